Background: an optimization exercise with open tools, aiming at small area, a short achievable clock period and few clock cycles per item. Do not read the settings as production practice.
Only simulation tests tie the RTL to the original design; equivalence was not proved.
The runs stand in the order in which they began. Some may have run side by side, so a run need not build on the results above it, and the first need not be the original design.
Some runs may be left out. An edit can pass the tests and still lose a function that they never use.
Power figures rest on the tool's default switching activity, not on a simulated workload.

==> flow/design.v <==
module controlFSM(clk, reset, input_valid, output_ready, addr_x, wr_en_x,addr_w,
                 clear_acc, en_acc, input_ready, output_valid, countToP);
    parameter M = 12;
    parameter N = 12;
    parameter P = 1;
    localparam LOGSIZE_M = $clog2(M*N);  
    localparam LOGSIZE_N = $clog2(N);
    localparam LOGSIZE_P = $clog2(P);
    localparam JUMP = N*(P-1) + 1; 
    input clk;
    input reset;
    input input_valid;
    input output_ready;
    output logic unsigned [LOGSIZE_N-1 : 0] addr_x;  
    output logic unsigned [LOGSIZE_M-1 : 0] addr_w;  
    output logic wr_en_x;  
    output logic clear_acc;
    output logic en_acc;
    output logic input_ready;
    output logic output_valid;
    logic unsigned [LOGSIZE_N : 0] countLoad;  
    logic unsigned [LOGSIZE_M : 0] countComp;  
    logic unsigned [LOGSIZE_N - 1: 0] countVec;
    logic unsigned iterationDone;
    logic unsigned loadingDone;
    logic unsigned [LOGSIZE_M : 0] out_index_count; 
    logic unsigned temp;
    logic unsigned [LOGSIZE_N-1 : 0] countToN;
    output logic unsigned [LOGSIZE_P-1 : 0] countToP;
    typedef enum logic [1:0] {Loading, Compute} State;
    State currentState, nextState;
    always_ff @(posedge clk) begin
        if(reset) begin
            currentState <= Loading;
        end
        else currentState <= nextState;
    end
    always_comb begin
        case (currentState)
            Loading: begin
                if(countLoad == N) begin
                    loadingDone = 1;
                    nextState = Compute;  
                end 
                else begin
                    nextState = Loading;
                    loadingDone = 0;
                end
            end
            Compute: begin
                loadingDone = 0;
                if(out_index_count == M) nextState = Loading;
                else nextState = Compute;
            end
            default: begin
                nextState = Loading;
                loadingDone = 0;
            end
        endcase
    end
    always_comb begin
        if (currentState == Loading) begin
            addr_w = 0;
            if(countLoad < N) begin
                input_ready = 1;
                wr_en_x = 1;
            end
            else begin
                input_ready = 0;
                wr_en_x = 0;
            end
            if(input_valid && input_ready) begin
                if(countLoad < N) begin
                    wr_en_x = 1; 
                    addr_x = countLoad;
                end
                else begin
                    wr_en_x = 0;
                    addr_x = 0;
                end
            end
            else begin
                wr_en_x = 0;
                addr_x = 0;
            end
        end
        else if (currentState == Compute) begin
            wr_en_x = 0;
            input_ready = 0;
            addr_w = countComp;
            addr_x = countVec;
        end
        else begin
            input_ready = 0;
            wr_en_x = 0;
            addr_x = 0;
            addr_w = 0;
        end
    end
    always_ff @(posedge clk) begin
        if(currentState == Loading) begin
            if(reset) countLoad <= 0;
            countComp <= 0;
            countVec <= 0;
            countToN <= 0;
            countToP <= 0;
            en_acc <= 0;
            clear_acc <= 1; 
            output_valid <= 0;
            iterationDone <= 0;
            temp <= 0;
            out_index_count <= 0;
            if(loadingDone == 1)begin
                countLoad <= 0;
            end
            if(input_valid && input_ready)
                countLoad <= countLoad + 1;  
        end
        if(currentState == Compute)begin
            if(iterationDone) begin
                countVec <= 0;
                countToN <= 0;
                en_acc <= 0;
                output_valid <= 1;
                if(output_ready && output_valid)begin
                    countToP <= countToP + 1;                    
                    if(countToP == P-1) begin
                        clear_acc <= 1;
                        countToP <= 0;
                        output_valid <= 0;
                        iterationDone <= 0;
                    end
                    temp <= 1;
                    out_index_count <= out_index_count + 1;
                end 
            end
            else begin
                clear_acc <= 0;
                if(countComp == 0 || temp || countVec != 0 ) begin  
                    if(countToN == N-1) begin
                        countComp <= countComp + JUMP;
                    end
                    else begin
                        countToN <= countToN + 1;
                        countComp <= countComp + 1;
                    end
                    if(countVec == N-1) countVec <= 0;
                    else countVec <= countVec + 1;
                    en_acc <= 1;
                    output_valid <= 0;
                    temp <= 0; 
                end        
                else begin
                    iterationDone <= 1;
                end
            end 
        end
    end
endmodule
module datapath(clk, reset, clear_acc, en_acc,
                output_data, output_ready, output_valid, m_out, v_out);
    parameter WIDTH = 12;
    parameter R = 0;
    input clk, reset;
    input unsigned clear_acc, en_acc;
    output logic signed [WIDTH-1 : 0] output_data;
    input logic output_ready;
    input logic output_valid;
    input logic signed [WIDTH - 1 : 0] v_out;
    input logic signed [WIDTH - 1 : 0] m_out;
    logic signed [WIDTH : 0] result;
    logic signed [WIDTH : 0] intermediate;
    always_comb begin
        if((v_out * m_out) > 2**(WIDTH-1) -1) intermediate = 2**(WIDTH-1) -1;
        else if((v_out * m_out) < -(2**(WIDTH-1))) intermediate = -(2**(WIDTH-1));
        else intermediate = (v_out * m_out); 
    end
    always_ff @(posedge clk) begin
        if(clear_acc) begin
        end
        else if (en_acc) begin
            if(result > 2**(WIDTH-1) -1) begin 
                output_data <= 2**(WIDTH-1) -1;
            end
            else if(result < -(2**(WIDTH-1))) begin
                if(R == 1) output_data <= 0;
                else begin                    
                    output_data <= -(2**(WIDTH-1));
                end
            end
            else begin
                if(R == 1 && result < 0)
                    output_data <= 0;
                else output_data <= result;                
            end
        end
    end
    always_ff @(posedge clk) begin
        if(clear_acc) begin
            result <= 0;
        end
        else if(en_acc) begin
            if((result + intermediate)  > 2**(WIDTH-1) -1) begin
                result <=  2**(WIDTH-1) -1;
            end
            else if ((result + intermediate) < -(2**(WIDTH-1))) begin
                result <= -(2**(WIDTH-1));
            end    
            else result <= intermediate + result;
        end
    end
endmodule
module memory(clk, data_in, data_out, addr, wr_en);
    parameter                   WIDTH = 16;  
    parameter                   SIZE = 64;   
    localparam                  LOGSIZE = $clog2(SIZE);  
    input [WIDTH-1 : 0]         data_in;
    output logic [WIDTH-1 : 0]  data_out;
    input [LOGSIZE-1 : 0]       addr;
    input                       clk;
    input                       wr_en;
    logic [SIZE-1 : 0][WIDTH-1 : 0] mem;
    always_ff @(posedge clk) begin
        data_out <= mem[addr];
        if(wr_en) 
            mem[addr] <= data_in;
    end
endmodule
module net_4_8_12_16_16_1_10(clk, reset, input_valid, input_ready, input_data, output_valid, output_ready, output_data);
	input clk, reset, input_valid, output_ready;
	input signed [15 : 0] input_data;
	output signed [15 : 0] output_data;
	output output_valid, input_ready;
	logic signed [15 : 0] layer1_output_data;
	logic unsigned layer1_output_valid;
	logic unsigned layer2_input_ready;
	logic signed [15 : 0] layer2_output_data;
	logic unsigned layer2_output_valid;
	logic unsigned layer3_input_ready;
l1_fc_8_4_16_1_2	layer1(.clk(clk), .reset(reset), .input_valid(input_valid), 
					.input_data(input_data), .input_ready(input_ready), .output_data(layer1_output_data), 
					.output_valid(layer1_output_valid), .output_ready(layer2_input_ready));
l2_fc_12_8_16_1_3	layer2(.clk(clk), .reset(reset), .input_data(layer1_output_data), .input_valid(layer1_output_valid), 
					 .input_ready(layer2_input_ready), .output_data(layer2_output_data), .output_valid(layer2_output_valid), .output_ready(layer3_input_ready));
l3_fc3_16_12_16_1_4	layer3(.clk(clk), .reset(reset), .input_data(layer2_output_data), .input_valid(layer2_output_valid), 
					 .input_ready(layer3_input_ready), .output_data(output_data), .output_valid(output_valid), .output_ready(output_ready));
endmodule
module l1_fc_8_4_16_1_2(clk, reset, input_valid, input_ready, input_data, output_valid, output_ready, output_data);
	parameter M = 8;
	parameter N = 4;
	parameter T = 16;
	parameter R = 1;
	localparam LOGSIZE_M = $clog2(M*N);
	localparam LOGSIZE_N = $clog2(N);
	input clk, reset, input_valid, output_ready;
	input signed [T-1 : 0] input_data;
	output signed [T-1 : 0] output_data;
	output output_valid, input_ready;
	logic unsigned [0 : 0] sel;
	logic signed [T-1 : 0] parallel_out0;
	logic signed [T-1 : 0] parallel_out1;
	logic unsigned[1 : 0] addr_x;
	logic signed [15 : 0] v_out;
	logic unsigned wr_en_x;
	logic unsigned[4 : 0] addr;
	logic unsigned[4 : 0] addr_w0;
	logic signed [15 : 0] m_out0;
	logic unsigned[4 : 0] addr_w1;
	logic signed [15 : 0] m_out1;
	logic unsigned clear_acc;
	logic unsigned en_acc;
	always_comb begin
		addr_w0 = addr + 0;
		addr_w1 = addr + 4;
	end
	controlFSM #(8,4,2) controlMod(.clk(clk), .reset(reset), .input_valid(input_valid), .output_ready(output_ready),
									.addr_x(addr_x) , .wr_en_x(wr_en_x),.addr_w(addr), .en_acc(en_acc), .clear_acc(clear_acc),
									.input_ready(input_ready), .output_valid(output_valid), .countToP(sel));
	memory #(16, 4 )  vector(.clk(clk), .data_in(input_data), .data_out(v_out), .addr(addr_x), .wr_en(wr_en_x));
	l1_fc_8_4_16_1_2_mux #(16, 2) muxMod(.parallel_out0(parallel_out0), .parallel_out1(parallel_out1), .sel(sel), .f(output_data));
	datapath #(16, 1) datapathMod0(.clk(clk), .reset(reset), .m_out(m_out0), .v_out(v_out),.en_acc(en_acc),
									.output_data(parallel_out0), .clear_acc(clear_acc), .output_valid(output_valid),
									.output_ready(output_ready));
	datapath #(16, 1) datapathMod1(.clk(clk), .reset(reset), .m_out(m_out1), .v_out(v_out),.en_acc(en_acc),
									.output_data(parallel_out1), .clear_acc(clear_acc), .output_valid(output_valid),
									.output_ready(output_ready));
	l1_fc_8_4_16_1_2_W_rom  matrixRom(.clk(clk),.addr0(addr_w0), .addr1(addr_w1), .z0(m_out0), .z1(m_out1));
endmodule
module l1_fc_8_4_16_1_2_mux(parallel_out0, parallel_out1, sel, f);
	parameter T = 16;
	parameter P = 2;
	output signed [T-1 : 0] f;
	input logic unsigned [0 : 0] sel;
	input signed [T-1 : 0] parallel_out0;
	input signed [T-1 : 0] parallel_out1;
	logic unsigned [P*T-1 : 0] array;
	assign  array = {parallel_out0[15 : 0], parallel_out1[15: 0]};
	assign f = (sel == 0) ? parallel_out0 : 
			(sel == 1) ? parallel_out1 : 16'b0;
endmodule
module l1_fc_8_4_16_1_2_W_rom(clk, addr0, addr1, z0, z1);
	input clk;
	input [4:0] addr0;
	input [4:0] addr1;
	output logic signed [15:0] z0;
	output logic signed [15:0] z1;
	always_ff @(posedge clk) begin
		case(addr0)
		0: z0 <= -16'd6;
		1: z0 <= -16'd3;
		2: z0 <= 16'd6;
		3: z0 <= 16'd2;
		8: z0 <= -16'd1;
		9: z0 <= 16'd0;
		10: z0 <= 16'd1;
		11: z0 <= -16'd7;
		16: z0 <= 16'd3;
		17: z0 <= 16'd6;
		18: z0 <= -16'd1;
		19: z0 <= -16'd8;
		24: z0 <= 16'd5;
		25: z0 <= -16'd1;
		26: z0 <= 16'd7;
		27: z0 <= -16'd7;
		endcase
		case(addr1)
		4: z1 <= -16'd1;
		5: z1 <= 16'd3;
		6: z1 <= 16'd4;
		7: z1 <= -16'd3;
		12: z1 <= -16'd1;
		13: z1 <= 16'd3;
		14: z1 <= 16'd3;
		15: z1 <= -16'd7;
		20: z1 <= -16'd5;
		21: z1 <= -16'd4;
		22: z1 <= 16'd3;
		23: z1 <= 16'd5;
		28: z1 <= -16'd5;
		29: z1 <= -16'd4;
		30: z1 <= 16'd6;
		31: z1 <= -16'd2;
		endcase
	end
endmodule
module l2_fc_12_8_16_1_3(clk, reset, input_valid, input_ready, input_data, output_valid, output_ready, output_data);
	parameter M = 12;
	parameter N = 8;
	parameter T = 16;
	parameter R = 1;
	localparam LOGSIZE_M = $clog2(M*N);
	localparam LOGSIZE_N = $clog2(N);
	input clk, reset, input_valid, output_ready;
	input signed [T-1 : 0] input_data;
	output signed [T-1 : 0] output_data;
	output output_valid, input_ready;
	logic unsigned [1 : 0] sel;
	logic signed [T-1 : 0] parallel_out0;
	logic signed [T-1 : 0] parallel_out1;
	logic signed [T-1 : 0] parallel_out2;
	logic unsigned[2 : 0] addr_x;
	logic signed [15 : 0] v_out;
	logic unsigned wr_en_x;
	logic unsigned[6 : 0] addr;
	logic unsigned[6 : 0] addr_w0;
	logic signed [15 : 0] m_out0;
	logic unsigned[6 : 0] addr_w1;
	logic signed [15 : 0] m_out1;
	logic unsigned[6 : 0] addr_w2;
	logic signed [15 : 0] m_out2;
	logic unsigned clear_acc;
	logic unsigned en_acc;
	always_comb begin
		addr_w0 = addr + 0;
		addr_w1 = addr + 8;
		addr_w2 = addr + 16;
	end
	controlFSM #(12,8,3) controlMod(.clk(clk), .reset(reset), .input_valid(input_valid), .output_ready(output_ready),
									.addr_x(addr_x) , .wr_en_x(wr_en_x),.addr_w(addr), .en_acc(en_acc), .clear_acc(clear_acc),
									.input_ready(input_ready), .output_valid(output_valid), .countToP(sel));
	memory #(16, 8 )  vector(.clk(clk), .data_in(input_data), .data_out(v_out), .addr(addr_x), .wr_en(wr_en_x));
	l2_fc_12_8_16_1_3_mux #(16, 3) muxMod(.parallel_out0(parallel_out0), .parallel_out1(parallel_out1), .parallel_out2(parallel_out2), .sel(sel), .f(output_data));
	datapath #(16, 1) datapathMod0(.clk(clk), .reset(reset), .m_out(m_out0), .v_out(v_out),.en_acc(en_acc),
									.output_data(parallel_out0), .clear_acc(clear_acc), .output_valid(output_valid),
									.output_ready(output_ready));
	datapath #(16, 1) datapathMod1(.clk(clk), .reset(reset), .m_out(m_out1), .v_out(v_out),.en_acc(en_acc),
									.output_data(parallel_out1), .clear_acc(clear_acc), .output_valid(output_valid),
									.output_ready(output_ready));
	datapath #(16, 1) datapathMod2(.clk(clk), .reset(reset), .m_out(m_out2), .v_out(v_out),.en_acc(en_acc),
									.output_data(parallel_out2), .clear_acc(clear_acc), .output_valid(output_valid),
									.output_ready(output_ready));
	l2_fc_12_8_16_1_3_W_rom  matrixRom(.clk(clk),.addr0(addr_w0), .addr1(addr_w1), .addr2(addr_w2), .z0(m_out0), .z1(m_out1), .z2(m_out2));
endmodule
module l2_fc_12_8_16_1_3_mux(parallel_out0, parallel_out1, parallel_out2, sel, f);
	parameter T = 16;
	parameter P = 3;
	output signed [T-1 : 0] f;
	input logic unsigned [1 : 0] sel;
	input signed [T-1 : 0] parallel_out0;
	input signed [T-1 : 0] parallel_out1;
	input signed [T-1 : 0] parallel_out2;
	logic unsigned [P*T-1 : 0] array;
	assign  array = {parallel_out0[15 : 0], parallel_out1[15 : 0], parallel_out2[15: 0]};
	assign f = (sel == 0) ? parallel_out0 : 
			(sel == 1) ? parallel_out1 : 
			(sel == 2) ? parallel_out2 : 16'b0;
endmodule
module l2_fc_12_8_16_1_3_W_rom(clk, addr0, addr1, addr2, z0, z1, z2);
	input clk;
	input [6:0] addr0;
	input [6:0] addr1;
	input [6:0] addr2;
	output logic signed [15:0] z0;
	output logic signed [15:0] z1;
	output logic signed [15:0] z2;
	always_ff @(posedge clk) begin
		case(addr0)
		0: z0 <= 16'd1;
		1: z0 <= 16'd4;
		2: z0 <= -16'd8;
		3: z0 <= -16'd8;
		4: z0 <= 16'd0;
		5: z0 <= 16'd4;
		6: z0 <= -16'd3;
		7: z0 <= 16'd7;
		24: z0 <= 16'd1;
		25: z0 <= 16'd1;
		26: z0 <= -16'd1;
		27: z0 <= 16'd4;
		28: z0 <= 16'd5;
		29: z0 <= -16'd3;
		30: z0 <= -16'd6;
		31: z0 <= -16'd2;
		48: z0 <= -16'd6;
		49: z0 <= -16'd6;
		50: z0 <= 16'd3;
		51: z0 <= 16'd3;
		52: z0 <= -16'd4;
		53: z0 <= -16'd3;
		54: z0 <= -16'd7;
		55: z0 <= 16'd5;
		72: z0 <= 16'd2;
		73: z0 <= -16'd5;
		74: z0 <= 16'd0;
		75: z0 <= 16'd7;
		76: z0 <= -16'd7;
		77: z0 <= -16'd4;
		78: z0 <= 16'd6;
		79: z0 <= -16'd4;
		endcase
		case(addr1)
		8: z1 <= -16'd3;
		9: z1 <= 16'd7;
		10: z1 <= -16'd8;
		11: z1 <= 16'd4;
		12: z1 <= 16'd2;
		13: z1 <= 16'd3;
		14: z1 <= 16'd5;
		15: z1 <= -16'd2;
		32: z1 <= -16'd7;
		33: z1 <= -16'd5;
		34: z1 <= -16'd1;
		35: z1 <= 16'd1;
		36: z1 <= 16'd7;
		37: z1 <= 16'd4;
		38: z1 <= 16'd1;
		39: z1 <= -16'd4;
		56: z1 <= 16'd7;
		57: z1 <= 16'd0;
		58: z1 <= 16'd1;
		59: z1 <= 16'd4;
		60: z1 <= 16'd5;
		61: z1 <= 16'd4;
		62: z1 <= -16'd5;
		63: z1 <= 16'd6;
		80: z1 <= -16'd2;
		81: z1 <= 16'd1;
		82: z1 <= 16'd7;
		83: z1 <= 16'd2;
		84: z1 <= 16'd7;
		85: z1 <= -16'd8;
		86: z1 <= -16'd1;
		87: z1 <= 16'd6;
		endcase
		case(addr2)
		16: z2 <= 16'd1;
		17: z2 <= -16'd4;
		18: z2 <= -16'd2;
		19: z2 <= 16'd5;
		20: z2 <= 16'd0;
		21: z2 <= -16'd7;
		22: z2 <= 16'd2;
		23: z2 <= -16'd2;
		40: z2 <= 16'd3;
		41: z2 <= 16'd1;
		42: z2 <= -16'd8;
		43: z2 <= -16'd2;
		44: z2 <= -16'd3;
		45: z2 <= 16'd6;
		46: z2 <= 16'd4;
		47: z2 <= 16'd6;
		64: z2 <= 16'd7;
		65: z2 <= 16'd2;
		66: z2 <= 16'd0;
		67: z2 <= 16'd6;
		68: z2 <= -16'd2;
		69: z2 <= -16'd7;
		70: z2 <= -16'd5;
		71: z2 <= -16'd6;
		88: z2 <= 16'd0;
		89: z2 <= -16'd7;
		90: z2 <= 16'd2;
		91: z2 <= -16'd3;
		92: z2 <= 16'd5;
		93: z2 <= 16'd5;
		94: z2 <= -16'd5;
		95: z2 <= 16'd4;
		endcase
	end
endmodule
module l3_fc3_16_12_16_1_4(clk, reset, input_valid, input_ready, input_data, output_valid, output_ready, output_data);
	parameter M = 16;
	parameter N = 12;
	parameter T = 16;
	parameter R = 1;
	localparam LOGSIZE_M = $clog2(M*N);
	localparam LOGSIZE_N = $clog2(N);
	input clk, reset, input_valid, output_ready;
	input signed [T-1 : 0] input_data;
	output signed [T-1 : 0] output_data;
	output output_valid, input_ready;
	logic unsigned [1 : 0] sel;
	logic signed [T-1 : 0] parallel_out0;
	logic signed [T-1 : 0] parallel_out1;
	logic signed [T-1 : 0] parallel_out2;
	logic signed [T-1 : 0] parallel_out3;
	logic unsigned[3 : 0] addr_x;
	logic signed [15 : 0] v_out;
	logic unsigned wr_en_x;
	logic unsigned[7 : 0] addr;
	logic unsigned[7 : 0] addr_w0;
	logic signed [15 : 0] m_out0;
	logic unsigned[7 : 0] addr_w1;
	logic signed [15 : 0] m_out1;
	logic unsigned[7 : 0] addr_w2;
	logic signed [15 : 0] m_out2;
	logic unsigned[7 : 0] addr_w3;
	logic signed [15 : 0] m_out3;
	logic unsigned clear_acc;
	logic unsigned en_acc;
	always_comb begin
		addr_w0 = addr + 0;
		addr_w1 = addr + 12;
		addr_w2 = addr + 24;
		addr_w3 = addr + 36;
	end
	controlFSM #(16,12,4) controlMod(.clk(clk), .reset(reset), .input_valid(input_valid), .output_ready(output_ready),
									.addr_x(addr_x) , .wr_en_x(wr_en_x),.addr_w(addr), .en_acc(en_acc), .clear_acc(clear_acc),
									.input_ready(input_ready), .output_valid(output_valid), .countToP(sel));
	memory #(16, 12 )  vector(.clk(clk), .data_in(input_data), .data_out(v_out), .addr(addr_x), .wr_en(wr_en_x));
	l3_fc3_16_12_16_1_4_mux #(16, 4) muxMod(.parallel_out0(parallel_out0), .parallel_out1(parallel_out1), .parallel_out2(parallel_out2), .parallel_out3(parallel_out3), .sel(sel), .f(output_data));
	datapath #(16, 1) datapathMod0(.clk(clk), .reset(reset), .m_out(m_out0), .v_out(v_out),.en_acc(en_acc),
									.output_data(parallel_out0), .clear_acc(clear_acc), .output_valid(output_valid),
									.output_ready(output_ready));
	datapath #(16, 1) datapathMod1(.clk(clk), .reset(reset), .m_out(m_out1), .v_out(v_out),.en_acc(en_acc),
									.output_data(parallel_out1), .clear_acc(clear_acc), .output_valid(output_valid),
									.output_ready(output_ready));
	datapath #(16, 1) datapathMod2(.clk(clk), .reset(reset), .m_out(m_out2), .v_out(v_out),.en_acc(en_acc),
									.output_data(parallel_out2), .clear_acc(clear_acc), .output_valid(output_valid),
									.output_ready(output_ready));
	datapath #(16, 1) datapathMod3(.clk(clk), .reset(reset), .m_out(m_out3), .v_out(v_out),.en_acc(en_acc),
									.output_data(parallel_out3), .clear_acc(clear_acc), .output_valid(output_valid),
									.output_ready(output_ready));
	l3_fc3_16_12_16_1_4_W_rom  matrixRom(.clk(clk),.addr0(addr_w0), .addr1(addr_w1), .addr2(addr_w2), .addr3(addr_w3), .z0(m_out0), .z1(m_out1), .z2(m_out2), .z3(m_out3));
endmodule
module l3_fc3_16_12_16_1_4_mux(parallel_out0, parallel_out1, parallel_out2, parallel_out3, sel, f);
	parameter T = 16;
	parameter P = 4;
	output signed [T-1 : 0] f;
	input logic unsigned [1 : 0] sel;
	input signed [T-1 : 0] parallel_out0;
	input signed [T-1 : 0] parallel_out1;
	input signed [T-1 : 0] parallel_out2;
	input signed [T-1 : 0] parallel_out3;
	logic unsigned [P*T-1 : 0] array;
	assign  array = {parallel_out0[15 : 0], parallel_out1[15 : 0], parallel_out2[15 : 0], parallel_out3[15: 0]};
	assign f = (sel == 0) ? parallel_out0 : 
			(sel == 1) ? parallel_out1 : 
			(sel == 2) ? parallel_out2 : 
			(sel == 3) ? parallel_out3 : 16'b0;
endmodule
module l3_fc3_16_12_16_1_4_W_rom(clk, addr0, addr1, addr2, addr3, z0, z1, z2, z3);
	input clk;
	input [7:0] addr0;
	input [7:0] addr1;
	input [7:0] addr2;
	input [7:0] addr3;
	output logic signed [15:0] z0;
	output logic signed [15:0] z1;
	output logic signed [15:0] z2;
	output logic signed [15:0] z3;
	always_ff @(posedge clk) begin
		case(addr0)
		0: z0 <= -16'd1;
		1: z0 <= 16'd3;
		2: z0 <= 16'd2;
		3: z0 <= 16'd6;
		4: z0 <= 16'd4;
		5: z0 <= 16'd5;
		6: z0 <= -16'd8;
		7: z0 <= -16'd1;
		8: z0 <= -16'd7;
		9: z0 <= 16'd0;
		10: z0 <= -16'd2;
		11: z0 <= -16'd6;
		48: z0 <= -16'd2;
		49: z0 <= 16'd4;
		50: z0 <= 16'd3;
		51: z0 <= 16'd3;
		52: z0 <= -16'd8;
		53: z0 <= -16'd2;
		54: z0 <= 16'd1;
		55: z0 <= -16'd2;
		56: z0 <= 16'd3;
		57: z0 <= 16'd3;
		58: z0 <= 16'd0;
		59: z0 <= 16'd6;
		96: z0 <= -16'd3;
		97: z0 <= -16'd4;
		98: z0 <= 16'd6;
		99: z0 <= 16'd7;
		100: z0 <= 16'd2;
		101: z0 <= 16'd4;
		102: z0 <= 16'd1;
		103: z0 <= 16'd3;
		104: z0 <= -16'd4;
		105: z0 <= -16'd8;
		106: z0 <= 16'd5;
		107: z0 <= 16'd5;
		144: z0 <= -16'd6;
		145: z0 <= 16'd1;
		146: z0 <= 16'd3;
		147: z0 <= 16'd2;
		148: z0 <= 16'd5;
		149: z0 <= 16'd7;
		150: z0 <= -16'd7;
		151: z0 <= -16'd7;
		152: z0 <= 16'd5;
		153: z0 <= 16'd0;
		154: z0 <= 16'd6;
		155: z0 <= 16'd6;
		endcase
		case(addr1)
		12: z1 <= 16'd4;
		13: z1 <= -16'd4;
		14: z1 <= -16'd2;
		15: z1 <= -16'd6;
		16: z1 <= 16'd6;
		17: z1 <= -16'd3;
		18: z1 <= 16'd5;
		19: z1 <= 16'd5;
		20: z1 <= -16'd3;
		21: z1 <= -16'd4;
		22: z1 <= 16'd3;
		23: z1 <= 16'd5;
		60: z1 <= -16'd7;
		61: z1 <= -16'd1;
		62: z1 <= 16'd1;
		63: z1 <= -16'd5;
		64: z1 <= -16'd8;
		65: z1 <= -16'd7;
		66: z1 <= -16'd7;
		67: z1 <= -16'd2;
		68: z1 <= 16'd2;
		69: z1 <= -16'd2;
		70: z1 <= 16'd6;
		71: z1 <= 16'd2;
		108: z1 <= -16'd2;
		109: z1 <= 16'd4;
		110: z1 <= 16'd3;
		111: z1 <= 16'd0;
		112: z1 <= -16'd1;
		113: z1 <= -16'd3;
		114: z1 <= 16'd3;
		115: z1 <= -16'd1;
		116: z1 <= 16'd0;
		117: z1 <= -16'd5;
		118: z1 <= -16'd5;
		119: z1 <= -16'd1;
		156: z1 <= -16'd6;
		157: z1 <= -16'd6;
		158: z1 <= -16'd3;
		159: z1 <= -16'd8;
		160: z1 <= -16'd3;
		161: z1 <= 16'd2;
		162: z1 <= 16'd0;
		163: z1 <= -16'd3;
		164: z1 <= 16'd1;
		165: z1 <= 16'd4;
		166: z1 <= 16'd1;
		167: z1 <= 16'd1;
		endcase
		case(addr2)
		24: z2 <= -16'd3;
		25: z2 <= -16'd3;
		26: z2 <= -16'd6;
		27: z2 <= -16'd6;
		28: z2 <= -16'd5;
		29: z2 <= -16'd2;
		30: z2 <= 16'd6;
		31: z2 <= 16'd2;
		32: z2 <= -16'd7;
		33: z2 <= 16'd1;
		34: z2 <= 16'd0;
		35: z2 <= 16'd6;
		72: z2 <= -16'd7;
		73: z2 <= 16'd0;
		74: z2 <= -16'd1;
		75: z2 <= -16'd7;
		76: z2 <= 16'd0;
		77: z2 <= -16'd2;
		78: z2 <= 16'd7;
		79: z2 <= 16'd6;
		80: z2 <= -16'd6;
		81: z2 <= 16'd2;
		82: z2 <= 16'd2;
		83: z2 <= -16'd6;
		120: z2 <= -16'd4;
		121: z2 <= 16'd6;
		122: z2 <= -16'd1;
		123: z2 <= 16'd4;
		124: z2 <= -16'd7;
		125: z2 <= 16'd2;
		126: z2 <= -16'd4;
		127: z2 <= -16'd2;
		128: z2 <= 16'd6;
		129: z2 <= -16'd5;
		130: z2 <= -16'd3;
		131: z2 <= 16'd0;
		168: z2 <= 16'd4;
		169: z2 <= 16'd2;
		170: z2 <= 16'd7;
		171: z2 <= 16'd1;
		172: z2 <= -16'd2;
		173: z2 <= 16'd5;
		174: z2 <= 16'd5;
		175: z2 <= 16'd0;
		176: z2 <= -16'd1;
		177: z2 <= 16'd1;
		178: z2 <= -16'd5;
		179: z2 <= -16'd4;
		endcase
		case(addr3)
		36: z3 <= -16'd2;
		37: z3 <= 16'd0;
		38: z3 <= -16'd3;
		39: z3 <= -16'd1;
		40: z3 <= -16'd8;
		41: z3 <= 16'd3;
		42: z3 <= 16'd2;
		43: z3 <= 16'd4;
		44: z3 <= -16'd8;
		45: z3 <= -16'd8;
		46: z3 <= 16'd7;
		47: z3 <= 16'd6;
		84: z3 <= -16'd8;
		85: z3 <= -16'd5;
		86: z3 <= 16'd0;
		87: z3 <= 16'd4;
		88: z3 <= 16'd6;
		89: z3 <= -16'd7;
		90: z3 <= 16'd2;
		91: z3 <= -16'd8;
		92: z3 <= 16'd0;
		93: z3 <= -16'd5;
		94: z3 <= -16'd5;
		95: z3 <= 16'd0;
		132: z3 <= 16'd7;
		133: z3 <= 16'd7;
		134: z3 <= -16'd5;
		135: z3 <= -16'd4;
		136: z3 <= 16'd7;
		137: z3 <= -16'd8;
		138: z3 <= -16'd7;
		139: z3 <= -16'd2;
		140: z3 <= 16'd5;
		141: z3 <= 16'd4;
		142: z3 <= 16'd6;
		143: z3 <= -16'd4;
		180: z3 <= 16'd0;
		181: z3 <= -16'd4;
		182: z3 <= -16'd3;
		183: z3 <= -16'd3;
		184: z3 <= 16'd5;
		185: z3 <= -16'd5;
		186: z3 <= -16'd5;
		187: z3 <= 16'd7;
		188: z3 <= -16'd2;
		189: z3 <= 16'd0;
		190: z3 <= -16'd8;
		191: z3 <= 16'd3;
		endcase
	end
endmodule
==> flow/run.sh <==
#!/bin/bash
# synth_recipe.tcl (not shown) runs the flow's synth.tcl, then flattens the netlist and writes it again
# the make line also repeats each setting of config.mk as NAME=value (left out here)
make -C /OpenROAD-flow-scripts/flow DESIGN_CONFIG=/design/flow/config.mk WORK_HOME=/design/flow/orfs CLKGATE_MAP_FILE= SYNTH_SCRIPT=/design/flow/synth_recipe.tcl finish
==> flow/config.mk <==
export PLATFORM = sky130hd
export DESIGN_NAME = net_4_8_12_16_16_1_10
export DESIGN_NICKNAME = net_4_8_12_16_16_1_10
export VERILOG_FILES = /design/flow/design.v
export SDC_FILE = /design/flow/constraint.sdc
export NUM_CORES = 4
export LEC_CHECK = 0
export CAP_MARGIN = 20
export CORE_MARGIN = 2
export CORE_UTILIZATION = 40
export SLEW_MARGIN = 20
==> flow/constraint.sdc <==
create_clock -name core_clock -period 12.0 [get_ports {clk}]
set_input_delay 2.4000 -clock core_clock [delete_from_list [all_inputs] [get_ports {clk}]]
set_output_delay 2.4000 -clock core_clock [all_outputs]
set_load 0.01 [all_outputs]
==> results of run 1 <==
## timing repair
item / in CTS / in global routing
setup endpoints to repair: 0 / 73
endpoints found under the hold margin: 0 / 0
resized for setup: 0 / 13
buffers inserted: 0 / 2
## cells in the mapped netlist, drive strengths merged (211+ instances only)
cell type	count
a22o	230
a21oi	507
o21ai	528
ha	972
edfxtp	576
inv	2819
a21o	211
nor2	924
xnor2	307
nand3	230
dfxtp	288
nand2	1278
clkbuf	492
fa	1765
and2	350
## logic make-up after synthesis
| family | synth area share [%] |
|---|---|
| AO/OA/AOI/OAI | 12.9 |
| XOR/XNOR | 3.58 |
| adder cells (fa/ha/maj) | 39.5 |
| buffers and inverters | 10.4 |
| flip-flops | 19.1 |
| multiplexers | 0.899 |
| other | 0.00311 |
| AND/OR/NAND/NOR | 13.6 |
## worst reg2reg max path: cells and delay by family (launching register included)
kind                       cells  cell delay, ns
AOI/OAI and AO/OA             13            3.66
adders and majority gates      8            3.91
DFF                            1            0.49
buffers and inverters          9            1.14
xor gates and xnor gates       1            0.18
and+or+nand+nor                6            1.95
## routing by layer
metal,routed length [um],up-vias
li1,-,42900
met1,144000,44400
met2,149000,2323
met3,16700,387
met4,9790,0
met5,0,-
## layout make-up
class	count	area, um^2
clock inverter	49	552
timing repair buffer	245	1950
multi-input combinational	9174	85100
fill	29600	171000
sequential	864	23100
inverter	2828	10600
clock buffer	147	2910
tap	3958	4950
antenna	32	80.1
## path summary, 6_finish.rpt
kind / startpoint / end / slack [ns] / cells past startpoint
worst max-delay path: layer3.vector.data_out[7] / layer3.datapathMod3.result[11] / 0.59 / 37
worst max register to register: layer3.vector.data_out[7] / layer3.datapathMod3.result[11] / 0.59 / 37
worst min-delay path: layer2.controlMod.out_index_count[1] / layer2.controlMod.out_index_count[1] / 0.48 / 2
worst min register to register: layer2.controlMod.out_index_count[1] / layer2.controlMod.out_index_count[1] / 0.48 / 2
## cells in the final DEF (no fill, tap or decap), types with 65 or more instances in the layout
cell / count
a221o_1: 74
a22o_1: 230
buf_4: 202
a21o_1: 210
a31oi_1: 89
nand2_1: 1278
nor2_1: 912
a211oi_1: 92
o21a_1: 85
nor3_1: 146
nand2b_1: 152
dfxtp_1: 286
clkbuf_16: 106
xor2_1: 186
a21oi_1: 504
o21ai_1: 134
inv_1: 2809
and2_1: 350
o21ai_0: 392
and3_1: 89
mux2i_1: 70
xnor2_1: 307
ha_1: 972
edfxtp_1: 576
nand3_1: 230
fa_1: 1763
nor2b_1: 65
## stage by stage
stage	instances	hold slack [ns]	utilization, %
6_report	17300	0.480	43.1
5_1_grt	17300	0.495	43.1
4_1_cts	17300	0.478	43.1
3_5_place_dp	17100	0.472	41.9
3_3_place_gp	17100	0.465	41.9
2_1_floorplan	13400	0.453	-
==> results.py, run 1 <==
metrics = {
    "status": {
        "status": "timing/DRC/antenna clean",
    },
    "clock_network": {
        "ctsHoldBuffers": 0,
        "cts_sinks": 864,
        "cts_buffers": 103,
        "cts_root_buf": "clkbuf_16",
        "clk_path_buf_depth": 3,
        "insertion_delay_ns": 0.77,
        "path_clk_slew_ns": 0.06,
        "cts_tree": "yes",
        "cts_max_level": 3,
    },
    "setup_path": {
        "end_kind": "register",
        "cp_data_arrival_time_ns": 12.07,
        "critical_path_required_ns": 12.66,
        "cpLargestDelayFamily": "adder cells",
        "crit_path_max_fanout": 17,
        "slowest_stage": "fa_1",
        "start_kind": "register",
        "slowest_delay_ns": 0.64,
        "critPathKind": "register to register",
        "crit_buf_inv": 9,
        "crit_path_frequent_cell": "inv_1",
    },
    "global_route": {
        "grt.total_usage_pct": 20.9,
        "antenna_found_initial": 7,
        "use_met2_pct": 34.3,
        "grt_pass1_wl_um": 514000,
        "top_usage_layer": "met2",
        "grt_pass1_vias": 91000,
        "grt_max_degree": 81,
        "grtUsageMet3_pct": 2.46,
        "globalRouteMet1Util_pct": 29.1,
        "grt_overflow": 0,
    },
    "logic_synthesis": {
        "synth-edff-count": 576,
        "async_flop_share_pct": 0,
        "yosys.area.top_type": "fa_1",
        "ys_warn_count": 13,
        "synth_seq_area_share_pct": 19.1,
        "ys_types": 97,
        "synth_top_area_share_pct": 29.3,
        "synthCells": 13400,
        "ys_seq_elements": 864,
        "synth_ff_type": "edfxtp_1",
        "synth_area_per_cell_um2": 9.01,
        "synthTopCellsByArea": "fa_1 (29%), edfxtp_1 (14%), ha_1 (10%)",
        "syn_area_um2": 120000,
    },
    "sta": {
        "fmax_ghz": 0.0876,
        "fin_crit_sh_pct": 95.1,
        "hold_viol_final": 0,
        "tns_ns": 0,
        "setup_slack_ns": 0.590,
        "setup_viol": 0,
        "finalClockSkew_ns": 0.0480,
        "drv_slew": 0,
        "worst_pin_slew_ns": 1.22,
        "period_minus_slack_ns": 11.41,
        "relSlewSlack_pct": 17.5,
    },
    "die": {
        "dieArea_um2": 306000,
        "die_x_um": 553,
        "start_util_pct": 40.2,
        "io_pins": 38,
        "row_count": 201,
        "dieHeight_um": 553,
        "core_area_um2": 300000,
    },
    "detailed_routing": {
        "vias": 90000,
        "drtIter0Drc": 6633,
        "postRouteWirelength_um": 320000,
        "first_pass_iters": 8,
        "post_drt_wl_per_cell_um": 18.5,
        "viasPerCell": 5.20,
        "ant_nets": 0,
        "drcViolationCount": 0,
    },
    "final_layout": {
        "largest_register_ffs": 192,
        "regMostFlops": "layer3.vector.mem",
        "area_growth_pct": 7.28,
        "nets": 16000,
        "reg_top3": "layer3.vector.mem (192), layer2.vector.mem (128), layer1.vector.mem (64)",
        "final_area_um2": 129000,
        "drive_above_1_share_pct": 3.79,
    },
    "run": {
        "maxCapViolations": 0,
    },
    "min_path": {
        "min_path_type": "register to register",
    },
    "placement": {
        "gp_congestion": 0.946,
        "detailed_place_hpwl_um": 258000,
        "post-place-ws_ns": 0.270,
        "portBuffers": 37,
        "postPlaceCellArea_um2": 126000,
    },
}
Testbench counts, summed over its fixed seeds: cycles 15,224, items 128.
Power of run 1 is not shown: default switching activity piles up to over one toggle a cycle in this logic, so the estimate is an artifact.
==> run 2: changes to the inputs <==
==> flow/design.v (replaced) <==
module net_4_8_12_16_16_1_10(clk, reset, input_valid, input_ready, input_data, output_valid, output_ready, output_data);
	input clk, reset, input_valid, output_ready;
	input signed [15 : 0] input_data;
	output signed [15 : 0] output_data;
	output output_valid, input_ready;
	logic [3:0] pos;           
	logic [2:0] vf;            
	logic [2:0] cnt;           
	logic in_rdy;
	logic sv;                  
	logic fv;                  
	logic go;
	assign go = ~sv;
	logic in_xfer, launch, wrap, idle, new_valid;
	logic [2:0] cnt_n;
	logic [3:0] pos_n;
	logic [2:0] vf_n;
	assign in_xfer = input_valid & in_rdy;
	assign cnt_n = cnt + {2'b0, in_xfer};
	assign idle = ~vf[0] & ~vf[1] & ~(vf[2] & (pos <= 4'd8));
	assign wrap = go & (pos == 4'd15);
	assign launch = go & (cnt_n == 3'd4) & (wrap | idle);
	assign new_valid = (pos >= 4'd9) ? vf[1] : vf[2];
	always_comb begin
		pos_n = pos;
		vf_n = vf;
		if (launch) begin
			pos_n = 4'd0;
			vf_n = {vf[1:0], 1'b1};
		end else if (wrap) begin
			pos_n = 4'd0;
			vf_n = {vf[1:0], 1'b0};
		end else if (go) begin
			pos_n = pos + 4'd1;
		end
	end
	always_ff @(posedge clk) begin
		if (reset) begin
			pos <= 4'd0;
			vf <= 3'd0;
			cnt <= 3'd0;
			in_rdy <= 1'b1;
		end else begin
			pos <= pos_n;
			vf <= vf_n;
			cnt <= launch ? 3'd0 : cnt_n;
			in_rdy <= ~launch & (cnt_n != 3'd4) & (~vf_n[0] | (pos_n >= 4'd11));
		end
	end
	function automatic logic signed [15:0] mulsat(input logic signed [3:0] wt, input logic signed [15:0] x);
		logic signed [19:0] m;
		m = wt * x;
		if (m[19:15] == 5'b00000 || m[19:15] == 5'b11111) mulsat = m[15:0];
		else mulsat = m[19] ? 16'sh8000 : 16'sh7fff;
	endfunction
	function automatic logic signed [15:0] addsat(input logic signed [15:0] a, input logic signed [15:0] b);
		logic signed [16:0] s;
		s = a + b;
		if (s[16] == s[15]) addsat = s[15:0];
		else addsat = s[16] ? 16'sh8000 : 16'sh7fff;
	endfunction
	function automatic logic [14:0] addrelu(input logic signed [15:0] a, input logic signed [15:0] b);
		logic signed [16:0] s;
		s = a + b;
		if (s[16]) addrelu = 15'd0;
		else if (s[15]) addrelu = 15'h7fff;
		else addrelu = s[14:0];
	endfunction
	logic signed [15:0] x1_0;
	logic signed [3:0] w1_0;
	logic signed [15:0] p1_0;
	logic signed [15:0] x1_1;
	logic signed [3:0] w1_1;
	logic signed [15:0] p1_1;
	logic signed [15:0] x1_2;
	logic signed [3:0] w1_2;
	logic signed [15:0] p1_2;
	logic signed [15:0] x1_3;
	logic signed [3:0] w1_3;
	logic signed [15:0] p1_3;
	logic signed [15:0] a1_1;
	logic signed [15:0] a1_2;
	logic [14:0] y1;
	logic [14:0] x2_0;
	logic signed [3:0] w2_0;
	logic signed [15:0] p2_0;
	logic [14:0] x2_1;
	logic signed [3:0] w2_1;
	logic signed [15:0] p2_1;
	logic [14:0] x2_2;
	logic signed [3:0] w2_2;
	logic signed [15:0] p2_2;
	logic [14:0] x2_3;
	logic signed [3:0] w2_3;
	logic signed [15:0] p2_3;
	logic [14:0] x2_4;
	logic signed [3:0] w2_4;
	logic signed [15:0] p2_4;
	logic [14:0] x2_5;
	logic signed [3:0] w2_5;
	logic signed [15:0] p2_5;
	logic [14:0] x2_6;
	logic signed [3:0] w2_6;
	logic signed [15:0] p2_6;
	logic [14:0] x2_7;
	logic signed [3:0] w2_7;
	logic signed [15:0] p2_7;
	logic signed [15:0] a2_1;
	logic signed [15:0] a2_2;
	logic signed [15:0] a2_3;
	logic signed [15:0] a2_4;
	logic signed [15:0] a2_5;
	logic signed [15:0] a2_6;
	logic [14:0] y2;
	logic [14:0] x3_0;
	logic signed [3:0] w3_0;
	logic signed [15:0] p3_0;
	logic [14:0] x3_1;
	logic signed [3:0] w3_1;
	logic signed [15:0] p3_1;
	logic [14:0] x3_2;
	logic signed [3:0] w3_2;
	logic signed [15:0] p3_2;
	logic [14:0] x3_3;
	logic signed [3:0] w3_3;
	logic signed [15:0] p3_3;
	logic [14:0] x3_4;
	logic signed [3:0] w3_4;
	logic signed [15:0] p3_4;
	logic [14:0] x3_5;
	logic signed [3:0] w3_5;
	logic signed [15:0] p3_5;
	logic [14:0] x3_6;
	logic signed [3:0] w3_6;
	logic signed [15:0] p3_6;
	logic [14:0] x3_7;
	logic signed [3:0] w3_7;
	logic signed [15:0] p3_7;
	logic [14:0] x3_8;
	logic signed [3:0] w3_8;
	logic signed [15:0] p3_8;
	logic [14:0] x3_9;
	logic signed [3:0] w3_9;
	logic signed [15:0] p3_9;
	logic [14:0] x3_10;
	logic signed [3:0] w3_10;
	logic signed [15:0] p3_10;
	logic [14:0] x3_11;
	logic signed [3:0] w3_11;
	logic signed [15:0] p3_11;
	logic signed [15:0] a3_0;
	logic signed [15:0] a3_1;
	logic signed [15:0] a3_2;
	logic signed [15:0] a3_3;
	logic signed [15:0] a3_4;
	logic signed [15:0] a3_5;
	logic signed [15:0] a3_6;
	logic signed [15:0] a3_7;
	logic signed [15:0] a3_8;
	logic signed [15:0] a3_9;
	logic signed [15:0] a3_10;
	logic [14:0] y3;
	always_ff @(posedge clk) begin
		if (in_xfer && cnt == 3'd0) x1_0 <= input_data;
		if (in_xfer && cnt == 3'd1) x1_1 <= input_data;
		if (in_xfer && cnt == 3'd2) x1_2 <= input_data;
		if (in_xfer && cnt == 3'd3) x1_3 <= input_data;
	end
	always_ff @(posedge clk) begin
		if (go && pos == 4'd4) x2_0 <= y1;
		if (go && pos == 4'd5) x2_1 <= y1;
		if (go && pos == 4'd6) x2_2 <= y1;
		if (go && pos == 4'd7) x2_3 <= y1;
		if (go && pos == 4'd8) x2_4 <= y1;
		if (go && pos == 4'd9) x2_5 <= y1;
		if (go && pos == 4'd10) x2_6 <= y1;
		if (go && pos == 4'd11) x2_7 <= y1;
	end
	always_ff @(posedge clk) begin
		if (go && pos == 4'd13) x3_0 <= y2;
		if (go && pos == 4'd14) x3_1 <= y2;
		if (go && pos == 4'd15) x3_2 <= y2;
		if (go && pos == 4'd0) x3_3 <= y2;
		if (go && pos == 4'd1) x3_4 <= y2;
		if (go && pos == 4'd2) x3_5 <= y2;
		if (go && pos == 4'd3) x3_6 <= y2;
		if (go && pos == 4'd4) x3_7 <= y2;
		if (go && pos == 4'd5) x3_8 <= y2;
		if (go && pos == 4'd6) x3_9 <= y2;
		if (go && pos == 4'd7) x3_10 <= y2;
		if (go && pos == 4'd8) x3_11 <= y2;
	end
	always_comb begin
		case (pos)
			4'd0: w1_0 = 4'sd0;
			4'd1: w1_0 = -4'sd6;
			4'd2: w1_0 = -4'sd1;
			4'd3: w1_0 = -4'sd1;
			4'd4: w1_0 = -4'sd1;
			4'd5: w1_0 = 4'sd3;
			4'd6: w1_0 = -4'sd5;
			4'd7: w1_0 = 4'sd5;
			4'd8: w1_0 = -4'sd5;
			4'd9: w1_0 = 4'sd0;
			4'd10: w1_0 = 4'sd0;
			4'd11: w1_0 = 4'sd0;
			4'd12: w1_0 = 4'sd0;
			4'd13: w1_0 = 4'sd0;
			4'd14: w1_0 = 4'sd0;
			4'd15: w1_0 = 4'sd0;
			default: w1_0 = 4'sd0;
		endcase
	end
	assign p1_0 = mulsat(w1_0, x1_0);
	always_comb begin
		case (pos)
			4'd0: w1_1 = 4'sd0;
			4'd1: w1_1 = -4'sd3;
			4'd2: w1_1 = 4'sd3;
			4'd3: w1_1 = 4'sd0;
			4'd4: w1_1 = 4'sd3;
			4'd5: w1_1 = 4'sd6;
			4'd6: w1_1 = -4'sd4;
			4'd7: w1_1 = -4'sd1;
			4'd8: w1_1 = -4'sd4;
			4'd9: w1_1 = 4'sd0;
			4'd10: w1_1 = 4'sd0;
			4'd11: w1_1 = 4'sd0;
			4'd12: w1_1 = 4'sd0;
			4'd13: w1_1 = 4'sd0;
			4'd14: w1_1 = 4'sd0;
			4'd15: w1_1 = 4'sd0;
			default: w1_1 = 4'sd0;
		endcase
	end
	assign p1_1 = mulsat(w1_1, x1_1);
	always_comb begin
		case (pos)
			4'd0: w1_2 = 4'sd0;
			4'd1: w1_2 = 4'sd0;
			4'd2: w1_2 = 4'sd6;
			4'd3: w1_2 = 4'sd4;
			4'd4: w1_2 = 4'sd1;
			4'd5: w1_2 = 4'sd3;
			4'd6: w1_2 = -4'sd1;
			4'd7: w1_2 = 4'sd3;
			4'd8: w1_2 = 4'sd7;
			4'd9: w1_2 = 4'sd6;
			4'd10: w1_2 = 4'sd0;
			4'd11: w1_2 = 4'sd0;
			4'd12: w1_2 = 4'sd0;
			4'd13: w1_2 = 4'sd0;
			4'd14: w1_2 = 4'sd0;
			4'd15: w1_2 = 4'sd0;
			default: w1_2 = 4'sd0;
		endcase
	end
	assign p1_2 = mulsat(w1_2, x1_2);
	always_comb begin
		case (pos)
			4'd0: w1_3 = 4'sd0;
			4'd1: w1_3 = 4'sd0;
			4'd2: w1_3 = 4'sd0;
			4'd3: w1_3 = 4'sd2;
			4'd4: w1_3 = -4'sd3;
			4'd5: w1_3 = -4'sd7;
			4'd6: w1_3 = -4'sd7;
			4'd7: w1_3 = -4'sd8;
			4'd8: w1_3 = 4'sd5;
			4'd9: w1_3 = -4'sd7;
			4'd10: w1_3 = -4'sd2;
			4'd11: w1_3 = 4'sd0;
			4'd12: w1_3 = 4'sd0;
			4'd13: w1_3 = 4'sd0;
			4'd14: w1_3 = 4'sd0;
			4'd15: w1_3 = 4'sd0;
			default: w1_3 = 4'sd0;
		endcase
	end
	assign p1_3 = mulsat(w1_3, x1_3);
	always_comb begin
		case (pos)
			4'd0: w2_0 = -4'sd2;
			4'd1: w2_0 = 4'sd0;
			4'd2: w2_0 = 4'sd0;
			4'd3: w2_0 = 4'sd0;
			4'd4: w2_0 = 4'sd0;
			4'd5: w2_0 = 4'sd0;
			4'd6: w2_0 = 4'sd1;
			4'd7: w2_0 = -4'sd3;
			4'd8: w2_0 = 4'sd1;
			4'd9: w2_0 = 4'sd1;
			4'd10: w2_0 = -4'sd7;
			4'd11: w2_0 = 4'sd3;
			4'd12: w2_0 = -4'sd6;
			4'd13: w2_0 = 4'sd7;
			4'd14: w2_0 = 4'sd7;
			4'd15: w2_0 = 4'sd2;
			default: w2_0 = 4'sd0;
		endcase
	end
	assign p2_0 = mulsat(w2_0, {1'b0, x2_0});
	always_comb begin
		case (pos)
			4'd0: w2_1 = 4'sd1;
			4'd1: w2_1 = -4'sd7;
			4'd2: w2_1 = 4'sd0;
			4'd3: w2_1 = 4'sd0;
			4'd4: w2_1 = 4'sd0;
			4'd5: w2_1 = 4'sd0;
			4'd6: w2_1 = 4'sd4;
			4'd7: w2_1 = 4'sd7;
			4'd8: w2_1 = -4'sd4;
			4'd9: w2_1 = 4'sd1;
			4'd10: w2_1 = -4'sd5;
			4'd11: w2_1 = 4'sd1;
			4'd12: w2_1 = -4'sd6;
			4'd13: w2_1 = 4'sd0;
			4'd14: w2_1 = 4'sd2;
			4'd15: w2_1 = -4'sd5;
			default: w2_1 = 4'sd0;
		endcase
	end
	assign p2_1 = mulsat(w2_1, {1'b0, x2_1});
	always_comb begin
		case (pos)
			4'd0: w2_2 = 4'sd0;
			4'd1: w2_2 = 4'sd7;
			4'd2: w2_2 = 4'sd2;
			4'd3: w2_2 = 4'sd0;
			4'd4: w2_2 = 4'sd0;
			4'd5: w2_2 = 4'sd0;
			4'd6: w2_2 = 4'sd0;
			4'd7: w2_2 = -4'sd8;
			4'd8: w2_2 = -4'sd8;
			4'd9: w2_2 = -4'sd2;
			4'd10: w2_2 = -4'sd1;
			4'd11: w2_2 = -4'sd1;
			4'd12: w2_2 = -4'sd8;
			4'd13: w2_2 = 4'sd3;
			4'd14: w2_2 = 4'sd1;
			4'd15: w2_2 = 4'sd0;
			default: w2_2 = 4'sd0;
		endcase
	end
	assign p2_2 = mulsat(w2_2, {1'b0, x2_2});
	always_comb begin
		case (pos)
			4'd0: w2_3 = 4'sd6;
			4'd1: w2_3 = 4'sd7;
			4'd2: w2_3 = 4'sd2;
			4'd3: w2_3 = -4'sd3;
			4'd4: w2_3 = 4'sd0;
			4'd5: w2_3 = 4'sd0;
			4'd6: w2_3 = 4'sd0;
			4'd7: w2_3 = 4'sd0;
			4'd8: w2_3 = -4'sd8;
			4'd9: w2_3 = 4'sd4;
			4'd10: w2_3 = 4'sd5;
			4'd11: w2_3 = 4'sd4;
			4'd12: w2_3 = 4'sd1;
			4'd13: w2_3 = -4'sd2;
			4'd14: w2_3 = 4'sd3;
			4'd15: w2_3 = 4'sd4;
			default: w2_3 = 4'sd0;
		endcase
	end
	assign p2_3 = mulsat(w2_3, {1'b0, x2_3});
	always_comb begin
		case (pos)
			4'd0: w2_4 = 4'sd5;
			4'd1: w2_4 = -4'sd2;
			4'd2: w2_4 = -4'sd7;
			4'd3: w2_4 = 4'sd7;
			4'd4: w2_4 = 4'sd5;
			4'd5: w2_4 = 4'sd0;
			4'd6: w2_4 = 4'sd0;
			4'd7: w2_4 = 4'sd0;
			4'd8: w2_4 = 4'sd0;
			4'd9: w2_4 = 4'sd0;
			4'd10: w2_4 = 4'sd2;
			4'd11: w2_4 = 4'sd0;
			4'd12: w2_4 = 4'sd5;
			4'd13: w2_4 = 4'sd7;
			4'd14: w2_4 = -4'sd3;
			4'd15: w2_4 = -4'sd4;
			default: w2_4 = 4'sd0;
		endcase
	end
	assign p2_4 = mulsat(w2_4, {1'b0, x2_4});
	always_comb begin
		case (pos)
			4'd0: w2_5 = -4'sd3;
			4'd1: w2_5 = 4'sd4;
			4'd2: w2_5 = -4'sd7;
			4'd3: w2_5 = -4'sd4;
			4'd4: w2_5 = -4'sd8;
			4'd5: w2_5 = 4'sd5;
			4'd6: w2_5 = 4'sd0;
			4'd7: w2_5 = 4'sd0;
			4'd8: w2_5 = 4'sd0;
			4'd9: w2_5 = 4'sd0;
			4'd10: w2_5 = 4'sd4;
			4'd11: w2_5 = 4'sd3;
			4'd12: w2_5 = -4'sd7;
			4'd13: w2_5 = -4'sd3;
			4'd14: w2_5 = 4'sd4;
			4'd15: w2_5 = 4'sd6;
			default: w2_5 = 4'sd0;
		endcase
	end
	assign p2_5 = mulsat(w2_5, {1'b0, x2_5});
	always_comb begin
		case (pos)
			4'd0: w2_6 = 4'sd4;
			4'd1: w2_6 = -4'sd7;
			4'd2: w2_6 = -4'sd5;
			4'd3: w2_6 = -4'sd5;
			4'd4: w2_6 = 4'sd6;
			4'd5: w2_6 = -4'sd1;
			4'd6: w2_6 = -4'sd5;
			4'd7: w2_6 = 4'sd0;
			4'd8: w2_6 = 4'sd0;
			4'd9: w2_6 = 4'sd0;
			4'd10: w2_6 = 4'sd0;
			4'd11: w2_6 = -4'sd3;
			4'd12: w2_6 = 4'sd5;
			4'd13: w2_6 = 4'sd2;
			4'd14: w2_6 = -4'sd6;
			4'd15: w2_6 = 4'sd1;
			default: w2_6 = 4'sd0;
		endcase
	end
	assign p2_6 = mulsat(w2_6, {1'b0, x2_6});
	always_comb begin
		case (pos)
			4'd0: w2_7 = -4'sd4;
			4'd1: w2_7 = 4'sd6;
			4'd2: w2_7 = 4'sd5;
			4'd3: w2_7 = 4'sd6;
			4'd4: w2_7 = -4'sd6;
			4'd5: w2_7 = -4'sd4;
			4'd6: w2_7 = 4'sd6;
			4'd7: w2_7 = 4'sd4;
			4'd8: w2_7 = 4'sd0;
			4'd9: w2_7 = 4'sd0;
			4'd10: w2_7 = 4'sd0;
			4'd11: w2_7 = 4'sd0;
			4'd12: w2_7 = 4'sd7;
			4'd13: w2_7 = -4'sd2;
			4'd14: w2_7 = -4'sd2;
			4'd15: w2_7 = -4'sd2;
			default: w2_7 = 4'sd0;
		endcase
	end
	assign p2_7 = mulsat(w2_7, {1'b0, x2_7});
	always_comb begin
		case (pos)
			4'd0: w3_0 = -4'sd3;
			4'd1: w3_0 = -4'sd2;
			4'd2: w3_0 = -4'sd2;
			4'd3: w3_0 = -4'sd7;
			4'd4: w3_0 = -4'sd7;
			4'd5: w3_0 = -4'sd8;
			4'd6: w3_0 = -4'sd3;
			4'd7: w3_0 = -4'sd2;
			4'd8: w3_0 = -4'sd4;
			4'd9: w3_0 = 4'sd7;
			4'd10: w3_0 = -4'sd6;
			4'd11: w3_0 = -4'sd6;
			4'd12: w3_0 = 4'sd4;
			4'd13: w3_0 = 4'sd0;
			4'd14: w3_0 = -4'sd1;
			4'd15: w3_0 = 4'sd4;
			default: w3_0 = 4'sd0;
		endcase
	end
	assign p3_0 = mulsat(w3_0, {1'b0, x3_0});
	always_comb begin
		case (pos)
			4'd0: w3_1 = -4'sd4;
			4'd1: w3_1 = -4'sd3;
			4'd2: w3_1 = 4'sd0;
			4'd3: w3_1 = 4'sd4;
			4'd4: w3_1 = -4'sd1;
			4'd5: w3_1 = 4'sd0;
			4'd6: w3_1 = -4'sd5;
			4'd7: w3_1 = -4'sd4;
			4'd8: w3_1 = 4'sd4;
			4'd9: w3_1 = 4'sd6;
			4'd10: w3_1 = 4'sd7;
			4'd11: w3_1 = 4'sd1;
			4'd12: w3_1 = -4'sd6;
			4'd13: w3_1 = 4'sd2;
			4'd14: w3_1 = -4'sd4;
			4'd15: w3_1 = 4'sd3;
			default: w3_1 = 4'sd0;
		endcase
	end
	assign p3_1 = mulsat(w3_1, {1'b0, x3_1});
	always_comb begin
		case (pos)
			4'd0: w3_2 = 4'sd2;
			4'd1: w3_2 = -4'sd2;
			4'd2: w3_2 = -4'sd6;
			4'd3: w3_2 = -4'sd3;
			4'd4: w3_2 = 4'sd3;
			4'd5: w3_2 = 4'sd1;
			4'd6: w3_2 = -4'sd1;
			4'd7: w3_2 = 4'sd0;
			4'd8: w3_2 = 4'sd6;
			4'd9: w3_2 = 4'sd3;
			4'd10: w3_2 = -4'sd1;
			4'd11: w3_2 = -4'sd5;
			4'd12: w3_2 = 4'sd3;
			4'd13: w3_2 = -4'sd3;
			4'd14: w3_2 = 4'sd7;
			4'd15: w3_2 = -4'sd3;
			default: w3_2 = 4'sd0;
		endcase
	end
	assign p3_2 = mulsat(w3_2, {1'b0, x3_2});
	always_comb begin
		case (pos)
			4'd0: w3_3 = -4'sd3;
			4'd1: w3_3 = 4'sd6;
			4'd2: w3_3 = -4'sd6;
			4'd3: w3_3 = -4'sd6;
			4'd4: w3_3 = -4'sd1;
			4'd5: w3_3 = 4'sd3;
			4'd6: w3_3 = -4'sd5;
			4'd7: w3_3 = -4'sd7;
			4'd8: w3_3 = 4'sd4;
			4'd9: w3_3 = 4'sd7;
			4'd10: w3_3 = 4'sd0;
			4'd11: w3_3 = 4'sd4;
			4'd12: w3_3 = -4'sd4;
			4'd13: w3_3 = 4'sd2;
			4'd14: w3_3 = -4'sd8;
			4'd15: w3_3 = 4'sd1;
			default: w3_3 = 4'sd0;
		endcase
	end
	assign p3_3 = mulsat(w3_3, {1'b0, x3_3});
	always_comb begin
		case (pos)
			4'd0: w3_4 = -4'sd2;
			4'd1: w3_4 = 4'sd5;
			4'd2: w3_4 = 4'sd4;
			4'd3: w3_4 = 4'sd6;
			4'd4: w3_4 = -4'sd5;
			4'd5: w3_4 = -4'sd8;
			4'd6: w3_4 = -4'sd8;
			4'd7: w3_4 = -4'sd8;
			4'd8: w3_4 = 4'sd0;
			4'd9: w3_4 = 4'sd6;
			4'd10: w3_4 = 4'sd2;
			4'd11: w3_4 = -4'sd1;
			4'd12: w3_4 = -4'sd7;
			4'd13: w3_4 = 4'sd7;
			4'd14: w3_4 = 4'sd5;
			4'd15: w3_4 = -4'sd3;
			default: w3_4 = 4'sd0;
		endcase
	end
	assign p3_4 = mulsat(w3_4, {1'b0, x3_4});
	always_comb begin
		case (pos)
			4'd0: w3_5 = 4'sd2;
			4'd1: w3_5 = 4'sd5;
			4'd2: w3_5 = -4'sd5;
			4'd3: w3_5 = 4'sd5;
			4'd4: w3_5 = -4'sd3;
			4'd5: w3_5 = -4'sd2;
			4'd6: w3_5 = 4'sd3;
			4'd7: w3_5 = -4'sd2;
			4'd8: w3_5 = -4'sd7;
			4'd9: w3_5 = -4'sd2;
			4'd10: w3_5 = -4'sd7;
			4'd11: w3_5 = 4'sd4;
			4'd12: w3_5 = -4'sd3;
			4'd13: w3_5 = 4'sd2;
			4'd14: w3_5 = -4'sd8;
			4'd15: w3_5 = 4'sd7;
			default: w3_5 = 4'sd0;
		endcase
	end
	assign p3_5 = mulsat(w3_5, {1'b0, x3_5});
	always_comb begin
		case (pos)
			4'd0: w3_6 = -4'sd7;
			4'd1: w3_6 = 4'sd0;
			4'd2: w3_6 = 4'sd5;
			4'd3: w3_6 = -4'sd5;
			4'd4: w3_6 = -4'sd8;
			4'd5: w3_6 = 4'sd5;
			4'd6: w3_6 = 4'sd6;
			4'd7: w3_6 = 4'sd2;
			4'd8: w3_6 = 4'sd1;
			4'd9: w3_6 = -4'sd7;
			4'd10: w3_6 = 4'sd7;
			4'd11: w3_6 = 4'sd2;
			4'd12: w3_6 = 4'sd1;
			4'd13: w3_6 = 4'sd3;
			4'd14: w3_6 = -4'sd4;
			4'd15: w3_6 = -4'sd7;
			default: w3_6 = 4'sd0;
		endcase
	end
	assign p3_6 = mulsat(w3_6, {1'b0, x3_6});
	always_comb begin
		case (pos)
			4'd0: w3_7 = -4'sd2;
			4'd1: w3_7 = -4'sd7;
			4'd2: w3_7 = -4'sd3;
			4'd3: w3_7 = 4'sd0;
			4'd4: w3_7 = 4'sd7;
			4'd5: w3_7 = -4'sd1;
			4'd6: w3_7 = 4'sd5;
			4'd7: w3_7 = 4'sd2;
			4'd8: w3_7 = 4'sd4;
			4'd9: w3_7 = -4'sd2;
			4'd10: w3_7 = -4'sd2;
			4'd11: w3_7 = 4'sd6;
			4'd12: w3_7 = -4'sd8;
			4'd13: w3_7 = 4'sd3;
			4'd14: w3_7 = -4'sd1;
			4'd15: w3_7 = -4'sd2;
			default: w3_7 = 4'sd0;
		endcase
	end
	assign p3_7 = mulsat(w3_7, {1'b0, x3_7});
	always_comb begin
		case (pos)
			4'd0: w3_8 = 4'sd6;
			4'd1: w3_8 = 4'sd5;
			4'd2: w3_8 = 4'sd5;
			4'd3: w3_8 = 4'sd1;
			4'd4: w3_8 = -4'sd1;
			4'd5: w3_8 = -4'sd2;
			4'd6: w3_8 = -4'sd7;
			4'd7: w3_8 = -4'sd3;
			4'd8: w3_8 = -4'sd7;
			4'd9: w3_8 = -4'sd8;
			4'd10: w3_8 = 4'sd3;
			4'd11: w3_8 = 4'sd2;
			4'd12: w3_8 = -4'sd6;
			4'd13: w3_8 = 4'sd0;
			4'd14: w3_8 = -4'sd4;
			4'd15: w3_8 = 4'sd0;
			default: w3_8 = 4'sd0;
		endcase
	end
	assign p3_8 = mulsat(w3_8, {1'b0, x3_8});
	always_comb begin
		case (pos)
			4'd0: w3_9 = -4'sd5;
			4'd1: w3_9 = -4'sd5;
			4'd2: w3_9 = 4'sd4;
			4'd3: w3_9 = 4'sd0;
			4'd4: w3_9 = 4'sd4;
			4'd5: w3_9 = 4'sd1;
			4'd6: w3_9 = 4'sd0;
			4'd7: w3_9 = 4'sd0;
			4'd8: w3_9 = -4'sd4;
			4'd9: w3_9 = 4'sd1;
			4'd10: w3_9 = -4'sd8;
			4'd11: w3_9 = 4'sd3;
			4'd12: w3_9 = -4'sd2;
			4'd13: w3_9 = 4'sd2;
			4'd14: w3_9 = -4'sd5;
			4'd15: w3_9 = -4'sd8;
			default: w3_9 = 4'sd0;
		endcase
	end
	assign p3_9 = mulsat(w3_9, {1'b0, x3_9});
	always_comb begin
		case (pos)
			4'd0: w3_10 = 4'sd5;
			4'd1: w3_10 = -4'sd5;
			4'd2: w3_10 = -4'sd3;
			4'd3: w3_10 = 4'sd6;
			4'd4: w3_10 = 4'sd6;
			4'd5: w3_10 = 4'sd1;
			4'd6: w3_10 = -4'sd5;
			4'd7: w3_10 = -4'sd8;
			4'd8: w3_10 = -4'sd2;
			4'd9: w3_10 = 4'sd3;
			4'd10: w3_10 = 4'sd0;
			4'd11: w3_10 = 4'sd7;
			4'd12: w3_10 = 4'sd0;
			4'd13: w3_10 = 4'sd6;
			4'd14: w3_10 = 4'sd2;
			4'd15: w3_10 = -4'sd5;
			default: w3_10 = 4'sd0;
		endcase
	end
	assign p3_10 = mulsat(w3_10, {1'b0, x3_10});
	always_comb begin
		case (pos)
			4'd0: w3_11 = 4'sd0;
			4'd1: w3_11 = 4'sd5;
			4'd2: w3_11 = -4'sd1;
			4'd3: w3_11 = 4'sd0;
			4'd4: w3_11 = -4'sd4;
			4'd5: w3_11 = 4'sd6;
			4'd6: w3_11 = 4'sd1;
			4'd7: w3_11 = -4'sd4;
			4'd8: w3_11 = 4'sd3;
			4'd9: w3_11 = -4'sd6;
			4'd10: w3_11 = 4'sd5;
			4'd11: w3_11 = 4'sd6;
			4'd12: w3_11 = 4'sd6;
			4'd13: w3_11 = 4'sd6;
			4'd14: w3_11 = 4'sd2;
			4'd15: w3_11 = -4'sd6;
			default: w3_11 = 4'sd0;
		endcase
	end
	assign p3_11 = mulsat(w3_11, {1'b0, x3_11});
	always_ff @(posedge clk) begin
		if (go) begin
			a1_1 <= addsat(p1_0, p1_1);
			a1_2 <= addsat(a1_1, p1_2);
			y1 <= addrelu(a1_2, p1_3);
		end
	end
	always_ff @(posedge clk) begin
		if (go) begin
			a2_1 <= addsat(p2_0, p2_1);
			a2_2 <= addsat(a2_1, p2_2);
			a2_3 <= addsat(a2_2, p2_3);
			a2_4 <= addsat(a2_3, p2_4);
			a2_5 <= addsat(a2_4, p2_5);
			a2_6 <= addsat(a2_5, p2_6);
			y2 <= addrelu(a2_6, p2_7);
		end
	end
	always_ff @(posedge clk) begin
		if (go) begin
			a3_0 <= p3_0;
			a3_1 <= addsat(a3_0, p3_1);
			a3_2 <= addsat(a3_1, p3_2);
			a3_3 <= addsat(a3_2, p3_3);
			a3_4 <= addsat(a3_3, p3_4);
			a3_5 <= addsat(a3_4, p3_5);
			a3_6 <= addsat(a3_5, p3_6);
			a3_7 <= addsat(a3_6, p3_7);
			a3_8 <= addsat(a3_7, p3_8);
			a3_9 <= addsat(a3_8, p3_9);
			a3_10 <= addsat(a3_9, p3_10);
		end
	end
	logic [14:0] s;
	logic [14:0] y3_new;
	logic y3_free;
	assign y3_new = addrelu(a3_10, p3_11);
	assign y3_free = ~fv | output_ready;
	always_ff @(posedge clk) begin
		if (y3_free) y3 <= sv ? s : y3_new;
		if (!y3_free && go) s <= y3_new;
	end
	always_ff @(posedge clk) begin
		if (reset) begin
			fv <= 1'b0;
			sv <= 1'b0;
		end else if (!y3_free) begin
			if (go) sv <= new_valid;
		end else if (sv) begin
			fv <= 1'b1;
			sv <= 1'b0;
		end else begin
			fv <= new_valid;
		end
	end
	assign output_valid = fv;
	assign output_data = {1'b0, y3};
	assign input_ready = in_rdy;
endmodule
==> results.py, run 2 <==
metrics = {
    "status": {
        "status": "timing/DRC/antenna clean",
    },
    "clock_network": {
        "cts_max_level": 3,
        "path_clk_slew_ns": 0.07,
        "insertion_delay_ns": 0.77,
        "cts_sinks": 837,
        "cts-resized-gates": 0,
        "ctsHoldBuffers": 0,
        "cts_root_buf": "clkbuf_16",
        "clk_path_buf_depth": 3,
        "cts_tree": "yes",
        "post_cts_buffers": 0,
        "cts_buffers": 106,
    },
    "setup_path": {
        "crit_path_max_fanout": 15,
        "slowest_delay_ns": 0.64,
        "cp_data_arrival_time_ns": 9.20,
        "crit_path_frequent_cell": "fa_1",
        "slowest_stage": "nor2_1",
        "critical_path_required_ns": 12.49,
        "start_kind": "register",
        "critPathKind": "register to register",
        "end_kind": "register",
    },
    "final_layout": {
        "nets": 11400,
        "layout_common_cells": "ha_1 (1279), and2_1 (998), a21oi_1 (837)",
        "layout.cells.non_filler": 12600,
        "drive_above_1_share_pct": 3.36,
        "final_common_cell": "ha_1",
        "n_fill_cell": 22000,
        "area_growth_pct": 7.94,
    },
    "sta": {
        "fin_crit_sh_pct": 72.5,
        "setup_slack_ns": 3.29,
        "period_minus_slack_ns": 8.71,
        "tns_ns": 0,
        "relSlewSlack_pct": 11.9,
        "finalClockSkew_ns": 0.0724,
        "rsz0062_at_grt": "false",
        "hold_viol_final": 0,
        "setup_viol": 0,
        "worst_pin_slew_ns": 1.31,
        "fmax_ghz": 0.115,
        "drv_slew": 0,
    },
    "logic_synthesis": {
        "synthCells": 9497,
        "synth_area_per_cell_um2": 9.77,
        "ys_types": 96,
        "syn_area_um2": 92700,
        "synth_common_cells": "ha_1 (1279), and2_1 (998), a21oi_1 (839)",
        "ys_seq_elements": 837,
        "synth_ff_type": "edfxtp_1",
        "ys_warn_count": 1,
        "synth_top_area_share_pct": 23.6,
        "async_flop_share_pct": 0,
        "synth-edff-count": 728,
        "synthTopCellsByArea": "edfxtp_1 (24%), ha_1 (17%), fa_1 (15%)",
        "yosysMostFrequentCell": "ha_1",
        "synth_seq_area_share_pct": 25.9,
        "yosys.area.top_type": "edfxtp_1",
    },
    "global_route": {
        "grt_pass1_vias": 70000,
        "antenna_found_initial": 19,
        "grt_max_degree": 79,
        "grt_pass1_wl_um": 383000,
        "grt_overflow": 0,
        "grt.total_usage_pct": 20.1,
    },
    "placement": {
        "portBuffers": 36,
        "detailed_place_hpwl_um": 190000,
        "gp_congestion": 0.915,
        "post-place-ws_ns": 3.45,
        "dp_cells": 12400,
    },
    "detailed_routing": {
        "ant_nets": 0,
        "post_drt_wl_per_cell_um": 19.0,
        "vias": 68900,
        "viasPerCell": 5.48,
        "drtIter0Drc": 4135,
        "postRouteWirelength_um": 238000,
        "first_pass_iters": 9,
        "drcViolationCount": 0,
    },
    "die": {
        "row_count": 176,
        "die_x_um": 486,
        "dieArea_um2": 236000,
        "start_util_pct": 40.3,
        "dieHeight_um": 486,
        "io_pins": 38,
        "core_area_um2": 230000,
    },
    "run": {
        "maxCapViolations": 0,
    },
    "min_path": {
        "min_path_type": "register to register",
    },
}
[run 2: cell count changes after synthesis, moves of 154 or more]
cell,previous run,this run
a21oi_1,505,839
a22o_1,230,5
ha_1,972,1279
inv_1,2812,528
fa_1,1765,693
and2_1,350,998
nor2_1,924,770
clkbuf_1,492,167
dfxtp_1,288,109
nand2_1,1278,440
[run 2: path summary, 6_finish.rpt]
kind | slack (ns) | from | cells after the start | end
min reg2reg | 0.48 | y2[8] | 0 | x3_9[8]
min | 0.48 | y2[8] | 0 | x3_9[8]
max reg2reg | 3.29 | w3_5[1] | 28 | a3_5[5]
max | 3.29 | w3_5[1] | 28 | a3_5[5]
[run 2: cell type report]
type	count	area, um^2	area share, %
multi-input cells	7887	65800	65.7
flip-flops and latches	837	24000	24.0
well taps	3026	3790	3.78
clock buffers	121	2810	2.81
inverters	529	1990	1.99
clock inverters	77	936	0.935
repair buffers	86	746	0.745
diodes	7	17.5	0.0175
[run 2: cell families after synthesis]
kind of cell	after synthesis	synth area share, %
adders and majority gates	2035	32.9
and+or+nand+nor	2844	15.8
xor gates and xnor gates	602	5.69
muxes	22	0.244
buffers and inverters	773	3.23
other	1	0.00404
DFF	837	25.9
AOI/OAI and AO/OA	2383	16.2
[run 2: per-stage QoR]
step | hold WS, ns | utilization, % | instance area, um^2
after detailed placement | 0.454 | 41.8 | 96300
after global placement | 0.450 | 41.8 | 96300
after floorplan | 0.471 | - | 92700
final | 0.476 | 43.5 | 100000
after CTS | 0.471 | 43.4 | 100000
after global routing | 0.483 | 43.5 | 100000
[run 2: worst max-delay path, delay by kind of cell, from the launching register on]
family,cells,cell delay [ns]
adders and majority gates,7,2.81
and+or+nand+nor,4,1.56
DFF,1,0.62
xor gates and xnor gates,1,0.57
AOI/OAI and AO/OA,14,2.72
buffers and inverters,2,0.13
[run 2: per-layer routing]
layer / GRT usage (%) / part of all wire (%) / wire length, um / vias to the layer above
li1: - / - / - / 33600
met1: 26.6 / 45 / 107000 / 33500
met2: 34.3 / 47 / 113000 / 1375
met3: 2.48 / 4.3 / 10200 / 380
met4: 6.38 / 3.3 / 7890 / 18
met5: 0 / 0.052 / 123 / -
Testbench counts for the RTL of run 2, summed over its fixed seeds: cycles 2,288, items 128.
Power of run 2 is not shown: the default activity estimate is doubtful for this run.
==> run 3: changes to the inputs <==
==> flow/design.v (replaced) <==
module net_4_8_12_16_16_1_10(clk, reset, input_valid, input_ready, input_data, output_valid, output_ready, output_data);
	input clk, reset, input_valid, output_ready;
	input signed [15 : 0] input_data;
	output signed [15 : 0] output_data;
	output output_valid, input_ready;
	logic [3:0] pos;           
	logic [2:0] vf;            
	logic [2:0] cnt;           
	logic in_rdy;
	logic sv;                  
	logic fv;                  
	logic go;
	assign go = ~sv;
	logic in_xfer, launch, wrap, idle, new_valid;
	logic [2:0] cnt_n;
	logic [3:0] pos_n;
	logic [2:0] vf_n;
	assign in_xfer = input_valid & in_rdy;
	assign idle = ~vf[0] & ~vf[1] & ~(vf[2] & (pos <= 4'd8));
	assign wrap = go & (pos == 4'd15);
	assign launch = go & (cnt == 3'd4) & (wrap | idle);
	assign cnt_n = launch ? 3'd0 : cnt + {2'b0, in_xfer};
	assign new_valid = (pos >= 4'd9) ? vf[1] : vf[2];
	always_comb begin
		pos_n = pos;
		vf_n = vf;
		if (launch) begin
			pos_n = 4'd0;
			vf_n = {vf[1:0], 1'b1};
		end else if (wrap) begin
			pos_n = 4'd0;
			vf_n = {vf[1:0], 1'b0};
		end else if (go) begin
			pos_n = pos + 4'd1;
		end
	end
	always_ff @(posedge clk) begin
		if (reset) begin
			pos <= 4'd0;
			vf <= 3'd0;
			cnt <= 3'd0;
			in_rdy <= 1'b1;
		end else begin
			pos <= pos_n;
			vf <= vf_n;
			cnt <= cnt_n;
			in_rdy <= (cnt_n != 3'd4) & (~vf_n[0] | (pos_n >= 4'd11));
		end
	end
	function automatic logic [16:0] prodq(input logic [5:0] k, input logic [14:0] x);
		logic s, a4, a8, b1, b2, bn;
		logic [17:0] pa, pb, m;
		logic [15:0] q;
		{s, a4, a8, b1, b2, bn} = k;
		pa = ({18{a4}} & {1'b0, x, 2'b0}) | ({18{a8}} & {x, 3'b0});
		pb = ({18{b1}} & {3'b0, x}) | ({18{b2}} & {2'b0, x, 1'b0}) | ({18{bn}} & ~{3'b0, x});
		m = pa + pb + {17'b0, bn};
		if (m[17:15] != 3'b000) q = {1'b0, 15'h7fff};
		else q = {1'b0, m[14:0]} ^ {16{s}};
		prodq = {s, q};
	endfunction
	function automatic logic [17:0] prodq1(input logic [5:0] k, input logic signed [15:0] x);
		logic s, a4, a8, b1, b2, bn, hi, lo;
		logic signed [19:0] pa, pb, m, xe;
		logic [16:0] q;
		{s, a4, a8, b1, b2, bn} = k;
		xe = x;
		pa = ({20{a4}} & (xe <<< 2)) | ({20{a8}} & (xe <<< 3));
		pb = ({20{b1}} & xe) | ({20{b2}} & (xe <<< 1)) | ({20{bn}} & ~xe);
		m = pa + pb + {19'b0, bn};
		if (s) begin
			hi = m < -20'sd32767;
			lo = m > 20'sd32768;
		end else begin
			hi = m > 20'sd32767;
			lo = m < -20'sd32768;
		end
		if (hi) q = s ? 17'h07ffe : 17'h07fff;
		else if (lo) q = s ? 17'h17fff : 17'h18000;
		else q = m[16:0] ^ {17{s}};
		prodq1 = {s, q};
	endfunction
	function automatic logic [16:0] ext(input logic [16:0] p);
		ext = {p[16], p[15:0]};
	endfunction
	function automatic logic signed [15:0] sat17(input logic [16:0] s);
		if (s[16] == s[15]) sat17 = s[15:0];
		else sat17 = s[16] ? 16'sh8000 : 16'sh7fff;
	endfunction
	function automatic logic [14:0] relu17(input logic [16:0] s);
		if (s[16]) relu17 = 15'd0;
		else if (s[15]) relu17 = 15'h7fff;
		else relu17 = s[14:0];
	endfunction
	logic signed [15:0] x1_0;
	logic [17:0] p1_0;
	logic [5:0] k1_0;
	logic signed [15:0] x1_1;
	logic [17:0] p1_1;
	logic [5:0] k1_1;
	logic signed [15:0] x1_2;
	logic [17:0] p1_2;
	logic [5:0] k1_2;
	logic signed [15:0] x1_3;
	logic [17:0] p1_3;
	logic [5:0] k1_3;
	logic signed [15:0] a1_1;
	logic signed [15:0] a1_2;
	logic [14:0] y1;
	logic [14:0] x2_0, x2_0_n;
	logic [16:0] p2_0;
	logic [5:0] k2_0;
	logic [14:0] x2_1, x2_1_n;
	logic [16:0] p2_1;
	logic [5:0] k2_1;
	logic [14:0] x2_2, x2_2_n;
	logic [16:0] p2_2;
	logic [5:0] k2_2;
	logic [14:0] x2_3, x2_3_n;
	logic [16:0] p2_3;
	logic [5:0] k2_3;
	logic [14:0] x2_4, x2_4_n;
	logic [16:0] p2_4;
	logic [5:0] k2_4;
	logic [14:0] x2_5, x2_5_n;
	logic [16:0] p2_5;
	logic [5:0] k2_5;
	logic [14:0] x2_6, x2_6_n;
	logic [16:0] p2_6;
	logic [5:0] k2_6;
	logic [14:0] x2_7, x2_7_n;
	logic [16:0] p2_7;
	logic [5:0] k2_7;
	logic signed [15:0] a2_1;
	logic signed [15:0] a2_2;
	logic signed [15:0] a2_3;
	logic signed [15:0] a2_4;
	logic signed [15:0] a2_5;
	logic signed [15:0] a2_6;
	logic [14:0] y2;
	logic [14:0] x3_0, x3_0_n;
	logic [16:0] p3_0;
	logic [5:0] k3_0;
	logic [14:0] x3_1, x3_1_n;
	logic [16:0] p3_1;
	logic [5:0] k3_1;
	logic [14:0] x3_2, x3_2_n;
	logic [16:0] p3_2;
	logic [5:0] k3_2;
	logic [14:0] x3_3, x3_3_n;
	logic [16:0] p3_3;
	logic [5:0] k3_3;
	logic [14:0] x3_4, x3_4_n;
	logic [16:0] p3_4;
	logic [5:0] k3_4;
	logic [14:0] x3_5, x3_5_n;
	logic [16:0] p3_5;
	logic [5:0] k3_5;
	logic [14:0] x3_6, x3_6_n;
	logic [16:0] p3_6;
	logic [5:0] k3_6;
	logic [14:0] x3_7, x3_7_n;
	logic [16:0] p3_7;
	logic [5:0] k3_7;
	logic [14:0] x3_8, x3_8_n;
	logic [16:0] p3_8;
	logic [5:0] k3_8;
	logic [14:0] x3_9, x3_9_n;
	logic [16:0] p3_9;
	logic [5:0] k3_9;
	logic [14:0] x3_10, x3_10_n;
	logic [16:0] p3_10;
	logic [5:0] k3_10;
	logic [14:0] x3_11, x3_11_n;
	logic [16:0] p3_11;
	logic [5:0] k3_11;
	logic signed [16:0] a3_0;
	logic signed [15:0] a3_1;
	logic signed [15:0] a3_2;
	logic signed [15:0] a3_3;
	logic signed [15:0] a3_4;
	logic signed [15:0] a3_5;
	logic signed [15:0] a3_6;
	logic signed [15:0] a3_7;
	logic signed [15:0] a3_8;
	logic signed [15:0] a3_9;
	logic signed [15:0] a3_10;
	logic [14:0] y3;
	always_ff @(posedge clk) begin
		if (in_xfer && cnt == 3'd0) x1_0 <= input_data;
		if (in_xfer && cnt == 3'd1) x1_1 <= input_data;
		if (in_xfer && cnt == 3'd2) x1_2 <= input_data;
		if (in_xfer && cnt == 3'd3) x1_3 <= input_data;
	end
	assign x2_0_n = (go && pos == 4'd4) ? y1 : x2_0;
	assign x2_1_n = (go && pos == 4'd5) ? y1 : x2_1;
	assign x2_2_n = (go && pos == 4'd6) ? y1 : x2_2;
	assign x2_3_n = (go && pos == 4'd7) ? y1 : x2_3;
	assign x2_4_n = (go && pos == 4'd8) ? y1 : x2_4;
	assign x2_5_n = (go && pos == 4'd9) ? y1 : x2_5;
	assign x2_6_n = (go && pos == 4'd10) ? y1 : x2_6;
	assign x2_7_n = (go && pos == 4'd11) ? y1 : x2_7;
	always_ff @(posedge clk) begin
		x2_0 <= x2_0_n;
		x2_1 <= x2_1_n;
		x2_2 <= x2_2_n;
		x2_3 <= x2_3_n;
		x2_4 <= x2_4_n;
		x2_5 <= x2_5_n;
		x2_6 <= x2_6_n;
		x2_7 <= x2_7_n;
	end
	assign x3_0_n = (go && pos == 4'd13) ? y2 : x3_0;
	assign x3_1_n = (go && pos == 4'd14) ? y2 : x3_1;
	assign x3_2_n = (go && pos == 4'd15) ? y2 : x3_2;
	assign x3_3_n = (go && pos == 4'd0) ? y2 : x3_3;
	assign x3_4_n = (go && pos == 4'd1) ? y2 : x3_4;
	assign x3_5_n = (go && pos == 4'd2) ? y2 : x3_5;
	assign x3_6_n = (go && pos == 4'd3) ? y2 : x3_6;
	assign x3_7_n = (go && pos == 4'd4) ? y2 : x3_7;
	assign x3_8_n = (go && pos == 4'd5) ? y2 : x3_8;
	assign x3_9_n = (go && pos == 4'd6) ? y2 : x3_9;
	assign x3_10_n = (go && pos == 4'd7) ? y2 : x3_10;
	assign x3_11_n = (go && pos == 4'd8) ? y2 : x3_11;
	always_ff @(posedge clk) begin
		x3_0 <= x3_0_n;
		x3_1 <= x3_1_n;
		x3_2 <= x3_2_n;
		x3_3 <= x3_3_n;
		x3_4 <= x3_4_n;
		x3_5 <= x3_5_n;
		x3_6 <= x3_6_n;
		x3_7 <= x3_7_n;
		x3_8 <= x3_8_n;
		x3_9 <= x3_9_n;
		x3_10 <= x3_10_n;
		x3_11 <= x3_11_n;
	end
	always_comb begin
		case (pos_n)
			4'd0: k1_0 = 6'b000000;   
			4'd1: k1_0 = 6'b110010;   
			4'd2: k1_0 = 6'b100100;   
			4'd3: k1_0 = 6'b100100;   
			4'd4: k1_0 = 6'b100100;   
			4'd5: k1_0 = 6'b010001;   
			4'd6: k1_0 = 6'b110100;   
			4'd7: k1_0 = 6'b010100;   
			4'd8: k1_0 = 6'b110100;   
			4'd9: k1_0 = 6'b000000;   
			4'd10: k1_0 = 6'b000000;   
			4'd11: k1_0 = 6'b000000;   
			4'd12: k1_0 = 6'b000000;   
			4'd13: k1_0 = 6'b000000;   
			4'd14: k1_0 = 6'b000000;   
			4'd15: k1_0 = 6'b000000;   
			default: k1_0 = 6'b000000;
		endcase
	end
	always_comb begin
		case (pos_n)
			4'd0: k1_1 = 6'b000000;   
			4'd1: k1_1 = 6'b110001;   
			4'd2: k1_1 = 6'b010001;   
			4'd3: k1_1 = 6'b000000;   
			4'd4: k1_1 = 6'b010001;   
			4'd5: k1_1 = 6'b010010;   
			4'd6: k1_1 = 6'b110000;   
			4'd7: k1_1 = 6'b100100;   
			4'd8: k1_1 = 6'b110000;   
			4'd9: k1_1 = 6'b000000;   
			4'd10: k1_1 = 6'b000000;   
			4'd11: k1_1 = 6'b000000;   
			4'd12: k1_1 = 6'b000000;   
			4'd13: k1_1 = 6'b000000;   
			4'd14: k1_1 = 6'b000000;   
			4'd15: k1_1 = 6'b000000;   
			default: k1_1 = 6'b000000;
		endcase
	end
	always_comb begin
		case (pos_n)
			4'd0: k1_2 = 6'b000000;   
			4'd1: k1_2 = 6'b000000;   
			4'd2: k1_2 = 6'b010010;   
			4'd3: k1_2 = 6'b010000;   
			4'd4: k1_2 = 6'b000100;   
			4'd5: k1_2 = 6'b010001;   
			4'd6: k1_2 = 6'b100100;   
			4'd7: k1_2 = 6'b010001;   
			4'd8: k1_2 = 6'b001001;   
			4'd9: k1_2 = 6'b010010;   
			4'd10: k1_2 = 6'b000000;   
			4'd11: k1_2 = 6'b000000;   
			4'd12: k1_2 = 6'b000000;   
			4'd13: k1_2 = 6'b000000;   
			4'd14: k1_2 = 6'b000000;   
			4'd15: k1_2 = 6'b000000;   
			default: k1_2 = 6'b000000;
		endcase
	end
	always_comb begin
		case (pos_n)
			4'd0: k1_3 = 6'b000000;   
			4'd1: k1_3 = 6'b000000;   
			4'd2: k1_3 = 6'b000000;   
			4'd3: k1_3 = 6'b000010;   
			4'd4: k1_3 = 6'b110001;   
			4'd5: k1_3 = 6'b101001;   
			4'd6: k1_3 = 6'b101001;   
			4'd7: k1_3 = 6'b101000;   
			4'd8: k1_3 = 6'b010100;   
			4'd9: k1_3 = 6'b101001;   
			4'd10: k1_3 = 6'b100010;   
			4'd11: k1_3 = 6'b000000;   
			4'd12: k1_3 = 6'b000000;   
			4'd13: k1_3 = 6'b000000;   
			4'd14: k1_3 = 6'b000000;   
			4'd15: k1_3 = 6'b000000;   
			default: k1_3 = 6'b000000;
		endcase
	end
	always_ff @(posedge clk) begin
		p1_0 <= prodq1(k1_0, x1_0);
		p1_1 <= prodq1(k1_1, x1_1);
		p1_2 <= prodq1(k1_2, x1_2);
		p1_3 <= prodq1(k1_3, x1_3);
	end
	always_comb begin
		case (pos_n)
			4'd0: k2_0 = 6'b100010;   
			4'd1: k2_0 = 6'b000000;   
			4'd2: k2_0 = 6'b000000;   
			4'd3: k2_0 = 6'b000000;   
			4'd4: k2_0 = 6'b000000;   
			4'd5: k2_0 = 6'b000000;   
			4'd6: k2_0 = 6'b000100;   
			4'd7: k2_0 = 6'b110001;   
			4'd8: k2_0 = 6'b000100;   
			4'd9: k2_0 = 6'b000100;   
			4'd10: k2_0 = 6'b101001;   
			4'd11: k2_0 = 6'b010001;   
			4'd12: k2_0 = 6'b110010;   
			4'd13: k2_0 = 6'b001001;   
			4'd14: k2_0 = 6'b001001;   
			4'd15: k2_0 = 6'b000010;   
			default: k2_0 = 6'b000000;
		endcase
	end
	always_comb begin
		case (pos_n)
			4'd0: k2_1 = 6'b000100;   
			4'd1: k2_1 = 6'b101001;   
			4'd2: k2_1 = 6'b000000;   
			4'd3: k2_1 = 6'b000000;   
			4'd4: k2_1 = 6'b000000;   
			4'd5: k2_1 = 6'b000000;   
			4'd6: k2_1 = 6'b010000;   
			4'd7: k2_1 = 6'b001001;   
			4'd8: k2_1 = 6'b110000;   
			4'd9: k2_1 = 6'b000100;   
			4'd10: k2_1 = 6'b110100;   
			4'd11: k2_1 = 6'b000100;   
			4'd12: k2_1 = 6'b110010;   
			4'd13: k2_1 = 6'b000000;   
			4'd14: k2_1 = 6'b000010;   
			4'd15: k2_1 = 6'b110100;   
			default: k2_1 = 6'b000000;
		endcase
	end
	always_comb begin
		case (pos_n)
			4'd0: k2_2 = 6'b000000;   
			4'd1: k2_2 = 6'b001001;   
			4'd2: k2_2 = 6'b000010;   
			4'd3: k2_2 = 6'b000000;   
			4'd4: k2_2 = 6'b000000;   
			4'd5: k2_2 = 6'b000000;   
			4'd6: k2_2 = 6'b000000;   
			4'd7: k2_2 = 6'b101000;   
			4'd8: k2_2 = 6'b101000;   
			4'd9: k2_2 = 6'b100010;   
			4'd10: k2_2 = 6'b100100;   
			4'd11: k2_2 = 6'b100100;   
			4'd12: k2_2 = 6'b101000;   
			4'd13: k2_2 = 6'b010001;   
			4'd14: k2_2 = 6'b000100;   
			4'd15: k2_2 = 6'b000000;   
			default: k2_2 = 6'b000000;
		endcase
	end
	always_comb begin
		case (pos_n)
			4'd0: k2_3 = 6'b010010;   
			4'd1: k2_3 = 6'b001001;   
			4'd2: k2_3 = 6'b000010;   
			4'd3: k2_3 = 6'b110001;   
			4'd4: k2_3 = 6'b000000;   
			4'd5: k2_3 = 6'b000000;   
			4'd6: k2_3 = 6'b000000;   
			4'd7: k2_3 = 6'b000000;   
			4'd8: k2_3 = 6'b101000;   
			4'd9: k2_3 = 6'b010000;   
			4'd10: k2_3 = 6'b010100;   
			4'd11: k2_3 = 6'b010000;   
			4'd12: k2_3 = 6'b000100;   
			4'd13: k2_3 = 6'b100010;   
			4'd14: k2_3 = 6'b010001;   
			4'd15: k2_3 = 6'b010000;   
			default: k2_3 = 6'b000000;
		endcase
	end
	always_comb begin
		case (pos_n)
			4'd0: k2_4 = 6'b010100;   
			4'd1: k2_4 = 6'b100010;   
			4'd2: k2_4 = 6'b101001;   
			4'd3: k2_4 = 6'b001001;   
			4'd4: k2_4 = 6'b010100;   
			4'd5: k2_4 = 6'b000000;   
			4'd6: k2_4 = 6'b000000;   
			4'd7: k2_4 = 6'b000000;   
			4'd8: k2_4 = 6'b000000;   
			4'd9: k2_4 = 6'b000000;   
			4'd10: k2_4 = 6'b000010;   
			4'd11: k2_4 = 6'b000000;   
			4'd12: k2_4 = 6'b010100;   
			4'd13: k2_4 = 6'b001001;   
			4'd14: k2_4 = 6'b110001;   
			4'd15: k2_4 = 6'b110000;   
			default: k2_4 = 6'b000000;
		endcase
	end
	always_comb begin
		case (pos_n)
			4'd0: k2_5 = 6'b110001;   
			4'd1: k2_5 = 6'b010000;   
			4'd2: k2_5 = 6'b101001;   
			4'd3: k2_5 = 6'b110000;   
			4'd4: k2_5 = 6'b101000;   
			4'd5: k2_5 = 6'b010100;   
			4'd6: k2_5 = 6'b000000;   
			4'd7: k2_5 = 6'b000000;   
			4'd8: k2_5 = 6'b000000;   
			4'd9: k2_5 = 6'b000000;   
			4'd10: k2_5 = 6'b010000;   
			4'd11: k2_5 = 6'b010001;   
			4'd12: k2_5 = 6'b101001;   
			4'd13: k2_5 = 6'b110001;   
			4'd14: k2_5 = 6'b010000;   
			4'd15: k2_5 = 6'b010010;   
			default: k2_5 = 6'b000000;
		endcase
	end
	always_comb begin
		case (pos_n)
			4'd0: k2_6 = 6'b010000;   
			4'd1: k2_6 = 6'b101001;   
			4'd2: k2_6 = 6'b110100;   
			4'd3: k2_6 = 6'b110100;   
			4'd4: k2_6 = 6'b010010;   
			4'd5: k2_6 = 6'b100100;   
			4'd6: k2_6 = 6'b110100;   
			4'd7: k2_6 = 6'b000000;   
			4'd8: k2_6 = 6'b000000;   
			4'd9: k2_6 = 6'b000000;   
			4'd10: k2_6 = 6'b000000;   
			4'd11: k2_6 = 6'b110001;   
			4'd12: k2_6 = 6'b010100;   
			4'd13: k2_6 = 6'b000010;   
			4'd14: k2_6 = 6'b110010;   
			4'd15: k2_6 = 6'b000100;   
			default: k2_6 = 6'b000000;
		endcase
	end
	always_comb begin
		case (pos_n)
			4'd0: k2_7 = 6'b110000;   
			4'd1: k2_7 = 6'b010010;   
			4'd2: k2_7 = 6'b010100;   
			4'd3: k2_7 = 6'b010010;   
			4'd4: k2_7 = 6'b110010;   
			4'd5: k2_7 = 6'b110000;   
			4'd6: k2_7 = 6'b010010;   
			4'd7: k2_7 = 6'b010000;   
			4'd8: k2_7 = 6'b000000;   
			4'd9: k2_7 = 6'b000000;   
			4'd10: k2_7 = 6'b000000;   
			4'd11: k2_7 = 6'b000000;   
			4'd12: k2_7 = 6'b001001;   
			4'd13: k2_7 = 6'b100010;   
			4'd14: k2_7 = 6'b100010;   
			4'd15: k2_7 = 6'b100010;   
			default: k2_7 = 6'b000000;
		endcase
	end
	always_ff @(posedge clk) begin
		p2_0 <= prodq(k2_0, x2_0_n);
		p2_1 <= prodq(k2_1, x2_1_n);
		p2_2 <= prodq(k2_2, x2_2_n);
		p2_3 <= prodq(k2_3, x2_3_n);
		p2_4 <= prodq(k2_4, x2_4_n);
		p2_5 <= prodq(k2_5, x2_5_n);
		p2_6 <= prodq(k2_6, x2_6_n);
		p2_7 <= prodq(k2_7, x2_7_n);
	end
	always_comb begin
		case (pos_n)
			4'd0: k3_0 = 6'b110001;   
			4'd1: k3_0 = 6'b100010;   
			4'd2: k3_0 = 6'b100010;   
			4'd3: k3_0 = 6'b101001;   
			4'd4: k3_0 = 6'b101001;   
			4'd5: k3_0 = 6'b101000;   
			4'd6: k3_0 = 6'b110001;   
			4'd7: k3_0 = 6'b100010;   
			4'd8: k3_0 = 6'b110000;   
			4'd9: k3_0 = 6'b001001;   
			4'd10: k3_0 = 6'b110010;   
			4'd11: k3_0 = 6'b110010;   
			4'd12: k3_0 = 6'b010000;   
			4'd13: k3_0 = 6'b000000;   
			4'd14: k3_0 = 6'b100100;   
			4'd15: k3_0 = 6'b010000;   
			default: k3_0 = 6'b000000;
		endcase
	end
	always_comb begin
		case (pos_n)
			4'd0: k3_1 = 6'b110000;   
			4'd1: k3_1 = 6'b110001;   
			4'd2: k3_1 = 6'b000000;   
			4'd3: k3_1 = 6'b010000;   
			4'd4: k3_1 = 6'b100100;   
			4'd5: k3_1 = 6'b000000;   
			4'd6: k3_1 = 6'b110100;   
			4'd7: k3_1 = 6'b110000;   
			4'd8: k3_1 = 6'b010000;   
			4'd9: k3_1 = 6'b010010;   
			4'd10: k3_1 = 6'b001001;   
			4'd11: k3_1 = 6'b000100;   
			4'd12: k3_1 = 6'b110010;   
			4'd13: k3_1 = 6'b000010;   
			4'd14: k3_1 = 6'b110000;   
			4'd15: k3_1 = 6'b010001;   
			default: k3_1 = 6'b000000;
		endcase
	end
	always_comb begin
		case (pos_n)
			4'd0: k3_2 = 6'b000010;   
			4'd1: k3_2 = 6'b100010;   
			4'd2: k3_2 = 6'b110010;   
			4'd3: k3_2 = 6'b110001;   
			4'd4: k3_2 = 6'b010001;   
			4'd5: k3_2 = 6'b000100;   
			4'd6: k3_2 = 6'b100100;   
			4'd7: k3_2 = 6'b000000;   
			4'd8: k3_2 = 6'b010010;   
			4'd9: k3_2 = 6'b010001;   
			4'd10: k3_2 = 6'b100100;   
			4'd11: k3_2 = 6'b110100;   
			4'd12: k3_2 = 6'b010001;   
			4'd13: k3_2 = 6'b110001;   
			4'd14: k3_2 = 6'b001001;   
			4'd15: k3_2 = 6'b110001;   
			default: k3_2 = 6'b000000;
		endcase
	end
	always_comb begin
		case (pos_n)
			4'd0: k3_3 = 6'b110001;   
			4'd1: k3_3 = 6'b010010;   
			4'd2: k3_3 = 6'b110010;   
			4'd3: k3_3 = 6'b110010;   
			4'd4: k3_3 = 6'b100100;   
			4'd5: k3_3 = 6'b010001;   
			4'd6: k3_3 = 6'b110100;   
			4'd7: k3_3 = 6'b101001;   
			4'd8: k3_3 = 6'b010000;   
			4'd9: k3_3 = 6'b001001;   
			4'd10: k3_3 = 6'b000000;   
			4'd11: k3_3 = 6'b010000;   
			4'd12: k3_3 = 6'b110000;   
			4'd13: k3_3 = 6'b000010;   
			4'd14: k3_3 = 6'b101000;   
			4'd15: k3_3 = 6'b000100;   
			default: k3_3 = 6'b000000;
		endcase
	end
	always_comb begin
		case (pos_n)
			4'd0: k3_4 = 6'b100010;   
			4'd1: k3_4 = 6'b010100;   
			4'd2: k3_4 = 6'b010000;   
			4'd3: k3_4 = 6'b010010;   
			4'd4: k3_4 = 6'b110100;   
			4'd5: k3_4 = 6'b101000;   
			4'd6: k3_4 = 6'b101000;   
			4'd7: k3_4 = 6'b101000;   
			4'd8: k3_4 = 6'b000000;   
			4'd9: k3_4 = 6'b010010;   
			4'd10: k3_4 = 6'b000010;   
			4'd11: k3_4 = 6'b100100;   
			4'd12: k3_4 = 6'b101001;   
			4'd13: k3_4 = 6'b001001;   
			4'd14: k3_4 = 6'b010100;   
			4'd15: k3_4 = 6'b110001;   
			default: k3_4 = 6'b000000;
		endcase
	end
	always_comb begin
		case (pos_n)
			4'd0: k3_5 = 6'b000010;   
			4'd1: k3_5 = 6'b010100;   
			4'd2: k3_5 = 6'b110100;   
			4'd3: k3_5 = 6'b010100;   
			4'd4: k3_5 = 6'b110001;   
			4'd5: k3_5 = 6'b100010;   
			4'd6: k3_5 = 6'b010001;   
			4'd7: k3_5 = 6'b100010;   
			4'd8: k3_5 = 6'b101001;   
			4'd9: k3_5 = 6'b100010;   
			4'd10: k3_5 = 6'b101001;   
			4'd11: k3_5 = 6'b010000;   
			4'd12: k3_5 = 6'b110001;   
			4'd13: k3_5 = 6'b000010;   
			4'd14: k3_5 = 6'b101000;   
			4'd15: k3_5 = 6'b001001;   
			default: k3_5 = 6'b000000;
		endcase
	end
	always_comb begin
		case (pos_n)
			4'd0: k3_6 = 6'b101001;   
			4'd1: k3_6 = 6'b000000;   
			4'd2: k3_6 = 6'b010100;   
			4'd3: k3_6 = 6'b110100;   
			4'd4: k3_6 = 6'b101000;   
			4'd5: k3_6 = 6'b010100;   
			4'd6: k3_6 = 6'b010010;   
			4'd7: k3_6 = 6'b000010;   
			4'd8: k3_6 = 6'b000100;   
			4'd9: k3_6 = 6'b101001;   
			4'd10: k3_6 = 6'b001001;   
			4'd11: k3_6 = 6'b000010;   
			4'd12: k3_6 = 6'b000100;   
			4'd13: k3_6 = 6'b010001;   
			4'd14: k3_6 = 6'b110000;   
			4'd15: k3_6 = 6'b101001;   
			default: k3_6 = 6'b000000;
		endcase
	end
	always_comb begin
		case (pos_n)
			4'd0: k3_7 = 6'b100010;   
			4'd1: k3_7 = 6'b101001;   
			4'd2: k3_7 = 6'b110001;   
			4'd3: k3_7 = 6'b000000;   
			4'd4: k3_7 = 6'b001001;   
			4'd5: k3_7 = 6'b100100;   
			4'd6: k3_7 = 6'b010100;   
			4'd7: k3_7 = 6'b000010;   
			4'd8: k3_7 = 6'b010000;   
			4'd9: k3_7 = 6'b100010;   
			4'd10: k3_7 = 6'b100010;   
			4'd11: k3_7 = 6'b010010;   
			4'd12: k3_7 = 6'b101000;   
			4'd13: k3_7 = 6'b010001;   
			4'd14: k3_7 = 6'b100100;   
			4'd15: k3_7 = 6'b100010;   
			default: k3_7 = 6'b000000;
		endcase
	end
	always_comb begin
		case (pos_n)
			4'd0: k3_8 = 6'b010010;   
			4'd1: k3_8 = 6'b010100;   
			4'd2: k3_8 = 6'b010100;   
			4'd3: k3_8 = 6'b000100;   
			4'd4: k3_8 = 6'b100100;   
			4'd5: k3_8 = 6'b100010;   
			4'd6: k3_8 = 6'b101001;   
			4'd7: k3_8 = 6'b110001;   
			4'd8: k3_8 = 6'b101001;   
			4'd9: k3_8 = 6'b101000;   
			4'd10: k3_8 = 6'b010001;   
			4'd11: k3_8 = 6'b000010;   
			4'd12: k3_8 = 6'b110010;   
			4'd13: k3_8 = 6'b000000;   
			4'd14: k3_8 = 6'b110000;   
			4'd15: k3_8 = 6'b000000;   
			default: k3_8 = 6'b000000;
		endcase
	end
	always_comb begin
		case (pos_n)
			4'd0: k3_9 = 6'b110100;   
			4'd1: k3_9 = 6'b110100;   
			4'd2: k3_9 = 6'b010000;   
			4'd3: k3_9 = 6'b000000;   
			4'd4: k3_9 = 6'b010000;   
			4'd5: k3_9 = 6'b000100;   
			4'd6: k3_9 = 6'b000000;   
			4'd7: k3_9 = 6'b000000;   
			4'd8: k3_9 = 6'b110000;   
			4'd9: k3_9 = 6'b000100;   
			4'd10: k3_9 = 6'b101000;   
			4'd11: k3_9 = 6'b010001;   
			4'd12: k3_9 = 6'b100010;   
			4'd13: k3_9 = 6'b000010;   
			4'd14: k3_9 = 6'b110100;   
			4'd15: k3_9 = 6'b101000;   
			default: k3_9 = 6'b000000;
		endcase
	end
	always_comb begin
		case (pos_n)
			4'd0: k3_10 = 6'b010100;   
			4'd1: k3_10 = 6'b110100;   
			4'd2: k3_10 = 6'b110001;   
			4'd3: k3_10 = 6'b010010;   
			4'd4: k3_10 = 6'b010010;   
			4'd5: k3_10 = 6'b000100;   
			4'd6: k3_10 = 6'b110100;   
			4'd7: k3_10 = 6'b101000;   
			4'd8: k3_10 = 6'b100010;   
			4'd9: k3_10 = 6'b010001;   
			4'd10: k3_10 = 6'b000000;   
			4'd11: k3_10 = 6'b001001;   
			4'd12: k3_10 = 6'b000000;   
			4'd13: k3_10 = 6'b010010;   
			4'd14: k3_10 = 6'b000010;   
			4'd15: k3_10 = 6'b110100;   
			default: k3_10 = 6'b000000;
		endcase
	end
	always_comb begin
		case (pos_n)
			4'd0: k3_11 = 6'b000000;   
			4'd1: k3_11 = 6'b010100;   
			4'd2: k3_11 = 6'b100100;   
			4'd3: k3_11 = 6'b000000;   
			4'd4: k3_11 = 6'b110000;   
			4'd5: k3_11 = 6'b010010;   
			4'd6: k3_11 = 6'b000100;   
			4'd7: k3_11 = 6'b110000;   
			4'd8: k3_11 = 6'b010001;   
			4'd9: k3_11 = 6'b110010;   
			4'd10: k3_11 = 6'b010100;   
			4'd11: k3_11 = 6'b010010;   
			4'd12: k3_11 = 6'b010010;   
			4'd13: k3_11 = 6'b010010;   
			4'd14: k3_11 = 6'b000010;   
			4'd15: k3_11 = 6'b110010;   
			default: k3_11 = 6'b000000;
		endcase
	end
	always_ff @(posedge clk) begin
		p3_0 <= prodq(k3_0, x3_0_n);
		p3_1 <= prodq(k3_1, x3_1_n);
		p3_2 <= prodq(k3_2, x3_2_n);
		p3_3 <= prodq(k3_3, x3_3_n);
		p3_4 <= prodq(k3_4, x3_4_n);
		p3_5 <= prodq(k3_5, x3_5_n);
		p3_6 <= prodq(k3_6, x3_6_n);
		p3_7 <= prodq(k3_7, x3_7_n);
		p3_8 <= prodq(k3_8, x3_8_n);
		p3_9 <= prodq(k3_9, x3_9_n);
		p3_10 <= prodq(k3_10, x3_10_n);
		p3_11 <= prodq(k3_11, x3_11_n);
	end
	always_ff @(posedge clk) begin
		if (go) begin
			a1_1 <= sat17(p1_0[16:0] + p1_1[16:0] + {16'b0, p1_0[17]} + {16'b0, p1_1[17]});
			a1_2 <= sat17({a1_1[15], a1_1} + p1_2[16:0] + {16'b0, p1_2[17]});
			y1 <= relu17({a1_2[15], a1_2} + p1_3[16:0] + {16'b0, p1_3[17]});
		end
	end
	always_ff @(posedge clk) begin
		if (go) begin
			a2_1 <= sat17(ext(p2_0) + ext(p2_1) + {16'b0, p2_0[16]} + {16'b0, p2_1[16]});
			a2_2 <= sat17({a2_1[15], a2_1} + ext(p2_2) + {16'b0, p2_2[16]});
			a2_3 <= sat17({a2_2[15], a2_2} + ext(p2_3) + {16'b0, p2_3[16]});
			a2_4 <= sat17({a2_3[15], a2_3} + ext(p2_4) + {16'b0, p2_4[16]});
			a2_5 <= sat17({a2_4[15], a2_4} + ext(p2_5) + {16'b0, p2_5[16]});
			a2_6 <= sat17({a2_5[15], a2_5} + ext(p2_6) + {16'b0, p2_6[16]});
			y2 <= relu17({a2_6[15], a2_6} + ext(p2_7) + {16'b0, p2_7[16]});
		end
	end
	always_ff @(posedge clk) begin
		if (go) begin
			a3_0 <= p3_0;   
			a3_1 <= sat17(ext(a3_0) + {16'b0, a3_0[16]} + ext(p3_1) + {16'b0, p3_1[16]});
			a3_2 <= sat17({a3_1[15], a3_1} + ext(p3_2) + {16'b0, p3_2[16]});
			a3_3 <= sat17({a3_2[15], a3_2} + ext(p3_3) + {16'b0, p3_3[16]});
			a3_4 <= sat17({a3_3[15], a3_3} + ext(p3_4) + {16'b0, p3_4[16]});
			a3_5 <= sat17({a3_4[15], a3_4} + ext(p3_5) + {16'b0, p3_5[16]});
			a3_6 <= sat17({a3_5[15], a3_5} + ext(p3_6) + {16'b0, p3_6[16]});
			a3_7 <= sat17({a3_6[15], a3_6} + ext(p3_7) + {16'b0, p3_7[16]});
			a3_8 <= sat17({a3_7[15], a3_7} + ext(p3_8) + {16'b0, p3_8[16]});
			a3_9 <= sat17({a3_8[15], a3_8} + ext(p3_9) + {16'b0, p3_9[16]});
			a3_10 <= sat17({a3_9[15], a3_9} + ext(p3_10) + {16'b0, p3_10[16]});
		end
	end
	logic [14:0] y3_new;
	assign y3_new = relu17({a3_10[15], a3_10} + ext(p3_11) + {16'b0, p3_11[16]});
	logic [14:0] s;
	logic y3_free;
	assign y3_free = ~fv | output_ready;
	always_ff @(posedge clk) begin
		if (y3_free) y3 <= sv ? s : y3_new;
		if (!y3_free && go) s <= y3_new;
	end
	always_ff @(posedge clk) begin
		if (reset) begin
			fv <= 1'b0;
			sv <= 1'b0;
		end else if (!y3_free) begin
			if (go) sv <= new_valid;
		end else if (sv) begin
			fv <= 1'b1;
			sv <= 1'b0;
		end else begin
			fv <= new_valid;
		end
	end
	assign output_valid = fv;
	assign output_data = {1'b0, y3};
	assign input_ready = in_rdy;
endmodule
==> results.py, run 3 <==
metrics = {
    "logic_synthesis": {
        "synth_seq_area_share_pct": 32.2,
        "synth_area_per_cell_um2": 8.76,
        "syn_area_um2": 85000,
        "synth_ff_type": "dfxtp_1",
        "async_flop_share_pct": 0,
        "synth_common_cells": "nand2_1 (915), ha_1 (795), a21oi_1 (743)",
        "ys_warn_count": 1,
        "ys_seq_elements": 1154,
        "synth-edff-count": 429,
        "synthTopCellsByArea": "dfxtp_1 (17%), edfxtp_1 (15%), ha_1 (12%)",
        "ys_types": 119,
        "yosysMostFrequentCell": "nand2_1",
        "yosys.area.top_type": "dfxtp_1",
        "synthCells": 9700,
        "synth_top_area_share_pct": 17.1,
    },
    "sta": {
        "drv_slew": 0,
        "hold_viol_final": 0,
        "worst_pin_slew_ns": 1.15,
        "period_minus_slack_ns": 9.28,
        "rsz0062_at_grt": "false",
        "setup_viol": 0,
        "relSlewSlack_pct": 23.2,
        "fin_crit_sh_pct": 77.4,
        "tns_ns": 0,
        "fmax_ghz": 0.108,
        "finalClockSkew_ns": 0.0303,
    },
    "setup_path": {
        "cp-startpoint": "pos[0]",
        "reg2reg_to": "p1_0[4]",
        "cp-endpoint": "p1_0[4]",
        "critPathKind": "register to register",
        "cp_data_arrival_time_ns": 9.90,
        "crit_path_max_fanout": 37,
        "end_kind": "register",
        "critical_path_required_ns": 12.61,
        "r2r_start": "pos[0]",
        "reg2reg_setup_slack_ns": 2.72,
        "start_kind": "register",
        "ff2ff_path_depth": 26,
    },
    "status": {
        "status": "timing/DRC/antenna clean",
    },
    "clock_network": {
        "post_cts_buffers": 0,
        "cts-resized-gates": 0,
        "path_clk_slew_ns": 0.06,
        "cts_sinks": 1154,
        "ctsHoldBuffers": 0,
        "cts_tree": "yes",
        "clk_path_buf_depth": 3,
        "cts_buffers": 133,
        "cts_root_buf": "clkbuf_16",
        "cts_max_level": 4,
        "insertion_delay_ns": 0.79,
    },
    "min_path": {
        "min_path_cells": 0,
        "min_path_type": "register to register",
    },
    "global_route": {
        "grt_overflow": 0,
        "grt_max_degree": 145,
        "grt_pass1_wl_um": 381000,
        "grt.total_usage_pct": 22.0,
        "grt_pass1_vias": 67200,
        "antenna_found_initial": 5,
    },
    "detailed_routing": {
        "ant_nets": 0,
        "post_drt_wl_per_cell_um": 19.6,
        "drtIter0Drc": 5236,
        "drcViolationCount": 0,
        "first_pass_iters": 6,
        "vias": 70700,
        "postRouteWirelength_um": 246000,
        "viasPerCell": 5.65,
    },
    "final_layout": {
        "layout_common_cells": "nand2_1 (915), ha_1 (795), a21oi_1 (739)",
        "nets": 10500,
        "drive_above_1_share_pct": 6.00,
        "final_common_cell": "nand2_1",
        "area_growth_pct": 9.49,
    },
    "die": {
        "dieHeight_um": 465,
        "start_util_pct": 40.1,
        "core_area_um2": 212000,
        "row_count": 169,
        "dieArea_um2": 216000,
        "io_pins": 38,
        "die_x_um": 465,
    },
    "placement": {
        "detailed_place_hpwl_um": 189000,
        "portBuffers": 36,
        "gp_congestion": 0.956,
    },
    "run": {
        "maxCapViolations": 0,
    },
}
run 3: cell count changes after synthesis, moves of 133 or more:
cell | before | now
fa_1 | 693 | 42
xnor2_1 | 353 | 655
o22ai_1 | 31 | 286
and2_1 | 998 | 122
ha_1 | 1279 | 795
nand3_1 | 81 | 214
clkbuf_1 | 167 | 304
nand2_1 | 440 | 915
o221ai_1 | 7 | 245
dfxtp_1 | 109 | 725
nor2_1 | 770 | 538
edfxtp_1 | 728 | 429
mux2i_1 | 17 | 302
run 3: worst max-delay path: stages (launching register included):
cell       delay, ns
dfxtp_1         0.59
inv_1           0.17
ha_1            0.27
nand3b_1        0.17
nand4_4         0.60
nand2_1         0.66
clkinv_1        0.47
ha_1            0.35
buf_4           0.22
clkinv_1        0.31
nor2_1          0.14
nand2_1         0.41
buf_4           0.37
nor2_1          0.07
a221o_1         0.27
ha_1            0.39
a211oi_1        0.37
o21ai_1         0.14
a21o_1          0.23
and3_1          0.18
o21ai_0         0.40
a2bb2oi_1       0.18
or4_1           0.54
or4_4           0.54
o21a_1          0.21
o31ai_4         0.60
o21ai_0         0.20
run 3: worst min path at each step:
stage | from | endpoint
floorplan | p3_0[0] | a3_0[0]
global placement | p3_0[15] | a3_0[15]
detailed placement | p3_0[6] | a3_0[6]
CTS | p3_0[9] | a3_0[9]
global route | p3_0[9] | a3_0[9]
finish | p3_0[15] | a3_0[15]
run 3: logic make-up (layout without fill, tap and decap cells):
group / Yosys count / count (layout) / share of synthesized area (%)
AO/OA/AOI/OAI: 2879 / 2879 / 22.7
AND/OR/NAND/NOR: 2516 / 2516 / 14.0
XOR/XNOR: 936 / 936 / 9.69
other: 1 / 4 / 0.00441
flip-flops: 1154 / 1154 / 32.2
adder cells (fa/ha/maj): 837 / 837 / 12.7
multiplexers: 316 / 316 / 3.74
buffers and inverters: 1061 / 1063 / 4.89
run 3: metrics by stage:
stage | utilization (%) | hold slack (ns) | instance area, um^2 | setup WS [ns] | cells
6_report | 43.9 | 0.397 | 93000 | 2.72 | 12500
5_1_grt | 43.9 | 0.405 | 93000 | 2.05 | 12500
4_1_cts | 43.9 | 0.397 | 92900 | 2.57 | 12500
3_5_place_dp | 41.8 | 0.391 | 88400 | 2.58 | 12300
3_3_place_gp | 41.8 | 0.391 | 88400 | 2.80 | 12300
2_1_floorplan | - | 0.386 | 85000 | 0.0111 | 9700
run 3: area by class of cell:
| cell class | instances | area (um^2) |
|---|---|---|
| Fill cell | 20500 | 119000 |
| Clock buffer | 187 | 3820 |
| Inverter | 642 | 2410 |
| Multi-Input combinational cell | 7485 | 53700 |
| Antenna cell | 3 | 7.51 |
| Tap cell | 2821 | 3530 |
| Timing Repair Buffer | 177 | 1440 |
| Sequential cell | 1154 | 27400 |
| Clock inverter | 57 | 668 |
run 3: routing by layer:
| layer | up-vias | global-route usage, % | wire length, um |
|---|---|---|---|
| met3 | 409 | 3.16 | 12600 |
| met1 | 33300 | 28.7 | 110000 |
| met5 | - | 0 | 0 |
| li1 | 35200 | - | - |
| met4 | 0 | 7.52 | 8190 |
| met2 | 1803 | 37.1 | 115000 |
Testbench counts for the RTL of run 3, summed over its fixed seeds: cycles 2,296, items 128.
Power of run 3 is not shown: the default activity estimate is doubtful for this run.
==> run 4: changes to the inputs <==
==> flow/design.v (replaced) <==
module net_4_8_12_16_16_1_10(clk, reset, input_valid, input_ready, input_data, output_valid, output_ready, output_data);
	input clk, reset, input_valid, output_ready;
	input signed [15 : 0] input_data;
	output signed [15 : 0] output_data;
	output output_valid, input_ready;
	logic [3:0] pos;           
	logic [2:0] vf;            
	logic [2:0] cnt;           
	logic in_rdy;
	logic sv;                  
	logic fv;                  
	logic go;
	assign go = ~sv;
	logic in_xfer, launch, wrap, idle, new_valid;
	logic [2:0] cnt_n;
	logic [3:0] pos_n;
	logic [2:0] vf_n;
	assign in_xfer = input_valid & in_rdy;
	assign idle = ~vf[0] & ~vf[1] & ~(vf[2] & (pos <= 4'd8));
	assign wrap = go & (pos == 4'd15);
	assign launch = go & (cnt == 3'd4) & (wrap | idle);
	assign cnt_n = launch ? 3'd0 : cnt + {2'b0, in_xfer};
	assign new_valid = (pos >= 4'd9) ? vf[1] : vf[2];
	always_comb begin
		pos_n = pos;
		vf_n = vf;
		if (launch) begin
			pos_n = 4'd0;
			vf_n = {vf[1:0], 1'b1};
		end else if (wrap) begin
			pos_n = 4'd0;
			vf_n = {vf[1:0], 1'b0};
		end else if (go) begin
			pos_n = pos + 4'd1;
		end
	end
	always_ff @(posedge clk) begin
		if (reset) begin
			pos <= 4'd0;
			vf <= 3'd0;
			cnt <= 3'd0;
			in_rdy <= 1'b1;
		end else begin
			pos <= pos_n;
			vf <= vf_n;
			cnt <= cnt_n;
			in_rdy <= (cnt_n != 3'd4) & (~vf_n[0] | (pos_n >= 4'd11));
		end
	end
	function automatic logic [16:0] prodq(input logic [5:0] k, input logic [14:0] x);
		logic s, a4, a8, b1, b2, bn;
		logic [17:0] pa, pb, m;
		logic [15:0] q;
		{s, a4, a8, b1, b2, bn} = k;
		pa = ({18{a4}} & {1'b0, x, 2'b0}) | ({18{a8}} & {x, 3'b0});
		pb = ({18{b1}} & {3'b0, x}) | ({18{b2}} & {2'b0, x, 1'b0}) | ({18{bn}} & ~{3'b0, x});
		m = pa + pb + {17'b0, bn};
		if (m[17:15] != 3'b000) q = {1'b0, 15'h7fff};
		else q = {1'b0, m[14:0]} ^ {16{s}};
		prodq = {s, q};
	endfunction
	function automatic logic [16:0] prodq1(input logic [5:0] k, input logic [15:0] xs);
		logic s, sx, a4, a8, b1, b2, bn;
		logic [14:0] x;
		logic [3:0] wa;
		logic [18:0] pa, pb, m;
		logic [15:0] q;
		{s, a4, a8, b1, b2, bn} = k;
		{sx, x} = xs;
		wa = {a8, a4, 2'b00} + {2'b00, b2, b1} - {3'b000, bn};
		pa = ({19{a4}} & {2'b0, x, 2'b0}) | ({19{a8}} & {1'b0, x, 3'b0});
		pb = ({19{b1}} & {4'b0, x}) | ({19{b2}} & {3'b0, x, 1'b0}) | ({19{bn}} & ~{4'b0, x});
		m = pa + pb + {18'b0, bn} + {15'b0, wa & {4{sx}}};
		if (m[18:15] != 4'b0000) q = {1'b0, 15'h7fff};
		else q = {1'b0, m[14:0]} ^ {16{s ^ sx}};
		prodq1 = {s ^ sx, q};
	endfunction
	function automatic logic [16:0] ext(input logic [16:0] p);
		ext = {p[16], p[15:0]};
	endfunction
	function automatic logic signed [15:0] sat17(input logic [16:0] s);
		if (s[16] == s[15]) sat17 = s[15:0];
		else sat17 = s[16] ? 16'sh8000 : 16'sh7fff;
	endfunction
	function automatic logic [14:0] relu17(input logic [16:0] s);
		if (s[16]) relu17 = 15'd0;
		else if (s[15]) relu17 = 15'h7fff;
		else relu17 = s[14:0];
	endfunction
	logic [15:0] x1_0;    
	logic [16:0] p1_0;
	logic [5:0] k1_0;
	logic [15:0] x1_1;    
	logic [16:0] p1_1;
	logic [5:0] k1_1;
	logic [15:0] x1_2;    
	logic [16:0] p1_2;
	logic [5:0] k1_2;
	logic [15:0] x1_3;    
	logic [16:0] p1_3;
	logic [5:0] k1_3;
	logic signed [15:0] a1_1;
	logic signed [15:0] a1_2;
	logic [14:0] y1;
	logic [14:0] x2_0, x2_0_n;
	logic [16:0] p2_0;
	logic [5:0] k2_0;
	logic [14:0] x2_1, x2_1_n;
	logic [16:0] p2_1;
	logic [5:0] k2_1;
	logic [14:0] x2_2, x2_2_n;
	logic [16:0] p2_2;
	logic [5:0] k2_2;
	logic [14:0] x2_3, x2_3_n;
	logic [16:0] p2_3;
	logic [5:0] k2_3;
	logic [14:0] x2_4, x2_4_n;
	logic [16:0] p2_4;
	logic [5:0] k2_4;
	logic [14:0] x2_5, x2_5_n;
	logic [16:0] p2_5;
	logic [5:0] k2_5;
	logic [14:0] x2_6, x2_6_n;
	logic [16:0] p2_6;
	logic [5:0] k2_6;
	logic [14:0] x2_7, x2_7_n;
	logic [16:0] p2_7;
	logic [5:0] k2_7;
	logic signed [15:0] a2_1;
	logic signed [15:0] a2_2;
	logic signed [15:0] a2_3;
	logic signed [15:0] a2_4;
	logic signed [15:0] a2_5;
	logic signed [15:0] a2_6;
	logic [14:0] y2;
	logic [14:0] x3_0, x3_0_n;
	logic [16:0] p3_0;
	logic [5:0] k3_0;
	logic [14:0] x3_1, x3_1_n;
	logic [16:0] p3_1;
	logic [5:0] k3_1;
	logic [14:0] x3_2, x3_2_n;
	logic [16:0] p3_2;
	logic [5:0] k3_2;
	logic [14:0] x3_3, x3_3_n;
	logic [16:0] p3_3;
	logic [5:0] k3_3;
	logic [14:0] x3_4, x3_4_n;
	logic [16:0] p3_4;
	logic [5:0] k3_4;
	logic [14:0] x3_5, x3_5_n;
	logic [16:0] p3_5;
	logic [5:0] k3_5;
	logic [14:0] x3_6, x3_6_n;
	logic [16:0] p3_6;
	logic [5:0] k3_6;
	logic [14:0] x3_7, x3_7_n;
	logic [16:0] p3_7;
	logic [5:0] k3_7;
	logic [14:0] x3_8, x3_8_n;
	logic [16:0] p3_8;
	logic [5:0] k3_8;
	logic [14:0] x3_9, x3_9_n;
	logic [16:0] p3_9;
	logic [5:0] k3_9;
	logic [14:0] x3_10, x3_10_n;
	logic [16:0] p3_10;
	logic [5:0] k3_10;
	logic [14:0] x3_11, x3_11_n;
	logic [16:0] p3_11;
	logic [5:0] k3_11;
	logic signed [16:0] a3_0;
	logic signed [15:0] a3_1;
	logic signed [15:0] a3_2;
	logic signed [15:0] a3_3;
	logic signed [15:0] a3_4;
	logic signed [15:0] a3_5;
	logic signed [15:0] a3_6;
	logic signed [15:0] a3_7;
	logic signed [15:0] a3_8;
	logic signed [15:0] a3_9;
	logic signed [15:0] a3_10;
	logic [14:0] y3;
	always_ff @(posedge clk) begin
		if (in_xfer && cnt == 3'd0) x1_0 <= {input_data[15], input_data[14:0] ^ {15{input_data[15]}}};
		if (in_xfer && cnt == 3'd1) x1_1 <= {input_data[15], input_data[14:0] ^ {15{input_data[15]}}};
		if (in_xfer && cnt == 3'd2) x1_2 <= {input_data[15], input_data[14:0] ^ {15{input_data[15]}}};
		if (in_xfer && cnt == 3'd3) x1_3 <= {input_data[15], input_data[14:0] ^ {15{input_data[15]}}};
	end
	assign x2_0_n = (go && pos == 4'd4) ? y1 : x2_0;
	assign x2_1_n = (go && pos == 4'd5) ? y1 : x2_1;
	assign x2_2_n = (go && pos == 4'd6) ? y1 : x2_2;
	assign x2_3_n = (go && pos == 4'd7) ? y1 : x2_3;
	assign x2_4_n = (go && pos == 4'd8) ? y1 : x2_4;
	assign x2_5_n = (go && pos == 4'd9) ? y1 : x2_5;
	assign x2_6_n = (go && pos == 4'd10) ? y1 : x2_6;
	assign x2_7_n = (go && pos == 4'd11) ? y1 : x2_7;
	always_ff @(posedge clk) begin
		x2_0 <= x2_0_n;
		x2_1 <= x2_1_n;
		x2_2 <= x2_2_n;
		x2_3 <= x2_3_n;
		x2_4 <= x2_4_n;
		x2_5 <= x2_5_n;
		x2_6 <= x2_6_n;
		x2_7 <= x2_7_n;
	end
	assign x3_0_n = (go && pos == 4'd13) ? y2 : x3_0;
	assign x3_1_n = (go && pos == 4'd14) ? y2 : x3_1;
	assign x3_2_n = (go && pos == 4'd15) ? y2 : x3_2;
	assign x3_3_n = (go && pos == 4'd0) ? y2 : x3_3;
	assign x3_4_n = (go && pos == 4'd1) ? y2 : x3_4;
	assign x3_5_n = (go && pos == 4'd2) ? y2 : x3_5;
	assign x3_6_n = (go && pos == 4'd3) ? y2 : x3_6;
	assign x3_7_n = (go && pos == 4'd4) ? y2 : x3_7;
	assign x3_8_n = (go && pos == 4'd5) ? y2 : x3_8;
	assign x3_9_n = (go && pos == 4'd6) ? y2 : x3_9;
	assign x3_10_n = (go && pos == 4'd7) ? y2 : x3_10;
	assign x3_11_n = (go && pos == 4'd8) ? y2 : x3_11;
	always_ff @(posedge clk) begin
		x3_0 <= x3_0_n;
		x3_1 <= x3_1_n;
		x3_2 <= x3_2_n;
		x3_3 <= x3_3_n;
		x3_4 <= x3_4_n;
		x3_5 <= x3_5_n;
		x3_6 <= x3_6_n;
		x3_7 <= x3_7_n;
		x3_8 <= x3_8_n;
		x3_9 <= x3_9_n;
		x3_10 <= x3_10_n;
		x3_11 <= x3_11_n;
	end
	logic [5:0] k1_0_h, k1_0_a;
	always_comb begin
		case (pos)
			4'd0: k1_0_h = 6'b000000;   
			4'd1: k1_0_h = 6'b110010;   
			4'd2: k1_0_h = 6'b100100;   
			4'd3: k1_0_h = 6'b100100;   
			4'd4: k1_0_h = 6'b100100;   
			4'd5: k1_0_h = 6'b010001;   
			4'd6: k1_0_h = 6'b110100;   
			4'd7: k1_0_h = 6'b010100;   
			4'd8: k1_0_h = 6'b110100;   
			4'd9: k1_0_h = 6'b000000;   
			4'd10: k1_0_h = 6'b000000;   
			4'd11: k1_0_h = 6'b000000;   
			4'd12: k1_0_h = 6'b000000;   
			4'd13: k1_0_h = 6'b000000;   
			4'd14: k1_0_h = 6'b000000;   
			4'd15: k1_0_h = 6'b000000;   
			default: k1_0_h = 6'b000000;
		endcase
	end
	always_comb begin
		case (pos)
			4'd0: k1_0_a = 6'b110010;   
			4'd1: k1_0_a = 6'b100100;   
			4'd2: k1_0_a = 6'b100100;   
			4'd3: k1_0_a = 6'b100100;   
			4'd4: k1_0_a = 6'b010001;   
			4'd5: k1_0_a = 6'b110100;   
			4'd6: k1_0_a = 6'b010100;   
			4'd7: k1_0_a = 6'b110100;   
			4'd8: k1_0_a = 6'b000000;   
			4'd9: k1_0_a = 6'b000000;   
			4'd10: k1_0_a = 6'b000000;   
			4'd11: k1_0_a = 6'b000000;   
			4'd12: k1_0_a = 6'b000000;   
			4'd13: k1_0_a = 6'b000000;   
			4'd14: k1_0_a = 6'b000000;   
			4'd15: k1_0_a = 6'b000000;   
			default: k1_0_a = 6'b000000;
		endcase
	end
	assign k1_0 = go ? k1_0_a : k1_0_h;
	logic [5:0] k1_1_h, k1_1_a;
	always_comb begin
		case (pos)
			4'd0: k1_1_h = 6'b000000;   
			4'd1: k1_1_h = 6'b110001;   
			4'd2: k1_1_h = 6'b010001;   
			4'd3: k1_1_h = 6'b000000;   
			4'd4: k1_1_h = 6'b010001;   
			4'd5: k1_1_h = 6'b010010;   
			4'd6: k1_1_h = 6'b110000;   
			4'd7: k1_1_h = 6'b100100;   
			4'd8: k1_1_h = 6'b110000;   
			4'd9: k1_1_h = 6'b000000;   
			4'd10: k1_1_h = 6'b000000;   
			4'd11: k1_1_h = 6'b000000;   
			4'd12: k1_1_h = 6'b000000;   
			4'd13: k1_1_h = 6'b000000;   
			4'd14: k1_1_h = 6'b000000;   
			4'd15: k1_1_h = 6'b000000;   
			default: k1_1_h = 6'b000000;
		endcase
	end
	always_comb begin
		case (pos)
			4'd0: k1_1_a = 6'b110001;   
			4'd1: k1_1_a = 6'b010001;   
			4'd2: k1_1_a = 6'b000000;   
			4'd3: k1_1_a = 6'b010001;   
			4'd4: k1_1_a = 6'b010010;   
			4'd5: k1_1_a = 6'b110000;   
			4'd6: k1_1_a = 6'b100100;   
			4'd7: k1_1_a = 6'b110000;   
			4'd8: k1_1_a = 6'b000000;   
			4'd9: k1_1_a = 6'b000000;   
			4'd10: k1_1_a = 6'b000000;   
			4'd11: k1_1_a = 6'b000000;   
			4'd12: k1_1_a = 6'b000000;   
			4'd13: k1_1_a = 6'b000000;   
			4'd14: k1_1_a = 6'b000000;   
			4'd15: k1_1_a = 6'b000000;   
			default: k1_1_a = 6'b000000;
		endcase
	end
	assign k1_1 = go ? k1_1_a : k1_1_h;
	logic [5:0] k1_2_h, k1_2_a;
	always_comb begin
		case (pos)
			4'd0: k1_2_h = 6'b000000;   
			4'd1: k1_2_h = 6'b000000;   
			4'd2: k1_2_h = 6'b010010;   
			4'd3: k1_2_h = 6'b010000;   
			4'd4: k1_2_h = 6'b000100;   
			4'd5: k1_2_h = 6'b010001;   
			4'd6: k1_2_h = 6'b100100;   
			4'd7: k1_2_h = 6'b010001;   
			4'd8: k1_2_h = 6'b001001;   
			4'd9: k1_2_h = 6'b010010;   
			4'd10: k1_2_h = 6'b000000;   
			4'd11: k1_2_h = 6'b000000;   
			4'd12: k1_2_h = 6'b000000;   
			4'd13: k1_2_h = 6'b000000;   
			4'd14: k1_2_h = 6'b000000;   
			4'd15: k1_2_h = 6'b000000;   
			default: k1_2_h = 6'b000000;
		endcase
	end
	always_comb begin
		case (pos)
			4'd0: k1_2_a = 6'b000000;   
			4'd1: k1_2_a = 6'b010010;   
			4'd2: k1_2_a = 6'b010000;   
			4'd3: k1_2_a = 6'b000100;   
			4'd4: k1_2_a = 6'b010001;   
			4'd5: k1_2_a = 6'b100100;   
			4'd6: k1_2_a = 6'b010001;   
			4'd7: k1_2_a = 6'b001001;   
			4'd8: k1_2_a = 6'b010010;   
			4'd9: k1_2_a = 6'b000000;   
			4'd10: k1_2_a = 6'b000000;   
			4'd11: k1_2_a = 6'b000000;   
			4'd12: k1_2_a = 6'b000000;   
			4'd13: k1_2_a = 6'b000000;   
			4'd14: k1_2_a = 6'b000000;   
			4'd15: k1_2_a = 6'b000000;   
			default: k1_2_a = 6'b000000;
		endcase
	end
	assign k1_2 = go ? k1_2_a : k1_2_h;
	logic [5:0] k1_3_h, k1_3_a;
	always_comb begin
		case (pos)
			4'd0: k1_3_h = 6'b000000;   
			4'd1: k1_3_h = 6'b000000;   
			4'd2: k1_3_h = 6'b000000;   
			4'd3: k1_3_h = 6'b000010;   
			4'd4: k1_3_h = 6'b110001;   
			4'd5: k1_3_h = 6'b101001;   
			4'd6: k1_3_h = 6'b101001;   
			4'd7: k1_3_h = 6'b101000;   
			4'd8: k1_3_h = 6'b010100;   
			4'd9: k1_3_h = 6'b101001;   
			4'd10: k1_3_h = 6'b100010;   
			4'd11: k1_3_h = 6'b000000;   
			4'd12: k1_3_h = 6'b000000;   
			4'd13: k1_3_h = 6'b000000;   
			4'd14: k1_3_h = 6'b000000;   
			4'd15: k1_3_h = 6'b000000;   
			default: k1_3_h = 6'b000000;
		endcase
	end
	always_comb begin
		case (pos)
			4'd0: k1_3_a = 6'b000000;   
			4'd1: k1_3_a = 6'b000000;   
			4'd2: k1_3_a = 6'b000010;   
			4'd3: k1_3_a = 6'b110001;   
			4'd4: k1_3_a = 6'b101001;   
			4'd5: k1_3_a = 6'b101001;   
			4'd6: k1_3_a = 6'b101000;   
			4'd7: k1_3_a = 6'b010100;   
			4'd8: k1_3_a = 6'b101001;   
			4'd9: k1_3_a = 6'b100010;   
			4'd10: k1_3_a = 6'b000000;   
			4'd11: k1_3_a = 6'b000000;   
			4'd12: k1_3_a = 6'b000000;   
			4'd13: k1_3_a = 6'b000000;   
			4'd14: k1_3_a = 6'b000000;   
			4'd15: k1_3_a = 6'b000000;   
			default: k1_3_a = 6'b000000;
		endcase
	end
	assign k1_3 = go ? k1_3_a : k1_3_h;
	always_ff @(posedge clk) begin
		p1_0 <= prodq1(k1_0, x1_0);
		p1_1 <= prodq1(k1_1, x1_1);
		p1_2 <= prodq1(k1_2, x1_2);
		p1_3 <= prodq1(k1_3, x1_3);
	end
	logic [5:0] k2_0_h, k2_0_a;
	always_comb begin
		case (pos)
			4'd0: k2_0_h = 6'b100010;   
			4'd1: k2_0_h = 6'b000000;   
			4'd2: k2_0_h = 6'b000000;   
			4'd3: k2_0_h = 6'b000000;   
			4'd4: k2_0_h = 6'b000000;   
			4'd5: k2_0_h = 6'b000000;   
			4'd6: k2_0_h = 6'b000100;   
			4'd7: k2_0_h = 6'b110001;   
			4'd8: k2_0_h = 6'b000100;   
			4'd9: k2_0_h = 6'b000100;   
			4'd10: k2_0_h = 6'b101001;   
			4'd11: k2_0_h = 6'b010001;   
			4'd12: k2_0_h = 6'b110010;   
			4'd13: k2_0_h = 6'b001001;   
			4'd14: k2_0_h = 6'b001001;   
			4'd15: k2_0_h = 6'b000010;   
			default: k2_0_h = 6'b000000;
		endcase
	end
	always_comb begin
		case (pos)
			4'd0: k2_0_a = 6'b000000;   
			4'd1: k2_0_a = 6'b000000;   
			4'd2: k2_0_a = 6'b000000;   
			4'd3: k2_0_a = 6'b000000;   
			4'd4: k2_0_a = 6'b000000;   
			4'd5: k2_0_a = 6'b000100;   
			4'd6: k2_0_a = 6'b110001;   
			4'd7: k2_0_a = 6'b000100;   
			4'd8: k2_0_a = 6'b000100;   
			4'd9: k2_0_a = 6'b101001;   
			4'd10: k2_0_a = 6'b010001;   
			4'd11: k2_0_a = 6'b110010;   
			4'd12: k2_0_a = 6'b001001;   
			4'd13: k2_0_a = 6'b001001;   
			4'd14: k2_0_a = 6'b000010;   
			4'd15: k2_0_a = 6'b100010;   
			default: k2_0_a = 6'b000000;
		endcase
	end
	assign k2_0 = go ? k2_0_a : k2_0_h;
	logic [5:0] k2_1_h, k2_1_a;
	always_comb begin
		case (pos)
			4'd0: k2_1_h = 6'b000100;   
			4'd1: k2_1_h = 6'b101001;   
			4'd2: k2_1_h = 6'b000000;   
			4'd3: k2_1_h = 6'b000000;   
			4'd4: k2_1_h = 6'b000000;   
			4'd5: k2_1_h = 6'b000000;   
			4'd6: k2_1_h = 6'b010000;   
			4'd7: k2_1_h = 6'b001001;   
			4'd8: k2_1_h = 6'b110000;   
			4'd9: k2_1_h = 6'b000100;   
			4'd10: k2_1_h = 6'b110100;   
			4'd11: k2_1_h = 6'b000100;   
			4'd12: k2_1_h = 6'b110010;   
			4'd13: k2_1_h = 6'b000000;   
			4'd14: k2_1_h = 6'b000010;   
			4'd15: k2_1_h = 6'b110100;   
			default: k2_1_h = 6'b000000;
		endcase
	end
	always_comb begin
		case (pos)
			4'd0: k2_1_a = 6'b101001;   
			4'd1: k2_1_a = 6'b000000;   
			4'd2: k2_1_a = 6'b000000;   
			4'd3: k2_1_a = 6'b000000;   
			4'd4: k2_1_a = 6'b000000;   
			4'd5: k2_1_a = 6'b010000;   
			4'd6: k2_1_a = 6'b001001;   
			4'd7: k2_1_a = 6'b110000;   
			4'd8: k2_1_a = 6'b000100;   
			4'd9: k2_1_a = 6'b110100;   
			4'd10: k2_1_a = 6'b000100;   
			4'd11: k2_1_a = 6'b110010;   
			4'd12: k2_1_a = 6'b000000;   
			4'd13: k2_1_a = 6'b000010;   
			4'd14: k2_1_a = 6'b110100;   
			4'd15: k2_1_a = 6'b000100;   
			default: k2_1_a = 6'b000000;
		endcase
	end
	assign k2_1 = go ? k2_1_a : k2_1_h;
	logic [5:0] k2_2_h, k2_2_a;
	always_comb begin
		case (pos)
			4'd0: k2_2_h = 6'b000000;   
			4'd1: k2_2_h = 6'b001001;   
			4'd2: k2_2_h = 6'b000010;   
			4'd3: k2_2_h = 6'b000000;   
			4'd4: k2_2_h = 6'b000000;   
			4'd5: k2_2_h = 6'b000000;   
			4'd6: k2_2_h = 6'b000000;   
			4'd7: k2_2_h = 6'b101000;   
			4'd8: k2_2_h = 6'b101000;   
			4'd9: k2_2_h = 6'b100010;   
			4'd10: k2_2_h = 6'b100100;   
			4'd11: k2_2_h = 6'b100100;   
			4'd12: k2_2_h = 6'b101000;   
			4'd13: k2_2_h = 6'b010001;   
			4'd14: k2_2_h = 6'b000100;   
			4'd15: k2_2_h = 6'b000000;   
			default: k2_2_h = 6'b000000;
		endcase
	end
	always_comb begin
		case (pos)
			4'd0: k2_2_a = 6'b001001;   
			4'd1: k2_2_a = 6'b000010;   
			4'd2: k2_2_a = 6'b000000;   
			4'd3: k2_2_a = 6'b000000;   
			4'd4: k2_2_a = 6'b000000;   
			4'd5: k2_2_a = 6'b000000;   
			4'd6: k2_2_a = 6'b101000;   
			4'd7: k2_2_a = 6'b101000;   
			4'd8: k2_2_a = 6'b100010;   
			4'd9: k2_2_a = 6'b100100;   
			4'd10: k2_2_a = 6'b100100;   
			4'd11: k2_2_a = 6'b101000;   
			4'd12: k2_2_a = 6'b010001;   
			4'd13: k2_2_a = 6'b000100;   
			4'd14: k2_2_a = 6'b000000;   
			4'd15: k2_2_a = 6'b000000;   
			default: k2_2_a = 6'b000000;
		endcase
	end
	assign k2_2 = go ? k2_2_a : k2_2_h;
	logic [5:0] k2_3_h, k2_3_a;
	always_comb begin
		case (pos)
			4'd0: k2_3_h = 6'b010010;   
			4'd1: k2_3_h = 6'b001001;   
			4'd2: k2_3_h = 6'b000010;   
			4'd3: k2_3_h = 6'b110001;   
			4'd4: k2_3_h = 6'b000000;   
			4'd5: k2_3_h = 6'b000000;   
			4'd6: k2_3_h = 6'b000000;   
			4'd7: k2_3_h = 6'b000000;   
			4'd8: k2_3_h = 6'b101000;   
			4'd9: k2_3_h = 6'b010000;   
			4'd10: k2_3_h = 6'b010100;   
			4'd11: k2_3_h = 6'b010000;   
			4'd12: k2_3_h = 6'b000100;   
			4'd13: k2_3_h = 6'b100010;   
			4'd14: k2_3_h = 6'b010001;   
			4'd15: k2_3_h = 6'b010000;   
			default: k2_3_h = 6'b000000;
		endcase
	end
	always_comb begin
		case (pos)
			4'd0: k2_3_a = 6'b001001;   
			4'd1: k2_3_a = 6'b000010;   
			4'd2: k2_3_a = 6'b110001;   
			4'd3: k2_3_a = 6'b000000;   
			4'd4: k2_3_a = 6'b000000;   
			4'd5: k2_3_a = 6'b000000;   
			4'd6: k2_3_a = 6'b000000;   
			4'd7: k2_3_a = 6'b101000;   
			4'd8: k2_3_a = 6'b010000;   
			4'd9: k2_3_a = 6'b010100;   
			4'd10: k2_3_a = 6'b010000;   
			4'd11: k2_3_a = 6'b000100;   
			4'd12: k2_3_a = 6'b100010;   
			4'd13: k2_3_a = 6'b010001;   
			4'd14: k2_3_a = 6'b010000;   
			4'd15: k2_3_a = 6'b010010;   
			default: k2_3_a = 6'b000000;
		endcase
	end
	assign k2_3 = go ? k2_3_a : k2_3_h;
	logic [5:0] k2_4_h, k2_4_a;
	always_comb begin
		case (pos)
			4'd0: k2_4_h = 6'b010100;   
			4'd1: k2_4_h = 6'b100010;   
			4'd2: k2_4_h = 6'b101001;   
			4'd3: k2_4_h = 6'b001001;   
			4'd4: k2_4_h = 6'b010100;   
			4'd5: k2_4_h = 6'b000000;   
			4'd6: k2_4_h = 6'b000000;   
			4'd7: k2_4_h = 6'b000000;   
			4'd8: k2_4_h = 6'b000000;   
			4'd9: k2_4_h = 6'b000000;   
			4'd10: k2_4_h = 6'b000010;   
			4'd11: k2_4_h = 6'b000000;   
			4'd12: k2_4_h = 6'b010100;   
			4'd13: k2_4_h = 6'b001001;   
			4'd14: k2_4_h = 6'b110001;   
			4'd15: k2_4_h = 6'b110000;   
			default: k2_4_h = 6'b000000;
		endcase
	end
	always_comb begin
		case (pos)
			4'd0: k2_4_a = 6'b100010;   
			4'd1: k2_4_a = 6'b101001;   
			4'd2: k2_4_a = 6'b001001;   
			4'd3: k2_4_a = 6'b010100;   
			4'd4: k2_4_a = 6'b000000;   
			4'd5: k2_4_a = 6'b000000;   
			4'd6: k2_4_a = 6'b000000;   
			4'd7: k2_4_a = 6'b000000;   
			4'd8: k2_4_a = 6'b000000;   
			4'd9: k2_4_a = 6'b000010;   
			4'd10: k2_4_a = 6'b000000;   
			4'd11: k2_4_a = 6'b010100;   
			4'd12: k2_4_a = 6'b001001;   
			4'd13: k2_4_a = 6'b110001;   
			4'd14: k2_4_a = 6'b110000;   
			4'd15: k2_4_a = 6'b010100;   
			default: k2_4_a = 6'b000000;
		endcase
	end
	assign k2_4 = go ? k2_4_a : k2_4_h;
	logic [5:0] k2_5_h, k2_5_a;
	always_comb begin
		case (pos)
			4'd0: k2_5_h = 6'b110001;   
			4'd1: k2_5_h = 6'b010000;   
			4'd2: k2_5_h = 6'b101001;   
			4'd3: k2_5_h = 6'b110000;   
			4'd4: k2_5_h = 6'b101000;   
			4'd5: k2_5_h = 6'b010100;   
			4'd6: k2_5_h = 6'b000000;   
			4'd7: k2_5_h = 6'b000000;   
			4'd8: k2_5_h = 6'b000000;   
			4'd9: k2_5_h = 6'b000000;   
			4'd10: k2_5_h = 6'b010000;   
			4'd11: k2_5_h = 6'b010001;   
			4'd12: k2_5_h = 6'b101001;   
			4'd13: k2_5_h = 6'b110001;   
			4'd14: k2_5_h = 6'b010000;   
			4'd15: k2_5_h = 6'b010010;   
			default: k2_5_h = 6'b000000;
		endcase
	end
	always_comb begin
		case (pos)
			4'd0: k2_5_a = 6'b010000;   
			4'd1: k2_5_a = 6'b101001;   
			4'd2: k2_5_a = 6'b110000;   
			4'd3: k2_5_a = 6'b101000;   
			4'd4: k2_5_a = 6'b010100;   
			4'd5: k2_5_a = 6'b000000;   
			4'd6: k2_5_a = 6'b000000;   
			4'd7: k2_5_a = 6'b000000;   
			4'd8: k2_5_a = 6'b000000;   
			4'd9: k2_5_a = 6'b010000;   
			4'd10: k2_5_a = 6'b010001;   
			4'd11: k2_5_a = 6'b101001;   
			4'd12: k2_5_a = 6'b110001;   
			4'd13: k2_5_a = 6'b010000;   
			4'd14: k2_5_a = 6'b010010;   
			4'd15: k2_5_a = 6'b110001;   
			default: k2_5_a = 6'b000000;
		endcase
	end
	assign k2_5 = go ? k2_5_a : k2_5_h;
	logic [5:0] k2_6_h, k2_6_a;
	always_comb begin
		case (pos)
			4'd0: k2_6_h = 6'b010000;   
			4'd1: k2_6_h = 6'b101001;   
			4'd2: k2_6_h = 6'b110100;   
			4'd3: k2_6_h = 6'b110100;   
			4'd4: k2_6_h = 6'b010010;   
			4'd5: k2_6_h = 6'b100100;   
			4'd6: k2_6_h = 6'b110100;   
			4'd7: k2_6_h = 6'b000000;   
			4'd8: k2_6_h = 6'b000000;   
			4'd9: k2_6_h = 6'b000000;   
			4'd10: k2_6_h = 6'b000000;   
			4'd11: k2_6_h = 6'b110001;   
			4'd12: k2_6_h = 6'b010100;   
			4'd13: k2_6_h = 6'b000010;   
			4'd14: k2_6_h = 6'b110010;   
			4'd15: k2_6_h = 6'b000100;   
			default: k2_6_h = 6'b000000;
		endcase
	end
	always_comb begin
		case (pos)
			4'd0: k2_6_a = 6'b101001;   
			4'd1: k2_6_a = 6'b110100;   
			4'd2: k2_6_a = 6'b110100;   
			4'd3: k2_6_a = 6'b010010;   
			4'd4: k2_6_a = 6'b100100;   
			4'd5: k2_6_a = 6'b110100;   
			4'd6: k2_6_a = 6'b000000;   
			4'd7: k2_6_a = 6'b000000;   
			4'd8: k2_6_a = 6'b000000;   
			4'd9: k2_6_a = 6'b000000;   
			4'd10: k2_6_a = 6'b110001;   
			4'd11: k2_6_a = 6'b010100;   
			4'd12: k2_6_a = 6'b000010;   
			4'd13: k2_6_a = 6'b110010;   
			4'd14: k2_6_a = 6'b000100;   
			4'd15: k2_6_a = 6'b010000;   
			default: k2_6_a = 6'b000000;
		endcase
	end
	assign k2_6 = go ? k2_6_a : k2_6_h;
	logic [5:0] k2_7_h, k2_7_a;
	always_comb begin
		case (pos)
			4'd0: k2_7_h = 6'b110000;   
			4'd1: k2_7_h = 6'b010010;   
			4'd2: k2_7_h = 6'b010100;   
			4'd3: k2_7_h = 6'b010010;   
			4'd4: k2_7_h = 6'b110010;   
			4'd5: k2_7_h = 6'b110000;   
			4'd6: k2_7_h = 6'b010010;   
			4'd7: k2_7_h = 6'b010000;   
			4'd8: k2_7_h = 6'b000000;   
			4'd9: k2_7_h = 6'b000000;   
			4'd10: k2_7_h = 6'b000000;   
			4'd11: k2_7_h = 6'b000000;   
			4'd12: k2_7_h = 6'b001001;   
			4'd13: k2_7_h = 6'b100010;   
			4'd14: k2_7_h = 6'b100010;   
			4'd15: k2_7_h = 6'b100010;   
			default: k2_7_h = 6'b000000;
		endcase
	end
	always_comb begin
		case (pos)
			4'd0: k2_7_a = 6'b010010;   
			4'd1: k2_7_a = 6'b010100;   
			4'd2: k2_7_a = 6'b010010;   
			4'd3: k2_7_a = 6'b110010;   
			4'd4: k2_7_a = 6'b110000;   
			4'd5: k2_7_a = 6'b010010;   
			4'd6: k2_7_a = 6'b010000;   
			4'd7: k2_7_a = 6'b000000;   
			4'd8: k2_7_a = 6'b000000;   
			4'd9: k2_7_a = 6'b000000;   
			4'd10: k2_7_a = 6'b000000;   
			4'd11: k2_7_a = 6'b001001;   
			4'd12: k2_7_a = 6'b100010;   
			4'd13: k2_7_a = 6'b100010;   
			4'd14: k2_7_a = 6'b100010;   
			4'd15: k2_7_a = 6'b110000;   
			default: k2_7_a = 6'b000000;
		endcase
	end
	assign k2_7 = go ? k2_7_a : k2_7_h;
	always_ff @(posedge clk) begin
		p2_0 <= prodq(k2_0, x2_0_n);
		p2_1 <= prodq(k2_1, x2_1_n);
		p2_2 <= prodq(k2_2, x2_2_n);
		p2_3 <= prodq(k2_3, x2_3_n);
		p2_4 <= prodq(k2_4, x2_4_n);
		p2_5 <= prodq(k2_5, x2_5_n);
		p2_6 <= prodq(k2_6, x2_6_n);
		p2_7 <= prodq(k2_7, x2_7_n);
	end
	logic [5:0] k3_0_h, k3_0_a;
	always_comb begin
		case (pos)
			4'd0: k3_0_h = 6'b110001;   
			4'd1: k3_0_h = 6'b100010;   
			4'd2: k3_0_h = 6'b100010;   
			4'd3: k3_0_h = 6'b101001;   
			4'd4: k3_0_h = 6'b101001;   
			4'd5: k3_0_h = 6'b101000;   
			4'd6: k3_0_h = 6'b110001;   
			4'd7: k3_0_h = 6'b100010;   
			4'd8: k3_0_h = 6'b110000;   
			4'd9: k3_0_h = 6'b001001;   
			4'd10: k3_0_h = 6'b110010;   
			4'd11: k3_0_h = 6'b110010;   
			4'd12: k3_0_h = 6'b010000;   
			4'd13: k3_0_h = 6'b000000;   
			4'd14: k3_0_h = 6'b100100;   
			4'd15: k3_0_h = 6'b010000;   
			default: k3_0_h = 6'b000000;
		endcase
	end
	always_comb begin
		case (pos)
			4'd0: k3_0_a = 6'b100010;   
			4'd1: k3_0_a = 6'b100010;   
			4'd2: k3_0_a = 6'b101001;   
			4'd3: k3_0_a = 6'b101001;   
			4'd4: k3_0_a = 6'b101000;   
			4'd5: k3_0_a = 6'b110001;   
			4'd6: k3_0_a = 6'b100010;   
			4'd7: k3_0_a = 6'b110000;   
			4'd8: k3_0_a = 6'b001001;   
			4'd9: k3_0_a = 6'b110010;   
			4'd10: k3_0_a = 6'b110010;   
			4'd11: k3_0_a = 6'b010000;   
			4'd12: k3_0_a = 6'b000000;   
			4'd13: k3_0_a = 6'b100100;   
			4'd14: k3_0_a = 6'b010000;   
			4'd15: k3_0_a = 6'b110001;   
			default: k3_0_a = 6'b000000;
		endcase
	end
	assign k3_0 = go ? k3_0_a : k3_0_h;
	logic [5:0] k3_1_h, k3_1_a;
	always_comb begin
		case (pos)
			4'd0: k3_1_h = 6'b110000;   
			4'd1: k3_1_h = 6'b110001;   
			4'd2: k3_1_h = 6'b000000;   
			4'd3: k3_1_h = 6'b010000;   
			4'd4: k3_1_h = 6'b100100;   
			4'd5: k3_1_h = 6'b000000;   
			4'd6: k3_1_h = 6'b110100;   
			4'd7: k3_1_h = 6'b110000;   
			4'd8: k3_1_h = 6'b010000;   
			4'd9: k3_1_h = 6'b010010;   
			4'd10: k3_1_h = 6'b001001;   
			4'd11: k3_1_h = 6'b000100;   
			4'd12: k3_1_h = 6'b110010;   
			4'd13: k3_1_h = 6'b000010;   
			4'd14: k3_1_h = 6'b110000;   
			4'd15: k3_1_h = 6'b010001;   
			default: k3_1_h = 6'b000000;
		endcase
	end
	always_comb begin
		case (pos)
			4'd0: k3_1_a = 6'b110001;   
			4'd1: k3_1_a = 6'b000000;   
			4'd2: k3_1_a = 6'b010000;   
			4'd3: k3_1_a = 6'b100100;   
			4'd4: k3_1_a = 6'b000000;   
			4'd5: k3_1_a = 6'b110100;   
			4'd6: k3_1_a = 6'b110000;   
			4'd7: k3_1_a = 6'b010000;   
			4'd8: k3_1_a = 6'b010010;   
			4'd9: k3_1_a = 6'b001001;   
			4'd10: k3_1_a = 6'b000100;   
			4'd11: k3_1_a = 6'b110010;   
			4'd12: k3_1_a = 6'b000010;   
			4'd13: k3_1_a = 6'b110000;   
			4'd14: k3_1_a = 6'b010001;   
			4'd15: k3_1_a = 6'b110000;   
			default: k3_1_a = 6'b000000;
		endcase
	end
	assign k3_1 = go ? k3_1_a : k3_1_h;
	logic [5:0] k3_2_h, k3_2_a;
	always_comb begin
		case (pos)
			4'd0: k3_2_h = 6'b000010;   
			4'd1: k3_2_h = 6'b100010;   
			4'd2: k3_2_h = 6'b110010;   
			4'd3: k3_2_h = 6'b110001;   
			4'd4: k3_2_h = 6'b010001;   
			4'd5: k3_2_h = 6'b000100;   
			4'd6: k3_2_h = 6'b100100;   
			4'd7: k3_2_h = 6'b000000;   
			4'd8: k3_2_h = 6'b010010;   
			4'd9: k3_2_h = 6'b010001;   
			4'd10: k3_2_h = 6'b100100;   
			4'd11: k3_2_h = 6'b110100;   
			4'd12: k3_2_h = 6'b010001;   
			4'd13: k3_2_h = 6'b110001;   
			4'd14: k3_2_h = 6'b001001;   
			4'd15: k3_2_h = 6'b110001;   
			default: k3_2_h = 6'b000000;
		endcase
	end
	always_comb begin
		case (pos)
			4'd0: k3_2_a = 6'b100010;   
			4'd1: k3_2_a = 6'b110010;   
			4'd2: k3_2_a = 6'b110001;   
			4'd3: k3_2_a = 6'b010001;   
			4'd4: k3_2_a = 6'b000100;   
			4'd5: k3_2_a = 6'b100100;   
			4'd6: k3_2_a = 6'b000000;   
			4'd7: k3_2_a = 6'b010010;   
			4'd8: k3_2_a = 6'b010001;   
			4'd9: k3_2_a = 6'b100100;   
			4'd10: k3_2_a = 6'b110100;   
			4'd11: k3_2_a = 6'b010001;   
			4'd12: k3_2_a = 6'b110001;   
			4'd13: k3_2_a = 6'b001001;   
			4'd14: k3_2_a = 6'b110001;   
			4'd15: k3_2_a = 6'b000010;   
			default: k3_2_a = 6'b000000;
		endcase
	end
	assign k3_2 = go ? k3_2_a : k3_2_h;
	logic [5:0] k3_3_h, k3_3_a;
	always_comb begin
		case (pos)
			4'd0: k3_3_h = 6'b110001;   
			4'd1: k3_3_h = 6'b010010;   
			4'd2: k3_3_h = 6'b110010;   
			4'd3: k3_3_h = 6'b110010;   
			4'd4: k3_3_h = 6'b100100;   
			4'd5: k3_3_h = 6'b010001;   
			4'd6: k3_3_h = 6'b110100;   
			4'd7: k3_3_h = 6'b101001;   
			4'd8: k3_3_h = 6'b010000;   
			4'd9: k3_3_h = 6'b001001;   
			4'd10: k3_3_h = 6'b000000;   
			4'd11: k3_3_h = 6'b010000;   
			4'd12: k3_3_h = 6'b110000;   
			4'd13: k3_3_h = 6'b000010;   
			4'd14: k3_3_h = 6'b101000;   
			4'd15: k3_3_h = 6'b000100;   
			default: k3_3_h = 6'b000000;
		endcase
	end
	always_comb begin
		case (pos)
			4'd0: k3_3_a = 6'b010010;   
			4'd1: k3_3_a = 6'b110010;   
			4'd2: k3_3_a = 6'b110010;   
			4'd3: k3_3_a = 6'b100100;   
			4'd4: k3_3_a = 6'b010001;   
			4'd5: k3_3_a = 6'b110100;   
			4'd6: k3_3_a = 6'b101001;   
			4'd7: k3_3_a = 6'b010000;   
			4'd8: k3_3_a = 6'b001001;   
			4'd9: k3_3_a = 6'b000000;   
			4'd10: k3_3_a = 6'b010000;   
			4'd11: k3_3_a = 6'b110000;   
			4'd12: k3_3_a = 6'b000010;   
			4'd13: k3_3_a = 6'b101000;   
			4'd14: k3_3_a = 6'b000100;   
			4'd15: k3_3_a = 6'b110001;   
			default: k3_3_a = 6'b000000;
		endcase
	end
	assign k3_3 = go ? k3_3_a : k3_3_h;
	logic [5:0] k3_4_h, k3_4_a;
	always_comb begin
		case (pos)
			4'd0: k3_4_h = 6'b100010;   
			4'd1: k3_4_h = 6'b010100;   
			4'd2: k3_4_h = 6'b010000;   
			4'd3: k3_4_h = 6'b010010;   
			4'd4: k3_4_h = 6'b110100;   
			4'd5: k3_4_h = 6'b101000;   
			4'd6: k3_4_h = 6'b101000;   
			4'd7: k3_4_h = 6'b101000;   
			4'd8: k3_4_h = 6'b000000;   
			4'd9: k3_4_h = 6'b010010;   
			4'd10: k3_4_h = 6'b000010;   
			4'd11: k3_4_h = 6'b100100;   
			4'd12: k3_4_h = 6'b101001;   
			4'd13: k3_4_h = 6'b001001;   
			4'd14: k3_4_h = 6'b010100;   
			4'd15: k3_4_h = 6'b110001;   
			default: k3_4_h = 6'b000000;
		endcase
	end
	always_comb begin
		case (pos)
			4'd0: k3_4_a = 6'b010100;   
			4'd1: k3_4_a = 6'b010000;   
			4'd2: k3_4_a = 6'b010010;   
			4'd3: k3_4_a = 6'b110100;   
			4'd4: k3_4_a = 6'b101000;   
			4'd5: k3_4_a = 6'b101000;   
			4'd6: k3_4_a = 6'b101000;   
			4'd7: k3_4_a = 6'b000000;   
			4'd8: k3_4_a = 6'b010010;   
			4'd9: k3_4_a = 6'b000010;   
			4'd10: k3_4_a = 6'b100100;   
			4'd11: k3_4_a = 6'b101001;   
			4'd12: k3_4_a = 6'b001001;   
			4'd13: k3_4_a = 6'b010100;   
			4'd14: k3_4_a = 6'b110001;   
			4'd15: k3_4_a = 6'b100010;   
			default: k3_4_a = 6'b000000;
		endcase
	end
	assign k3_4 = go ? k3_4_a : k3_4_h;
	logic [5:0] k3_5_h, k3_5_a;
	always_comb begin
		case (pos)
			4'd0: k3_5_h = 6'b000010;   
			4'd1: k3_5_h = 6'b010100;   
			4'd2: k3_5_h = 6'b110100;   
			4'd3: k3_5_h = 6'b010100;   
			4'd4: k3_5_h = 6'b110001;   
			4'd5: k3_5_h = 6'b100010;   
			4'd6: k3_5_h = 6'b010001;   
			4'd7: k3_5_h = 6'b100010;   
			4'd8: k3_5_h = 6'b101001;   
			4'd9: k3_5_h = 6'b100010;   
			4'd10: k3_5_h = 6'b101001;   
			4'd11: k3_5_h = 6'b010000;   
			4'd12: k3_5_h = 6'b110001;   
			4'd13: k3_5_h = 6'b000010;   
			4'd14: k3_5_h = 6'b101000;   
			4'd15: k3_5_h = 6'b001001;   
			default: k3_5_h = 6'b000000;
		endcase
	end
	always_comb begin
		case (pos)
			4'd0: k3_5_a = 6'b010100;   
			4'd1: k3_5_a = 6'b110100;   
			4'd2: k3_5_a = 6'b010100;   
			4'd3: k3_5_a = 6'b110001;   
			4'd4: k3_5_a = 6'b100010;   
			4'd5: k3_5_a = 6'b010001;   
			4'd6: k3_5_a = 6'b100010;   
			4'd7: k3_5_a = 6'b101001;   
			4'd8: k3_5_a = 6'b100010;   
			4'd9: k3_5_a = 6'b101001;   
			4'd10: k3_5_a = 6'b010000;   
			4'd11: k3_5_a = 6'b110001;   
			4'd12: k3_5_a = 6'b000010;   
			4'd13: k3_5_a = 6'b101000;   
			4'd14: k3_5_a = 6'b001001;   
			4'd15: k3_5_a = 6'b000010;   
			default: k3_5_a = 6'b000000;
		endcase
	end
	assign k3_5 = go ? k3_5_a : k3_5_h;
	logic [5:0] k3_6_h, k3_6_a;
	always_comb begin
		case (pos)
			4'd0: k3_6_h = 6'b101001;   
			4'd1: k3_6_h = 6'b000000;   
			4'd2: k3_6_h = 6'b010100;   
			4'd3: k3_6_h = 6'b110100;   
			4'd4: k3_6_h = 6'b101000;   
			4'd5: k3_6_h = 6'b010100;   
			4'd6: k3_6_h = 6'b010010;   
			4'd7: k3_6_h = 6'b000010;   
			4'd8: k3_6_h = 6'b000100;   
			4'd9: k3_6_h = 6'b101001;   
			4'd10: k3_6_h = 6'b001001;   
			4'd11: k3_6_h = 6'b000010;   
			4'd12: k3_6_h = 6'b000100;   
			4'd13: k3_6_h = 6'b010001;   
			4'd14: k3_6_h = 6'b110000;   
			4'd15: k3_6_h = 6'b101001;   
			default: k3_6_h = 6'b000000;
		endcase
	end
	always_comb begin
		case (pos)
			4'd0: k3_6_a = 6'b000000;   
			4'd1: k3_6_a = 6'b010100;   
			4'd2: k3_6_a = 6'b110100;   
			4'd3: k3_6_a = 6'b101000;   
			4'd4: k3_6_a = 6'b010100;   
			4'd5: k3_6_a = 6'b010010;   
			4'd6: k3_6_a = 6'b000010;   
			4'd7: k3_6_a = 6'b000100;   
			4'd8: k3_6_a = 6'b101001;   
			4'd9: k3_6_a = 6'b001001;   
			4'd10: k3_6_a = 6'b000010;   
			4'd11: k3_6_a = 6'b000100;   
			4'd12: k3_6_a = 6'b010001;   
			4'd13: k3_6_a = 6'b110000;   
			4'd14: k3_6_a = 6'b101001;   
			4'd15: k3_6_a = 6'b101001;   
			default: k3_6_a = 6'b000000;
		endcase
	end
	assign k3_6 = go ? k3_6_a : k3_6_h;
	logic [5:0] k3_7_h, k3_7_a;
	always_comb begin
		case (pos)
			4'd0: k3_7_h = 6'b100010;   
			4'd1: k3_7_h = 6'b101001;   
			4'd2: k3_7_h = 6'b110001;   
			4'd3: k3_7_h = 6'b000000;   
			4'd4: k3_7_h = 6'b001001;   
			4'd5: k3_7_h = 6'b100100;   
			4'd6: k3_7_h = 6'b010100;   
			4'd7: k3_7_h = 6'b000010;   
			4'd8: k3_7_h = 6'b010000;   
			4'd9: k3_7_h = 6'b100010;   
			4'd10: k3_7_h = 6'b100010;   
			4'd11: k3_7_h = 6'b010010;   
			4'd12: k3_7_h = 6'b101000;   
			4'd13: k3_7_h = 6'b010001;   
			4'd14: k3_7_h = 6'b100100;   
			4'd15: k3_7_h = 6'b100010;   
			default: k3_7_h = 6'b000000;
		endcase
	end
	always_comb begin
		case (pos)
			4'd0: k3_7_a = 6'b101001;   
			4'd1: k3_7_a = 6'b110001;   
			4'd2: k3_7_a = 6'b000000;   
			4'd3: k3_7_a = 6'b001001;   
			4'd4: k3_7_a = 6'b100100;   
			4'd5: k3_7_a = 6'b010100;   
			4'd6: k3_7_a = 6'b000010;   
			4'd7: k3_7_a = 6'b010000;   
			4'd8: k3_7_a = 6'b100010;   
			4'd9: k3_7_a = 6'b100010;   
			4'd10: k3_7_a = 6'b010010;   
			4'd11: k3_7_a = 6'b101000;   
			4'd12: k3_7_a = 6'b010001;   
			4'd13: k3_7_a = 6'b100100;   
			4'd14: k3_7_a = 6'b100010;   
			4'd15: k3_7_a = 6'b100010;   
			default: k3_7_a = 6'b000000;
		endcase
	end
	assign k3_7 = go ? k3_7_a : k3_7_h;
	logic [5:0] k3_8_h, k3_8_a;
	always_comb begin
		case (pos)
			4'd0: k3_8_h = 6'b010010;   
			4'd1: k3_8_h = 6'b010100;   
			4'd2: k3_8_h = 6'b010100;   
			4'd3: k3_8_h = 6'b000100;   
			4'd4: k3_8_h = 6'b100100;   
			4'd5: k3_8_h = 6'b100010;   
			4'd6: k3_8_h = 6'b101001;   
			4'd7: k3_8_h = 6'b110001;   
			4'd8: k3_8_h = 6'b101001;   
			4'd9: k3_8_h = 6'b101000;   
			4'd10: k3_8_h = 6'b010001;   
			4'd11: k3_8_h = 6'b000010;   
			4'd12: k3_8_h = 6'b110010;   
			4'd13: k3_8_h = 6'b000000;   
			4'd14: k3_8_h = 6'b110000;   
			4'd15: k3_8_h = 6'b000000;   
			default: k3_8_h = 6'b000000;
		endcase
	end
	always_comb begin
		case (pos)
			4'd0: k3_8_a = 6'b010100;   
			4'd1: k3_8_a = 6'b010100;   
			4'd2: k3_8_a = 6'b000100;   
			4'd3: k3_8_a = 6'b100100;   
			4'd4: k3_8_a = 6'b100010;   
			4'd5: k3_8_a = 6'b101001;   
			4'd6: k3_8_a = 6'b110001;   
			4'd7: k3_8_a = 6'b101001;   
			4'd8: k3_8_a = 6'b101000;   
			4'd9: k3_8_a = 6'b010001;   
			4'd10: k3_8_a = 6'b000010;   
			4'd11: k3_8_a = 6'b110010;   
			4'd12: k3_8_a = 6'b000000;   
			4'd13: k3_8_a = 6'b110000;   
			4'd14: k3_8_a = 6'b000000;   
			4'd15: k3_8_a = 6'b010010;   
			default: k3_8_a = 6'b000000;
		endcase
	end
	assign k3_8 = go ? k3_8_a : k3_8_h;
	logic [5:0] k3_9_h, k3_9_a;
	always_comb begin
		case (pos)
			4'd0: k3_9_h = 6'b110100;   
			4'd1: k3_9_h = 6'b110100;   
			4'd2: k3_9_h = 6'b010000;   
			4'd3: k3_9_h = 6'b000000;   
			4'd4: k3_9_h = 6'b010000;   
			4'd5: k3_9_h = 6'b000100;   
			4'd6: k3_9_h = 6'b000000;   
			4'd7: k3_9_h = 6'b000000;   
			4'd8: k3_9_h = 6'b110000;   
			4'd9: k3_9_h = 6'b000100;   
			4'd10: k3_9_h = 6'b101000;   
			4'd11: k3_9_h = 6'b010001;   
			4'd12: k3_9_h = 6'b100010;   
			4'd13: k3_9_h = 6'b000010;   
			4'd14: k3_9_h = 6'b110100;   
			4'd15: k3_9_h = 6'b101000;   
			default: k3_9_h = 6'b000000;
		endcase
	end
	always_comb begin
		case (pos)
			4'd0: k3_9_a = 6'b110100;   
			4'd1: k3_9_a = 6'b010000;   
			4'd2: k3_9_a = 6'b000000;   
			4'd3: k3_9_a = 6'b010000;   
			4'd4: k3_9_a = 6'b000100;   
			4'd5: k3_9_a = 6'b000000;   
			4'd6: k3_9_a = 6'b000000;   
			4'd7: k3_9_a = 6'b110000;   
			4'd8: k3_9_a = 6'b000100;   
			4'd9: k3_9_a = 6'b101000;   
			4'd10: k3_9_a = 6'b010001;   
			4'd11: k3_9_a = 6'b100010;   
			4'd12: k3_9_a = 6'b000010;   
			4'd13: k3_9_a = 6'b110100;   
			4'd14: k3_9_a = 6'b101000;   
			4'd15: k3_9_a = 6'b110100;   
			default: k3_9_a = 6'b000000;
		endcase
	end
	assign k3_9 = go ? k3_9_a : k3_9_h;
	logic [5:0] k3_10_h, k3_10_a;
	always_comb begin
		case (pos)
			4'd0: k3_10_h = 6'b010100;   
			4'd1: k3_10_h = 6'b110100;   
			4'd2: k3_10_h = 6'b110001;   
			4'd3: k3_10_h = 6'b010010;   
			4'd4: k3_10_h = 6'b010010;   
			4'd5: k3_10_h = 6'b000100;   
			4'd6: k3_10_h = 6'b110100;   
			4'd7: k3_10_h = 6'b101000;   
			4'd8: k3_10_h = 6'b100010;   
			4'd9: k3_10_h = 6'b010001;   
			4'd10: k3_10_h = 6'b000000;   
			4'd11: k3_10_h = 6'b001001;   
			4'd12: k3_10_h = 6'b000000;   
			4'd13: k3_10_h = 6'b010010;   
			4'd14: k3_10_h = 6'b000010;   
			4'd15: k3_10_h = 6'b110100;   
			default: k3_10_h = 6'b000000;
		endcase
	end
	always_comb begin
		case (pos)
			4'd0: k3_10_a = 6'b110100;   
			4'd1: k3_10_a = 6'b110001;   
			4'd2: k3_10_a = 6'b010010;   
			4'd3: k3_10_a = 6'b010010;   
			4'd4: k3_10_a = 6'b000100;   
			4'd5: k3_10_a = 6'b110100;   
			4'd6: k3_10_a = 6'b101000;   
			4'd7: k3_10_a = 6'b100010;   
			4'd8: k3_10_a = 6'b010001;   
			4'd9: k3_10_a = 6'b000000;   
			4'd10: k3_10_a = 6'b001001;   
			4'd11: k3_10_a = 6'b000000;   
			4'd12: k3_10_a = 6'b010010;   
			4'd13: k3_10_a = 6'b000010;   
			4'd14: k3_10_a = 6'b110100;   
			4'd15: k3_10_a = 6'b010100;   
			default: k3_10_a = 6'b000000;
		endcase
	end
	assign k3_10 = go ? k3_10_a : k3_10_h;
	logic [5:0] k3_11_h, k3_11_a;
	always_comb begin
		case (pos)
			4'd0: k3_11_h = 6'b000000;   
			4'd1: k3_11_h = 6'b010100;   
			4'd2: k3_11_h = 6'b100100;   
			4'd3: k3_11_h = 6'b000000;   
			4'd4: k3_11_h = 6'b110000;   
			4'd5: k3_11_h = 6'b010010;   
			4'd6: k3_11_h = 6'b000100;   
			4'd7: k3_11_h = 6'b110000;   
			4'd8: k3_11_h = 6'b010001;   
			4'd9: k3_11_h = 6'b110010;   
			4'd10: k3_11_h = 6'b010100;   
			4'd11: k3_11_h = 6'b010010;   
			4'd12: k3_11_h = 6'b010010;   
			4'd13: k3_11_h = 6'b010010;   
			4'd14: k3_11_h = 6'b000010;   
			4'd15: k3_11_h = 6'b110010;   
			default: k3_11_h = 6'b000000;
		endcase
	end
	always_comb begin
		case (pos)
			4'd0: k3_11_a = 6'b010100;   
			4'd1: k3_11_a = 6'b100100;   
			4'd2: k3_11_a = 6'b000000;   
			4'd3: k3_11_a = 6'b110000;   
			4'd4: k3_11_a = 6'b010010;   
			4'd5: k3_11_a = 6'b000100;   
			4'd6: k3_11_a = 6'b110000;   
			4'd7: k3_11_a = 6'b010001;   
			4'd8: k3_11_a = 6'b110010;   
			4'd9: k3_11_a = 6'b010100;   
			4'd10: k3_11_a = 6'b010010;   
			4'd11: k3_11_a = 6'b010010;   
			4'd12: k3_11_a = 6'b010010;   
			4'd13: k3_11_a = 6'b000010;   
			4'd14: k3_11_a = 6'b110010;   
			4'd15: k3_11_a = 6'b000000;   
			default: k3_11_a = 6'b000000;
		endcase
	end
	assign k3_11 = go ? k3_11_a : k3_11_h;
	always_ff @(posedge clk) begin
		p3_0 <= prodq(k3_0, x3_0_n);
		p3_1 <= prodq(k3_1, x3_1_n);
		p3_2 <= prodq(k3_2, x3_2_n);
		p3_3 <= prodq(k3_3, x3_3_n);
		p3_4 <= prodq(k3_4, x3_4_n);
		p3_5 <= prodq(k3_5, x3_5_n);
		p3_6 <= prodq(k3_6, x3_6_n);
		p3_7 <= prodq(k3_7, x3_7_n);
		p3_8 <= prodq(k3_8, x3_8_n);
		p3_9 <= prodq(k3_9, x3_9_n);
		p3_10 <= prodq(k3_10, x3_10_n);
		p3_11 <= prodq(k3_11, x3_11_n);
	end
	always_ff @(posedge clk) begin
		if (go) begin
			a1_1 <= sat17(ext(p1_0) + ext(p1_1) + {16'b0, p1_0[16]} + {16'b0, p1_1[16]});
			a1_2 <= sat17({a1_1[15], a1_1} + ext(p1_2) + {16'b0, p1_2[16]});
			y1 <= relu17({a1_2[15], a1_2} + ext(p1_3) + {16'b0, p1_3[16]});
		end
	end
	always_ff @(posedge clk) begin
		if (go) begin
			a2_1 <= sat17(ext(p2_0) + ext(p2_1) + {16'b0, p2_0[16]} + {16'b0, p2_1[16]});
			a2_2 <= sat17({a2_1[15], a2_1} + ext(p2_2) + {16'b0, p2_2[16]});
			a2_3 <= sat17({a2_2[15], a2_2} + ext(p2_3) + {16'b0, p2_3[16]});
			a2_4 <= sat17({a2_3[15], a2_3} + ext(p2_4) + {16'b0, p2_4[16]});
			a2_5 <= sat17({a2_4[15], a2_4} + ext(p2_5) + {16'b0, p2_5[16]});
			a2_6 <= sat17({a2_5[15], a2_5} + ext(p2_6) + {16'b0, p2_6[16]});
			y2 <= relu17({a2_6[15], a2_6} + ext(p2_7) + {16'b0, p2_7[16]});
		end
	end
	always_ff @(posedge clk) begin
		if (go) begin
			a3_0 <= p3_0;   
			a3_1 <= sat17(ext(a3_0) + {16'b0, a3_0[16]} + ext(p3_1) + {16'b0, p3_1[16]});
			a3_2 <= sat17({a3_1[15], a3_1} + ext(p3_2) + {16'b0, p3_2[16]});
			a3_3 <= sat17({a3_2[15], a3_2} + ext(p3_3) + {16'b0, p3_3[16]});
			a3_4 <= sat17({a3_3[15], a3_3} + ext(p3_4) + {16'b0, p3_4[16]});
			a3_5 <= sat17({a3_4[15], a3_4} + ext(p3_5) + {16'b0, p3_5[16]});
			a3_6 <= sat17({a3_5[15], a3_5} + ext(p3_6) + {16'b0, p3_6[16]});
			a3_7 <= sat17({a3_6[15], a3_6} + ext(p3_7) + {16'b0, p3_7[16]});
			a3_8 <= sat17({a3_7[15], a3_7} + ext(p3_8) + {16'b0, p3_8[16]});
			a3_9 <= sat17({a3_8[15], a3_8} + ext(p3_9) + {16'b0, p3_9[16]});
			a3_10 <= sat17({a3_9[15], a3_9} + ext(p3_10) + {16'b0, p3_10[16]});
		end
	end
	logic [14:0] y3_new;
	assign y3_new = relu17({a3_10[15], a3_10} + ext(p3_11) + {16'b0, p3_11[16]});
	logic [14:0] s;
	logic y3_free;
	assign y3_free = ~fv | output_ready;
	always_ff @(posedge clk) begin
		if (y3_free) y3 <= sv ? s : y3_new;
		if (!y3_free && go) s <= y3_new;
	end
	always_ff @(posedge clk) begin
		if (reset) begin
			fv <= 1'b0;
			sv <= 1'b0;
		end else if (!y3_free) begin
			if (go) sv <= new_valid;
		end else if (sv) begin
			fv <= 1'b1;
			sv <= 1'b0;
		end else begin
			fv <= new_valid;
		end
	end
	assign output_valid = fv;
	assign output_data = {1'b0, y3};
	assign input_ready = in_rdy;
endmodule
==> results.py, run 4 <==
metrics = {
    "status": {
        "status": "timing/DRC/antenna clean",
    },
    "sta": {
        "hold_viol_final": 0,
        "rsz0062_at_grt": "false",
        "period_minus_slack_ns": 6.32,
        "worst_pin_slew_ns": 1.11,
        "fin_crit_sh_pct": 52.7,
        "tns_ns": 0,
        "finalClockSkew_ns": 0.0326,
        "relSlewSlack_pct": 24.2,
        "fmax_ghz": 0.158,
        "setup_viol": 0,
        "drv_slew": 0,
    },
    "logic_synthesis": {
        "yosysMostFrequentCell": "nand2_1",
        "synthTopCellsByArea": "dfxtp_1 (21%), edfxtp_1 (14%), ha_1 (12%)",
        "syn_area_um2": 93100,
        "synth-edff-count": 429,
        "yosys.area_share.xor_xnor_pct": 9.75,
        "synthCells": 10100,
        "synth_fa_ha_area_share_pct": 13.8,
        "async_flop_share_pct": 0,
        "ys_warn_count": 1,
        "synth_seq_area_share_pct": 34.9,
        "synth_top_area_share_pct": 21.0,
        "synth.mux.area_fraction_pct": 5.34,
        "yosys.area_share.simple_pct": 11.9,
        "synth_compound_area_share_pct": 19.7,
        "ys_types": 120,
        "synth_top_family_by_area": "compound AO/OA/AOI/OAI gates",
        "synth_common_cells": "nand2_1 (1043), dfxtp_1 (978), ha_1 (863)",
        "synth_area_per_cell_um2": 9.23,
        "synth_ff_type": "dfxtp_1",
        "yosys.area.top_type": "dfxtp_1",
        "ys_seq_elements": 1407,
    },
    "die": {
        "start_util_pct": 40.1,
        "io_pins": 38,
        "row_count": 177,
        "die_x_um": 486,
        "dieArea_um2": 237000,
        "dieHeight_um": 486,
        "core_area_um2": 232000,
    },
    "run": {
        "maxCapViolations": 0,
    },
    "detailed_routing": {
        "viasPerCell": 5.60,
        "first_pass_iters": 6,
        "post_drt_wl_per_cell_um": 19.5,
        "drcViolationCount": 0,
        "vias": 74100,
        "drtIter0Drc": 5559,
        "postRouteWirelength_um": 258000,
        "ant_nets": 0,
    },
    "clock_network": {
        "cts_buffers": 153,
        "post_cts_buffers": 0,
        "cts_max_level": 4,
        "cts_tree": "yes",
        "cts-resized-gates": 0,
        "insertion_delay_ns": 0.82,
        "path_clk_slew_ns": 0.06,
        "clk_path_buf_depth": 3,
        "ctsHoldBuffers": 0,
        "cts_root_buf": "clkbuf_16",
        "cts_sinks": 1407,
    },
    "min_path": {
        "min_path_cells": 0,
        "min_path_type": "register to register",
    },
    "global_route": {
        "grt_pass1_wl_um": 403000,
        "antenna_found_initial": 6,
        "grt.total_usage_pct": 21.2,
        "grt_max_degree": 155,
        "grt_overflow": 0,
        "grt_pass1_vias": 71600,
    },
    "setup_path": {
        "crit_cells": 11,
        "crit_path_frequent_cell": "buf_4",
        "crit_buf_inv": 5,
        "slowest_delay_ns": 0.75,
        "crit_path_max_fanout": 117,
        "critPathKind": "register to register",
        "ff2ff_path_depth": 11,
        "cpLargestDelayFamily": "simple AND/OR/NAND/NOR gates",
        "start_kind": "register",
        "slowest_stage": "nor2_4",
        "path_cells": "buf_12 -> inv_8 -> and4_1 -> or3_1 -> nor2_4 -> buf_4 -> inv_1 -> buf_4 -> and2_0 -> nand2_1 -> nand3_1",
        "critical_path_required_ns": 12.62,
        "end_kind": "register",
        "cp_data_arrival_time_ns": 6.94,
    },
    "final_layout": {
        "multi_input_comb_area_um2": 56700,
        "drive_above_1_share_pct": 5.92,
        "nets": 11000,
        "final_common_cell": "nand2_1",
        "area_growth_pct": 9.95,
        "n_fill_cell": 22300,
        "register_area_um2": 32500,
        "layout_common_cells": "nand2_1 (1043), dfxtp_1 (977), ha_1 (863)",
    },
    "placement": {
        "gp_congestion": 0.957,
        "detailed_place_hpwl_um": 194000,
        "portBuffers": 36,
    },
}
## run 4: changes by cell type in the layout (fill, tap and decap cells not counted), moves of 47 or more
| cell | change |
|---|---|
| a21oi_1 | -56 |
| nand2_1 | +128 |
| nor2_1 | -63 |
| dfxtp_1 | +253 |
| xnor2_1 | +53 |
| mux2i_2 | +47 |
| mux2i_1 | +91 |
| ha_1 | +68 |
| a21o_1 | +157 |
| or2_2 | -47 |
| nor3_1 | -57 |
| maj3_1 | +92 |
| and2_1 | -67 |
## run 4: logic make-up (layout without fill, tap and decap cells)
family	Yosys count	after routing
compound gates	2726	2726
xor+xnor	1033	1033
fa+ha+maj	1013	1013
buf+inv	1044	1140
flops	1407	1407
mux	480	480
other cells	1	2
simple gates	2384	2384
## run 4: per-stage QoR
step | instance area, um^2 | utilization, % | instances | hold slack, ns | setup WS (ns)
2_1_floorplan | 93100 | - | 10100 | 0.386 | 0.576
3_3_place_gp | 96800 | 41.7 | 12900 | 0.387 | 5.84
3_5_place_dp | 96800 | 41.7 | 12900 | 0.389 | 5.86
4_1_cts | 102000 | 44.0 | 13200 | 0.403 | 5.88
5_1_grt | 102000 | 44.1 | 13200 | 0.409 | 5.47
6_report | 102000 | 44.1 | 13200 | 0.402 | 5.68
## run 4: area by class of cell
| type | count | area share (%) |
|---|---|---|
| Multi-Input combinational cell | 7637 | 55.4 |
| Sequential cell | 1407 | 31.7 |
| Clock buffer | 204 | 4.20 |
| Tap cell | 3043 | 3.72 |
| Inverter | 674 | 2.48 |
| Timing Repair Buffer | 181 | 1.46 |
| Clock inverter | 81 | 1.04 |
| Antenna cell | 1 | 0.00244 |
## run 4: path summary, 6_finish.rpt
path | startpoint | to | slack, ns
worst max-delay path | sv | k3_9_h[4] | 5.68
worst min register to register | p3_0[8] | a3_0[8] | 0.40
worst max register to register | sv | k3_9_h[4] | 5.68
worst min-delay path | p3_0[8] | a3_0[8] | 0.40
## run 4: layer usage
layer,vias to the layer above,part of all wire (%),global-route usage (%)
met5,-,0.082,0
met4,2,2.5,5.61
met3,335,4.4,2.35
met2,1834,47,36.5
met1,35400,46,28.1
li1,36500,-,-
## run 4: worst reg2reg max path, stage by stage (launching register included)
cell     delay [ns]
dfxtp_4        0.67
buf_12         0.59
inv_8          0.76
and4_1         0.54
or3_1          0.72
nor2_4         0.75
buf_4          0.40
inv_1          0.10
buf_4          0.35
and2_0         0.42
nand2_1        0.65
nand3_1        0.19
Testbench counts for the RTL of run 4, summed over its fixed seeds: cycles 2,296, items 128.
Power of run 4 is not shown: the default activity estimate is doubtful for this run.
==> run 5: changes to the inputs <==
==> flow/design.v (replaced) <==
module net_4_8_12_16_16_1_10(clk, reset, input_valid, input_ready, input_data, output_valid, output_ready, output_data);
	input clk, reset, input_valid, output_ready;
	input signed [15 : 0] input_data;
	output signed [15 : 0] output_data;
	output output_valid, input_ready;
	logic [3:0] pos;           
	logic [15:0] pos1h;        
	logic [2:0] vf;            
	logic [2:0] cnt;           
	logic in_rdy;
	logic sv;                  
	logic fv;                  
	logic go;
	assign go = ~sv;
	logic in_xfer, launch, wrap, idle, new_valid;
	logic [2:0] cnt_n;
	logic [3:0] pos_n;
	logic [2:0] vf_n;
	assign in_xfer = input_valid & in_rdy;
	assign idle = ~vf[0] & ~vf[1] & ~(vf[2] & (pos <= 4'd8));
	assign wrap = go & (pos == 4'd15);
	assign launch = go & (cnt == 3'd4) & (wrap | idle);
	assign cnt_n = launch ? 3'd0 : cnt + {2'b0, in_xfer};
	assign new_valid = (pos >= 4'd9) ? vf[1] : vf[2];
	always_comb begin
		pos_n = pos;
		vf_n = vf;
		if (launch) begin
			pos_n = 4'd0;
			vf_n = {vf[1:0], 1'b1};
		end else if (wrap) begin
			pos_n = 4'd0;
			vf_n = {vf[1:0], 1'b0};
		end else if (go) begin
			pos_n = pos + 4'd1;
		end
	end
	always_ff @(posedge clk) begin
		if (reset) begin
			pos <= 4'd0;
			pos1h <= 16'd1;
			vf <= 3'd0;
			cnt <= 3'd0;
			in_rdy <= 1'b1;
		end else begin
			pos <= pos_n;
			pos1h <= 16'd1 << pos_n;
			vf <= vf_n;
			cnt <= cnt_n;
			in_rdy <= (cnt_n != 3'd4) & (~vf_n[0] | (pos_n >= 4'd11));
		end
	end
	function automatic logic [16:0] prodq(input logic [5:0] k, input logic [14:0] x);
		logic s, a4, a8, b1, b2, bn;
		logic [17:0] pa, pb, m;
		logic [15:0] q;
		{s, a4, a8, b1, b2, bn} = k;
		pa = ({18{a4}} & {1'b0, x, 2'b0}) | ({18{a8}} & {x, 3'b0});
		pb = ({18{b1}} & {3'b0, x}) | ({18{b2}} & {2'b0, x, 1'b0}) | ({18{bn}} & ~{3'b0, x});
		m = pa + pb + {17'b0, bn};
		prodq = {s, m[17:15] != 3'b000, m[14:0]};
	endfunction
	function automatic logic [16:0] prodq1(input logic [9:0] k, input logic [15:0] xs);
		logic s, sx, a4, a8, b1, b2, bn;
		logic [14:0] x;
		logic [3:0] wa;
		logic [18:0] pa, pb, m;
		logic [15:0] q;
		{s, a4, a8, b1, b2, bn, wa} = k;
		{sx, x} = xs;
		pa = ({19{a4}} & {2'b0, x, 2'b0}) | ({19{a8}} & {1'b0, x, 3'b0});
		pb = ({19{b1}} & {4'b0, x}) | ({19{b2}} & {3'b0, x, 1'b0}) | ({19{bn}} & ~{4'b0, x});
		m = pa + pb + {18'b0, bn} + {15'b0, wa & {4{sx}}};
		prodq1 = {s ^ sx, m[18:15] != 4'b0000, m[14:0]};
	endfunction
	function automatic logic [16:0] ext(input logic [16:0] p);
		ext = {p[16], p[15] ? 16'h7fff : ({1'b0, p[14:0]} ^ {16{p[16]}})};
	endfunction
	function automatic logic signed [15:0] sat17(input logic [16:0] s);
		if (s[16] == s[15]) sat17 = s[15:0];
		else sat17 = s[16] ? 16'sh8000 : 16'sh7fff;
	endfunction
	function automatic logic [14:0] relu17(input logic [16:0] s);
		if (s[16]) relu17 = 15'd0;
		else if (s[15]) relu17 = 15'h7fff;
		else relu17 = s[14:0];
	endfunction
	logic [15:0] x1_0;    
	logic [16:0] p1_0;
	logic [9:0] k1_0, k1_0_r;
	logic [15:0] x1_1;    
	logic [16:0] p1_1;
	logic [9:0] k1_1, k1_1_r;
	logic [15:0] x1_2;    
	logic [16:0] p1_2;
	logic [9:0] k1_2, k1_2_r;
	logic [15:0] x1_3;    
	logic [16:0] p1_3;
	logic [9:0] k1_3, k1_3_r;
	logic signed [15:0] a1_1;
	logic signed [15:0] a1_2;
	logic [14:0] y1;
	logic [14:0] x2_0, x2_0_n;
	logic [16:0] p2_0;
	logic [5:0] k2_0, k2_0_r;
	logic [14:0] x2_1, x2_1_n;
	logic [16:0] p2_1;
	logic [5:0] k2_1, k2_1_r;
	logic [14:0] x2_2, x2_2_n;
	logic [16:0] p2_2;
	logic [5:0] k2_2, k2_2_r;
	logic [14:0] x2_3, x2_3_n;
	logic [16:0] p2_3;
	logic [5:0] k2_3, k2_3_r;
	logic [14:0] x2_4, x2_4_n;
	logic [16:0] p2_4;
	logic [5:0] k2_4, k2_4_r;
	logic [14:0] x2_5, x2_5_n;
	logic [16:0] p2_5;
	logic [5:0] k2_5, k2_5_r;
	logic [14:0] x2_6, x2_6_n;
	logic [16:0] p2_6;
	logic [5:0] k2_6, k2_6_r;
	logic [14:0] x2_7, x2_7_n;
	logic [16:0] p2_7;
	logic [5:0] k2_7, k2_7_r;
	logic signed [15:0] a2_1;
	logic signed [15:0] a2_2;
	logic signed [15:0] a2_3;
	logic signed [15:0] a2_4;
	logic signed [15:0] a2_5;
	logic signed [15:0] a2_6;
	logic [14:0] y2;
	logic [14:0] x3_0, x3_0_n;
	logic [16:0] p3_0;
	logic [5:0] k3_0, k3_0_r;
	logic [14:0] x3_1, x3_1_n;
	logic [16:0] p3_1;
	logic [5:0] k3_1, k3_1_r;
	logic [14:0] x3_2, x3_2_n;
	logic [16:0] p3_2;
	logic [5:0] k3_2, k3_2_r;
	logic [14:0] x3_3, x3_3_n;
	logic [16:0] p3_3;
	logic [5:0] k3_3, k3_3_r;
	logic [14:0] x3_4, x3_4_n;
	logic [16:0] p3_4;
	logic [5:0] k3_4, k3_4_r;
	logic [14:0] x3_5, x3_5_n;
	logic [16:0] p3_5;
	logic [5:0] k3_5, k3_5_r;
	logic [14:0] x3_6, x3_6_n;
	logic [16:0] p3_6;
	logic [5:0] k3_6, k3_6_r;
	logic [14:0] x3_7, x3_7_n;
	logic [16:0] p3_7;
	logic [5:0] k3_7, k3_7_r;
	logic [14:0] x3_8, x3_8_n;
	logic [16:0] p3_8;
	logic [5:0] k3_8, k3_8_r;
	logic [14:0] x3_9, x3_9_n;
	logic [16:0] p3_9;
	logic [5:0] k3_9, k3_9_r;
	logic [14:0] x3_10, x3_10_n;
	logic [16:0] p3_10;
	logic [5:0] k3_10, k3_10_r;
	logic [14:0] x3_11, x3_11_n;
	logic [16:0] p3_11;
	logic [5:0] k3_11, k3_11_r;
	logic signed [16:0] a3_0;
	logic signed [15:0] a3_1;
	logic signed [15:0] a3_2;
	logic signed [15:0] a3_3;
	logic signed [15:0] a3_4;
	logic signed [15:0] a3_5;
	logic signed [15:0] a3_6;
	logic signed [15:0] a3_7;
	logic signed [15:0] a3_8;
	logic signed [15:0] a3_9;
	logic signed [15:0] a3_10;
	logic [14:0] y3;
	always_ff @(posedge clk) begin
		if (in_xfer && cnt == 3'd0) x1_0 <= {input_data[15], input_data[14:0] ^ {15{input_data[15]}}};
		if (in_xfer && cnt == 3'd1) x1_1 <= {input_data[15], input_data[14:0] ^ {15{input_data[15]}}};
		if (in_xfer && cnt == 3'd2) x1_2 <= {input_data[15], input_data[14:0] ^ {15{input_data[15]}}};
		if (in_xfer && cnt == 3'd3) x1_3 <= {input_data[15], input_data[14:0] ^ {15{input_data[15]}}};
	end
	assign x2_0_n = pos1h[4] ? y1 : x2_0;
	assign x2_1_n = pos1h[5] ? y1 : x2_1;
	assign x2_2_n = pos1h[6] ? y1 : x2_2;
	assign x2_3_n = pos1h[7] ? y1 : x2_3;
	assign x2_4_n = pos1h[8] ? y1 : x2_4;
	assign x2_5_n = pos1h[9] ? y1 : x2_5;
	assign x2_6_n = pos1h[10] ? y1 : x2_6;
	assign x2_7_n = pos1h[11] ? y1 : x2_7;
	always_ff @(posedge clk) begin
		x2_0 <= x2_0_n;
		x2_1 <= x2_1_n;
		x2_2 <= x2_2_n;
		x2_3 <= x2_3_n;
		x2_4 <= x2_4_n;
		x2_5 <= x2_5_n;
		x2_6 <= x2_6_n;
		x2_7 <= x2_7_n;
	end
	assign x3_0_n = pos1h[13] ? y2 : x3_0;
	assign x3_1_n = pos1h[14] ? y2 : x3_1;
	assign x3_2_n = pos1h[15] ? y2 : x3_2;
	assign x3_3_n = pos1h[0] ? y2 : x3_3;
	assign x3_4_n = pos1h[1] ? y2 : x3_4;
	assign x3_5_n = pos1h[2] ? y2 : x3_5;
	assign x3_6_n = pos1h[3] ? y2 : x3_6;
	assign x3_7_n = pos1h[4] ? y2 : x3_7;
	assign x3_8_n = pos1h[5] ? y2 : x3_8;
	assign x3_9_n = pos1h[6] ? y2 : x3_9;
	assign x3_10_n = pos1h[7] ? y2 : x3_10;
	assign x3_11_n = pos1h[8] ? y2 : x3_11;
	always_ff @(posedge clk) begin
		x3_0 <= x3_0_n;
		x3_1 <= x3_1_n;
		x3_2 <= x3_2_n;
		x3_3 <= x3_3_n;
		x3_4 <= x3_4_n;
		x3_5 <= x3_5_n;
		x3_6 <= x3_6_n;
		x3_7 <= x3_7_n;
		x3_8 <= x3_8_n;
		x3_9 <= x3_9_n;
		x3_10 <= x3_10_n;
		x3_11 <= x3_11_n;
	end
	localparam logic [15:0] R_k1_0_r_0 = 16'b1000000001010111;
	localparam logic [15:0] R_k1_0_r_1 = 16'b1000000001111000;
	localparam logic [15:0] R_k1_0_r_2 = 16'b0000000000000000;
	localparam logic [15:0] R_k1_0_r_3 = 16'b0000000001110111;
	localparam logic [15:0] R_k1_0_r_4 = 16'b1000000000000000;
	localparam logic [15:0] R_k1_0_r_5 = 16'b0000000000001000;
	localparam logic [15:0] R_k1_0_r_6 = 16'b0000000000000000;
	localparam logic [15:0] R_k1_0_r_7 = 16'b1000000001110000;
	localparam logic [15:0] R_k1_0_r_8 = 16'b1000000000001000;
	localparam logic [15:0] R_k1_0_r_9 = 16'b0000000001111111;
	assign k1_0_r = {R_k1_0_r_0[pos], R_k1_0_r_1[pos], R_k1_0_r_2[pos], R_k1_0_r_3[pos], R_k1_0_r_4[pos], R_k1_0_r_5[pos], R_k1_0_r_6[pos], R_k1_0_r_7[pos], R_k1_0_r_8[pos], R_k1_0_r_9[pos]};
	always_ff @(posedge clk) if (go) k1_0 <= launch ? 10'b1100100110 : k1_0_r;
	localparam logic [15:0] R_k1_1_r_0 = 16'b1000000001110000;
	localparam logic [15:0] R_k1_1_r_1 = 16'b1000000001011101;
	localparam logic [15:0] R_k1_1_r_2 = 16'b0000000000000000;
	localparam logic [15:0] R_k1_1_r_3 = 16'b0000000000100000;
	localparam logic [15:0] R_k1_1_r_4 = 16'b0000000000001000;
	localparam logic [15:0] R_k1_1_r_5 = 16'b1000000000000101;
	localparam logic [15:0] R_k1_1_r_6 = 16'b0000000000000000;
	localparam logic [15:0] R_k1_1_r_7 = 16'b0000000001011000;
	localparam logic [15:0] R_k1_1_r_8 = 16'b1000000000001101;
	localparam logic [15:0] R_k1_1_r_9 = 16'b1000000000100101;
	assign k1_1_r = {R_k1_1_r_0[pos], R_k1_1_r_1[pos], R_k1_1_r_2[pos], R_k1_1_r_3[pos], R_k1_1_r_4[pos], R_k1_1_r_5[pos], R_k1_1_r_6[pos], R_k1_1_r_7[pos], R_k1_1_r_8[pos], R_k1_1_r_9[pos]};
	always_ff @(posedge clk) if (go) k1_1 <= launch ? 10'b1100010011 : k1_1_r;
	localparam logic [15:0] R_k1_2_r_0 = 16'b0000000000010000;
	localparam logic [15:0] R_k1_2_r_1 = 16'b0000000010101011;
	localparam logic [15:0] R_k1_2_r_2 = 16'b0000000001000000;
	localparam logic [15:0] R_k1_2_r_3 = 16'b0000000000010100;
	localparam logic [15:0] R_k1_2_r_4 = 16'b0000000010000001;
	localparam logic [15:0] R_k1_2_r_5 = 16'b0000000001101000;
	localparam logic [15:0] R_k1_2_r_6 = 16'b0000000000000000;
	localparam logic [15:0] R_k1_2_r_7 = 16'b0000000011000011;
	localparam logic [15:0] R_k1_2_r_8 = 16'b0000000011101001;
	localparam logic [15:0] R_k1_2_r_9 = 16'b0000000001111100;
	assign k1_2_r = {R_k1_2_r_0[pos], R_k1_2_r_1[pos], R_k1_2_r_2[pos], R_k1_2_r_3[pos], R_k1_2_r_4[pos], R_k1_2_r_5[pos], R_k1_2_r_6[pos], R_k1_2_r_7[pos], R_k1_2_r_8[pos], R_k1_2_r_9[pos]};
	always_ff @(posedge clk) if (go) k1_2 <= launch ? 10'b0000000000 : k1_2_r;
	localparam logic [15:0] R_k1_3_r_0 = 16'b0000000110111100;
	localparam logic [15:0] R_k1_3_r_1 = 16'b0000000001000100;
	localparam logic [15:0] R_k1_3_r_2 = 16'b0000000010111000;
	localparam logic [15:0] R_k1_3_r_3 = 16'b0000000001000000;
	localparam logic [15:0] R_k1_3_r_4 = 16'b0000000100000010;
	localparam logic [15:0] R_k1_3_r_5 = 16'b0000000010011100;
	localparam logic [15:0] R_k1_3_r_6 = 16'b0000000000100000;
	localparam logic [15:0] R_k1_3_r_7 = 16'b0000000011011000;
	localparam logic [15:0] R_k1_3_r_8 = 16'b0000000110011110;
	localparam logic [15:0] R_k1_3_r_9 = 16'b0000000011011100;
	assign k1_3_r = {R_k1_3_r_0[pos], R_k1_3_r_1[pos], R_k1_3_r_2[pos], R_k1_3_r_3[pos], R_k1_3_r_4[pos], R_k1_3_r_5[pos], R_k1_3_r_6[pos], R_k1_3_r_7[pos], R_k1_3_r_8[pos], R_k1_3_r_9[pos]};
	always_ff @(posedge clk) if (go) k1_3 <= launch ? 10'b0000000000 : k1_3_r;
	always_ff @(posedge clk) if (go) begin
		p1_0 <= prodq1(k1_0, x1_0);
		p1_1 <= prodq1(k1_1, x1_1);
		p1_2 <= prodq1(k1_2, x1_2);
		p1_3 <= prodq1(k1_3, x1_3);
	end
	localparam logic [15:0] R_k2_0_r_0 = 16'b0100010100100000;
	localparam logic [15:0] R_k2_0_r_1 = 16'b0000011000100000;
	localparam logic [15:0] R_k2_0_r_2 = 16'b0001100100000000;
	localparam logic [15:0] R_k2_0_r_3 = 16'b0000000011010000;
	localparam logic [15:0] R_k2_0_r_4 = 16'b0110010000000000;
	localparam logic [15:0] R_k2_0_r_5 = 16'b0001101100100000;
	assign k2_0_r = {R_k2_0_r_0[pos], R_k2_0_r_1[pos], R_k2_0_r_2[pos], R_k2_0_r_3[pos], R_k2_0_r_4[pos], R_k2_0_r_5[pos]};
	always_ff @(posedge clk) if (go) k2_0 <= launch ? 6'b000000 : k2_0_r;
	localparam logic [15:0] R_k2_1_r_0 = 16'b1010010101000000;
	localparam logic [15:0] R_k2_1_r_1 = 16'b0010010101010000;
	localparam logic [15:0] R_k2_1_r_2 = 16'b1000000000100000;
	localparam logic [15:0] R_k2_1_r_3 = 16'b0110001110000000;
	localparam logic [15:0] R_k2_1_r_4 = 16'b0001010000000000;
	localparam logic [15:0] R_k2_1_r_5 = 16'b1000000000100000;
	assign k2_1_r = {R_k2_1_r_0[pos], R_k2_1_r_1[pos], R_k2_1_r_2[pos], R_k2_1_r_3[pos], R_k2_1_r_4[pos], R_k2_1_r_5[pos]};
	always_ff @(posedge clk) if (go) k2_1 <= launch ? 6'b101001 : k2_1_r;
	localparam logic [15:0] R_k2_2_r_0 = 16'b0000011111100000;
	localparam logic [15:0] R_k2_2_r_1 = 16'b0000100000000000;
	localparam logic [15:0] R_k2_2_r_2 = 16'b1000010001100000;
	localparam logic [15:0] R_k2_2_r_3 = 16'b0001001100000000;
	localparam logic [15:0] R_k2_2_r_4 = 16'b0000000010000001;
	localparam logic [15:0] R_k2_2_r_5 = 16'b1000100000000000;
	assign k2_2_r = {R_k2_2_r_0[pos], R_k2_2_r_1[pos], R_k2_2_r_2[pos], R_k2_2_r_3[pos], R_k2_2_r_4[pos], R_k2_2_r_5[pos]};
	always_ff @(posedge clk) if (go) k2_2 <= launch ? 6'b001001 : k2_2_r;
	localparam logic [15:0] R_k2_3_r_0 = 16'b0000100001000010;
	localparam logic [15:0] R_k2_3_r_1 = 16'b0111001110000010;
	localparam logic [15:0] R_k2_3_r_2 = 16'b1000000001000000;
	localparam logic [15:0] R_k2_3_r_3 = 16'b0000010100000000;
	localparam logic [15:0] R_k2_3_r_4 = 16'b0100100000000001;
	localparam logic [15:0] R_k2_3_r_5 = 16'b1001000000000010;
	assign k2_3_r = {R_k2_3_r_0[pos], R_k2_3_r_1[pos], R_k2_3_r_2[pos], R_k2_3_r_3[pos], R_k2_3_r_4[pos], R_k2_3_r_5[pos]};
	always_ff @(posedge clk) if (go) k2_3 <= launch ? 6'b001001 : k2_3_r;
	localparam logic [15:0] R_k2_4_r_0 = 16'b1011000000000001;
	localparam logic [15:0] R_k2_4_r_1 = 16'b0111010000000100;
	localparam logic [15:0] R_k2_4_r_2 = 16'b0000100000000011;
	localparam logic [15:0] R_k2_4_r_3 = 16'b0100010000000100;
	localparam logic [15:0] R_k2_4_r_4 = 16'b1000000100000000;
	localparam logic [15:0] R_k2_4_r_5 = 16'b0001100000000011;
	assign k2_4_r = {R_k2_4_r_0[pos], R_k2_4_r_1[pos], R_k2_4_r_2[pos], R_k2_4_r_3[pos], R_k2_4_r_4[pos], R_k2_4_r_5[pos]};
	always_ff @(posedge clk) if (go) k2_4 <= launch ? 6'b100010 : k2_4_r;
	localparam logic [15:0] R_k2_5_r_0 = 16'b0100110000000111;
	localparam logic [15:0] R_k2_5_r_1 = 16'b1111101100001010;
	localparam logic [15:0] R_k2_5_r_2 = 16'b0000010000000101;
	localparam logic [15:0] R_k2_5_r_3 = 16'b0000000000001000;
	localparam logic [15:0] R_k2_5_r_4 = 16'b0010000000000000;
	localparam logic [15:0] R_k2_5_r_5 = 16'b0100111000000001;
	assign k2_5_r = {R_k2_5_r_0[pos], R_k2_5_r_1[pos], R_k2_5_r_2[pos], R_k2_5_r_3[pos], R_k2_5_r_4[pos], R_k2_5_r_5[pos]};
	always_ff @(posedge clk) if (go) k2_5 <= launch ? 6'b010000 : k2_5_r;
	localparam logic [15:0] R_k2_6_r_0 = 16'b1001001000011011;
	localparam logic [15:0] R_k2_6_r_1 = 16'b0101011000010111;
	localparam logic [15:0] R_k2_6_r_2 = 16'b1000000000000000;
	localparam logic [15:0] R_k2_6_r_3 = 16'b0010010000011011;
	localparam logic [15:0] R_k2_6_r_4 = 16'b0001100000000100;
	localparam logic [15:0] R_k2_6_r_5 = 16'b1000001000000000;
	assign k2_6_r = {R_k2_6_r_0[pos], R_k2_6_r_1[pos], R_k2_6_r_2[pos], R_k2_6_r_3[pos], R_k2_6_r_4[pos], R_k2_6_r_5[pos]};
	always_ff @(posedge clk) if (go) k2_6 <= launch ? 6'b101001 : k2_6_r;
	localparam logic [15:0] R_k2_7_r_0 = 16'b0111100000001100;
	localparam logic [15:0] R_k2_7_r_1 = 16'b1100000000111111;
	localparam logic [15:0] R_k2_7_r_2 = 16'b0000010000000000;
	localparam logic [15:0] R_k2_7_r_3 = 16'b0000000000000001;
	localparam logic [15:0] R_k2_7_r_4 = 16'b1011100000010110;
	localparam logic [15:0] R_k2_7_r_5 = 16'b0000010000000000;
	assign k2_7_r = {R_k2_7_r_0[pos], R_k2_7_r_1[pos], R_k2_7_r_2[pos], R_k2_7_r_3[pos], R_k2_7_r_4[pos], R_k2_7_r_5[pos]};
	always_ff @(posedge clk) if (go) k2_7 <= launch ? 6'b010010 : k2_7_r;
	always_ff @(posedge clk) if (go) begin
		p2_0 <= prodq(k2_0, x2_0_n);
		p2_1 <= prodq(k2_1, x2_1_n);
		p2_2 <= prodq(k2_2, x2_2_n);
		p2_3 <= prodq(k2_3, x2_3_n);
		p2_4 <= prodq(k2_4, x2_4_n);
		p2_5 <= prodq(k2_5, x2_5_n);
		p2_6 <= prodq(k2_6, x2_6_n);
		p2_7 <= prodq(k2_7, x2_7_n);
	end
	localparam logic [15:0] R_k3_0_r_0 = 16'b1101001101111111;
	localparam logic [15:0] R_k3_0_r_1 = 16'b0110011101010000;
	localparam logic [15:0] R_k3_0_r_2 = 16'b0000000010001110;
	localparam logic [15:0] R_k3_0_r_3 = 16'b0001000000000000;
	localparam logic [15:0] R_k3_0_r_4 = 16'b1000001100100001;
	localparam logic [15:0] R_k3_0_r_5 = 16'b0100000010010110;
	assign k3_0_r = {R_k3_0_r_0[pos], R_k3_0_r_1[pos], R_k3_0_r_2[pos], R_k3_0_r_3[pos], R_k3_0_r_4[pos], R_k3_0_r_5[pos]};
	always_ff @(posedge clk) if (go) k3_0 <= launch ? 6'b100010 : k3_0_r;
	localparam logic [15:0] R_k3_1_r_0 = 16'b1101010000110100;
	localparam logic [15:0] R_k3_1_r_1 = 16'b1111010011110010;
	localparam logic [15:0] R_k3_1_r_2 = 16'b0000000100000000;
	localparam logic [15:0] R_k3_1_r_3 = 16'b0000001000010100;
	localparam logic [15:0] R_k3_1_r_4 = 16'b0000110010000000;
	localparam logic [15:0] R_k3_1_r_5 = 16'b1010000100000000;
	assign k3_1_r = {R_k3_1_r_0[pos], R_k3_1_r_1[pos], R_k3_1_r_2[pos], R_k3_1_r_3[pos], R_k3_1_r_4[pos], R_k3_1_r_5[pos]};
	always_ff @(posedge clk) if (go) k3_1 <= launch ? 6'b110001 : k3_1_r;
	localparam logic [15:0] R_k3_2_r_0 = 16'b1010101100010011;
	localparam logic [15:0] R_k3_2_r_1 = 16'b0010111011000111;
	localparam logic [15:0] R_k3_2_r_2 = 16'b0001000000000000;
	localparam logic [15:0] R_k3_2_r_3 = 16'b0000001100011000;
	localparam logic [15:0] R_k3_2_r_4 = 16'b1100000001000001;
	localparam logic [15:0] R_k3_2_r_5 = 16'b0011110010000110;
	assign k3_2_r = {R_k3_2_r_0[pos], R_k3_2_r_1[pos], R_k3_2_r_2[pos], R_k3_2_r_3[pos], R_k3_2_r_4[pos], R_k3_2_r_5[pos]};
	always_ff @(posedge clk) if (go) k3_2 <= launch ? 6'b100010 : k3_2_r;
	localparam logic [15:0] R_k3_3_r_0 = 16'b0101010000110111;
	localparam logic [15:0] R_k3_3_r_1 = 16'b1100011001011011;
	localparam logic [15:0] R_k3_3_r_2 = 16'b0001000010100000;
	localparam logic [15:0] R_k3_3_r_3 = 16'b0010000000010100;
	localparam logic [15:0] R_k3_3_r_4 = 16'b1000100000000011;
	localparam logic [15:0] R_k3_3_r_5 = 16'b0100000010101000;
	assign k3_3_r = {R_k3_3_r_0[pos], R_k3_3_r_1[pos], R_k3_3_r_2[pos], R_k3_3_r_3[pos], R_k3_3_r_4[pos], R_k3_3_r_5[pos]};
	always_ff @(posedge clk) if (go) k3_3 <= launch ? 6'b010010 : k3_3_r;
	localparam logic [15:0] R_k3_4_r_0 = 16'b0110011000111100;
	localparam logic [15:0] R_k3_4_r_1 = 16'b1011000010000111;
	localparam logic [15:0] R_k3_4_r_2 = 16'b0000110000111000;
	localparam logic [15:0] R_k3_4_r_3 = 16'b1001001000000100;
	localparam logic [15:0] R_k3_4_r_4 = 16'b0100000110000010;
	localparam logic [15:0] R_k3_4_r_5 = 16'b0010110000000000;
	assign k3_4_r = {R_k3_4_r_0[pos], R_k3_4_r_1[pos], R_k3_4_r_2[pos], R_k3_4_r_3[pos], R_k3_4_r_4[pos], R_k3_4_r_5[pos]};
	always_ff @(posedge clk) if (go) k3_4 <= launch ? 6'b010100 : k3_4_r;
	localparam logic [15:0] R_k3_5_r_0 = 16'b0001010111101101;
	localparam logic [15:0] R_k3_5_r_1 = 16'b1000011000010111;
	localparam logic [15:0] R_k3_5_r_2 = 16'b0011000101000000;
	localparam logic [15:0] R_k3_5_r_3 = 16'b1000000000000011;
	localparam logic [15:0] R_k3_5_r_4 = 16'b0100100010101000;
	localparam logic [15:0] R_k3_5_r_5 = 16'b0010010101010100;
	assign k3_5_r = {R_k3_5_r_0[pos], R_k3_5_r_1[pos], R_k3_5_r_2[pos], R_k3_5_r_3[pos], R_k3_5_r_4[pos], R_k3_5_r_5[pos]};
	always_ff @(posedge clk) if (go) k3_5 <= launch ? 6'b010100 : k3_5_r;
	localparam logic [15:0] R_k3_6_r_0 = 16'b0111000010000110;
	localparam logic [15:0] R_k3_6_r_1 = 16'b0001100000011011;
	localparam logic [15:0] R_k3_6_r_2 = 16'b0110000110000100;
	localparam logic [15:0] R_k3_6_r_3 = 16'b0000010001001011;
	localparam logic [15:0] R_k3_6_r_4 = 16'b0000001000110000;
	localparam logic [15:0] R_k3_6_r_5 = 16'b0110100110000000;
	assign k3_6_r = {R_k3_6_r_0[pos], R_k3_6_r_1[pos], R_k3_6_r_2[pos], R_k3_6_r_3[pos], R_k3_6_r_4[pos], R_k3_6_r_5[pos]};
	always_ff @(posedge clk) if (go) k3_6 <= launch ? 6'b000000 : k3_6_r;
	localparam logic [15:0] R_k3_7_r_0 = 16'b1111010110001001;
	localparam logic [15:0] R_k3_7_r_1 = 16'b0000101001010001;
	localparam logic [15:0] R_k3_7_r_2 = 16'b1000010000000100;
	localparam logic [15:0] R_k3_7_r_3 = 16'b0001000000011000;
	localparam logic [15:0] R_k3_7_r_4 = 16'b0110001110100000;
	localparam logic [15:0] R_k3_7_r_5 = 16'b1000100000000101;
	assign k3_7_r = {R_k3_7_r_0[pos], R_k3_7_r_1[pos], R_k3_7_r_2[pos], R_k3_7_r_3[pos], R_k3_7_r_4[pos], R_k3_7_r_5[pos]};
	always_ff @(posedge clk) if (go) k3_7 <= launch ? 6'b101001 : k3_7_r;
	localparam logic [15:0] R_k3_8_r_0 = 16'b0001010011111100;
	localparam logic [15:0] R_k3_8_r_1 = 16'b1101010100100001;
	localparam logic [15:0] R_k3_8_r_2 = 16'b0000000011010000;
	localparam logic [15:0] R_k3_8_r_3 = 16'b1000000000000111;
	localparam logic [15:0] R_k3_8_r_4 = 16'b0100011000001000;
	localparam logic [15:0] R_k3_8_r_5 = 16'b0000000101110000;
	assign k3_8_r = {R_k3_8_r_0[pos], R_k3_8_r_1[pos], R_k3_8_r_2[pos], R_k3_8_r_3[pos], R_k3_8_r_4[pos], R_k3_8_r_5[pos]};
	always_ff @(posedge clk) if (go) k3_8 <= launch ? 6'b010100 : k3_8_r;
	localparam logic [15:0] R_k3_9_r_0 = 16'b1111010101000000;
	localparam logic [15:0] R_k3_9_r_1 = 16'b1101001001000101;
	localparam logic [15:0] R_k3_9_r_2 = 16'b0010000100000000;
	localparam logic [15:0] R_k3_9_r_3 = 16'b1101000010001000;
	localparam logic [15:0] R_k3_9_r_4 = 16'b0000110000000000;
	localparam logic [15:0] R_k3_9_r_5 = 16'b0000001000000000;
	assign k3_9_r = {R_k3_9_r_0[pos], R_k3_9_r_1[pos], R_k3_9_r_2[pos], R_k3_9_r_3[pos], R_k3_9_r_4[pos], R_k3_9_r_5[pos]};
	always_ff @(posedge clk) if (go) k3_9 <= launch ? 6'b110100 : k3_9_r;
	localparam logic [15:0] R_k3_10_r_0 = 16'b1010000001110001;
	localparam logic [15:0] R_k3_10_r_1 = 16'b1110100010010111;
	localparam logic [15:0] R_k3_10_r_2 = 16'b0000001000100000;
	localparam logic [15:0] R_k3_10_r_3 = 16'b1110000000011000;
	localparam logic [15:0] R_k3_10_r_4 = 16'b0001100001000110;
	localparam logic [15:0] R_k3_10_r_5 = 16'b0000001010000001;
	assign k3_10_r = {R_k3_10_r_0[pos], R_k3_10_r_1[pos], R_k3_10_r_2[pos], R_k3_10_r_3[pos], R_k3_10_r_4[pos], R_k3_10_r_5[pos]};
	always_ff @(posedge clk) if (go) k3_10 <= launch ? 6'b110100 : k3_10_r;
	localparam logic [15:0] R_k3_11_r_0 = 16'b0010000010100101;
	localparam logic [15:0] R_k3_11_r_1 = 16'b1010111111101100;
	localparam logic [15:0] R_k3_11_r_2 = 16'b0000000000000000;
	localparam logic [15:0] R_k3_11_r_3 = 16'b1000000100010001;
	localparam logic [15:0] R_k3_11_r_4 = 16'b0011111010001000;
	localparam logic [15:0] R_k3_11_r_5 = 16'b0000000001000000;
	assign k3_11_r = {R_k3_11_r_0[pos], R_k3_11_r_1[pos], R_k3_11_r_2[pos], R_k3_11_r_3[pos], R_k3_11_r_4[pos], R_k3_11_r_5[pos]};
	always_ff @(posedge clk) if (go) k3_11 <= launch ? 6'b010100 : k3_11_r;
	always_ff @(posedge clk) if (go) begin
		p3_0 <= prodq(k3_0, x3_0_n);
		p3_1 <= prodq(k3_1, x3_1_n);
		p3_2 <= prodq(k3_2, x3_2_n);
		p3_3 <= prodq(k3_3, x3_3_n);
		p3_4 <= prodq(k3_4, x3_4_n);
		p3_5 <= prodq(k3_5, x3_5_n);
		p3_6 <= prodq(k3_6, x3_6_n);
		p3_7 <= prodq(k3_7, x3_7_n);
		p3_8 <= prodq(k3_8, x3_8_n);
		p3_9 <= prodq(k3_9, x3_9_n);
		p3_10 <= prodq(k3_10, x3_10_n);
		p3_11 <= prodq(k3_11, x3_11_n);
	end
	always_ff @(posedge clk) begin
		if (go) begin
			a1_1 <= sat17(ext(p1_0) + ext(p1_1) + {16'b0, p1_0[16]} + {16'b0, p1_1[16]});
			a1_2 <= sat17({a1_1[15], a1_1} + ext(p1_2) + {16'b0, p1_2[16]});
			y1 <= relu17({a1_2[15], a1_2} + ext(p1_3) + {16'b0, p1_3[16]});
		end
	end
	always_ff @(posedge clk) begin
		if (go) begin
			a2_1 <= sat17(ext(p2_0) + ext(p2_1) + {16'b0, p2_0[16]} + {16'b0, p2_1[16]});
			a2_2 <= sat17({a2_1[15], a2_1} + ext(p2_2) + {16'b0, p2_2[16]});
			a2_3 <= sat17({a2_2[15], a2_2} + ext(p2_3) + {16'b0, p2_3[16]});
			a2_4 <= sat17({a2_3[15], a2_3} + ext(p2_4) + {16'b0, p2_4[16]});
			a2_5 <= sat17({a2_4[15], a2_4} + ext(p2_5) + {16'b0, p2_5[16]});
			a2_6 <= sat17({a2_5[15], a2_5} + ext(p2_6) + {16'b0, p2_6[16]});
			y2 <= relu17({a2_6[15], a2_6} + ext(p2_7) + {16'b0, p2_7[16]});
		end
	end
	always_ff @(posedge clk) begin
		if (go) begin
			a3_0 <= p3_0;   
			a3_1 <= sat17(ext(a3_0) + {16'b0, a3_0[16]} + ext(p3_1) + {16'b0, p3_1[16]});
			a3_2 <= sat17({a3_1[15], a3_1} + ext(p3_2) + {16'b0, p3_2[16]});
			a3_3 <= sat17({a3_2[15], a3_2} + ext(p3_3) + {16'b0, p3_3[16]});
			a3_4 <= sat17({a3_3[15], a3_3} + ext(p3_4) + {16'b0, p3_4[16]});
			a3_5 <= sat17({a3_4[15], a3_4} + ext(p3_5) + {16'b0, p3_5[16]});
			a3_6 <= sat17({a3_5[15], a3_5} + ext(p3_6) + {16'b0, p3_6[16]});
			a3_7 <= sat17({a3_6[15], a3_6} + ext(p3_7) + {16'b0, p3_7[16]});
			a3_8 <= sat17({a3_7[15], a3_7} + ext(p3_8) + {16'b0, p3_8[16]});
			a3_9 <= sat17({a3_8[15], a3_8} + ext(p3_9) + {16'b0, p3_9[16]});
			a3_10 <= sat17({a3_9[15], a3_9} + ext(p3_10) + {16'b0, p3_10[16]});
		end
	end
	logic [14:0] y3_new;
	assign y3_new = relu17({a3_10[15], a3_10} + ext(p3_11) + {16'b0, p3_11[16]});
	logic [14:0] s;
	logic y3_free;
	assign y3_free = ~fv | output_ready;
	always_ff @(posedge clk) begin
		if (y3_free) y3 <= sv ? s : y3_new;
		if (!y3_free && go) s <= y3_new;
	end
	always_ff @(posedge clk) begin
		if (reset) begin
			fv <= 1'b0;
			sv <= 1'b0;
		end else if (!y3_free) begin
			if (go) sv <= new_valid;
		end else if (sv) begin
			fv <= 1'b1;
			sv <= 1'b0;
		end else begin
			fv <= new_valid;
		end
	end
	assign output_valid = fv;
	assign output_data = {1'b0, y3};
	assign input_ready = in_rdy;
endmodule
==> results.py, run 5 <==
metrics = {
    "logic_synthesis": {
        "synth_ff_type": "edfxtp_1",
        "synthTopCellsByArea": "edfxtp_1 (31%), ha_1 (11%), xnor2_1 (7.2%)",
        "synth.mux.area_fraction_pct": 5.04,
        "synth_top_area_share_pct": 31.4,
        "synth_seq_area_share_pct": 38.4,
        "async_flop_share_pct": 0,
        "syn_area_um2": 93600,
        "synth_compound_area_share_pct": 18.5,
        "yosys.area_share.xor_xnor_pct": 9.42,
        "synth_area_per_cell_um2": 9.98,
        "synthCells": 9374,
        "synth_fa_ha_area_share_pct": 13.3,
        "ys_seq_elements": 1307,
        "synth_common_cells": "edfxtp_1 (979), ha_1 (859), xnor2_1 (766)",
        "synth_top_family_by_area": "compound AO/OA/AOI/OAI gates",
        "ys_warn_count": 1,
        "yosys.area.top_type": "edfxtp_1",
        "yosys.area_share.simple_pct": 12.6,
        "synth-edff-count": 979,
        "yosysMostFrequentCell": "edfxtp_1",
        "ys_types": 90,
    },
    "sta": {
        "finalClockSkew_ns": 0.0367,
        "hold_viol_final": 0,
        "fin_crit_sh_pct": 42.6,
        "tns_ns": 0,
        "fmax_ghz": 0.196,
        "period_minus_slack_ns": 5.11,
        "setup_viol": 0,
        "relSlewSlack_pct": 22.8,
        "drv_slew": 0,
        "rsz0062_at_grt": "false",
        "worst_pin_slew_ns": 1.16,
    },
    "global_route": {
        "antenna_found_initial": 20,
        "grt.total_usage_pct": 19.8,
        "grt_pass1_wl_um": 376000,
        "grt_pass1_vias": 66200,
        "grt_overflow": 0,
        "grt_max_degree": 170,
    },
    "final_layout": {
        "area_growth_pct": 9.09,
        "final_area_um2": 102000,
        "layout.cells.non_filler": 12400,
        "layout_common_cells": "edfxtp_1 (979), ha_1 (859), xnor2_1 (764)",
        "fin_util_pct": 43.9,
        "drive_above_1_share_pct": 7.35,
        "nets": 10200,
        "n_fill_cell": 21900,
        "final_common_cell": "edfxtp_1",
    },
    "setup_path": {
        "end_kind": "register",
        "critical_path_required_ns": 12.54,
        "cp_data_arrival_time_ns": 5.65,
        "start_kind": "register",
        "crit_path_max_fanout": 18,
        "critPathKind": "register to register",
    },
    "clock_network": {
        "cts_max_level": 4,
        "cts_tree": "yes",
        "clk_path_buf_depth": 3,
        "ctsHoldBuffers": 0,
        "cts-resized-gates": 0,
        "insertion_delay_ns": 0.83,
        "path_clk_slew_ns": 0.06,
        "cts_root_buf": "clkbuf_16",
        "post_cts_buffers": 0,
        "cts_buffers": 154,
        "cts_sinks": 1307,
    },
    "detailed_routing": {
        "first_pass_iters": 6,
        "postRouteWirelength_um": 240000,
        "vias": 69800,
        "drcViolationCount": 0,
        "ant_nets": 0,
        "post_drt_wl_per_cell_um": 19.3,
        "viasPerCell": 5.61,
        "drtIter0Drc": 5530,
    },
    "die": {
        "row_count": 177,
        "die_x_um": 488,
        "io_pins": 38,
        "dieHeight_um": 488,
        "start_util_pct": 40.2,
        "core_area_um2": 233000,
        "dieArea_um2": 238000,
    },
    "status": {
        "status": "timing/DRC/antenna clean",
    },
    "min_path": {
        "min_path_type": "register to register",
    },
    "placement": {
        "dp_cells": 12100,
        "detailed_place_hpwl_um": 180000,
        "portBuffers": 36,
        "postPlaceCellArea_um2": 96800,
        "gp_congestion": 0.913,
    },
    "run": {
        "maxCapViolations": 0,
    },
    "power_and_ir_drop": {
        "power.leakage_uw": 0.0419,
        "power_density_nw_per_um2": 287,
        "peakVddDrop_mv": 0.170,
    },
}
[run 5: changes by cell type after synthesis, moves of 280 or more]
cell	delta
inv_1	-374
mux2i_1	-298
edfxtp_1	+550
mux2_2	+280
nand2b_1	+357
nand2_1	-354
dfxtp_1	-650
[run 5: area by class of cell]
class | count | area, um^2 | share of cell area (%)
inverters | 297 | 1120 | 1.10
multi-input cells | 7408 | 55200 | 54.0
well taps | 3043 | 3810 | 3.73
clock inverters | 88 | 968 | 0.949
diodes | 11 | 27.5 | 0.0270
repair buffers | 90 | 806 | 0.789
flip-flops and latches | 1307 | 36000 | 35.2
clock buffers | 197 | 4220 | 4.14
[run 5: critical path: stages, from the launching register on]
cell	delay [ns]
edfxtp_1	0.90
xnor2_1	0.20
nand2b_1	0.10
fa_1	0.44
ha_1	0.24
fa_1	0.49
a211o_1	0.28
a21oi_1	0.17
o21ai_0	0.17
a211oi_1	0.36
o21bai_1	0.12
mux2i_1	0.13
a2111o_1	0.46
nor2_1	0.53
o21ai_0	0.22
[run 5: final timing paths]
kind / startpoint / to / slack (ns) / cells after the start
worst max-delay path: p2_1[16] / a2_1[7] / 6.89 / 14
worst min-delay path: p3_0[16] / a3_0[16] / 0.42 / 0
worst max register to register: p2_1[16] / a2_1[7] / 6.89 / 14
worst min register to register: p3_0[16] / a3_0[16] / 0.42 / 0
[run 5: kinds of logic after synthesis]
| group | count (synthesis) |
|---|---|
| multiplexers | 432 |
| buffers and inverters | 659 |
| XOR/XNOR | 1007 |
| AO/OA/AOI/OAI | 2580 |
| other | 1 |
| adder cells (fa/ha/maj) | 973 |
| AND/OR/NAND/NOR | 2415 |
| flip-flops | 1307 |
[run 5: stage by stage]
stage / setup slack [ns] / total power (uW) / hold slack (ns)
after CTS: 6.83 / 29400 / 0.418
after floorplan: -2.27 / 20400 / 0.400
after global placement: 6.92 / 24200 / 0.406
after global routing: 6.44 / 31700 / 0.431
after detailed placement: 6.90 / 24500 / 0.405
final: 6.89 / 29300 / 0.418
[run 5: routing by layer]
layer / wire length (um) / GRT usage (%) / share of wire [%] / vias up
met5: 55 / 0 / 0.023 / -
met4: 6980 / 6.04 / 2.9 / 8
li1: - / - / - / 34400
met2: 113000 / 33.2 / 47 / 1602
met1: 109000 / 26.3 / 45 / 33400
met3: 11200 / 2.77 / 4.7 / 346
[run 5: power breakdown]
group | internal [uW] | total [uW] | switching, uW
logic | 6760 | 15700 | 8950
clock network | 2750 | 4770 | 2020
registers | 7490 | 8830 | 1340
total | 17000 | 29300 | 12300
Testbench counts for the RTL of run 5, summed over its fixed seeds: cycles 2,296, items 128.
==> run 6: changes to the inputs <==
--- a/flow/config.mk
+++ b/flow/config.mk
@@ -5,7 +5,7 @@
 export SDC_FILE = /design/flow/constraint.sdc
 export NUM_CORES = 4
 export LEC_CHECK = 0
-export CAP_MARGIN = 20
+export CAP_MARGIN = 50
 export CORE_MARGIN = 2
-export CORE_UTILIZATION = 40
-export SLEW_MARGIN = 20
+export CORE_UTILIZATION = 60
+export SLEW_MARGIN = 70
==> results.py, run 6 <==
metrics = {
    "status": {
        "status": "timing/DRC/antenna clean",
    },
    "setup_path": {
        "critical_path_required_ns": 12.50,
        "critPathKind": "register to register",
        "slowest_stage": "edfxtp_1",
        "crit_path_frequent_cell": "buf_2",
        "crit_path_max_fanout": 7,
        "start_kind": "register",
        "slowest_delay_ns": 0.46,
        "path_cells": "buf_4 -> buf_2 -> buf_2 -> xnor2_1 -> nand2b_1 -> fa_1 -> inv_1 -> fa_1 -> nor2b_1 -> o31ai_1 -> a21oi_1 -> nor2_1 -> o21ai_0 -> o41ai_1 -> o21ai_0 -> xnor2_2 -> clkdlybuf4s18_2 -> buf_2 -> a21oi_1",
        "ff2ff_path_depth": 19,
        "end_kind": "register",
        "cp_data_arrival_time_ns": 5.14,
    },
    "run": {
        "maxCapViolations": 0,
    },
    "global_route": {
        "grt.total_usage_pct": 29.0,
        "antenna_found_initial": 18,
        "grt_pass1_wl_um": 368000,
        "grt_pass1_vias": 67300,
        "grt_max_degree": 69,
        "grt_overflow": 0,
    },
    "logic_synthesis": {
        "synth_seq_area_share_pct": 38.4,
        "synth_top_area_share_pct": 31.4,
        "synth-edff-count": 979,
        "synthCells": 9374,
        "ys_types": 90,
        "async_flop_share_pct": 0,
        "ys_warn_count": 1,
        "synthTopCellsByArea": "edfxtp_1 (31%), ha_1 (11%), xnor2_1 (7.2%)",
        "yosys.area.top_type": "edfxtp_1",
        "synth_common_cells": "edfxtp_1 (979), ha_1 (859), xnor2_1 (766)",
        "synth_ff_type": "edfxtp_1",
        "synth_area_per_cell_um2": 9.98,
        "yosysMostFrequentCell": "edfxtp_1",
        "syn_area_um2": 93600,
        "ys_seq_elements": 1307,
    },
    "sta": {
        "drv_slew": 0,
        "period_minus_slack_ns": 4.64,
        "worst_pin_slew_ns": 0.491,
        "setup_viol": 0,
        "fin_crit_sh_pct": 38.7,
        "hold_viol_final": 0,
        "rsz0062_at_grt": "false",
        "finalClockSkew_ns": 0.0289,
        "relSlewSlack_pct": 66.9,
        "worst_hold_slack_ns": 0.407,
        "fmax_ghz": 0.215,
    },
    "die": {
        "core_area_um2": 154000,
        "dieHeight_um": 399,
        "start_util_pct": 60.6,
        "die_x_um": 399,
        "row_count": 144,
        "io_pins": 38,
        "dieArea_um2": 159000,
    },
    "clock_network": {
        "insertion_delay_ns": 0.78,
        "cts_max_level": 4,
        "cts_root_buf": "clkbuf_16",
        "cts_sinks": 1307,
        "cts-resized-gates": 0,
        "clk_path_buf_depth": 3,
        "ctsHoldBuffers": 0,
        "cts_buffers": 150,
        "post_cts_buffers": 0,
        "cts_tree": "yes",
        "path_clk_slew_ns": 0.06,
    },
    "final_layout": {
        "layout_common_cells": "edfxtp_1 (979), ha_1 (855), xnor2_1 (747)",
        "area_growth_pct": 10.8,
        "final_area_um2": 104000,
        "final_common_cell": "edfxtp_1",
        "drive_above_1_share_pct": 11.6,
        "layout.cells.non_filler": 11700,
        "nets": 10500,
        "fin_util_pct": 67.1,
        "n_fill_cell": 12200,
    },
    "detailed_routing": {
        "post_drt_wl_per_cell_um": 20.0,
        "vias": 71200,
        "first_pass_iters": 9,
        "postRouteWirelength_um": 235000,
        "drcViolationCount": 0,
        "viasPerCell": 6.08,
        "drtIter0Drc": 5648,
        "ant_nets": 0,
    },
    "min_path": {
        "min_path_cells": 0,
        "min_path_type": "register to register",
    },
    "power_and_ir_drop": {
        "power_density_nw_per_um2": 286,
        "power.leakage_uw": 0.0437,
        "finalPower_uw": 29700,
        "peakVddDrop_mv": 0.252,
    },
    "placement": {
        "postPlaceCellArea_um2": 98000,
        "detailed_place_hpwl_um": 178000,
        "portBuffers": 36,
        "dp_cells": 11400,
        "gp_congestion": 0.931,
    },
}
==> run 6: cell counts after synthesis <==
No cell type changed its count.
==> run 6: worst max-delay path: cells and delay by family (launching register included) <==
kind | cells | cell delay [ns]
buffers and inverters | 6 | 1.23
xor gates and xnor gates | 2 | 0.44
and+or+nand+nor | 3 | 0.38
AOI/OAI and AO/OA | 6 | 1.25
DFF | 1 | 0.46
adders and majority gates | 2 | 0.60
==> run 6: cell families (layout without fill, tap and decap cells) <==
group                      after synthesis  after routing  share of synthesized area (%)
AOI/OAI and AO/OA                     2580           2580                           18.5
and+or+nand+nor                       2415           2415                           12.6
DFF                                   1307           1307                           38.4
xor gates and xnor gates              1007           1007                           9.42
adders and majority gates              973            973                           13.3
buffers and inverters                  659            948                           2.68
muxes                                  432            432                           5.04
other                                    1              6                        0.00401
==> run 6: layer usage <==
layer  up-vias  global-route usage [%]  wire length [um]
met4         8                    8.86              7470
met3       412                    3.48             11400
met2      1801                    49.1            112000
met1     34000                    38.8            104000
li1      34900                       -                 -
met5         -                       0                65
==> run 6: final timing paths <==
path         startpoint  endpoint  slack [ns]
max reg2reg    p2_7[16]     y2[1]        7.36
min            p3_0[15]  a3_0[15]        0.41
max            p2_7[16]     y2[1]        7.36
min reg2reg    p3_0[15]  a3_0[15]        0.41
==> run 6: final cells by class <==
class | instances | area [um^2] | share of cell area (%)
Clock buffer | 210 | 4410 | 4.26
Sequential cell | 1307 | 36000 | 34.7
Tap cell | 2044 | 2560 | 2.47
Antenna cell | 5 | 12.5 | 0.0121
Multi-Input combinational cell | 7408 | 56000 | 54.1
Clock inverter | 71 | 637 | 0.614
Inverter | 297 | 1120 | 1.08
Timing Repair Buffer | 370 | 2890 | 2.78
==> run 6: power breakdown <==
part / internal (uW) / switching (uW)
clock network: 2720 / 1920
registers: 7480 / 879
logic: 7130 / 9570
==> run 6: stage by stage <==
stage	setup TNS [ns]	setup slack, ns
2_1_floorplan	-2177.73	-2.27
3_3_place_gp	0	6.99
3_5_place_dp	0	7.37
4_1_cts	0	7.33
5_1_grt	0	6.96
6_report	0	7.36
==> run 7: changes to the inputs <==
--- a/flow/design.v
+++ b/flow/design.v
@@ -21,6 +21,8 @@
 	assign wrap = go & (pos == 4'd15);
 	assign launch = go & (cnt == 3'd4) & (wrap | idle);
 	assign cnt_n = launch ? 3'd0 : cnt + {2'b0, in_xfer};
+	logic rdy_room;
+	assign rdy_room = ~vf_n[0] | (pos_n >= 4'd11);
 	assign new_valid = (pos >= 4'd9) ? vf[1] : vf[2];
 	always_comb begin
 		pos_n = pos;
@@ -47,7 +49,7 @@
 			pos1h <= 16'd1 << pos_n;
 			vf <= vf_n;
 			cnt <= cnt_n;
-			in_rdy <= (cnt_n != 3'd4) & (~vf_n[0] | (pos_n >= 4'd11));
+			in_rdy <= in_xfer ? (cnt != 3'd3) & rdy_room : (launch | (cnt != 3'd4)) & rdy_room;
 		end
 	end
 	function automatic logic [16:0] prodq(input logic [5:0] k, input logic [14:0] x);
@@ -513,13 +515,9 @@
 		if (reset) begin
 			fv <= 1'b0;
 			sv <= 1'b0;
-		end else if (!y3_free) begin
-			if (go) sv <= new_valid;
-		end else if (sv) begin
-			fv <= 1'b1;
-			sv <= 1'b0;
 		end else begin
-			fv <= new_valid;
+			fv <= (output_ready | ~fv) ? (sv | new_valid) : 1'b1;
+			sv <= (output_ready | ~fv) ? 1'b0 : (go ? new_valid : sv);
 		end
 	end
 	assign output_valid = fv;
--- a/flow/config.mk
+++ b/flow/config.mk
@@ -5,6 +5,7 @@
 export SDC_FILE = /design/flow/constraint.sdc
 export NUM_CORES = 4
 export LEC_CHECK = 0
+export ABC_AREA = 1
 export CAP_MARGIN = 50
 export CORE_MARGIN = 2
 export CORE_UTILIZATION = 60
==> results.py, run 7 <==
metrics = {
    "logic_synthesis": {
        "synth_top_family_by_area": "simple AND/OR/NAND/NOR gates",
        "yosysMostFrequentCell": "nand2_1",
        "synth_top_area_share_pct": 30.1,
        "synth-edff-count": 979,
        "async_flop_share_pct": 0,
        "synth_seq_area_share_pct": 36.8,
        "synthCells": 12600,
        "ys_seq_elements": 1307,
        "synth_area_per_cell_um2": 7.75,
        "yosys.area_share.xor_xnor_pct": 5.34,
        "synth.mux.area_fraction_pct": 0,
        "yosys.area_share.simple_pct": 20.6,
        "synth_ff_type": "edfxtp_1",
        "ys_types": 59,
        "ys_warn_count": 1,
        "synth_compound_area_share_pct": 18.0,
        "synth_common_cells": "nand2_1 (3320), inv_1 (1391), a21oi_1 (988)",
        "synth_fa_ha_area_share_pct": 12.1,
        "synthTopCellsByArea": "edfxtp_1 (30%), nand2_1 (13%), ha_1 (11%)",
        "syn_area_um2": 97700,
        "yosys.area.top_type": "edfxtp_1",
    },
    "sta": {
        "period_minus_slack_ns": 4.34,
        "finalClockSkew_ns": 0.0318,
        "setup_viol": 0,
        "tns_ns": 0,
        "hold_viol_final": 0,
        "rsz0062_at_grt": "false",
        "fmax_ghz": 0.230,
        "drv_slew": 0,
        "fin_crit_sh_pct": 36.2,
    },
    "final_layout": {
        "n_fill_cell": 14000,
        "fin_util_pct": 65.4,
        "layout_common_cells": "nand2_1 (3309), inv_1 (1283), a21oi_1 (982)",
        "area_growth_pct": 8.68,
        "nets": 13500,
        "drive_above_1_share_pct": 5.46,
        "final_common_cell": "nand2_1",
    },
    "die": {
        "io_pins": 38,
        "dieArea_um2": 166000,
        "row_count": 148,
        "dieHeight_um": 407,
        "die_x_um": 407,
        "start_util_pct": 60.2,
        "core_area_um2": 162000,
    },
    "clock_network": {
        "ctsHoldBuffers": 0,
        "insertion_delay_ns": 0.82,
        "cts_sinks": 1307,
        "cts-resized-gates": 0,
        "path_clk_slew_ns": 0.07,
        "clk_path_buf_depth": 3,
        "cts_root_buf": "clkbuf_16",
        "cts_max_level": 4,
        "cts_buffers": 148,
        "cts_tree": "yes",
        "post_cts_buffers": 0,
    },
    "setup_path": {
        "cpLargestDelayFamily": "buffers and inverters",
        "cp-startpoint": "in_rdy",
        "cp_data_arrival_time_ns": 1.94,
        "crit_path_max_fanout": 2,
        "crit_cells": 1,
        "critPathKind": "register to output port",
        "critical_path_required_ns": 9.60,
        "slowest_delay_ns": 0.60,
        "start_kind": "register",
        "r2r_start": "p1_1[16]",
        "end_kind": "output port",
        "slowest_stage": "clkdlybuf4s50_1",
        "ff2ff_path_depth": 15,
        "path_cells": "clkdlybuf4s50_1",
        "crit_buf_inv": 1,
    },
    "detailed_routing": {
        "post_drt_wl_per_cell_um": 18.9,
        "drcViolationCount": 0,
        "postRouteWirelength_um": 280000,
        "vias": 87200,
        "drtIter0Drc": 8015,
        "ant_nets": 0,
        "viasPerCell": 5.86,
        "first_pass_iters": 6,
    },
    "min_path": {
        "min_from": "p3_0[5]",
        "min_path_type": "register to register",
        "min_path_cells": 0,
    },
    "run": {
        "maxCapViolations": 0,
    },
    "placement": {
        "portBuffers": 36,
        "detailed_place_hpwl_um": 218000,
        "gp_congestion": 1.00,
    },
    "global_route": {
        "grt_pass1_vias": 80700,
        "grt_max_degree": 92,
        "grt_pass1_wl_um": 439000,
        "grt_overflow": 0,
        "antenna_found_initial": 5,
        "grt.total_usage_pct": 32.9,
    },
    "status": {
        "status": "timing/DRC/antenna clean",
    },
    "power_and_ir_drop": {
        "power_density_nw_per_um2": 284,
        "power.leakage_uw": 0.0504,
        "peakVddDrop_mv": 0.291,
    },
}
-- run 7: layer usage --
metal,GRT usage [%],vias to the layer above,share of wire [%]
met4,12.8,2,4.1
li1,-,43300,-
met3,4.42,555,6.5
met5,0,-,0.0046
met1,43.6,40400,43
met2,54.6,2970,46
-- run 7: metrics by stage --
stage	cell area, um^2	worst slack [ns]	power, uW	hold slack [ns]	cells
2_1_floorplan	97700	3.86	20600	0.400	12600
3_3_place_gp	99400	7.54	24700	0.401	14400
3_5_place_dp	101000	7.81	25200	0.405	14600
4_1_cts	106000	7.63	29900	0.419	14900
5_1_grt	106000	7.66	32700	0.425	14900
6_report	106000	7.66	30200	0.419	14900
-- run 7: area by class of cell --
class | count | area, um^2 | area share, %
Antenna cell | 4 | 10.0 | 0.00943
Sequential cell | 1307 | 36000 | 33.9
Multi-Input combinational cell | 9484 | 55300 | 52.1
Tap cell | 2175 | 2720 | 2.56
Clock buffer | 195 | 4100 | 3.86
Clock inverter | 81 | 779 | 0.734
Timing Repair Buffer | 210 | 1880 | 1.78
Inverter | 1406 | 5380 | 5.07
-- run 7: kinds of logic after synthesis --
| family | Yosys count |
|---|---|
| xor gates and xnor gates | 594 |
| and+or+nand+nor | 4968 |
| other | 1 |
| DFF | 1307 |
| AOI/OAI and AO/OA | 3007 |
| buffers and inverters | 1806 |
| adders and majority gates | 914 |
-- run 7: path summary, 6_finish.rpt --
path | to | slack [ns]
worst max register to register | a1_1[7] | 8.26
worst min-delay path | a3_0[5] | 0.42
worst min register to register | a3_0[5] | 0.42
worst max-delay path | input_ready | 7.66
-- run 7: power by group --
part / internal [uW] / switching [uW] / leakage (uW)
registers: 7410 / 946 / 0.0132
clock network: 2630 / 1960 / 0.00237
logic: 5980 / 11300 / 0.0348
Testbench counts for the RTL of run 7, summed over its fixed seeds: cycles 2,296, items 128.
==> run 8: changes to the inputs <==
==> flow/flow/run.sh (new file) <==
#!/bin/bash
set -euo pipefail
export BUFFER_PORTS_ARGS="-buffer_cell sky130_fd_sc_hd__buf_4"
export SETUP_SLACK_MARGIN=8.6
bash standard.sh > standard.log 2>&1
==> flow/standard.sh (new file) <==
#!/bin/bash
# synth_recipe.tcl (not shown) runs the flow's synth.tcl, then flattens the netlist and writes it again
# the make line also repeats each setting of config.mk as NAME=value (left out here)
make -C /OpenROAD-flow-scripts/flow DESIGN_CONFIG=/design/flow/config.mk WORK_HOME=/design/flow/orfs CLKGATE_MAP_FILE= SYNTH_SCRIPT=/design/flow/synth_recipe.tcl "${@:-finish}"
removed: flow/run.sh
==> results.py, run 8 <==
metrics = {
    "status": {
        "status": "timing/DRC/antenna clean",
    },
    "detailed_routing": {
        "vias": 88400,
        "drtIter0Drc": 8501,
        "viasPerCell": 5.91,
        "postRouteWirelength_um": 286000,
        "ant_nets": 0,
        "first_pass_iters": 8,
        "post_drt_wl_per_cell_um": 19.1,
        "drcViolationCount": 0,
    },
    "global_route": {
        "globalRouteMet1Util_pct": 45.0,
        "grt_pass1_wl_um": 446000,
        "grt_pass1_vias": 81900,
        "antenna_found_initial": 3,
        "grt_max_degree": 84,
        "grtUsageMet3_pct": 4.51,
        "grt.total_usage_pct": 33.5,
        "use_met2_pct": 55.1,
        "grt_overflow": 0,
        "top_usage_layer": "met2",
    },
    "setup_path": {
        "crit_buf_inv": 1,
        "ff2ff_path_depth": 15,
        "slowest_delay_ns": 0.41,
        "critPathKind": "register to output port",
        "critical_path_required_ns": 9.60,
        "slowest_stage": "edfxtp_1",
        "crit_cells": 1,
        "crit_path_max_fanout": 1,
        "end_kind": "output port",
        "cpLargestDelayFamily": "flip-flops",
        "cp_data_arrival_time_ns": 1.38,
        "path_cells": "buf_6",
        "start_kind": "register",
    },
    "logic_synthesis": {
        "synth-edff-count": 979,
        "yosysMostFrequentCell": "nand2_1",
        "ys_seq_elements": 1307,
        "ys_types": 59,
        "async_flop_share_pct": 0,
        "synthCells": 12600,
        "ys_warn_count": 1,
        "synth_ff_type": "edfxtp_1",
        "synthTopCellsByArea": "edfxtp_1 (30%), nand2_1 (13%), ha_1 (11%)",
        "synth_seq_area_share_pct": 36.8,
        "synth_area_per_cell_um2": 7.75,
        "syn_area_um2": 97700,
        "yosys.area.top_type": "edfxtp_1",
        "synth_top_area_share_pct": 30.1,
        "synth_common_cells": "nand2_1 (3320), inv_1 (1391), a21oi_1 (988)",
    },
    "min_path": {
        "min_path_type": "register to register",
        "min_path_cells": 0,
    },
    "clock_network": {
        "cts_sinks": 1307,
        "clk_path_buf_depth": 3,
        "cts_max_level": 4,
        "insertion_delay_ns": 0.81,
        "path_clk_slew_ns": 0.06,
        "cts_tree": "yes",
        "ctsHoldBuffers": 0,
        "cts_buffers": 147,
        "cts_root_buf": "clkbuf_16",
    },
    "power_and_ir_drop": {
        "power.leakage_uw": 0.0512,
        "peakVddDrop_mv": 0.287,
        "finalPower_uw": 30700,
        "power_density_nw_per_um2": 285,
    },
    "sta": {
        "setup_viol": 0,
        "fin_crit_sh_pct": 31.5,
        "relSlewSlack_pct": 64.2,
        "finalClockSkew_ns": 0.0290,
        "fmax_ghz": 0.264,
        "hold_viol_final": 0,
        "tns_ns": 0,
        "period_minus_slack_ns": 3.78,
        "rsz0062_at_grt": "true",
        "drv_slew": 0,
        "worst_pin_slew_ns": 0.532,
    },
    "die": {
        "dieHeight_um": 407,
        "start_util_pct": 60.2,
        "row_count": 148,
        "dieArea_um2": 166000,
        "core_area_um2": 162000,
        "die_x_um": 407,
        "io_pins": 38,
    },
    "run": {
        "maxCapViolations": 0,
    },
    "final_layout": {
        "layout_common_cells": "nand2_1 (3293), inv_1 (1284), edfxtp_1 (979)",
        "multi_input_comb_area_um2": 55900,
        "area_growth_pct": 10.6,
        "nets": 13600,
        "drive_above_1_share_pct": 7.34,
        "register_area_um2": 36000,
        "final_common_cell": "nand2_1",
        "n_fill_cell": 13800,
    },
    "placement": {
        "portBuffers": 36,
        "gp_congestion": 0.974,
        "detailed_place_hpwl_um": 220000,
    },
}
[run 8: final timing paths]
check / from / endpoint / slack [ns]
setup reg to reg: pos[0] / k3_1[1] / 8.67
hold reg to reg: k2_2[5] / p2_2[16] / 0.41
setup / recovery: y3[3] / output_data[3] / 8.22
hold / removal: k2_2[5] / p2_2[16] / 0.41
[run 8: power breakdown]
part | internal, uW | switching [uW] | leakage, uW
clock | 2840 | 1950 | 0.00246
sequential | 7410 | 962 | 0.0132
combinational | 6150 | 11400 | 0.0356
[run 8: cells by family (layout without fill, tap and decap cells)]
| kind of cell | after synthesis | in the layout | share of synthesized area (%) |
|---|---|---|---|
| other cells | 1 | 5 | 0.00384 |
| compound gates | 3007 | 3007 | 18.0 |
| buf+inv | 1806 | 1992 | 7.10 |
| xor+xnor | 594 | 594 | 5.34 |
| simple gates | 4968 | 4969 | 20.6 |
| fa+ha+maj | 914 | 914 | 12.1 |
| flops | 1307 | 1307 | 36.8 |
[run 8: layout make-up]
cell class	instances	area share, %
diodes	4	0.00927
clock buffers	188	3.75
clock inverters	83	0.947
inverters	1406	5.09
multi-input cells	9485	51.8
flip-flops and latches	1307	33.4
well taps	2175	2.52
repair buffers	297	2.47
repair inverters	18	0.0857
[run 8: repair_timing]
item	4_1_cts	5_1_grt
gates cloned	2	17
buffers inserted	9	69
pin swaps	0	10
gates resized for setup	63	177
endpoints found under the setup margin	242	376
[run 8: worst register-to-register path, stage by stage (launching register included)]
cell        delay, ns
dfxtp_1          0.31
buf_4            0.28
clkinvlp_4       0.31
ha_1             0.29
inv_1            0.09
nor2_2           0.08
o21ai_1          0.16
nand3_1          0.08
nand2_1          0.08
nand2_2          0.06
buf_6            0.21
nand2_1          0.12
buf_6            0.31
clkinv_2         0.30
nand2_1          0.19
o21ai_0          0.17
[run 8: layer usage]
metal  part of all wire [%]  vias up  wire (um)
met5                 0.0045        -         13
met4                    3.9        2      11200
met3                    7.1      532      20300
met2                     46     3118     133000
met1                     43    41300     122000
li1                       -    43500          -
[run 8: through the flow]
step	setup WS, ns	hold slack [ns]	instance area (um^2)	util, %	std cells
after floorplan	8.38	0.400	97800	-	12600
after global placement	7.67	0.403	99400	61.2	14400
after detailed placement	8.13	0.405	101000	62.4	14600
after CTS	8.16	0.417	107000	65.7	14900
after global routing	8.18	0.429	108000	66.6	15000
final	8.22	0.411	108000	66.6	15000
==> run 9: changes to the inputs <==
--- a/flow/design.v
+++ b/flow/design.v
@@ -7,23 +7,20 @@
 	logic [15:0] pos1h;        
 	logic [2:0] vf;            
 	logic [2:0] cnt;           
+	logic lch;                 
 	logic in_rdy;
 	logic sv;                  
 	logic fv;                  
-	logic go;
-	assign go = ~sv;
+	logic go;                  
+	logic starve;              
 	logic in_xfer, launch, wrap, idle, new_valid;
-	logic [2:0] cnt_n;
 	logic [3:0] pos_n;
 	logic [2:0] vf_n;
 	assign in_xfer = input_valid & in_rdy;
 	assign idle = ~vf[0] & ~vf[1] & ~(vf[2] & (pos <= 4'd8));
 	assign wrap = go & (pos == 4'd15);
-	assign launch = go & (cnt == 3'd4) & (wrap | idle);
-	assign cnt_n = launch ? 3'd0 : cnt + {2'b0, in_xfer};
-	logic rdy_room;
-	assign rdy_room = ~vf_n[0] | (pos_n >= 4'd11);
-	assign new_valid = (pos >= 4'd9) ? vf[1] : vf[2];
+	assign launch = go & ~lch & (cnt != 3'd0) & (wrap | idle);
+	assign new_valid = go & ((pos >= 4'd9) ? vf[1] : vf[2]);
 	always_comb begin
 		pos_n = pos;
 		vf_n = vf;
@@ -37,21 +34,42 @@
 			pos_n = pos + 4'd1;
 		end
 	end
+	function automatic logic [5:0] nxt(input logic xf, input logic [2:0] cnt, input logic lch,
+		input logic launch, input logic busy, input logic [3:0] pos_n);
+		logic [2:0] c;
+		logic l, r, st;
+		c = cnt + {2'b0, xf};
+		l = lch | launch;
+		if (l && c == 3'd4) begin
+			c = 3'd0;
+			l = 1'b0;
+		end
+		r = (c != 3'd4) & (l | ~busy | (pos_n >= 4'd11));
+		st = l & ((pos_n == 4'd0 && c < 3'd2) || (pos_n == 4'd1 && c < 3'd3) ||
+		          (pos_n == 4'd2 && c < 3'd4));
+		nxt = {c, l, r, st};
+	endfunction
+	logic [5:0] nx0, nx1, nx;
+	assign nx0 = nxt(1'b0, cnt, lch, launch, vf_n[0], pos_n);
+	assign nx1 = nxt(1'b1, cnt, lch, launch, vf_n[0], pos_n);
+	assign nx = in_xfer ? nx1 : nx0;
 	always_ff @(posedge clk) begin
 		if (reset) begin
 			pos <= 4'd0;
 			pos1h <= 16'd1;
 			vf <= 3'd0;
 			cnt <= 3'd0;
+			lch <= 1'b0;
 			in_rdy <= 1'b1;
+			starve <= 1'b0;
 		end else begin
 			pos <= pos_n;
 			pos1h <= 16'd1 << pos_n;
 			vf <= vf_n;
-			cnt <= cnt_n;
-			in_rdy <= in_xfer ? (cnt != 3'd3) & rdy_room : (launch | (cnt != 3'd4)) & rdy_room;
+			{cnt, lch, in_rdy, starve} <= nx;
 		end
 	end
+	assign go = ~sv & ~starve;
 	function automatic logic [16:0] prodq(input logic [5:0] k, input logic [14:0] x);
 		logic s, a4, a8, b1, b2, bn;
 		logic [17:0] pa, pb, m;
==> results.py, run 9 <==
metrics = {
    "sta": {
        "fin_crit_sh_pct": 32.6,
        "worst_pin_slew_ns": 0.520,
        "relSlewSlack_pct": 64.9,
        "drv_slew": 0,
        "fmax_ghz": 0.256,
        "hold_viol_final": 0,
        "period_minus_slack_ns": 3.91,
        "rsz0062_at_grt": "true",
        "worst_hold_slack_ns": 0.418,
        "finalClockSkew_ns": 0.0272,
        "setup_slack_ns": 8.09,
        "setup_viol": 0,
        "tns_ns": 0,
    },
    "logic_synthesis": {
        "async_flop_share_pct": 0,
        "synth_common_cells": "nand2_1 (2959), inv_1 (1331), a21oi_1 (1044)",
        "syn_area_um2": 96900,
        "synthCells": 12200,
        "synth_top_area_share_pct": 30.3,
        "ys_types": 62,
        "synth-edff-count": 979,
        "synth_seq_area_share_pct": 37.2,
        "yosysMostFrequentCell": "nand2_1",
        "ys_warn_count": 1,
        "ys_seq_elements": 1309,
        "synth_ff_type": "edfxtp_1",
        "yosys.area.top_type": "edfxtp_1",
        "synth_area_per_cell_um2": 7.94,
        "synthTopCellsByArea": "edfxtp_1 (30%), nand2_1 (11%), ha_1 (11%)",
    },
    "global_route": {
        "grt_overflow": 0,
        "grt_max_degree": 65,
        "antenna_found_initial": 8,
        "globalRouteMet1Util_pct": 46.6,
        "grt_pass1_wl_um": 429000,
        "grt_pass1_vias": 78300,
        "top_usage_layer": "met2",
        "grtUsageMet3_pct": 5.64,
        "use_met2_pct": 51.0,
        "grt.total_usage_pct": 32.7,
    },
    "setup_path": {
        "slowest_stage": "edfxtp_1",
        "crit_path_max_fanout": 1,
        "end_kind": "output port",
        "critPathKind": "register to output port",
        "crit_buf_inv": 1,
        "start_kind": "register",
        "slowest_delay_ns": 0.53,
        "cpLargestDelayFamily": "flip-flops",
        "critical_path_required_ns": 9.60,
        "path_cells": "buf_6",
        "cp_data_arrival_time_ns": 1.51,
    },
    "detailed_routing": {
        "drtIter0Drc": 9079,
        "drcViolationCount": 0,
        "post_drt_wl_per_cell_um": 19.0,
        "first_pass_iters": 8,
        "postRouteWirelength_um": 278000,
        "ant_nets": 0,
        "viasPerCell": 5.92,
        "vias": 86400,
    },
    "placement": {
        "detailed_place_hpwl_um": 208000,
        "post-place-ws_ns": 8.08,
        "gp_congestion": 1.02,
        "portBuffers": 36,
    },
    "die": {
        "core_area_um2": 160000,
        "io_pins": 38,
        "row_count": 147,
        "start_util_pct": 60.4,
        "dieArea_um2": 165000,
        "dieHeight_um": 406,
        "die_x_um": 406,
    },
    "clock_network": {
        "cts_max_level": 4,
        "clk_path_buf_depth": 3,
        "cts_sinks": 1309,
        "cts_root_buf": "clkbuf_16",
        "ctsHoldBuffers": 0,
        "cts_buffers": 149,
        "insertion_delay_ns": 0.79,
        "cts_tree": "yes",
        "path_clk_slew_ns": 0.07,
    },
    "status": {
        "status": "timing/DRC/antenna clean",
    },
    "final_layout": {
        "layout_common_cells": "nand2_1 (2939), inv_1 (1233), a21oi_1 (999)",
        "drive_above_1_share_pct": 8.97,
        "n_fill_cell": 13600,
        "nets": 13300,
        "register_area_um2": 36100,
        "final_common_cell": "nand2_1",
        "area_growth_pct": 11.2,
        "fin_util_pct": 67.2,
        "multi_input_comb_area_um2": 55400,
    },
    "run": {
        "maxCapViolations": 0,
    },
    "min_path": {
        "min_path_type": "register to register",
    },
}
-- run 9: cell types whose count changed in the layout (fill, tap and decap cells not counted), sizes merged, moves of 42 or more --
cell / delta
inv: -59
buf: +50
o21ai: +169
nor2: -97
nand2: -334
a21o: -59
o21bai: -42
a21oi: +75
nand3: -105
-- run 9: final timing paths --
kind | from | endpoint | slack (ns) | cells after the start
worst max-delay path | y3[0] | output_data[0] | 8.09 | 1
worst min-delay path | k2_2[5] | p2_2[16] | 0.42 | 0
worst max register to register | k1_0[4] | p1_1[11] | 8.69 | 13
worst min register to register | k2_2[5] | p2_2[16] | 0.42 | 0
-- run 9: layer usage --
layer	wire, um	up-vias
met3	23700	510
li1	-	42600
met4	9090	4
met5	23	-
met1	123000	40100
met2	122000	3235
-- run 9: cell families after synthesis --
logic type      count (synthesis)  share of synthesized area, %
other cells                     1                       0.00387
compound gates               3149                          19.0
buf+inv                      1756                          7.06
simple gates                 4446                          18.8
flops                        1309                          37.2
fa+ha+maj                     922                          12.3
xor+xnor                      621                          5.62
-- run 9: final cells by class --
class | count | share of cell area (%)
Multi-Input combinational cell | 9141 | 51.4
Sequential cell | 1309 | 33.5
Inverter | 1350 | 4.91
Clock buffer | 189 | 3.87
Timing Repair Buffer | 340 | 2.93
Tap cell | 2160 | 2.51
Clock inverter | 86 | 0.784
Timing Repair inverter | 17 | 0.0813
Antenna cell | 2 | 0.00465
-- run 9: repair_timing --
item | 4_1_cts | 5_1_grt
gates resized for setup | 97 | 240
endpoints found under the setup margin | 216 | 417
pin swaps | 8 | 33
gates cloned | 4 | 15
setup buffers | 30 | 106
-- run 9: metrics by stage --
| stage | std cells | area, um^2 |
|---|---|---|
| final | 14600 | 108000 |
| after global routing | 14600 | 108000 |
| after CTS | 14500 | 106000 |
| after detailed placement | 14200 | 100000 |
| after global placement | 14000 | 98400 |
| after floorplan | 12200 | 97000 |
Testbench counts for the RTL of run 9, summed over its fixed seeds: cycles 2,272, items 128.
Power of run 9 is not shown: default switching activity piles up to over one toggle a cycle in this logic, so the estimate is an artifact.
==> run 10: changes to the inputs <==
==> flow/design.v (replaced) <==
module net_4_8_12_16_16_1_10(clk, reset, input_valid, input_ready, input_data, output_valid, output_ready, output_data);
	input clk, reset, input_valid, output_ready;
	input signed [15 : 0] input_data;
	output signed [15 : 0] output_data;
	output output_valid, input_ready;
	logic [3:0] pos;           
	logic [15:0] pos1h;        
	logic [2:0] vf;            
	logic [2:0] cnt;           
	logic lch;                 
	logic in_rdy;
	logic sv;                  
	logic fv;                  
	logic go;                  
	logic starve;              
	logic in_xfer, launch, wrap, idle, new_valid;
	logic [3:0] pos_n;
	logic [2:0] vf_n;
	assign in_xfer = input_valid & in_rdy;
	assign idle = ~vf[0] & ~vf[1] & ~(vf[2] & (pos <= 4'd8));
	assign wrap = go & (pos == 4'd15);
	assign launch = go & ~lch & (cnt != 3'd0) & (wrap | idle);
	assign new_valid = go & ((pos >= 4'd9) ? vf[1] : vf[2]);
	always_comb begin
		pos_n = pos;
		vf_n = vf;
		if (launch) begin
			pos_n = 4'd0;
			vf_n = {vf[1:0], 1'b1};
		end else if (wrap) begin
			pos_n = 4'd0;
			vf_n = {vf[1:0], 1'b0};
		end else if (go) begin
			pos_n = pos + 4'd1;
		end
	end
	function automatic logic [5:0] nxt(input logic xf, input logic [2:0] cnt, input logic lch,
		input logic launch, input logic busy, input logic [3:0] pos_n);
		logic [2:0] c;
		logic l, r, st;
		c = cnt + {2'b0, xf};
		l = lch | launch;
		if (l && c == 3'd4) begin
			c = 3'd0;
			l = 1'b0;
		end
		r = (c != 3'd4) & (l | ~busy | (pos_n >= 4'd11));
		st = l & ((pos_n == 4'd0 && c < 3'd2) || (pos_n == 4'd1 && c < 3'd3) ||
		          (pos_n == 4'd2 && c < 3'd4));
		nxt = {c, l, r, st};
	endfunction
	logic [5:0] nx0, nx1, nx;
	assign nx0 = nxt(1'b0, cnt, lch, launch, vf_n[0], pos_n);
	assign nx1 = nxt(1'b1, cnt, lch, launch, vf_n[0], pos_n);
	assign nx = in_xfer ? nx1 : nx0;
	always_ff @(posedge clk) begin
		if (reset) begin
			pos <= 4'd0;
			pos1h <= 16'd1;
			vf <= 3'd0;
			cnt <= 3'd0;
			lch <= 1'b0;
			in_rdy <= 1'b1;
			starve <= 1'b0;
		end else begin
			pos <= pos_n;
			pos1h <= 16'd1 << pos_n;
			vf <= vf_n;
			{cnt, lch, in_rdy, starve} <= nx;
		end
	end
	assign go = ~sv & ~starve;
	function automatic logic [16:0] prodq(input logic [5:0] k, input logic [14:0] x);
		logic s, a4, a8, b1, b2, bn;
		logic [17:0] pa, pb, m;
		logic [15:0] q;
		{s, a4, a8, b1, b2, bn} = k;
		pa = ({18{a4}} & {1'b0, x, 2'b0}) | ({18{a8}} & {x, 3'b0});
		pb = ({18{b1}} & {3'b0, x}) | ({18{b2}} & {2'b0, x, 1'b0}) | ({18{bn}} & ~{3'b0, x});
		m = pa + pb + {17'b0, bn};
		prodq = {s, m[17:15] != 3'b000, m[14:0]};
	endfunction
	function automatic logic [16:0] prodq1(input logic [9:0] k, input logic [15:0] xs);
		logic s, sx, a4, a8, b1, b2, bn;
		logic [14:0] x;
		logic [3:0] wa;
		logic [18:0] pa, pb, m;
		logic [15:0] q;
		{s, a4, a8, b1, b2, bn, wa} = k;
		{sx, x} = xs;
		pa = ({19{a4}} & {2'b0, x, 2'b0}) | ({19{a8}} & {1'b0, x, 3'b0});
		pb = ({19{b1}} & {4'b0, x}) | ({19{b2}} & {3'b0, x, 1'b0}) | ({19{bn}} & ~{4'b0, x});
		m = pa + pb + {18'b0, bn} + {15'b0, wa & {4{sx}}};
		prodq1 = {s ^ sx, m[18:15] != 4'b0000, m[14:0]};
	endfunction
	function automatic logic [16:0] ext(input logic [16:0] p);
		ext = {p[16], p[15] ? 16'h7fff : ({1'b0, p[14:0]} ^ {16{p[16]}})};
	endfunction
	function automatic logic signed [15:0] sat17(input logic [16:0] s);
		if (s[16] == s[15]) sat17 = s[15:0];
		else sat17 = s[16] ? 16'sh8000 : 16'sh7fff;
	endfunction
	function automatic logic [14:0] relu17(input logic [16:0] s);
		if (s[16]) relu17 = 15'd0;
		else if (s[15]) relu17 = 15'h7fff;
		else relu17 = s[14:0];
	endfunction
	logic [15:0] x1_0;    
	logic [16:0] p1_0;
	logic [9:0] k1_0, k1_0_r;
	logic [15:0] x1_1;    
	logic [16:0] p1_1;
	logic [9:0] k1_1, k1_1_r;
	logic [15:0] x1_2;    
	logic [16:0] p1_2;
	logic [9:0] k1_2, k1_2_r;
	logic [15:0] x1_3;    
	logic [16:0] p1_3;
	logic [9:0] k1_3, k1_3_r;
	logic signed [15:0] a1_1;
	logic signed [15:0] a1_2;
	logic [14:0] y1;
	logic [14:0] x2_0, x2_0_n;
	logic [16:0] p2_0;
	logic [5:0] k2_0, k2_0_r;
	logic [14:0] x2_1, x2_1_n;
	logic [16:0] p2_1;
	logic [5:0] k2_1, k2_1_r;
	logic [14:0] x2_2, x2_2_n;
	logic [16:0] p2_2;
	logic [5:0] k2_2, k2_2_r;
	logic [14:0] x2_3, x2_3_n;
	logic [16:0] p2_3;
	logic [5:0] k2_3, k2_3_r;
	logic [14:0] x2_4, x2_4_n;
	logic [16:0] p2_4;
	logic [5:0] k2_4, k2_4_r;
	logic [14:0] x2_5, x2_5_n;
	logic [16:0] p2_5;
	logic [5:0] k2_5, k2_5_r;
	logic [14:0] x2_6, x2_6_n;
	logic [16:0] p2_6;
	logic [5:0] k2_6, k2_6_r;
	logic [14:0] x2_7, x2_7_n;
	logic [16:0] p2_7;
	logic [5:0] k2_7, k2_7_r;
	logic signed [15:0] a2_1;
	logic signed [15:0] a2_2;
	logic signed [15:0] a2_3;
	logic signed [15:0] a2_4;
	logic signed [15:0] a2_5;
	logic signed [15:0] a2_6;
	logic [14:0] y2;
	logic [14:0] x3_0, x3_0_n;
	logic [16:0] p3_0;
	logic [5:0] k3_0, k3_0_r;
	logic [14:0] x3_1, x3_1_n;
	logic [16:0] p3_1;
	logic [5:0] k3_1, k3_1_r;
	logic [14:0] x3_2, x3_2_n;
	logic [16:0] p3_2;
	logic [5:0] k3_2, k3_2_r;
	logic [14:0] x3_3, x3_3_n;
	logic [16:0] p3_3;
	logic [5:0] k3_3, k3_3_r;
	logic [14:0] x3_4, x3_4_n;
	logic [16:0] p3_4;
	logic [5:0] k3_4, k3_4_r;
	logic [14:0] x3_5, x3_5_n;
	logic [16:0] p3_5;
	logic [5:0] k3_5, k3_5_r;
	logic [14:0] x3_6, x3_6_n;
	logic [16:0] p3_6;
	logic [5:0] k3_6, k3_6_r;
	logic [14:0] x3_7, x3_7_n;
	logic [16:0] p3_7;
	logic [5:0] k3_7, k3_7_r;
	logic [14:0] x3_8, x3_8_n;
	logic [16:0] p3_8;
	logic [5:0] k3_8, k3_8_r;
	logic [14:0] x3_9, x3_9_n;
	logic [16:0] p3_9;
	logic [5:0] k3_9, k3_9_r;
	logic [14:0] x3_10, x3_10_n;
	logic [16:0] p3_10;
	logic [5:0] k3_10, k3_10_r;
	logic [14:0] x3_11, x3_11_n;
	logic [16:0] p3_11;
	logic [5:0] k3_11, k3_11_r;
	logic signed [16:0] a3_0;
	logic signed [15:0] a3_1;
	logic signed [15:0] a3_2;
	logic signed [15:0] a3_3;
	logic signed [15:0] a3_4;
	logic signed [15:0] a3_5;
	logic signed [15:0] a3_6;
	logic signed [15:0] a3_7;
	logic signed [15:0] a3_8;
	logic signed [15:0] a3_9;
	logic signed [15:0] a3_10;
	logic [14:0] y3;
	always_ff @(posedge clk) begin
		if (in_xfer && cnt == 3'd0) x1_0 <= {input_data[15], input_data[14:0] ^ {15{input_data[15]}}};
		if (in_xfer && cnt == 3'd1) x1_1 <= {input_data[15], input_data[14:0] ^ {15{input_data[15]}}};
		if (in_xfer && cnt == 3'd2) x1_2 <= {input_data[15], input_data[14:0] ^ {15{input_data[15]}}};
		if (in_xfer && cnt == 3'd3) x1_3 <= {input_data[15], input_data[14:0] ^ {15{input_data[15]}}};
	end
	assign x2_0_n = pos1h[4] ? y1 : x2_0;
	assign x2_1_n = pos1h[5] ? y1 : x2_1;
	assign x2_2_n = pos1h[6] ? y1 : x2_2;
	assign x2_3_n = pos1h[7] ? y1 : x2_3;
	assign x2_4_n = pos1h[8] ? y1 : x2_4;
	assign x2_5_n = pos1h[9] ? y1 : x2_5;
	assign x2_6_n = pos1h[10] ? y1 : x2_6;
	assign x2_7_n = pos1h[11] ? y1 : x2_7;
	always_ff @(posedge clk) begin
		x2_0 <= x2_0_n;
		x2_1 <= x2_1_n;
		x2_2 <= x2_2_n;
		x2_3 <= x2_3_n;
		x2_4 <= x2_4_n;
		x2_5 <= x2_5_n;
		x2_6 <= x2_6_n;
		x2_7 <= x2_7_n;
	end
	assign x3_0_n = pos1h[13] ? y2 : x3_0;
	assign x3_1_n = pos1h[14] ? y2 : x3_1;
	assign x3_2_n = pos1h[15] ? y2 : x3_2;
	assign x3_3_n = pos1h[0] ? y2 : x3_3;
	assign x3_4_n = pos1h[1] ? y2 : x3_4;
	assign x3_5_n = pos1h[2] ? y2 : x3_5;
	assign x3_6_n = pos1h[3] ? y2 : x3_6;
	assign x3_7_n = pos1h[4] ? y2 : x3_7;
	assign x3_8_n = pos1h[5] ? y2 : x3_8;
	assign x3_9_n = pos1h[6] ? y2 : x3_9;
	assign x3_10_n = pos1h[7] ? y2 : x3_10;
	assign x3_11_n = pos1h[8] ? y2 : x3_11;
	always_ff @(posedge clk) begin
		x3_0 <= x3_0_n;
		x3_1 <= x3_1_n;
		x3_2 <= x3_2_n;
		x3_3 <= x3_3_n;
		x3_4 <= x3_4_n;
		x3_5 <= x3_5_n;
		x3_6 <= x3_6_n;
		x3_7 <= x3_7_n;
		x3_8 <= x3_8_n;
		x3_9 <= x3_9_n;
		x3_10 <= x3_10_n;
		x3_11 <= x3_11_n;
	end
	localparam logic [15:0] R_k1_0_r_0 = 16'b0000000010101111;
	localparam logic [15:0] R_k1_0_r_1 = 16'b0000000011110001;
	localparam logic [15:0] R_k1_0_r_2 = 16'b0000000000000000;
	localparam logic [15:0] R_k1_0_r_3 = 16'b0000000011101110;
	localparam logic [15:0] R_k1_0_r_4 = 16'b0000000000000001;
	localparam logic [15:0] R_k1_0_r_5 = 16'b0000000000010000;
	localparam logic [15:0] R_k1_0_r_6 = 16'b0000000000000000;
	localparam logic [15:0] R_k1_0_r_7 = 16'b0000000011100001;
	localparam logic [15:0] R_k1_0_r_8 = 16'b0000000000010001;
	localparam logic [15:0] R_k1_0_r_9 = 16'b0000000011111110;
	assign k1_0_r = {R_k1_0_r_0[pos_n], R_k1_0_r_1[pos_n], R_k1_0_r_2[pos_n], R_k1_0_r_3[pos_n], R_k1_0_r_4[pos_n], R_k1_0_r_5[pos_n], R_k1_0_r_6[pos_n], R_k1_0_r_7[pos_n], R_k1_0_r_8[pos_n], R_k1_0_r_9[pos_n]};
	always_ff @(posedge clk) k1_0 <= k1_0_r;
	localparam logic [15:0] R_k1_1_r_0 = 16'b0000000011100001;
	localparam logic [15:0] R_k1_1_r_1 = 16'b0000000010111011;
	localparam logic [15:0] R_k1_1_r_2 = 16'b0000000000000000;
	localparam logic [15:0] R_k1_1_r_3 = 16'b0000000001000000;
	localparam logic [15:0] R_k1_1_r_4 = 16'b0000000000010000;
	localparam logic [15:0] R_k1_1_r_5 = 16'b0000000000001011;
	localparam logic [15:0] R_k1_1_r_6 = 16'b0000000000000000;
	localparam logic [15:0] R_k1_1_r_7 = 16'b0000000010110000;
	localparam logic [15:0] R_k1_1_r_8 = 16'b0000000000011011;
	localparam logic [15:0] R_k1_1_r_9 = 16'b0000000001001011;
	assign k1_1_r = {R_k1_1_r_0[pos_n], R_k1_1_r_1[pos_n], R_k1_1_r_2[pos_n], R_k1_1_r_3[pos_n], R_k1_1_r_4[pos_n], R_k1_1_r_5[pos_n], R_k1_1_r_6[pos_n], R_k1_1_r_7[pos_n], R_k1_1_r_8[pos_n], R_k1_1_r_9[pos_n]};
	always_ff @(posedge clk) k1_1 <= k1_1_r;
	localparam logic [15:0] R_k1_2_r_0 = 16'b0000000000100000;
	localparam logic [15:0] R_k1_2_r_1 = 16'b0000000101010110;
	localparam logic [15:0] R_k1_2_r_2 = 16'b0000000010000000;
	localparam logic [15:0] R_k1_2_r_3 = 16'b0000000000101000;
	localparam logic [15:0] R_k1_2_r_4 = 16'b0000000100000010;
	localparam logic [15:0] R_k1_2_r_5 = 16'b0000000011010000;
	localparam logic [15:0] R_k1_2_r_6 = 16'b0000000000000000;
	localparam logic [15:0] R_k1_2_r_7 = 16'b0000000110000110;
	localparam logic [15:0] R_k1_2_r_8 = 16'b0000000111010010;
	localparam logic [15:0] R_k1_2_r_9 = 16'b0000000011111000;
	assign k1_2_r = {R_k1_2_r_0[pos_n], R_k1_2_r_1[pos_n], R_k1_2_r_2[pos_n], R_k1_2_r_3[pos_n], R_k1_2_r_4[pos_n], R_k1_2_r_5[pos_n], R_k1_2_r_6[pos_n], R_k1_2_r_7[pos_n], R_k1_2_r_8[pos_n], R_k1_2_r_9[pos_n]};
	always_ff @(posedge clk) k1_2 <= k1_2_r;
	localparam logic [15:0] R_k1_3_r_0 = 16'b0000001101111000;
	localparam logic [15:0] R_k1_3_r_1 = 16'b0000000010001000;
	localparam logic [15:0] R_k1_3_r_2 = 16'b0000000101110000;
	localparam logic [15:0] R_k1_3_r_3 = 16'b0000000010000000;
	localparam logic [15:0] R_k1_3_r_4 = 16'b0000001000000100;
	localparam logic [15:0] R_k1_3_r_5 = 16'b0000000100111000;
	localparam logic [15:0] R_k1_3_r_6 = 16'b0000000001000000;
	localparam logic [15:0] R_k1_3_r_7 = 16'b0000000110110000;
	localparam logic [15:0] R_k1_3_r_8 = 16'b0000001100111100;
	localparam logic [15:0] R_k1_3_r_9 = 16'b0000000110111000;
	assign k1_3_r = {R_k1_3_r_0[pos_n], R_k1_3_r_1[pos_n], R_k1_3_r_2[pos_n], R_k1_3_r_3[pos_n], R_k1_3_r_4[pos_n], R_k1_3_r_5[pos_n], R_k1_3_r_6[pos_n], R_k1_3_r_7[pos_n], R_k1_3_r_8[pos_n], R_k1_3_r_9[pos_n]};
	always_ff @(posedge clk) k1_3 <= k1_3_r;
	always_ff @(posedge clk) if (go) begin
		p1_0 <= prodq1(k1_0, x1_0);
		p1_1 <= prodq1(k1_1, x1_1);
		p1_2 <= prodq1(k1_2, x1_2);
		p1_3 <= prodq1(k1_3, x1_3);
	end
	localparam logic [15:0] R_k2_0_r_0 = 16'b1000101001000000;
	localparam logic [15:0] R_k2_0_r_1 = 16'b0000110001000000;
	localparam logic [15:0] R_k2_0_r_2 = 16'b0011001000000000;
	localparam logic [15:0] R_k2_0_r_3 = 16'b0000000110100000;
	localparam logic [15:0] R_k2_0_r_4 = 16'b1100100000000000;
	localparam logic [15:0] R_k2_0_r_5 = 16'b0011011001000000;
	assign k2_0_r = {R_k2_0_r_0[pos_n], R_k2_0_r_1[pos_n], R_k2_0_r_2[pos_n], R_k2_0_r_3[pos_n], R_k2_0_r_4[pos_n], R_k2_0_r_5[pos_n]};
	always_ff @(posedge clk) k2_0 <= k2_0_r;
	localparam logic [15:0] R_k2_1_r_0 = 16'b0100101010000001;
	localparam logic [15:0] R_k2_1_r_1 = 16'b0100101010100000;
	localparam logic [15:0] R_k2_1_r_2 = 16'b0000000001000001;
	localparam logic [15:0] R_k2_1_r_3 = 16'b1100011100000000;
	localparam logic [15:0] R_k2_1_r_4 = 16'b0010100000000000;
	localparam logic [15:0] R_k2_1_r_5 = 16'b0000000001000001;
	assign k2_1_r = {R_k2_1_r_0[pos_n], R_k2_1_r_1[pos_n], R_k2_1_r_2[pos_n], R_k2_1_r_3[pos_n], R_k2_1_r_4[pos_n], R_k2_1_r_5[pos_n]};
	always_ff @(posedge clk) k2_1 <= k2_1_r;
	localparam logic [15:0] R_k2_2_r_0 = 16'b0000111111000000;
	localparam logic [15:0] R_k2_2_r_1 = 16'b0001000000000000;
	localparam logic [15:0] R_k2_2_r_2 = 16'b0000100011000001;
	localparam logic [15:0] R_k2_2_r_3 = 16'b0010011000000000;
	localparam logic [15:0] R_k2_2_r_4 = 16'b0000000100000010;
	localparam logic [15:0] R_k2_2_r_5 = 16'b0001000000000001;
	assign k2_2_r = {R_k2_2_r_0[pos_n], R_k2_2_r_1[pos_n], R_k2_2_r_2[pos_n], R_k2_2_r_3[pos_n], R_k2_2_r_4[pos_n], R_k2_2_r_5[pos_n]};
	always_ff @(posedge clk) k2_2 <= k2_2_r;
	localparam logic [15:0] R_k2_3_r_0 = 16'b0001000010000100;
	localparam logic [15:0] R_k2_3_r_1 = 16'b1110011100000100;
	localparam logic [15:0] R_k2_3_r_2 = 16'b0000000010000001;
	localparam logic [15:0] R_k2_3_r_3 = 16'b0000101000000000;
	localparam logic [15:0] R_k2_3_r_4 = 16'b1001000000000010;
	localparam logic [15:0] R_k2_3_r_5 = 16'b0010000000000101;
	assign k2_3_r = {R_k2_3_r_0[pos_n], R_k2_3_r_1[pos_n], R_k2_3_r_2[pos_n], R_k2_3_r_3[pos_n], R_k2_3_r_4[pos_n], R_k2_3_r_5[pos_n]};
	always_ff @(posedge clk) k2_3 <= k2_3_r;
	localparam logic [15:0] R_k2_4_r_0 = 16'b0110000000000011;
	localparam logic [15:0] R_k2_4_r_1 = 16'b1110100000001000;
	localparam logic [15:0] R_k2_4_r_2 = 16'b0001000000000110;
	localparam logic [15:0] R_k2_4_r_3 = 16'b1000100000001000;
	localparam logic [15:0] R_k2_4_r_4 = 16'b0000001000000001;
	localparam logic [15:0] R_k2_4_r_5 = 16'b0011000000000110;
	assign k2_4_r = {R_k2_4_r_0[pos_n], R_k2_4_r_1[pos_n], R_k2_4_r_2[pos_n], R_k2_4_r_3[pos_n], R_k2_4_r_4[pos_n], R_k2_4_r_5[pos_n]};
	always_ff @(posedge clk) k2_4 <= k2_4_r;
	localparam logic [15:0] R_k2_5_r_0 = 16'b1001100000001110;
	localparam logic [15:0] R_k2_5_r_1 = 16'b1111011000010101;
	localparam logic [15:0] R_k2_5_r_2 = 16'b0000100000001010;
	localparam logic [15:0] R_k2_5_r_3 = 16'b0000000000010000;
	localparam logic [15:0] R_k2_5_r_4 = 16'b0100000000000000;
	localparam logic [15:0] R_k2_5_r_5 = 16'b1001110000000010;
	assign k2_5_r = {R_k2_5_r_0[pos_n], R_k2_5_r_1[pos_n], R_k2_5_r_2[pos_n], R_k2_5_r_3[pos_n], R_k2_5_r_4[pos_n], R_k2_5_r_5[pos_n]};
	always_ff @(posedge clk) k2_5 <= k2_5_r;
	localparam logic [15:0] R_k2_6_r_0 = 16'b0010010000110111;
	localparam logic [15:0] R_k2_6_r_1 = 16'b1010110000101110;
	localparam logic [15:0] R_k2_6_r_2 = 16'b0000000000000001;
	localparam logic [15:0] R_k2_6_r_3 = 16'b0100100000110110;
	localparam logic [15:0] R_k2_6_r_4 = 16'b0011000000001000;
	localparam logic [15:0] R_k2_6_r_5 = 16'b0000010000000001;
	assign k2_6_r = {R_k2_6_r_0[pos_n], R_k2_6_r_1[pos_n], R_k2_6_r_2[pos_n], R_k2_6_r_3[pos_n], R_k2_6_r_4[pos_n], R_k2_6_r_5[pos_n]};
	always_ff @(posedge clk) k2_6 <= k2_6_r;
	localparam logic [15:0] R_k2_7_r_0 = 16'b1111000000011000;
	localparam logic [15:0] R_k2_7_r_1 = 16'b1000000001111111;
	localparam logic [15:0] R_k2_7_r_2 = 16'b0000100000000000;
	localparam logic [15:0] R_k2_7_r_3 = 16'b0000000000000010;
	localparam logic [15:0] R_k2_7_r_4 = 16'b0111000000101101;
	localparam logic [15:0] R_k2_7_r_5 = 16'b0000100000000000;
	assign k2_7_r = {R_k2_7_r_0[pos_n], R_k2_7_r_1[pos_n], R_k2_7_r_2[pos_n], R_k2_7_r_3[pos_n], R_k2_7_r_4[pos_n], R_k2_7_r_5[pos_n]};
	always_ff @(posedge clk) k2_7 <= k2_7_r;
	always_ff @(posedge clk) if (go) begin
		p2_0 <= prodq(k2_0, x2_0_n);
		p2_1 <= prodq(k2_1, x2_1_n);
		p2_2 <= prodq(k2_2, x2_2_n);
		p2_3 <= prodq(k2_3, x2_3_n);
		p2_4 <= prodq(k2_4, x2_4_n);
		p2_5 <= prodq(k2_5, x2_5_n);
		p2_6 <= prodq(k2_6, x2_6_n);
		p2_7 <= prodq(k2_7, x2_7_n);
	end
	localparam logic [15:0] R_k3_0_r_0 = 16'b1010011011111111;
	localparam logic [15:0] R_k3_0_r_1 = 16'b1100111010100000;
	localparam logic [15:0] R_k3_0_r_2 = 16'b0000000100011100;
	localparam logic [15:0] R_k3_0_r_3 = 16'b0010000000000000;
	localparam logic [15:0] R_k3_0_r_4 = 16'b0000011001000011;
	localparam logic [15:0] R_k3_0_r_5 = 16'b1000000100101100;
	assign k3_0_r = {R_k3_0_r_0[pos_n], R_k3_0_r_1[pos_n], R_k3_0_r_2[pos_n], R_k3_0_r_3[pos_n], R_k3_0_r_4[pos_n], R_k3_0_r_5[pos_n]};
	always_ff @(posedge clk) k3_0 <= k3_0_r;
	localparam logic [15:0] R_k3_1_r_0 = 16'b1010100001101001;
	localparam logic [15:0] R_k3_1_r_1 = 16'b1110100111100101;
	localparam logic [15:0] R_k3_1_r_2 = 16'b0000001000000000;
	localparam logic [15:0] R_k3_1_r_3 = 16'b0000010000101000;
	localparam logic [15:0] R_k3_1_r_4 = 16'b0001100100000000;
	localparam logic [15:0] R_k3_1_r_5 = 16'b0100001000000001;
	assign k3_1_r = {R_k3_1_r_0[pos_n], R_k3_1_r_1[pos_n], R_k3_1_r_2[pos_n], R_k3_1_r_3[pos_n], R_k3_1_r_4[pos_n], R_k3_1_r_5[pos_n]};
	always_ff @(posedge clk) k3_1 <= k3_1_r;
	localparam logic [15:0] R_k3_2_r_0 = 16'b0101011000100111;
	localparam logic [15:0] R_k3_2_r_1 = 16'b0101110110001110;
	localparam logic [15:0] R_k3_2_r_2 = 16'b0010000000000000;
	localparam logic [15:0] R_k3_2_r_3 = 16'b0000011000110000;
	localparam logic [15:0] R_k3_2_r_4 = 16'b1000000010000011;
	localparam logic [15:0] R_k3_2_r_5 = 16'b0111100100001100;
	assign k3_2_r = {R_k3_2_r_0[pos_n], R_k3_2_r_1[pos_n], R_k3_2_r_2[pos_n], R_k3_2_r_3[pos_n], R_k3_2_r_4[pos_n], R_k3_2_r_5[pos_n]};
	always_ff @(posedge clk) k3_2 <= k3_2_r;
	localparam logic [15:0] R_k3_3_r_0 = 16'b1010100001101110;
	localparam logic [15:0] R_k3_3_r_1 = 16'b1000110010110111;
	localparam logic [15:0] R_k3_3_r_2 = 16'b0010000101000000;
	localparam logic [15:0] R_k3_3_r_3 = 16'b0100000000101000;
	localparam logic [15:0] R_k3_3_r_4 = 16'b0001000000000111;
	localparam logic [15:0] R_k3_3_r_5 = 16'b1000000101010000;
	assign k3_3_r = {R_k3_3_r_0[pos_n], R_k3_3_r_1[pos_n], R_k3_3_r_2[pos_n], R_k3_3_r_3[pos_n], R_k3_3_r_4[pos_n], R_k3_3_r_5[pos_n]};
	always_ff @(posedge clk) k3_3 <= k3_3_r;
	localparam logic [15:0] R_k3_4_r_0 = 16'b1100110001111000;
	localparam logic [15:0] R_k3_4_r_1 = 16'b0110000100001111;
	localparam logic [15:0] R_k3_4_r_2 = 16'b0001100001110000;
	localparam logic [15:0] R_k3_4_r_3 = 16'b0010010000001001;
	localparam logic [15:0] R_k3_4_r_4 = 16'b1000001100000100;
	localparam logic [15:0] R_k3_4_r_5 = 16'b0101100000000000;
	assign k3_4_r = {R_k3_4_r_0[pos_n], R_k3_4_r_1[pos_n], R_k3_4_r_2[pos_n], R_k3_4_r_3[pos_n], R_k3_4_r_4[pos_n], R_k3_4_r_5[pos_n]};
	always_ff @(posedge clk) k3_4 <= k3_4_r;
	localparam logic [15:0] R_k3_5_r_0 = 16'b0010101111011010;
	localparam logic [15:0] R_k3_5_r_1 = 16'b0000110000101111;
	localparam logic [15:0] R_k3_5_r_2 = 16'b0110001010000000;
	localparam logic [15:0] R_k3_5_r_3 = 16'b0000000000000111;
	localparam logic [15:0] R_k3_5_r_4 = 16'b1001000101010000;
	localparam logic [15:0] R_k3_5_r_5 = 16'b0100101010101000;
	assign k3_5_r = {R_k3_5_r_0[pos_n], R_k3_5_r_1[pos_n], R_k3_5_r_2[pos_n], R_k3_5_r_3[pos_n], R_k3_5_r_4[pos_n], R_k3_5_r_5[pos_n]};
	always_ff @(posedge clk) k3_5 <= k3_5_r;
	localparam logic [15:0] R_k3_6_r_0 = 16'b1110000100001100;
	localparam logic [15:0] R_k3_6_r_1 = 16'b0011000000110110;
	localparam logic [15:0] R_k3_6_r_2 = 16'b1100001100001000;
	localparam logic [15:0] R_k3_6_r_3 = 16'b0000100010010110;
	localparam logic [15:0] R_k3_6_r_4 = 16'b0000010001100000;
	localparam logic [15:0] R_k3_6_r_5 = 16'b1101001100000000;
	assign k3_6_r = {R_k3_6_r_0[pos_n], R_k3_6_r_1[pos_n], R_k3_6_r_2[pos_n], R_k3_6_r_3[pos_n], R_k3_6_r_4[pos_n], R_k3_6_r_5[pos_n]};
	always_ff @(posedge clk) k3_6 <= k3_6_r;
	localparam logic [15:0] R_k3_7_r_0 = 16'b1110101100010011;
	localparam logic [15:0] R_k3_7_r_1 = 16'b0001010010100010;
	localparam logic [15:0] R_k3_7_r_2 = 16'b0000100000001001;
	localparam logic [15:0] R_k3_7_r_3 = 16'b0010000000110000;
	localparam logic [15:0] R_k3_7_r_4 = 16'b1100011101000000;
	localparam logic [15:0] R_k3_7_r_5 = 16'b0001000000001011;
	assign k3_7_r = {R_k3_7_r_0[pos_n], R_k3_7_r_1[pos_n], R_k3_7_r_2[pos_n], R_k3_7_r_3[pos_n], R_k3_7_r_4[pos_n], R_k3_7_r_5[pos_n]};
	always_ff @(posedge clk) k3_7 <= k3_7_r;
	localparam logic [15:0] R_k3_8_r_0 = 16'b0010100111111000;
	localparam logic [15:0] R_k3_8_r_1 = 16'b1010101001000011;
	localparam logic [15:0] R_k3_8_r_2 = 16'b0000000110100000;
	localparam logic [15:0] R_k3_8_r_3 = 16'b0000000000001111;
	localparam logic [15:0] R_k3_8_r_4 = 16'b1000110000010000;
	localparam logic [15:0] R_k3_8_r_5 = 16'b0000001011100000;
	assign k3_8_r = {R_k3_8_r_0[pos_n], R_k3_8_r_1[pos_n], R_k3_8_r_2[pos_n], R_k3_8_r_3[pos_n], R_k3_8_r_4[pos_n], R_k3_8_r_5[pos_n]};
	always_ff @(posedge clk) k3_8 <= k3_8_r;
	localparam logic [15:0] R_k3_9_r_0 = 16'b1110101010000001;
	localparam logic [15:0] R_k3_9_r_1 = 16'b1010010010001011;
	localparam logic [15:0] R_k3_9_r_2 = 16'b0100001000000000;
	localparam logic [15:0] R_k3_9_r_3 = 16'b1010000100010001;
	localparam logic [15:0] R_k3_9_r_4 = 16'b0001100000000000;
	localparam logic [15:0] R_k3_9_r_5 = 16'b0000010000000000;
	assign k3_9_r = {R_k3_9_r_0[pos_n], R_k3_9_r_1[pos_n], R_k3_9_r_2[pos_n], R_k3_9_r_3[pos_n], R_k3_9_r_4[pos_n], R_k3_9_r_5[pos_n]};
	always_ff @(posedge clk) k3_9 <= k3_9_r;
	localparam logic [15:0] R_k3_10_r_0 = 16'b0100000011100011;
	localparam logic [15:0] R_k3_10_r_1 = 16'b1101000100101111;
	localparam logic [15:0] R_k3_10_r_2 = 16'b0000010001000000;
	localparam logic [15:0] R_k3_10_r_3 = 16'b1100000000110001;
	localparam logic [15:0] R_k3_10_r_4 = 16'b0011000010001100;
	localparam logic [15:0] R_k3_10_r_5 = 16'b0000010100000010;
	assign k3_10_r = {R_k3_10_r_0[pos_n], R_k3_10_r_1[pos_n], R_k3_10_r_2[pos_n], R_k3_10_r_3[pos_n], R_k3_10_r_4[pos_n], R_k3_10_r_5[pos_n]};
	always_ff @(posedge clk) k3_10 <= k3_10_r;
	localparam logic [15:0] R_k3_11_r_0 = 16'b0100000101001010;
	localparam logic [15:0] R_k3_11_r_1 = 16'b0101111111011001;
	localparam logic [15:0] R_k3_11_r_2 = 16'b0000000000000000;
	localparam logic [15:0] R_k3_11_r_3 = 16'b0000001000100011;
	localparam logic [15:0] R_k3_11_r_4 = 16'b0111110100010000;
	localparam logic [15:0] R_k3_11_r_5 = 16'b0000000010000000;
	assign k3_11_r = {R_k3_11_r_0[pos_n], R_k3_11_r_1[pos_n], R_k3_11_r_2[pos_n], R_k3_11_r_3[pos_n], R_k3_11_r_4[pos_n], R_k3_11_r_5[pos_n]};
	always_ff @(posedge clk) k3_11 <= k3_11_r;
	always_ff @(posedge clk) if (go) begin
		p3_0 <= prodq(k3_0, x3_0_n);
		p3_1 <= prodq(k3_1, x3_1_n);
		p3_2 <= prodq(k3_2, x3_2_n);
		p3_3 <= prodq(k3_3, x3_3_n);
		p3_4 <= prodq(k3_4, x3_4_n);
		p3_5 <= prodq(k3_5, x3_5_n);
		p3_6 <= prodq(k3_6, x3_6_n);
		p3_7 <= prodq(k3_7, x3_7_n);
		p3_8 <= prodq(k3_8, x3_8_n);
		p3_9 <= prodq(k3_9, x3_9_n);
		p3_10 <= prodq(k3_10, x3_10_n);
		p3_11 <= prodq(k3_11, x3_11_n);
	end
	always_ff @(posedge clk) begin
		if (go) begin
			a1_1 <= sat17(ext(p1_0) + ext(p1_1) + {16'b0, p1_0[16]} + {16'b0, p1_1[16]});
			a1_2 <= sat17({a1_1[15], a1_1} + ext(p1_2) + {16'b0, p1_2[16]});
			y1 <= relu17({a1_2[15], a1_2} + ext(p1_3) + {16'b0, p1_3[16]});
		end
	end
	always_ff @(posedge clk) begin
		if (go) begin
			a2_1 <= sat17(ext(p2_0) + ext(p2_1) + {16'b0, p2_0[16]} + {16'b0, p2_1[16]});
			a2_2 <= sat17({a2_1[15], a2_1} + ext(p2_2) + {16'b0, p2_2[16]});
			a2_3 <= sat17({a2_2[15], a2_2} + ext(p2_3) + {16'b0, p2_3[16]});
			a2_4 <= sat17({a2_3[15], a2_3} + ext(p2_4) + {16'b0, p2_4[16]});
			a2_5 <= sat17({a2_4[15], a2_4} + ext(p2_5) + {16'b0, p2_5[16]});
			a2_6 <= sat17({a2_5[15], a2_5} + ext(p2_6) + {16'b0, p2_6[16]});
			y2 <= relu17({a2_6[15], a2_6} + ext(p2_7) + {16'b0, p2_7[16]});
		end
	end
	always_ff @(posedge clk) begin
		if (go) begin
			a3_0 <= p3_0;   
			a3_1 <= sat17(ext(a3_0) + {16'b0, a3_0[16]} + ext(p3_1) + {16'b0, p3_1[16]});
			a3_2 <= sat17({a3_1[15], a3_1} + ext(p3_2) + {16'b0, p3_2[16]});
			a3_3 <= sat17({a3_2[15], a3_2} + ext(p3_3) + {16'b0, p3_3[16]});
			a3_4 <= sat17({a3_3[15], a3_3} + ext(p3_4) + {16'b0, p3_4[16]});
			a3_5 <= sat17({a3_4[15], a3_4} + ext(p3_5) + {16'b0, p3_5[16]});
			a3_6 <= sat17({a3_5[15], a3_5} + ext(p3_6) + {16'b0, p3_6[16]});
			a3_7 <= sat17({a3_6[15], a3_6} + ext(p3_7) + {16'b0, p3_7[16]});
			a3_8 <= sat17({a3_7[15], a3_7} + ext(p3_8) + {16'b0, p3_8[16]});
			a3_9 <= sat17({a3_8[15], a3_8} + ext(p3_9) + {16'b0, p3_9[16]});
			a3_10 <= sat17({a3_9[15], a3_9} + ext(p3_10) + {16'b0, p3_10[16]});
		end
	end
	logic [14:0] y3_new;
	assign y3_new = relu17({a3_10[15], a3_10} + ext(p3_11) + {16'b0, p3_11[16]});
	logic [14:0] s;
	logic y3_free;
	assign y3_free = ~fv | output_ready;
	always_ff @(posedge clk) begin
		if (y3_free) y3 <= sv ? s : y3_new;
		if (!y3_free && go) s <= y3_new;
	end
	always_ff @(posedge clk) begin
		if (reset) begin
			fv <= 1'b0;
			sv <= 1'b0;
		end else begin
			fv <= (output_ready | ~fv) ? (sv | new_valid) : 1'b1;
			sv <= (output_ready | ~fv) ? 1'b0 : (go ? new_valid : sv);
		end
	end
	assign output_valid = fv;
	assign output_data = {1'b0, y3};
	assign input_ready = in_rdy;
endmodule
==> results.py, run 10 <==
metrics = {
    "status": {
        "status": "timing/DRC/antenna clean",
    },
    "logic_synthesis": {
        "synth_fa_ha_area_share_pct": 12.4,
        "ys_warn_count": 1,
        "async_flop_share_pct": 0,
        "yosys.area_share.xor_xnor_pct": 5.43,
        "synth_seq_area_share_pct": 36.3,
        "synth-edff-count": 837,
        "yosys.area_share.simple_pct": 20.4,
        "synth.mux.area_fraction_pct": 0,
        "syn_area_um2": 95400,
        "synth_compound_area_share_pct": 18.2,
        "synth_ff_type": "edfxtp_1",
        "synth_top_family_by_area": "simple AND/OR/NAND/NOR gates",
        "yosysMostFrequentCell": "nand2_1",
        "synthTopCellsByArea": "edfxtp_1 (26%), nand2_1 (13%), ha_1 (11%)",
        "ys_seq_elements": 1309,
        "synth_top_area_share_pct": 26.3,
        "ys_types": 57,
        "synthCells": 12400,
        "synth_area_per_cell_um2": 7.71,
        "yosys.area.top_type": "edfxtp_1",
        "synth_common_cells": "nand2_1 (3198), inv_1 (1390), o21ai_0 (992)",
    },
    "clock_network": {
        "cts_root_buf": "clkbuf_16",
        "insertion_delay_ns": 0.78,
        "cts_sinks": 1309,
        "path_clk_slew_ns": 0.06,
        "cts_max_level": 4,
        "cts_buffers": 149,
        "cts_tree": "yes",
        "clk_path_buf_depth": 3,
    },
    "placement": {
        "portBuffers": 36,
        "detailed_place_hpwl_um": 211000,
        "gp_congestion": 0.977,
    },
    "setup_path": {
        "end_kind": "output port",
        "crit_path_max_fanout": 1,
        "cp_data_arrival_time_ns": 1.52,
        "ff2ff_path_depth": 14,
        "path_cells": "buf_6",
        "crit_buf_inv": 1,
        "start_kind": "register",
        "reg2reg_to": "a1_1[10]",
        "slowest_stage": "edfxtp_1",
        "reg2reg_setup_slack_ns": 8.74,
        "cpLargestDelayFamily": "flip-flops",
        "r2r_start": "p1_1[16]",
        "critical_path_required_ns": 9.60,
        "critPathKind": "register to output port",
        "slowest_delay_ns": 0.53,
    },
    "detailed_routing": {
        "drtIter0Drc": 8584,
        "vias": 86200,
        "ant_nets": 0,
        "viasPerCell": 5.89,
        "post_drt_wl_per_cell_um": 19.1,
        "postRouteWirelength_um": 279000,
        "drcViolationCount": 0,
        "first_pass_iters": 8,
    },
    "final_layout": {
        "n_fill_cell": 13400,
        "multi_input_comb_area_um2": 55200,
        "drive_above_1_share_pct": 7.94,
        "layout_common_cells": "nand2_1 (3158), inv_1 (1281), a21oi_1 (917)",
        "final_common_cell": "nand2_1",
        "area_growth_pct": 11.0,
        "nets": 13400,
        "register_area_um2": 34700,
    },
    "min_path": {
        "min_from": "k3_7[5]",
        "holdPathEnd": "p3_7[16]",
        "min_path_cells": 0,
        "min_path_type": "register to register",
    },
    "die": {
        "die_x_um": 403,
        "io_pins": 38,
        "dieArea_um2": 162000,
        "dieHeight_um": 403,
        "core_area_um2": 158000,
        "start_util_pct": 60.3,
        "row_count": 146,
    },
    "sta": {
        "period_minus_slack_ns": 3.92,
        "drv_slew": 0,
        "fin_crit_sh_pct": 32.7,
        "rsz0062_at_grt": "true",
        "setup_viol": 0,
        "fmax_ghz": 0.255,
        "finalClockSkew_ns": 0.0262,
        "hold_viol_final": 0,
        "tns_ns": 0,
    },
    "global_route": {
        "grt_pass1_vias": 79000,
        "grt_pass1_wl_um": 431000,
        "grt_max_degree": 65,
        "grt.total_usage_pct": 33.3,
        "grt_overflow": 0,
        "antenna_found_initial": 6,
    },
    "run": {
        "maxCapViolations": 0,
    },
}
-- run 10: cell types whose count changed in the layout (fill, tap and decap cells not counted), moves of 35 or more --
cell | before | now
edfxtp_1 | 979 | 837
nor2_1 | 655 | 697
o221ai_1 | 236 | 193
nand2_1 | 2939 | 3158
dfxtp_1 | 310 | 412
o21ai_1 | 244 | 284
nand3_1 | 458 | 513
inv_1 | 1233 | 1281
o21ai_0 | 723 | 688
nand3b_1 | 57 | 112
o21ai_2 | 159 | 89
a21oi_1 | 999 | 917
buf_2 | 67 | 28
o211ai_1 | 87 | 136
-- run 10: stage by stage --
| step | utilization (%) | worst slack (ns) | std cells | hold WS [ns] | cell area, um^2 |
|---|---|---|---|---|---|
| final | 67.0 | 8.08 | 14600 | 0.408 | 106000 |
| after floorplan | - | 3.00 | 12400 | 0.386 | 95700 |
| after detailed placement | 62.2 | 8.14 | 14200 | 0.394 | 98500 |
| after global placement | 61.3 | 6.87 | 14100 | 0.394 | 97000 |
| after global routing | 66.9 | 8.07 | 14600 | 0.414 | 106000 |
| after CTS | 65.8 | 8.06 | 14500 | 0.411 | 104000 |
-- run 10: worst max path at each step --
stage | end | start | cells after the start | slack [ns]
2_1_floorplan | in_rdy | sv | 12 | 3.00
3_3_place_gp | a2_4[6] | sv | 6 | 6.87
3_5_place_dp | a3_1[12] | p3_1[16] | 16 | 8.14
4_1_cts | output_data[3] | y3[3] | 1 | 8.06
5_1_grt | output_data[5] | y3[5] | 1 | 8.07
6_report | output_data[3] | y3[3] | 1 | 8.08
-- run 10: area by class of cell --
class	instances	share of cell area, %
Antenna cell	4	0.00945
Inverter	1408	5.21
Timing Repair Buffer	283	2.57
Clock inverter	72	0.748
Clock buffer	201	4.06
Tap cell	2072	2.45
Multi-Input combinational cell	9259	52.1
Sequential cell	1309	32.8
Timing Repair inverter	18	0.0851
-- run 10: what timing repair did --
action	in CTS	in global routing
endpoints found under the setup margin	419	429
setup buffers	25	105
pin swaps	6	26
hold endpoints to repair	0	0
hold buffers	0	0
gates resized for setup	115	244
gates cloned	3	17
-- run 10: logic make-up (layout without fill, tap and decap cells) --
kind of cell / after synthesis / count (layout)
XOR/XNOR: 591 / 591
flip-flops: 1309 / 1309
AO/OA/AOI/OAI: 2982 / 2982
adder cells (fa/ha/maj): 911 / 911
AND/OR/NAND/NOR: 4772 / 4774
other: 1 / 5
buffers and inverters: 1810 / 1982
-- run 10: routing by layer --
metal | part of all wire [%] | wire [um] | global-route usage (%) | up-vias
met4 | 3.5 | 9710 | 11.1 | 4
li1 | - | - | - | 42600
met1 | 45 | 125000 | 47.6 | 40100
met2 | 44 | 122000 | 51.5 | 3021
met3 | 8.0 | 22200 | 5.08 | 524
met5 | 0.0097 | 27 | 0 | -
Testbench counts for the RTL of run 10, summed over its fixed seeds: cycles 2,272, items 128.
Power of run 10 is left out for the same reason.
==> run 11: changes to the inputs <==
--- a/flow/config.mk
+++ b/flow/config.mk
@@ -6,7 +6,7 @@
 export NUM_CORES = 4
 export LEC_CHECK = 0
 export ABC_AREA = 1
-export CAP_MARGIN = 50
+export CAP_MARGIN = 20
 export CORE_MARGIN = 2
 export CORE_UTILIZATION = 60
-export SLEW_MARGIN = 70
+export SLEW_MARGIN = 20
==> results.py, run 11 <==
metrics = {
    "logic_synthesis": {
        "ys_warn_count": 1,
        "synthCells": 12400,
        "yosysMostFrequentCell": "nand2_1",
        "synth_fa_ha_area_share_pct": 12.4,
        "synth_common_cells": "nand2_1 (3198), inv_1 (1390), o21ai_0 (992)",
        "ys_types": 57,
        "synth-edff-count": 837,
        "ys_seq_elements": 1309,
        "synthTopCellsByArea": "edfxtp_1 (26%), nand2_1 (13%), ha_1 (11%)",
        "yosys.area_share.simple_pct": 20.4,
        "synth.mux.area_fraction_pct": 0,
        "synth_compound_area_share_pct": 18.2,
        "synth_area_per_cell_um2": 7.71,
        "async_flop_share_pct": 0,
        "yosys.area_share.xor_xnor_pct": 5.43,
        "synth_ff_type": "edfxtp_1",
        "synth_seq_area_share_pct": 36.3,
        "synth_top_area_share_pct": 26.3,
        "yosys.area.top_type": "edfxtp_1",
        "syn_area_um2": 95400,
        "synth_top_family_by_area": "simple AND/OR/NAND/NOR gates",
    },
    "setup_path": {
        "crit_buf_inv": 1,
        "start_kind": "register",
        "cp_data_arrival_time_ns": 1.54,
        "critPathKind": "register to output port",
        "slowest_stage": "edfxtp_1",
        "critical_path_required_ns": 9.60,
        "ff2ff_path_depth": 15,
        "path_cells": "buf_6",
        "slowest_delay_ns": 0.55,
        "cpLargestDelayFamily": "flip-flops",
        "end_kind": "output port",
        "r2r_start": "p2_0[16]",
        "reg2reg_setup_slack_ns": 8.71,
        "crit_path_max_fanout": 1,
        "reg2reg_to": "a2_1[10]",
    },
    "clock_network": {
        "cts_max_level": 4,
        "path_clk_slew_ns": 0.06,
        "insertion_delay_ns": 0.79,
        "cts_buffers": 149,
        "cts_sinks": 1309,
        "cts_tree": "yes",
        "cts_root_buf": "clkbuf_16",
        "ctsHoldBuffers": 0,
        "clk_path_buf_depth": 3,
    },
    "final_layout": {
        "area_growth_pct": 11.3,
        "register_area_um2": 34700,
        "nets": 13400,
        "final_common_cell": "nand2_1",
        "drive_above_1_share_pct": 8.00,
        "multi_input_comb_area_um2": 54900,
        "layout_common_cells": "nand2_1 (3157), inv_1 (1327), a21oi_1 (911)",
        "n_fill_cell": 13400,
    },
    "placement": {
        "gp_congestion": 0.977,
        "detailed_place_hpwl_um": 208000,
        "portBuffers": 36,
    },
    "sta": {
        "fin_crit_sh_pct": 32.8,
        "finalClockSkew_ns": 0.0391,
        "setup_viol": 0,
        "rsz0062_at_grt": "true",
        "drv_slew": 0,
        "tns_ns": 0,
        "hold_viol_final": 0,
        "fmax_ghz": 0.254,
        "worst_pin_slew_ns": 1.25,
        "relSlewSlack_pct": 16.5,
        "period_minus_slack_ns": 3.94,
    },
    "die": {
        "io_pins": 38,
        "core_area_um2": 158000,
        "die_x_um": 403,
        "start_util_pct": 60.3,
        "dieArea_um2": 162000,
        "dieHeight_um": 403,
        "row_count": 146,
    },
    "min_path": {
        "holdPathEnd": "a3_0[9]",
        "min_path_type": "register to register",
        "min_path_cells": 0,
        "min_from": "p3_0[9]",
    },
    "detailed_routing": {
        "post_drt_wl_per_cell_um": 19.3,
        "drtIter0Drc": 8862,
        "vias": 86900,
        "postRouteWirelength_um": 284000,
        "drcViolationCount": 0,
        "ant_nets": 0,
        "viasPerCell": 5.91,
        "first_pass_iters": 9,
    },
    "global_route": {
        "grt_pass1_vias": 79500,
        "grt_max_degree": 165,
        "grt_overflow": 0,
        "grt_pass1_wl_um": 434000,
        "antenna_found_initial": 10,
        "grt.total_usage_pct": 33.6,
    },
    "run": {
        "maxCapViolations": 0,
    },
    "status": {
        "status": "timing/DRC/antenna clean",
    },
}
## run 11: cell count changes in the layout (fill, tap and decap cells not counted), moves of 27 or more
| cell | change |
|---|---|
| buf_4 | +115 |
| inv_2 | -43 |
| buf_2 | -27 |
| o21ai_1 | -144 |
| inv_1 | +46 |
| o21ai_2 | -38 |
| clkinvlp_4 | +66 |
| o21ai_0 | +182 |
## run 11: layout make-up
class,instances,area share [%]
diodes,1,0.00236
clock buffers,206,4.05
clock inverters,71,0.652
inverters,1408,5.19
multi-input cells,9261,51.7
flip-flops and latches,1309,32.7
well taps,2072,2.44
repair buffers,361,3.14
repair inverters,28,0.191
## run 11: how the worst max path moves through the flow
| stage | from | to | slack (ns) | depth (start not counted) |
|---|---|---|---|---|
| final | y3[4] | output_data[4] | 8.06 | 1 |
| after CTS | y3[5] | output_data[5] | 8.06 | 1 |
| after floorplan | sv | in_rdy | 3.00 | 12 |
| after global placement | sv | a2_4[6] | 6.87 | 6 |
| after detailed placement | sv | a2_4[5] | 6.72 | 6 |
| after global routing | y3[4] | output_data[4] | 8.03 | 1 |
## run 11: kinds of logic after synthesis
logic type      Yosys count
xor+xnor                591
flops                  1309
compound gates         2982
buf+inv                1810
simple gates           4772
other cells               1
fa+ha+maj               911
## run 11: metrics by stage
step	instances	cell area (um^2)	utilization [%]	hold WS, ns	setup WS [ns]
2_1_floorplan	12400	95700	-	0.386	3.00
3_3_place_gp	14100	97000	61.3	0.394	6.87
3_5_place_dp	14100	97000	61.3	0.389	6.72
4_1_cts	14500	104000	65.6	0.404	8.06
5_1_grt	14700	106000	67.1	0.419	8.03
6_report	14700	106000	67.1	0.405	8.06
## run 11: routing by layer
| layer | up-vias | GRT usage, % | wire length (um) |
|---|---|---|---|
| met5 | - | 0 | 61 |
| met4 | 8 | 11.3 | 10200 |
| met3 | 539 | 5.39 | 23600 |
| met2 | 3232 | 52.0 | 124000 |
| met1 | 40500 | 47.8 | 126000 |
| li1 | 42700 | - | - |
## run 11: what timing repair did
| item | in CTS | in global routing |
|---|---|---|
| pin swaps | 12 | 47 |
| endpoints found under the setup margin | 792 | 432 |
| gates resized for setup | 168 | 396 |
| gates cloned | 26 | 8 |
| buffers inserted | 125 | 166 |
Power of run 11 is left out for the same reason.
==> run 12: changes to the inputs <==
--- a/flow/config.mk
+++ b/flow/config.mk
@@ -6,7 +6,7 @@
 export NUM_CORES = 4
 export LEC_CHECK = 0
 export ABC_AREA = 1
-export CAP_MARGIN = 20
+export CAP_MARGIN = 50
 export CORE_MARGIN = 2
-export CORE_UTILIZATION = 60
-export SLEW_MARGIN = 20
+export CORE_UTILIZATION = 65
+export SLEW_MARGIN = 70
==> results.py, run 12 <==
metrics = {
    "status": {
        "status": "timing/DRC/antenna clean",
    },
    "logic_synthesis": {
        "yosys.area.top_type": "edfxtp_1",
        "synth_common_cells": "nand2_1 (3198), inv_1 (1390), o21ai_0 (992)",
        "yosysMostFrequentCell": "nand2_1",
        "ys_types": 57,
        "synth_area_per_cell_um2": 7.71,
        "synth_seq_area_share_pct": 36.3,
        "synthTopCellsByArea": "edfxtp_1 (26%), nand2_1 (13%), ha_1 (11%)",
        "ys_seq_elements": 1309,
        "synth_top_area_share_pct": 26.3,
        "synthCells": 12400,
        "ys_warn_count": 1,
        "synth_ff_type": "edfxtp_1",
        "synth-edff-count": 837,
        "syn_area_um2": 95400,
        "async_flop_share_pct": 0,
    },
    "clock_network": {
        "cts_root_buf": "clkbuf_16",
        "cts_tree": "yes",
        "cts_sinks": 1309,
        "cts_buffers": 146,
        "ctsHoldBuffers": 0,
        "cts_max_level": 4,
        "path_clk_slew_ns": 0.06,
        "insertion_delay_ns": 0.79,
        "clk_path_buf_depth": 3,
    },
    "sta": {
        "drv_slew": 0,
        "fmax_ghz": 0.259,
        "setup_viol": 0,
        "tns_ns": 0,
        "fin_crit_sh_pct": 32.2,
        "period_minus_slack_ns": 3.86,
        "setup_slack_ns": 8.14,
        "hold_viol_final": 0,
        "rsz0062_at_grt": "true",
        "finalClockSkew_ns": 0.0319,
    },
    "setup_path": {
        "end_kind": "output port",
        "critPathKind": "register to output port",
        "slowest_delay_ns": 0.51,
        "crit_path_max_fanout": 1,
        "cp_data_arrival_time_ns": 1.46,
        "crit_cells": 1,
        "start_kind": "register",
        "ff2ff_path_depth": 15,
        "critical_path_required_ns": 9.60,
        "crit_buf_inv": 1,
        "path_cells": "buf_6",
        "slowest_stage": "edfxtp_1",
        "cpLargestDelayFamily": "flip-flops",
    },
    "detailed_routing": {
        "postRouteWirelength_um": 275000,
        "drcViolationCount": 0,
        "viasPerCell": 6.02,
        "ant_nets": 0,
        "post_drt_wl_per_cell_um": 19.0,
        "vias": 87200,
        "drtIter0Drc": 8486,
        "first_pass_iters": 13,
    },
    "die": {
        "dieArea_um2": 150000,
        "dieHeight_um": 387,
        "die_x_um": 387,
        "start_util_pct": 65.5,
        "io_pins": 38,
        "core_area_um2": 146000,
        "row_count": 140,
    },
    "final_layout": {
        "layout.cells.non_filler": 14500,
        "layout_common_cells": "nand2_1 (3157), inv_1 (1279), a21oi_1 (925)",
        "n_fill_cell": 11500,
        "area_growth_pct": 10.7,
        "nets": 13400,
        "drive_above_1_share_pct": 7.95,
        "final_common_cell": "nand2_1",
    },
    "placement": {
        "gp_congestion": 0.997,
        "dp_cells": 14000,
        "detailed_place_hpwl_um": 207000,
        "post-place-ws_ns": 7.96,
        "portBuffers": 36,
    },
    "global_route": {
        "grt_max_degree": 63,
        "grt_overflow": 0,
        "antenna_found_initial": 3,
        "grt_pass1_vias": 80500,
        "grt.total_usage_pct": 35.2,
        "grt_pass1_wl_um": 425000,
    },
    "min_path": {
        "min_path_cells": 0,
        "min_path_type": "register to register",
    },
    "run": {
        "maxCapViolations": 0,
    },
}
-- run 12: cell counts after synthesis --
No cell type changed its count.
-- run 12: final timing paths --
path	endpoint	startpoint	slack [ns]
hold / removal	p3_4[16]	k3_4[5]	0.41
setup reg to reg	a1_1[4]	p1_0[15]	8.69
setup / recovery	output_data[2]	y3[2]	8.14
hold reg to reg	p3_4[16]	k3_4[5]	0.41
-- run 12: kinds of logic after synthesis --
kind of cell / after synthesis / synth area share [%]
simple gates: 4772 / 20.4
compound gates: 2982 / 18.2
buf+inv: 1810 / 7.35
flops: 1309 / 36.3
fa+ha+maj: 911 / 12.4
xor+xnor: 591 / 5.43
other cells: 1 / 0.00393
-- run 12: metrics by stage --
stage          instance area, um^2  utilization [%]  hold WS (ns)
2_1_floorplan                95700                -         0.386
3_3_place_gp                 96800             66.4         0.392
3_5_place_dp                 98200             67.4         0.390
4_1_cts                     104000             71.1         0.405
5_1_grt                     106000             72.5         0.417
6_report                    106000             72.5         0.407
-- run 12: repair_timing --
action,CTS,global route
setup buffers,25,120
gates resized for setup,120,236
cloned,3,16
setup endpoints to repair,345,405
endpoints found under the hold margin,0,0
pin swaps,7,27
-- run 12: routing by layer --
layer / vias to the layer above / GRT usage, % / share of wire, %
met5: - / 0 / 0
met4: 0 / 14.1 / 4.4
li1: 42500 / - / -
met3: 688 / 4.83 / 7.8
met2: 3481 / 57.9 / 46
met1: 40500 / 46.9 / 42
-- run 12: cell type report --
| cell class | count | area [um^2] | area share [%] |
|---|---|---|---|
| clock buffer | 189 | 4110 | 3.89 |
| antenna | 5 | 12.5 | 0.0118 |
| clock inverter | 79 | 888 | 0.841 |
| tap | 1917 | 2400 | 2.27 |
| sequential | 1309 | 34700 | 32.9 |
| timing repair buffer | 288 | 2710 | 2.57 |
| multi-input combinational | 9261 | 55100 | 52.2 |
| inverter | 1408 | 5530 | 5.24 |
| timing repair inverter | 15 | 76.3 | 0.0723 |
Power of run 12 is left out for the same reason.
==> run 13: changes to the inputs <==
--- a/flow/config.mk
+++ b/flow/config.mk
@@ -8,5 +8,5 @@
 export ABC_AREA = 1
 export CAP_MARGIN = 50
 export CORE_MARGIN = 2
-export CORE_UTILIZATION = 65
+export CORE_UTILIZATION = 70
 export SLEW_MARGIN = 70
==> results.py, run 13 <==
metrics = {
    "placement": {
        "detailed_place_hpwl_um": 210000,
        "gp_congestion": 1.02,
        "portBuffers": 36,
    },
    "logic_synthesis": {
        "yosys.area.top_type": "edfxtp_1",
        "synth_seq_area_share_pct": 36.3,
        "synth_ff_type": "edfxtp_1",
        "synth_top_area_share_pct": 26.3,
        "ys_types": 57,
        "ys_warn_count": 1,
        "synth_compound_area_share_pct": 18.2,
        "synth_common_cells": "nand2_1 (3198), inv_1 (1390), o21ai_0 (992)",
        "yosysMostFrequentCell": "nand2_1",
        "yosys.area_share.simple_pct": 20.4,
        "syn_area_um2": 95400,
        "ys_seq_elements": 1309,
        "synth-edff-count": 837,
        "async_flop_share_pct": 0,
        "yosys.area_share.xor_xnor_pct": 5.43,
        "synth.mux.area_fraction_pct": 0,
        "synth_top_family_by_area": "simple AND/OR/NAND/NOR gates",
        "synth_fa_ha_area_share_pct": 12.4,
        "synth_area_per_cell_um2": 7.71,
        "synthTopCellsByArea": "edfxtp_1 (26%), nand2_1 (13%), ha_1 (11%)",
        "synthCells": 12400,
    },
    "die": {
        "dieArea_um2": 139000,
        "start_util_pct": 70.5,
        "dieHeight_um": 373,
        "core_area_um2": 135000,
        "die_x_um": 373,
        "row_count": 135,
        "io_pins": 38,
    },
    "min_path": {
        "min_path_type": "register to register",
    },
    "final_layout": {
        "nets": 13400,
        "area_growth_pct": 10.4,
        "multi_input_comb_area_um2": 55000,
        "register_area_um2": 34700,
        "n_fill_cell": 9504,
        "final_common_cell": "nand2_1",
        "drive_above_1_share_pct": 7.93,
        "layout_common_cells": "nand2_1 (3157), inv_1 (1278), a21oi_1 (927)",
    },
    "detailed_routing": {
        "drcViolationCount": 0,
        "vias": 89900,
        "post_drt_wl_per_cell_um": 20.1,
        "ant_nets": 0,
        "drtIter0Drc": 10800,
        "postRouteWirelength_um": 288000,
        "viasPerCell": 6.27,
        "first_pass_iters": 9,
    },
    "global_route": {
        "antenna_found_initial": 11,
        "grt_pass1_vias": 82500,
        "grt.total_usage_pct": 39.4,
        "grt_overflow": 0,
        "grt_max_degree": 62,
        "grt_pass1_wl_um": 441000,
    },
    "clock_network": {
        "cts_sinks": 1309,
        "cts_tree": "yes",
        "clk_path_buf_depth": 3,
        "path_clk_slew_ns": 0.07,
        "ctsHoldBuffers": 0,
        "cts_buffers": 147,
        "insertion_delay_ns": 0.82,
        "cts_root_buf": "clkbuf_16",
        "cts_max_level": 4,
    },
    "status": {
        "status": "timing/DRC/antenna clean",
    },
    "setup_path": {
        "start_kind": "register",
        "slowest_stage": "edfxtp_1",
        "crit_buf_inv": 1,
        "path_cells": "buf_6",
        "cpLargestDelayFamily": "flip-flops",
        "critical_path_required_ns": 9.60,
        "end_kind": "output port",
        "critPathKind": "register to output port",
        "crit_path_max_fanout": 1,
        "slowest_delay_ns": 0.42,
        "reg2reg_setup_slack_ns": 8.59,
        "cp_data_arrival_time_ns": 1.36,
    },
    "sta": {
        "setup_viol": 0,
        "fin_crit_sh_pct": 31.3,
        "drv_slew": 0,
        "worst_pin_slew_ns": 0.533,
        "relSlewSlack_pct": 64.1,
        "tns_ns": 0,
        "rsz0062_at_grt": "true",
        "period_minus_slack_ns": 3.76,
        "worst_hold_slack_ns": 0.411,
        "finalClockSkew_ns": 0.0428,
        "fmax_ghz": 0.266,
        "hold_viol_final": 0,
    },
    "run": {
        "maxCapViolations": 0,
    },
}
==> run 13: cell counts after synthesis <==
Identical to the previous run, type by type.
==> run 13: timing repair <==
action	in CTS	in global routing
setup buffers	30	104
endpoints found under the setup margin	398	402
gates resized for setup	122	223
pin swaps	10	24
cloned	4	18
==> run 13: through the flow <==
step	utilization, %	worst slack (ns)	std cells	instance area [um^2]
floorplan	-	3.00	12400	95700
global placement	71.4	7.77	13800	96600
detailed placement	72.3	8.15	13900	97800
CTS	76.5	8.21	14200	103000
global route	77.8	8.22	14300	105000
finish	77.8	8.24	14300	105000
==> run 13: final cells by class <==
cell class,instances,area share [%]
Multi-Input combinational cell,9260,52.2
Clock buffer,184,3.82
Tap cell,1781,2.12
Sequential cell,1309,33.0
Timing Repair Buffer,275,2.51
Timing Repair inverter,19,0.0891
Antenna cell,5,0.0119
Clock inverter,92,1.01
Inverter,1408,5.21
==> run 13: worst paths after layout <==
| check | start | endpoint | cells past startpoint |
|---|---|---|---|
| min reg2reg | p3_0[3] | a3_0[3] | 0 |
| min | p3_0[3] | a3_0[3] | 0 |
| max reg2reg | p3_4[16] | a3_4[11] | 14 |
| max | y3[11] | output_data[11] | 1 |
==> run 13: logic make-up after synthesis <==
| kind of cell | Yosys count |
|---|---|
| simple gates | 4772 |
| compound gates | 2982 |
| buf+inv | 1810 |
| flops | 1309 |
| fa+ha+maj | 911 |
| xor+xnor | 591 |
| other cells | 1 |
==> run 13: routing by layer <==
layer  share of wire [%]  vias to the layer above  GRT usage, %
li1                    -                    42500             -
met1                  40                    41600          52.9
met2                  45                     4911          62.0
met3                  10                      879          7.32
met4                 4.9                        4          17.7
met5              0.0094                        -             0
Power of run 13 is left out for the same reason.

## what the ideal ports hide
No port has a modelled driver above. Below, the same layouts with a new extraction and two added sets of constraints.
Step 1 assumes that a clkbuf_16 drives the clock port and a buf_2 every other input.
Step 2 also shifts input and output timing later by t, the mid clock arrival at the registers, as if the neighbouring blocks saw the same clock.
a / b / c = no drivers / after step 1 / after step 2; a / b = the first two.
run | shift t [ns] | setup slack, ns | hold WS [ns] | clock arrival spread, ns | worst register clock-pin slew, ns
run 1 | 0.847 | 0.590 / 0.590 / 0.590 | 0.480 / 0.480 / 0.480 | 0.054 / 0.055 | 0.08 / 0.08
run 2 | 0.834 | 3.295 / 3.295 / 3.295 | 0.476 / 0.476 / 0.476 | 0.080 / 0.080 | 0.07 / 0.07
run 3 | 0.865 | 2.717 / 2.717 / 2.717 | 0.397 / 0.397 / 0.397 | 0.034 / 0.034 | 0.06 / 0.06
run 4 | 0.896 | 5.681 / 5.681 / 5.681 | 0.402 / 0.402 / 0.402 | 0.034 / 0.034 | 0.07 / 0.07
run 5 | 0.904 | 6.892 / 6.892 / 6.892 | 0.418 / 0.418 / 0.418 | 0.051 / 0.050 | 0.07 / 0.07
run 6 | 0.857 | 7.359 / 7.359 / 7.359 | 0.407 / 0.407 / 0.407 | 0.032 / 0.032 | 0.07 / 0.07
run 7 | 0.902 | 7.661 / 7.567 / 7.778 | 0.419 / 0.419 / 0.419 | 0.032 / 0.032 | 0.07 / 0.07
run 8 | 0.894 | 8.217 / 8.124 / 8.140 | 0.411 / 0.411 / 0.411 | 0.032 / 0.032 | 0.07 / 0.07
run 9 | 0.870 | 8.091 / 7.996 / 8.064 | 0.418 / 0.418 / 0.418 | 0.034 / 0.034 | 0.07 / 0.07
run 10 | 0.857 | 8.081 / 7.988 / 8.185 | 0.408 / 0.408 / 0.408 | 0.027 / 0.026 | 0.07 / 0.07
run 11 | 0.858 | 8.065 / 7.982 / 8.023 | 0.405 / 0.405 / 0.405 | 0.042 / 0.042 | 0.07 / 0.07
run 12 | 0.853 | 8.139 / 8.060 / 8.346 | 0.407 / 0.407 / 0.407 | 0.037 / 0.037 | 0.07 / 0.07
run 13 | 0.875 | 8.242 / 8.162 / 8.163 | 0.411 / 0.411 / 0.411 | 0.045 / 0.045 | 0.07 / 0.07
After both steps setup and hold are still met in every run listed. The setup slack of run 13, which loses most, moves by -0.080 ns with the drivers and by -0.079 ns with both steps.
